This is an optimization exercise on Yosys and OpenROAD, whose aim is small area, not a production implementation.
RTL that was checked went through simulation tests only; none was proved equivalent to the original.
Order is by start time. A run may have started before the one above it ended, and the first run may already hold edits.
The series may have gaps, and a smaller design here may also do less where the tests do not look.
For runs 12 and 13, only the layout was checked, not whether the RTL still works.
No driver is modelled on the clock port, so clocking that relies on it looks cheaper here than on a real chip.

## flow/design.v

```verilog
module bldc_esc #(parameter DATA_WIDTH = 16,parameter debounce = 3)(
  input clk,              		 
  input reset,            		 
  input pwm_en,						 
  input encoder_a,  				 
  input encoder_b,  				 
  input [DATA_WIDTH-1:0] pwm_period,	 
  input [DATA_WIDTH-1:0] period_reference,	 
  input [DATA_WIDTH-1:0] Kp_ext, 
  input [DATA_WIDTH-1:0] Ki_ext, 
  input [DATA_WIDTH-1:0] Kd_ext, 
  input override_internal_pid,		 
  output reg motor_positive,   		 
  output reg motor_negative 			 
);
  reg motor_pwm;
  reg [DATA_WIDTH-1:0] pwm_counter;
  reg [DATA_WIDTH-1:0] pwm_duty_cycle;
  reg [1:0]encoder_state;
  reg [1:0]prev_encoder_state;
  reg [1:0]pwm_direction;
  reg [DATA_WIDTH-1:0] period_speed ; 
  reg [DATA_WIDTH-1:0] speed_ctr;
  reg [DATA_WIDTH-1:0] Kp ;
  reg [DATA_WIDTH-1:0] Ki ;
  reg [DATA_WIDTH-1:0] Kd ;
  reg signed[DATA_WIDTH-1:0] error;
  reg signed[(DATA_WIDTH)-1:0] integral;
  reg signed[DATA_WIDTH-1:0] derivative;
  reg signed [(DATA_WIDTH)-1:0] pid_output;
  reg signed[DATA_WIDTH-1:0] previous_error;
  reg [2:0] encoder_a_shift_reg;
  reg encoder_a_reg;
  reg [2:0] encoder_b_shift_reg;
  reg encoder_b_reg;
 always @(posedge clk or posedge reset) begin
    if (reset) begin
        integral <= 16'b0;
        pwm_counter <= {DATA_WIDTH{1'b0}};
        encoder_state <= 2'b0;
        prev_encoder_state <= 2'b0;
        pwm_direction<=2'b00;
        motor_positive<=1'b0;
        motor_negative<=1'b0;
        Kp <= 16'd1;
        Ki <= 16'd0;
        Kd <= 16'd0;
        speed_ctr<={DATA_WIDTH{1'b0}};
        previous_error <= {DATA_WIDTH{1'b0}};
        error<=8'b0;
        period_speed <= 16'b0;
        pid_output <= 16'b0;
        derivative <= 16'b0;
        pwm_duty_cycle <= 16'b0;
        motor_pwm <= 1'b0;
        encoder_a_shift_reg <= 3'b0;
        encoder_a_reg <= 1'b0;
        encoder_b_shift_reg <= 3'b0;
        encoder_b_reg <= 1'b0;
    end 
    else begin
        encoder_a_shift_reg <= {encoder_a_shift_reg[debounce-2:0],encoder_a};
        if (encoder_a_shift_reg == {debounce{1'b0}} || encoder_a_shift_reg == {debounce{1'b1}})begin
            encoder_a_reg <= encoder_a_shift_reg[0];
        end
        encoder_b_shift_reg <= {encoder_b_shift_reg[debounce-2:0],encoder_b};
        if (encoder_b_shift_reg == {debounce{1'b0}} || encoder_b_shift_reg == {debounce{1'b1}})begin
            encoder_b_reg <= encoder_b_shift_reg[0];
        end
        pid_output <= Kp * error + Ki * integral + Kd * derivative;	 
        if(pid_output<1) begin			 
			pwm_duty_cycle<=pwm_period;
		end 
		else if (pid_output>pwm_period) begin	 
			pwm_duty_cycle<=1;
		end 
		else begin
			pwm_duty_cycle<= pid_output;	 
		end
        derivative <= error - previous_error;
        if (integral + error > 2047) begin  
            integral <= 2047;  
        end 
        else if (integral + error < -2048) begin
            integral <= -2048; 
        end 
        else begin
            integral <= integral + error;  
        end
        previous_error<=error;
        error <= period_reference - period_speed;
        motor_pwm <= (pwm_counter < pwm_duty_cycle) & pwm_en;  
        if (pwm_counter == pwm_period) begin
            pwm_counter <= 16'd0;
        end
        else begin
            pwm_counter <= pwm_counter + 1;
        end
        encoder_state <= {encoder_a_reg, encoder_b_reg};
        prev_encoder_state <= encoder_state;
        case ({encoder_state, prev_encoder_state})
            4'b0100, 4'b1101,4'b1011: begin 
                pwm_direction<=2'b10;
            end
            4'b1000,4'b1110,4'b0111: begin 
                pwm_direction<=2'b01;
            end
            4'b1100, 4'b0011, 4'b1001,4'b0110: begin 
                pwm_direction<=2'b00;
            end
            default: begin
                pwm_direction<=pwm_direction; 
            end
        endcase
        if(pwm_en==1'b0)begin
            motor_positive<=1'b0;
            motor_negative<=1'b0;
		end 
		else begin
            case(pwm_direction)
                2'b00: begin
      				if(period_reference>32767) begin  
						motor_positive<=1'b0;
						motor_negative<=motor_pwm;
					end
					else begin
						motor_positive<=motor_pwm;
						motor_negative<=1'b0;
					end
                end 
                2'b01:begin
                    motor_positive<=1'b0;
                    motor_negative<=motor_pwm;
                end
                2'b10:begin
                    motor_positive<=motor_pwm;
                    motor_negative<=1'b0;
                end
                default: begin
                    motor_positive <= 1'b0;
                    motor_negative <= 1'b0;
                end
            endcase
        end
		if(override_internal_pid) begin
			Kp<=Kp_ext;
			Ki<=Ki_ext;
			Kd<=Kd_ext;
		end 
		else begin
			Kp<=Kp;
			Ki<=Ki;
			Kd<=Kd;
		end
      if((prev_encoder_state[0]==1'b0 && encoder_a_reg==1'b1) || speed_ctr==16'h00ff) begin
            period_speed<=speed_ctr;
            speed_ctr<={DATA_WIDTH{1'b0}};
        end else begin
            speed_ctr<=speed_ctr+1;
        end
    end
 end
endmodule
```

## flow/run.sh

```bash
#!/bin/bash
# synth_recipe.tcl (not shown) runs the flow's synth.tcl, then flattens the netlist and writes it again
# the make line also repeats each setting of config.mk as NAME=value (left out here)
make -C /OpenROAD-flow-scripts/flow DESIGN_CONFIG=/design/flow/config.mk WORK_HOME=/design/flow/orfs CLKGATE_MAP_FILE= SYNTH_SCRIPT=/design/flow/synth_recipe.tcl finish
```

## flow/config.mk

```make
export PLATFORM = sky130hd
export DESIGN_NAME = bldc_esc
export DESIGN_NICKNAME = bldc_esc
export VERILOG_FILES = /design/flow/design.v
export SDC_FILE = /design/flow/constraint.sdc
export NUM_CORES = 4
export LEC_CHECK = 0
export CAP_MARGIN = 20
export CORE_MARGIN = 2
export CORE_UTILIZATION = 40
export PLACE_DENSITY = 0.6
export SLEW_MARGIN = 20
```

## flow/constraint.sdc

```tcl
create_clock -name core_clock -period 8.0 [get_ports {clk}]
set_input_delay 1.6000 -clock core_clock [delete_from_list [all_inputs] [get_ports {clk}]]
set_output_delay 1.6000 -clock core_clock [all_outputs]
set_load 0.01 [all_outputs]
```

==> results of run 1 <==
==> final cells by class <==
cell class / instances / area share [%]
Inverter: 489 / 7.32
Clock inverter: 13 / 0.541
Multi-Input combinational cell: 1584 / 60.9
Tap cell: 756 / 3.75
Clock buffer: 36 / 2.90
Sequential cell: 209 / 20.8
Timing Repair Buffer: 97 / 3.78
==> per-layer routing <==
layer  global-route usage, %  vias to the layer above
li1                        -                     7330
met1                    24.5                     7880
met2                    36.2                      271
met3                    1.79                      104
met4                    6.94                        0
met5                       0                        -
==> path summary, 6_finish.rpt <==
| path | startpoint | endpoint | slack (ns) | cells after the start |
|---|---|---|---|---|
| worst max register to register | error[3] | pid_output[15] | 0.73 | 24 |
| worst min-delay path | encoder_b_shift_reg[0] | encoder_b_shift_reg[1] | 0.38 | 0 |
| min in group asynchronous | reset | motor_positive | 1.64 | 2 |
| worst min register to register | encoder_b_shift_reg[0] | encoder_b_shift_reg[1] | 0.38 | 0 |
| max in group asynchronous | reset | pid_output[15] | 5.05 | 4 |
| worst max-delay path | error[3] | pid_output[15] | 0.73 | 24 |
==> kinds of logic after synthesis <==
family                   share of synthesized area, %
AND/OR/NAND/NOR                                  15.1
AO/OA/AOI/OAI                                    5.39
adder cells (fa/ha/maj)                          37.6
buffers and inverters                            9.22
XOR/XNOR                                         7.08
flip-flops                                       23.1
multiplexers                                     2.49
==> cell usage in the layout, fill, tap and decap left out, types with 3 or more instances in the layout <==
master,count
a2111oi_0,3
a211oi_1,7
a21o_1,9
a21oi_1,42
a31oi_1,5
and2_1,267
and3_1,19
buf_4,9
clkbuf_1,7
clkbuf_16,27
clkdlybuf4s50_1,86
clkinv_2,8
dfrtp_1,208
fa_1,291
ha_1,215
inv_1,488
mux2_2,50
nand2_1,194
nand2b_1,5
nand3_1,27
nand3b_1,3
nand4_1,10
nor2_1,76
nor2b_1,13
nor3_1,21
nor4_1,10
o2111ai_1,4
o21a_1,14
o21ai_0,38
o21ai_1,9
o21ai_2,10
o21bai_1,5
o22ai_1,13
o41ai_1,3
or3_1,11
xnor2_1,139
xor2_1,44
==> per-stage QoR <==
stage	cell area (um2)	hold WS, ns	std cells	utilization (%)
3_3_place_gp	24300	0.362	3134	43.3
2_1_floorplan	22600	0.354	2346	-
4_1_cts	25200	0.377	3183	44.8
5_1_grt	25200	0.393	3184	44.8
6_report	25200	0.376	3184	44.8
3_5_place_dp	24300	0.364	3134	43.3
==> worst reg2reg max path: cells and delay by family (launching register included) <==
| family | cells | cell delay [ns] |
|---|---|---|
| XOR/XNOR | 8 | 1.43 |
| AND/OR/NAND/NOR | 1 | 0.18 |
| flip-flops | 1 | 0.76 |
| adder cells (fa/ha/maj) | 9 | 4.49 |
| buffers and inverters | 6 | 0.32 |
==> impl_metrics.env, run 1 <==
export IMPL_synthTopCellsByArea="fa_1 26%, dfrtp_1 23%, ha_1 12%, inv_1 8.1%, and2_1 7.4%"
export IMPL_critPathBufInv=6
export IMPL_cts_root_buffer="clkbuf_16"
export IMPL_ys_warn_count=1
export IMPL_wl_met2_mm=29.1
export IMPL_ios=88
export IMPL_multi_input_area_mm2=0.0154
export IMPL_drt_wl_total_mm=55.9
export IMPL_track_usage_pct=19.8
export IMPL_cp_data_arrival_time_ns=7.74
export IMPL_setup_viol=0
export IMPL_synth_cell_types=57
export IMPL_io_buffers=87
export IMPL_clock_latency_ns=0.58
export IMPL_floorplan_initialDensity_pct=40.3
export IMPL_maxSlewHeadroom_pct=35.0
export IMPL_cts_max_path_buffers=3
export IMPL_synth_area_mm2=0.0226
export IMPL_post_cts_buffers=0
export IMPL_critPathKind="reg2reg"
export IMPL_pre_cts_ws_ns=0.767
export IMPL_required_ns=8.47
export IMPL_numClockSinks=209
export IMPL_cp_cell_sequence="nand2_1, fa_1, inv_1, fa_1, inv_1, fa_1, inv_1, fa_1, inv_1, fa_1, fa_1, fa_1, inv_1, fa_1, inv_1, fa_1, xor2_1, xnor2_1, xnor2_1, xnor2_1, xnor2_1, xnor2_1, xnor2_1, xnor2_1"
export IMPL_detail_route_antenna_nets=0
export IMPL_rows=87
export IMPL_grt_max_degree=140
export IMPL_drive_gt1_share_pct=5.35
export IMPL_syn_avg_cell_area_um2=9.65
export IMPL_fin_skew_ns=0.0313
export IMPL_dieArea_mm2=0.0585
export IMPL_yosysTopAreaCell="fa_1"
export IMPL_startpoint_type="register"
export IMPL_cts_buffers=27
export IMPL_yosys_register_bits=209
export IMPL_synth_commonest_cells="489 x inv_1, 291 x fa_1, 267 x and2_1"
export IMPL_status="timing/DRC/antenna clean"
export IMPL_worst_pin_slew_ns=0.975
export IMPL_diodes=0
export IMPL_synthArstFlopShare_pct=100
export IMPL_syn_instance_count=2346
export IMPL_antenna_found_initial=0
export IMPL_layout_setup_ws_ns=0.728
export IMPL_cts_resized=0
export IMPL_dr_max_layer_used="met4"
export IMPL_fin_setup_tns_ns=0
export IMPL_synth_flop_cell="dfrtp_1"
export IMPL_post_route_period_util_pct=90.9
export IMPL_crit_path_top_delay_cell="dfrtp_1"
export IMPL_gp_congestion=0.888
export IMPL_fp_coreArea_mm2=0.0562
export IMPL_cp_slowest_stage_delay_ns=0.76
export IMPL_cts_hold_buf=0
export IMPL_crit_path_max_fanout=16
export IMPL_seqCellArea_mm2=0.00523
export IMPL_dr_pass1_iters=5
export IMPL_period_needed_ns=7.27
export IMPL_cpMostUsedCell="fa_1"
export IMPL_synth_edf_count=0
export IMPL_wl_met1_mm=23.4
export IMPL_overflow=0
export IMPL_drt_iter0_drc=660
export IMPL_dp_hpwl_mm=46.0
export IMPL_synth_most_common_cell="inv_1"
export IMPL_clkTransAtPathRegs_ns=0.06
export IMPL_fin_nets=3000
export IMPL_viasPerCell=4.89
export IMPL_max_freq_mhz=138
export IMPL_drc=0
export IMPL_synth_top_cell_area_share_pct=25.7
export IMPL_synth_seq_area_share_pct=23.1
export IMPL_synth_nets=2938
export IMPL_slew_viol_final=0
export IMPL_cp_end_kind="register"
export IMPL_die_x_um=242
export IMPL_syn2layout_area_growth_pct=11.3
export IMPL_rsz0062_at_grt="no"
export IMPL_hp_class="reg2reg"
export IMPL_grt_pass1_vias=17100
export IMPL_critPathTopFamily="adder cells"
export IMPL_vias=15600
export IMPL_grt_pass1_wl_mm=92.3
export IMPL_cts_tree="built"
export IMPL_max_cap_violations=0
export IMPL_cts_htree_levels=1
export IMPL_wl_met3_mm=1.48
export IMPL_die_h_um=242
export IMPL_finalHoldViolCount=0
export IMPL_filler_cell_count=5478
export IMPL_wl_per_cell_um=17.6
Power of run 1 is not shown: default switching activity piles up to over one toggle a cycle in this logic, so the estimate is an artifact.
==> run 2: changes to the inputs <==
==> flow/design.v (replaced) <==
module bldc_esc #(parameter DATA_WIDTH = 16, parameter debounce = 3)(
  input clk,
  input reset,
  input pwm_en,
  input encoder_a,
  input encoder_b,
  input [DATA_WIDTH-1:0] pwm_period,
  input [DATA_WIDTH-1:0] period_reference,
  input [DATA_WIDTH-1:0] Kp_ext,
  input [DATA_WIDTH-1:0] Ki_ext,
  input [DATA_WIDTH-1:0] Kd_ext,
  input override_internal_pid,
  output reg motor_positive,
  output reg motor_negative
);
  reg motor_pwm;
  reg [15:0] pwm_counter;
  reg [15:0] pwm_duty_cycle;
  reg [1:0] encoder_state;
  reg [1:0] prev_encoder_state;
  reg [1:0] pwm_direction;
  reg [7:0] period_speed;
  reg [7:0] speed_ctr;
  reg [15:0] Kp_n;
  reg [15:0] Ki_n;
  reg [15:0] Kd_n;
  reg [15:0] error_n;
  reg [11:0] integral_n;
  reg [15:0] derivative_n;
  reg [15:0] pid_output;
  reg [15:0] previous_error;
  reg [2:0] encoder_a_shift_reg;
  reg encoder_a_reg;
  reg [2:0] encoder_b_shift_reg;
  reg encoder_b_reg;
  wire p0 = ~error_n[0] & ~Kp_n[0];
  wire p2 = ~error_n[0] & ~Kp_n[1];
  wire p4 = ~error_n[0] & ~Kp_n[2];
  wire p6 = ~error_n[0] & ~Kp_n[3];
  wire p8 = ~error_n[0] & ~Kp_n[4];
  wire p10 = ~error_n[0] & ~Kp_n[5];
  wire p12 = ~error_n[0] & ~Kp_n[6];
  wire p14 = ~error_n[0] & ~Kp_n[7];
  wire p16 = ~error_n[0] & ~Kp_n[8];
  wire p18 = ~error_n[0] & ~Kp_n[9];
  wire p20 = ~error_n[0] & ~Kp_n[10];
  wire p22 = ~error_n[0] & ~Kp_n[11];
  wire p24 = ~error_n[0] & ~Kp_n[12];
  wire p26 = ~error_n[0] & ~Kp_n[13];
  wire p28 = ~error_n[0] & ~Kp_n[14];
  wire p30 = ~error_n[0] & ~Kp_n[15];
  wire p32 = ~error_n[1] & ~Kp_n[0];
  wire p34 = ~error_n[1] & ~Kp_n[1];
  wire p36 = ~error_n[1] & ~Kp_n[2];
  wire p38 = ~error_n[1] & ~Kp_n[3];
  wire p40 = ~error_n[1] & ~Kp_n[4];
  wire p42 = ~error_n[1] & ~Kp_n[5];
  wire p44 = ~error_n[1] & ~Kp_n[6];
  wire p46 = ~error_n[1] & ~Kp_n[7];
  wire p48 = ~error_n[1] & ~Kp_n[8];
  wire p50 = ~error_n[1] & ~Kp_n[9];
  wire p52 = ~error_n[1] & ~Kp_n[10];
  wire p54 = ~error_n[1] & ~Kp_n[11];
  wire p56 = ~error_n[1] & ~Kp_n[12];
  wire p58 = ~error_n[1] & ~Kp_n[13];
  wire p60 = ~error_n[1] & ~Kp_n[14];
  wire p62 = ~error_n[2] & ~Kp_n[0];
  wire p64 = ~error_n[2] & ~Kp_n[1];
  wire p66 = ~error_n[2] & ~Kp_n[2];
  wire p68 = ~error_n[2] & ~Kp_n[3];
  wire p70 = ~error_n[2] & ~Kp_n[4];
  wire p72 = ~error_n[2] & ~Kp_n[5];
  wire p74 = ~error_n[2] & ~Kp_n[6];
  wire p76 = ~error_n[2] & ~Kp_n[7];
  wire p78 = ~error_n[2] & ~Kp_n[8];
  wire p80 = ~error_n[2] & ~Kp_n[9];
  wire p82 = ~error_n[2] & ~Kp_n[10];
  wire p84 = ~error_n[2] & ~Kp_n[11];
  wire p86 = ~error_n[2] & ~Kp_n[12];
  wire p88 = ~error_n[2] & ~Kp_n[13];
  wire p90 = ~error_n[3] & ~Kp_n[0];
  wire p92 = ~error_n[3] & ~Kp_n[1];
  wire p94 = ~error_n[3] & ~Kp_n[2];
  wire p96 = ~error_n[3] & ~Kp_n[3];
  wire p98 = ~error_n[3] & ~Kp_n[4];
  wire p100 = ~error_n[3] & ~Kp_n[5];
  wire p102 = ~error_n[3] & ~Kp_n[6];
  wire p104 = ~error_n[3] & ~Kp_n[7];
  wire p106 = ~error_n[3] & ~Kp_n[8];
  wire p108 = ~error_n[3] & ~Kp_n[9];
  wire p110 = ~error_n[3] & ~Kp_n[10];
  wire p112 = ~error_n[3] & ~Kp_n[11];
  wire p114 = ~error_n[3] & ~Kp_n[12];
  wire p116 = ~error_n[4] & ~Kp_n[0];
  wire p118 = ~error_n[4] & ~Kp_n[1];
  wire p120 = ~error_n[4] & ~Kp_n[2];
  wire p122 = ~error_n[4] & ~Kp_n[3];
  wire p124 = ~error_n[4] & ~Kp_n[4];
  wire p126 = ~error_n[4] & ~Kp_n[5];
  wire p128 = ~error_n[4] & ~Kp_n[6];
  wire p130 = ~error_n[4] & ~Kp_n[7];
  wire p132 = ~error_n[4] & ~Kp_n[8];
  wire p134 = ~error_n[4] & ~Kp_n[9];
  wire p136 = ~error_n[4] & ~Kp_n[10];
  wire p138 = ~error_n[4] & ~Kp_n[11];
  wire p140 = ~error_n[5] & ~Kp_n[0];
  wire p142 = ~error_n[5] & ~Kp_n[1];
  wire p144 = ~error_n[5] & ~Kp_n[2];
  wire p146 = ~error_n[5] & ~Kp_n[3];
  wire p148 = ~error_n[5] & ~Kp_n[4];
  wire p150 = ~error_n[5] & ~Kp_n[5];
  wire p152 = ~error_n[5] & ~Kp_n[6];
  wire p154 = ~error_n[5] & ~Kp_n[7];
  wire p156 = ~error_n[5] & ~Kp_n[8];
  wire p158 = ~error_n[5] & ~Kp_n[9];
  wire p160 = ~error_n[5] & ~Kp_n[10];
  wire p162 = ~error_n[6] & ~Kp_n[0];
  wire p164 = ~error_n[6] & ~Kp_n[1];
  wire p166 = ~error_n[6] & ~Kp_n[2];
  wire p168 = ~error_n[6] & ~Kp_n[3];
  wire p170 = ~error_n[6] & ~Kp_n[4];
  wire p172 = ~error_n[6] & ~Kp_n[5];
  wire p174 = ~error_n[6] & ~Kp_n[6];
  wire p176 = ~error_n[6] & ~Kp_n[7];
  wire p178 = ~error_n[6] & ~Kp_n[8];
  wire p180 = ~error_n[6] & ~Kp_n[9];
  wire p182 = ~error_n[7] & ~Kp_n[0];
  wire p184 = ~error_n[7] & ~Kp_n[1];
  wire p186 = ~error_n[7] & ~Kp_n[2];
  wire p188 = ~error_n[7] & ~Kp_n[3];
  wire p190 = ~error_n[7] & ~Kp_n[4];
  wire p192 = ~error_n[7] & ~Kp_n[5];
  wire p194 = ~error_n[7] & ~Kp_n[6];
  wire p196 = ~error_n[7] & ~Kp_n[7];
  wire p198 = ~error_n[7] & ~Kp_n[8];
  wire p200 = ~error_n[8] & ~Kp_n[0];
  wire p202 = ~error_n[8] & ~Kp_n[1];
  wire p204 = ~error_n[8] & ~Kp_n[2];
  wire p206 = ~error_n[8] & ~Kp_n[3];
  wire p208 = ~error_n[8] & ~Kp_n[4];
  wire p210 = ~error_n[8] & ~Kp_n[5];
  wire p212 = ~error_n[8] & ~Kp_n[6];
  wire p214 = ~error_n[8] & ~Kp_n[7];
  wire p216 = ~error_n[9] & ~Kp_n[0];
  wire p218 = ~error_n[9] & ~Kp_n[1];
  wire p220 = ~error_n[9] & ~Kp_n[2];
  wire p222 = ~error_n[9] & ~Kp_n[3];
  wire p224 = ~error_n[9] & ~Kp_n[4];
  wire p226 = ~error_n[9] & ~Kp_n[5];
  wire p228 = ~error_n[9] & ~Kp_n[6];
  wire p230 = ~error_n[10] & ~Kp_n[0];
  wire p232 = ~error_n[10] & ~Kp_n[1];
  wire p234 = ~error_n[10] & ~Kp_n[2];
  wire p236 = ~error_n[10] & ~Kp_n[3];
  wire p238 = ~error_n[10] & ~Kp_n[4];
  wire p240 = ~error_n[10] & ~Kp_n[5];
  wire p242 = ~error_n[11] & ~Kp_n[0];
  wire p244 = ~error_n[11] & ~Kp_n[1];
  wire p246 = ~error_n[11] & ~Kp_n[2];
  wire p248 = ~error_n[11] & ~Kp_n[3];
  wire p250 = ~error_n[11] & ~Kp_n[4];
  wire p252 = ~error_n[12] & ~Kp_n[0];
  wire p254 = ~error_n[12] & ~Kp_n[1];
  wire p256 = ~error_n[12] & ~Kp_n[2];
  wire p258 = ~error_n[12] & ~Kp_n[3];
  wire p260 = ~error_n[13] & ~Kp_n[0];
  wire p262 = ~error_n[13] & ~Kp_n[1];
  wire p264 = ~error_n[13] & ~Kp_n[2];
  wire p266 = ~error_n[14] & ~Kp_n[0];
  wire p268 = ~error_n[14] & ~Kp_n[1];
  wire p270 = ~error_n[15] & ~Kp_n[0];
  wire p272 = ~derivative_n[0] & ~Kd_n[0];
  wire p274 = ~derivative_n[0] & ~Kd_n[1];
  wire p276 = ~derivative_n[0] & ~Kd_n[2];
  wire p278 = ~derivative_n[0] & ~Kd_n[3];
  wire p280 = ~derivative_n[0] & ~Kd_n[4];
  wire p282 = ~derivative_n[0] & ~Kd_n[5];
  wire p284 = ~derivative_n[0] & ~Kd_n[6];
  wire p286 = ~derivative_n[0] & ~Kd_n[7];
  wire p288 = ~derivative_n[0] & ~Kd_n[8];
  wire p290 = ~derivative_n[0] & ~Kd_n[9];
  wire p292 = ~derivative_n[0] & ~Kd_n[10];
  wire p294 = ~derivative_n[0] & ~Kd_n[11];
  wire p296 = ~derivative_n[0] & ~Kd_n[12];
  wire p298 = ~derivative_n[0] & ~Kd_n[13];
  wire p300 = ~derivative_n[0] & ~Kd_n[14];
  wire p302 = ~derivative_n[0] & ~Kd_n[15];
  wire p304 = ~derivative_n[1] & ~Kd_n[0];
  wire p306 = ~derivative_n[1] & ~Kd_n[1];
  wire p308 = ~derivative_n[1] & ~Kd_n[2];
  wire p310 = ~derivative_n[1] & ~Kd_n[3];
  wire p312 = ~derivative_n[1] & ~Kd_n[4];
  wire p314 = ~derivative_n[1] & ~Kd_n[5];
  wire p316 = ~derivative_n[1] & ~Kd_n[6];
  wire p318 = ~derivative_n[1] & ~Kd_n[7];
  wire p320 = ~derivative_n[1] & ~Kd_n[8];
  wire p322 = ~derivative_n[1] & ~Kd_n[9];
  wire p324 = ~derivative_n[1] & ~Kd_n[10];
  wire p326 = ~derivative_n[1] & ~Kd_n[11];
  wire p328 = ~derivative_n[1] & ~Kd_n[12];
  wire p330 = ~derivative_n[1] & ~Kd_n[13];
  wire p332 = ~derivative_n[1] & ~Kd_n[14];
  wire p334 = ~derivative_n[2] & ~Kd_n[0];
  wire p336 = ~derivative_n[2] & ~Kd_n[1];
  wire p338 = ~derivative_n[2] & ~Kd_n[2];
  wire p340 = ~derivative_n[2] & ~Kd_n[3];
  wire p342 = ~derivative_n[2] & ~Kd_n[4];
  wire p344 = ~derivative_n[2] & ~Kd_n[5];
  wire p346 = ~derivative_n[2] & ~Kd_n[6];
  wire p348 = ~derivative_n[2] & ~Kd_n[7];
  wire p350 = ~derivative_n[2] & ~Kd_n[8];
  wire p352 = ~derivative_n[2] & ~Kd_n[9];
  wire p354 = ~derivative_n[2] & ~Kd_n[10];
  wire p356 = ~derivative_n[2] & ~Kd_n[11];
  wire p358 = ~derivative_n[2] & ~Kd_n[12];
  wire p360 = ~derivative_n[2] & ~Kd_n[13];
  wire p362 = ~derivative_n[3] & ~Kd_n[0];
  wire p364 = ~derivative_n[3] & ~Kd_n[1];
  wire p366 = ~derivative_n[3] & ~Kd_n[2];
  wire p368 = ~derivative_n[3] & ~Kd_n[3];
  wire p370 = ~derivative_n[3] & ~Kd_n[4];
  wire p372 = ~derivative_n[3] & ~Kd_n[5];
  wire p374 = ~derivative_n[3] & ~Kd_n[6];
  wire p376 = ~derivative_n[3] & ~Kd_n[7];
  wire p378 = ~derivative_n[3] & ~Kd_n[8];
  wire p380 = ~derivative_n[3] & ~Kd_n[9];
  wire p382 = ~derivative_n[3] & ~Kd_n[10];
  wire p384 = ~derivative_n[3] & ~Kd_n[11];
  wire p386 = ~derivative_n[3] & ~Kd_n[12];
  wire p388 = ~derivative_n[4] & ~Kd_n[0];
  wire p390 = ~derivative_n[4] & ~Kd_n[1];
  wire p392 = ~derivative_n[4] & ~Kd_n[2];
  wire p394 = ~derivative_n[4] & ~Kd_n[3];
  wire p396 = ~derivative_n[4] & ~Kd_n[4];
  wire p398 = ~derivative_n[4] & ~Kd_n[5];
  wire p400 = ~derivative_n[4] & ~Kd_n[6];
  wire p402 = ~derivative_n[4] & ~Kd_n[7];
  wire p404 = ~derivative_n[4] & ~Kd_n[8];
  wire p406 = ~derivative_n[4] & ~Kd_n[9];
  wire p408 = ~derivative_n[4] & ~Kd_n[10];
  wire p410 = ~derivative_n[4] & ~Kd_n[11];
  wire p412 = ~derivative_n[5] & ~Kd_n[0];
  wire p414 = ~derivative_n[5] & ~Kd_n[1];
  wire p416 = ~derivative_n[5] & ~Kd_n[2];
  wire p418 = ~derivative_n[5] & ~Kd_n[3];
  wire p420 = ~derivative_n[5] & ~Kd_n[4];
  wire p422 = ~derivative_n[5] & ~Kd_n[5];
  wire p424 = ~derivative_n[5] & ~Kd_n[6];
  wire p426 = ~derivative_n[5] & ~Kd_n[7];
  wire p428 = ~derivative_n[5] & ~Kd_n[8];
  wire p430 = ~derivative_n[5] & ~Kd_n[9];
  wire p432 = ~derivative_n[5] & ~Kd_n[10];
  wire p434 = ~derivative_n[6] & ~Kd_n[0];
  wire p436 = ~derivative_n[6] & ~Kd_n[1];
  wire p438 = ~derivative_n[6] & ~Kd_n[2];
  wire p440 = ~derivative_n[6] & ~Kd_n[3];
  wire p442 = ~derivative_n[6] & ~Kd_n[4];
  wire p444 = ~derivative_n[6] & ~Kd_n[5];
  wire p446 = ~derivative_n[6] & ~Kd_n[6];
  wire p448 = ~derivative_n[6] & ~Kd_n[7];
  wire p450 = ~derivative_n[6] & ~Kd_n[8];
  wire p452 = ~derivative_n[6] & ~Kd_n[9];
  wire p454 = ~derivative_n[7] & ~Kd_n[0];
  wire p456 = ~derivative_n[7] & ~Kd_n[1];
  wire p458 = ~derivative_n[7] & ~Kd_n[2];
  wire p460 = ~derivative_n[7] & ~Kd_n[3];
  wire p462 = ~derivative_n[7] & ~Kd_n[4];
  wire p464 = ~derivative_n[7] & ~Kd_n[5];
  wire p466 = ~derivative_n[7] & ~Kd_n[6];
  wire p468 = ~derivative_n[7] & ~Kd_n[7];
  wire p470 = ~derivative_n[7] & ~Kd_n[8];
  wire p472 = ~derivative_n[8] & ~Kd_n[0];
  wire p474 = ~derivative_n[8] & ~Kd_n[1];
  wire p476 = ~derivative_n[8] & ~Kd_n[2];
  wire p478 = ~derivative_n[8] & ~Kd_n[3];
  wire p480 = ~derivative_n[8] & ~Kd_n[4];
  wire p482 = ~derivative_n[8] & ~Kd_n[5];
  wire p484 = ~derivative_n[8] & ~Kd_n[6];
  wire p486 = ~derivative_n[8] & ~Kd_n[7];
  wire p488 = ~derivative_n[9] & ~Kd_n[0];
  wire p490 = ~derivative_n[9] & ~Kd_n[1];
  wire p492 = ~derivative_n[9] & ~Kd_n[2];
  wire p494 = ~derivative_n[9] & ~Kd_n[3];
  wire p496 = ~derivative_n[9] & ~Kd_n[4];
  wire p498 = ~derivative_n[9] & ~Kd_n[5];
  wire p500 = ~derivative_n[9] & ~Kd_n[6];
  wire p502 = ~derivative_n[10] & ~Kd_n[0];
  wire p504 = ~derivative_n[10] & ~Kd_n[1];
  wire p506 = ~derivative_n[10] & ~Kd_n[2];
  wire p508 = ~derivative_n[10] & ~Kd_n[3];
  wire p510 = ~derivative_n[10] & ~Kd_n[4];
  wire p512 = ~derivative_n[10] & ~Kd_n[5];
  wire p514 = ~derivative_n[11] & ~Kd_n[0];
  wire p516 = ~derivative_n[11] & ~Kd_n[1];
  wire p518 = ~derivative_n[11] & ~Kd_n[2];
  wire p520 = ~derivative_n[11] & ~Kd_n[3];
  wire p522 = ~derivative_n[11] & ~Kd_n[4];
  wire p524 = ~derivative_n[12] & ~Kd_n[0];
  wire p526 = ~derivative_n[12] & ~Kd_n[1];
  wire p528 = ~derivative_n[12] & ~Kd_n[2];
  wire p530 = ~derivative_n[12] & ~Kd_n[3];
  wire p532 = ~derivative_n[13] & ~Kd_n[0];
  wire p534 = ~derivative_n[13] & ~Kd_n[1];
  wire p536 = ~derivative_n[13] & ~Kd_n[2];
  wire p538 = ~derivative_n[14] & ~Kd_n[0];
  wire p540 = ~derivative_n[14] & ~Kd_n[1];
  wire p542 = ~derivative_n[15] & ~Kd_n[0];
  wire p544 = ~integral_n[0] & ~Ki_n[0];
  wire p546 = ~integral_n[0] & ~Ki_n[1];
  wire p548 = ~integral_n[0] & ~Ki_n[2];
  wire p550 = ~integral_n[0] & ~Ki_n[3];
  wire p552 = ~integral_n[0] & ~Ki_n[4];
  wire p554 = ~integral_n[0] & ~Ki_n[5];
  wire p556 = ~integral_n[0] & ~Ki_n[6];
  wire p558 = ~integral_n[0] & ~Ki_n[7];
  wire p560 = ~integral_n[0] & ~Ki_n[8];
  wire p562 = ~integral_n[0] & ~Ki_n[9];
  wire p564 = ~integral_n[0] & ~Ki_n[10];
  wire p566 = ~integral_n[0] & ~Ki_n[11];
  wire p568 = ~integral_n[0] & ~Ki_n[12];
  wire p570 = ~integral_n[0] & ~Ki_n[13];
  wire p572 = ~integral_n[0] & ~Ki_n[14];
  wire p574 = ~integral_n[0] & ~Ki_n[15];
  wire p576 = ~integral_n[1] & ~Ki_n[0];
  wire p578 = ~integral_n[1] & ~Ki_n[1];
  wire p580 = ~integral_n[1] & ~Ki_n[2];
  wire p582 = ~integral_n[1] & ~Ki_n[3];
  wire p584 = ~integral_n[1] & ~Ki_n[4];
  wire p586 = ~integral_n[1] & ~Ki_n[5];
  wire p588 = ~integral_n[1] & ~Ki_n[6];
  wire p590 = ~integral_n[1] & ~Ki_n[7];
  wire p592 = ~integral_n[1] & ~Ki_n[8];
  wire p594 = ~integral_n[1] & ~Ki_n[9];
  wire p596 = ~integral_n[1] & ~Ki_n[10];
  wire p598 = ~integral_n[1] & ~Ki_n[11];
  wire p600 = ~integral_n[1] & ~Ki_n[12];
  wire p602 = ~integral_n[1] & ~Ki_n[13];
  wire p604 = ~integral_n[1] & ~Ki_n[14];
  wire p606 = ~integral_n[2] & ~Ki_n[0];
  wire p608 = ~integral_n[2] & ~Ki_n[1];
  wire p610 = ~integral_n[2] & ~Ki_n[2];
  wire p612 = ~integral_n[2] & ~Ki_n[3];
  wire p614 = ~integral_n[2] & ~Ki_n[4];
  wire p616 = ~integral_n[2] & ~Ki_n[5];
  wire p618 = ~integral_n[2] & ~Ki_n[6];
  wire p620 = ~integral_n[2] & ~Ki_n[7];
  wire p622 = ~integral_n[2] & ~Ki_n[8];
  wire p624 = ~integral_n[2] & ~Ki_n[9];
  wire p626 = ~integral_n[2] & ~Ki_n[10];
  wire p628 = ~integral_n[2] & ~Ki_n[11];
  wire p630 = ~integral_n[2] & ~Ki_n[12];
  wire p632 = ~integral_n[2] & ~Ki_n[13];
  wire p634 = ~integral_n[3] & ~Ki_n[0];
  wire p636 = ~integral_n[3] & ~Ki_n[1];
  wire p638 = ~integral_n[3] & ~Ki_n[2];
  wire p640 = ~integral_n[3] & ~Ki_n[3];
  wire p642 = ~integral_n[3] & ~Ki_n[4];
  wire p644 = ~integral_n[3] & ~Ki_n[5];
  wire p646 = ~integral_n[3] & ~Ki_n[6];
  wire p648 = ~integral_n[3] & ~Ki_n[7];
  wire p650 = ~integral_n[3] & ~Ki_n[8];
  wire p652 = ~integral_n[3] & ~Ki_n[9];
  wire p654 = ~integral_n[3] & ~Ki_n[10];
  wire p656 = ~integral_n[3] & ~Ki_n[11];
  wire p658 = ~integral_n[3] & ~Ki_n[12];
  wire p660 = ~integral_n[4] & ~Ki_n[0];
  wire p662 = ~integral_n[4] & ~Ki_n[1];
  wire p664 = ~integral_n[4] & ~Ki_n[2];
  wire p666 = ~integral_n[4] & ~Ki_n[3];
  wire p668 = ~integral_n[4] & ~Ki_n[4];
  wire p670 = ~integral_n[4] & ~Ki_n[5];
  wire p672 = ~integral_n[4] & ~Ki_n[6];
  wire p674 = ~integral_n[4] & ~Ki_n[7];
  wire p676 = ~integral_n[4] & ~Ki_n[8];
  wire p678 = ~integral_n[4] & ~Ki_n[9];
  wire p680 = ~integral_n[4] & ~Ki_n[10];
  wire p682 = ~integral_n[4] & ~Ki_n[11];
  wire p684 = ~integral_n[5] & ~Ki_n[0];
  wire p686 = ~integral_n[5] & ~Ki_n[1];
  wire p688 = ~integral_n[5] & ~Ki_n[2];
  wire p690 = ~integral_n[5] & ~Ki_n[3];
  wire p692 = ~integral_n[5] & ~Ki_n[4];
  wire p694 = ~integral_n[5] & ~Ki_n[5];
  wire p696 = ~integral_n[5] & ~Ki_n[6];
  wire p698 = ~integral_n[5] & ~Ki_n[7];
  wire p700 = ~integral_n[5] & ~Ki_n[8];
  wire p702 = ~integral_n[5] & ~Ki_n[9];
  wire p704 = ~integral_n[5] & ~Ki_n[10];
  wire p706 = ~integral_n[6] & ~Ki_n[0];
  wire p708 = ~integral_n[6] & ~Ki_n[1];
  wire p710 = ~integral_n[6] & ~Ki_n[2];
  wire p712 = ~integral_n[6] & ~Ki_n[3];
  wire p714 = ~integral_n[6] & ~Ki_n[4];
  wire p716 = ~integral_n[6] & ~Ki_n[5];
  wire p718 = ~integral_n[6] & ~Ki_n[6];
  wire p720 = ~integral_n[6] & ~Ki_n[7];
  wire p722 = ~integral_n[6] & ~Ki_n[8];
  wire p724 = ~integral_n[6] & ~Ki_n[9];
  wire p726 = ~integral_n[7] & ~Ki_n[0];
  wire p728 = ~integral_n[7] & ~Ki_n[1];
  wire p730 = ~integral_n[7] & ~Ki_n[2];
  wire p732 = ~integral_n[7] & ~Ki_n[3];
  wire p734 = ~integral_n[7] & ~Ki_n[4];
  wire p736 = ~integral_n[7] & ~Ki_n[5];
  wire p738 = ~integral_n[7] & ~Ki_n[6];
  wire p740 = ~integral_n[7] & ~Ki_n[7];
  wire p742 = ~integral_n[7] & ~Ki_n[8];
  wire p744 = ~integral_n[8] & ~Ki_n[0];
  wire p746 = ~integral_n[8] & ~Ki_n[1];
  wire p748 = ~integral_n[8] & ~Ki_n[2];
  wire p750 = ~integral_n[8] & ~Ki_n[3];
  wire p752 = ~integral_n[8] & ~Ki_n[4];
  wire p754 = ~integral_n[8] & ~Ki_n[5];
  wire p756 = ~integral_n[8] & ~Ki_n[6];
  wire p758 = ~integral_n[8] & ~Ki_n[7];
  wire p760 = ~integral_n[9] & ~Ki_n[0];
  wire p762 = ~integral_n[9] & ~Ki_n[1];
  wire p764 = ~integral_n[9] & ~Ki_n[2];
  wire p766 = ~integral_n[9] & ~Ki_n[3];
  wire p768 = ~integral_n[9] & ~Ki_n[4];
  wire p770 = ~integral_n[9] & ~Ki_n[5];
  wire p772 = ~integral_n[9] & ~Ki_n[6];
  wire p774 = ~integral_n[10] & ~Ki_n[0];
  wire p776 = ~integral_n[10] & ~Ki_n[1];
  wire p778 = ~integral_n[10] & ~Ki_n[2];
  wire p780 = ~integral_n[10] & ~Ki_n[3];
  wire p782 = ~integral_n[10] & ~Ki_n[4];
  wire p784 = ~integral_n[10] & ~Ki_n[5];
  wire p786 = ~(~integral_n[11] & ~Ki_n[0]);
  wire p788 = ~(~integral_n[11] & ~Ki_n[1]);
  wire p790 = ~(~integral_n[11] & ~Ki_n[2]);
  wire p792 = ~(~integral_n[11] & ~Ki_n[3]);
  wire p794 = ~(~integral_n[11] & ~Ki_n[4]);
  wire p797 = p0 ^ p272 ^ p544;
  wire p798 = (p0 & p272) | (p0 & p544) | (p272 & p544);
  wire p801 = p2 ^ p32 ^ p274;
  wire p802 = (p2 & p32) | (p2 & p274) | (p32 & p274);
  wire p805 = p304 ^ p546 ^ p576;
  wire p806 = (p304 & p546) | (p304 & p576) | (p546 & p576);
  wire p809 = p798 ^ p801 ^ p805;
  wire p810 = (p798 & p801) | (p798 & p805) | (p801 & p805);
  wire p813 = p4 ^ p34 ^ p62;
  wire p814 = (p4 & p34) | (p4 & p62) | (p34 & p62);
  wire p817 = p276 ^ p306 ^ p334;
  wire p818 = (p276 & p306) | (p276 & p334) | (p306 & p334);
  wire p821 = p548 ^ p578 ^ p606;
  wire p822 = (p548 & p578) | (p548 & p606) | (p578 & p606);
  wire p825 = p802 ^ p806 ^ p813;
  wire p826 = (p802 & p806) | (p802 & p813) | (p806 & p813);
  wire p829 = p817 ^ p821 ^ p810;
  wire p830 = (p817 & p821) | (p817 & p810) | (p821 & p810);
  wire p833 = p825 ^ p829;
  wire p834 = p825 & p829;
  wire p837 = p6 ^ p36 ^ p64;
  wire p838 = (p6 & p36) | (p6 & p64) | (p36 & p64);
  wire p841 = p90 ^ p278 ^ p308;
  wire p842 = (p90 & p278) | (p90 & p308) | (p278 & p308);
  wire p845 = p336 ^ p362 ^ p550;
  wire p846 = (p336 & p362) | (p336 & p550) | (p362 & p550);
  wire p849 = p580 ^ p608 ^ p634;
  wire p850 = (p580 & p608) | (p580 & p634) | (p608 & p634);
  wire p853 = p814 ^ p818 ^ p822;
  wire p854 = (p814 & p818) | (p814 & p822) | (p818 & p822);
  wire p857 = p837 ^ p841 ^ p845;
  wire p858 = (p837 & p841) | (p837 & p845) | (p841 & p845);
  wire p861 = p849 ^ p826 ^ p853;
  wire p862 = (p849 & p826) | (p849 & p853) | (p826 & p853);
  wire p865 = p857 ^ p830 ^ p861;
  wire p866 = (p857 & p830) | (p857 & p861) | (p830 & p861);
  wire p869 = p834 ^ p865;
  wire p870 = p834 & p865;
  wire p873 = p8 ^ p38 ^ p66;
  wire p874 = (p8 & p38) | (p8 & p66) | (p38 & p66);
  wire p877 = p92 ^ p116 ^ p280;
  wire p878 = (p92 & p116) | (p92 & p280) | (p116 & p280);
  wire p881 = p310 ^ p338 ^ p364;
  wire p882 = (p310 & p338) | (p310 & p364) | (p338 & p364);
  wire p885 = p388 ^ p552 ^ p582;
  wire p886 = (p388 & p552) | (p388 & p582) | (p552 & p582);
  wire p889 = p610 ^ p636 ^ p660;
  wire p890 = (p610 & p636) | (p610 & p660) | (p636 & p660);
  wire p893 = p838 ^ p842 ^ p846;
  wire p894 = (p838 & p842) | (p838 & p846) | (p842 & p846);
  wire p897 = p850 ^ p873 ^ p877;
  wire p898 = (p850 & p873) | (p850 & p877) | (p873 & p877);
  wire p901 = p881 ^ p885 ^ p889;
  wire p902 = (p881 & p885) | (p881 & p889) | (p885 & p889);
  wire p905 = p854 ^ p858 ^ p893;
  wire p906 = (p854 & p858) | (p854 & p893) | (p858 & p893);
  wire p909 = p897 ^ p901 ^ p862;
  wire p910 = (p897 & p901) | (p897 & p862) | (p901 & p862);
  wire p913 = p905 ^ p909 ^ p866;
  wire p914 = (p905 & p909) | (p905 & p866) | (p909 & p866);
  wire p917 = p870 ^ p913;
  wire p918 = p870 & p913;
  wire p921 = p10 ^ p40 ^ p68;
  wire p922 = (p10 & p40) | (p10 & p68) | (p40 & p68);
  wire p925 = p94 ^ p118 ^ p140;
  wire p926 = (p94 & p118) | (p94 & p140) | (p118 & p140);
  wire p929 = p282 ^ p312 ^ p340;
  wire p930 = (p282 & p312) | (p282 & p340) | (p312 & p340);
  wire p933 = p366 ^ p390 ^ p412;
  wire p934 = (p366 & p390) | (p366 & p412) | (p390 & p412);
  wire p937 = p554 ^ p584 ^ p612;
  wire p938 = (p554 & p584) | (p554 & p612) | (p584 & p612);
  wire p941 = p638 ^ p662 ^ p684;
  wire p942 = (p638 & p662) | (p638 & p684) | (p662 & p684);
  wire p945 = p874 ^ p878 ^ p882;
  wire p946 = (p874 & p878) | (p874 & p882) | (p878 & p882);
  wire p949 = p886 ^ p890 ^ p921;
  wire p950 = (p886 & p890) | (p886 & p921) | (p890 & p921);
  wire p953 = p925 ^ p929 ^ p933;
  wire p954 = (p925 & p929) | (p925 & p933) | (p929 & p933);
  wire p957 = p937 ^ p941 ^ p894;
  wire p958 = (p937 & p941) | (p937 & p894) | (p941 & p894);
  wire p961 = p898 ^ p902 ^ p945;
  wire p962 = (p898 & p902) | (p898 & p945) | (p902 & p945);
  wire p965 = p949 ^ p953 ^ p906;
  wire p966 = (p949 & p953) | (p949 & p906) | (p953 & p906);
  wire p969 = p957 ^ p961 ^ p910;
  wire p970 = (p957 & p961) | (p957 & p910) | (p961 & p910);
  wire p973 = p965 ^ p914 ^ p969;
  wire p974 = (p965 & p914) | (p965 & p969) | (p914 & p969);
  wire p977 = p918 ^ p973;
  wire p978 = p918 & p973;
  wire p981 = p12 ^ p42 ^ p70;
  wire p982 = (p12 & p42) | (p12 & p70) | (p42 & p70);
  wire p985 = p96 ^ p120 ^ p142;
  wire p986 = (p96 & p120) | (p96 & p142) | (p120 & p142);
  wire p989 = p162 ^ p284 ^ p314;
  wire p990 = (p162 & p284) | (p162 & p314) | (p284 & p314);
  wire p993 = p342 ^ p368 ^ p392;
  wire p994 = (p342 & p368) | (p342 & p392) | (p368 & p392);
  wire p997 = p414 ^ p434 ^ p556;
  wire p998 = (p414 & p434) | (p414 & p556) | (p434 & p556);
  wire p1001 = p586 ^ p614 ^ p640;
  wire p1002 = (p586 & p614) | (p586 & p640) | (p614 & p640);
  wire p1005 = p664 ^ p686 ^ p706;
  wire p1006 = (p664 & p686) | (p664 & p706) | (p686 & p706);
  wire p1009 = p922 ^ p926 ^ p930;
  wire p1010 = (p922 & p926) | (p922 & p930) | (p926 & p930);
  wire p1013 = p934 ^ p938 ^ p942;
  wire p1014 = (p934 & p938) | (p934 & p942) | (p938 & p942);
  wire p1017 = p981 ^ p985 ^ p989;
  wire p1018 = (p981 & p985) | (p981 & p989) | (p985 & p989);
  wire p1021 = p993 ^ p997 ^ p1001;
  wire p1022 = (p993 & p997) | (p993 & p1001) | (p997 & p1001);
  wire p1025 = p1005 ^ p946 ^ p950;
  wire p1026 = (p1005 & p946) | (p1005 & p950) | (p946 & p950);
  wire p1029 = p954 ^ p1009 ^ p1013;
  wire p1030 = (p954 & p1009) | (p954 & p1013) | (p1009 & p1013);
  wire p1033 = p1017 ^ p1021 ^ p958;
  wire p1034 = (p1017 & p1021) | (p1017 & p958) | (p1021 & p958);
  wire p1037 = p962 ^ p1025 ^ p1029;
  wire p1038 = (p962 & p1025) | (p962 & p1029) | (p1025 & p1029);
  wire p1041 = p966 ^ p1033 ^ p1037;
  wire p1042 = (p966 & p1033) | (p966 & p1037) | (p1033 & p1037);
  wire p1045 = p970 ^ p1041 ^ p974;
  wire p1046 = (p970 & p1041) | (p970 & p974) | (p1041 & p974);
  wire p1049 = p978 ^ p1045;
  wire p1050 = p978 & p1045;
  wire p1053 = p14 ^ p44 ^ p72;
  wire p1054 = (p14 & p44) | (p14 & p72) | (p44 & p72);
  wire p1057 = p98 ^ p122 ^ p144;
  wire p1058 = (p98 & p122) | (p98 & p144) | (p122 & p144);
  wire p1061 = p164 ^ p182 ^ p286;
  wire p1062 = (p164 & p182) | (p164 & p286) | (p182 & p286);
  wire p1065 = p316 ^ p344 ^ p370;
  wire p1066 = (p316 & p344) | (p316 & p370) | (p344 & p370);
  wire p1069 = p394 ^ p416 ^ p436;
  wire p1070 = (p394 & p416) | (p394 & p436) | (p416 & p436);
  wire p1073 = p454 ^ p558 ^ p588;
  wire p1074 = (p454 & p558) | (p454 & p588) | (p558 & p588);
  wire p1077 = p616 ^ p642 ^ p666;
  wire p1078 = (p616 & p642) | (p616 & p666) | (p642 & p666);
  wire p1081 = p688 ^ p708 ^ p726;
  wire p1082 = (p688 & p708) | (p688 & p726) | (p708 & p726);
  wire p1085 = p982 ^ p986 ^ p990;
  wire p1086 = (p982 & p986) | (p982 & p990) | (p986 & p990);
  wire p1089 = p994 ^ p998 ^ p1002;
  wire p1090 = (p994 & p998) | (p994 & p1002) | (p998 & p1002);
  wire p1093 = p1006 ^ p1053 ^ p1057;
  wire p1094 = (p1006 & p1053) | (p1006 & p1057) | (p1053 & p1057);
  wire p1097 = p1061 ^ p1065 ^ p1069;
  wire p1098 = (p1061 & p1065) | (p1061 & p1069) | (p1065 & p1069);
  wire p1101 = p1073 ^ p1077 ^ p1081;
  wire p1102 = (p1073 & p1077) | (p1073 & p1081) | (p1077 & p1081);
  wire p1105 = p1010 ^ p1014 ^ p1018;
  wire p1106 = (p1010 & p1014) | (p1010 & p1018) | (p1014 & p1018);
  wire p1109 = p1022 ^ p1085 ^ p1089;
  wire p1110 = (p1022 & p1085) | (p1022 & p1089) | (p1085 & p1089);
  wire p1113 = p1093 ^ p1097 ^ p1101;
  wire p1114 = (p1093 & p1097) | (p1093 & p1101) | (p1097 & p1101);
  wire p1117 = p1026 ^ p1030 ^ p1105;
  wire p1118 = (p1026 & p1030) | (p1026 & p1105) | (p1030 & p1105);
  wire p1121 = p1109 ^ p1113 ^ p1034;
  wire p1122 = (p1109 & p1113) | (p1109 & p1034) | (p1113 & p1034);
  wire p1125 = p1038 ^ p1117 ^ p1121;
  wire p1126 = (p1038 & p1117) | (p1038 & p1121) | (p1117 & p1121);
  wire p1129 = p1042 ^ p1125 ^ p1046;
  wire p1130 = (p1042 & p1125) | (p1042 & p1046) | (p1125 & p1046);
  wire p1133 = p1050 ^ p1129;
  wire p1134 = p1050 & p1129;
  wire p1137 = p16 ^ p46 ^ p74;
  wire p1138 = (p16 & p46) | (p16 & p74) | (p46 & p74);
  wire p1141 = p100 ^ p124 ^ p146;
  wire p1142 = (p100 & p124) | (p100 & p146) | (p124 & p146);
  wire p1145 = p166 ^ p184 ^ p200;
  wire p1146 = (p166 & p184) | (p166 & p200) | (p184 & p200);
  wire p1149 = p288 ^ p318 ^ p346;
  wire p1150 = (p288 & p318) | (p288 & p346) | (p318 & p346);
  wire p1153 = p372 ^ p396 ^ p418;
  wire p1154 = (p372 & p396) | (p372 & p418) | (p396 & p418);
  wire p1157 = p438 ^ p456 ^ p472;
  wire p1158 = (p438 & p456) | (p438 & p472) | (p456 & p472);
  wire p1161 = p560 ^ p590 ^ p618;
  wire p1162 = (p560 & p590) | (p560 & p618) | (p590 & p618);
  wire p1165 = p644 ^ p668 ^ p690;
  wire p1166 = (p644 & p668) | (p644 & p690) | (p668 & p690);
  wire p1169 = p710 ^ p728 ^ p744;
  wire p1170 = (p710 & p728) | (p710 & p744) | (p728 & p744);
  wire p1173 = p1054 ^ p1058 ^ p1062;
  wire p1174 = (p1054 & p1058) | (p1054 & p1062) | (p1058 & p1062);
  wire p1177 = p1066 ^ p1070 ^ p1074;
  wire p1178 = (p1066 & p1070) | (p1066 & p1074) | (p1070 & p1074);
  wire p1181 = p1078 ^ p1082 ^ p1137;
  wire p1182 = (p1078 & p1082) | (p1078 & p1137) | (p1082 & p1137);
  wire p1185 = p1141 ^ p1145 ^ p1149;
  wire p1186 = (p1141 & p1145) | (p1141 & p1149) | (p1145 & p1149);
  wire p1189 = p1153 ^ p1157 ^ p1161;
  wire p1190 = (p1153 & p1157) | (p1153 & p1161) | (p1157 & p1161);
  wire p1193 = p1165 ^ p1169 ^ p1086;
  wire p1194 = (p1165 & p1169) | (p1165 & p1086) | (p1169 & p1086);
  wire p1197 = p1090 ^ p1094 ^ p1098;
  wire p1198 = (p1090 & p1094) | (p1090 & p1098) | (p1094 & p1098);
  wire p1201 = p1102 ^ p1173 ^ p1177;
  wire p1202 = (p1102 & p1173) | (p1102 & p1177) | (p1173 & p1177);
  wire p1205 = p1181 ^ p1185 ^ p1189;
  wire p1206 = (p1181 & p1185) | (p1181 & p1189) | (p1185 & p1189);
  wire p1209 = p1106 ^ p1110 ^ p1193;
  wire p1210 = (p1106 & p1110) | (p1106 & p1193) | (p1110 & p1193);
  wire p1213 = p1114 ^ p1197 ^ p1201;
  wire p1214 = (p1114 & p1197) | (p1114 & p1201) | (p1197 & p1201);
  wire p1217 = p1205 ^ p1118 ^ p1209;
  wire p1218 = (p1205 & p1118) | (p1205 & p1209) | (p1118 & p1209);
  wire p1221 = p1213 ^ p1122 ^ p1217;
  wire p1222 = (p1213 & p1122) | (p1213 & p1217) | (p1122 & p1217);
  wire p1225 = p1126 ^ p1221 ^ p1130;
  wire p1226 = (p1126 & p1221) | (p1126 & p1130) | (p1221 & p1130);
  wire p1229 = p1134 ^ p1225;
  wire p1230 = p1134 & p1225;
  wire p1233 = p18 ^ p48 ^ p76;
  wire p1234 = (p18 & p48) | (p18 & p76) | (p48 & p76);
  wire p1237 = p102 ^ p126 ^ p148;
  wire p1238 = (p102 & p126) | (p102 & p148) | (p126 & p148);
  wire p1241 = p168 ^ p186 ^ p202;
  wire p1242 = (p168 & p186) | (p168 & p202) | (p186 & p202);
  wire p1245 = p216 ^ p290 ^ p320;
  wire p1246 = (p216 & p290) | (p216 & p320) | (p290 & p320);
  wire p1249 = p348 ^ p374 ^ p398;
  wire p1250 = (p348 & p374) | (p348 & p398) | (p374 & p398);
  wire p1253 = p420 ^ p440 ^ p458;
  wire p1254 = (p420 & p440) | (p420 & p458) | (p440 & p458);
  wire p1257 = p474 ^ p488 ^ p562;
  wire p1258 = (p474 & p488) | (p474 & p562) | (p488 & p562);
  wire p1261 = p592 ^ p620 ^ p646;
  wire p1262 = (p592 & p620) | (p592 & p646) | (p620 & p646);
  wire p1265 = p670 ^ p692 ^ p712;
  wire p1266 = (p670 & p692) | (p670 & p712) | (p692 & p712);
  wire p1269 = p730 ^ p746 ^ p760;
  wire p1270 = (p730 & p746) | (p730 & p760) | (p746 & p760);
  wire p1273 = p1138 ^ p1142 ^ p1146;
  wire p1274 = (p1138 & p1142) | (p1138 & p1146) | (p1142 & p1146);
  wire p1277 = p1150 ^ p1154 ^ p1158;
  wire p1278 = (p1150 & p1154) | (p1150 & p1158) | (p1154 & p1158);
  wire p1281 = p1162 ^ p1166 ^ p1170;
  wire p1282 = (p1162 & p1166) | (p1162 & p1170) | (p1166 & p1170);
  wire p1285 = p1233 ^ p1237 ^ p1241;
  wire p1286 = (p1233 & p1237) | (p1233 & p1241) | (p1237 & p1241);
  wire p1289 = p1245 ^ p1249 ^ p1253;
  wire p1290 = (p1245 & p1249) | (p1245 & p1253) | (p1249 & p1253);
  wire p1293 = p1257 ^ p1261 ^ p1265;
  wire p1294 = (p1257 & p1261) | (p1257 & p1265) | (p1261 & p1265);
  wire p1297 = p1269 ^ p1174 ^ p1178;
  wire p1298 = (p1269 & p1174) | (p1269 & p1178) | (p1174 & p1178);
  wire p1301 = p1182 ^ p1186 ^ p1190;
  wire p1302 = (p1182 & p1186) | (p1182 & p1190) | (p1186 & p1190);
  wire p1305 = p1273 ^ p1277 ^ p1281;
  wire p1306 = (p1273 & p1277) | (p1273 & p1281) | (p1277 & p1281);
  wire p1309 = p1285 ^ p1289 ^ p1293;
  wire p1310 = (p1285 & p1289) | (p1285 & p1293) | (p1289 & p1293);
  wire p1313 = p1194 ^ p1198 ^ p1202;
  wire p1314 = (p1194 & p1198) | (p1194 & p1202) | (p1198 & p1202);
  wire p1317 = p1297 ^ p1206 ^ p1301;
  wire p1318 = (p1297 & p1206) | (p1297 & p1301) | (p1206 & p1301);
  wire p1321 = p1305 ^ p1309 ^ p1210;
  wire p1322 = (p1305 & p1309) | (p1305 & p1210) | (p1309 & p1210);
  wire p1325 = p1313 ^ p1214 ^ p1317;
  wire p1326 = (p1313 & p1214) | (p1313 & p1317) | (p1214 & p1317);
  wire p1329 = p1218 ^ p1321 ^ p1325;
  wire p1330 = (p1218 & p1321) | (p1218 & p1325) | (p1321 & p1325);
  wire p1333 = p1222 ^ p1329 ^ p1226;
  wire p1334 = (p1222 & p1329) | (p1222 & p1226) | (p1329 & p1226);
  wire p1337 = p1230 ^ p1333;
  wire p1338 = p1230 & p1333;
  wire p1341 = p20 ^ p50 ^ p78;
  wire p1342 = (p20 & p50) | (p20 & p78) | (p50 & p78);
  wire p1345 = p104 ^ p128 ^ p150;
  wire p1346 = (p104 & p128) | (p104 & p150) | (p128 & p150);
  wire p1349 = p170 ^ p188 ^ p204;
  wire p1350 = (p170 & p188) | (p170 & p204) | (p188 & p204);
  wire p1353 = p218 ^ p230 ^ p292;
  wire p1354 = (p218 & p230) | (p218 & p292) | (p230 & p292);
  wire p1357 = p322 ^ p350 ^ p376;
  wire p1358 = (p322 & p350) | (p322 & p376) | (p350 & p376);
  wire p1361 = p400 ^ p422 ^ p442;
  wire p1362 = (p400 & p422) | (p400 & p442) | (p422 & p442);
  wire p1365 = p460 ^ p476 ^ p490;
  wire p1366 = (p460 & p476) | (p460 & p490) | (p476 & p490);
  wire p1369 = p502 ^ p564 ^ p594;
  wire p1370 = (p502 & p564) | (p502 & p594) | (p564 & p594);
  wire p1373 = p622 ^ p648 ^ p672;
  wire p1374 = (p622 & p648) | (p622 & p672) | (p648 & p672);
  wire p1377 = p694 ^ p714 ^ p732;
  wire p1378 = (p694 & p714) | (p694 & p732) | (p714 & p732);
  wire p1381 = p748 ^ p762 ^ p774;
  wire p1382 = (p748 & p762) | (p748 & p774) | (p762 & p774);
  wire p1385 = p1234 ^ p1238 ^ p1242;
  wire p1386 = (p1234 & p1238) | (p1234 & p1242) | (p1238 & p1242);
  wire p1389 = p1246 ^ p1250 ^ p1254;
  wire p1390 = (p1246 & p1250) | (p1246 & p1254) | (p1250 & p1254);
  wire p1393 = p1258 ^ p1262 ^ p1266;
  wire p1394 = (p1258 & p1262) | (p1258 & p1266) | (p1262 & p1266);
  wire p1397 = p1270 ^ p1341 ^ p1345;
  wire p1398 = (p1270 & p1341) | (p1270 & p1345) | (p1341 & p1345);
  wire p1401 = p1349 ^ p1353 ^ p1357;
  wire p1402 = (p1349 & p1353) | (p1349 & p1357) | (p1353 & p1357);
  wire p1405 = p1361 ^ p1365 ^ p1369;
  wire p1406 = (p1361 & p1365) | (p1361 & p1369) | (p1365 & p1369);
  wire p1409 = p1373 ^ p1377 ^ p1381;
  wire p1410 = (p1373 & p1377) | (p1373 & p1381) | (p1377 & p1381);
  wire p1413 = p1274 ^ p1278 ^ p1282;
  wire p1414 = (p1274 & p1278) | (p1274 & p1282) | (p1278 & p1282);
  wire p1417 = p1286 ^ p1290 ^ p1294;
  wire p1418 = (p1286 & p1290) | (p1286 & p1294) | (p1290 & p1294);
  wire p1421 = p1385 ^ p1389 ^ p1393;
  wire p1422 = (p1385 & p1389) | (p1385 & p1393) | (p1389 & p1393);
  wire p1425 = p1397 ^ p1401 ^ p1405;
  wire p1426 = (p1397 & p1401) | (p1397 & p1405) | (p1401 & p1405);
  wire p1429 = p1409 ^ p1298 ^ p1302;
  wire p1430 = (p1409 & p1298) | (p1409 & p1302) | (p1298 & p1302);
  wire p1433 = p1306 ^ p1413 ^ p1310;
  wire p1434 = (p1306 & p1413) | (p1306 & p1310) | (p1413 & p1310);
  wire p1437 = p1417 ^ p1421 ^ p1425;
  wire p1438 = (p1417 & p1421) | (p1417 & p1425) | (p1421 & p1425);
  wire p1441 = p1314 ^ p1429 ^ p1318;
  wire p1442 = (p1314 & p1429) | (p1314 & p1318) | (p1429 & p1318);
  wire p1445 = p1433 ^ p1437 ^ p1322;
  wire p1446 = (p1433 & p1437) | (p1433 & p1322) | (p1437 & p1322);
  wire p1449 = p1326 ^ p1441 ^ p1445;
  wire p1450 = (p1326 & p1441) | (p1326 & p1445) | (p1441 & p1445);
  wire p1453 = p1330 ^ p1449 ^ p1334;
  wire p1454 = (p1330 & p1449) | (p1330 & p1334) | (p1449 & p1334);
  wire p1457 = p1338 ^ p1453;
  wire p1458 = p1338 & p1453;
  wire p1461 = 1'b1 ^ p22 ^ p52;
  wire p1462 = (1'b1 & p22) | (1'b1 & p52) | (p22 & p52);
  wire p1465 = p80 ^ p106 ^ p130;
  wire p1466 = (p80 & p106) | (p80 & p130) | (p106 & p130);
  wire p1469 = p152 ^ p172 ^ p190;
  wire p1470 = (p152 & p172) | (p152 & p190) | (p172 & p190);
  wire p1473 = p206 ^ p220 ^ p232;
  wire p1474 = (p206 & p220) | (p206 & p232) | (p220 & p232);
  wire p1477 = p242 ^ p294 ^ p324;
  wire p1478 = (p242 & p294) | (p242 & p324) | (p294 & p324);
  wire p1481 = p352 ^ p378 ^ p402;
  wire p1482 = (p352 & p378) | (p352 & p402) | (p378 & p402);
  wire p1485 = p424 ^ p444 ^ p462;
  wire p1486 = (p424 & p444) | (p424 & p462) | (p444 & p462);
  wire p1489 = p478 ^ p492 ^ p504;
  wire p1490 = (p478 & p492) | (p478 & p504) | (p492 & p504);
  wire p1493 = p514 ^ p566 ^ p596;
  wire p1494 = (p514 & p566) | (p514 & p596) | (p566 & p596);
  wire p1497 = p624 ^ p650 ^ p674;
  wire p1498 = (p624 & p650) | (p624 & p674) | (p650 & p674);
  wire p1501 = p696 ^ p716 ^ p734;
  wire p1502 = (p696 & p716) | (p696 & p734) | (p716 & p734);
  wire p1505 = p750 ^ p764 ^ p776;
  wire p1506 = (p750 & p764) | (p750 & p776) | (p764 & p776);
  wire p1509 = p786 ^ p1342 ^ p1346;
  wire p1510 = (p786 & p1342) | (p786 & p1346) | (p1342 & p1346);
  wire p1513 = p1350 ^ p1354 ^ p1358;
  wire p1514 = (p1350 & p1354) | (p1350 & p1358) | (p1354 & p1358);
  wire p1517 = p1362 ^ p1366 ^ p1370;
  wire p1518 = (p1362 & p1366) | (p1362 & p1370) | (p1366 & p1370);
  wire p1521 = p1374 ^ p1378 ^ p1382;
  wire p1522 = (p1374 & p1378) | (p1374 & p1382) | (p1378 & p1382);
  wire p1525 = p1461 ^ p1465 ^ p1469;
  wire p1526 = (p1461 & p1465) | (p1461 & p1469) | (p1465 & p1469);
  wire p1529 = p1473 ^ p1477 ^ p1481;
  wire p1530 = (p1473 & p1477) | (p1473 & p1481) | (p1477 & p1481);
  wire p1533 = p1485 ^ p1489 ^ p1493;
  wire p1534 = (p1485 & p1489) | (p1485 & p1493) | (p1489 & p1493);
  wire p1537 = p1497 ^ p1501 ^ p1505;
  wire p1538 = (p1497 & p1501) | (p1497 & p1505) | (p1501 & p1505);
  wire p1541 = p1386 ^ p1390 ^ p1394;
  wire p1542 = (p1386 & p1390) | (p1386 & p1394) | (p1390 & p1394);
  wire p1545 = p1398 ^ p1402 ^ p1406;
  wire p1546 = (p1398 & p1402) | (p1398 & p1406) | (p1402 & p1406);
  wire p1549 = p1410 ^ p1509 ^ p1513;
  wire p1550 = (p1410 & p1509) | (p1410 & p1513) | (p1509 & p1513);
  wire p1553 = p1517 ^ p1521 ^ p1525;
  wire p1554 = (p1517 & p1521) | (p1517 & p1525) | (p1521 & p1525);
  wire p1557 = p1529 ^ p1533 ^ p1537;
  wire p1558 = (p1529 & p1533) | (p1529 & p1537) | (p1533 & p1537);
  wire p1561 = p1414 ^ p1418 ^ p1422;
  wire p1562 = (p1414 & p1418) | (p1414 & p1422) | (p1418 & p1422);
  wire p1565 = p1541 ^ p1426 ^ p1545;
  wire p1566 = (p1541 & p1426) | (p1541 & p1545) | (p1426 & p1545);
  wire p1569 = p1549 ^ p1553 ^ p1557;
  wire p1570 = (p1549 & p1553) | (p1549 & p1557) | (p1553 & p1557);
  wire p1573 = p1430 ^ p1561 ^ p1434;
  wire p1574 = (p1430 & p1561) | (p1430 & p1434) | (p1561 & p1434);
  wire p1577 = p1565 ^ p1438 ^ p1569;
  wire p1578 = (p1565 & p1438) | (p1565 & p1569) | (p1438 & p1569);
  wire p1581 = p1442 ^ p1573 ^ p1446;
  wire p1582 = (p1442 & p1573) | (p1442 & p1446) | (p1573 & p1446);
  wire p1585 = p1577 ^ p1450 ^ p1581;
  wire p1586 = (p1577 & p1450) | (p1577 & p1581) | (p1450 & p1581);
  wire p1589 = p1585 ^ p1454 ^ p1458;
  wire p1590 = (p1585 & p1454) | (p1585 & p1458) | (p1454 & p1458);
  wire p1593 = p24 ^ p54 ^ p82;
  wire p1594 = (p24 & p54) | (p24 & p82) | (p54 & p82);
  wire p1597 = p108 ^ p132 ^ p154;
  wire p1598 = (p108 & p132) | (p108 & p154) | (p132 & p154);
  wire p1601 = p174 ^ p192 ^ p208;
  wire p1602 = (p174 & p192) | (p174 & p208) | (p192 & p208);
  wire p1605 = p222 ^ p234 ^ p244;
  wire p1606 = (p222 & p234) | (p222 & p244) | (p234 & p244);
  wire p1609 = p252 ^ p296 ^ p326;
  wire p1610 = (p252 & p296) | (p252 & p326) | (p296 & p326);
  wire p1613 = p354 ^ p380 ^ p404;
  wire p1614 = (p354 & p380) | (p354 & p404) | (p380 & p404);
  wire p1617 = p426 ^ p446 ^ p464;
  wire p1618 = (p426 & p446) | (p426 & p464) | (p446 & p464);
  wire p1621 = p480 ^ p494 ^ p506;
  wire p1622 = (p480 & p494) | (p480 & p506) | (p494 & p506);
  wire p1625 = p516 ^ p524 ^ p568;
  wire p1626 = (p516 & p524) | (p516 & p568) | (p524 & p568);
  wire p1629 = p598 ^ p626 ^ p652;
  wire p1630 = (p598 & p626) | (p598 & p652) | (p626 & p652);
  wire p1633 = p676 ^ p698 ^ p718;
  wire p1634 = (p676 & p698) | (p676 & p718) | (p698 & p718);
  wire p1637 = p736 ^ p752 ^ p766;
  wire p1638 = (p736 & p752) | (p736 & p766) | (p752 & p766);
  wire p1641 = p778 ^ p788 ^ p1462;
  wire p1642 = (p778 & p788) | (p778 & p1462) | (p788 & p1462);
  wire p1645 = p1466 ^ p1470 ^ p1474;
  wire p1646 = (p1466 & p1470) | (p1466 & p1474) | (p1470 & p1474);
  wire p1649 = p1478 ^ p1482 ^ p1486;
  wire p1650 = (p1478 & p1482) | (p1478 & p1486) | (p1482 & p1486);
  wire p1653 = p1490 ^ p1494 ^ p1498;
  wire p1654 = (p1490 & p1494) | (p1490 & p1498) | (p1494 & p1498);
  wire p1657 = p1502 ^ p1506 ^ p1593;
  wire p1658 = (p1502 & p1506) | (p1502 & p1593) | (p1506 & p1593);
  wire p1661 = p1597 ^ p1601 ^ p1605;
  wire p1662 = (p1597 & p1601) | (p1597 & p1605) | (p1601 & p1605);
  wire p1665 = p1609 ^ p1613 ^ p1617;
  wire p1666 = (p1609 & p1613) | (p1609 & p1617) | (p1613 & p1617);
  wire p1669 = p1621 ^ p1625 ^ p1629;
  wire p1670 = (p1621 & p1625) | (p1621 & p1629) | (p1625 & p1629);
  wire p1673 = p1633 ^ p1637 ^ p1510;
  wire p1674 = (p1633 & p1637) | (p1633 & p1510) | (p1637 & p1510);
  wire p1677 = p1514 ^ p1518 ^ p1522;
  wire p1678 = (p1514 & p1518) | (p1514 & p1522) | (p1518 & p1522);
  wire p1681 = p1526 ^ p1530 ^ p1534;
  wire p1682 = (p1526 & p1530) | (p1526 & p1534) | (p1530 & p1534);
  wire p1685 = p1538 ^ p1641 ^ p1645;
  wire p1686 = (p1538 & p1641) | (p1538 & p1645) | (p1641 & p1645);
  wire p1689 = p1649 ^ p1653 ^ p1657;
  wire p1690 = (p1649 & p1653) | (p1649 & p1657) | (p1653 & p1657);
  wire p1693 = p1661 ^ p1665 ^ p1669;
  wire p1694 = (p1661 & p1665) | (p1661 & p1669) | (p1665 & p1669);
  wire p1697 = p1542 ^ p1546 ^ p1550;
  wire p1698 = (p1542 & p1546) | (p1542 & p1550) | (p1546 & p1550);
  wire p1701 = p1673 ^ p1677 ^ p1554;
  wire p1702 = (p1673 & p1677) | (p1673 & p1554) | (p1677 & p1554);
  wire p1705 = p1558 ^ p1681 ^ p1685;
  wire p1706 = (p1558 & p1681) | (p1558 & p1685) | (p1681 & p1685);
  wire p1709 = p1689 ^ p1693 ^ p1562;
  wire p1710 = (p1689 & p1693) | (p1689 & p1562) | (p1693 & p1562);
  wire p1713 = p1697 ^ p1566 ^ p1701;
  wire p1714 = (p1697 & p1566) | (p1697 & p1701) | (p1566 & p1701);
  wire p1717 = p1705 ^ p1570 ^ p1574;
  wire p1718 = (p1705 & p1570) | (p1705 & p1574) | (p1570 & p1574);
  wire p1721 = p1709 ^ p1578 ^ p1713;
  wire p1722 = (p1709 & p1578) | (p1709 & p1713) | (p1578 & p1713);
  wire p1725 = p1717 ^ p1582 ^ p1721;
  wire p1726 = (p1717 & p1582) | (p1717 & p1721) | (p1582 & p1721);
  wire p1729 = p1586 ^ p1725 ^ p1590;
  wire p1730 = (p1586 & p1725) | (p1586 & p1590) | (p1725 & p1590);
  wire p1733 = p26 ^ p56 ^ p84;
  wire p1734 = (p26 & p56) | (p26 & p84) | (p56 & p84);
  wire p1737 = p110 ^ p134 ^ p156;
  wire p1738 = (p110 & p134) | (p110 & p156) | (p134 & p156);
  wire p1741 = p176 ^ p194 ^ p210;
  wire p1742 = (p176 & p194) | (p176 & p210) | (p194 & p210);
  wire p1745 = p224 ^ p236 ^ p246;
  wire p1746 = (p224 & p236) | (p224 & p246) | (p236 & p246);
  wire p1749 = p254 ^ p260 ^ p298;
  wire p1750 = (p254 & p260) | (p254 & p298) | (p260 & p298);
  wire p1753 = p328 ^ p356 ^ p382;
  wire p1754 = (p328 & p356) | (p328 & p382) | (p356 & p382);
  wire p1757 = p406 ^ p428 ^ p448;
  wire p1758 = (p406 & p428) | (p406 & p448) | (p428 & p448);
  wire p1761 = p466 ^ p482 ^ p496;
  wire p1762 = (p466 & p482) | (p466 & p496) | (p482 & p496);
  wire p1765 = p508 ^ p518 ^ p526;
  wire p1766 = (p508 & p518) | (p508 & p526) | (p518 & p526);
  wire p1769 = p532 ^ p570 ^ p600;
  wire p1770 = (p532 & p570) | (p532 & p600) | (p570 & p600);
  wire p1773 = p628 ^ p654 ^ p678;
  wire p1774 = (p628 & p654) | (p628 & p678) | (p654 & p678);
  wire p1777 = p700 ^ p720 ^ p738;
  wire p1778 = (p700 & p720) | (p700 & p738) | (p720 & p738);
  wire p1781 = p754 ^ p768 ^ p780;
  wire p1782 = (p754 & p768) | (p754 & p780) | (p768 & p780);
  wire p1785 = p790 ^ p1594 ^ p1598;
  wire p1786 = (p790 & p1594) | (p790 & p1598) | (p1594 & p1598);
  wire p1789 = p1602 ^ p1606 ^ p1610;
  wire p1790 = (p1602 & p1606) | (p1602 & p1610) | (p1606 & p1610);
  wire p1793 = p1614 ^ p1618 ^ p1622;
  wire p1794 = (p1614 & p1618) | (p1614 & p1622) | (p1618 & p1622);
  wire p1797 = p1626 ^ p1630 ^ p1634;
  wire p1798 = (p1626 & p1630) | (p1626 & p1634) | (p1630 & p1634);
  wire p1801 = p1638 ^ p1733 ^ p1737;
  wire p1802 = (p1638 & p1733) | (p1638 & p1737) | (p1733 & p1737);
  wire p1805 = p1741 ^ p1745 ^ p1749;
  wire p1806 = (p1741 & p1745) | (p1741 & p1749) | (p1745 & p1749);
  wire p1809 = p1753 ^ p1757 ^ p1761;
  wire p1810 = (p1753 & p1757) | (p1753 & p1761) | (p1757 & p1761);
  wire p1813 = p1765 ^ p1769 ^ p1773;
  wire p1814 = (p1765 & p1769) | (p1765 & p1773) | (p1769 & p1773);
  wire p1817 = p1777 ^ p1781 ^ p1642;
  wire p1818 = (p1777 & p1781) | (p1777 & p1642) | (p1781 & p1642);
  wire p1821 = p1646 ^ p1650 ^ p1654;
  wire p1822 = (p1646 & p1650) | (p1646 & p1654) | (p1650 & p1654);
  wire p1825 = p1658 ^ p1662 ^ p1666;
  wire p1826 = (p1658 & p1662) | (p1658 & p1666) | (p1662 & p1666);
  wire p1829 = p1670 ^ p1785 ^ p1789;
  wire p1830 = (p1670 & p1785) | (p1670 & p1789) | (p1785 & p1789);
  wire p1833 = p1793 ^ p1797 ^ p1801;
  wire p1834 = (p1793 & p1797) | (p1793 & p1801) | (p1797 & p1801);
  wire p1837 = p1805 ^ p1809 ^ p1813;
  wire p1838 = (p1805 & p1809) | (p1805 & p1813) | (p1809 & p1813);
  wire p1841 = p1674 ^ p1678 ^ p1682;
  wire p1842 = (p1674 & p1678) | (p1674 & p1682) | (p1678 & p1682);
  wire p1845 = p1686 ^ p1817 ^ p1821;
  wire p1846 = (p1686 & p1817) | (p1686 & p1821) | (p1817 & p1821);
  wire p1849 = p1690 ^ p1694 ^ p1825;
  wire p1850 = (p1690 & p1694) | (p1690 & p1825) | (p1694 & p1825);
  wire p1853 = p1829 ^ p1833 ^ p1837;
  wire p1854 = (p1829 & p1833) | (p1829 & p1837) | (p1833 & p1837);
  wire p1857 = p1698 ^ p1841 ^ p1702;
  wire p1858 = (p1698 & p1841) | (p1698 & p1702) | (p1841 & p1702);
  wire p1861 = p1706 ^ p1845 ^ p1849;
  wire p1862 = (p1706 & p1845) | (p1706 & p1849) | (p1845 & p1849);
  wire p1865 = p1853 ^ p1710 ^ p1714;
  wire p1866 = (p1853 & p1710) | (p1853 & p1714) | (p1710 & p1714);
  wire p1869 = p1857 ^ p1861 ^ p1718;
  wire p1870 = (p1857 & p1861) | (p1857 & p1718) | (p1861 & p1718);
  wire p1873 = p1722 ^ p1865 ^ p1869;
  wire p1874 = (p1722 & p1865) | (p1722 & p1869) | (p1865 & p1869);
  wire p1877 = p1726 ^ p1873 ^ p1730;
  wire p1878 = (p1726 & p1873) | (p1726 & p1730) | (p1873 & p1730);
  wire p1881 = p28 ^ p58 ^ p86;
  wire p1882 = (p28 & p58) | (p28 & p86) | (p58 & p86);
  wire p1885 = p112 ^ p136 ^ p158;
  wire p1886 = (p112 & p136) | (p112 & p158) | (p136 & p158);
  wire p1889 = p178 ^ p196 ^ p212;
  wire p1890 = (p178 & p196) | (p178 & p212) | (p196 & p212);
  wire p1893 = p226 ^ p238 ^ p248;
  wire p1894 = (p226 & p238) | (p226 & p248) | (p238 & p248);
  wire p1897 = p256 ^ p262 ^ p266;
  wire p1898 = (p256 & p262) | (p256 & p266) | (p262 & p266);
  wire p1901 = p300 ^ p330 ^ p358;
  wire p1902 = (p300 & p330) | (p300 & p358) | (p330 & p358);
  wire p1905 = p384 ^ p408 ^ p430;
  wire p1906 = (p384 & p408) | (p384 & p430) | (p408 & p430);
  wire p1909 = p450 ^ p468 ^ p484;
  wire p1910 = (p450 & p468) | (p450 & p484) | (p468 & p484);
  wire p1913 = p498 ^ p510 ^ p520;
  wire p1914 = (p498 & p510) | (p498 & p520) | (p510 & p520);
  wire p1917 = p528 ^ p534 ^ p538;
  wire p1918 = (p528 & p534) | (p528 & p538) | (p534 & p538);
  wire p1921 = p572 ^ p602 ^ p630;
  wire p1922 = (p572 & p602) | (p572 & p630) | (p602 & p630);
  wire p1925 = p656 ^ p680 ^ p702;
  wire p1926 = (p656 & p680) | (p656 & p702) | (p680 & p702);
  wire p1929 = p722 ^ p740 ^ p756;
  wire p1930 = (p722 & p740) | (p722 & p756) | (p740 & p756);
  wire p1933 = p770 ^ p782 ^ p792;
  wire p1934 = (p770 & p782) | (p770 & p792) | (p782 & p792);
  wire p1937 = p1734 ^ p1738 ^ p1742;
  wire p1938 = (p1734 & p1738) | (p1734 & p1742) | (p1738 & p1742);
  wire p1941 = p1746 ^ p1750 ^ p1754;
  wire p1942 = (p1746 & p1750) | (p1746 & p1754) | (p1750 & p1754);
  wire p1945 = p1758 ^ p1762 ^ p1766;
  wire p1946 = (p1758 & p1762) | (p1758 & p1766) | (p1762 & p1766);
  wire p1949 = p1770 ^ p1774 ^ p1778;
  wire p1950 = (p1770 & p1774) | (p1770 & p1778) | (p1774 & p1778);
  wire p1953 = p1782 ^ p1881 ^ p1885;
  wire p1954 = (p1782 & p1881) | (p1782 & p1885) | (p1881 & p1885);
  wire p1957 = p1889 ^ p1893 ^ p1897;
  wire p1958 = (p1889 & p1893) | (p1889 & p1897) | (p1893 & p1897);
  wire p1961 = p1901 ^ p1905 ^ p1909;
  wire p1962 = (p1901 & p1905) | (p1901 & p1909) | (p1905 & p1909);
  wire p1965 = p1913 ^ p1917 ^ p1921;
  wire p1966 = (p1913 & p1917) | (p1913 & p1921) | (p1917 & p1921);
  wire p1969 = p1925 ^ p1929 ^ p1933;
  wire p1970 = (p1925 & p1929) | (p1925 & p1933) | (p1929 & p1933);
  wire p1973 = p1786 ^ p1790 ^ p1794;
  wire p1974 = (p1786 & p1790) | (p1786 & p1794) | (p1790 & p1794);
  wire p1977 = p1798 ^ p1802 ^ p1806;
  wire p1978 = (p1798 & p1802) | (p1798 & p1806) | (p1802 & p1806);
  wire p1981 = p1810 ^ p1814 ^ p1937;
  wire p1982 = (p1810 & p1814) | (p1810 & p1937) | (p1814 & p1937);
  wire p1985 = p1941 ^ p1945 ^ p1949;
  wire p1986 = (p1941 & p1945) | (p1941 & p1949) | (p1945 & p1949);
  wire p1989 = p1953 ^ p1957 ^ p1961;
  wire p1990 = (p1953 & p1957) | (p1953 & p1961) | (p1957 & p1961);
  wire p1993 = p1965 ^ p1969 ^ p1818;
  wire p1994 = (p1965 & p1969) | (p1965 & p1818) | (p1969 & p1818);
  wire p1997 = p1822 ^ p1826 ^ p1830;
  wire p1998 = (p1822 & p1826) | (p1822 & p1830) | (p1826 & p1830);
  wire p2001 = p1973 ^ p1834 ^ p1838;
  wire p2002 = (p1973 & p1834) | (p1973 & p1838) | (p1834 & p1838);
  wire p2005 = p1977 ^ p1981 ^ p1985;
  wire p2006 = (p1977 & p1981) | (p1977 & p1985) | (p1981 & p1985);
  wire p2009 = p1989 ^ p1842 ^ p1846;
  wire p2010 = (p1989 & p1842) | (p1989 & p1846) | (p1842 & p1846);
  wire p2013 = p1993 ^ p1997 ^ p1850;
  wire p2014 = (p1993 & p1997) | (p1993 & p1850) | (p1997 & p1850);
  wire p2017 = p2001 ^ p2005 ^ p1854;
  wire p2018 = (p2001 & p2005) | (p2001 & p1854) | (p2005 & p1854);
  wire p2021 = p1858 ^ p2009 ^ p1862;
  wire p2022 = (p1858 & p2009) | (p1858 & p1862) | (p2009 & p1862);
  wire p2025 = p2013 ^ p2017 ^ p1866;
  wire p2026 = (p2013 & p2017) | (p2013 & p1866) | (p2017 & p1866);
  wire p2029 = p2021 ^ p1870 ^ p2025;
  wire p2030 = (p2021 & p1870) | (p2021 & p2025) | (p1870 & p2025);
  wire p2033 = p1874 ^ p2029 ^ p1878;
  wire p2034 = (p1874 & p2029) | (p1874 & p1878) | (p2029 & p1878);
  wire p2038 = p30 ^ p60;
  wire p2040 = p88 ^ p114;
  wire p2042 = p138 ^ p160;
  wire p2044 = p180 ^ p198;
  wire p2046 = p214 ^ p228;
  wire p2048 = p240 ^ p250;
  wire p2050 = p258 ^ p264;
  wire p2052 = p268 ^ p270;
  wire p2054 = p302 ^ p332;
  wire p2056 = p360 ^ p386;
  wire p2058 = p410 ^ p432;
  wire p2060 = p452 ^ p470;
  wire p2062 = p486 ^ p500;
  wire p2064 = p512 ^ p522;
  wire p2066 = p530 ^ p536;
  wire p2068 = p540 ^ p542;
  wire p2070 = p574 ^ p604;
  wire p2072 = p632 ^ p658;
  wire p2074 = p682 ^ p704;
  wire p2076 = p724 ^ p742;
  wire p2078 = p758 ^ p772;
  wire p2080 = p784 ^ p794;
  wire p2082 = p2038 ^ p2040;
  wire p2084 = p2042 ^ p2044;
  wire p2086 = p2046 ^ p2048;
  wire p2088 = p2050 ^ p2052;
  wire p2090 = p2054 ^ p2056;
  wire p2092 = p2058 ^ p2060;
  wire p2094 = p2062 ^ p2064;
  wire p2096 = p2066 ^ p2068;
  wire p2098 = p2070 ^ p2072;
  wire p2100 = p2074 ^ p2076;
  wire p2102 = p2078 ^ p2080;
  wire p2104 = p1882 ^ p1886;
  wire p2106 = p1890 ^ p1894;
  wire p2108 = p1898 ^ p1902;
  wire p2110 = p1906 ^ p1910;
  wire p2112 = p1914 ^ p1918;
  wire p2114 = p1922 ^ p1926;
  wire p2116 = p1930 ^ p1934;
  wire p2118 = p2082 ^ p2084;
  wire p2120 = p2086 ^ p2088;
  wire p2122 = p2090 ^ p2092;
  wire p2124 = p2094 ^ p2096;
  wire p2126 = p2098 ^ p2100;
  wire p2128 = p2102 ^ p2104;
  wire p2130 = p2106 ^ p2108;
  wire p2132 = p2110 ^ p2112;
  wire p2134 = p2114 ^ p2116;
  wire p2136 = p2118 ^ p2120;
  wire p2138 = p2122 ^ p2124;
  wire p2140 = p2126 ^ p1938;
  wire p2142 = p1942 ^ p1946;
  wire p2144 = p1950 ^ p2128;
  wire p2146 = p2130 ^ p2132;
  wire p2148 = p2134 ^ p1954;
  wire p2150 = p1958 ^ p1962;
  wire p2152 = p1966 ^ p1970;
  wire p2154 = p2136 ^ p2138;
  wire p2156 = p2140 ^ p2142;
  wire p2158 = p2144 ^ p2146;
  wire p2160 = p2148 ^ p2150;
  wire p2162 = p2152 ^ p1974;
  wire p2164 = p2154 ^ p2156;
  wire p2166 = p1978 ^ p1982;
  wire p2168 = p1986 ^ p2158;
  wire p2170 = p2160 ^ p1990;
  wire p2172 = p2162 ^ p2164;
  wire p2174 = p2166 ^ p1994;
  wire p2176 = p2168 ^ p2170;
  wire p2178 = p1998 ^ p2172;
  wire p2180 = p2002 ^ p2006;
  wire p2182 = p2174 ^ p2176;
  wire p2184 = p2178 ^ p2180;
  wire p2186 = p2010 ^ p2182;
  wire p2188 = p2014 ^ p2184;
  wire p2190 = p2018 ^ p2186;
  wire p2192 = p2188 ^ p2190;
  wire p2194 = p2022 ^ p2192;
  wire p2196 = p2026 ^ p2194;
  wire p2198 = p2196 ^ p2030;
  wire p2200 = p2198 ^ p2034;
  wire [15:0] pid_next = {p2200, p2033, p1877, p1729, p1589, p1457, p1337, p1229, p1133, p1049, p977, p917, p869, p833, p809, p797};
  function [16:0] add16(input [15:0] a, input [15:0] b, input cin);
    integer i;
    reg c;
    begin
      c = cin;
      for (i = 0; i < 16; i = i + 1) begin
        add16[i] = a[i] ^ b[i] ^ c;
        c = (a[i] & b[i]) | (a[i] & c) | (b[i] & c);
      end
      add16[16] = c;
    end
  endfunction
  function lt16(input [15:0] a, input [15:0] b);
    integer i;
    reg c;
    begin
      c = 1'b0;
      for (i = 0; i < 16; i = i + 1)
        c = (~a[i] & b[i]) | (~a[i] & c) | (b[i] & c);
      lt16 = c;
    end
  endfunction
  function [15:0] inc16(input [15:0] a);
    integer i;
    reg c;
    begin
      c = 1'b1;
      for (i = 0; i < 16; i = i + 1) begin
        inc16[i] = a[i] ^ c;
        c = a[i] & c;
      end
    end
  endfunction
  function [7:0] inc8(input [7:0] a);
    integer i;
    reg c;
    begin
      c = 1'b1;
      for (i = 0; i < 8; i = i + 1) begin
        inc8[i] = a[i] ^ c;
        c = a[i] & c;
      end
    end
  endfunction
  wire [16:0] err_sum = add16(~period_reference, {8'h00, period_speed}, 1'b0);
  wire [16:0] der_sum = add16(error_n, previous_error, 1'b0);
  wire [16:0] int_add = add16({{4{integral_n[11]}}, integral_n}, error_n, 1'b1);
  wire int_neg = integral_n[11] ^ error_n[15] ^ int_add[16];
  wire [15:0] int_sum = int_add[15:0];
  wire int_hi = ~int_neg & (int_sum[15:11] != 5'b00000);
  wire int_lo = int_neg & (int_sum[15:11] != 5'b11111);
  wire [11:0] int_next_n = int_hi ? 12'h7ff : int_lo ? 12'h800 : int_sum[11:0];
  wire pid_le0 = pid_output[15] | (pid_output == 16'd0);
  wire pid_gt = lt16(pwm_period, pid_output);
  wire [15:0] duty_next = pid_le0 ? pwm_period : pid_gt ? 16'd1 : pid_output;
  wire a_stable = (encoder_a_shift_reg == 3'b000) | (encoder_a_shift_reg == 3'b111);
  wire b_stable = (encoder_b_shift_reg == 3'b000) | (encoder_b_shift_reg == 3'b111);
  always @(posedge clk or posedge reset) begin
    if (reset) begin
      integral_n <= 12'hfff;
      pwm_counter <= 16'd0;
      encoder_state <= 2'b0;
      prev_encoder_state <= 2'b0;
      pwm_direction <= 2'b00;
      motor_positive <= 1'b0;
      motor_negative <= 1'b0;
      Kp_n <= 16'hfffe;
      Ki_n <= 16'hffff;
      Kd_n <= 16'hffff;
      speed_ctr <= 8'd0;
      previous_error <= 16'd0;
      error_n <= 16'hffff;
      period_speed <= 8'd0;
      pid_output <= 16'd0;
      derivative_n <= 16'hffff;
      pwm_duty_cycle <= 16'd0;
      motor_pwm <= 1'b0;
      encoder_a_shift_reg <= 3'b0;
      encoder_a_reg <= 1'b0;
      encoder_b_shift_reg <= 3'b0;
      encoder_b_reg <= 1'b0;
    end else begin
      encoder_a_shift_reg <= {encoder_a_shift_reg[1:0], encoder_a};
      if (a_stable) encoder_a_reg <= encoder_a_shift_reg[0];
      encoder_b_shift_reg <= {encoder_b_shift_reg[1:0], encoder_b};
      if (b_stable) encoder_b_reg <= encoder_b_shift_reg[0];
      pid_output <= pid_next;
      pwm_duty_cycle <= duty_next;
      derivative_n <= der_sum[15:0];
      integral_n <= int_next_n;
      previous_error <= ~error_n;
      error_n <= err_sum[15:0];
      motor_pwm <= lt16(pwm_counter, pwm_duty_cycle) & pwm_en;
      if (pwm_counter == pwm_period) pwm_counter <= 16'd0;
      else pwm_counter <= inc16(pwm_counter);
      encoder_state <= {encoder_a_reg, encoder_b_reg};
      prev_encoder_state <= encoder_state;
      case ({encoder_state, prev_encoder_state})
        4'b0100, 4'b1101, 4'b1011: pwm_direction <= 2'b10;
        4'b1000, 4'b1110, 4'b0111: pwm_direction <= 2'b01;
        4'b1100, 4'b0011, 4'b1001, 4'b0110: pwm_direction <= 2'b00;
        default: pwm_direction <= pwm_direction;
      endcase
      if (!pwm_en) begin
        motor_positive <= 1'b0;
        motor_negative <= 1'b0;
      end else begin
        case (pwm_direction)
          2'b00: begin
            motor_positive <= ~period_reference[15] & motor_pwm;
            motor_negative <= period_reference[15] & motor_pwm;
          end
          2'b01: begin
            motor_positive <= 1'b0;
            motor_negative <= motor_pwm;
          end
          2'b10: begin
            motor_positive <= motor_pwm;
            motor_negative <= 1'b0;
          end
          default: begin
            motor_positive <= 1'b0;
            motor_negative <= 1'b0;
          end
        endcase
      end
      if (override_internal_pid) begin
        Kp_n <= ~Kp_ext;
        Ki_n <= ~Ki_ext;
        Kd_n <= ~Kd_ext;
      end
      if ((!prev_encoder_state[0] && encoder_a_reg) || speed_ctr == 8'hff) begin
        period_speed <= speed_ctr;
        speed_ctr <= 8'd0;
      end else begin
        speed_ctr <= inc8(speed_ctr);
      end
    end
  end
endmodule
==> flow/flow/run.sh (new file) <==
#!/bin/bash
# Layout flow: the standard ORFS flow, except that synthesis skips the
# quick ABC pass that Yosys's synth runs before extract_fa. Without it
# extract_fa sees the RTL's explicit full-adder logic in its own polarity and
# maps it to sky130 fa/ha cells without the inverters ABC's phase choices
# leave between adders. Everything else (registers, flatten, renames, the
# later ABC mapping and all layout steps) is the standard flow's.
set -euo pipefail
here=$(pwd)
sed 's/synth -top $::env(DESIGN_NAME) -run fine: {\*}$synth_full_args/synth -top $::env(DESIGN_NAME) -run fine: -noabc {*}$synth_full_args/' \
  "$FLOW_HOME/scripts/synth.tcl" > "$here/synth_noabc.tcl"
grep -q -- '-run fine: -noabc' "$here/synth_noabc.tcl"
sed "s|source \$::env(SCRIPTS_DIR)/synth.tcl|source $here/synth_noabc.tcl|" \
  "$here/synth_recipe.tcl" > "$here/synth_recipe_noabc.tcl"
grep -q "synth_noabc.tcl" "$here/synth_recipe_noabc.tcl"
bash standard.sh SYNTH_SCRIPT="$here/synth_recipe_noabc.tcl" ${EXTRA_MAKE_ARGS:-} finish > "$here/orfs_make.log" 2>&1
==> flow/standard.sh (new file) <==
#!/bin/bash
# synth_recipe.tcl (not shown) runs the flow's synth.tcl, then flattens the netlist and writes it again
# the make line also repeats each setting of config.mk as NAME=value (left out here)
make -C /OpenROAD-flow-scripts/flow DESIGN_CONFIG=/design/flow/config.mk WORK_HOME=/design/flow/orfs CLKGATE_MAP_FILE= SYNTH_SCRIPT=/design/flow/synth_recipe.tcl "${@:-finish}"
--- a/flow/config.mk
+++ b/flow/config.mk
@@ -7,6 +7,6 @@
 export LEC_CHECK = 0
 export CAP_MARGIN = 20
 export CORE_MARGIN = 2
-export CORE_UTILIZATION = 40
-export PLACE_DENSITY = 0.6
+export CORE_UTILIZATION = 60
+export PLACE_DENSITY = 0.7
 export SLEW_MARGIN = 20
removed: flow/run.sh
==> impl_metrics.env, run 2 <==
export IMPL_status="complete, but fails checks"
export IMPL_violations="setup timing"
export IMPL_worst_pin_slew_ns=0.977
export IMPL_fin_skew_ns=0.0140
export IMPL_track_usage_pct=36.9
export IMPL_rsz0062_at_grt="yes"
export IMPL_dieArea_mm2=0.0295
export IMPL_whs_ns=0.378
export IMPL_ys_warn_count=1
export IMPL_rows=61
export IMPL_floorplan_initialDensity_pct=60.8
export IMPL_synth_nets=2004
export IMPL_syn_avg_cell_area_um2=11.0
export IMPL_synth_compound_area_share_pct=5.60
export IMPL_synthTopCellsByArea="fa_1 40%, dfrtp_1 15%, dfstp_2 14%, nor2_1 10%, xnor2_1 3.7%"
export IMPL_cts_tree="built"
export IMPL_numClockSinks=189
export IMPL_yosys_register_bits=189
export IMPL_synth_most_common_cell="nor2_1"
export IMPL_cts_max_path_buffers=2
export IMPL_crit_start="Kd_n[0]"
export IMPL_required_ns=8.32
export IMPL_grt_max_degree=104
export IMPL_syn_instance_count=1541
export IMPL_cp_end_kind="register"
export IMPL_layout_setup_ws_ns=-0.134
export IMPL_io_buffers=87
export IMPL_drt_wl_total_mm=51.4
export IMPL_synth_commonest_cells="469 x nor2_1, 336 x fa_1, 98 x dfrtp_1"
export IMPL_layout_common_cells="466 x nor2_1, 304 x fa_1, 103 x buf_4"
export IMPL_cts_root_buffer="clkbuf_16"
export IMPL_cts_buffers=17
export IMPL_synth_edf_count=0
export IMPL_viasPerCell=5.88
export IMPL_synth_top_family_by_area="adder cells"
export IMPL_yosys_area_share_simple_pct=12.8
export IMPL_synth_mux_area_share_pct=0.126
export IMPL_die_x_um=172
export IMPL_ios=88
export IMPL_cp_data_arrival_time_ns=8.46
export IMPL_setup_viol=1
export IMPL_synth_flop_cell="dfrtp_1"
export IMPL_crit_path_max_fanout=5
export IMPL_r2r_start="Kd_n[0]"
export IMPL_slew_viol_final=0
export IMPL_max_cap_violations=0
export IMPL_fin_nets=2131
export IMPL_antenna_found_initial=1
export IMPL_yosysTopAreaCell="fa_1"
export IMPL_period_needed_ns=8.13
export IMPL_max_freq_mhz=123
export IMPL_dr_pass1_iters=6
export IMPL_synth_top_cell_area_share_pct=39.8
export IMPL_drive_gt1_share_pct=17.2
export IMPL_gp_congestion=1.04
export IMPL_synth_xor_area_share_pct=5.34
export IMPL_vias=12100
export IMPL_critPathKind="reg2reg"
export IMPL_filler_cell_count=2102
export IMPL_startpoint_type="register"
export IMPL_maxSlewHeadroom_pct=34.9
export IMPL_finalHoldViolCount=0
export IMPL_cts_htree_levels=4
export IMPL_syn2layout_area_growth_pct=15.1
export IMPL_post_route_period_util_pct=102
export IMPL_clock_latency_ns=0.46
export IMPL_hp_start="encoder_b_shift_reg[0]"
export IMPL_synth_area_mm2=0.0169
export IMPL_fp_coreArea_mm2=0.0278
export IMPL_synth_seq_area_share_pct=28.7
export IMPL_grt_pass1_vias=12500
export IMPL_grt_pass1_wl_mm=76.1
export IMPL_synth_cell_types=50
export IMPL_drc=0
export IMPL_clkTransAtPathRegs_ns=0.07
export IMPL_drt_iter0_drc=1400
export IMPL_overflow=0
export IMPL_synthAdderAreaFrac_pct=43.3
export IMPL_dp_hpwl_mm=40.3
export IMPL_detail_route_antenna_nets=0
export IMPL_hp_class="reg2reg"
export IMPL_synthArstFlopShare_pct=100
export IMPL_die_h_um=172
export IMPL_mostFrequentLayoutCell="nor2_1"
export IMPL_wl_per_cell_um=24.9
==> run 2: cell count changes after synthesis, moves of 23 or more <==
cell / change
inv_1: -395
nor2_1: +393
and2_1: -250
ha_1: -174
nand2_1: -174
dfrtp_1: -110
dfstp_2: +90
xnor2_1: -68
mux2_2: -49
fa_1: +45
nand3_1: -25
buf_2: +24
o21ai_0: -23
==> run 2: critical path, stage by stage, from the launching register on <==
cell and delay (ns):
dfstp_2 0.60, nor2_4 0.05, fa_2 0.39, fa_1 0.58, fa_2 0.45, fa_2 0.36, fa_2 0.40, fa_2 0.41
fa_2 0.38, fa_2 0.38, fa_2 0.38, fa_2 0.35, fa_1 0.44, ha_2 0.20, fa_2 0.34, fa_2 0.37
fa_2 0.42, fa_2 0.38, xor2_2 0.16, xnor2_1 0.14, xnor2_1 0.21, xnor2_1 0.11, xnor2_1 0.16, xnor2_1 0.22
xnor2_1 0.11
==> run 2: area by class of cell <==
cell class | instances | area, um2 | share of cell area, %
multi-input cells | 1172 | 11500 | 58.9
flip-flops and latches | 189 | 4840 | 24.9
repair buffers | 194 | 1680 | 8.63
clock buffers | 20 | 479 | 2.46
well taps | 378 | 473 | 2.43
inverters | 94 | 360 | 1.85
clock inverters | 12 | 161 | 0.830
diodes | 1 | 2.50 | 0.0129
==> run 2: path summary, 6_finish.rpt <==
check,endpoint,slack (ns),cells past startpoint
worst max-delay path,pid_output[15],-0.13,24
worst min-delay path,encoder_b_shift_reg[1],0.38,0
worst max register to register,pid_output[15],-0.13,24
worst min register to register,encoder_b_shift_reg[1],0.38,0
max in group asynchronous,previous_error[10],5.08,3
min in group asynchronous,pwm_counter[12],1.71,2
==> run 2: metal layers <==
metal,vias up,global-route usage [%],part of all wire (%)
li1,5040,-,-
met1,6175,52.3,41
met2,747,52.0,43
met3,143,13.2,12
met4,0,15.3,4.2
met5,-,0,0
==> run 2: logic make-up (layout without fill, tap and decap cells) <==
| group | count (synthesis) | in the layout |
|---|---|---|
| simple gates | 542 | 542 |
| fa+ha+maj | 384 | 384 |
| xor+xnor | 103 | 103 |
| buf+inv | 180 | 320 |
| mux | 2 | 2 |
| other cells | 0 | 1 |
| flops | 189 | 189 |
| compound gates | 141 | 141 |
==> run 2: timing repair <==
item	4_1_cts	5_1_grt
endpoints found under the setup margin	1	12
pin swaps	4	29
setup buffers	2	4
gates cloned	0	2
hold buffers	0	0
resized for setup	7	21
==> run 2: per-stage QoR <==
step | setup WS (ns) | setup TNS, ns | cells | instance area (um2) | util [%]
after floorplan | 0.0128 | 0 | 1541 | 17100 | -
after global placement | -0.0486 | -0.0486 | 2019 | 18700 | 67.2
after detailed placement | -0.132 | -0.132 | 2019 | 18700 | 67.2
after CTS | -0.0683 | -0.0683 | 2053 | 19400 | 69.7
after global routing | -0.355 | -0.380 | 2059 | 19400 | 70.0
final | -0.134 | -0.134 | 2060 | 19500 | 70.0
Power of run 2 is left out for the same reason.
==> run 3: changes to the inputs <==
==> flow/design.v (replaced) <==
module bldc_fa (input a, input b, input c, output s, output co);
  assign s = a ^ b ^ c;
  assign co = (a & b) | (a & c) | (b & c);
endmodule
module bldc_esc #(parameter DATA_WIDTH = 16, parameter debounce = 3)(
  input clk,
  input reset,
  input pwm_en,
  input encoder_a,
  input encoder_b,
  input [DATA_WIDTH-1:0] pwm_period,
  input [DATA_WIDTH-1:0] period_reference,
  input [DATA_WIDTH-1:0] Kp_ext,
  input [DATA_WIDTH-1:0] Ki_ext,
  input [DATA_WIDTH-1:0] Kd_ext,
  input override_internal_pid,
  output reg motor_positive,
  output reg motor_negative
);
  reg motor_pwm;
  reg [15:0] pwm_counter;
  reg [15:0] pwm_duty_cycle;
  reg [1:0] encoder_state;
  reg [1:0] prev_encoder_state;
  reg [1:0] pwm_direction;
  reg [7:0] period_speed;
  reg [7:0] speed_ctr;
  reg [15:0] Kp_n;
  reg [15:0] Ki_n;
  reg [15:0] Kd_n;
  reg [15:0] error_n;
  reg [11:0] integral_n;
  reg [15:0] derivative_n;
  reg [15:0] pid_output;
  reg pid_msb_late;
  reg [15:0] previous_error;
  reg [2:0] encoder_a_shift_reg;
  reg encoder_a_reg;
  reg [2:0] encoder_b_shift_reg;
  reg encoder_b_reg;
  wire p0 = ~error_n[0] & ~Kp_n[0];
  wire p2 = ~error_n[0] & ~Kp_n[1];
  wire p4 = ~error_n[0] & ~Kp_n[2];
  wire p6 = ~error_n[0] & ~Kp_n[3];
  wire p8 = ~error_n[0] & ~Kp_n[4];
  wire p10 = ~error_n[0] & ~Kp_n[5];
  wire p12 = ~error_n[0] & ~Kp_n[6];
  wire p14 = ~error_n[0] & ~Kp_n[7];
  wire p16 = ~error_n[0] & ~Kp_n[8];
  wire p18 = ~error_n[0] & ~Kp_n[9];
  wire p20 = ~error_n[0] & ~Kp_n[10];
  wire p22 = ~error_n[0] & ~Kp_n[11];
  wire p24 = ~error_n[0] & ~Kp_n[12];
  wire p26 = ~error_n[0] & ~Kp_n[13];
  wire p28 = ~error_n[0] & ~Kp_n[14];
  wire p30 = ~error_n[0] & ~Kp_n[15];
  wire p32 = ~error_n[1] & ~Kp_n[0];
  wire p34 = ~error_n[1] & ~Kp_n[1];
  wire p36 = ~error_n[1] & ~Kp_n[2];
  wire p38 = ~error_n[1] & ~Kp_n[3];
  wire p40 = ~error_n[1] & ~Kp_n[4];
  wire p42 = ~error_n[1] & ~Kp_n[5];
  wire p44 = ~error_n[1] & ~Kp_n[6];
  wire p46 = ~error_n[1] & ~Kp_n[7];
  wire p48 = ~error_n[1] & ~Kp_n[8];
  wire p50 = ~error_n[1] & ~Kp_n[9];
  wire p52 = ~error_n[1] & ~Kp_n[10];
  wire p54 = ~error_n[1] & ~Kp_n[11];
  wire p56 = ~error_n[1] & ~Kp_n[12];
  wire p58 = ~error_n[1] & ~Kp_n[13];
  wire p60 = ~error_n[1] & ~Kp_n[14];
  wire p62 = ~error_n[2] & ~Kp_n[0];
  wire p64 = ~error_n[2] & ~Kp_n[1];
  wire p66 = ~error_n[2] & ~Kp_n[2];
  wire p68 = ~error_n[2] & ~Kp_n[3];
  wire p70 = ~error_n[2] & ~Kp_n[4];
  wire p72 = ~error_n[2] & ~Kp_n[5];
  wire p74 = ~error_n[2] & ~Kp_n[6];
  wire p76 = ~error_n[2] & ~Kp_n[7];
  wire p78 = ~error_n[2] & ~Kp_n[8];
  wire p80 = ~error_n[2] & ~Kp_n[9];
  wire p82 = ~error_n[2] & ~Kp_n[10];
  wire p84 = ~error_n[2] & ~Kp_n[11];
  wire p86 = ~error_n[2] & ~Kp_n[12];
  wire p88 = ~error_n[2] & ~Kp_n[13];
  wire p90 = ~error_n[3] & ~Kp_n[0];
  wire p92 = ~error_n[3] & ~Kp_n[1];
  wire p94 = ~error_n[3] & ~Kp_n[2];
  wire p96 = ~error_n[3] & ~Kp_n[3];
  wire p98 = ~error_n[3] & ~Kp_n[4];
  wire p100 = ~error_n[3] & ~Kp_n[5];
  wire p102 = ~error_n[3] & ~Kp_n[6];
  wire p104 = ~error_n[3] & ~Kp_n[7];
  wire p106 = ~error_n[3] & ~Kp_n[8];
  wire p108 = ~error_n[3] & ~Kp_n[9];
  wire p110 = ~error_n[3] & ~Kp_n[10];
  wire p112 = ~error_n[3] & ~Kp_n[11];
  wire p114 = ~error_n[3] & ~Kp_n[12];
  wire p116 = ~error_n[4] & ~Kp_n[0];
  wire p118 = ~error_n[4] & ~Kp_n[1];
  wire p120 = ~error_n[4] & ~Kp_n[2];
  wire p122 = ~error_n[4] & ~Kp_n[3];
  wire p124 = ~error_n[4] & ~Kp_n[4];
  wire p126 = ~error_n[4] & ~Kp_n[5];
  wire p128 = ~error_n[4] & ~Kp_n[6];
  wire p130 = ~error_n[4] & ~Kp_n[7];
  wire p132 = ~error_n[4] & ~Kp_n[8];
  wire p134 = ~error_n[4] & ~Kp_n[9];
  wire p136 = ~error_n[4] & ~Kp_n[10];
  wire p138 = ~error_n[4] & ~Kp_n[11];
  wire p140 = ~error_n[5] & ~Kp_n[0];
  wire p142 = ~error_n[5] & ~Kp_n[1];
  wire p144 = ~error_n[5] & ~Kp_n[2];
  wire p146 = ~error_n[5] & ~Kp_n[3];
  wire p148 = ~error_n[5] & ~Kp_n[4];
  wire p150 = ~error_n[5] & ~Kp_n[5];
  wire p152 = ~error_n[5] & ~Kp_n[6];
  wire p154 = ~error_n[5] & ~Kp_n[7];
  wire p156 = ~error_n[5] & ~Kp_n[8];
  wire p158 = ~error_n[5] & ~Kp_n[9];
  wire p160 = ~error_n[5] & ~Kp_n[10];
  wire p162 = ~error_n[6] & ~Kp_n[0];
  wire p164 = ~error_n[6] & ~Kp_n[1];
  wire p166 = ~error_n[6] & ~Kp_n[2];
  wire p168 = ~error_n[6] & ~Kp_n[3];
  wire p170 = ~error_n[6] & ~Kp_n[4];
  wire p172 = ~error_n[6] & ~Kp_n[5];
  wire p174 = ~error_n[6] & ~Kp_n[6];
  wire p176 = ~error_n[6] & ~Kp_n[7];
  wire p178 = ~error_n[6] & ~Kp_n[8];
  wire p180 = ~error_n[6] & ~Kp_n[9];
  wire p182 = ~error_n[7] & ~Kp_n[0];
  wire p184 = ~error_n[7] & ~Kp_n[1];
  wire p186 = ~error_n[7] & ~Kp_n[2];
  wire p188 = ~error_n[7] & ~Kp_n[3];
  wire p190 = ~error_n[7] & ~Kp_n[4];
  wire p192 = ~error_n[7] & ~Kp_n[5];
  wire p194 = ~error_n[7] & ~Kp_n[6];
  wire p196 = ~error_n[7] & ~Kp_n[7];
  wire p198 = ~error_n[7] & ~Kp_n[8];
  wire p200 = ~error_n[8] & ~Kp_n[0];
  wire p202 = ~error_n[8] & ~Kp_n[1];
  wire p204 = ~error_n[8] & ~Kp_n[2];
  wire p206 = ~error_n[8] & ~Kp_n[3];
  wire p208 = ~error_n[8] & ~Kp_n[4];
  wire p210 = ~error_n[8] & ~Kp_n[5];
  wire p212 = ~error_n[8] & ~Kp_n[6];
  wire p214 = ~error_n[8] & ~Kp_n[7];
  wire p216 = ~error_n[9] & ~Kp_n[0];
  wire p218 = ~error_n[9] & ~Kp_n[1];
  wire p220 = ~error_n[9] & ~Kp_n[2];
  wire p222 = ~error_n[9] & ~Kp_n[3];
  wire p224 = ~error_n[9] & ~Kp_n[4];
  wire p226 = ~error_n[9] & ~Kp_n[5];
  wire p228 = ~error_n[9] & ~Kp_n[6];
  wire p230 = ~error_n[10] & ~Kp_n[0];
  wire p232 = ~error_n[10] & ~Kp_n[1];
  wire p234 = ~error_n[10] & ~Kp_n[2];
  wire p236 = ~error_n[10] & ~Kp_n[3];
  wire p238 = ~error_n[10] & ~Kp_n[4];
  wire p240 = ~error_n[10] & ~Kp_n[5];
  wire p242 = ~error_n[11] & ~Kp_n[0];
  wire p244 = ~error_n[11] & ~Kp_n[1];
  wire p246 = ~error_n[11] & ~Kp_n[2];
  wire p248 = ~error_n[11] & ~Kp_n[3];
  wire p250 = ~error_n[11] & ~Kp_n[4];
  wire p252 = ~error_n[12] & ~Kp_n[0];
  wire p254 = ~error_n[12] & ~Kp_n[1];
  wire p256 = ~error_n[12] & ~Kp_n[2];
  wire p258 = ~error_n[12] & ~Kp_n[3];
  wire p260 = ~error_n[13] & ~Kp_n[0];
  wire p262 = ~error_n[13] & ~Kp_n[1];
  wire p264 = ~error_n[13] & ~Kp_n[2];
  wire p266 = ~error_n[14] & ~Kp_n[0];
  wire p268 = ~error_n[14] & ~Kp_n[1];
  wire p270 = ~error_n[15] & ~Kp_n[0];
  wire p272 = ~derivative_n[0] & ~Kd_n[0];
  wire p274 = ~derivative_n[0] & ~Kd_n[1];
  wire p276 = ~derivative_n[0] & ~Kd_n[2];
  wire p278 = ~derivative_n[0] & ~Kd_n[3];
  wire p280 = ~derivative_n[0] & ~Kd_n[4];
  wire p282 = ~derivative_n[0] & ~Kd_n[5];
  wire p284 = ~derivative_n[0] & ~Kd_n[6];
  wire p286 = ~derivative_n[0] & ~Kd_n[7];
  wire p288 = ~derivative_n[0] & ~Kd_n[8];
  wire p290 = ~derivative_n[0] & ~Kd_n[9];
  wire p292 = ~derivative_n[0] & ~Kd_n[10];
  wire p294 = ~derivative_n[0] & ~Kd_n[11];
  wire p296 = ~derivative_n[0] & ~Kd_n[12];
  wire p298 = ~derivative_n[0] & ~Kd_n[13];
  wire p300 = ~derivative_n[0] & ~Kd_n[14];
  wire p302 = ~derivative_n[0] & ~Kd_n[15];
  wire p304 = ~derivative_n[1] & ~Kd_n[0];
  wire p306 = ~derivative_n[1] & ~Kd_n[1];
  wire p308 = ~derivative_n[1] & ~Kd_n[2];
  wire p310 = ~derivative_n[1] & ~Kd_n[3];
  wire p312 = ~derivative_n[1] & ~Kd_n[4];
  wire p314 = ~derivative_n[1] & ~Kd_n[5];
  wire p316 = ~derivative_n[1] & ~Kd_n[6];
  wire p318 = ~derivative_n[1] & ~Kd_n[7];
  wire p320 = ~derivative_n[1] & ~Kd_n[8];
  wire p322 = ~derivative_n[1] & ~Kd_n[9];
  wire p324 = ~derivative_n[1] & ~Kd_n[10];
  wire p326 = ~derivative_n[1] & ~Kd_n[11];
  wire p328 = ~derivative_n[1] & ~Kd_n[12];
  wire p330 = ~derivative_n[1] & ~Kd_n[13];
  wire p332 = ~derivative_n[1] & ~Kd_n[14];
  wire p334 = ~derivative_n[2] & ~Kd_n[0];
  wire p336 = ~derivative_n[2] & ~Kd_n[1];
  wire p338 = ~derivative_n[2] & ~Kd_n[2];
  wire p340 = ~derivative_n[2] & ~Kd_n[3];
  wire p342 = ~derivative_n[2] & ~Kd_n[4];
  wire p344 = ~derivative_n[2] & ~Kd_n[5];
  wire p346 = ~derivative_n[2] & ~Kd_n[6];
  wire p348 = ~derivative_n[2] & ~Kd_n[7];
  wire p350 = ~derivative_n[2] & ~Kd_n[8];
  wire p352 = ~derivative_n[2] & ~Kd_n[9];
  wire p354 = ~derivative_n[2] & ~Kd_n[10];
  wire p356 = ~derivative_n[2] & ~Kd_n[11];
  wire p358 = ~derivative_n[2] & ~Kd_n[12];
  wire p360 = ~derivative_n[2] & ~Kd_n[13];
  wire p362 = ~derivative_n[3] & ~Kd_n[0];
  wire p364 = ~derivative_n[3] & ~Kd_n[1];
  wire p366 = ~derivative_n[3] & ~Kd_n[2];
  wire p368 = ~derivative_n[3] & ~Kd_n[3];
  wire p370 = ~derivative_n[3] & ~Kd_n[4];
  wire p372 = ~derivative_n[3] & ~Kd_n[5];
  wire p374 = ~derivative_n[3] & ~Kd_n[6];
  wire p376 = ~derivative_n[3] & ~Kd_n[7];
  wire p378 = ~derivative_n[3] & ~Kd_n[8];
  wire p380 = ~derivative_n[3] & ~Kd_n[9];
  wire p382 = ~derivative_n[3] & ~Kd_n[10];
  wire p384 = ~derivative_n[3] & ~Kd_n[11];
  wire p386 = ~derivative_n[3] & ~Kd_n[12];
  wire p388 = ~derivative_n[4] & ~Kd_n[0];
  wire p390 = ~derivative_n[4] & ~Kd_n[1];
  wire p392 = ~derivative_n[4] & ~Kd_n[2];
  wire p394 = ~derivative_n[4] & ~Kd_n[3];
  wire p396 = ~derivative_n[4] & ~Kd_n[4];
  wire p398 = ~derivative_n[4] & ~Kd_n[5];
  wire p400 = ~derivative_n[4] & ~Kd_n[6];
  wire p402 = ~derivative_n[4] & ~Kd_n[7];
  wire p404 = ~derivative_n[4] & ~Kd_n[8];
  wire p406 = ~derivative_n[4] & ~Kd_n[9];
  wire p408 = ~derivative_n[4] & ~Kd_n[10];
  wire p410 = ~derivative_n[4] & ~Kd_n[11];
  wire p412 = ~derivative_n[5] & ~Kd_n[0];
  wire p414 = ~derivative_n[5] & ~Kd_n[1];
  wire p416 = ~derivative_n[5] & ~Kd_n[2];
  wire p418 = ~derivative_n[5] & ~Kd_n[3];
  wire p420 = ~derivative_n[5] & ~Kd_n[4];
  wire p422 = ~derivative_n[5] & ~Kd_n[5];
  wire p424 = ~derivative_n[5] & ~Kd_n[6];
  wire p426 = ~derivative_n[5] & ~Kd_n[7];
  wire p428 = ~derivative_n[5] & ~Kd_n[8];
  wire p430 = ~derivative_n[5] & ~Kd_n[9];
  wire p432 = ~derivative_n[5] & ~Kd_n[10];
  wire p434 = ~derivative_n[6] & ~Kd_n[0];
  wire p436 = ~derivative_n[6] & ~Kd_n[1];
  wire p438 = ~derivative_n[6] & ~Kd_n[2];
  wire p440 = ~derivative_n[6] & ~Kd_n[3];
  wire p442 = ~derivative_n[6] & ~Kd_n[4];
  wire p444 = ~derivative_n[6] & ~Kd_n[5];
  wire p446 = ~derivative_n[6] & ~Kd_n[6];
  wire p448 = ~derivative_n[6] & ~Kd_n[7];
  wire p450 = ~derivative_n[6] & ~Kd_n[8];
  wire p452 = ~derivative_n[6] & ~Kd_n[9];
  wire p454 = ~derivative_n[7] & ~Kd_n[0];
  wire p456 = ~derivative_n[7] & ~Kd_n[1];
  wire p458 = ~derivative_n[7] & ~Kd_n[2];
  wire p460 = ~derivative_n[7] & ~Kd_n[3];
  wire p462 = ~derivative_n[7] & ~Kd_n[4];
  wire p464 = ~derivative_n[7] & ~Kd_n[5];
  wire p466 = ~derivative_n[7] & ~Kd_n[6];
  wire p468 = ~derivative_n[7] & ~Kd_n[7];
  wire p470 = ~derivative_n[7] & ~Kd_n[8];
  wire p472 = ~derivative_n[8] & ~Kd_n[0];
  wire p474 = ~derivative_n[8] & ~Kd_n[1];
  wire p476 = ~derivative_n[8] & ~Kd_n[2];
  wire p478 = ~derivative_n[8] & ~Kd_n[3];
  wire p480 = ~derivative_n[8] & ~Kd_n[4];
  wire p482 = ~derivative_n[8] & ~Kd_n[5];
  wire p484 = ~derivative_n[8] & ~Kd_n[6];
  wire p486 = ~derivative_n[8] & ~Kd_n[7];
  wire p488 = ~derivative_n[9] & ~Kd_n[0];
  wire p490 = ~derivative_n[9] & ~Kd_n[1];
  wire p492 = ~derivative_n[9] & ~Kd_n[2];
  wire p494 = ~derivative_n[9] & ~Kd_n[3];
  wire p496 = ~derivative_n[9] & ~Kd_n[4];
  wire p498 = ~derivative_n[9] & ~Kd_n[5];
  wire p500 = ~derivative_n[9] & ~Kd_n[6];
  wire p502 = ~derivative_n[10] & ~Kd_n[0];
  wire p504 = ~derivative_n[10] & ~Kd_n[1];
  wire p506 = ~derivative_n[10] & ~Kd_n[2];
  wire p508 = ~derivative_n[10] & ~Kd_n[3];
  wire p510 = ~derivative_n[10] & ~Kd_n[4];
  wire p512 = ~derivative_n[10] & ~Kd_n[5];
  wire p514 = ~derivative_n[11] & ~Kd_n[0];
  wire p516 = ~derivative_n[11] & ~Kd_n[1];
  wire p518 = ~derivative_n[11] & ~Kd_n[2];
  wire p520 = ~derivative_n[11] & ~Kd_n[3];
  wire p522 = ~derivative_n[11] & ~Kd_n[4];
  wire p524 = ~derivative_n[12] & ~Kd_n[0];
  wire p526 = ~derivative_n[12] & ~Kd_n[1];
  wire p528 = ~derivative_n[12] & ~Kd_n[2];
  wire p530 = ~derivative_n[12] & ~Kd_n[3];
  wire p532 = ~derivative_n[13] & ~Kd_n[0];
  wire p534 = ~derivative_n[13] & ~Kd_n[1];
  wire p536 = ~derivative_n[13] & ~Kd_n[2];
  wire p538 = ~derivative_n[14] & ~Kd_n[0];
  wire p540 = ~derivative_n[14] & ~Kd_n[1];
  wire p542 = ~derivative_n[15] & ~Kd_n[0];
  wire p544 = ~integral_n[0] & ~Ki_n[0];
  wire p546 = ~integral_n[0] & ~Ki_n[1];
  wire p548 = ~integral_n[0] & ~Ki_n[2];
  wire p550 = ~integral_n[0] & ~Ki_n[3];
  wire p552 = ~integral_n[0] & ~Ki_n[4];
  wire p554 = ~integral_n[0] & ~Ki_n[5];
  wire p556 = ~integral_n[0] & ~Ki_n[6];
  wire p558 = ~integral_n[0] & ~Ki_n[7];
  wire p560 = ~integral_n[0] & ~Ki_n[8];
  wire p562 = ~integral_n[0] & ~Ki_n[9];
  wire p564 = ~integral_n[0] & ~Ki_n[10];
  wire p566 = ~integral_n[0] & ~Ki_n[11];
  wire p568 = ~integral_n[0] & ~Ki_n[12];
  wire p570 = ~integral_n[0] & ~Ki_n[13];
  wire p572 = ~integral_n[0] & ~Ki_n[14];
  wire p574 = ~integral_n[0] & ~Ki_n[15];
  wire p576 = ~integral_n[1] & ~Ki_n[0];
  wire p578 = ~integral_n[1] & ~Ki_n[1];
  wire p580 = ~integral_n[1] & ~Ki_n[2];
  wire p582 = ~integral_n[1] & ~Ki_n[3];
  wire p584 = ~integral_n[1] & ~Ki_n[4];
  wire p586 = ~integral_n[1] & ~Ki_n[5];
  wire p588 = ~integral_n[1] & ~Ki_n[6];
  wire p590 = ~integral_n[1] & ~Ki_n[7];
  wire p592 = ~integral_n[1] & ~Ki_n[8];
  wire p594 = ~integral_n[1] & ~Ki_n[9];
  wire p596 = ~integral_n[1] & ~Ki_n[10];
  wire p598 = ~integral_n[1] & ~Ki_n[11];
  wire p600 = ~integral_n[1] & ~Ki_n[12];
  wire p602 = ~integral_n[1] & ~Ki_n[13];
  wire p604 = ~integral_n[1] & ~Ki_n[14];
  wire p606 = ~integral_n[2] & ~Ki_n[0];
  wire p608 = ~integral_n[2] & ~Ki_n[1];
  wire p610 = ~integral_n[2] & ~Ki_n[2];
  wire p612 = ~integral_n[2] & ~Ki_n[3];
  wire p614 = ~integral_n[2] & ~Ki_n[4];
  wire p616 = ~integral_n[2] & ~Ki_n[5];
  wire p618 = ~integral_n[2] & ~Ki_n[6];
  wire p620 = ~integral_n[2] & ~Ki_n[7];
  wire p622 = ~integral_n[2] & ~Ki_n[8];
  wire p624 = ~integral_n[2] & ~Ki_n[9];
  wire p626 = ~integral_n[2] & ~Ki_n[10];
  wire p628 = ~integral_n[2] & ~Ki_n[11];
  wire p630 = ~integral_n[2] & ~Ki_n[12];
  wire p632 = ~integral_n[2] & ~Ki_n[13];
  wire p634 = ~integral_n[3] & ~Ki_n[0];
  wire p636 = ~integral_n[3] & ~Ki_n[1];
  wire p638 = ~integral_n[3] & ~Ki_n[2];
  wire p640 = ~integral_n[3] & ~Ki_n[3];
  wire p642 = ~integral_n[3] & ~Ki_n[4];
  wire p644 = ~integral_n[3] & ~Ki_n[5];
  wire p646 = ~integral_n[3] & ~Ki_n[6];
  wire p648 = ~integral_n[3] & ~Ki_n[7];
  wire p650 = ~integral_n[3] & ~Ki_n[8];
  wire p652 = ~integral_n[3] & ~Ki_n[9];
  wire p654 = ~integral_n[3] & ~Ki_n[10];
  wire p656 = ~integral_n[3] & ~Ki_n[11];
  wire p658 = ~integral_n[3] & ~Ki_n[12];
  wire p660 = ~integral_n[4] & ~Ki_n[0];
  wire p662 = ~integral_n[4] & ~Ki_n[1];
  wire p664 = ~integral_n[4] & ~Ki_n[2];
  wire p666 = ~integral_n[4] & ~Ki_n[3];
  wire p668 = ~integral_n[4] & ~Ki_n[4];
  wire p670 = ~integral_n[4] & ~Ki_n[5];
  wire p672 = ~integral_n[4] & ~Ki_n[6];
  wire p674 = ~integral_n[4] & ~Ki_n[7];
  wire p676 = ~integral_n[4] & ~Ki_n[8];
  wire p678 = ~integral_n[4] & ~Ki_n[9];
  wire p680 = ~integral_n[4] & ~Ki_n[10];
  wire p682 = ~integral_n[4] & ~Ki_n[11];
  wire p684 = ~integral_n[5] & ~Ki_n[0];
  wire p686 = ~integral_n[5] & ~Ki_n[1];
  wire p688 = ~integral_n[5] & ~Ki_n[2];
  wire p690 = ~integral_n[5] & ~Ki_n[3];
  wire p692 = ~integral_n[5] & ~Ki_n[4];
  wire p694 = ~integral_n[5] & ~Ki_n[5];
  wire p696 = ~integral_n[5] & ~Ki_n[6];
  wire p698 = ~integral_n[5] & ~Ki_n[7];
  wire p700 = ~integral_n[5] & ~Ki_n[8];
  wire p702 = ~integral_n[5] & ~Ki_n[9];
  wire p704 = ~integral_n[5] & ~Ki_n[10];
  wire p706 = ~integral_n[6] & ~Ki_n[0];
  wire p708 = ~integral_n[6] & ~Ki_n[1];
  wire p710 = ~integral_n[6] & ~Ki_n[2];
  wire p712 = ~integral_n[6] & ~Ki_n[3];
  wire p714 = ~integral_n[6] & ~Ki_n[4];
  wire p716 = ~integral_n[6] & ~Ki_n[5];
  wire p718 = ~integral_n[6] & ~Ki_n[6];
  wire p720 = ~integral_n[6] & ~Ki_n[7];
  wire p722 = ~integral_n[6] & ~Ki_n[8];
  wire p724 = ~integral_n[6] & ~Ki_n[9];
  wire p726 = ~integral_n[7] & ~Ki_n[0];
  wire p728 = ~integral_n[7] & ~Ki_n[1];
  wire p730 = ~integral_n[7] & ~Ki_n[2];
  wire p732 = ~integral_n[7] & ~Ki_n[3];
  wire p734 = ~integral_n[7] & ~Ki_n[4];
  wire p736 = ~integral_n[7] & ~Ki_n[5];
  wire p738 = ~integral_n[7] & ~Ki_n[6];
  wire p740 = ~integral_n[7] & ~Ki_n[7];
  wire p742 = ~integral_n[7] & ~Ki_n[8];
  wire p744 = ~integral_n[8] & ~Ki_n[0];
  wire p746 = ~integral_n[8] & ~Ki_n[1];
  wire p748 = ~integral_n[8] & ~Ki_n[2];
  wire p750 = ~integral_n[8] & ~Ki_n[3];
  wire p752 = ~integral_n[8] & ~Ki_n[4];
  wire p754 = ~integral_n[8] & ~Ki_n[5];
  wire p756 = ~integral_n[8] & ~Ki_n[6];
  wire p758 = ~integral_n[8] & ~Ki_n[7];
  wire p760 = ~integral_n[9] & ~Ki_n[0];
  wire p762 = ~integral_n[9] & ~Ki_n[1];
  wire p764 = ~integral_n[9] & ~Ki_n[2];
  wire p766 = ~integral_n[9] & ~Ki_n[3];
  wire p768 = ~integral_n[9] & ~Ki_n[4];
  wire p770 = ~integral_n[9] & ~Ki_n[5];
  wire p772 = ~integral_n[9] & ~Ki_n[6];
  wire p774 = ~integral_n[10] & ~Ki_n[0];
  wire p776 = ~integral_n[10] & ~Ki_n[1];
  wire p778 = ~integral_n[10] & ~Ki_n[2];
  wire p780 = ~integral_n[10] & ~Ki_n[3];
  wire p782 = ~integral_n[10] & ~Ki_n[4];
  wire p784 = ~integral_n[10] & ~Ki_n[5];
  wire p786 = ~(~integral_n[11] & ~Ki_n[0]);
  wire p788 = ~(~integral_n[11] & ~Ki_n[1]);
  wire p790 = ~(~integral_n[11] & ~Ki_n[2]);
  wire p792 = ~(~integral_n[11] & ~Ki_n[3]);
  wire p794 = ~(~integral_n[11] & ~Ki_n[4]);
  wire p797 = ~period_reference[0] ^ period_speed[0];
  wire p798 = ~period_reference[0] & period_speed[0];
  wire p799, p100799;
  bldc_fa u799 (.a(~period_reference[1]), .b(period_speed[1]), .c(p798), .s(p799), .co(p100799));
  wire p800, p100800;
  bldc_fa u800 (.a(~period_reference[2]), .b(period_speed[2]), .c(p100799), .s(p800), .co(p100800));
  wire p801, p100801;
  bldc_fa u801 (.a(~period_reference[3]), .b(period_speed[3]), .c(p100800), .s(p801), .co(p100801));
  wire p802, p100802;
  bldc_fa u802 (.a(~period_reference[4]), .b(period_speed[4]), .c(p100801), .s(p802), .co(p100802));
  wire p803, p100803;
  bldc_fa u803 (.a(~period_reference[5]), .b(period_speed[5]), .c(p100802), .s(p803), .co(p100803));
  wire p804, p100804;
  bldc_fa u804 (.a(~period_reference[6]), .b(period_speed[6]), .c(p100803), .s(p804), .co(p100804));
  wire p805, p100805;
  bldc_fa u805 (.a(~period_reference[7]), .b(period_speed[7]), .c(p100804), .s(p805), .co(p100805));
  wire p806 = ~period_reference[8] ^ p100805;
  wire p807 = ~period_reference[8] & p100805;
  wire p808 = ~period_reference[9] ^ p807;
  wire p809 = ~period_reference[9] & p807;
  wire p810 = ~period_reference[10] ^ p809;
  wire p811 = ~period_reference[10] & p809;
  wire p812 = ~period_reference[11] ^ p811;
  wire p813 = ~period_reference[11] & p811;
  wire p814 = ~period_reference[12] ^ p813;
  wire p815 = ~period_reference[12] & p813;
  wire p816 = ~period_reference[13] ^ p815;
  wire p817 = ~period_reference[13] & p815;
  wire p818 = ~period_reference[14] ^ p817;
  wire p819 = ~period_reference[14] & p817;
  wire p820 = ~period_reference[15] ^ p819;
  wire p821 = ~period_reference[15] & p819;
  wire [16:0] err_sum = {p821, p820, p818, p816, p814, p812, p810, p808, p806, p805, p804, p803, p802, p801, p800, p799, p797};
  wire p822 = error_n[0] ^ previous_error[0];
  wire p823 = error_n[0] & previous_error[0];
  wire p824, p100824;
  bldc_fa u824 (.a(error_n[1]), .b(previous_error[1]), .c(p823), .s(p824), .co(p100824));
  wire p825, p100825;
  bldc_fa u825 (.a(error_n[2]), .b(previous_error[2]), .c(p100824), .s(p825), .co(p100825));
  wire p826, p100826;
  bldc_fa u826 (.a(error_n[3]), .b(previous_error[3]), .c(p100825), .s(p826), .co(p100826));
  wire p827, p100827;
  bldc_fa u827 (.a(error_n[4]), .b(previous_error[4]), .c(p100826), .s(p827), .co(p100827));
  wire p828, p100828;
  bldc_fa u828 (.a(error_n[5]), .b(previous_error[5]), .c(p100827), .s(p828), .co(p100828));
  wire p829, p100829;
  bldc_fa u829 (.a(error_n[6]), .b(previous_error[6]), .c(p100828), .s(p829), .co(p100829));
  wire p830, p100830;
  bldc_fa u830 (.a(error_n[7]), .b(previous_error[7]), .c(p100829), .s(p830), .co(p100830));
  wire p831, p100831;
  bldc_fa u831 (.a(error_n[8]), .b(previous_error[8]), .c(p100830), .s(p831), .co(p100831));
  wire p832, p100832;
  bldc_fa u832 (.a(error_n[9]), .b(previous_error[9]), .c(p100831), .s(p832), .co(p100832));
  wire p833, p100833;
  bldc_fa u833 (.a(error_n[10]), .b(previous_error[10]), .c(p100832), .s(p833), .co(p100833));
  wire p834, p100834;
  bldc_fa u834 (.a(error_n[11]), .b(previous_error[11]), .c(p100833), .s(p834), .co(p100834));
  wire p835, p100835;
  bldc_fa u835 (.a(error_n[12]), .b(previous_error[12]), .c(p100834), .s(p835), .co(p100835));
  wire p836, p100836;
  bldc_fa u836 (.a(error_n[13]), .b(previous_error[13]), .c(p100835), .s(p836), .co(p100836));
  wire p837, p100837;
  bldc_fa u837 (.a(error_n[14]), .b(previous_error[14]), .c(p100836), .s(p837), .co(p100837));
  wire p838, p100838;
  bldc_fa u838 (.a(error_n[15]), .b(previous_error[15]), .c(p100837), .s(p838), .co(p100838));
  wire [16:0] der_sum = {p100838, p838, p837, p836, p835, p834, p833, p832, p831, p830, p829, p828, p827, p826, p825, p824, p822};
  wire p839 = ~(integral_n[0] ^ error_n[0]);
  wire p840 = integral_n[0] | error_n[0];
  wire p841, p100841;
  bldc_fa u841 (.a(integral_n[1]), .b(error_n[1]), .c(p840), .s(p841), .co(p100841));
  wire p842, p100842;
  bldc_fa u842 (.a(integral_n[2]), .b(error_n[2]), .c(p100841), .s(p842), .co(p100842));
  wire p843, p100843;
  bldc_fa u843 (.a(integral_n[3]), .b(error_n[3]), .c(p100842), .s(p843), .co(p100843));
  wire p844, p100844;
  bldc_fa u844 (.a(integral_n[4]), .b(error_n[4]), .c(p100843), .s(p844), .co(p100844));
  wire p845, p100845;
  bldc_fa u845 (.a(integral_n[5]), .b(error_n[5]), .c(p100844), .s(p845), .co(p100845));
  wire p846, p100846;
  bldc_fa u846 (.a(integral_n[6]), .b(error_n[6]), .c(p100845), .s(p846), .co(p100846));
  wire p847, p100847;
  bldc_fa u847 (.a(integral_n[7]), .b(error_n[7]), .c(p100846), .s(p847), .co(p100847));
  wire p848, p100848;
  bldc_fa u848 (.a(integral_n[8]), .b(error_n[8]), .c(p100847), .s(p848), .co(p100848));
  wire p849, p100849;
  bldc_fa u849 (.a(integral_n[9]), .b(error_n[9]), .c(p100848), .s(p849), .co(p100849));
  wire p850, p100850;
  bldc_fa u850 (.a(integral_n[10]), .b(error_n[10]), .c(p100849), .s(p850), .co(p100850));
  wire [11:0] int_lo11 = {p100850, p850, p849, p848, p847, p846, p845, p844, p843, p842, p841, p839};
  wire p851, p100851;
  bldc_fa u851 (.a(p0), .b(p272), .c(p544), .s(p851), .co(p100851));
  wire p854, p100854;
  bldc_fa u854 (.a(p2), .b(p32), .c(p274), .s(p854), .co(p100854));
  wire p857, p100857;
  bldc_fa u857 (.a(p304), .b(p546), .c(p576), .s(p857), .co(p100857));
  wire p860, p100860;
  bldc_fa u860 (.a(p100851), .b(p854), .c(p857), .s(p860), .co(p100860));
  wire p863, p100863;
  bldc_fa u863 (.a(p4), .b(p34), .c(p62), .s(p863), .co(p100863));
  wire p866, p100866;
  bldc_fa u866 (.a(p276), .b(p306), .c(p334), .s(p866), .co(p100866));
  wire p869, p100869;
  bldc_fa u869 (.a(p548), .b(p578), .c(p606), .s(p869), .co(p100869));
  wire p872, p100872;
  bldc_fa u872 (.a(p100854), .b(p100857), .c(p863), .s(p872), .co(p100872));
  wire p875, p100875;
  bldc_fa u875 (.a(p866), .b(p869), .c(p100860), .s(p875), .co(p100875));
  wire p878 = p872 ^ p875;
  wire p879 = p872 & p875;
  wire p882, p100882;
  bldc_fa u882 (.a(p6), .b(p36), .c(p64), .s(p882), .co(p100882));
  wire p885, p100885;
  bldc_fa u885 (.a(p90), .b(p278), .c(p308), .s(p885), .co(p100885));
  wire p888, p100888;
  bldc_fa u888 (.a(p336), .b(p362), .c(p550), .s(p888), .co(p100888));
  wire p891, p100891;
  bldc_fa u891 (.a(p580), .b(p608), .c(p634), .s(p891), .co(p100891));
  wire p894, p100894;
  bldc_fa u894 (.a(p100863), .b(p100866), .c(p100869), .s(p894), .co(p100894));
  wire p897, p100897;
  bldc_fa u897 (.a(p882), .b(p885), .c(p888), .s(p897), .co(p100897));
  wire p900, p100900;
  bldc_fa u900 (.a(p891), .b(p100872), .c(p894), .s(p900), .co(p100900));
  wire p903, p100903;
  bldc_fa u903 (.a(p897), .b(p100875), .c(p900), .s(p903), .co(p100903));
  wire p906 = p879 ^ p903;
  wire p907 = p879 & p903;
  wire p910, p100910;
  bldc_fa u910 (.a(p8), .b(p38), .c(p66), .s(p910), .co(p100910));
  wire p913, p100913;
  bldc_fa u913 (.a(p92), .b(p116), .c(p280), .s(p913), .co(p100913));
  wire p916, p100916;
  bldc_fa u916 (.a(p310), .b(p338), .c(p364), .s(p916), .co(p100916));
  wire p919, p100919;
  bldc_fa u919 (.a(p388), .b(p552), .c(p582), .s(p919), .co(p100919));
  wire p922, p100922;
  bldc_fa u922 (.a(p610), .b(p636), .c(p660), .s(p922), .co(p100922));
  wire p925, p100925;
  bldc_fa u925 (.a(p100882), .b(p100885), .c(p100888), .s(p925), .co(p100925));
  wire p928, p100928;
  bldc_fa u928 (.a(p100891), .b(p910), .c(p913), .s(p928), .co(p100928));
  wire p931, p100931;
  bldc_fa u931 (.a(p916), .b(p919), .c(p922), .s(p931), .co(p100931));
  wire p934, p100934;
  bldc_fa u934 (.a(p100894), .b(p100897), .c(p925), .s(p934), .co(p100934));
  wire p937, p100937;
  bldc_fa u937 (.a(p928), .b(p931), .c(p100900), .s(p937), .co(p100937));
  wire p940, p100940;
  bldc_fa u940 (.a(p934), .b(p100903), .c(p937), .s(p940), .co(p100940));
  wire p943 = p907 ^ p940;
  wire p944 = p907 & p940;
  wire p947, p100947;
  bldc_fa u947 (.a(p10), .b(p40), .c(p68), .s(p947), .co(p100947));
  wire p950, p100950;
  bldc_fa u950 (.a(p94), .b(p118), .c(p140), .s(p950), .co(p100950));
  wire p953, p100953;
  bldc_fa u953 (.a(p282), .b(p312), .c(p340), .s(p953), .co(p100953));
  wire p956, p100956;
  bldc_fa u956 (.a(p366), .b(p390), .c(p412), .s(p956), .co(p100956));
  wire p959, p100959;
  bldc_fa u959 (.a(p554), .b(p584), .c(p612), .s(p959), .co(p100959));
  wire p962, p100962;
  bldc_fa u962 (.a(p638), .b(p662), .c(p684), .s(p962), .co(p100962));
  wire p965, p100965;
  bldc_fa u965 (.a(p100910), .b(p100913), .c(p100916), .s(p965), .co(p100965));
  wire p968, p100968;
  bldc_fa u968 (.a(p100919), .b(p100922), .c(p947), .s(p968), .co(p100968));
  wire p971, p100971;
  bldc_fa u971 (.a(p950), .b(p953), .c(p956), .s(p971), .co(p100971));
  wire p974, p100974;
  bldc_fa u974 (.a(p959), .b(p962), .c(p100925), .s(p974), .co(p100974));
  wire p977, p100977;
  bldc_fa u977 (.a(p100928), .b(p100931), .c(p965), .s(p977), .co(p100977));
  wire p980, p100980;
  bldc_fa u980 (.a(p968), .b(p971), .c(p100934), .s(p980), .co(p100980));
  wire p983, p100983;
  bldc_fa u983 (.a(p974), .b(p977), .c(p100937), .s(p983), .co(p100983));
  wire p986, p100986;
  bldc_fa u986 (.a(p980), .b(p100940), .c(p983), .s(p986), .co(p100986));
  wire p989 = p944 ^ p986;
  wire p990 = p944 & p986;
  wire p993, p100993;
  bldc_fa u993 (.a(p12), .b(p42), .c(p70), .s(p993), .co(p100993));
  wire p996, p100996;
  bldc_fa u996 (.a(p96), .b(p120), .c(p142), .s(p996), .co(p100996));
  wire p999, p100999;
  bldc_fa u999 (.a(p162), .b(p284), .c(p314), .s(p999), .co(p100999));
  wire p1002, p101002;
  bldc_fa u1002 (.a(p342), .b(p368), .c(p392), .s(p1002), .co(p101002));
  wire p1005, p101005;
  bldc_fa u1005 (.a(p414), .b(p434), .c(p556), .s(p1005), .co(p101005));
  wire p1008, p101008;
  bldc_fa u1008 (.a(p586), .b(p614), .c(p640), .s(p1008), .co(p101008));
  wire p1011, p101011;
  bldc_fa u1011 (.a(p664), .b(p686), .c(p706), .s(p1011), .co(p101011));
  wire p1014, p101014;
  bldc_fa u1014 (.a(p100947), .b(p100950), .c(p100953), .s(p1014), .co(p101014));
  wire p1017, p101017;
  bldc_fa u1017 (.a(p100956), .b(p100959), .c(p100962), .s(p1017), .co(p101017));
  wire p1020, p101020;
  bldc_fa u1020 (.a(p993), .b(p996), .c(p999), .s(p1020), .co(p101020));
  wire p1023, p101023;
  bldc_fa u1023 (.a(p1002), .b(p1005), .c(p1008), .s(p1023), .co(p101023));
  wire p1026, p101026;
  bldc_fa u1026 (.a(p1011), .b(p100965), .c(p100968), .s(p1026), .co(p101026));
  wire p1029, p101029;
  bldc_fa u1029 (.a(p100971), .b(p1014), .c(p1017), .s(p1029), .co(p101029));
  wire p1032, p101032;
  bldc_fa u1032 (.a(p1020), .b(p1023), .c(p100974), .s(p1032), .co(p101032));
  wire p1035, p101035;
  bldc_fa u1035 (.a(p100977), .b(p1026), .c(p1029), .s(p1035), .co(p101035));
  wire p1038, p101038;
  bldc_fa u1038 (.a(p100980), .b(p1032), .c(p1035), .s(p1038), .co(p101038));
  wire p1041, p101041;
  bldc_fa u1041 (.a(p100983), .b(p1038), .c(p100986), .s(p1041), .co(p101041));
  wire p1044 = p990 ^ p1041;
  wire p1045 = p990 & p1041;
  wire p1048, p101048;
  bldc_fa u1048 (.a(p14), .b(p44), .c(p72), .s(p1048), .co(p101048));
  wire p1051, p101051;
  bldc_fa u1051 (.a(p98), .b(p122), .c(p144), .s(p1051), .co(p101051));
  wire p1054, p101054;
  bldc_fa u1054 (.a(p164), .b(p182), .c(p286), .s(p1054), .co(p101054));
  wire p1057, p101057;
  bldc_fa u1057 (.a(p316), .b(p344), .c(p370), .s(p1057), .co(p101057));
  wire p1060, p101060;
  bldc_fa u1060 (.a(p394), .b(p416), .c(p436), .s(p1060), .co(p101060));
  wire p1063, p101063;
  bldc_fa u1063 (.a(p454), .b(p558), .c(p588), .s(p1063), .co(p101063));
  wire p1066, p101066;
  bldc_fa u1066 (.a(p616), .b(p642), .c(p666), .s(p1066), .co(p101066));
  wire p1069, p101069;
  bldc_fa u1069 (.a(p688), .b(p708), .c(p726), .s(p1069), .co(p101069));
  wire p1072, p101072;
  bldc_fa u1072 (.a(p100993), .b(p100996), .c(p100999), .s(p1072), .co(p101072));
  wire p1075, p101075;
  bldc_fa u1075 (.a(p101002), .b(p101005), .c(p101008), .s(p1075), .co(p101075));
  wire p1078, p101078;
  bldc_fa u1078 (.a(p101011), .b(p1048), .c(p1051), .s(p1078), .co(p101078));
  wire p1081, p101081;
  bldc_fa u1081 (.a(p1054), .b(p1057), .c(p1060), .s(p1081), .co(p101081));
  wire p1084, p101084;
  bldc_fa u1084 (.a(p1063), .b(p1066), .c(p1069), .s(p1084), .co(p101084));
  wire p1087, p101087;
  bldc_fa u1087 (.a(p101014), .b(p101017), .c(p101020), .s(p1087), .co(p101087));
  wire p1090, p101090;
  bldc_fa u1090 (.a(p101023), .b(p1072), .c(p1075), .s(p1090), .co(p101090));
  wire p1093, p101093;
  bldc_fa u1093 (.a(p1078), .b(p1081), .c(p1084), .s(p1093), .co(p101093));
  wire p1096, p101096;
  bldc_fa u1096 (.a(p101026), .b(p101029), .c(p1087), .s(p1096), .co(p101096));
  wire p1099, p101099;
  bldc_fa u1099 (.a(p1090), .b(p1093), .c(p101032), .s(p1099), .co(p101099));
  wire p1102, p101102;
  bldc_fa u1102 (.a(p101035), .b(p1096), .c(p1099), .s(p1102), .co(p101102));
  wire p1105, p101105;
  bldc_fa u1105 (.a(p101038), .b(p1102), .c(p101041), .s(p1105), .co(p101105));
  wire p1108 = p1045 ^ p1105;
  wire p1109 = p1045 & p1105;
  wire p1112, p101112;
  bldc_fa u1112 (.a(p16), .b(p46), .c(p74), .s(p1112), .co(p101112));
  wire p1115, p101115;
  bldc_fa u1115 (.a(p100), .b(p124), .c(p146), .s(p1115), .co(p101115));
  wire p1118, p101118;
  bldc_fa u1118 (.a(p166), .b(p184), .c(p200), .s(p1118), .co(p101118));
  wire p1121, p101121;
  bldc_fa u1121 (.a(p288), .b(p318), .c(p346), .s(p1121), .co(p101121));
  wire p1124, p101124;
  bldc_fa u1124 (.a(p372), .b(p396), .c(p418), .s(p1124), .co(p101124));
  wire p1127, p101127;
  bldc_fa u1127 (.a(p438), .b(p456), .c(p472), .s(p1127), .co(p101127));
  wire p1130, p101130;
  bldc_fa u1130 (.a(p560), .b(p590), .c(p618), .s(p1130), .co(p101130));
  wire p1133, p101133;
  bldc_fa u1133 (.a(p644), .b(p668), .c(p690), .s(p1133), .co(p101133));
  wire p1136, p101136;
  bldc_fa u1136 (.a(p710), .b(p728), .c(p744), .s(p1136), .co(p101136));
  wire p1139, p101139;
  bldc_fa u1139 (.a(p101048), .b(p101051), .c(p101054), .s(p1139), .co(p101139));
  wire p1142, p101142;
  bldc_fa u1142 (.a(p101057), .b(p101060), .c(p101063), .s(p1142), .co(p101142));
  wire p1145, p101145;
  bldc_fa u1145 (.a(p101066), .b(p101069), .c(p1112), .s(p1145), .co(p101145));
  wire p1148, p101148;
  bldc_fa u1148 (.a(p1115), .b(p1118), .c(p1121), .s(p1148), .co(p101148));
  wire p1151, p101151;
  bldc_fa u1151 (.a(p1124), .b(p1127), .c(p1130), .s(p1151), .co(p101151));
  wire p1154, p101154;
  bldc_fa u1154 (.a(p1133), .b(p1136), .c(p101072), .s(p1154), .co(p101154));
  wire p1157, p101157;
  bldc_fa u1157 (.a(p101075), .b(p101078), .c(p101081), .s(p1157), .co(p101157));
  wire p1160, p101160;
  bldc_fa u1160 (.a(p101084), .b(p1139), .c(p1142), .s(p1160), .co(p101160));
  wire p1163, p101163;
  bldc_fa u1163 (.a(p1145), .b(p1148), .c(p1151), .s(p1163), .co(p101163));
  wire p1166, p101166;
  bldc_fa u1166 (.a(p101087), .b(p101090), .c(p1154), .s(p1166), .co(p101166));
  wire p1169, p101169;
  bldc_fa u1169 (.a(p101093), .b(p1157), .c(p1160), .s(p1169), .co(p101169));
  wire p1172, p101172;
  bldc_fa u1172 (.a(p1163), .b(p101096), .c(p1166), .s(p1172), .co(p101172));
  wire p1175, p101175;
  bldc_fa u1175 (.a(p1169), .b(p101099), .c(p1172), .s(p1175), .co(p101175));
  wire p1178, p101178;
  bldc_fa u1178 (.a(p101102), .b(p1175), .c(p101105), .s(p1178), .co(p101178));
  wire p1181 = p1109 ^ p1178;
  wire p1182 = p1109 & p1178;
  wire p1185, p101185;
  bldc_fa u1185 (.a(p18), .b(p48), .c(p76), .s(p1185), .co(p101185));
  wire p1188, p101188;
  bldc_fa u1188 (.a(p102), .b(p126), .c(p148), .s(p1188), .co(p101188));
  wire p1191, p101191;
  bldc_fa u1191 (.a(p168), .b(p186), .c(p202), .s(p1191), .co(p101191));
  wire p1194, p101194;
  bldc_fa u1194 (.a(p216), .b(p290), .c(p320), .s(p1194), .co(p101194));
  wire p1197, p101197;
  bldc_fa u1197 (.a(p348), .b(p374), .c(p398), .s(p1197), .co(p101197));
  wire p1200, p101200;
  bldc_fa u1200 (.a(p420), .b(p440), .c(p458), .s(p1200), .co(p101200));
  wire p1203, p101203;
  bldc_fa u1203 (.a(p474), .b(p488), .c(p562), .s(p1203), .co(p101203));
  wire p1206, p101206;
  bldc_fa u1206 (.a(p592), .b(p620), .c(p646), .s(p1206), .co(p101206));
  wire p1209, p101209;
  bldc_fa u1209 (.a(p670), .b(p692), .c(p712), .s(p1209), .co(p101209));
  wire p1212, p101212;
  bldc_fa u1212 (.a(p730), .b(p746), .c(p760), .s(p1212), .co(p101212));
  wire p1215, p101215;
  bldc_fa u1215 (.a(p101112), .b(p101115), .c(p101118), .s(p1215), .co(p101215));
  wire p1218, p101218;
  bldc_fa u1218 (.a(p101121), .b(p101124), .c(p101127), .s(p1218), .co(p101218));
  wire p1221, p101221;
  bldc_fa u1221 (.a(p101130), .b(p101133), .c(p101136), .s(p1221), .co(p101221));
  wire p1224, p101224;
  bldc_fa u1224 (.a(p1185), .b(p1188), .c(p1191), .s(p1224), .co(p101224));
  wire p1227, p101227;
  bldc_fa u1227 (.a(p1194), .b(p1197), .c(p1200), .s(p1227), .co(p101227));
  wire p1230, p101230;
  bldc_fa u1230 (.a(p1203), .b(p1206), .c(p1209), .s(p1230), .co(p101230));
  wire p1233, p101233;
  bldc_fa u1233 (.a(p1212), .b(p101139), .c(p101142), .s(p1233), .co(p101233));
  wire p1236, p101236;
  bldc_fa u1236 (.a(p101145), .b(p101148), .c(p101151), .s(p1236), .co(p101236));
  wire p1239, p101239;
  bldc_fa u1239 (.a(p1215), .b(p1218), .c(p1221), .s(p1239), .co(p101239));
  wire p1242, p101242;
  bldc_fa u1242 (.a(p1224), .b(p1227), .c(p1230), .s(p1242), .co(p101242));
  wire p1245, p101245;
  bldc_fa u1245 (.a(p101154), .b(p101157), .c(p101160), .s(p1245), .co(p101245));
  wire p1248, p101248;
  bldc_fa u1248 (.a(p1233), .b(p101163), .c(p1236), .s(p1248), .co(p101248));
  wire p1251, p101251;
  bldc_fa u1251 (.a(p1239), .b(p1242), .c(p101166), .s(p1251), .co(p101251));
  wire p1254, p101254;
  bldc_fa u1254 (.a(p101169), .b(p1245), .c(p1248), .s(p1254), .co(p101254));
  wire p1257, p101257;
  bldc_fa u1257 (.a(p101172), .b(p1251), .c(p1254), .s(p1257), .co(p101257));
  wire p1260, p101260;
  bldc_fa u1260 (.a(p101175), .b(p1257), .c(p101178), .s(p1260), .co(p101260));
  wire p1263 = p1182 ^ p1260;
  wire p1264 = p1182 & p1260;
  wire p1267, p101267;
  bldc_fa u1267 (.a(p20), .b(p50), .c(p78), .s(p1267), .co(p101267));
  wire p1270, p101270;
  bldc_fa u1270 (.a(p104), .b(p128), .c(p150), .s(p1270), .co(p101270));
  wire p1273, p101273;
  bldc_fa u1273 (.a(p170), .b(p188), .c(p204), .s(p1273), .co(p101273));
  wire p1276, p101276;
  bldc_fa u1276 (.a(p218), .b(p230), .c(p292), .s(p1276), .co(p101276));
  wire p1279, p101279;
  bldc_fa u1279 (.a(p322), .b(p350), .c(p376), .s(p1279), .co(p101279));
  wire p1282, p101282;
  bldc_fa u1282 (.a(p400), .b(p422), .c(p442), .s(p1282), .co(p101282));
  wire p1285, p101285;
  bldc_fa u1285 (.a(p460), .b(p476), .c(p490), .s(p1285), .co(p101285));
  wire p1288, p101288;
  bldc_fa u1288 (.a(p502), .b(p564), .c(p594), .s(p1288), .co(p101288));
  wire p1291, p101291;
  bldc_fa u1291 (.a(p622), .b(p648), .c(p672), .s(p1291), .co(p101291));
  wire p1294, p101294;
  bldc_fa u1294 (.a(p694), .b(p714), .c(p732), .s(p1294), .co(p101294));
  wire p1297, p101297;
  bldc_fa u1297 (.a(p748), .b(p762), .c(p774), .s(p1297), .co(p101297));
  wire p1300, p101300;
  bldc_fa u1300 (.a(p101185), .b(p101188), .c(p101191), .s(p1300), .co(p101300));
  wire p1303, p101303;
  bldc_fa u1303 (.a(p101194), .b(p101197), .c(p101200), .s(p1303), .co(p101303));
  wire p1306, p101306;
  bldc_fa u1306 (.a(p101203), .b(p101206), .c(p101209), .s(p1306), .co(p101306));
  wire p1309, p101309;
  bldc_fa u1309 (.a(p101212), .b(p1267), .c(p1270), .s(p1309), .co(p101309));
  wire p1312, p101312;
  bldc_fa u1312 (.a(p1273), .b(p1276), .c(p1279), .s(p1312), .co(p101312));
  wire p1315, p101315;
  bldc_fa u1315 (.a(p1282), .b(p1285), .c(p1288), .s(p1315), .co(p101315));
  wire p1318, p101318;
  bldc_fa u1318 (.a(p1291), .b(p1294), .c(p1297), .s(p1318), .co(p101318));
  wire p1321, p101321;
  bldc_fa u1321 (.a(p101215), .b(p101218), .c(p101221), .s(p1321), .co(p101321));
  wire p1324, p101324;
  bldc_fa u1324 (.a(p101224), .b(p101227), .c(p101230), .s(p1324), .co(p101324));
  wire p1327, p101327;
  bldc_fa u1327 (.a(p1300), .b(p1303), .c(p1306), .s(p1327), .co(p101327));
  wire p1330, p101330;
  bldc_fa u1330 (.a(p1309), .b(p1312), .c(p1315), .s(p1330), .co(p101330));
  wire p1333, p101333;
  bldc_fa u1333 (.a(p1318), .b(p101233), .c(p101236), .s(p1333), .co(p101333));
  wire p1336, p101336;
  bldc_fa u1336 (.a(p101239), .b(p1321), .c(p101242), .s(p1336), .co(p101336));
  wire p1339, p101339;
  bldc_fa u1339 (.a(p1324), .b(p1327), .c(p1330), .s(p1339), .co(p101339));
  wire p1342, p101342;
  bldc_fa u1342 (.a(p101245), .b(p101248), .c(p1333), .s(p1342), .co(p101342));
  wire p1345, p101345;
  bldc_fa u1345 (.a(p1336), .b(p1339), .c(p101251), .s(p1345), .co(p101345));
  wire p1348, p101348;
  bldc_fa u1348 (.a(p101254), .b(p1342), .c(p1345), .s(p1348), .co(p101348));
  wire p1351, p101351;
  bldc_fa u1351 (.a(p101257), .b(p1348), .c(p101260), .s(p1351), .co(p101351));
  wire p1354 = p1264 ^ p1351;
  wire p1355 = p1264 & p1351;
  wire p1358 = ~(p22 ^ p52);
  wire p1359 = p22 | p52;
  wire p1362, p101362;
  bldc_fa u1362 (.a(p80), .b(p106), .c(p130), .s(p1362), .co(p101362));
  wire p1365, p101365;
  bldc_fa u1365 (.a(p152), .b(p172), .c(p190), .s(p1365), .co(p101365));
  wire p1368, p101368;
  bldc_fa u1368 (.a(p206), .b(p220), .c(p232), .s(p1368), .co(p101368));
  wire p1371, p101371;
  bldc_fa u1371 (.a(p242), .b(p294), .c(p324), .s(p1371), .co(p101371));
  wire p1374, p101374;
  bldc_fa u1374 (.a(p352), .b(p378), .c(p402), .s(p1374), .co(p101374));
  wire p1377, p101377;
  bldc_fa u1377 (.a(p424), .b(p444), .c(p462), .s(p1377), .co(p101377));
  wire p1380, p101380;
  bldc_fa u1380 (.a(p478), .b(p492), .c(p504), .s(p1380), .co(p101380));
  wire p1383, p101383;
  bldc_fa u1383 (.a(p514), .b(p566), .c(p596), .s(p1383), .co(p101383));
  wire p1386, p101386;
  bldc_fa u1386 (.a(p624), .b(p650), .c(p674), .s(p1386), .co(p101386));
  wire p1389, p101389;
  bldc_fa u1389 (.a(p696), .b(p716), .c(p734), .s(p1389), .co(p101389));
  wire p1392, p101392;
  bldc_fa u1392 (.a(p750), .b(p764), .c(p776), .s(p1392), .co(p101392));
  wire p1395, p101395;
  bldc_fa u1395 (.a(p786), .b(p101267), .c(p101270), .s(p1395), .co(p101395));
  wire p1398, p101398;
  bldc_fa u1398 (.a(p101273), .b(p101276), .c(p101279), .s(p1398), .co(p101398));
  wire p1401, p101401;
  bldc_fa u1401 (.a(p101282), .b(p101285), .c(p101288), .s(p1401), .co(p101401));
  wire p1404, p101404;
  bldc_fa u1404 (.a(p101291), .b(p101294), .c(p101297), .s(p1404), .co(p101404));
  wire p1407, p101407;
  bldc_fa u1407 (.a(p1358), .b(p1362), .c(p1365), .s(p1407), .co(p101407));
  wire p1410, p101410;
  bldc_fa u1410 (.a(p1368), .b(p1371), .c(p1374), .s(p1410), .co(p101410));
  wire p1413, p101413;
  bldc_fa u1413 (.a(p1377), .b(p1380), .c(p1383), .s(p1413), .co(p101413));
  wire p1416, p101416;
  bldc_fa u1416 (.a(p1386), .b(p1389), .c(p1392), .s(p1416), .co(p101416));
  wire p1419, p101419;
  bldc_fa u1419 (.a(p101300), .b(p101303), .c(p101306), .s(p1419), .co(p101419));
  wire p1422, p101422;
  bldc_fa u1422 (.a(p101309), .b(p101312), .c(p101315), .s(p1422), .co(p101422));
  wire p1425, p101425;
  bldc_fa u1425 (.a(p101318), .b(p1395), .c(p1398), .s(p1425), .co(p101425));
  wire p1428, p101428;
  bldc_fa u1428 (.a(p1401), .b(p1404), .c(p1407), .s(p1428), .co(p101428));
  wire p1431, p101431;
  bldc_fa u1431 (.a(p1410), .b(p1413), .c(p1416), .s(p1431), .co(p101431));
  wire p1434, p101434;
  bldc_fa u1434 (.a(p101321), .b(p101324), .c(p101327), .s(p1434), .co(p101434));
  wire p1437, p101437;
  bldc_fa u1437 (.a(p1419), .b(p101330), .c(p1422), .s(p1437), .co(p101437));
  wire p1440, p101440;
  bldc_fa u1440 (.a(p1425), .b(p1428), .c(p1431), .s(p1440), .co(p101440));
  wire p1443, p101443;
  bldc_fa u1443 (.a(p101333), .b(p101336), .c(p1434), .s(p1443), .co(p101443));
  wire p1446, p101446;
  bldc_fa u1446 (.a(p101339), .b(p1437), .c(p1440), .s(p1446), .co(p101446));
  wire p1449, p101449;
  bldc_fa u1449 (.a(p101342), .b(p1443), .c(p101345), .s(p1449), .co(p101449));
  wire p1452, p101452;
  bldc_fa u1452 (.a(p1446), .b(p101348), .c(p1449), .s(p1452), .co(p101452));
  wire p1455, p101455;
  bldc_fa u1455 (.a(p1452), .b(p101351), .c(p1355), .s(p1455), .co(p101455));
  wire p1458, p101458;
  bldc_fa u1458 (.a(p24), .b(p54), .c(p82), .s(p1458), .co(p101458));
  wire p1461, p101461;
  bldc_fa u1461 (.a(p108), .b(p132), .c(p154), .s(p1461), .co(p101461));
  wire p1464, p101464;
  bldc_fa u1464 (.a(p174), .b(p192), .c(p208), .s(p1464), .co(p101464));
  wire p1467, p101467;
  bldc_fa u1467 (.a(p222), .b(p234), .c(p244), .s(p1467), .co(p101467));
  wire p1470, p101470;
  bldc_fa u1470 (.a(p252), .b(p296), .c(p326), .s(p1470), .co(p101470));
  wire p1473, p101473;
  bldc_fa u1473 (.a(p354), .b(p380), .c(p404), .s(p1473), .co(p101473));
  wire p1476, p101476;
  bldc_fa u1476 (.a(p426), .b(p446), .c(p464), .s(p1476), .co(p101476));
  wire p1479, p101479;
  bldc_fa u1479 (.a(p480), .b(p494), .c(p506), .s(p1479), .co(p101479));
  wire p1482, p101482;
  bldc_fa u1482 (.a(p516), .b(p524), .c(p568), .s(p1482), .co(p101482));
  wire p1485, p101485;
  bldc_fa u1485 (.a(p598), .b(p626), .c(p652), .s(p1485), .co(p101485));
  wire p1488, p101488;
  bldc_fa u1488 (.a(p676), .b(p698), .c(p718), .s(p1488), .co(p101488));
  wire p1491, p101491;
  bldc_fa u1491 (.a(p736), .b(p752), .c(p766), .s(p1491), .co(p101491));
  wire p1494, p101494;
  bldc_fa u1494 (.a(p778), .b(p788), .c(p1359), .s(p1494), .co(p101494));
  wire p1497, p101497;
  bldc_fa u1497 (.a(p101362), .b(p101365), .c(p101368), .s(p1497), .co(p101497));
  wire p1500, p101500;
  bldc_fa u1500 (.a(p101371), .b(p101374), .c(p101377), .s(p1500), .co(p101500));
  wire p1503, p101503;
  bldc_fa u1503 (.a(p101380), .b(p101383), .c(p101386), .s(p1503), .co(p101503));
  wire p1506, p101506;
  bldc_fa u1506 (.a(p101389), .b(p101392), .c(p1458), .s(p1506), .co(p101506));
  wire p1509, p101509;
  bldc_fa u1509 (.a(p1461), .b(p1464), .c(p1467), .s(p1509), .co(p101509));
  wire p1512, p101512;
  bldc_fa u1512 (.a(p1470), .b(p1473), .c(p1476), .s(p1512), .co(p101512));
  wire p1515, p101515;
  bldc_fa u1515 (.a(p1479), .b(p1482), .c(p1485), .s(p1515), .co(p101515));
  wire p1518, p101518;
  bldc_fa u1518 (.a(p1488), .b(p1491), .c(p101395), .s(p1518), .co(p101518));
  wire p1521, p101521;
  bldc_fa u1521 (.a(p101398), .b(p101401), .c(p101404), .s(p1521), .co(p101521));
  wire p1524, p101524;
  bldc_fa u1524 (.a(p101407), .b(p101410), .c(p101413), .s(p1524), .co(p101524));
  wire p1527, p101527;
  bldc_fa u1527 (.a(p101416), .b(p1494), .c(p1497), .s(p1527), .co(p101527));
  wire p1530, p101530;
  bldc_fa u1530 (.a(p1500), .b(p1503), .c(p1506), .s(p1530), .co(p101530));
  wire p1533, p101533;
  bldc_fa u1533 (.a(p1509), .b(p1512), .c(p1515), .s(p1533), .co(p101533));
  wire p1536, p101536;
  bldc_fa u1536 (.a(p101419), .b(p101422), .c(p101425), .s(p1536), .co(p101536));
  wire p1539, p101539;
  bldc_fa u1539 (.a(p1518), .b(p1521), .c(p101428), .s(p1539), .co(p101539));
  wire p1542, p101542;
  bldc_fa u1542 (.a(p101431), .b(p1524), .c(p1527), .s(p1542), .co(p101542));
  wire p1545, p101545;
  bldc_fa u1545 (.a(p1530), .b(p1533), .c(p101434), .s(p1545), .co(p101545));
  wire p1548, p101548;
  bldc_fa u1548 (.a(p101437), .b(p1536), .c(p101440), .s(p1548), .co(p101548));
  wire p1551, p101551;
  bldc_fa u1551 (.a(p1539), .b(p1542), .c(p101443), .s(p1551), .co(p101551));
  wire p1554, p101554;
  bldc_fa u1554 (.a(p1545), .b(p101446), .c(p1548), .s(p1554), .co(p101554));
  wire p1557, p101557;
  bldc_fa u1557 (.a(p1551), .b(p101449), .c(p1554), .s(p1557), .co(p101557));
  wire p1560, p101560;
  bldc_fa u1560 (.a(p101452), .b(p1557), .c(p101455), .s(p1560), .co(p101560));
  wire p1563, p101563;
  bldc_fa u1563 (.a(p26), .b(p56), .c(p84), .s(p1563), .co(p101563));
  wire p1566, p101566;
  bldc_fa u1566 (.a(p110), .b(p134), .c(p156), .s(p1566), .co(p101566));
  wire p1569, p101569;
  bldc_fa u1569 (.a(p176), .b(p194), .c(p210), .s(p1569), .co(p101569));
  wire p1572, p101572;
  bldc_fa u1572 (.a(p224), .b(p236), .c(p246), .s(p1572), .co(p101572));
  wire p1575, p101575;
  bldc_fa u1575 (.a(p254), .b(p260), .c(p298), .s(p1575), .co(p101575));
  wire p1578, p101578;
  bldc_fa u1578 (.a(p328), .b(p356), .c(p382), .s(p1578), .co(p101578));
  wire p1581, p101581;
  bldc_fa u1581 (.a(p406), .b(p428), .c(p448), .s(p1581), .co(p101581));
  wire p1584, p101584;
  bldc_fa u1584 (.a(p466), .b(p482), .c(p496), .s(p1584), .co(p101584));
  wire p1587, p101587;
  bldc_fa u1587 (.a(p508), .b(p518), .c(p526), .s(p1587), .co(p101587));
  wire p1590, p101590;
  bldc_fa u1590 (.a(p532), .b(p570), .c(p600), .s(p1590), .co(p101590));
  wire p1593, p101593;
  bldc_fa u1593 (.a(p628), .b(p654), .c(p678), .s(p1593), .co(p101593));
  wire p1596, p101596;
  bldc_fa u1596 (.a(p700), .b(p720), .c(p738), .s(p1596), .co(p101596));
  wire p1599, p101599;
  bldc_fa u1599 (.a(p754), .b(p768), .c(p780), .s(p1599), .co(p101599));
  wire p1602, p101602;
  bldc_fa u1602 (.a(p790), .b(p101458), .c(p101461), .s(p1602), .co(p101602));
  wire p1605, p101605;
  bldc_fa u1605 (.a(p101464), .b(p101467), .c(p101470), .s(p1605), .co(p101605));
  wire p1608, p101608;
  bldc_fa u1608 (.a(p101473), .b(p101476), .c(p101479), .s(p1608), .co(p101608));
  wire p1611, p101611;
  bldc_fa u1611 (.a(p101482), .b(p101485), .c(p101488), .s(p1611), .co(p101611));
  wire p1614, p101614;
  bldc_fa u1614 (.a(p101491), .b(p1563), .c(p1566), .s(p1614), .co(p101614));
  wire p1617, p101617;
  bldc_fa u1617 (.a(p1569), .b(p1572), .c(p1575), .s(p1617), .co(p101617));
  wire p1620, p101620;
  bldc_fa u1620 (.a(p1578), .b(p1581), .c(p1584), .s(p1620), .co(p101620));
  wire p1623, p101623;
  bldc_fa u1623 (.a(p1587), .b(p1590), .c(p1593), .s(p1623), .co(p101623));
  wire p1626, p101626;
  bldc_fa u1626 (.a(p1596), .b(p1599), .c(p101494), .s(p1626), .co(p101626));
  wire p1629, p101629;
  bldc_fa u1629 (.a(p101497), .b(p101500), .c(p101503), .s(p1629), .co(p101629));
  wire p1632, p101632;
  bldc_fa u1632 (.a(p101506), .b(p101509), .c(p101512), .s(p1632), .co(p101632));
  wire p1635, p101635;
  bldc_fa u1635 (.a(p101515), .b(p1602), .c(p1605), .s(p1635), .co(p101635));
  wire p1638, p101638;
  bldc_fa u1638 (.a(p1608), .b(p1611), .c(p1614), .s(p1638), .co(p101638));
  wire p1641, p101641;
  bldc_fa u1641 (.a(p1617), .b(p1620), .c(p1623), .s(p1641), .co(p101641));
  wire p1644, p101644;
  bldc_fa u1644 (.a(p101518), .b(p101521), .c(p101524), .s(p1644), .co(p101644));
  wire p1647, p101647;
  bldc_fa u1647 (.a(p101527), .b(p1626), .c(p1629), .s(p1647), .co(p101647));
  wire p1650, p101650;
  bldc_fa u1650 (.a(p101530), .b(p101533), .c(p1632), .s(p1650), .co(p101650));
  wire p1653, p101653;
  bldc_fa u1653 (.a(p1635), .b(p1638), .c(p1641), .s(p1653), .co(p101653));
  wire p1656, p101656;
  bldc_fa u1656 (.a(p101536), .b(p101539), .c(p101542), .s(p1656), .co(p101656));
  wire p1659, p101659;
  bldc_fa u1659 (.a(p1644), .b(p1647), .c(p1650), .s(p1659), .co(p101659));
  wire p1662, p101662;
  bldc_fa u1662 (.a(p1653), .b(p101545), .c(p101548), .s(p1662), .co(p101662));
  wire p1665, p101665;
  bldc_fa u1665 (.a(p1656), .b(p1659), .c(p101551), .s(p1665), .co(p101665));
  wire p1668, p101668;
  bldc_fa u1668 (.a(p101554), .b(p1662), .c(p1665), .s(p1668), .co(p101668));
  wire p1671, p101671;
  bldc_fa u1671 (.a(p101557), .b(p1668), .c(p101560), .s(p1671), .co(p101671));
  wire p1674, p101674;
  bldc_fa u1674 (.a(p28), .b(p58), .c(p86), .s(p1674), .co(p101674));
  wire p1677, p101677;
  bldc_fa u1677 (.a(p112), .b(p136), .c(p158), .s(p1677), .co(p101677));
  wire p1680, p101680;
  bldc_fa u1680 (.a(p178), .b(p196), .c(p212), .s(p1680), .co(p101680));
  wire p1683, p101683;
  bldc_fa u1683 (.a(p226), .b(p238), .c(p248), .s(p1683), .co(p101683));
  wire p1686, p101686;
  bldc_fa u1686 (.a(p256), .b(p262), .c(p266), .s(p1686), .co(p101686));
  wire p1689, p101689;
  bldc_fa u1689 (.a(p300), .b(p330), .c(p358), .s(p1689), .co(p101689));
  wire p1692, p101692;
  bldc_fa u1692 (.a(p384), .b(p408), .c(p430), .s(p1692), .co(p101692));
  wire p1695, p101695;
  bldc_fa u1695 (.a(p450), .b(p468), .c(p484), .s(p1695), .co(p101695));
  wire p1698, p101698;
  bldc_fa u1698 (.a(p498), .b(p510), .c(p520), .s(p1698), .co(p101698));
  wire p1701, p101701;
  bldc_fa u1701 (.a(p528), .b(p534), .c(p538), .s(p1701), .co(p101701));
  wire p1704, p101704;
  bldc_fa u1704 (.a(p572), .b(p602), .c(p630), .s(p1704), .co(p101704));
  wire p1707, p101707;
  bldc_fa u1707 (.a(p656), .b(p680), .c(p702), .s(p1707), .co(p101707));
  wire p1710, p101710;
  bldc_fa u1710 (.a(p722), .b(p740), .c(p756), .s(p1710), .co(p101710));
  wire p1713, p101713;
  bldc_fa u1713 (.a(p770), .b(p782), .c(p792), .s(p1713), .co(p101713));
  wire p1716, p101716;
  bldc_fa u1716 (.a(p101563), .b(p101566), .c(p101569), .s(p1716), .co(p101716));
  wire p1719, p101719;
  bldc_fa u1719 (.a(p101572), .b(p101575), .c(p101578), .s(p1719), .co(p101719));
  wire p1722, p101722;
  bldc_fa u1722 (.a(p101581), .b(p101584), .c(p101587), .s(p1722), .co(p101722));
  wire p1725, p101725;
  bldc_fa u1725 (.a(p101590), .b(p101593), .c(p101596), .s(p1725), .co(p101725));
  wire p1728, p101728;
  bldc_fa u1728 (.a(p101599), .b(p1674), .c(p1677), .s(p1728), .co(p101728));
  wire p1731, p101731;
  bldc_fa u1731 (.a(p1680), .b(p1683), .c(p1686), .s(p1731), .co(p101731));
  wire p1734, p101734;
  bldc_fa u1734 (.a(p1689), .b(p1692), .c(p1695), .s(p1734), .co(p101734));
  wire p1737, p101737;
  bldc_fa u1737 (.a(p1698), .b(p1701), .c(p1704), .s(p1737), .co(p101737));
  wire p1740, p101740;
  bldc_fa u1740 (.a(p1707), .b(p1710), .c(p1713), .s(p1740), .co(p101740));
  wire p1743, p101743;
  bldc_fa u1743 (.a(p101602), .b(p101605), .c(p101608), .s(p1743), .co(p101743));
  wire p1746, p101746;
  bldc_fa u1746 (.a(p101611), .b(p101614), .c(p101617), .s(p1746), .co(p101746));
  wire p1749, p101749;
  bldc_fa u1749 (.a(p101620), .b(p101623), .c(p1716), .s(p1749), .co(p101749));
  wire p1752, p101752;
  bldc_fa u1752 (.a(p1719), .b(p1722), .c(p1725), .s(p1752), .co(p101752));
  wire p1755, p101755;
  bldc_fa u1755 (.a(p1728), .b(p1731), .c(p1734), .s(p1755), .co(p101755));
  wire p1758, p101758;
  bldc_fa u1758 (.a(p1737), .b(p1740), .c(p101626), .s(p1758), .co(p101758));
  wire p1761, p101761;
  bldc_fa u1761 (.a(p101629), .b(p101632), .c(p101635), .s(p1761), .co(p101761));
  wire p1764, p101764;
  bldc_fa u1764 (.a(p1743), .b(p101638), .c(p101641), .s(p1764), .co(p101764));
  wire p1767, p101767;
  bldc_fa u1767 (.a(p1746), .b(p1749), .c(p1752), .s(p1767), .co(p101767));
  wire p1770, p101770;
  bldc_fa u1770 (.a(p1755), .b(p101644), .c(p101647), .s(p1770), .co(p101770));
  wire p1773, p101773;
  bldc_fa u1773 (.a(p1758), .b(p101650), .c(p1761), .s(p1773), .co(p101773));
  wire p1776, p101776;
  bldc_fa u1776 (.a(p101653), .b(p1764), .c(p1767), .s(p1776), .co(p101776));
  wire p1779, p101779;
  bldc_fa u1779 (.a(p101656), .b(p1770), .c(p101659), .s(p1779), .co(p101779));
  wire p1782, p101782;
  bldc_fa u1782 (.a(p1773), .b(p1776), .c(p101662), .s(p1782), .co(p101782));
  wire p1785, p101785;
  bldc_fa u1785 (.a(p1779), .b(p101665), .c(p1782), .s(p1785), .co(p101785));
  wire p1788, p101788;
  bldc_fa u1788 (.a(p101668), .b(p1785), .c(p101671), .s(p1788), .co(p101788));
  wire p1792 = p101785 ^ p101788;
  wire p1794 = p30 ^ p60;
  wire p1796 = p88 ^ p114;
  wire p1798 = p138 ^ p160;
  wire p1800 = p180 ^ p198;
  wire p1802 = p214 ^ p228;
  wire p1804 = p240 ^ p250;
  wire p1806 = p258 ^ p264;
  wire p1808 = p268 ^ p270;
  wire p1810 = p302 ^ p332;
  wire p1812 = p360 ^ p386;
  wire p1814 = p410 ^ p432;
  wire p1816 = p452 ^ p470;
  wire p1818 = p486 ^ p500;
  wire p1820 = p512 ^ p522;
  wire p1822 = p530 ^ p536;
  wire p1824 = p540 ^ p542;
  wire p1826 = p574 ^ p604;
  wire p1828 = p632 ^ p658;
  wire p1830 = p682 ^ p704;
  wire p1832 = p724 ^ p742;
  wire p1834 = p758 ^ p772;
  wire p1836 = p784 ^ p794;
  wire p1838 = p1794 ^ p1796;
  wire p1840 = p1798 ^ p1800;
  wire p1842 = p1802 ^ p1804;
  wire p1844 = p1806 ^ p1808;
  wire p1846 = p1810 ^ p1812;
  wire p1848 = p1814 ^ p1816;
  wire p1850 = p1818 ^ p1820;
  wire p1852 = p1822 ^ p1824;
  wire p1854 = p1826 ^ p1828;
  wire p1856 = p1830 ^ p1832;
  wire p1858 = p1834 ^ p1836;
  wire p1860 = p101674 ^ p101677;
  wire p1862 = p101680 ^ p101683;
  wire p1864 = p101686 ^ p101689;
  wire p1866 = p101692 ^ p101695;
  wire p1868 = p101698 ^ p101701;
  wire p1870 = p101704 ^ p101707;
  wire p1872 = p101710 ^ p101713;
  wire p1874 = p1838 ^ p1840;
  wire p1876 = p1842 ^ p1844;
  wire p1878 = p1846 ^ p1848;
  wire p1880 = p1850 ^ p1852;
  wire p1882 = p1854 ^ p1856;
  wire p1884 = p1858 ^ p1860;
  wire p1886 = p1862 ^ p1864;
  wire p1888 = p1866 ^ p1868;
  wire p1890 = p1870 ^ p1872;
  wire p1892 = p1874 ^ p1876;
  wire p1894 = p1878 ^ p1880;
  wire p1896 = p1882 ^ p101716;
  wire p1898 = p101719 ^ p101722;
  wire p1900 = p101725 ^ p1884;
  wire p1902 = p1886 ^ p1888;
  wire p1904 = p1890 ^ p101728;
  wire p1906 = p101731 ^ p101734;
  wire p1908 = p101737 ^ p101740;
  wire p1910 = p1892 ^ p1894;
  wire p1912 = p1896 ^ p1898;
  wire p1914 = p1900 ^ p1902;
  wire p1916 = p1904 ^ p1906;
  wire p1918 = p1908 ^ p1910;
  wire p1920 = p101743 ^ p1912;
  wire p1922 = p1914 ^ p101746;
  wire p1924 = p101749 ^ p101752;
  wire p1926 = p1916 ^ p1918;
  wire p1928 = p101755 ^ p1920;
  wire p1930 = p1922 ^ p1924;
  wire p1932 = p101758 ^ p1926;
  wire p1934 = p101761 ^ p1928;
  wire p1936 = p1930 ^ p101764;
  wire p1938 = p1932 ^ p101767;
  wire p1940 = p1934 ^ p1936;
  wire p1942 = p1938 ^ p101770;
  wire p1944 = p101773 ^ p1940;
  wire p1946 = p1942 ^ p101776;
  wire p1948 = p1944 ^ p1946;
  wire p1950 = p101779 ^ p1948;
  wire p1952 = p1950 ^ p101782;
  wire pid_msb_late_next = p1792;
  wire [15:0] pid_next = {p1952, p1788, p1671, p1560, p1455, p1354, p1263, p1181, p1108, p1044, p989, p943, p906, p878, p860, p851};
  function [16:0] add16(input [15:0] a, input [15:0] b, input cin);
    integer i;
    reg c;
    begin
      c = cin;
      for (i = 0; i < 16; i = i + 1) begin
        add16[i] = a[i] ^ b[i] ^ c;
        c = (a[i] & b[i]) | (a[i] & c) | (b[i] & c);
      end
      add16[16] = c;
    end
  endfunction
  function lt16(input [15:0] a, input [15:0] b);
    integer i;
    reg c;
    begin
      c = 1'b0;
      for (i = 0; i < 16; i = i + 1)
        c = (~a[i] & b[i]) | (~a[i] & c) | (b[i] & c);
      lt16 = c;
    end
  endfunction
  function [15:0] inc16(input [15:0] a);
    integer i;
    reg c;
    begin
      c = 1'b1;
      for (i = 0; i < 16; i = i + 1) begin
        inc16[i] = a[i] ^ c;
        c = a[i] & c;
      end
    end
  endfunction
  function [7:0] inc8(input [7:0] a);
    integer i;
    reg c;
    begin
      c = 1'b1;
      for (i = 0; i < 8; i = i + 1) begin
        inc8[i] = a[i] ^ c;
        c = a[i] & c;
      end
    end
  endfunction
  wire [5:0] int_a_hi = {6{integral_n[11]}};
  wire [5:0] int_b_hi = {error_n[15], error_n[15:11]};
  wire [5:0] int_hi0 = int_a_hi + int_b_hi;
  wire [5:0] int_hi1 = int_a_hi + int_b_hi + 6'd1;
  wire [5:0] int_top = int_lo11[11] ? int_hi1 : int_hi0;
  wire int_neg = int_top[5];
  wire [15:0] int_sum = {int_top[4:0], int_lo11[10:0]};
  wire int_hi = ~int_neg & (int_sum[15:11] != 5'b00000);
  wire int_lo = int_neg & (int_sum[15:11] != 5'b11111);
  wire [11:0] int_next_n = int_hi ? 12'h7ff : int_lo ? 12'h800 : int_sum[11:0];
  wire [15:0] pid = {pid_output[15] ^ pid_msb_late, pid_output[14:0]};
  wire pid_le0 = pid[15] | (pid == 16'd0);
  wire pid_gt = lt16(pwm_period, pid);
  wire [15:0] duty_next = pid_le0 ? pwm_period : pid_gt ? 16'd1 : pid;
  wire a_stable = (encoder_a_shift_reg == 3'b000) | (encoder_a_shift_reg == 3'b111);
  wire b_stable = (encoder_b_shift_reg == 3'b000) | (encoder_b_shift_reg == 3'b111);
  always @(posedge clk or posedge reset) begin
    if (reset) begin
      integral_n <= 12'hfff;
      pwm_counter <= 16'd0;
      encoder_state <= 2'b0;
      prev_encoder_state <= 2'b0;
      pwm_direction <= 2'b00;
      motor_positive <= 1'b0;
      motor_negative <= 1'b0;
      Kp_n <= 16'hfffe;
      Ki_n <= 16'hffff;
      Kd_n <= 16'hffff;
      speed_ctr <= 8'd0;
      previous_error <= 16'd0;
      error_n <= 16'hffff;
      period_speed <= 8'd0;
      pid_output <= 16'd0;
      pid_msb_late <= 1'b0;
      derivative_n <= 16'hffff;
      pwm_duty_cycle <= 16'd0;
      motor_pwm <= 1'b0;
      encoder_a_shift_reg <= 3'b0;
      encoder_a_reg <= 1'b0;
      encoder_b_shift_reg <= 3'b0;
      encoder_b_reg <= 1'b0;
    end else begin
      encoder_a_shift_reg <= {encoder_a_shift_reg[1:0], encoder_a};
      if (a_stable) encoder_a_reg <= encoder_a_shift_reg[0];
      encoder_b_shift_reg <= {encoder_b_shift_reg[1:0], encoder_b};
      if (b_stable) encoder_b_reg <= encoder_b_shift_reg[0];
      pid_output <= pid_next;
      pid_msb_late <= pid_msb_late_next;
      pwm_duty_cycle <= duty_next;
      derivative_n <= der_sum[15:0];
      integral_n <= int_next_n;
      previous_error <= ~error_n;
      error_n <= err_sum[15:0];
      motor_pwm <= lt16(pwm_counter, pwm_duty_cycle) & pwm_en;
      if (pwm_counter == pwm_period) pwm_counter <= 16'd0;
      else pwm_counter <= inc16(pwm_counter);
      encoder_state <= {encoder_a_reg, encoder_b_reg};
      prev_encoder_state <= encoder_state;
      case ({encoder_state, prev_encoder_state})
        4'b0100, 4'b1101, 4'b1011: pwm_direction <= 2'b10;
        4'b1000, 4'b1110, 4'b0111: pwm_direction <= 2'b01;
        4'b1100, 4'b0011, 4'b1001, 4'b0110: pwm_direction <= 2'b00;
        default: pwm_direction <= pwm_direction;
      endcase
      if (!pwm_en) begin
        motor_positive <= 1'b0;
        motor_negative <= 1'b0;
      end else begin
        case (pwm_direction)
          2'b00: begin
            motor_positive <= ~period_reference[15] & motor_pwm;
            motor_negative <= period_reference[15] & motor_pwm;
          end
          2'b01: begin
            motor_positive <= 1'b0;
            motor_negative <= motor_pwm;
          end
          2'b10: begin
            motor_positive <= motor_pwm;
            motor_negative <= 1'b0;
          end
          default: begin
            motor_positive <= 1'b0;
            motor_negative <= 1'b0;
          end
        endcase
      end
      if (override_internal_pid) begin
        Kp_n <= ~Kp_ext;
        Ki_n <= ~Ki_ext;
        Kd_n <= ~Kd_ext;
      end
      if ((!prev_encoder_state[0] && encoder_a_reg) || speed_ctr == 8'hff) begin
        period_speed <= speed_ctr;
        speed_ctr <= 8'd0;
      end else begin
        speed_ctr <= inc8(speed_ctr);
      end
    end
  end
endmodule
==> flow/run.sh (new file) <==
#!/bin/bash
# synth_recipe.tcl (not shown) runs the flow's synth.tcl, then flattens the netlist and writes it again
# the make line also repeats each setting of config.mk as NAME=value (left out here)
make -C /OpenROAD-flow-scripts/flow DESIGN_CONFIG=/design/flow/config.mk WORK_HOME=/design/flow/orfs CLKGATE_MAP_FILE= SYNTH_SCRIPT=/design/flow/synth_recipe.tcl finish
--- a/flow/config.mk
+++ b/flow/config.mk
@@ -7,6 +7,7 @@
 export LEC_CHECK = 0
 export CAP_MARGIN = 20
 export CORE_MARGIN = 2
-export CORE_UTILIZATION = 60
-export PLACE_DENSITY = 0.7
+export CORE_UTILIZATION = 70
+export PLACE_DENSITY = 0.8
 export SLEW_MARGIN = 20
+export SYNTH_HIERARCHICAL = 1
removed: flow/flow/run.sh
removed: flow/standard.sh
==> impl_metrics.env, run 3 <==
export IMPL_numClockSinks=190
export IMPL_dieArea_mm2=0.0255
export IMPL_rrSetupSlack_ns=0.32
export IMPL_critPathBufInv=0
export IMPL_cts_resized=0
export IMPL_synth_top_cell_area_share_pct=39.3
export IMPL_fin_setup_tns_ns=0
export IMPL_period_needed_ns=7.68
export IMPL_crit_path_max_fanout=16
export IMPL_filler_cell_count=1439
export IMPL_slew_viol_final=0
export IMPL_clock_latency_ns=0.45
export IMPL_dp_hpwl_mm=39.1
export IMPL_viasPerCell=6.51
export IMPL_maxSlewHeadroom_pct=34.3
export IMPL_stdcell_count=1928
export IMPL_yosysTopAreaCell="fa_1"
export IMPL_die_h_um=160
export IMPL_antenna_found_initial=1
export IMPL_seqCellArea_mm2=0.00487
export IMPL_rsz0062_at_grt="no"
export IMPL_numPlacedInstances=1895
export IMPL_clkTransAtPathRegs_ns=0.08
export IMPL_wl_met2_mm=24.0
export IMPL_gp_congestion=1.03
export IMPL_synth_cell_types=50
export IMPL_cp_cell_sequence="nor2_1, fa_1, fa_1, fa_1, fa_1, fa_1, fa_1, fa_1, fa_1, fa_1, fa_1, fa_1, ha_1, fa_1, fa_1, fa_1, fa_1, xor2_1"
export IMPL_cts_buffers=17
export IMPL_rows=56
export IMPL_syn_instance_count=1532
export IMPL_critPathTopFamily="adder cells"
export IMPL_cp_data_arrival_time_ns=8.00
export IMPL_detail_route_antenna_nets=0
export IMPL_synth_flop_cell="dfrtp_1"
export IMPL_cp_end_kind="register"
export IMPL_vias=12600
export IMPL_fp_coreArea_mm2=0.0236
export IMPL_synth_most_common_cell="nor2_1"
export IMPL_synthArstFlopShare_pct=100
export IMPL_fin_skew_ns=0.0171
export IMPL_dr_max_layer_used="met5"
export IMPL_worst_pin_slew_ns=0.986
export IMPL_wl_met1_mm=17.3
export IMPL_fin_util_pct=79.7
export IMPL_cts_max_path_buffers=2
export IMPL_synthTopCellsByArea="fa_1 39%, dfrtp_1 15%, dfstp_2 14%, nor2_1 9.5%, xnor2_1 3.6%"
export IMPL_drt_wl_total_mm=51.9
export IMPL_synth_edf_count=0
export IMPL_hp_class="reg2reg"
export IMPL_fin_nets=2060
export IMPL_io_buffers=87
export IMPL_mostFrequentLayoutCell="nor2_1"
export IMPL_cp_slowest_stage_delay_ns=0.78
export IMPL_dr_pass1_iters=6
export IMPL_cts_hold_buf=0
export IMPL_track_usage_pct=43.2
export IMPL_synth_area_mm2=0.0170
export IMPL_finalHoldViolCount=0
export IMPL_max_cap_violations=0
export IMPL_drt_iter0_drc=1344
export IMPL_drc=0
export IMPL_synth_seq_area_share_pct=28.7
export IMPL_multi_input_area_mm2=0.0114
export IMPL_die_x_um=160
export IMPL_yosys_register_bits=190
export IMPL_ios=88
export IMPL_wl_per_cell_um=26.9
export IMPL_post_cts_buffers=0
export IMPL_grt_max_degree=113
export IMPL_grt_pass1_vias=14000
export IMPL_crit_path_top_delay_cell="dfstp_2"
export IMPL_floorplan_initialDensity_pct=71.9
export IMPL_startpoint_type="register"
export IMPL_wl_met3_mm=6.39
export IMPL_grt_pass1_wl_mm=80.0
export IMPL_syn2layout_area_growth_pct=10.9
export IMPL_max_freq_mhz=130
export IMPL_syn_avg_cell_area_um2=11.1
export IMPL_cts_htree_levels=4
export IMPL_cts_tree="built"
export IMPL_cts_root_buffer="clkbuf_16"
export IMPL_cpMostUsedCell="fa_1"
export IMPL_ys_warn_count=7
export IMPL_overflow=0
export IMPL_required_ns=8.33
export IMPL_synth_nets=1997
export IMPL_synth_commonest_cells="430 x nor2_1, 333 x fa_1, 100 x inv_1"
export IMPL_status="timing/DRC/antenna clean"
export IMPL_critPathKind="reg2reg"
export IMPL_setup_viol=0
export IMPL_layout_common_cells="430 x nor2_1, 333 x fa_1, 99 x dfrtp_1, 99 x inv_1, 91 x dfstp_2"
export IMPL_post_route_period_util_pct=95.9
export IMPL_drive_gt1_share_pct=11.1
[run 3: cell count changes after synthesis, sizes merged, moves of 5 or more]
cell / previous run / this run
nor2: 469 / 430
buf: 29 / 8
mux2: 1 / 6
o22ai: 12 / 6
a221oi: 13 / 3
nand2: 20 / 32
mux2i: 1 / 28
ha: 41 / 46
inv: 94 / 100
clkbuf: 57 / 72
o21ai: 16 / 23
a21oi: 60 / 34
[run 3: final cells by class]
| type | instances | share of cell area [%] |
|---|---|---|
| sequential | 190 | 25.9 |
| inverter | 100 | 2.03 |
| timing repair buffer | 124 | 6.10 |
| tap | 319 | 2.12 |
| clock inverter | 14 | 0.864 |
| antenna | 1 | 0.0133 |
| clock buffer | 18 | 2.28 |
| multi-input combinational | 1162 | 60.7 |
[run 3: per-module statistics from Yosys, one instance, submodules excluded]
| module | cells inside | copies in the design | area, um2 |
|---|---|---|---|
| bldc_esc | 1200 | 1 | 10300 |
| bldc_fa | 1 | 332 | 20.0 |
[run 3: per-layer routing]
metal,vias up,global-route usage (%)
met5,-,0
met4,2,26.9
met3,351,15.8
met2,1049,67.1
met1,6284,51.9
li1,4867,-
[run 3: logic make-up after synthesis]
kind of cell | after synthesis | synth area share, %
simple gates | 527 | 12.6
xor+xnor | 105 | 5.42
fa+ha+maj | 386 | 43.1
mux | 34 | 2.05
flops | 190 | 28.7
buf+inv | 180 | 4.00
compound gates | 110 | 4.07
[run 3: final timing paths]
check | from | end | depth (start not counted)
min in group asynchronous | reset | pwm_counter[11] | 2
worst max register to register | integral_n[1] | pid_msb_late | 18
max in group asynchronous | reset | previous_error[6] | 3
worst max-delay path | integral_n[1] | pid_msb_late | 18
worst min register to register | encoder_a_shift_reg[0] | encoder_a_shift_reg[1] | 0
worst min-delay path | encoder_a_shift_reg[0] | encoder_a_shift_reg[1] | 0
[run 3: per-stage QoR]
step | setup WS [ns] | area (um2) | hold slack, ns
2_1_floorplan | 0.309 | 17000 | 0.354
5_1_grt | 0.113 | 18800 | 0.385
4_1_cts | 0.337 | 18800 | 0.380
3_5_place_dp | 0.425 | 18200 | 0.362
3_3_place_gp | 0.514 | 18200 | 0.358
6_report | 0.324 | 18800 | 0.378
Power of run 3 is left out for the same reason.
==> run 4: changes to the inputs <==
==> flow/flow/run.sh (new file) <==
#!/bin/bash
# Layout flow: the standard flow (standard.sh, standard synthesis
# unchanged), with the input and output port buffers made from the smallest
# plain buffer, sky130_fd_sc_hd__buf_1, instead of the flow's default pick.
# Every port still gets its own buffer. The make output goes to
# orfs_make.log; each ORFS step keeps its own log under orfs/logs/.
set -euo pipefail
here=$(pwd)
bash standard.sh "BUFFER_PORTS_ARGS=-buffer_cell sky130_fd_sc_hd__buf_1" finish > "$here/orfs_make.log" 2>&1
==> flow/standard.sh (new file) <==
#!/bin/bash
# synth_recipe.tcl (not shown) runs the flow's synth.tcl, then flattens the netlist and writes it again
# the make line also repeats each setting of config.mk as NAME=value (left out here)
make -C /OpenROAD-flow-scripts/flow DESIGN_CONFIG=/design/flow/config.mk WORK_HOME=/design/flow/orfs CLKGATE_MAP_FILE= SYNTH_SCRIPT=/design/flow/synth_recipe.tcl "${@:-finish}"
removed: flow/run.sh
==> impl_metrics.env, run 4 <==
export IMPL_rows=56
export IMPL_crit_path_top_delay_cell="dfstp_2"
export IMPL_grt_use_met2_pct=61.8
export IMPL_crit_path_max_fanout=13
export IMPL_ios=88
export IMPL_worst_pin_slew_ns=1.11
export IMPL_top_usage_layer="met2"
export IMPL_status="timing/DRC/antenna clean"
export IMPL_fin_nets=2066
export IMPL_slew_viol_final=0
export IMPL_gp_congestion=1.03
export IMPL_diodes=0
export IMPL_die_h_um=160
export IMPL_cts_tree="built"
export IMPL_dp_hpwl_mm=38.2
export IMPL_drt_wl_total_mm=48.9
export IMPL_grt_pass1_wl_mm=74.9
export IMPL_synthArstFlopShare_pct=100
export IMPL_cp_data_arrival_time_ns=7.84
export IMPL_syn_avg_cell_area_um2=11.1
export IMPL_critPathKind="reg2reg"
export IMPL_detail_route_antenna_nets=0
export IMPL_wl_per_cell_um=25.3
export IMPL_hp_class="reg2reg"
export IMPL_cts_root_buffer="clkbuf_16"
export IMPL_yosys_register_bits=190
export IMPL_ys_warn_count=7
export IMPL_clock_latency_ns=0.46
export IMPL_cp_cell_sequence="nor2_1, fa_1, fa_1, fa_1, fa_1, fa_1, fa_1, fa_1, fa_1, fa_1, fa_1, fa_1, ha_1, fa_1, fa_1, fa_1, fa_1, xor2_1"
export IMPL_fp_coreArea_mm2=0.0236
export IMPL_post_cts_buffers=0
export IMPL_die_x_um=160
export IMPL_syn2layout_area_growth_pct=8.02
export IMPL_grt_pass1_vias=13000
export IMPL_grt_max_degree=119
export IMPL_period_needed_ns=7.51
export IMPL_grtUsageMet1_pct=50.2
export IMPL_r2r_start="Ki_n[1]"
export IMPL_hp_start="encoder_b_shift_reg[0]"
export IMPL_min_to="encoder_b_shift_reg[1]"
export IMPL_syn_instance_count=1532
export IMPL_overflow=0
export IMPL_pre_cts_ws_ns=0.464
export IMPL_setup_viol=0
export IMPL_antenna_found_initial=0
export IMPL_synth_seq_area_share_pct=28.7
export IMPL_reg2reg_to="pid_msb_late"
export IMPL_yosysTopAreaCell="fa_1"
export IMPL_finalHoldViolCount=0
export IMPL_vias=12200
export IMPL_drc=0
export IMPL_grtUsageMet3_pct=12.6
export IMPL_synth_commonest_cells="430 x nor2_1, 333 x fa_1, 100 x inv_1"
export IMPL_viasPerCell=6.30
export IMPL_synth_area_mm2=0.0170
export IMPL_maxSlewHeadroom_pct=26.3
export IMPL_post_route_period_util_pct=93.8
export IMPL_whs_ns=0.387
export IMPL_synth_edf_count=0
export IMPL_cts_buffers=17
export IMPL_cpMostUsedCell="fa_1"
export IMPL_cts_hold_buf=0
export IMPL_floorplan_initialDensity_pct=71.9
export IMPL_fin_skew_ns=0.0159
export IMPL_synthTopCellsByArea="fa_1 39%, dfrtp_1 15%, dfstp_2 14%, nor2_1 9.5%, xnor2_1 3.6%"
export IMPL_drive_gt1_share_pct=11.5
export IMPL_cp_end_kind="register"
export IMPL_synth_top_cell_area_share_pct=39.3
export IMPL_track_usage_pct=40.3
export IMPL_layout_setup_ws_ns=0.494
export IMPL_cts_htree_levels=4
export IMPL_rsz0062_at_grt="no"
export IMPL_min_delay_path_depth=0
export IMPL_cts_resized=0
export IMPL_dieArea_mm2=0.0255
export IMPL_required_ns=8.34
export IMPL_dr_pass1_iters=7
export IMPL_max_freq_mhz=133
export IMPL_io_buffers=87
export IMPL_rrSetupSlack_ns=0.49
export IMPL_synth_most_common_cell="nor2_1"
export IMPL_max_cap_violations=0
export IMPL_startpoint_type="register"
export IMPL_layout_common_cells="430 x nor2_1, 333 x fa_1, 99 x dfrtp_1, 99 x inv_1, 91 x dfstp_2"
export IMPL_clkTransAtPathRegs_ns=0.08
export IMPL_drt_iter0_drc=1467
export IMPL_fin_util_pct=77.6
export IMPL_synth_flop_cell="dfrtp_1"
export IMPL_fin_setup_tns_ns=0
export IMPL_reg2regPathDepth=18
export IMPL_mostFrequentLayoutCell="nor2_1"
export IMPL_cts_max_path_buffers=2
export IMPL_numClockSinks=190
export IMPL_cp_slowest_stage_delay_ns=0.70
export IMPL_synth_nets=1997
export IMPL_synth_cell_types=50
==> run 4: cell count changes in the layout (fill, tap and decap cells not counted), moves of 3 or more <==
cell / before / now
buf_1: 0 / 86
clkdlybuf4s50_1: 86 / 0
inv_8: 5 / 2
buf_4: 36 / 43
clkinv_8: 2 / 5
==> run 4: layout make-up <==
cell class	instances	area (um2)
Timing Repair Buffer	130	651
Clock buffer	18	439
Clock inverter	14	168
Multi-Input combinational cell	1162	11400
Fill cell	1550	5290
Inverter	100	383
Sequential cell	190	4870
Tap cell	319	399
==> run 4: metrics by stage <==
step                cells  cell area (um2)
finish               1933            18300
global route         1933            18300
CTS                  1933            18300
detailed placement   1901            17700
global placement     1901            17700
floorplan            1532            17000
==> run 4: worst max-delay path, delay by kind of cell, from the launching register on <==
family | cells | cell delay (ns)
xor+xnor | 1 | 0.17
simple gates | 1 | 0.11
fa+ha+maj | 16 | 6.42
flops | 1 | 0.70
==> run 4: routing by layer <==
metal / vias to the layer above / share of wire, %
met5: - / 0
met4: 0 / 8.3
met3: 251 / 12
met2: 903 / 46
met1: 6150 / 34
li1: 4872 / -
==> run 4: logic make-up (layout without fill, tap and decap cells) <==
family / Yosys count / in the layout / synth area share (%)
fa+ha+maj: 386 / 386 / 43.1
xor+xnor: 105 / 105 / 5.42
flops: 190 / 190 / 28.7
simple gates: 527 / 527 / 12.6
mux: 34 / 34 / 2.05
compound gates: 110 / 110 / 4.07
buf+inv: 180 / 262 / 4.00
==> run 4: worst max-delay path by stage <==
stage               cells past startpoint  slack (ns)  startpoint      endpoint
CTS                                    18        0.45     Ki_n[1]  pid_msb_late
global placement                       18        0.47     Ki_n[1]  pid_msb_late
detailed placement                     18        0.46     Ki_n[1]  pid_msb_late
global route                           18        0.22     Ki_n[0]  pid_msb_late
floorplan                              20        0.31  error_n[0]  pid_msb_late
finish                                 18        0.49     Ki_n[1]  pid_msb_late
==> run 4: Yosys stat by module (local to each module, per instance) <==
module / flip-flops and latches / cells / copies in the design / area [um2]
bldc_esc: 190 / 1200 / 1 / 10300
bldc_fa: 0 / 1 / 332 / 20.0
Power of run 4 is left out for the same reason.
==> run 5: changes to the inputs <==
==> flow/flow/run.sh (replaced) <==
#!/bin/bash
# Layout flow: the standard flow (standard.sh, standard synthesis
# unchanged) with two layout changes:
#  - the input and output port buffers use the smallest plain buffer,
#    sky130_fd_sc_hd__buf_1 (every port still gets its own buffer);
#  - clock tree synthesis runs with ORFS's usual arguments plus
#    -dont_use_dummy_load, so it adds no dummy load cells to balance the
#    tree's leaves.
# The make output goes to orfs_make.log; each ORFS step keeps its own log
# under orfs/logs/.
set -euo pipefail
here=$(pwd)
bash standard.sh \
  "BUFFER_PORTS_ARGS=-buffer_cell sky130_fd_sc_hd__buf_1" \
  "CTS_ARGS=-sink_clustering_enable -repair_clock_nets -dont_use_dummy_load" \
  finish > "$here/orfs_make.log" 2>&1
==> impl_metrics.env, run 5 <==
export IMPL_viasPerCell=6.32
export IMPL_floorplan_initialDensity_pct=71.9
export IMPL_ios=88
export IMPL_dr_pass1_iters=6
export IMPL_cts_resized=0
export IMPL_mostFrequentLayoutCell="nor2_1"
export IMPL_post_cts_buffers=0
export IMPL_gp_congestion=1.03
export IMPL_cts_tree="built"
export IMPL_drc=0
export IMPL_status="timing/DRC/antenna clean"
export IMPL_cts_htree_levels=4
export IMPL_synth_area_mm2=0.0170
export IMPL_max_freq_mhz=133
export IMPL_diodes=0
export IMPL_wl_per_cell_um=25.3
export IMPL_yosysTopAreaCell="fa_1"
export IMPL_period_needed_ns=7.50
export IMPL_fp_coreArea_mm2=0.0236
export IMPL_crit_path_top_delay_cell="dfstp_2"
export IMPL_ys_warn_count=7
export IMPL_dieArea_mm2=0.0255
export IMPL_synth_top_cell_area_share_pct=39.3
export IMPL_track_usage_pct=39.8
export IMPL_maxSlewHeadroom_pct=31.2
export IMPL_yosys_register_bits=190
export IMPL_grtUsageMet1_pct=49.9
export IMPL_finalHoldViolCount=0
export IMPL_startpoint_type="register"
export IMPL_grt_pass1_wl_mm=74.0
export IMPL_overflow=0
export IMPL_drt_wl_total_mm=48.4
export IMPL_syn_avg_cell_area_um2=11.1
export IMPL_grt_use_met2_pct=61.7
export IMPL_fin_nets=2066
export IMPL_synthArstFlopShare_pct=100
export IMPL_required_ns=8.33
export IMPL_grtUsageMet3_pct=11.3
export IMPL_detail_route_antenna_nets=0
export IMPL_rows=56
export IMPL_io_buffers=87
export IMPL_critPathTopFamily="adder cells"
export IMPL_setup_viol=0
export IMPL_cpMostUsedCell="fa_1"
export IMPL_die_x_um=160
export IMPL_cts_buffers=17
export IMPL_synth_commonest_cells="430 x nor2_1, 333 x fa_1, 100 x inv_1"
export IMPL_dp_hpwl_mm=38.2
export IMPL_cp_end_kind="register"
export IMPL_fin_setup_tns_ns=0
export IMPL_synth_edf_count=0
export IMPL_cp_slowest_stage_delay_ns=0.68
export IMPL_clock_latency_ns=0.46
export IMPL_worst_pin_slew_ns=1.03
export IMPL_synthTopCellsByArea="fa_1 39%, dfrtp_1 15%, dfstp_2 14%, nor2_1 9.5%, xnor2_1 3.6%"
export IMPL_rsz0062_at_grt="no"
export IMPL_layout_common_cells="430 x nor2_1, 333 x fa_1, 99 x dfrtp_1, 99 x inv_1, 91 x dfstp_2"
export IMPL_synth_most_common_cell="nor2_1"
export IMPL_die_h_um=160
export IMPL_drive_gt1_share_pct=10.6
export IMPL_synth_cell_types=50
export IMPL_synth_seq_area_share_pct=28.7
export IMPL_cts_root_buffer="clkbuf_16"
export IMPL_critPathBufInv=0
export IMPL_syn_instance_count=1532
export IMPL_antenna_found_initial=0
export IMPL_vias=12100
export IMPL_critPathKind="reg2reg"
export IMPL_cts_max_path_buffers=2
export IMPL_numClockSinks=190
export IMPL_crit_path_max_fanout=13
export IMPL_cts_hold_buf=0
export IMPL_cp_cell_sequence="nor2_1, fa_1, fa_1, fa_1, fa_1, fa_1, fa_1, fa_1, fa_1, fa_1, fa_1, fa_1, ha_1, fa_1, fa_1, fa_1, fa_1, xor2_1"
export IMPL_synth_flop_cell="dfrtp_1"
export IMPL_syn2layout_area_growth_pct=6.95
export IMPL_fin_skew_ns=0.0378
export IMPL_post_route_period_util_pct=93.8
export IMPL_top_usage_layer="met2"
export IMPL_synth_nets=1997
export IMPL_grt_pass1_vias=13000
export IMPL_grt_max_degree=119
export IMPL_hp_class="reg2reg"
export IMPL_cp_data_arrival_time_ns=7.83
export IMPL_clkTransAtPathRegs_ns=0.07
export IMPL_max_cap_violations=0
export IMPL_drt_iter0_drc=1415
export IMPL_slew_viol_final=0
==> run 5: through the flow <==
stage	util, %	instances	hold slack [ns]	area, um2	worst slack [ns]
finish	76.8	1918	0.371	18100	0.499
global route	76.8	1918	0.398	18100	0.224
CTS	76.8	1918	0.377	18100	0.457
detailed placement	75.0	1901	0.369	17700	0.464
global placement	75.0	1901	0.359	17700	0.472
floorplan	-	1532	0.354	17000	0.309
==> run 5: layout make-up <==
class / count / area (um2)
inverters: 100 / 383
flip-flops and latches: 190 / 4870
repair buffers: 130 / 651
clock buffers: 17 / 425
multi-input cells: 1162 / 11400
fillers: 1587 / 5470
well taps: 319 / 399
==> run 5: worst paths after layout <==
kind | from | endpoint | slack [ns] | cells after the start
min in group asynchronous | reset | pwm_counter[13] | 1.35 | 2
worst max-delay path | Ki_n[1] | pid_msb_late | 0.50 | 18
worst min-delay path | encoder_b_shift_reg[0] | encoder_b_shift_reg[1] | 0.37 | 0
max in group asynchronous | reset | previous_error[2] | 5.17 | 3
worst min register to register | encoder_b_shift_reg[0] | encoder_b_shift_reg[1] | 0.37 | 0
worst max register to register | Ki_n[1] | pid_msb_late | 0.50 | 18
==> run 5: Yosys stat by module, one instance, submodules excluded <==
module	copies in the design	area (um2)	flip-flops and latches
bldc_esc	1	10300	190
bldc_fa	332	20.0	0
==> run 5: logic make-up (layout without fill, tap and decap cells) <==
| kind of cell | count (synthesis) | after routing | share of synthesized area (%) |
|---|---|---|---|
| XOR/XNOR | 105 | 105 | 5.42 |
| buffers and inverters | 180 | 247 | 4.00 |
| flip-flops | 190 | 190 | 28.7 |
| adder cells (fa/ha/maj) | 386 | 386 | 43.1 |
| multiplexers | 34 | 34 | 2.05 |
| AND/OR/NAND/NOR | 527 | 527 | 12.6 |
| AO/OA/AOI/OAI | 110 | 110 | 4.07 |
==> run 5: worst register-to-register path, cell delays in order, from the launching register on <==
cell	delay [ns]
dfstp_2	0.68
nor2_1	0.12
fa_1	0.45
fa_1	0.51
fa_1	0.43
fa_1	0.41
fa_1	0.43
fa_1	0.41
fa_1	0.41
fa_1	0.39
fa_1	0.41
fa_1	0.39
fa_1	0.44
ha_1	0.22
fa_1	0.37
fa_1	0.39
fa_1	0.39
fa_1	0.38
xor2_1	0.17
==> run 5: per-layer routing <==
metal	wire length, um	part of all wire (%)
met5	0	0
met4	3910	8.1
met3	5120	11
met2	22400	46
met1	17000	35
Power of run 5 is left out for the same reason.
==> run 6: changes to the inputs <==
--- a/flow/design.v
+++ b/flow/design.v
@@ -1228,18 +1228,6 @@
   wire p1952 = p1950 ^ p101782;
   wire pid_msb_late_next = p1792;
   wire [15:0] pid_next = {p1952, p1788, p1671, p1560, p1455, p1354, p1263, p1181, p1108, p1044, p989, p943, p906, p878, p860, p851};
-  function [16:0] add16(input [15:0] a, input [15:0] b, input cin);
-    integer i;
-    reg c;
-    begin
-      c = cin;
-      for (i = 0; i < 16; i = i + 1) begin
-        add16[i] = a[i] ^ b[i] ^ c;
-        c = (a[i] & b[i]) | (a[i] & c) | (b[i] & c);
-      end
-      add16[16] = c;
-    end
-  endfunction
   function lt16(input [15:0] a, input [15:0] b);
     integer i;
     reg c;
@@ -1272,16 +1260,14 @@
       end
     end
   endfunction
-  wire [5:0] int_a_hi = {6{integral_n[11]}};
-  wire [5:0] int_b_hi = {error_n[15], error_n[15:11]};
-  wire [5:0] int_hi0 = int_a_hi + int_b_hi;
-  wire [5:0] int_hi1 = int_a_hi + int_b_hi + 6'd1;
-  wire [5:0] int_top = int_lo11[11] ? int_hi1 : int_hi0;
-  wire int_neg = int_top[5];
-  wire [15:0] int_sum = {int_top[4:0], int_lo11[10:0]};
-  wire int_hi = ~int_neg & (int_sum[15:11] != 5'b00000);
-  wire int_lo = int_neg & (int_sum[15:11] != 5'b11111);
-  wire [11:0] int_next_n = int_hi ? 12'h7ff : int_lo ? 12'h800 : int_sum[11:0];
+  wire signed [5:0] int_v = {error_n[15], error_n[15:11]};
+  wire signed [5:0] int_s = {5'd0, integral_n[11]};
+  wire int_c = int_lo11[11];
+  wire signed [5:0] int_u = int_v - int_s;
+  wire int_hi = (int_u >= 6'sd1) | ((int_u == 6'sd0) & int_c);
+  wire int_lo = (int_u <= -6'sd3) | ((int_u == -6'sd2) & ~int_c);
+  wire int_b11 = ((int_u == -6'sd1) & ~int_c) | ((int_u == -6'sd2) & int_c);
+  wire [11:0] int_next_n = int_hi ? 12'h7ff : int_lo ? 12'h800 : {int_b11, int_lo11[10:0]};
   wire [15:0] pid = {pid_output[15] ^ pid_msb_late, pid_output[14:0]};
   wire pid_le0 = pid[15] | (pid == 16'd0);
   wire pid_gt = lt16(pwm_period, pid);
==> impl_metrics.env, run 6 <==
export IMPL_synth_seq_area_share_pct=28.7
export IMPL_fp_coreArea_mm2=0.0236
export IMPL_post_cts_buffers=0
export IMPL_synth_edf_count=0
export IMPL_post_route_period_util_pct=95.1
export IMPL_vias=11900
export IMPL_drive_gt1_share_pct=11.3
export IMPL_filler_cell_count=1612
export IMPL_max_freq_mhz=132
export IMPL_cts_resized=0
export IMPL_placed_cell_area_mm2=0.0176
export IMPL_clkTransAtPathRegs_ns=0.09
export IMPL_cts_htree_levels=4
export IMPL_numClockSinks=190
export IMPL_syn2layout_area_growth_pct=6.65
export IMPL_syn_instance_count=1516
export IMPL_reg2reg_to="pid_msb_late"
export IMPL_wl_per_cell_um=25.4
export IMPL_fin_skew_ns=0.0442
export IMPL_period_needed_ns=7.60
export IMPL_whs_ns=0.384
export IMPL_required_ns=8.31
export IMPL_synth_most_common_cell="nor2_1"
export IMPL_syn_avg_cell_area_um2=11.2
export IMPL_max_cap_violations=0
export IMPL_synth_cell_types=59
export IMPL_hp_start="encoder_a_shift_reg[0]"
export IMPL_cts_buffers=17
export IMPL_cts_max_path_buffers=2
export IMPL_grt_pass1_wl_mm=74.7
export IMPL_slew_viol_final=0
export IMPL_fin_setup_tns_ns=0
export IMPL_dp_hpwl_mm=37.6
export IMPL_antenna_found_initial=0
export IMPL_hp_class="reg2reg"
export IMPL_stdcell_count=1900
export IMPL_drc=0
export IMPL_setup_viol=0
export IMPL_crit_start="derivative_n[1]"
export IMPL_numPlacedInstances=1882
export IMPL_min_to="encoder_a_shift_reg[1]"
export IMPL_ys_warn_count=7
export IMPL_fin_nets=2042
export IMPL_io_buffers=87
export IMPL_synthTopCellsByArea="fa_1 39%, dfrtp_1 15%, dfstp_2 14%, nor2_1 9.2%, xnor2_1 3.5%"
export IMPL_floorplan_initialDensity_pct=71.7
export IMPL_cts_hold_buf=0
export IMPL_die_x_um=160
export IMPL_detail_route_antenna_nets=0
export IMPL_cts_tree="built"
export IMPL_synthArstFlopShare_pct=100
export IMPL_yosysTopAreaCell="fa_1"
export IMPL_clock_latency_ns=0.46
export IMPL_rrSetupSlack_ns=0.40
export IMPL_min_delay_path_depth=0
export IMPL_critPathKind="reg2reg"
export IMPL_synth_area_mm2=0.0169
export IMPL_track_usage_pct=40.2
export IMPL_finalHoldViolCount=0
export IMPL_design_area_mm2=0.0181
export IMPL_drt_wl_total_mm=48.3
export IMPL_cp_end_kind="register"
export IMPL_overflow=0
export IMPL_worst_pin_slew_ns=0.945
export IMPL_cp_data_arrival_time_ns=7.91
export IMPL_mostFrequentLayoutCell="nor2_1"
export IMPL_status="timing/DRC/antenna clean"
export IMPL_synth_nets=1976
export IMPL_drt_iter0_drc=1644
export IMPL_layout_common_cells="416 x nor2_1, 332 x fa_1, 115 x inv_1"
export IMPL_cts_root_buffer="clkbuf_16"
export IMPL_rows=56
export IMPL_gp_congestion=1.00
export IMPL_grt_pass1_vias=13100
export IMPL_ios=88
export IMPL_synth_commonest_cells="416 x nor2_1, 332 x fa_1, 116 x inv_1"
export IMPL_synth_top_cell_area_share_pct=39.2
export IMPL_startpoint_type="register"
export IMPL_dieArea_mm2=0.0255
export IMPL_maxSlewHeadroom_pct=37.0
export IMPL_viasPerCell=6.24
export IMPL_synth_flop_cell="dfrtp_1"
export IMPL_yosys_register_bits=190
export IMPL_grt_max_degree=108
export IMPL_crit_path_max_fanout=10
export IMPL_r2r_start="derivative_n[1]"
export IMPL_reg2regPathDepth=18
export IMPL_die_h_um=160
export IMPL_rsz0062_at_grt="no"
export IMPL_dr_pass1_iters=6
run 6: cell types whose count changed in the layout (fill, tap and decap cells not counted), sizes merged, moves of 4 or more:
cell / change
nand2: +9
mux2i: +11
ha: -4
o21a: -12
nand3: +4
nor2b: +5
nor2: -14
buf: -5
inv: +16
a21oi: -13
run 6: worst max-delay path by stage:
stage | slack [ns] | end
final | 0.40 | pid_msb_late
after global routing | 0.20 | pid_msb_late
after global placement | 0.51 | pid_msb_late
after floorplan | 0.36 | pid_msb_late
after CTS | 0.39 | pid_msb_late
after detailed placement | 0.42 | pid_msb_late
run 6: per-layer routing:
| metal | up-vias | GRT usage (%) | share of wire (%) |
|---|---|---|---|
| met2 | 797 | 64.4 | 48 |
| met1 | 6054 | 51.7 | 36 |
| met3 | 235 | 8.54 | 9.2 |
| met4 | 0 | 23.0 | 7.0 |
| li1 | 4768 | - | - |
| met5 | - | 0 | 0 |
run 6: Yosys stat by module (local to each module, per instance):
module,flip-flops and latches,cells,cell area [um2]
bldc_fa,0,1,20.0
bldc_esc,190,1184,10300
run 6: worst max-delay path: stages, from the launching register on:
cell	delay, ns
dfstp_2	0.68
nor2_1	0.15
fa_1	0.47
fa_1	0.45
fa_1	0.48
fa_1	0.40
fa_1	0.43
fa_1	0.42
fa_1	0.38
fa_1	0.41
fa_1	0.40
fa_1	0.39
fa_1	0.45
ha_1	0.23
fa_1	0.38
fa_1	0.39
fa_1	0.39
fa_1	0.39
xor2_1	0.18
run 6: logic make-up (layout without fill, tap and decap cells):
family                   after synthesis  in the layout  synth area share (%)
other                                  0              1                     0
adder cells (fa/ha/maj)              378            378                  42.6
flip-flops                           190            190                  28.7
buffers and inverters                194            258                  4.51
AND/OR/NAND/NOR                      529            529                  12.8
AO/OA/AOI/OAI                         79             79                  3.43
XOR/XNOR                             101            101                  5.22
multiplexers                          45             45                  2.70
run 6: final cells by class:
type                       count  area [um2]  area share [%]
multi-input combinational   1132       11300            62.6
sequential                   190        4870            27.0
timing repair buffer         125         617            3.42
inverter                     116         443            2.45
clock buffer                  17         425            2.36
tap                          319         399            2.21
antenna                        1        2.50          0.0139
run 6: metrics by stage:
stage	setup WS (ns)	utilization (%)
5_1_grt	0.199	76.5
6_report	0.395	76.5
2_1_floorplan	0.364	-
3_5_place_dp	0.418	74.6
3_3_place_gp	0.513	74.6
4_1_cts	0.391	76.4
Power of run 6 is left out for the same reason.
==> run 7: changes to the inputs <==
==> flow/design.v (replaced) <==
module bldc_fa (input a, input b, input c, output s, output co);
  assign s = a ^ b ^ c;
  assign co = (a & b) | (a & c) | (b & c);
endmodule
module bldc_bone (input b1, input b0, output one_n);
  assign one_n = ~(b1 ^ b0);
endmodule
module bldc_btwo (input b2, input b1, input one_n, output two_n);
  assign two_n = ~(one_n & (b2 ^ b1));
endmodule
module bldc_bsel (input one_n, input two_n, input a1, input a0, output sel);
  assign sel = ~((one_n | a1) & (two_n | a0));
endmodule
module bldc_bselp (input one_n, input two_n, input a1, input a0, output sel);
  assign sel = (~one_n & a1) | (~two_n & a0);
endmodule
module bldc_esc #(parameter DATA_WIDTH = 16, parameter debounce = 3)(
  input clk,
  input reset,
  input pwm_en,
  input encoder_a,
  input encoder_b,
  input [DATA_WIDTH-1:0] pwm_period,
  input [DATA_WIDTH-1:0] period_reference,
  input [DATA_WIDTH-1:0] Kp_ext,
  input [DATA_WIDTH-1:0] Ki_ext,
  input [DATA_WIDTH-1:0] Kd_ext,
  input override_internal_pid,
  output reg motor_positive,
  output reg motor_negative
);
  reg motor_pwm;
  reg [15:0] pwm_counter;
  reg [15:0] pwm_duty_cycle;
  reg [1:0] encoder_state;
  reg [1:0] prev_encoder_state;
  reg [1:0] pwm_direction;
  reg [7:0] period_speed;
  reg [7:0] speed_ctr;
  reg [15:0] Kp;
  reg [15:0] Ki_n;
  reg [15:0] Kd;
  reg [15:0] error_n;
  reg [11:0] integral_n;
  reg [15:0] derivative_n;
  reg [15:0] pid_output;
  reg pid_msb_late;
  reg [15:0] previous_error;
  reg [2:0] encoder_a_shift_reg;
  reg encoder_a_reg;
  reg [2:0] encoder_b_shift_reg;
  reg encoder_b_reg;
  wire one_n0, two_n0;
  assign one_n0 = ~Kp[0];
  bldc_btwo f0 (.b2(Kp[1]), .b1(Kp[0]), .one_n(one_n0), .two_n(two_n0));
  wire q1;
  assign q1 = ~(one_n0 | error_n[0]);
  wire p2 = q1 ^ Kp[1];
  wire q4;
  bldc_bsel b4 (.one_n(one_n0), .two_n(two_n0), .a1(error_n[1]), .a0(error_n[0]), .sel(q4));
  wire p5 = q4 ^ Kp[1];
  wire q7;
  bldc_bsel b7 (.one_n(one_n0), .two_n(two_n0), .a1(error_n[2]), .a0(error_n[1]), .sel(q7));
  wire p8 = q7 ^ Kp[1];
  wire q10;
  bldc_bsel b10 (.one_n(one_n0), .two_n(two_n0), .a1(error_n[3]), .a0(error_n[2]), .sel(q10));
  wire p11 = q10 ^ Kp[1];
  wire q13;
  bldc_bsel b13 (.one_n(one_n0), .two_n(two_n0), .a1(error_n[4]), .a0(error_n[3]), .sel(q13));
  wire p14 = q13 ^ Kp[1];
  wire q16;
  bldc_bsel b16 (.one_n(one_n0), .two_n(two_n0), .a1(error_n[5]), .a0(error_n[4]), .sel(q16));
  wire p17 = q16 ^ Kp[1];
  wire q19;
  bldc_bsel b19 (.one_n(one_n0), .two_n(two_n0), .a1(error_n[6]), .a0(error_n[5]), .sel(q19));
  wire p20 = q19 ^ Kp[1];
  wire q22;
  bldc_bsel b22 (.one_n(one_n0), .two_n(two_n0), .a1(error_n[7]), .a0(error_n[6]), .sel(q22));
  wire p23 = q22 ^ Kp[1];
  wire q25;
  bldc_bsel b25 (.one_n(one_n0), .two_n(two_n0), .a1(error_n[8]), .a0(error_n[7]), .sel(q25));
  wire p26 = q25 ^ Kp[1];
  wire q28;
  bldc_bsel b28 (.one_n(one_n0), .two_n(two_n0), .a1(error_n[9]), .a0(error_n[8]), .sel(q28));
  wire p29 = q28 ^ Kp[1];
  wire q31;
  bldc_bsel b31 (.one_n(one_n0), .two_n(two_n0), .a1(error_n[10]), .a0(error_n[9]), .sel(q31));
  wire p32 = q31 ^ Kp[1];
  wire q34;
  bldc_bsel b34 (.one_n(one_n0), .two_n(two_n0), .a1(error_n[11]), .a0(error_n[10]), .sel(q34));
  wire p35 = q34 ^ Kp[1];
  wire q37;
  bldc_bsel b37 (.one_n(one_n0), .two_n(two_n0), .a1(error_n[12]), .a0(error_n[11]), .sel(q37));
  wire p38 = q37 ^ Kp[1];
  wire q40;
  bldc_bsel b40 (.one_n(one_n0), .two_n(two_n0), .a1(error_n[13]), .a0(error_n[12]), .sel(q40));
  wire p41 = q40 ^ Kp[1];
  wire q43;
  bldc_bsel b43 (.one_n(one_n0), .two_n(two_n0), .a1(error_n[14]), .a0(error_n[13]), .sel(q43));
  wire p44 = q43 ^ Kp[1];
  wire q46;
  bldc_bsel b46 (.one_n(one_n0), .two_n(two_n0), .a1(error_n[15]), .a0(error_n[14]), .sel(q46));
  wire p47 = q46 ^ Kp[1];
  wire one_n50, two_n50;
  bldc_bone e50 (.b1(Kp[2]), .b0(Kp[1]), .one_n(one_n50));
  bldc_btwo f50 (.b2(Kp[3]), .b1(Kp[2]), .one_n(one_n50), .two_n(two_n50));
  wire q51;
  assign q51 = ~(one_n50 | error_n[0]);
  wire p52 = q51 ^ Kp[3];
  wire q54;
  bldc_bsel b54 (.one_n(one_n50), .two_n(two_n50), .a1(error_n[1]), .a0(error_n[0]), .sel(q54));
  wire p55 = q54 ^ Kp[3];
  wire q57;
  bldc_bsel b57 (.one_n(one_n50), .two_n(two_n50), .a1(error_n[2]), .a0(error_n[1]), .sel(q57));
  wire p58 = q57 ^ Kp[3];
  wire q60;
  bldc_bsel b60 (.one_n(one_n50), .two_n(two_n50), .a1(error_n[3]), .a0(error_n[2]), .sel(q60));
  wire p61 = q60 ^ Kp[3];
  wire q63;
  bldc_bsel b63 (.one_n(one_n50), .two_n(two_n50), .a1(error_n[4]), .a0(error_n[3]), .sel(q63));
  wire p64 = q63 ^ Kp[3];
  wire q66;
  bldc_bsel b66 (.one_n(one_n50), .two_n(two_n50), .a1(error_n[5]), .a0(error_n[4]), .sel(q66));
  wire p67 = q66 ^ Kp[3];
  wire q69;
  bldc_bsel b69 (.one_n(one_n50), .two_n(two_n50), .a1(error_n[6]), .a0(error_n[5]), .sel(q69));
  wire p70 = q69 ^ Kp[3];
  wire q72;
  bldc_bsel b72 (.one_n(one_n50), .two_n(two_n50), .a1(error_n[7]), .a0(error_n[6]), .sel(q72));
  wire p73 = q72 ^ Kp[3];
  wire q75;
  bldc_bsel b75 (.one_n(one_n50), .two_n(two_n50), .a1(error_n[8]), .a0(error_n[7]), .sel(q75));
  wire p76 = q75 ^ Kp[3];
  wire q78;
  bldc_bsel b78 (.one_n(one_n50), .two_n(two_n50), .a1(error_n[9]), .a0(error_n[8]), .sel(q78));
  wire p79 = q78 ^ Kp[3];
  wire q81;
  bldc_bsel b81 (.one_n(one_n50), .two_n(two_n50), .a1(error_n[10]), .a0(error_n[9]), .sel(q81));
  wire p82 = q81 ^ Kp[3];
  wire q84;
  bldc_bsel b84 (.one_n(one_n50), .two_n(two_n50), .a1(error_n[11]), .a0(error_n[10]), .sel(q84));
  wire p85 = q84 ^ Kp[3];
  wire q87;
  bldc_bsel b87 (.one_n(one_n50), .two_n(two_n50), .a1(error_n[12]), .a0(error_n[11]), .sel(q87));
  wire p88 = q87 ^ Kp[3];
  wire q90;
  bldc_bsel b90 (.one_n(one_n50), .two_n(two_n50), .a1(error_n[13]), .a0(error_n[12]), .sel(q90));
  wire p91 = q90 ^ Kp[3];
  wire one_n94, two_n94;
  bldc_bone e94 (.b1(Kp[4]), .b0(Kp[3]), .one_n(one_n94));
  bldc_btwo f94 (.b2(Kp[5]), .b1(Kp[4]), .one_n(one_n94), .two_n(two_n94));
  wire q95;
  assign q95 = ~(one_n94 | error_n[0]);
  wire p96 = q95 ^ Kp[5];
  wire q98;
  bldc_bsel b98 (.one_n(one_n94), .two_n(two_n94), .a1(error_n[1]), .a0(error_n[0]), .sel(q98));
  wire p99 = q98 ^ Kp[5];
  wire q101;
  bldc_bsel b101 (.one_n(one_n94), .two_n(two_n94), .a1(error_n[2]), .a0(error_n[1]), .sel(q101));
  wire p102 = q101 ^ Kp[5];
  wire q104;
  bldc_bsel b104 (.one_n(one_n94), .two_n(two_n94), .a1(error_n[3]), .a0(error_n[2]), .sel(q104));
  wire p105 = q104 ^ Kp[5];
  wire q107;
  bldc_bsel b107 (.one_n(one_n94), .two_n(two_n94), .a1(error_n[4]), .a0(error_n[3]), .sel(q107));
  wire p108 = q107 ^ Kp[5];
  wire q110;
  bldc_bsel b110 (.one_n(one_n94), .two_n(two_n94), .a1(error_n[5]), .a0(error_n[4]), .sel(q110));
  wire p111 = q110 ^ Kp[5];
  wire q113;
  bldc_bsel b113 (.one_n(one_n94), .two_n(two_n94), .a1(error_n[6]), .a0(error_n[5]), .sel(q113));
  wire p114 = q113 ^ Kp[5];
  wire q116;
  bldc_bsel b116 (.one_n(one_n94), .two_n(two_n94), .a1(error_n[7]), .a0(error_n[6]), .sel(q116));
  wire p117 = q116 ^ Kp[5];
  wire q119;
  bldc_bsel b119 (.one_n(one_n94), .two_n(two_n94), .a1(error_n[8]), .a0(error_n[7]), .sel(q119));
  wire p120 = q119 ^ Kp[5];
  wire q122;
  bldc_bsel b122 (.one_n(one_n94), .two_n(two_n94), .a1(error_n[9]), .a0(error_n[8]), .sel(q122));
  wire p123 = q122 ^ Kp[5];
  wire q125;
  bldc_bsel b125 (.one_n(one_n94), .two_n(two_n94), .a1(error_n[10]), .a0(error_n[9]), .sel(q125));
  wire p126 = q125 ^ Kp[5];
  wire q128;
  bldc_bsel b128 (.one_n(one_n94), .two_n(two_n94), .a1(error_n[11]), .a0(error_n[10]), .sel(q128));
  wire p129 = q128 ^ Kp[5];
  wire one_n132, two_n132;
  bldc_bone e132 (.b1(Kp[6]), .b0(Kp[5]), .one_n(one_n132));
  bldc_btwo f132 (.b2(Kp[7]), .b1(Kp[6]), .one_n(one_n132), .two_n(two_n132));
  wire q133;
  assign q133 = ~(one_n132 | error_n[0]);
  wire p134 = q133 ^ Kp[7];
  wire q136;
  bldc_bsel b136 (.one_n(one_n132), .two_n(two_n132), .a1(error_n[1]), .a0(error_n[0]), .sel(q136));
  wire p137 = q136 ^ Kp[7];
  wire q139;
  bldc_bsel b139 (.one_n(one_n132), .two_n(two_n132), .a1(error_n[2]), .a0(error_n[1]), .sel(q139));
  wire p140 = q139 ^ Kp[7];
  wire q142;
  bldc_bsel b142 (.one_n(one_n132), .two_n(two_n132), .a1(error_n[3]), .a0(error_n[2]), .sel(q142));
  wire p143 = q142 ^ Kp[7];
  wire q145;
  bldc_bsel b145 (.one_n(one_n132), .two_n(two_n132), .a1(error_n[4]), .a0(error_n[3]), .sel(q145));
  wire p146 = q145 ^ Kp[7];
  wire q148;
  bldc_bsel b148 (.one_n(one_n132), .two_n(two_n132), .a1(error_n[5]), .a0(error_n[4]), .sel(q148));
  wire p149 = q148 ^ Kp[7];
  wire q151;
  bldc_bsel b151 (.one_n(one_n132), .two_n(two_n132), .a1(error_n[6]), .a0(error_n[5]), .sel(q151));
  wire p152 = q151 ^ Kp[7];
  wire q154;
  bldc_bsel b154 (.one_n(one_n132), .two_n(two_n132), .a1(error_n[7]), .a0(error_n[6]), .sel(q154));
  wire p155 = q154 ^ Kp[7];
  wire q157;
  bldc_bsel b157 (.one_n(one_n132), .two_n(two_n132), .a1(error_n[8]), .a0(error_n[7]), .sel(q157));
  wire p158 = q157 ^ Kp[7];
  wire q160;
  bldc_bsel b160 (.one_n(one_n132), .two_n(two_n132), .a1(error_n[9]), .a0(error_n[8]), .sel(q160));
  wire p161 = q160 ^ Kp[7];
  wire one_n164, two_n164;
  bldc_bone e164 (.b1(Kp[8]), .b0(Kp[7]), .one_n(one_n164));
  bldc_btwo f164 (.b2(Kp[9]), .b1(Kp[8]), .one_n(one_n164), .two_n(two_n164));
  wire q165;
  assign q165 = ~(one_n164 | error_n[0]);
  wire p166 = q165 ^ Kp[9];
  wire q168;
  bldc_bsel b168 (.one_n(one_n164), .two_n(two_n164), .a1(error_n[1]), .a0(error_n[0]), .sel(q168));
  wire p169 = q168 ^ Kp[9];
  wire q171;
  bldc_bsel b171 (.one_n(one_n164), .two_n(two_n164), .a1(error_n[2]), .a0(error_n[1]), .sel(q171));
  wire p172 = q171 ^ Kp[9];
  wire q174;
  bldc_bsel b174 (.one_n(one_n164), .two_n(two_n164), .a1(error_n[3]), .a0(error_n[2]), .sel(q174));
  wire p175 = q174 ^ Kp[9];
  wire q177;
  bldc_bsel b177 (.one_n(one_n164), .two_n(two_n164), .a1(error_n[4]), .a0(error_n[3]), .sel(q177));
  wire p178 = q177 ^ Kp[9];
  wire q180;
  bldc_bsel b180 (.one_n(one_n164), .two_n(two_n164), .a1(error_n[5]), .a0(error_n[4]), .sel(q180));
  wire p181 = q180 ^ Kp[9];
  wire q183;
  bldc_bsel b183 (.one_n(one_n164), .two_n(two_n164), .a1(error_n[6]), .a0(error_n[5]), .sel(q183));
  wire p184 = q183 ^ Kp[9];
  wire q186;
  bldc_bsel b186 (.one_n(one_n164), .two_n(two_n164), .a1(error_n[7]), .a0(error_n[6]), .sel(q186));
  wire p187 = q186 ^ Kp[9];
  wire one_n190, two_n190;
  bldc_bone e190 (.b1(Kp[10]), .b0(Kp[9]), .one_n(one_n190));
  bldc_btwo f190 (.b2(Kp[11]), .b1(Kp[10]), .one_n(one_n190), .two_n(two_n190));
  wire q191;
  assign q191 = ~(one_n190 | error_n[0]);
  wire p192 = q191 ^ Kp[11];
  wire q194;
  bldc_bsel b194 (.one_n(one_n190), .two_n(two_n190), .a1(error_n[1]), .a0(error_n[0]), .sel(q194));
  wire p195 = q194 ^ Kp[11];
  wire q197;
  bldc_bsel b197 (.one_n(one_n190), .two_n(two_n190), .a1(error_n[2]), .a0(error_n[1]), .sel(q197));
  wire p198 = q197 ^ Kp[11];
  wire q200;
  bldc_bsel b200 (.one_n(one_n190), .two_n(two_n190), .a1(error_n[3]), .a0(error_n[2]), .sel(q200));
  wire p201 = q200 ^ Kp[11];
  wire q203;
  bldc_bsel b203 (.one_n(one_n190), .two_n(two_n190), .a1(error_n[4]), .a0(error_n[3]), .sel(q203));
  wire p204 = q203 ^ Kp[11];
  wire q206;
  bldc_bsel b206 (.one_n(one_n190), .two_n(two_n190), .a1(error_n[5]), .a0(error_n[4]), .sel(q206));
  wire p207 = q206 ^ Kp[11];
  wire one_n210, two_n210;
  bldc_bone e210 (.b1(Kp[12]), .b0(Kp[11]), .one_n(one_n210));
  bldc_btwo f210 (.b2(Kp[13]), .b1(Kp[12]), .one_n(one_n210), .two_n(two_n210));
  wire q211;
  assign q211 = ~(one_n210 | error_n[0]);
  wire p212 = q211 ^ Kp[13];
  wire q214;
  bldc_bsel b214 (.one_n(one_n210), .two_n(two_n210), .a1(error_n[1]), .a0(error_n[0]), .sel(q214));
  wire p215 = q214 ^ Kp[13];
  wire q217;
  bldc_bsel b217 (.one_n(one_n210), .two_n(two_n210), .a1(error_n[2]), .a0(error_n[1]), .sel(q217));
  wire p218 = q217 ^ Kp[13];
  wire q220;
  bldc_bsel b220 (.one_n(one_n210), .two_n(two_n210), .a1(error_n[3]), .a0(error_n[2]), .sel(q220));
  wire p221 = q220 ^ Kp[13];
  wire one_n224, two_n224;
  bldc_bone e224 (.b1(Kp[14]), .b0(Kp[13]), .one_n(one_n224));
  bldc_btwo f224 (.b2(Kp[15]), .b1(Kp[14]), .one_n(one_n224), .two_n(two_n224));
  wire q225;
  assign q225 = ~(one_n224 | error_n[0]);
  wire p226 = q225 ^ Kp[15];
  wire q228;
  bldc_bsel b228 (.one_n(one_n224), .two_n(two_n224), .a1(error_n[1]), .a0(error_n[0]), .sel(q228));
  wire p229 = q228 ^ Kp[15];
  wire one_n232, two_n232;
  assign one_n232 = ~Kd[0];
  bldc_btwo f232 (.b2(Kd[1]), .b1(Kd[0]), .one_n(one_n232), .two_n(two_n232));
  wire q233;
  assign q233 = ~(one_n232 | derivative_n[0]);
  wire p234 = q233 ^ Kd[1];
  wire q236;
  bldc_bsel b236 (.one_n(one_n232), .two_n(two_n232), .a1(derivative_n[1]), .a0(derivative_n[0]), .sel(q236));
  wire p237 = q236 ^ Kd[1];
  wire q239;
  bldc_bsel b239 (.one_n(one_n232), .two_n(two_n232), .a1(derivative_n[2]), .a0(derivative_n[1]), .sel(q239));
  wire p240 = q239 ^ Kd[1];
  wire q242;
  bldc_bsel b242 (.one_n(one_n232), .two_n(two_n232), .a1(derivative_n[3]), .a0(derivative_n[2]), .sel(q242));
  wire p243 = q242 ^ Kd[1];
  wire q245;
  bldc_bsel b245 (.one_n(one_n232), .two_n(two_n232), .a1(derivative_n[4]), .a0(derivative_n[3]), .sel(q245));
  wire p246 = q245 ^ Kd[1];
  wire q248;
  bldc_bsel b248 (.one_n(one_n232), .two_n(two_n232), .a1(derivative_n[5]), .a0(derivative_n[4]), .sel(q248));
  wire p249 = q248 ^ Kd[1];
  wire q251;
  bldc_bsel b251 (.one_n(one_n232), .two_n(two_n232), .a1(derivative_n[6]), .a0(derivative_n[5]), .sel(q251));
  wire p252 = q251 ^ Kd[1];
  wire q254;
  bldc_bsel b254 (.one_n(one_n232), .two_n(two_n232), .a1(derivative_n[7]), .a0(derivative_n[6]), .sel(q254));
  wire p255 = q254 ^ Kd[1];
  wire q257;
  bldc_bsel b257 (.one_n(one_n232), .two_n(two_n232), .a1(derivative_n[8]), .a0(derivative_n[7]), .sel(q257));
  wire p258 = q257 ^ Kd[1];
  wire q260;
  bldc_bsel b260 (.one_n(one_n232), .two_n(two_n232), .a1(derivative_n[9]), .a0(derivative_n[8]), .sel(q260));
  wire p261 = q260 ^ Kd[1];
  wire q263;
  bldc_bsel b263 (.one_n(one_n232), .two_n(two_n232), .a1(derivative_n[10]), .a0(derivative_n[9]), .sel(q263));
  wire p264 = q263 ^ Kd[1];
  wire q266;
  bldc_bsel b266 (.one_n(one_n232), .two_n(two_n232), .a1(derivative_n[11]), .a0(derivative_n[10]), .sel(q266));
  wire p267 = q266 ^ Kd[1];
  wire q269;
  bldc_bsel b269 (.one_n(one_n232), .two_n(two_n232), .a1(derivative_n[12]), .a0(derivative_n[11]), .sel(q269));
  wire p270 = q269 ^ Kd[1];
  wire q272;
  bldc_bsel b272 (.one_n(one_n232), .two_n(two_n232), .a1(derivative_n[13]), .a0(derivative_n[12]), .sel(q272));
  wire p273 = q272 ^ Kd[1];
  wire q275;
  bldc_bsel b275 (.one_n(one_n232), .two_n(two_n232), .a1(derivative_n[14]), .a0(derivative_n[13]), .sel(q275));
  wire p276 = q275 ^ Kd[1];
  wire q278;
  bldc_bsel b278 (.one_n(one_n232), .two_n(two_n232), .a1(derivative_n[15]), .a0(derivative_n[14]), .sel(q278));
  wire p279 = q278 ^ Kd[1];
  wire one_n282, two_n282;
  bldc_bone e282 (.b1(Kd[2]), .b0(Kd[1]), .one_n(one_n282));
  bldc_btwo f282 (.b2(Kd[3]), .b1(Kd[2]), .one_n(one_n282), .two_n(two_n282));
  wire q283;
  assign q283 = ~(one_n282 | derivative_n[0]);
  wire p284 = q283 ^ Kd[3];
  wire q286;
  bldc_bsel b286 (.one_n(one_n282), .two_n(two_n282), .a1(derivative_n[1]), .a0(derivative_n[0]), .sel(q286));
  wire p287 = q286 ^ Kd[3];
  wire q289;
  bldc_bsel b289 (.one_n(one_n282), .two_n(two_n282), .a1(derivative_n[2]), .a0(derivative_n[1]), .sel(q289));
  wire p290 = q289 ^ Kd[3];
  wire q292;
  bldc_bsel b292 (.one_n(one_n282), .two_n(two_n282), .a1(derivative_n[3]), .a0(derivative_n[2]), .sel(q292));
  wire p293 = q292 ^ Kd[3];
  wire q295;
  bldc_bsel b295 (.one_n(one_n282), .two_n(two_n282), .a1(derivative_n[4]), .a0(derivative_n[3]), .sel(q295));
  wire p296 = q295 ^ Kd[3];
  wire q298;
  bldc_bsel b298 (.one_n(one_n282), .two_n(two_n282), .a1(derivative_n[5]), .a0(derivative_n[4]), .sel(q298));
  wire p299 = q298 ^ Kd[3];
  wire q301;
  bldc_bsel b301 (.one_n(one_n282), .two_n(two_n282), .a1(derivative_n[6]), .a0(derivative_n[5]), .sel(q301));
  wire p302 = q301 ^ Kd[3];
  wire q304;
  bldc_bsel b304 (.one_n(one_n282), .two_n(two_n282), .a1(derivative_n[7]), .a0(derivative_n[6]), .sel(q304));
  wire p305 = q304 ^ Kd[3];
  wire q307;
  bldc_bsel b307 (.one_n(one_n282), .two_n(two_n282), .a1(derivative_n[8]), .a0(derivative_n[7]), .sel(q307));
  wire p308 = q307 ^ Kd[3];
  wire q310;
  bldc_bsel b310 (.one_n(one_n282), .two_n(two_n282), .a1(derivative_n[9]), .a0(derivative_n[8]), .sel(q310));
  wire p311 = q310 ^ Kd[3];
  wire q313;
  bldc_bsel b313 (.one_n(one_n282), .two_n(two_n282), .a1(derivative_n[10]), .a0(derivative_n[9]), .sel(q313));
  wire p314 = q313 ^ Kd[3];
  wire q316;
  bldc_bsel b316 (.one_n(one_n282), .two_n(two_n282), .a1(derivative_n[11]), .a0(derivative_n[10]), .sel(q316));
  wire p317 = q316 ^ Kd[3];
  wire q319;
  bldc_bsel b319 (.one_n(one_n282), .two_n(two_n282), .a1(derivative_n[12]), .a0(derivative_n[11]), .sel(q319));
  wire p320 = q319 ^ Kd[3];
  wire q322;
  bldc_bsel b322 (.one_n(one_n282), .two_n(two_n282), .a1(derivative_n[13]), .a0(derivative_n[12]), .sel(q322));
  wire p323 = q322 ^ Kd[3];
  wire one_n326, two_n326;
  bldc_bone e326 (.b1(Kd[4]), .b0(Kd[3]), .one_n(one_n326));
  bldc_btwo f326 (.b2(Kd[5]), .b1(Kd[4]), .one_n(one_n326), .two_n(two_n326));
  wire q327;
  assign q327 = ~(one_n326 | derivative_n[0]);
  wire p328 = q327 ^ Kd[5];
  wire q330;
  bldc_bsel b330 (.one_n(one_n326), .two_n(two_n326), .a1(derivative_n[1]), .a0(derivative_n[0]), .sel(q330));
  wire p331 = q330 ^ Kd[5];
  wire q333;
  bldc_bsel b333 (.one_n(one_n326), .two_n(two_n326), .a1(derivative_n[2]), .a0(derivative_n[1]), .sel(q333));
  wire p334 = q333 ^ Kd[5];
  wire q336;
  bldc_bsel b336 (.one_n(one_n326), .two_n(two_n326), .a1(derivative_n[3]), .a0(derivative_n[2]), .sel(q336));
  wire p337 = q336 ^ Kd[5];
  wire q339;
  bldc_bsel b339 (.one_n(one_n326), .two_n(two_n326), .a1(derivative_n[4]), .a0(derivative_n[3]), .sel(q339));
  wire p340 = q339 ^ Kd[5];
  wire q342;
  bldc_bsel b342 (.one_n(one_n326), .two_n(two_n326), .a1(derivative_n[5]), .a0(derivative_n[4]), .sel(q342));
  wire p343 = q342 ^ Kd[5];
  wire q345;
  bldc_bsel b345 (.one_n(one_n326), .two_n(two_n326), .a1(derivative_n[6]), .a0(derivative_n[5]), .sel(q345));
  wire p346 = q345 ^ Kd[5];
  wire q348;
  bldc_bsel b348 (.one_n(one_n326), .two_n(two_n326), .a1(derivative_n[7]), .a0(derivative_n[6]), .sel(q348));
  wire p349 = q348 ^ Kd[5];
  wire q351;
  bldc_bsel b351 (.one_n(one_n326), .two_n(two_n326), .a1(derivative_n[8]), .a0(derivative_n[7]), .sel(q351));
  wire p352 = q351 ^ Kd[5];
  wire q354;
  bldc_bsel b354 (.one_n(one_n326), .two_n(two_n326), .a1(derivative_n[9]), .a0(derivative_n[8]), .sel(q354));
  wire p355 = q354 ^ Kd[5];
  wire q357;
  bldc_bsel b357 (.one_n(one_n326), .two_n(two_n326), .a1(derivative_n[10]), .a0(derivative_n[9]), .sel(q357));
  wire p358 = q357 ^ Kd[5];
  wire q360;
  bldc_bsel b360 (.one_n(one_n326), .two_n(two_n326), .a1(derivative_n[11]), .a0(derivative_n[10]), .sel(q360));
  wire p361 = q360 ^ Kd[5];
  wire one_n364, two_n364;
  bldc_bone e364 (.b1(Kd[6]), .b0(Kd[5]), .one_n(one_n364));
  bldc_btwo f364 (.b2(Kd[7]), .b1(Kd[6]), .one_n(one_n364), .two_n(two_n364));
  wire q365;
  assign q365 = ~(one_n364 | derivative_n[0]);
  wire p366 = q365 ^ Kd[7];
  wire q368;
  bldc_bsel b368 (.one_n(one_n364), .two_n(two_n364), .a1(derivative_n[1]), .a0(derivative_n[0]), .sel(q368));
  wire p369 = q368 ^ Kd[7];
  wire q371;
  bldc_bsel b371 (.one_n(one_n364), .two_n(two_n364), .a1(derivative_n[2]), .a0(derivative_n[1]), .sel(q371));
  wire p372 = q371 ^ Kd[7];
  wire q374;
  bldc_bsel b374 (.one_n(one_n364), .two_n(two_n364), .a1(derivative_n[3]), .a0(derivative_n[2]), .sel(q374));
  wire p375 = q374 ^ Kd[7];
  wire q377;
  bldc_bsel b377 (.one_n(one_n364), .two_n(two_n364), .a1(derivative_n[4]), .a0(derivative_n[3]), .sel(q377));
  wire p378 = q377 ^ Kd[7];
  wire q380;
  bldc_bsel b380 (.one_n(one_n364), .two_n(two_n364), .a1(derivative_n[5]), .a0(derivative_n[4]), .sel(q380));
  wire p381 = q380 ^ Kd[7];
  wire q383;
  bldc_bsel b383 (.one_n(one_n364), .two_n(two_n364), .a1(derivative_n[6]), .a0(derivative_n[5]), .sel(q383));
  wire p384 = q383 ^ Kd[7];
  wire q386;
  bldc_bsel b386 (.one_n(one_n364), .two_n(two_n364), .a1(derivative_n[7]), .a0(derivative_n[6]), .sel(q386));
  wire p387 = q386 ^ Kd[7];
  wire q389;
  bldc_bsel b389 (.one_n(one_n364), .two_n(two_n364), .a1(derivative_n[8]), .a0(derivative_n[7]), .sel(q389));
  wire p390 = q389 ^ Kd[7];
  wire q392;
  bldc_bsel b392 (.one_n(one_n364), .two_n(two_n364), .a1(derivative_n[9]), .a0(derivative_n[8]), .sel(q392));
  wire p393 = q392 ^ Kd[7];
  wire one_n396, two_n396;
  bldc_bone e396 (.b1(Kd[8]), .b0(Kd[7]), .one_n(one_n396));
  bldc_btwo f396 (.b2(Kd[9]), .b1(Kd[8]), .one_n(one_n396), .two_n(two_n396));
  wire q397;
  assign q397 = ~(one_n396 | derivative_n[0]);
  wire p398 = q397 ^ Kd[9];
  wire q400;
  bldc_bsel b400 (.one_n(one_n396), .two_n(two_n396), .a1(derivative_n[1]), .a0(derivative_n[0]), .sel(q400));
  wire p401 = q400 ^ Kd[9];
  wire q403;
  bldc_bsel b403 (.one_n(one_n396), .two_n(two_n396), .a1(derivative_n[2]), .a0(derivative_n[1]), .sel(q403));
  wire p404 = q403 ^ Kd[9];
  wire q406;
  bldc_bsel b406 (.one_n(one_n396), .two_n(two_n396), .a1(derivative_n[3]), .a0(derivative_n[2]), .sel(q406));
  wire p407 = q406 ^ Kd[9];
  wire q409;
  bldc_bsel b409 (.one_n(one_n396), .two_n(two_n396), .a1(derivative_n[4]), .a0(derivative_n[3]), .sel(q409));
  wire p410 = q409 ^ Kd[9];
  wire q412;
  bldc_bsel b412 (.one_n(one_n396), .two_n(two_n396), .a1(derivative_n[5]), .a0(derivative_n[4]), .sel(q412));
  wire p413 = q412 ^ Kd[9];
  wire q415;
  bldc_bsel b415 (.one_n(one_n396), .two_n(two_n396), .a1(derivative_n[6]), .a0(derivative_n[5]), .sel(q415));
  wire p416 = q415 ^ Kd[9];
  wire q418;
  bldc_bsel b418 (.one_n(one_n396), .two_n(two_n396), .a1(derivative_n[7]), .a0(derivative_n[6]), .sel(q418));
  wire p419 = q418 ^ Kd[9];
  wire one_n422, two_n422;
  bldc_bone e422 (.b1(Kd[10]), .b0(Kd[9]), .one_n(one_n422));
  bldc_btwo f422 (.b2(Kd[11]), .b1(Kd[10]), .one_n(one_n422), .two_n(two_n422));
  wire q423;
  assign q423 = ~(one_n422 | derivative_n[0]);
  wire p424 = q423 ^ Kd[11];
  wire q426;
  bldc_bsel b426 (.one_n(one_n422), .two_n(two_n422), .a1(derivative_n[1]), .a0(derivative_n[0]), .sel(q426));
  wire p427 = q426 ^ Kd[11];
  wire q429;
  bldc_bsel b429 (.one_n(one_n422), .two_n(two_n422), .a1(derivative_n[2]), .a0(derivative_n[1]), .sel(q429));
  wire p430 = q429 ^ Kd[11];
  wire q432;
  bldc_bsel b432 (.one_n(one_n422), .two_n(two_n422), .a1(derivative_n[3]), .a0(derivative_n[2]), .sel(q432));
  wire p433 = q432 ^ Kd[11];
  wire q435;
  bldc_bsel b435 (.one_n(one_n422), .two_n(two_n422), .a1(derivative_n[4]), .a0(derivative_n[3]), .sel(q435));
  wire p436 = q435 ^ Kd[11];
  wire q438;
  bldc_bsel b438 (.one_n(one_n422), .two_n(two_n422), .a1(derivative_n[5]), .a0(derivative_n[4]), .sel(q438));
  wire p439 = q438 ^ Kd[11];
  wire one_n442, two_n442;
  bldc_bone e442 (.b1(Kd[12]), .b0(Kd[11]), .one_n(one_n442));
  bldc_btwo f442 (.b2(Kd[13]), .b1(Kd[12]), .one_n(one_n442), .two_n(two_n442));
  wire q443;
  assign q443 = ~(one_n442 | derivative_n[0]);
  wire p444 = q443 ^ Kd[13];
  wire q446;
  bldc_bsel b446 (.one_n(one_n442), .two_n(two_n442), .a1(derivative_n[1]), .a0(derivative_n[0]), .sel(q446));
  wire p447 = q446 ^ Kd[13];
  wire q449;
  bldc_bsel b449 (.one_n(one_n442), .two_n(two_n442), .a1(derivative_n[2]), .a0(derivative_n[1]), .sel(q449));
  wire p450 = q449 ^ Kd[13];
  wire q452;
  bldc_bsel b452 (.one_n(one_n442), .two_n(two_n442), .a1(derivative_n[3]), .a0(derivative_n[2]), .sel(q452));
  wire p453 = q452 ^ Kd[13];
  wire one_n456, two_n456;
  bldc_bone e456 (.b1(Kd[14]), .b0(Kd[13]), .one_n(one_n456));
  bldc_btwo f456 (.b2(Kd[15]), .b1(Kd[14]), .one_n(one_n456), .two_n(two_n456));
  wire q457;
  assign q457 = ~(one_n456 | derivative_n[0]);
  wire p458 = q457 ^ Kd[15];
  wire q460;
  bldc_bsel b460 (.one_n(one_n456), .two_n(two_n456), .a1(derivative_n[1]), .a0(derivative_n[0]), .sel(q460));
  wire p461 = q460 ^ Kd[15];
  wire one_n464, two_n464;
  assign one_n464 = integral_n[0];
  bldc_btwo f464 (.b2(integral_n[1]), .b1(integral_n[0]), .one_n(one_n464), .two_n(two_n464));
  wire p465 = ~integral_n[1];
  wire q466;
  assign q466 = ~(one_n464 | Ki_n[0]);
  wire p467 = q466 ^ p465;
  wire q469;
  bldc_bsel b469 (.one_n(one_n464), .two_n(two_n464), .a1(Ki_n[1]), .a0(Ki_n[0]), .sel(q469));
  wire p470 = q469 ^ p465;
  wire q472;
  bldc_bsel b472 (.one_n(one_n464), .two_n(two_n464), .a1(Ki_n[2]), .a0(Ki_n[1]), .sel(q472));
  wire p473 = q472 ^ p465;
  wire q475;
  bldc_bsel b475 (.one_n(one_n464), .two_n(two_n464), .a1(Ki_n[3]), .a0(Ki_n[2]), .sel(q475));
  wire p476 = q475 ^ p465;
  wire q478;
  bldc_bsel b478 (.one_n(one_n464), .two_n(two_n464), .a1(Ki_n[4]), .a0(Ki_n[3]), .sel(q478));
  wire p479 = q478 ^ p465;
  wire q481;
  bldc_bsel b481 (.one_n(one_n464), .two_n(two_n464), .a1(Ki_n[5]), .a0(Ki_n[4]), .sel(q481));
  wire p482 = q481 ^ p465;
  wire q484;
  bldc_bsel b484 (.one_n(one_n464), .two_n(two_n464), .a1(Ki_n[6]), .a0(Ki_n[5]), .sel(q484));
  wire p485 = q484 ^ p465;
  wire q487;
  bldc_bsel b487 (.one_n(one_n464), .two_n(two_n464), .a1(Ki_n[7]), .a0(Ki_n[6]), .sel(q487));
  wire p488 = q487 ^ p465;
  wire q490;
  bldc_bsel b490 (.one_n(one_n464), .two_n(two_n464), .a1(Ki_n[8]), .a0(Ki_n[7]), .sel(q490));
  wire p491 = q490 ^ p465;
  wire q493;
  bldc_bsel b493 (.one_n(one_n464), .two_n(two_n464), .a1(Ki_n[9]), .a0(Ki_n[8]), .sel(q493));
  wire p494 = q493 ^ p465;
  wire q496;
  bldc_bsel b496 (.one_n(one_n464), .two_n(two_n464), .a1(Ki_n[10]), .a0(Ki_n[9]), .sel(q496));
  wire p497 = q496 ^ p465;
  wire q499;
  bldc_bsel b499 (.one_n(one_n464), .two_n(two_n464), .a1(Ki_n[11]), .a0(Ki_n[10]), .sel(q499));
  wire p500 = q499 ^ p465;
  wire q502;
  bldc_bsel b502 (.one_n(one_n464), .two_n(two_n464), .a1(Ki_n[12]), .a0(Ki_n[11]), .sel(q502));
  wire p503 = q502 ^ p465;
  wire q505;
  bldc_bsel b505 (.one_n(one_n464), .two_n(two_n464), .a1(Ki_n[13]), .a0(Ki_n[12]), .sel(q505));
  wire p506 = q505 ^ p465;
  wire q508;
  bldc_bsel b508 (.one_n(one_n464), .two_n(two_n464), .a1(Ki_n[14]), .a0(Ki_n[13]), .sel(q508));
  wire p509 = q508 ^ p465;
  wire q511;
  bldc_bsel b511 (.one_n(one_n464), .two_n(two_n464), .a1(Ki_n[15]), .a0(Ki_n[14]), .sel(q511));
  wire p512 = q511 ^ p465;
  wire one_n515, two_n515;
  bldc_bone e515 (.b1(integral_n[2]), .b0(integral_n[1]), .one_n(one_n515));
  bldc_btwo f515 (.b2(integral_n[3]), .b1(integral_n[2]), .one_n(one_n515), .two_n(two_n515));
  wire p516 = ~integral_n[3];
  wire q517;
  assign q517 = ~(one_n515 | Ki_n[0]);
  wire p518 = q517 ^ p516;
  wire q520;
  bldc_bsel b520 (.one_n(one_n515), .two_n(two_n515), .a1(Ki_n[1]), .a0(Ki_n[0]), .sel(q520));
  wire p521 = q520 ^ p516;
  wire q523;
  bldc_bsel b523 (.one_n(one_n515), .two_n(two_n515), .a1(Ki_n[2]), .a0(Ki_n[1]), .sel(q523));
  wire p524 = q523 ^ p516;
  wire q526;
  bldc_bsel b526 (.one_n(one_n515), .two_n(two_n515), .a1(Ki_n[3]), .a0(Ki_n[2]), .sel(q526));
  wire p527 = q526 ^ p516;
  wire q529;
  bldc_bsel b529 (.one_n(one_n515), .two_n(two_n515), .a1(Ki_n[4]), .a0(Ki_n[3]), .sel(q529));
  wire p530 = q529 ^ p516;
  wire q532;
  bldc_bsel b532 (.one_n(one_n515), .two_n(two_n515), .a1(Ki_n[5]), .a0(Ki_n[4]), .sel(q532));
  wire p533 = q532 ^ p516;
  wire q535;
  bldc_bsel b535 (.one_n(one_n515), .two_n(two_n515), .a1(Ki_n[6]), .a0(Ki_n[5]), .sel(q535));
  wire p536 = q535 ^ p516;
  wire q538;
  bldc_bsel b538 (.one_n(one_n515), .two_n(two_n515), .a1(Ki_n[7]), .a0(Ki_n[6]), .sel(q538));
  wire p539 = q538 ^ p516;
  wire q541;
  bldc_bsel b541 (.one_n(one_n515), .two_n(two_n515), .a1(Ki_n[8]), .a0(Ki_n[7]), .sel(q541));
  wire p542 = q541 ^ p516;
  wire q544;
  bldc_bsel b544 (.one_n(one_n515), .two_n(two_n515), .a1(Ki_n[9]), .a0(Ki_n[8]), .sel(q544));
  wire p545 = q544 ^ p516;
  wire q547;
  bldc_bsel b547 (.one_n(one_n515), .two_n(two_n515), .a1(Ki_n[10]), .a0(Ki_n[9]), .sel(q547));
  wire p548 = q547 ^ p516;
  wire q550;
  bldc_bsel b550 (.one_n(one_n515), .two_n(two_n515), .a1(Ki_n[11]), .a0(Ki_n[10]), .sel(q550));
  wire p551 = q550 ^ p516;
  wire q553;
  bldc_bsel b553 (.one_n(one_n515), .two_n(two_n515), .a1(Ki_n[12]), .a0(Ki_n[11]), .sel(q553));
  wire p554 = q553 ^ p516;
  wire q556;
  bldc_bsel b556 (.one_n(one_n515), .two_n(two_n515), .a1(Ki_n[13]), .a0(Ki_n[12]), .sel(q556));
  wire p557 = q556 ^ p516;
  wire one_n560, two_n560;
  bldc_bone e560 (.b1(integral_n[4]), .b0(integral_n[3]), .one_n(one_n560));
  bldc_btwo f560 (.b2(integral_n[5]), .b1(integral_n[4]), .one_n(one_n560), .two_n(two_n560));
  wire p561 = ~integral_n[5];
  wire q562;
  assign q562 = ~(one_n560 | Ki_n[0]);
  wire p563 = q562 ^ p561;
  wire q565;
  bldc_bsel b565 (.one_n(one_n560), .two_n(two_n560), .a1(Ki_n[1]), .a0(Ki_n[0]), .sel(q565));
  wire p566 = q565 ^ p561;
  wire q568;
  bldc_bsel b568 (.one_n(one_n560), .two_n(two_n560), .a1(Ki_n[2]), .a0(Ki_n[1]), .sel(q568));
  wire p569 = q568 ^ p561;
  wire q571;
  bldc_bsel b571 (.one_n(one_n560), .two_n(two_n560), .a1(Ki_n[3]), .a0(Ki_n[2]), .sel(q571));
  wire p572 = q571 ^ p561;
  wire q574;
  bldc_bsel b574 (.one_n(one_n560), .two_n(two_n560), .a1(Ki_n[4]), .a0(Ki_n[3]), .sel(q574));
  wire p575 = q574 ^ p561;
  wire q577;
  bldc_bsel b577 (.one_n(one_n560), .two_n(two_n560), .a1(Ki_n[5]), .a0(Ki_n[4]), .sel(q577));
  wire p578 = q577 ^ p561;
  wire q580;
  bldc_bsel b580 (.one_n(one_n560), .two_n(two_n560), .a1(Ki_n[6]), .a0(Ki_n[5]), .sel(q580));
  wire p581 = q580 ^ p561;
  wire q583;
  bldc_bsel b583 (.one_n(one_n560), .two_n(two_n560), .a1(Ki_n[7]), .a0(Ki_n[6]), .sel(q583));
  wire p584 = q583 ^ p561;
  wire q586;
  bldc_bsel b586 (.one_n(one_n560), .two_n(two_n560), .a1(Ki_n[8]), .a0(Ki_n[7]), .sel(q586));
  wire p587 = q586 ^ p561;
  wire q589;
  bldc_bsel b589 (.one_n(one_n560), .two_n(two_n560), .a1(Ki_n[9]), .a0(Ki_n[8]), .sel(q589));
  wire p590 = q589 ^ p561;
  wire q592;
  bldc_bsel b592 (.one_n(one_n560), .two_n(two_n560), .a1(Ki_n[10]), .a0(Ki_n[9]), .sel(q592));
  wire p593 = q592 ^ p561;
  wire q595;
  bldc_bsel b595 (.one_n(one_n560), .two_n(two_n560), .a1(Ki_n[11]), .a0(Ki_n[10]), .sel(q595));
  wire p596 = q595 ^ p561;
  wire one_n599, two_n599;
  bldc_bone e599 (.b1(integral_n[6]), .b0(integral_n[5]), .one_n(one_n599));
  bldc_btwo f599 (.b2(integral_n[7]), .b1(integral_n[6]), .one_n(one_n599), .two_n(two_n599));
  wire p600 = ~integral_n[7];
  wire q601;
  assign q601 = ~(one_n599 | Ki_n[0]);
  wire p602 = q601 ^ p600;
  wire q604;
  bldc_bsel b604 (.one_n(one_n599), .two_n(two_n599), .a1(Ki_n[1]), .a0(Ki_n[0]), .sel(q604));
  wire p605 = q604 ^ p600;
  wire q607;
  bldc_bsel b607 (.one_n(one_n599), .two_n(two_n599), .a1(Ki_n[2]), .a0(Ki_n[1]), .sel(q607));
  wire p608 = q607 ^ p600;
  wire q610;
  bldc_bsel b610 (.one_n(one_n599), .two_n(two_n599), .a1(Ki_n[3]), .a0(Ki_n[2]), .sel(q610));
  wire p611 = q610 ^ p600;
  wire q613;
  bldc_bsel b613 (.one_n(one_n599), .two_n(two_n599), .a1(Ki_n[4]), .a0(Ki_n[3]), .sel(q613));
  wire p614 = q613 ^ p600;
  wire q616;
  bldc_bsel b616 (.one_n(one_n599), .two_n(two_n599), .a1(Ki_n[5]), .a0(Ki_n[4]), .sel(q616));
  wire p617 = q616 ^ p600;
  wire q619;
  bldc_bsel b619 (.one_n(one_n599), .two_n(two_n599), .a1(Ki_n[6]), .a0(Ki_n[5]), .sel(q619));
  wire p620 = q619 ^ p600;
  wire q622;
  bldc_bsel b622 (.one_n(one_n599), .two_n(two_n599), .a1(Ki_n[7]), .a0(Ki_n[6]), .sel(q622));
  wire p623 = q622 ^ p600;
  wire q625;
  bldc_bsel b625 (.one_n(one_n599), .two_n(two_n599), .a1(Ki_n[8]), .a0(Ki_n[7]), .sel(q625));
  wire p626 = q625 ^ p600;
  wire q628;
  bldc_bsel b628 (.one_n(one_n599), .two_n(two_n599), .a1(Ki_n[9]), .a0(Ki_n[8]), .sel(q628));
  wire p629 = q628 ^ p600;
  wire one_n632, two_n632;
  bldc_bone e632 (.b1(integral_n[8]), .b0(integral_n[7]), .one_n(one_n632));
  bldc_btwo f632 (.b2(integral_n[9]), .b1(integral_n[8]), .one_n(one_n632), .two_n(two_n632));
  wire p633 = ~integral_n[9];
  wire q634;
  assign q634 = ~(one_n632 | Ki_n[0]);
  wire p635 = q634 ^ p633;
  wire q637;
  bldc_bsel b637 (.one_n(one_n632), .two_n(two_n632), .a1(Ki_n[1]), .a0(Ki_n[0]), .sel(q637));
  wire p638 = q637 ^ p633;
  wire q640;
  bldc_bsel b640 (.one_n(one_n632), .two_n(two_n632), .a1(Ki_n[2]), .a0(Ki_n[1]), .sel(q640));
  wire p641 = q640 ^ p633;
  wire q643;
  bldc_bsel b643 (.one_n(one_n632), .two_n(two_n632), .a1(Ki_n[3]), .a0(Ki_n[2]), .sel(q643));
  wire p644 = q643 ^ p633;
  wire q646;
  bldc_bsel b646 (.one_n(one_n632), .two_n(two_n632), .a1(Ki_n[4]), .a0(Ki_n[3]), .sel(q646));
  wire p647 = q646 ^ p633;
  wire q649;
  bldc_bsel b649 (.one_n(one_n632), .two_n(two_n632), .a1(Ki_n[5]), .a0(Ki_n[4]), .sel(q649));
  wire p650 = q649 ^ p633;
  wire q652;
  bldc_bsel b652 (.one_n(one_n632), .two_n(two_n632), .a1(Ki_n[6]), .a0(Ki_n[5]), .sel(q652));
  wire p653 = q652 ^ p633;
  wire q655;
  bldc_bsel b655 (.one_n(one_n632), .two_n(two_n632), .a1(Ki_n[7]), .a0(Ki_n[6]), .sel(q655));
  wire p656 = q655 ^ p633;
  wire one_n659, two_n659;
  bldc_bone e659 (.b1(integral_n[10]), .b0(integral_n[9]), .one_n(one_n659));
  bldc_btwo f659 (.b2(integral_n[11]), .b1(integral_n[10]), .one_n(one_n659), .two_n(two_n659));
  wire p660 = ~integral_n[11];
  wire q661;
  assign q661 = ~(one_n659 | Ki_n[0]);
  wire p662 = q661 ^ p660;
  wire q664;
  bldc_bsel b664 (.one_n(one_n659), .two_n(two_n659), .a1(Ki_n[1]), .a0(Ki_n[0]), .sel(q664));
  wire p665 = q664 ^ p660;
  wire q667;
  bldc_bsel b667 (.one_n(one_n659), .two_n(two_n659), .a1(Ki_n[2]), .a0(Ki_n[1]), .sel(q667));
  wire p668 = q667 ^ p660;
  wire q670;
  bldc_bsel b670 (.one_n(one_n659), .two_n(two_n659), .a1(Ki_n[3]), .a0(Ki_n[2]), .sel(q670));
  wire p671 = q670 ^ p660;
  wire q673;
  bldc_bsel b673 (.one_n(one_n659), .two_n(two_n659), .a1(Ki_n[4]), .a0(Ki_n[3]), .sel(q673));
  wire p674 = q673 ^ p660;
  wire q676;
  bldc_bsel b676 (.one_n(one_n659), .two_n(two_n659), .a1(Ki_n[5]), .a0(Ki_n[4]), .sel(q676));
  wire p677 = q676 ^ p660;
  wire p680 = ~period_reference[0] ^ period_speed[0];
  wire p681 = ~period_reference[0] & period_speed[0];
  wire p682, p100682;
  bldc_fa u682 (.a(~period_reference[1]), .b(period_speed[1]), .c(p681), .s(p682), .co(p100682));
  wire p683, p100683;
  bldc_fa u683 (.a(~period_reference[2]), .b(period_speed[2]), .c(p100682), .s(p683), .co(p100683));
  wire p684, p100684;
  bldc_fa u684 (.a(~period_reference[3]), .b(period_speed[3]), .c(p100683), .s(p684), .co(p100684));
  wire p685, p100685;
  bldc_fa u685 (.a(~period_reference[4]), .b(period_speed[4]), .c(p100684), .s(p685), .co(p100685));
  wire p686, p100686;
  bldc_fa u686 (.a(~period_reference[5]), .b(period_speed[5]), .c(p100685), .s(p686), .co(p100686));
  wire p687, p100687;
  bldc_fa u687 (.a(~period_reference[6]), .b(period_speed[6]), .c(p100686), .s(p687), .co(p100687));
  wire p688, p100688;
  bldc_fa u688 (.a(~period_reference[7]), .b(period_speed[7]), .c(p100687), .s(p688), .co(p100688));
  wire p689 = ~period_reference[8] ^ p100688;
  wire p690 = ~period_reference[8] & p100688;
  wire p691 = ~period_reference[9] ^ p690;
  wire p692 = ~period_reference[9] & p690;
  wire p693 = ~period_reference[10] ^ p692;
  wire p694 = ~period_reference[10] & p692;
  wire p695 = ~period_reference[11] ^ p694;
  wire p696 = ~period_reference[11] & p694;
  wire p697 = ~period_reference[12] ^ p696;
  wire p698 = ~period_reference[12] & p696;
  wire p699 = ~period_reference[13] ^ p698;
  wire p700 = ~period_reference[13] & p698;
  wire p701 = ~period_reference[14] ^ p700;
  wire p702 = ~period_reference[14] & p700;
  wire p703 = ~period_reference[15] ^ p702;
  wire p704 = ~period_reference[15] & p702;
  wire [16:0] err_sum = {p704, p703, p701, p699, p697, p695, p693, p691, p689, p688, p687, p686, p685, p684, p683, p682, p680};
  wire p705 = error_n[0] ^ previous_error[0];
  wire p706 = error_n[0] & previous_error[0];
  wire p707, p100707;
  bldc_fa u707 (.a(error_n[1]), .b(previous_error[1]), .c(p706), .s(p707), .co(p100707));
  wire p708, p100708;
  bldc_fa u708 (.a(error_n[2]), .b(previous_error[2]), .c(p100707), .s(p708), .co(p100708));
  wire p709, p100709;
  bldc_fa u709 (.a(error_n[3]), .b(previous_error[3]), .c(p100708), .s(p709), .co(p100709));
  wire p710, p100710;
  bldc_fa u710 (.a(error_n[4]), .b(previous_error[4]), .c(p100709), .s(p710), .co(p100710));
  wire p711, p100711;
  bldc_fa u711 (.a(error_n[5]), .b(previous_error[5]), .c(p100710), .s(p711), .co(p100711));
  wire p712, p100712;
  bldc_fa u712 (.a(error_n[6]), .b(previous_error[6]), .c(p100711), .s(p712), .co(p100712));
  wire p713, p100713;
  bldc_fa u713 (.a(error_n[7]), .b(previous_error[7]), .c(p100712), .s(p713), .co(p100713));
  wire p714, p100714;
  bldc_fa u714 (.a(error_n[8]), .b(previous_error[8]), .c(p100713), .s(p714), .co(p100714));
  wire p715, p100715;
  bldc_fa u715 (.a(error_n[9]), .b(previous_error[9]), .c(p100714), .s(p715), .co(p100715));
  wire p716, p100716;
  bldc_fa u716 (.a(error_n[10]), .b(previous_error[10]), .c(p100715), .s(p716), .co(p100716));
  wire p717, p100717;
  bldc_fa u717 (.a(error_n[11]), .b(previous_error[11]), .c(p100716), .s(p717), .co(p100717));
  wire p718, p100718;
  bldc_fa u718 (.a(error_n[12]), .b(previous_error[12]), .c(p100717), .s(p718), .co(p100718));
  wire p719, p100719;
  bldc_fa u719 (.a(error_n[13]), .b(previous_error[13]), .c(p100718), .s(p719), .co(p100719));
  wire p720, p100720;
  bldc_fa u720 (.a(error_n[14]), .b(previous_error[14]), .c(p100719), .s(p720), .co(p100720));
  wire p721, p100721;
  bldc_fa u721 (.a(error_n[15]), .b(previous_error[15]), .c(p100720), .s(p721), .co(p100721));
  wire [16:0] der_sum = {p100721, p721, p720, p719, p718, p717, p716, p715, p714, p713, p712, p711, p710, p709, p708, p707, p705};
  wire p722 = ~(integral_n[0] ^ error_n[0]);
  wire p723 = integral_n[0] | error_n[0];
  wire p724, p100724;
  bldc_fa u724 (.a(integral_n[1]), .b(error_n[1]), .c(p723), .s(p724), .co(p100724));
  wire p725, p100725;
  bldc_fa u725 (.a(integral_n[2]), .b(error_n[2]), .c(p100724), .s(p725), .co(p100725));
  wire p726, p100726;
  bldc_fa u726 (.a(integral_n[3]), .b(error_n[3]), .c(p100725), .s(p726), .co(p100726));
  wire p727, p100727;
  bldc_fa u727 (.a(integral_n[4]), .b(error_n[4]), .c(p100726), .s(p727), .co(p100727));
  wire p728, p100728;
  bldc_fa u728 (.a(integral_n[5]), .b(error_n[5]), .c(p100727), .s(p728), .co(p100728));
  wire p729, p100729;
  bldc_fa u729 (.a(integral_n[6]), .b(error_n[6]), .c(p100728), .s(p729), .co(p100729));
  wire p730, p100730;
  bldc_fa u730 (.a(integral_n[7]), .b(error_n[7]), .c(p100729), .s(p730), .co(p100730));
  wire p731, p100731;
  bldc_fa u731 (.a(integral_n[8]), .b(error_n[8]), .c(p100730), .s(p731), .co(p100731));
  wire p732, p100732;
  bldc_fa u732 (.a(integral_n[9]), .b(error_n[9]), .c(p100731), .s(p732), .co(p100732));
  wire p733, p100733;
  bldc_fa u733 (.a(integral_n[10]), .b(error_n[10]), .c(p100732), .s(p733), .co(p100733));
  wire [11:0] int_lo11 = {p100733, p733, p732, p731, p730, p729, p728, p727, p726, p725, p724, p722};
  wire p734, p100734;
  bldc_fa u734 (.a(Kp[1]), .b(Kd[1]), .c(p465), .s(p734), .co(p100734));
  wire p737, p100737;
  bldc_fa u737 (.a(p734), .b(p2), .c(p234), .s(p737), .co(p100737));
  wire p740 = p467 ^ p737;
  wire p741 = p467 & p737;
  wire p744, p100744;
  bldc_fa u744 (.a(p100734), .b(p5), .c(p237), .s(p744), .co(p100744));
  wire p747, p100747;
  bldc_fa u747 (.a(p470), .b(p100737), .c(p744), .s(p747), .co(p100747));
  wire p750 = p741 ^ p747;
  wire p751 = p741 & p747;
  wire p754, p100754;
  bldc_fa u754 (.a(Kp[3]), .b(Kd[3]), .c(p516), .s(p754), .co(p100754));
  wire p757, p100757;
  bldc_fa u757 (.a(p754), .b(p8), .c(p52), .s(p757), .co(p100757));
  wire p760, p100760;
  bldc_fa u760 (.a(p240), .b(p284), .c(p473), .s(p760), .co(p100760));
  wire p763, p100763;
  bldc_fa u763 (.a(p518), .b(p100744), .c(p757), .s(p763), .co(p100763));
  wire p766, p100766;
  bldc_fa u766 (.a(p760), .b(p100747), .c(p763), .s(p766), .co(p100766));
  wire p769 = p751 ^ p766;
  wire p770 = p751 & p766;
  wire p773, p100773;
  bldc_fa u773 (.a(p100754), .b(p11), .c(p55), .s(p773), .co(p100773));
  wire p776, p100776;
  bldc_fa u776 (.a(p243), .b(p287), .c(p476), .s(p776), .co(p100776));
  wire p779, p100779;
  bldc_fa u779 (.a(p521), .b(p100757), .c(p100760), .s(p779), .co(p100779));
  wire p782, p100782;
  bldc_fa u782 (.a(p773), .b(p776), .c(p100763), .s(p782), .co(p100782));
  wire p785, p100785;
  bldc_fa u785 (.a(p779), .b(p100766), .c(p782), .s(p785), .co(p100785));
  wire p788 = p770 ^ p785;
  wire p789 = p770 & p785;
  wire p792, p100792;
  bldc_fa u792 (.a(Kp[5]), .b(Kd[5]), .c(p561), .s(p792), .co(p100792));
  wire p795, p100795;
  bldc_fa u795 (.a(p792), .b(p14), .c(p58), .s(p795), .co(p100795));
  wire p798, p100798;
  bldc_fa u798 (.a(p96), .b(p246), .c(p290), .s(p798), .co(p100798));
  wire p801, p100801;
  bldc_fa u801 (.a(p328), .b(p479), .c(p524), .s(p801), .co(p100801));
  wire p804, p100804;
  bldc_fa u804 (.a(p563), .b(p100773), .c(p100776), .s(p804), .co(p100804));
  wire p807, p100807;
  bldc_fa u807 (.a(p795), .b(p798), .c(p801), .s(p807), .co(p100807));
  wire p810, p100810;
  bldc_fa u810 (.a(p100779), .b(p804), .c(p807), .s(p810), .co(p100810));
  wire p813, p100813;
  bldc_fa u813 (.a(p100782), .b(p810), .c(p100785), .s(p813), .co(p100813));
  wire p816 = p789 ^ p813;
  wire p817 = p789 & p813;
  wire p820, p100820;
  bldc_fa u820 (.a(p100792), .b(p17), .c(p61), .s(p820), .co(p100820));
  wire p823, p100823;
  bldc_fa u823 (.a(p99), .b(p249), .c(p293), .s(p823), .co(p100823));
  wire p826, p100826;
  bldc_fa u826 (.a(p331), .b(p482), .c(p527), .s(p826), .co(p100826));
  wire p829, p100829;
  bldc_fa u829 (.a(p566), .b(p100795), .c(p100798), .s(p829), .co(p100829));
  wire p832, p100832;
  bldc_fa u832 (.a(p100801), .b(p820), .c(p823), .s(p832), .co(p100832));
  wire p835, p100835;
  bldc_fa u835 (.a(p826), .b(p100804), .c(p100807), .s(p835), .co(p100835));
  wire p838, p100838;
  bldc_fa u838 (.a(p829), .b(p832), .c(p100810), .s(p838), .co(p100838));
  wire p841, p100841;
  bldc_fa u841 (.a(p835), .b(p838), .c(p100813), .s(p841), .co(p100841));
  wire p844 = p817 ^ p841;
  wire p845 = p817 & p841;
  wire p848, p100848;
  bldc_fa u848 (.a(Kp[7]), .b(Kd[7]), .c(p600), .s(p848), .co(p100848));
  wire p851, p100851;
  bldc_fa u851 (.a(p848), .b(p20), .c(p64), .s(p851), .co(p100851));
  wire p854, p100854;
  bldc_fa u854 (.a(p102), .b(p134), .c(p252), .s(p854), .co(p100854));
  wire p857, p100857;
  bldc_fa u857 (.a(p296), .b(p334), .c(p366), .s(p857), .co(p100857));
  wire p860, p100860;
  bldc_fa u860 (.a(p485), .b(p530), .c(p569), .s(p860), .co(p100860));
  wire p863, p100863;
  bldc_fa u863 (.a(p602), .b(p100820), .c(p100823), .s(p863), .co(p100863));
  wire p866, p100866;
  bldc_fa u866 (.a(p100826), .b(p851), .c(p854), .s(p866), .co(p100866));
  wire p869, p100869;
  bldc_fa u869 (.a(p857), .b(p860), .c(p100829), .s(p869), .co(p100869));
  wire p872, p100872;
  bldc_fa u872 (.a(p100832), .b(p863), .c(p866), .s(p872), .co(p100872));
  wire p875, p100875;
  bldc_fa u875 (.a(p100835), .b(p869), .c(p872), .s(p875), .co(p100875));
  wire p878, p100878;
  bldc_fa u878 (.a(p100838), .b(p875), .c(p100841), .s(p878), .co(p100878));
  wire p881 = p845 ^ p878;
  wire p882 = p845 & p878;
  wire p885, p100885;
  bldc_fa u885 (.a(p100848), .b(p23), .c(p67), .s(p885), .co(p100885));
  wire p888, p100888;
  bldc_fa u888 (.a(p105), .b(p137), .c(p255), .s(p888), .co(p100888));
  wire p891, p100891;
  bldc_fa u891 (.a(p299), .b(p337), .c(p369), .s(p891), .co(p100891));
  wire p894, p100894;
  bldc_fa u894 (.a(p488), .b(p533), .c(p572), .s(p894), .co(p100894));
  wire p897, p100897;
  bldc_fa u897 (.a(p605), .b(p100851), .c(p100854), .s(p897), .co(p100897));
  wire p900, p100900;
  bldc_fa u900 (.a(p100857), .b(p100860), .c(p885), .s(p900), .co(p100900));
  wire p903, p100903;
  bldc_fa u903 (.a(p888), .b(p891), .c(p894), .s(p903), .co(p100903));
  wire p906, p100906;
  bldc_fa u906 (.a(p100863), .b(p100866), .c(p897), .s(p906), .co(p100906));
  wire p909, p100909;
  bldc_fa u909 (.a(p900), .b(p903), .c(p100869), .s(p909), .co(p100909));
  wire p912, p100912;
  bldc_fa u912 (.a(p100872), .b(p906), .c(p909), .s(p912), .co(p100912));
  wire p915, p100915;
  bldc_fa u915 (.a(p100875), .b(p912), .c(p100878), .s(p915), .co(p100915));
  wire p918 = p882 ^ p915;
  wire p919 = p882 & p915;
  wire p922, p100922;
  bldc_fa u922 (.a(Kp[9]), .b(Kd[9]), .c(p633), .s(p922), .co(p100922));
  wire p925, p100925;
  bldc_fa u925 (.a(p922), .b(p26), .c(p70), .s(p925), .co(p100925));
  wire p928, p100928;
  bldc_fa u928 (.a(p108), .b(p140), .c(p166), .s(p928), .co(p100928));
  wire p931, p100931;
  bldc_fa u931 (.a(p258), .b(p302), .c(p340), .s(p931), .co(p100931));
  wire p934, p100934;
  bldc_fa u934 (.a(p372), .b(p398), .c(p491), .s(p934), .co(p100934));
  wire p937, p100937;
  bldc_fa u937 (.a(p536), .b(p575), .c(p608), .s(p937), .co(p100937));
  wire p940, p100940;
  bldc_fa u940 (.a(p635), .b(p100885), .c(p100888), .s(p940), .co(p100940));
  wire p943, p100943;
  bldc_fa u943 (.a(p100891), .b(p100894), .c(p925), .s(p943), .co(p100943));
  wire p946, p100946;
  bldc_fa u946 (.a(p928), .b(p931), .c(p934), .s(p946), .co(p100946));
  wire p949, p100949;
  bldc_fa u949 (.a(p937), .b(p100897), .c(p100900), .s(p949), .co(p100949));
  wire p952, p100952;
  bldc_fa u952 (.a(p100903), .b(p940), .c(p943), .s(p952), .co(p100952));
  wire p955, p100955;
  bldc_fa u955 (.a(p946), .b(p100906), .c(p949), .s(p955), .co(p100955));
  wire p958, p100958;
  bldc_fa u958 (.a(p952), .b(p100909), .c(p955), .s(p958), .co(p100958));
  wire p961, p100961;
  bldc_fa u961 (.a(p100912), .b(p958), .c(p100915), .s(p961), .co(p100961));
  wire p964 = p919 ^ p961;
  wire p965 = p919 & p961;
  wire p968, p100968;
  bldc_fa u968 (.a(p100922), .b(p29), .c(p73), .s(p968), .co(p100968));
  wire p971, p100971;
  bldc_fa u971 (.a(p111), .b(p143), .c(p169), .s(p971), .co(p100971));
  wire p974, p100974;
  bldc_fa u974 (.a(p261), .b(p305), .c(p343), .s(p974), .co(p100974));
  wire p977, p100977;
  bldc_fa u977 (.a(p375), .b(p401), .c(p494), .s(p977), .co(p100977));
  wire p980, p100980;
  bldc_fa u980 (.a(p539), .b(p578), .c(p611), .s(p980), .co(p100980));
  wire p983, p100983;
  bldc_fa u983 (.a(p638), .b(p100925), .c(p100928), .s(p983), .co(p100983));
  wire p986, p100986;
  bldc_fa u986 (.a(p100931), .b(p100934), .c(p100937), .s(p986), .co(p100986));
  wire p989, p100989;
  bldc_fa u989 (.a(p968), .b(p971), .c(p974), .s(p989), .co(p100989));
  wire p992, p100992;
  bldc_fa u992 (.a(p977), .b(p980), .c(p100940), .s(p992), .co(p100992));
  wire p995, p100995;
  bldc_fa u995 (.a(p100943), .b(p100946), .c(p983), .s(p995), .co(p100995));
  wire p998, p100998;
  bldc_fa u998 (.a(p986), .b(p989), .c(p100949), .s(p998), .co(p100998));
  wire p1001, p101001;
  bldc_fa u1001 (.a(p992), .b(p100952), .c(p995), .s(p1001), .co(p101001));
  wire p1004, p101004;
  bldc_fa u1004 (.a(p100955), .b(p998), .c(p1001), .s(p1004), .co(p101004));
  wire p1007, p101007;
  bldc_fa u1007 (.a(p100958), .b(p1004), .c(p100961), .s(p1007), .co(p101007));
  wire p1010 = p965 ^ p1007;
  wire p1011 = p965 & p1007;
  wire p1014, p101014;
  bldc_fa u1014 (.a(Kp[11]), .b(Kd[11]), .c(p660), .s(p1014), .co(p101014));
  wire p1017, p101017;
  bldc_fa u1017 (.a(p1014), .b(p32), .c(p76), .s(p1017), .co(p101017));
  wire p1020, p101020;
  bldc_fa u1020 (.a(p114), .b(p146), .c(p172), .s(p1020), .co(p101020));
  wire p1023, p101023;
  bldc_fa u1023 (.a(p192), .b(p264), .c(p308), .s(p1023), .co(p101023));
  wire p1026, p101026;
  bldc_fa u1026 (.a(p346), .b(p378), .c(p404), .s(p1026), .co(p101026));
  wire p1029, p101029;
  bldc_fa u1029 (.a(p424), .b(p497), .c(p542), .s(p1029), .co(p101029));
  wire p1032, p101032;
  bldc_fa u1032 (.a(p581), .b(p614), .c(p641), .s(p1032), .co(p101032));
  wire p1035, p101035;
  bldc_fa u1035 (.a(p662), .b(p100968), .c(p100971), .s(p1035), .co(p101035));
  wire p1038, p101038;
  bldc_fa u1038 (.a(p100974), .b(p100977), .c(p100980), .s(p1038), .co(p101038));
  wire p1041, p101041;
  bldc_fa u1041 (.a(p1017), .b(p1020), .c(p1023), .s(p1041), .co(p101041));
  wire p1044, p101044;
  bldc_fa u1044 (.a(p1026), .b(p1029), .c(p1032), .s(p1044), .co(p101044));
  wire p1047, p101047;
  bldc_fa u1047 (.a(p100983), .b(p100986), .c(p100989), .s(p1047), .co(p101047));
  wire p1050, p101050;
  bldc_fa u1050 (.a(p1035), .b(p1038), .c(p1041), .s(p1050), .co(p101050));
  wire p1053, p101053;
  bldc_fa u1053 (.a(p1044), .b(p100992), .c(p100995), .s(p1053), .co(p101053));
  wire p1056, p101056;
  bldc_fa u1056 (.a(p1047), .b(p1050), .c(p100998), .s(p1056), .co(p101056));
  wire p1059, p101059;
  bldc_fa u1059 (.a(p101001), .b(p1053), .c(p1056), .s(p1059), .co(p101059));
  wire p1062, p101062;
  bldc_fa u1062 (.a(p101004), .b(p1059), .c(p101007), .s(p1062), .co(p101062));
  wire p1065 = p1011 ^ p1062;
  wire p1066 = p1011 & p1062;
  wire p1069, p101069;
  bldc_fa u1069 (.a(p101014), .b(p35), .c(p79), .s(p1069), .co(p101069));
  wire p1072, p101072;
  bldc_fa u1072 (.a(p117), .b(p149), .c(p175), .s(p1072), .co(p101072));
  wire p1075, p101075;
  bldc_fa u1075 (.a(p195), .b(p267), .c(p311), .s(p1075), .co(p101075));
  wire p1078, p101078;
  bldc_fa u1078 (.a(p349), .b(p381), .c(p407), .s(p1078), .co(p101078));
  wire p1081, p101081;
  bldc_fa u1081 (.a(p427), .b(p500), .c(p545), .s(p1081), .co(p101081));
  wire p1084, p101084;
  bldc_fa u1084 (.a(p584), .b(p617), .c(p644), .s(p1084), .co(p101084));
  wire p1087, p101087;
  bldc_fa u1087 (.a(p665), .b(p101017), .c(p101020), .s(p1087), .co(p101087));
  wire p1090, p101090;
  bldc_fa u1090 (.a(p101023), .b(p101026), .c(p101029), .s(p1090), .co(p101090));
  wire p1093, p101093;
  bldc_fa u1093 (.a(p101032), .b(p1069), .c(p1072), .s(p1093), .co(p101093));
  wire p1096, p101096;
  bldc_fa u1096 (.a(p1075), .b(p1078), .c(p1081), .s(p1096), .co(p101096));
  wire p1099, p101099;
  bldc_fa u1099 (.a(p1084), .b(p101035), .c(p101038), .s(p1099), .co(p101099));
  wire p1102, p101102;
  bldc_fa u1102 (.a(p101041), .b(p101044), .c(p1087), .s(p1102), .co(p101102));
  wire p1105, p101105;
  bldc_fa u1105 (.a(p1090), .b(p1093), .c(p1096), .s(p1105), .co(p101105));
  wire p1108, p101108;
  bldc_fa u1108 (.a(p101047), .b(p1099), .c(p101050), .s(p1108), .co(p101108));
  wire p1111, p101111;
  bldc_fa u1111 (.a(p1102), .b(p1105), .c(p101053), .s(p1111), .co(p101111));
  wire p1114, p101114;
  bldc_fa u1114 (.a(p1108), .b(p101056), .c(p1111), .s(p1114), .co(p101114));
  wire p1117, p101117;
  bldc_fa u1117 (.a(p101059), .b(p1114), .c(p101062), .s(p1117), .co(p101117));
  wire p1120 = p1066 ^ p1117;
  wire p1121 = p1066 & p1117;
  wire p1124, p101124;
  bldc_fa u1124 (.a(Kp[13]), .b(Kd[13]), .c(p38), .s(p1124), .co(p101124));
  wire p1127, p101127;
  bldc_fa u1127 (.a(p82), .b(p120), .c(p152), .s(p1127), .co(p101127));
  wire p1130, p101130;
  bldc_fa u1130 (.a(p178), .b(p198), .c(p212), .s(p1130), .co(p101130));
  wire p1133, p101133;
  bldc_fa u1133 (.a(p270), .b(p314), .c(p352), .s(p1133), .co(p101133));
  wire p1136, p101136;
  bldc_fa u1136 (.a(p384), .b(p410), .c(p430), .s(p1136), .co(p101136));
  wire p1139, p101139;
  bldc_fa u1139 (.a(p444), .b(p503), .c(p548), .s(p1139), .co(p101139));
  wire p1142, p101142;
  bldc_fa u1142 (.a(p587), .b(p620), .c(p647), .s(p1142), .co(p101142));
  wire p1145, p101145;
  bldc_fa u1145 (.a(p668), .b(p101069), .c(p101072), .s(p1145), .co(p101145));
  wire p1148, p101148;
  bldc_fa u1148 (.a(p101075), .b(p101078), .c(p101081), .s(p1148), .co(p101148));
  wire p1151, p101151;
  bldc_fa u1151 (.a(p101084), .b(p1124), .c(p1127), .s(p1151), .co(p101151));
  wire p1154, p101154;
  bldc_fa u1154 (.a(p1130), .b(p1133), .c(p1136), .s(p1154), .co(p101154));
  wire p1157, p101157;
  bldc_fa u1157 (.a(p1139), .b(p1142), .c(p101087), .s(p1157), .co(p101157));
  wire p1160, p101160;
  bldc_fa u1160 (.a(p101090), .b(p101093), .c(p101096), .s(p1160), .co(p101160));
  wire p1163, p101163;
  bldc_fa u1163 (.a(p1145), .b(p1148), .c(p1151), .s(p1163), .co(p101163));
  wire p1166, p101166;
  bldc_fa u1166 (.a(p1154), .b(p101099), .c(p101102), .s(p1166), .co(p101166));
  wire p1169, p101169;
  bldc_fa u1169 (.a(p1157), .b(p101105), .c(p1160), .s(p1169), .co(p101169));
  wire p1172, p101172;
  bldc_fa u1172 (.a(p1163), .b(p101108), .c(p1166), .s(p1172), .co(p101172));
  wire p1175, p101175;
  bldc_fa u1175 (.a(p1169), .b(p101111), .c(p1172), .s(p1175), .co(p101175));
  wire p1178, p101178;
  bldc_fa u1178 (.a(p101114), .b(p1175), .c(p101117), .s(p1178), .co(p101178));
  wire p1181 = p1121 ^ p1178;
  wire p1182 = p1121 & p1178;
  wire p1185, p101185;
  bldc_fa u1185 (.a(p41), .b(p85), .c(p123), .s(p1185), .co(p101185));
  wire p1188, p101188;
  bldc_fa u1188 (.a(p155), .b(p181), .c(p201), .s(p1188), .co(p101188));
  wire p1191, p101191;
  bldc_fa u1191 (.a(p215), .b(p273), .c(p317), .s(p1191), .co(p101191));
  wire p1194, p101194;
  bldc_fa u1194 (.a(p355), .b(p387), .c(p413), .s(p1194), .co(p101194));
  wire p1197, p101197;
  bldc_fa u1197 (.a(p433), .b(p447), .c(p506), .s(p1197), .co(p101197));
  wire p1200, p101200;
  bldc_fa u1200 (.a(p551), .b(p590), .c(p623), .s(p1200), .co(p101200));
  wire p1203, p101203;
  bldc_fa u1203 (.a(p650), .b(p671), .c(p101124), .s(p1203), .co(p101203));
  wire p1206, p101206;
  bldc_fa u1206 (.a(p101127), .b(p101130), .c(p101133), .s(p1206), .co(p101206));
  wire p1209, p101209;
  bldc_fa u1209 (.a(p101136), .b(p101139), .c(p101142), .s(p1209), .co(p101209));
  wire p1212, p101212;
  bldc_fa u1212 (.a(p1185), .b(p1188), .c(p1191), .s(p1212), .co(p101212));
  wire p1215, p101215;
  bldc_fa u1215 (.a(p1194), .b(p1197), .c(p1200), .s(p1215), .co(p101215));
  wire p1218, p101218;
  bldc_fa u1218 (.a(p101145), .b(p101148), .c(p101151), .s(p1218), .co(p101218));
  wire p1221, p101221;
  bldc_fa u1221 (.a(p101154), .b(p1203), .c(p1206), .s(p1221), .co(p101221));
  wire p1224, p101224;
  bldc_fa u1224 (.a(p1209), .b(p1212), .c(p1215), .s(p1224), .co(p101224));
  wire p1227, p101227;
  bldc_fa u1227 (.a(p101157), .b(p101160), .c(p101163), .s(p1227), .co(p101227));
  wire p1230, p101230;
  bldc_fa u1230 (.a(p1218), .b(p1221), .c(p1224), .s(p1230), .co(p101230));
  wire p1233, p101233;
  bldc_fa u1233 (.a(p101166), .b(p101169), .c(p1227), .s(p1233), .co(p101233));
  wire p1236, p101236;
  bldc_fa u1236 (.a(p1230), .b(p101172), .c(p1233), .s(p1236), .co(p101236));
  wire p1239, p101239;
  bldc_fa u1239 (.a(p101175), .b(p1236), .c(p101178), .s(p1239), .co(p101239));
  wire p1242 = p1182 ^ p1239;
  wire p1243 = p1182 & p1239;
  wire p1246, p101246;
  bldc_fa u1246 (.a(Kp[15]), .b(Kd[15]), .c(p44), .s(p1246), .co(p101246));
  wire p1249, p101249;
  bldc_fa u1249 (.a(p88), .b(p126), .c(p158), .s(p1249), .co(p101249));
  wire p1252, p101252;
  bldc_fa u1252 (.a(p184), .b(p204), .c(p218), .s(p1252), .co(p101252));
  wire p1255, p101255;
  bldc_fa u1255 (.a(p226), .b(p276), .c(p320), .s(p1255), .co(p101255));
  wire p1258, p101258;
  bldc_fa u1258 (.a(p358), .b(p390), .c(p416), .s(p1258), .co(p101258));
  wire p1261, p101261;
  bldc_fa u1261 (.a(p436), .b(p450), .c(p458), .s(p1261), .co(p101261));
  wire p1264, p101264;
  bldc_fa u1264 (.a(p509), .b(p554), .c(p593), .s(p1264), .co(p101264));
  wire p1267, p101267;
  bldc_fa u1267 (.a(p626), .b(p653), .c(p674), .s(p1267), .co(p101267));
  wire p1270, p101270;
  bldc_fa u1270 (.a(p101185), .b(p101188), .c(p101191), .s(p1270), .co(p101270));
  wire p1273, p101273;
  bldc_fa u1273 (.a(p101194), .b(p101197), .c(p101200), .s(p1273), .co(p101273));
  wire p1276, p101276;
  bldc_fa u1276 (.a(p1246), .b(p1249), .c(p1252), .s(p1276), .co(p101276));
  wire p1279, p101279;
  bldc_fa u1279 (.a(p1255), .b(p1258), .c(p1261), .s(p1279), .co(p101279));
  wire p1282, p101282;
  bldc_fa u1282 (.a(p1264), .b(p1267), .c(p101203), .s(p1282), .co(p101282));
  wire p1285, p101285;
  bldc_fa u1285 (.a(p101206), .b(p101209), .c(p101212), .s(p1285), .co(p101285));
  wire p1288, p101288;
  bldc_fa u1288 (.a(p101215), .b(p1270), .c(p1273), .s(p1288), .co(p101288));
  wire p1291, p101291;
  bldc_fa u1291 (.a(p1276), .b(p1279), .c(p101218), .s(p1291), .co(p101291));
  wire p1294, p101294;
  bldc_fa u1294 (.a(p101221), .b(p1282), .c(p101224), .s(p1294), .co(p101294));
  wire p1297, p101297;
  bldc_fa u1297 (.a(p1285), .b(p1288), .c(p101227), .s(p1297), .co(p101297));
  wire p1300, p101300;
  bldc_fa u1300 (.a(p1291), .b(p101230), .c(p1294), .s(p1300), .co(p101300));
  wire p1303, p101303;
  bldc_fa u1303 (.a(p101233), .b(p1297), .c(p1300), .s(p1303), .co(p101303));
  wire p1306, p101306;
  bldc_fa u1306 (.a(p101236), .b(p1303), .c(p101239), .s(p1306), .co(p101306));
  wire p1309 = p1243 ^ p1306;
  wire p1310 = p1243 & p1306;
  wire p1314 = p101306 ^ p1310;
  wire p1316 = p47 ^ p91;
  wire p1318 = p129 ^ p161;
  wire p1320 = p187 ^ p207;
  wire p1322 = p221 ^ p229;
  wire p1324 = p279 ^ p323;
  wire p1326 = p361 ^ p393;
  wire p1328 = p419 ^ p439;
  wire p1330 = p453 ^ p461;
  wire p1332 = p512 ^ p557;
  wire p1334 = p596 ^ p629;
  wire p1336 = p656 ^ p677;
  wire p1338 = p1316 ^ p1318;
  wire p1340 = p1320 ^ p1322;
  wire p1342 = p1324 ^ p1326;
  wire p1344 = p1328 ^ p1330;
  wire p1346 = p1332 ^ p1334;
  wire p1348 = p1336 ^ p101246;
  wire p1350 = p101249 ^ p101252;
  wire p1352 = p101255 ^ p101258;
  wire p1354 = p101261 ^ p101264;
  wire p1356 = p101267 ^ p1338;
  wire p1358 = p1340 ^ p1342;
  wire p1360 = p1344 ^ p1346;
  wire p1362 = p1348 ^ p1350;
  wire p1364 = p1352 ^ p1354;
  wire p1366 = p1356 ^ p1358;
  wire p1368 = p1360 ^ p101270;
  wire p1370 = p101273 ^ p1362;
  wire p1372 = p1364 ^ p101276;
  wire p1374 = p101279 ^ p1366;
  wire p1376 = p1368 ^ p1370;
  wire p1378 = p1372 ^ p1374;
  wire p1380 = p101282 ^ p101285;
  wire p1382 = p101288 ^ p1376;
  wire p1384 = p1378 ^ p1380;
  wire p1386 = p1382 ^ p101291;
  wire p1388 = p1384 ^ p101294;
  wire p1390 = p1386 ^ p1388;
  wire p1392 = p101297 ^ p1390;
  wire p1394 = p101300 ^ p1392;
  wire p1396 = p1394 ^ p101303;
  wire pid_msb_late_next = p1314;
  wire [15:0] pid_next = {p1396, p1309, p1242, p1181, p1120, p1065, p1010, p964, p918, p881, p844, p816, p788, p769, p750, p740};
  function lt16(input [15:0] a, input [15:0] b);
    integer i;
    reg c;
    begin
      c = 1'b0;
      for (i = 0; i < 16; i = i + 1)
        c = (~a[i] & b[i]) | (~a[i] & c) | (b[i] & c);
      lt16 = c;
    end
  endfunction
  function [15:0] inc16(input [15:0] a);
    integer i;
    reg c;
    begin
      c = 1'b1;
      for (i = 0; i < 16; i = i + 1) begin
        inc16[i] = a[i] ^ c;
        c = a[i] & c;
      end
    end
  endfunction
  function [7:0] inc8(input [7:0] a);
    integer i;
    reg c;
    begin
      c = 1'b1;
      for (i = 0; i < 8; i = i + 1) begin
        inc8[i] = a[i] ^ c;
        c = a[i] & c;
      end
    end
  endfunction
  wire signed [5:0] int_v = {error_n[15], error_n[15:11]};
  wire signed [5:0] int_s = {5'd0, integral_n[11]};
  wire int_c = int_lo11[11];
  wire signed [5:0] int_u = int_v - int_s;
  wire int_hi = (int_u >= 6'sd1) | ((int_u == 6'sd0) & int_c);
  wire int_lo = (int_u <= -6'sd3) | ((int_u == -6'sd2) & ~int_c);
  wire int_b11 = ((int_u == -6'sd1) & ~int_c) | ((int_u == -6'sd2) & int_c);
  wire [11:0] int_next_n = int_hi ? 12'h7ff : int_lo ? 12'h800 : {int_b11, int_lo11[10:0]};
  wire [15:0] pid = {pid_output[15] ^ pid_msb_late, pid_output[14:0]};
  wire pid_le0 = pid[15] | (pid == 16'd0);
  wire pid_gt = lt16(pwm_period, pid);
  wire [15:0] duty_next = pid_le0 ? pwm_period : pid_gt ? 16'd1 : pid;
  wire a_stable = (encoder_a_shift_reg == 3'b000) | (encoder_a_shift_reg == 3'b111);
  wire b_stable = (encoder_b_shift_reg == 3'b000) | (encoder_b_shift_reg == 3'b111);
  always @(posedge clk or posedge reset) begin
    if (reset) begin
      integral_n <= 12'hfff;
      pwm_counter <= 16'd0;
      encoder_state <= 2'b0;
      prev_encoder_state <= 2'b0;
      pwm_direction <= 2'b00;
      motor_positive <= 1'b0;
      motor_negative <= 1'b0;
      Kp <= 16'd1;
      Ki_n <= 16'hffff;
      Kd <= 16'd0;
      speed_ctr <= 8'd0;
      previous_error <= 16'd0;
      error_n <= 16'hffff;
      period_speed <= 8'd0;
      pid_output <= 16'd0;
      pid_msb_late <= 1'b0;
      derivative_n <= 16'hffff;
      pwm_duty_cycle <= 16'd0;
      motor_pwm <= 1'b0;
      encoder_a_shift_reg <= 3'b0;
      encoder_a_reg <= 1'b0;
      encoder_b_shift_reg <= 3'b0;
      encoder_b_reg <= 1'b0;
    end else begin
      encoder_a_shift_reg <= {encoder_a_shift_reg[1:0], encoder_a};
      if (a_stable) encoder_a_reg <= encoder_a_shift_reg[0];
      encoder_b_shift_reg <= {encoder_b_shift_reg[1:0], encoder_b};
      if (b_stable) encoder_b_reg <= encoder_b_shift_reg[0];
      pid_output <= pid_next;
      pid_msb_late <= pid_msb_late_next;
      pwm_duty_cycle <= duty_next;
      derivative_n <= der_sum[15:0];
      integral_n <= int_next_n;
      previous_error <= ~error_n;
      error_n <= err_sum[15:0];
      motor_pwm <= lt16(pwm_counter, pwm_duty_cycle) & pwm_en;
      if (pwm_counter == pwm_period) pwm_counter <= 16'd0;
      else pwm_counter <= inc16(pwm_counter);
      encoder_state <= {encoder_a_reg, encoder_b_reg};
      prev_encoder_state <= encoder_state;
      case ({encoder_state, prev_encoder_state})
        4'b0100, 4'b1101, 4'b1011: pwm_direction <= 2'b10;
        4'b1000, 4'b1110, 4'b0111: pwm_direction <= 2'b01;
        4'b1100, 4'b0011, 4'b1001, 4'b0110: pwm_direction <= 2'b00;
        default: pwm_direction <= pwm_direction;
      endcase
      if (!pwm_en) begin
        motor_positive <= 1'b0;
        motor_negative <= 1'b0;
      end else begin
        case (pwm_direction)
          2'b00: begin
            motor_positive <= ~period_reference[15] & motor_pwm;
            motor_negative <= period_reference[15] & motor_pwm;
          end
          2'b01: begin
            motor_positive <= 1'b0;
            motor_negative <= motor_pwm;
          end
          2'b10: begin
            motor_positive <= motor_pwm;
            motor_negative <= 1'b0;
          end
          default: begin
            motor_positive <= 1'b0;
            motor_negative <= 1'b0;
          end
        endcase
      end
      if (override_internal_pid) begin
        Kp <= Kp_ext;
        Ki_n <= ~Ki_ext;
        Kd <= Kd_ext;
      end
      if ((!prev_encoder_state[0] && encoder_a_reg) || speed_ctr == 8'hff) begin
        period_speed <= speed_ctr;
        speed_ctr <= 8'd0;
      end else begin
        speed_ctr <= inc8(speed_ctr);
      end
    end
  end
endmodule
==> impl_metrics.env, run 7 <==
export IMPL_fin_skew_ns=0.0402
export IMPL_antenna_found_initial=0
export IMPL_drc=0
export IMPL_post_cts_buffers=0
export IMPL_required_ns=8.31
export IMPL_track_usage_pct=36.9
export IMPL_fin_setup_tns_ns=0
export IMPL_setup_viol=0
export IMPL_cts_htree_levels=4
export IMPL_whs_ns=0.382
export IMPL_ios=88
export IMPL_synthArstFlopShare_pct=100
export IMPL_overflow=0
export IMPL_die_h_um=155
export IMPL_synth_most_common_cell="fa_1"
export IMPL_maxSlewHeadroom_pct=43.3
export IMPL_synth_seq_area_share_pct=30.3
export IMPL_synth_area_mm2=0.0159
export IMPL_wl_per_cell_um=23.9
export IMPL_r2r_start="Kp[1]"
export IMPL_critPathKind="reg2reg"
export IMPL_placed_cell_area_mm2=0.0168
export IMPL_period_needed_ns=7.79
export IMPL_synth_nets=1703
export IMPL_clkTransAtPathRegs_ns=0.09
export IMPL_slew_viol_final=0
export IMPL_max_freq_mhz=128
export IMPL_crit_start="Kp[1]"
export IMPL_drt_wl_total_mm=42.0
export IMPL_mostFrequentLayoutCell="fa_1"
export IMPL_synth_cell_types=53
export IMPL_io_buffers=87
export IMPL_drive_gt1_share_pct=13.1
export IMPL_ys_warn_count=7
export IMPL_stdcell_count=1760
export IMPL_cts_root_buffer="clkbuf_16"
export IMPL_fp_coreArea_mm2=0.0225
export IMPL_cts_buffers=17
export IMPL_grt_pass1_wl_mm=66.2
export IMPL_grt_max_degree=125
export IMPL_dr_pass1_iters=6
export IMPL_post_route_period_util_pct=97.3
export IMPL_layout_common_cells="202 x fa_1, 187 x o22ai_1, 174 x xor2_1"
export IMPL_synth_edf_count=0
export IMPL_dp_hpwl_mm=32.8
export IMPL_numPlacedInstances=1743
export IMPL_clock_latency_ns=0.45
export IMPL_viasPerCell=6.39
export IMPL_floorplan_initialDensity_pct=70.8
export IMPL_hp_class="reg2reg"
export IMPL_max_cap_violations=0
export IMPL_fin_nets=1815
export IMPL_hp_start="encoder_a_shift_reg[0]"
export IMPL_dieArea_mm2=0.0240
export IMPL_synth_flop_cell="dfrtp_1"
export IMPL_cts_hold_buf=0
export IMPL_gp_congestion=0.996
export IMPL_die_x_um=155
export IMPL_cts_tree="built"
export IMPL_cp_end_kind="register"
export IMPL_syn_instance_count=1365
export IMPL_drt_iter0_drc=1319
export IMPL_syn2layout_area_growth_pct=8.48
export IMPL_design_area_mm2=0.0173
export IMPL_finalHoldViolCount=0
export IMPL_vias=11300
export IMPL_numClockSinks=190
export IMPL_grt_pass1_vias=11700
export IMPL_startpoint_type="register"
export IMPL_syn_avg_cell_area_um2=11.7
export IMPL_synth_commonest_cells="205 x fa_1, 189 x o22ai_1, 174 x xor2_1"
export IMPL_diodes=0
export IMPL_synth_top_cell_area_share_pct=25.8
export IMPL_filler_cell_count=1520
export IMPL_rows=55
export IMPL_crit_path_max_fanout=19
export IMPL_status="timing/DRC/antenna clean"
export IMPL_yosysTopAreaCell="fa_1"
export IMPL_detail_route_antenna_nets=0
export IMPL_yosys_register_bits=190
export IMPL_cts_max_path_buffers=2
export IMPL_cp_data_arrival_time_ns=8.09
export IMPL_synthTopCellsByArea="fa_1 26%, dfrtp_1 20%, dfstp_2 10%, xor2_1 9.6%, xnor2_1 7.7%"
export IMPL_worst_pin_slew_ns=0.851
==> run 7: cell count changes after synthesis, sizes merged, moves of 30 or more <==
cell    change
fa        -127
dfrtp      +30
xor2      +140
nor2      -381
dfstp      -30
o22ai     +183
clkbuf     -36
mux2       +30
xnor2      +73
==> run 7: timing repair <==
item,4_1_cts,5_1_grt
resized for setup,0,7
endpoints found under the setup margin,0,2
hold endpoints to repair,0,0
==> run 7: per-module statistics from Yosys, one instance, submodules excluded <==
| module | cells inside | times used | area [um2] |
|---|---|---|---|
| bldc_fa | 1 | 205 | 20.0 |
| bldc_btwo | 2 | 22 | 12.5 |
| bldc_bsel | 1 | 188 | 6.26 |
| bldc_esc | 909 | 1 | 10200 |
| bldc_bone | 1 | 19 | 8.76 |
==> run 7: logic make-up after synthesis <==
kind of cell	after synthesis	share of synthesized area, %
adders and majority gates	261	30.0
buffers and inverters	134	3.35
DFF	190	30.3
and+or+nand+nor	156	4.79
AOI/OAI and AO/OA	259	10.7
xor gates and xnor gates	314	17.3
muxes	51	3.49
==> run 7: worst max-delay path, cell delays in order, from the launching register on <==
cell and delay (ns):
dfrtp_1 0.42, buf_12 0.18, xnor2_2 0.20, nand2_1 0.19
o22ai_1 0.18, xor2_1 0.19, fa_1 0.49, fa_1 0.58
fa_1 0.44, fa_1 0.43, fa_2 0.37, fa_2 0.38
fa_1 0.39, fa_1 0.40, fa_1 0.39, fa_1 0.40
fa_1 0.41, fa_1 0.39, fa_1 0.39, fa_1 0.44
ha_1 0.22, xor2_1 0.16
==> run 7: area by class of cell <==
cell class | count | area (um2) | share of cell area, %
multi-input combinational | 1041 | 10600 | 61.4
sequential | 190 | 4830 | 28.0
tap | 285 | 357 | 2.06
timing repair buffer | 136 | 712 | 4.12
clock buffer | 17 | 425 | 2.46
inverter | 91 | 349 | 2.02
==> run 7: stage by stage <==
step | setup WS [ns] | util [%]
CTS | 0.101 | 76.6
finish | 0.213 | 76.8
detailed placement | 0.132 | 74.8
floorplan | 0.00884 | -
global placement | 0.244 | 74.8
global route | -0.0157 | 76.8
==> run 7: worst paths after layout <==
path                                     endpoint  slack [ns]  cells after the start
setup / recovery                     pid_msb_late        0.21                     21
hold / removal             encoder_a_shift_reg[1]        0.38                      0
setup reg to reg                     pid_msb_late        0.21                     21
hold reg to reg            encoder_a_shift_reg[1]        0.38                      0
max in group asynchronous       previous_error[3]        5.29                      3
min in group asynchronous         pwm_counter[12]        1.39                      2
==> run 7: per-layer routing <==
metal / track usage (%) / up-vias / share of wire, %
li1: - / 4869 / -
met4: 16.7 / 0 / 5.2
met5: 0 / - / 0
met1: 50.3 / 5633 / 39
met3: 5.97 / 118 / 8.3
met2: 59.4 / 630 / 47
Power of run 7 is left out for the same reason.
==> run 8: changes to the inputs <==
==> flow/flow/run.sh (replaced) <==
#!/bin/bash
# Layout flow: the standard flow (standard.sh, standard synthesis
# unchanged) with these layout changes:
#  - the input and output port buffers use the smallest plain buffer,
#    sky130_fd_sc_hd__buf_1 (every port still gets its own buffer);
#  - clock tree synthesis adds no dummy loads and builds the tree from
#    clkbuf_8 under a clkbuf_16 root; after it, flow/fixclk.tcl swaps any
#    leaf buffer that drives more than 15 pins for a clkbuf_16 and
#    legalizes the placement again.
# Each tool's output goes to a log of its own in this folder (orfs_cts.log,
# fixclk.log, orfs_finish.log); each ORFS step also keeps its log under
# orfs/logs/.
set -euo pipefail
here=$(pwd)
args=("BUFFER_PORTS_ARGS=-buffer_cell sky130_fd_sc_hd__buf_1"
      "CTS_ARGS=-sink_clustering_enable -repair_clock_nets -dont_use_dummy_load -buf_list sky130_fd_sc_hd__clkbuf_8 -root_buf sky130_fd_sc_hd__clkbuf_16")
bash standard.sh "${args[@]}" cts > "$here/orfs_cts.log" 2>&1
RES="$here/orfs/results/$FLOW_PLATFORM/bldc_esc/base" openroad -no_init -exit "$here/flow/fixclk.tcl" > "$here/fixclk.log" 2>&1
bash standard.sh "${args[@]}" finish > "$here/orfs_finish.log" 2>&1
==> flow/flow/fixclk.tcl (new file) <==
# After clock tree synthesis: a leaf clock buffer (clkbuf_8) that drives
# more than 15 pins is swapped for clkbuf_16, so that the slew at its flip-flop
# clock pins stays low; the placement is then legalized again.
set res $::env(RES)
read_db $res/4_cts.odb
set db [ord::get_db]
set block [[$db getChip] getBlock]
set m16 [$db findMaster sky130_fd_sc_hd__clkbuf_16]
set swapped 0
foreach inst [$block getInsts] {
  if {[[$inst getMaster] getName] ne "sky130_fd_sc_hd__clkbuf_8"} { continue }
  set n 0
  foreach it [$inst getITerms] {
    if {[$it isOutputSignal] && [$it getNet] ne "NULL"} {
      set n [expr {[llength [[$it getNet] getITerms]] - 1}]
    }
  }
  if {$n > 15} {
    puts "fixclk: [$inst getName] drives $n pins: clkbuf_16"
    $inst swapMaster $m16
    incr swapped
  }
}
puts "fixclk: swapped $swapped"
detailed_placement
check_placement -verbose
write_db $res/4_cts.odb
==> impl_metrics.env, run 8 <==
export IMPL_drc=0
export IMPL_finalHoldViolCount=0
export IMPL_ios=88
export IMPL_overflow=0
export IMPL_period_needed_ns=7.76
export IMPL_clkTransAtPathRegs_ns=0.09
export IMPL_yosys_register_bits=190
export IMPL_fin_nets=1817
export IMPL_detail_route_antenna_nets=0
export IMPL_floorplan_initialDensity_pct=70.8
export IMPL_grt_pass1_wl_mm=65.8
export IMPL_worst_pin_slew_ns=0.847
export IMPL_rsz0062_at_grt="no"
export IMPL_critPathKind="reg2reg"
export IMPL_mostFrequentLayoutCell="fa_1"
export IMPL_synthArstFlopShare_pct=100
export IMPL_multi_input_area_mm2=0.0106
export IMPL_stdcell_count=1762
export IMPL_vias=11300
export IMPL_layout_setup_ws_ns=0.242
export IMPL_track_usage_pct=36.8
export IMPL_clock_latency_ns=0.41
export IMPL_synth_top_cell_area_share_pct=25.8
export IMPL_hp_class="reg2reg"
export IMPL_dr_pass1_iters=8
export IMPL_cts_htree_levels=4
export IMPL_ys_warn_count=7
export IMPL_rows=55
export IMPL_syn_avg_cell_area_um2=11.7
export IMPL_cts_max_path_buffers=2
export IMPL_drt_iter0_drc=1239
export IMPL_max_freq_mhz=129
export IMPL_min_delay_path_depth=0
export IMPL_synth_nets=1703
export IMPL_fin_setup_tns_ns=0
export IMPL_max_cap_violations=0
export IMPL_crit_path_max_fanout=13
export IMPL_status="timing/DRC/antenna clean"
export IMPL_synth_most_common_cell="fa_1"
export IMPL_gp_congestion=0.996
export IMPL_filler_cell_count=1552
export IMPL_dieArea_mm2=0.0240
export IMPL_io_buffers=87
export IMPL_cts_root_buffer="clkbuf_16"
export IMPL_die_h_um=155
export IMPL_antenna_found_initial=0
export IMPL_setup_viol=0
export IMPL_syn2layout_area_growth_pct=7.64
export IMPL_slew_viol_final=0
export IMPL_dp_hpwl_mm=32.8
export IMPL_grt_pass1_vias=11700
export IMPL_synth_commonest_cells="205 x fa_1, 189 x o22ai_1, 174 x xor2_1"
export IMPL_drt_wl_total_mm=41.7
export IMPL_fp_coreArea_mm2=0.0225
export IMPL_wl_per_cell_um=23.7
export IMPL_synth_flop_cell="dfrtp_1"
export IMPL_syn_instance_count=1365
export IMPL_cts_buffers=17
export IMPL_cts_tree="built"
export IMPL_cp_end_kind="register"
export IMPL_numClockSinks=190
export IMPL_die_x_um=155
export IMPL_post_route_period_util_pct=97.0
export IMPL_viasPerCell=6.39
export IMPL_cts_hold_buf=0
export IMPL_synth_area_mm2=0.0159
export IMPL_maxSlewHeadroom_pct=43.5
export IMPL_required_ns=8.27
export IMPL_cp_data_arrival_time_ns=8.02
export IMPL_drive_gt1_share_pct=13.3
export IMPL_yosysTopAreaCell="fa_1"
export IMPL_pre_cts_ws_ns=0.132
export IMPL_reg2regPathDepth=21
export IMPL_grt_max_degree=125
export IMPL_seqCellArea_mm2=0.00483
export IMPL_synth_seq_area_share_pct=30.3
export IMPL_startpoint_type="register"
export IMPL_diodes=0
export IMPL_numPlacedInstances=1743
export IMPL_layout_common_cells="201 x fa_1, 187 x o22ai_1, 174 x xor2_1"
export IMPL_synth_cell_types=53
export IMPL_fin_skew_ns=0.0453
export IMPL_synthTopCellsByArea="fa_1 26%, dfrtp_1 20%, dfstp_2 10%, xor2_1 9.6%, xnor2_1 7.7%"
export IMPL_synth_edf_count=0
-- run 8: critical path: stages, from the launching register on --
cell     delay (ns)
dfstp_2        0.55
xor2_1         0.13
nand2_1        0.13
buf_4          0.21
o22ai_1        0.15
xor2_1         0.22
fa_1           0.47
fa_1           0.59
fa_1           0.44
fa_1           0.43
fa_2           0.38
fa_2           0.38
fa_1           0.39
fa_1           0.41
fa_2           0.36
fa_1           0.39
fa_1           0.40
fa_1           0.39
fa_1           0.40
fa_1           0.44
ha_1           0.22
xor2_1         0.16
-- run 8: routing by layer --
metal  part of all wire (%)  GRT usage [%]
met1                     40           50.4
met2                     47           58.3
met3                    8.1           5.80
met4                    5.3           17.9
met5                      0              0
-- run 8: path summary, 6_finish.rpt --
check / from / to / slack [ns]
min: encoder_a_shift_reg[0] / encoder_a_shift_reg[1] / 0.38
max: Kp[0] / pid_msb_late / 0.24
min reg2reg: encoder_a_shift_reg[0] / encoder_a_shift_reg[1] / 0.38
max reg2reg: Kp[0] / pid_msb_late / 0.24
max in group asynchronous: reset / Kp[1] / 5.24
min in group asynchronous: reset / pwm_counter[12] / 1.41
-- run 8: cell families (layout without fill, tap and decap cells) --
family	Yosys count	in the layout	synth area share [%]
buffers and inverters	134	246	3.35
adder cells (fa/ha/maj)	261	261	30.0
multiplexers	51	51	3.49
XOR/XNOR	314	314	17.3
AO/OA/AOI/OAI	259	259	10.7
AND/OR/NAND/NOR	156	156	4.79
flip-flops	190	190	30.3
-- run 8: repair_timing --
item / in CTS / in global routing
gates resized for setup: 0 / 7
setup endpoints to repair: 0 / 2
buffers inserted: 0 / 2
-- run 8: per-stage QoR --
| stage | hold slack (ns) | cell area, um2 | util (%) |
|---|---|---|---|
| final | 0.383 | 17100 | 76.2 |
| after global routing | 0.399 | 17100 | 76.2 |
| after CTS | 0.395 | 17100 | 75.8 |
| after detailed placement | 0.365 | 16800 | 74.8 |
| after global placement | 0.359 | 16800 | 74.8 |
| after floorplan | 0.354 | 15900 | - |
-- run 8: modules after synthesis, one instance, submodules excluded --
module,cells inside,cell area (um2),flops+latches
bldc_esc,909,10200,190
bldc_fa,1,20.0,0
bldc_btwo,2,12.5,0
bldc_bone,1,8.76,0
bldc_bsel,1,6.26,0
-- run 8: area by class of cell --
cell class                 count  area share, %
clock buffer                  17           1.63
inverter                      91           2.04
multi-input combinational   1041           61.8
sequential                   190           28.2
tap                          285           2.08
timing repair buffer         138           4.22
Power of run 8 is left out for the same reason.
==> run 9: changes to the inputs <==
--- a/flow/config.mk
+++ b/flow/config.mk
@@ -8,6 +8,6 @@
 export CAP_MARGIN = 20
 export CORE_MARGIN = 2
 export CORE_UTILIZATION = 70
-export PLACE_DENSITY = 0.8
+export PLACE_DENSITY = 0.7
 export SLEW_MARGIN = 20
 export SYNTH_HIERARCHICAL = 1
==> impl_metrics.env, run 9 <==
export IMPL_synth_commonest_cells="205 x fa_1, 189 x o22ai_1, 174 x xor2_1"
export IMPL_reg2regPathDepth=21
export IMPL_synth_seq_area_share_pct=30.3
export IMPL_seqCellArea_mm2=0.00483
export IMPL_rrSetupSlack_ns=0.16
export IMPL_cp_slowest_stage_delay_ns=0.59
export IMPL_r2r_start="Kp[0]"
export IMPL_startpoint_type="register"
export IMPL_fin_nets=1822
export IMPL_required_ns=8.27
export IMPL_synth_flop_cell="dfrtp_1"
export IMPL_synth_area_mm2=0.0159
export IMPL_clkTransAtPathRegs_ns=0.10
export IMPL_layout_common_cells="201 x fa_1, 185 x o22ai_1, 171 x xor2_1"
export IMPL_cts_root_buffer="clkbuf_16"
export IMPL_dr_pass1_iters=6
export IMPL_drt_iter0_drc=1271
export IMPL_cts_buffers=17
export IMPL_yosysTopAreaCell="fa_1"
export IMPL_synth_cell_types=53
export IMPL_die_h_um=155
export IMPL_grt_pass1_vias=11600
export IMPL_max_freq_mhz=128
export IMPL_hp_class="reg2reg"
export IMPL_filler_cell_count=1586
export IMPL_crit_path_max_fanout=3
export IMPL_finalHoldViolCount=0
export IMPL_dieArea_mm2=0.0240
export IMPL_synth_most_common_cell="fa_1"
export IMPL_post_route_period_util_pct=98.0
export IMPL_crit_path_top_delay_cell="dfstp_2"
export IMPL_detail_route_antenna_nets=0
export IMPL_dp_hpwl_mm=33.0
export IMPL_io_buffers=87
export IMPL_stdcell_count=1767
export IMPL_cpMostUsedCell="fa_1"
export IMPL_period_needed_ns=7.84
export IMPL_crit_start="Kp[0]"
export IMPL_ys_warn_count=7
export IMPL_slew_viol_final=0
export IMPL_synthArstFlopShare_pct=100
export IMPL_yosys_register_bits=190
export IMPL_maxSlewHeadroom_pct=38.6
export IMPL_drive_gt1_share_pct=13.9
export IMPL_grt_pass1_wl_mm=65.9
export IMPL_antenna_found_initial=0
export IMPL_syn2layout_area_growth_pct=8.17
export IMPL_synthTopCellsByArea="fa_1 26%, dfrtp_1 20%, dfstp_2 10%, xor2_1 9.6%, xnor2_1 7.7%"
export IMPL_rows=55
export IMPL_wl_per_cell_um=23.8
export IMPL_cp_cell_sequence="xor2_2, nand2_4, o22ai_2, xor2_1, fa_1, fa_1, fa_1, fa_2, fa_1, fa_2, fa_2, fa_1, fa_1, fa_1, fa_1, fa_1, fa_1, fa_1, fa_1, ha_1, xor2_1"
export IMPL_track_usage_pct=36.9
export IMPL_worstSetupEndpoint="pid_msb_late"
export IMPL_cts_max_path_buffers=2
export IMPL_max_cap_violations=0
export IMPL_cp_data_arrival_time_ns=8.12
export IMPL_diodes=0
export IMPL_synth_nets=1703
export IMPL_grt_max_degree=114
export IMPL_synth_top_cell_area_share_pct=25.8
export IMPL_multi_input_area_mm2=0.0106
export IMPL_numClockSinks=190
export IMPL_ios=88
export IMPL_worst_pin_slew_ns=0.921
export IMPL_fin_skew_ns=0.0458
export IMPL_syn_avg_cell_area_um2=11.7
export IMPL_setup_viol=0
export IMPL_numPlacedInstances=1748
export IMPL_gp_congestion=0.976
export IMPL_critPathKind="reg2reg"
export IMPL_overflow=0
export IMPL_cp_end_kind="register"
export IMPL_reg2reg_to="pid_msb_late"
export IMPL_viasPerCell=6.38
export IMPL_cts_tree="built"
export IMPL_status="timing/DRC/antenna clean"
export IMPL_cts_hold_buf=0
export IMPL_fp_coreArea_mm2=0.0225
export IMPL_mostFrequentLayoutCell="fa_1"
export IMPL_drc=0
export IMPL_vias=11300
export IMPL_synth_edf_count=0
export IMPL_cts_htree_levels=4
export IMPL_drt_wl_total_mm=42.1
export IMPL_syn_instance_count=1365
export IMPL_floorplan_initialDensity_pct=70.8
export IMPL_die_x_um=155
export IMPL_clock_latency_ns=0.41
-- run 9: cell counts after synthesis --
No cell type changed its count.
-- run 9: Yosys stat by module, one instance, submodules excluded --
module / area, um2 / times used / cells inside / flops+latches
bldc_esc: 10200 / 1 / 909 / 190
bldc_bone: 8.76 / 19 / 1 / 0
bldc_btwo: 12.5 / 22 / 2 / 0
bldc_bsel: 6.26 / 188 / 1 / 0
bldc_fa: 20.0 / 205 / 1 / 0
-- run 9: how the worst min path moves through the flow --
stage                     cells after the start                   start                     end  slack, ns
after floorplan                               0  encoder_a_shift_reg[0]  encoder_a_shift_reg[1]       0.35
after global placement                        0  encoder_b_shift_reg[0]  encoder_b_shift_reg[1]       0.36
after detailed placement                      0  encoder_b_shift_reg[0]  encoder_b_shift_reg[1]       0.37
after CTS                                     0  encoder_b_shift_reg[0]  encoder_b_shift_reg[1]       0.40
after global routing                          0  encoder_b_shift_reg[0]  encoder_b_shift_reg[1]       0.40
final                                         0  encoder_b_shift_reg[0]  encoder_b_shift_reg[1]       0.39
-- run 9: final cells by class --
class | count | area share (%)
repair buffers | 143 | 4.36
inverters | 91 | 2.05
flip-flops and latches | 190 | 28.1
well taps | 285 | 2.07
multi-input cells | 1041 | 61.8
clock buffers | 17 | 1.68
-- run 9: cells by family (layout without fill, tap and decap cells) --
| family | Yosys count | in the layout | share of synthesized area (%) |
|---|---|---|---|
| adders and majority gates | 261 | 261 | 30.0 |
| AOI/OAI and AO/OA | 259 | 259 | 10.7 |
| DFF | 190 | 190 | 30.3 |
| muxes | 51 | 51 | 3.49 |
| xor gates and xnor gates | 314 | 314 | 17.3 |
| and+or+nand+nor | 156 | 156 | 4.79 |
| buffers and inverters | 134 | 251 | 3.35 |
-- run 9: per-stage QoR --
stage / area, um2 / setup TNS, ns / worst slack [ns] / utilization (%) / hold WS, ns
floorplan: 15900 / 0 / 0.00884 / - / 0.354
global placement: 16800 / 0 / 0.224 / 74.9 / 0.359
detailed placement: 16800 / 0 / 0.0950 / 74.9 / 0.366
CTS: 17100 / 0 / 0.0867 / 76.0 / 0.399
global route: 17200 / -0.0572 / -0.0572 / 76.6 / 0.398
finish: 17200 / 0 / 0.158 / 76.6 / 0.386
-- run 9: worst max-delay path: cells and delay by family, from the launching register on --
family                   cells  cell delay, ns
AO/OA/AOI/OAI                1            0.12
XOR/XNOR                     3            0.62
adder cells (fa/ha/maj)     16            6.30
flip-flops                   1            0.59
AND/OR/NAND/NOR              1            0.09
-- run 9: what timing repair did --
action | in CTS | in global routing
endpoints found under the setup margin | 0 | 2
setup buffers | 0 | 2
gates resized for setup | 0 | 16
-- run 9: per-layer routing --
metal	share of wire [%]	GRT usage, %	routed length (um)
met5	0	0	0
met4	5.0	15.7	2120
met3	8.6	6.30	3610
met2	46	57.8	19500
met1	40	51.7	16800
Power of run 9 is left out for the same reason.
==> run 10: changes to the inputs <==
--- a/flow/config.mk
+++ b/flow/config.mk
@@ -8,6 +8,6 @@
 export CAP_MARGIN = 20
 export CORE_MARGIN = 2
 export CORE_UTILIZATION = 70
-export PLACE_DENSITY = 0.7
+export PLACE_DENSITY = 0.9
 export SLEW_MARGIN = 20
 export SYNTH_HIERARCHICAL = 1
==> impl_metrics.env, run 10 <==
export IMPL_diodes=0
export IMPL_filler_cell_count=1423
export IMPL_seqCellArea_mm2=0.00483
export IMPL_cts_buffers=17
export IMPL_gp_congestion=1.04
export IMPL_rrSetupSlack_ns=0.16
export IMPL_worst_pin_slew_ns=0.837
export IMPL_cts_root_buffer="clkbuf_16"
export IMPL_synthTopCellsByArea="fa_1 26%, dfrtp_1 20%, dfstp_2 10%, xor2_1 9.6%, xnor2_1 7.7%"
export IMPL_dr_pass1_iters=7
export IMPL_multi_input_area_mm2=0.0106
export IMPL_cts_tree="built"
export IMPL_fin_skew_ns=0.0229
export IMPL_synth_most_common_cell="fa_1"
export IMPL_cts_hold_buf=0
export IMPL_syn2layout_area_growth_pct=8.15
export IMPL_ys_warn_count=7
export IMPL_clock_latency_ns=0.41
export IMPL_track_usage_pct=36.6
export IMPL_slew_viol_final=0
export IMPL_max_cap_violations=0
export IMPL_setup_viol=0
export IMPL_required_ns=8.28
export IMPL_clkTransAtPathRegs_ns=0.08
export IMPL_fin_util_pct=76.5
export IMPL_reg2regPathDepth=21
export IMPL_cts_max_path_buffers=2
export IMPL_rows=55
export IMPL_die_h_um=155
export IMPL_yosys_register_bits=190
export IMPL_drt_wl_total_mm=42.3
export IMPL_synth_nets=1703
export IMPL_top_usage_layer="met2"
export IMPL_overflow=0
export IMPL_drc=0
export IMPL_grt_pass1_wl_mm=65.0
export IMPL_dp_hpwl_mm=33.0
export IMPL_hp_start="encoder_a_shift_reg[0]"
export IMPL_critPathKind="reg2reg"
export IMPL_maxSlewHeadroom_pct=44.2
export IMPL_startpoint_type="register"
export IMPL_status="timing/DRC/antenna clean"
export IMPL_synth_commonest_cells="205 x fa_1, 189 x o22ai_1, 174 x xor2_1"
export IMPL_layout_common_cells="200 x fa_1, 185 x o22ai_1, 173 x xor2_1"
export IMPL_dieArea_mm2=0.0240
export IMPL_synth_seq_area_share_pct=30.3
export IMPL_synth_flop_cell="dfrtp_1"
export IMPL_synthArstFlopShare_pct=100
export IMPL_grt_use_met2_pct=59.1
export IMPL_min_delay_path_depth=0
export IMPL_period_needed_ns=7.84
export IMPL_drive_gt1_share_pct=14.0
export IMPL_syn_instance_count=1365
export IMPL_fin_nets=1822
export IMPL_post_route_period_util_pct=98.0
export IMPL_drt_iter0_drc=1276
export IMPL_detail_route_antenna_nets=0
export IMPL_crit_start="Kp[0]"
export IMPL_grtUsageMet1_pct=48.7
export IMPL_io_buffers=87
export IMPL_synth_cell_types=53
export IMPL_vias=11300
export IMPL_cp_data_arrival_time_ns=8.12
export IMPL_die_x_um=155
export IMPL_reg2reg_to="pid_msb_late"
export IMPL_mostFrequentLayoutCell="fa_1"
export IMPL_wl_per_cell_um=24.0
export IMPL_crit_path_max_fanout=13
export IMPL_viasPerCell=6.42
export IMPL_max_freq_mhz=128
export IMPL_synth_area_mm2=0.0159
export IMPL_syn_avg_cell_area_um2=11.7
export IMPL_finalHoldViolCount=0
export IMPL_hp_class="reg2reg"
export IMPL_min_to="encoder_a_shift_reg[1]"
export IMPL_cts_htree_levels=4
export IMPL_synth_top_cell_area_share_pct=25.8
export IMPL_yosysTopAreaCell="fa_1"
export IMPL_cp_end_kind="register"
export IMPL_ios=88
export IMPL_grtUsageMet3_pct=6.56
export IMPL_numClockSinks=190
export IMPL_whs_ns=0.382
export IMPL_grt_max_degree=124
export IMPL_grt_pass1_vias=11500
export IMPL_r2r_start="Kp[0]"
export IMPL_synth_edf_count=0
export IMPL_floorplan_initialDensity_pct=70.8
export IMPL_antenna_found_initial=0
export IMPL_fp_coreArea_mm2=0.0225
[run 10: critical path: stages (launching register included)]
cell and delay (ns):
dfstp_2 0.58, xor2_1 0.21, nand2_2 0.13, buf_6 0.17, o22ai_2 0.14, xor2_1 0.23
fa_1 0.48, fa_1 0.51, fa_1 0.41, fa_1 0.47, fa_1 0.43, fa_2 0.37
fa_1 0.40, fa_1 0.40, fa_1 0.40, fa_1 0.40, fa_1 0.39, fa_1 0.39
fa_1 0.39, fa_1 0.45, ha_1 0.22, xor2_1 0.16
[run 10: worst max-delay path by stage]
stage,to,depth (start not counted)
after floorplan,pid_msb_late,21
after global placement,pid_msb_late,21
after detailed placement,pid_msb_late,21
after CTS,pid_msb_late,21
after global routing,pid_msb_late,21
final,pid_msb_late,21
[run 10: what timing repair did]
action	4_1_cts	5_1_grt
setup buffers	0	1
gates resized for setup	0	17
setup endpoints to repair	0	2
[run 10: per-module statistics from Yosys, one instance, submodules excluded]
| module | cells inside | copies in the design | area [um2] | flip-flops and latches |
|---|---|---|---|---|
| bldc_bone | 1 | 19 | 8.76 | 0 |
| bldc_bsel | 1 | 188 | 6.26 | 0 |
| bldc_btwo | 2 | 22 | 12.5 | 0 |
| bldc_esc | 909 | 1 | 10200 | 190 |
| bldc_fa | 1 | 205 | 20.0 | 0 |
[run 10: stage by stage]
step,setup WS [ns],instance area [um2],instances,setup TNS (ns)
after floorplan,0.00884,15900,1365,0
after global routing,-0.0951,17200,1767,-0.0951
after CTS,0.00604,17100,1766,0
final,0.161,17200,1767,0
after detailed placement,0.0665,16900,1749,0
after global placement,0.186,16900,1749,0
[run 10: routing by layer]
layer,up-vias,routed length [um]
met1,5661,16200
met5,-,0
met4,0,2440
met2,657,20200
met3,136,3540
li1,4883,-
[run 10: area by class of cell]
cell class,count,area share (%)
clock buffer,17,1.69
sequential,190,28.1
multi-input combinational,1041,61.8
timing repair buffer,143,4.39
inverter,91,2.05
tap,285,2.07
[run 10: logic make-up after synthesis]
kind of cell	share of synthesized area, %
AOI/OAI and AO/OA	10.7
buffers and inverters	3.35
muxes	3.49
adders and majority gates	30.0
DFF	30.3
and+or+nand+nor	4.79
xor gates and xnor gates	17.3
Power of run 10 is left out for the same reason.
==> run 11: changes to the inputs <==
--- a/flow/config.mk
+++ b/flow/config.mk
@@ -8,6 +8,7 @@
 export CAP_MARGIN = 20
 export CORE_MARGIN = 2
 export CORE_UTILIZATION = 70
-export PLACE_DENSITY = 0.9
+export GPL_TIMING_DRIVEN = 0
+export PLACE_DENSITY = 0.8
 export SLEW_MARGIN = 20
 export SYNTH_HIERARCHICAL = 1
==> impl_metrics.env, run 11 <==
export IMPL_status="timing/DRC/antenna clean"
export IMPL_maxSlewHeadroom_pct=42.1
export IMPL_setup_viol=0
export IMPL_cp_data_arrival_time_ns=8.07
export IMPL_critPathKind="reg2reg"
export IMPL_yosys_area_share_simple_pct=4.79
export IMPL_rows=55
export IMPL_synth_top_family_by_area="adder cells"
export IMPL_track_usage_pct=35.7
export IMPL_cts_root_buffer="clkbuf_16"
export IMPL_synthTopCellsByArea="fa_1 26%, dfrtp_1 20%, dfstp_2 10%, xor2_1 9.6%, xnor2_1 7.7%"
export IMPL_cts_tree="built"
export IMPL_syn_instance_count=1365
export IMPL_dp_hpwl_mm=31.7
export IMPL_synth_most_common_cell="fa_1"
export IMPL_fin_nets=1822
export IMPL_worst_pin_slew_ns=0.862
export IMPL_synth_flop_cell="dfrtp_1"
export IMPL_grt_pass1_vias=11600
export IMPL_detail_route_antenna_nets=0
export IMPL_min_delay_path_depth=0
export IMPL_cpMostUsedCell="fa_1"
export IMPL_grt_pass1_wl_mm=64.2
export IMPL_startpoint_type="register"
export IMPL_synth_mux_area_share_pct=3.49
export IMPL_dieArea_mm2=0.0240
export IMPL_slew_viol_final=0
export IMPL_antenna_found_initial=0
export IMPL_drt_wl_total_mm=40.9
export IMPL_cp_slowest_stage_delay_ns=0.50
export IMPL_fin_skew_ns=0.0276
export IMPL_synth_commonest_cells="205 x fa_1, 189 x o22ai_1, 174 x xor2_1"
export IMPL_clock_latency_ns=0.41
export IMPL_cp_end_kind="register"
export IMPL_synth_edf_count=0
export IMPL_cts_max_path_buffers=2
export IMPL_critPathTopFamily="adder cells"
export IMPL_viasPerCell=6.43
export IMPL_synth_xor_area_share_pct=17.3
export IMPL_overflow=0
export IMPL_max_cap_violations=0
export IMPL_synthArstFlopShare_pct=100
export IMPL_synthAdderAreaFrac_pct=30.0
export IMPL_clkTransAtPathRegs_ns=0.09
export IMPL_wl_per_cell_um=23.1
export IMPL_rsz0062_at_grt="no"
export IMPL_max_freq_mhz=128
export IMPL_yosysTopAreaCell="fa_1"
export IMPL_cp_cell_sequence="clkbuf_2, clkbuf_4, xor2_1, fa_1, fa_2, fa_1, fa_1, fa_1, fa_2, fa_1, fa_2, fa_1, fa_2, fa_1, fa_2, fa_2, fa_1, fa_1, ha_1, xor2_1"
export IMPL_drt_iter0_drc=1209
export IMPL_drc=0
export IMPL_syn2layout_area_growth_pct=8.76
export IMPL_synth_cell_types=53
export IMPL_ios=88
export IMPL_vias=11400
export IMPL_synth_area_mm2=0.0159
export IMPL_critPathBufInv=2
export IMPL_drive_gt1_share_pct=14.2
export IMPL_cts_htree_levels=4
export IMPL_io_buffers=86
export IMPL_synth_nets=1703
export IMPL_post_route_period_util_pct=97.4
export IMPL_synth_compound_area_share_pct=10.7
export IMPL_yosys_register_bits=190
export IMPL_cts_hold_buf=0
export IMPL_fp_coreArea_mm2=0.0225
export IMPL_fin_setup_tns_ns=0
export IMPL_die_h_um=155
export IMPL_diodes=0
export IMPL_hp_class="reg2reg"
export IMPL_reg2regPathDepth=20
export IMPL_grt_max_degree=111
export IMPL_period_needed_ns=7.79
export IMPL_crit_path_max_fanout=10
export IMPL_synth_top_cell_area_share_pct=25.8
export IMPL_dr_pass1_iters=6
export IMPL_syn_avg_cell_area_um2=11.7
export IMPL_mostFrequentLayoutCell="fa_1"
export IMPL_die_x_um=155
export IMPL_cts_buffers=17
export IMPL_cp_depth=20
export IMPL_gp_congestion=1.02
export IMPL_layout_common_cells="195 x fa_1, 187 x o22ai_1, 171 x xor2_1"
export IMPL_numClockSinks=190
export IMPL_synth_seq_area_share_pct=30.3
export IMPL_finalHoldViolCount=0
export IMPL_crit_path_top_delay_cell="dfrtp_2"
export IMPL_ys_warn_count=7
export IMPL_floorplan_initialDensity_pct=70.8
export IMPL_required_ns=8.27
-- run 11: cell count changes in the layout (fill, tap and decap cells not counted), sizes merged --
cell	before	now
inv	90	89
clkinvlp	1	2
buf	142	126
clkbuf	18	34
-- run 11: worst paths after layout --
kind,startpoint,endpoint,slack (ns)
worst max register to register,Kp[3],pid_msb_late,0.21
max in group asynchronous,reset,Kp[3],5.76
worst max-delay path,Kp[3],pid_msb_late,0.21
min in group asynchronous,reset,pwm_counter[10],1.30
worst min register to register,encoder_a_shift_reg[0],encoder_a_shift_reg[1],0.39
worst min-delay path,encoder_a_shift_reg[0],encoder_a_shift_reg[1],0.39
-- run 11: logic make-up after synthesis --
logic type,after synthesis
xor gates and xnor gates,314
adders and majority gates,261
AOI/OAI and AO/OA,259
DFF,190
and+or+nand+nor,156
buffers and inverters,134
muxes,51
-- run 11: timing repair --
item                                    in CTS  in global routing
resized for setup                           39                 18
endpoints found under the setup margin       3                  2
setup buffers                               10                  9
pin swaps                                    3                  2
-- run 11: area by class of cell --
type / count / area (um2)
timing repair buffer: 106 / 493
inverter: 91 / 357
clock buffer: 17 / 279
fill: 1495 / 5180
sequential: 190 / 4840
tap: 285 / 357
multi-input combinational: 1041 / 10800
buffer: 37 / 210
-- run 11: per-module statistics from Yosys (local to each module, per instance) --
module | times used | cell area, um2 | flops+latches
bldc_bone | 19 | 8.76 | 0
bldc_esc | 1 | 10200 | 190
bldc_btwo | 22 | 12.5 | 0
bldc_fa | 205 | 20.0 | 0
bldc_bsel | 188 | 6.26 | 0
-- run 11: stage by stage --
stage / worst slack [ns] / hold WS (ns) / area [um2] / instances / util [%]
after floorplan: 0.00884 / 0.354 / 15900 / 1365 / -
after global placement: -0.511 / 0.359 / 16600 / 1736 / 73.9
after detailed placement: -0.664 / 0.381 / 16700 / 1737 / 74.0
after CTS: 0.00415 / 0.412 / 17100 / 1758 / 76.2
after global routing: 0.0170 / 0.412 / 17300 / 1767 / 77.0
final: 0.207 / 0.394 / 17300 / 1767 / 77.0
-- run 11: per-layer routing --
layer  GRT usage, %  part of all wire, %  up-vias  wire length [um]
met2           56.4                   47      669             19100
met3           7.62                  9.2      145              3750
li1               -                    -     4866                 -
met1           48.6                   39     5675             16100
met5              0                    0        -                 0
met4           15.3                  5.0        0              2050
Power of run 11 is left out for the same reason.
==> run 12: changes to the inputs <==
--- a/flow/design.v
+++ b/flow/design.v
@@ -45,6 +45,7 @@
   reg [15:0] derivative_n;
   reg [15:0] pid_output;
   reg pid_msb_late;
+  reg pid_b14;
   reg [15:0] previous_error;
   reg [2:0] encoder_a_shift_reg;
   reg encoder_a_reg;
@@ -1215,52 +1216,50 @@
   bldc_fa u1303 (.a(p101233), .b(p1297), .c(p1300), .s(p1303), .co(p101303));
   wire p1306, p101306;
   bldc_fa u1306 (.a(p101236), .b(p1303), .c(p101239), .s(p1306), .co(p101306));
-  wire p1309 = p1243 ^ p1306;
-  wire p1310 = p1243 & p1306;
-  wire p1314 = p101306 ^ p1310;
-  wire p1316 = p47 ^ p91;
-  wire p1318 = p129 ^ p161;
-  wire p1320 = p187 ^ p207;
-  wire p1322 = p221 ^ p229;
-  wire p1324 = p279 ^ p323;
-  wire p1326 = p361 ^ p393;
-  wire p1328 = p419 ^ p439;
-  wire p1330 = p453 ^ p461;
-  wire p1332 = p512 ^ p557;
-  wire p1334 = p596 ^ p629;
-  wire p1336 = p656 ^ p677;
-  wire p1338 = p1316 ^ p1318;
-  wire p1340 = p1320 ^ p1322;
-  wire p1342 = p1324 ^ p1326;
-  wire p1344 = p1328 ^ p1330;
-  wire p1346 = p1332 ^ p1334;
-  wire p1348 = p1336 ^ p101246;
-  wire p1350 = p101249 ^ p101252;
-  wire p1352 = p101255 ^ p101258;
-  wire p1354 = p101261 ^ p101264;
-  wire p1356 = p101267 ^ p1338;
-  wire p1358 = p1340 ^ p1342;
-  wire p1360 = p1344 ^ p1346;
-  wire p1362 = p1348 ^ p1350;
-  wire p1364 = p1352 ^ p1354;
-  wire p1366 = p1356 ^ p1358;
-  wire p1368 = p1360 ^ p101270;
-  wire p1370 = p101273 ^ p1362;
-  wire p1372 = p1364 ^ p101276;
-  wire p1374 = p101279 ^ p1366;
-  wire p1376 = p1368 ^ p1370;
-  wire p1378 = p1372 ^ p1374;
-  wire p1380 = p101282 ^ p101285;
-  wire p1382 = p101288 ^ p1376;
-  wire p1384 = p1378 ^ p1380;
-  wire p1386 = p1382 ^ p101291;
-  wire p1388 = p1384 ^ p101294;
-  wire p1390 = p1386 ^ p1388;
-  wire p1392 = p101297 ^ p1390;
-  wire p1394 = p101300 ^ p1392;
-  wire p1396 = p1394 ^ p101303;
-  wire pid_msb_late_next = p1314;
-  wire [15:0] pid_next = {p1396, p1309, p1242, p1181, p1120, p1065, p1010, p964, p918, p881, p844, p816, p788, p769, p750, p740};
+  wire p1310 = p101303 ^ p101306;
+  wire p1312 = p47 ^ p91;
+  wire p1314 = p129 ^ p161;
+  wire p1316 = p187 ^ p207;
+  wire p1318 = p221 ^ p229;
+  wire p1320 = p279 ^ p323;
+  wire p1322 = p361 ^ p393;
+  wire p1324 = p419 ^ p439;
+  wire p1326 = p453 ^ p461;
+  wire p1328 = p512 ^ p557;
+  wire p1330 = p596 ^ p629;
+  wire p1332 = p656 ^ p677;
+  wire p1334 = p1312 ^ p1314;
+  wire p1336 = p1316 ^ p1318;
+  wire p1338 = p1320 ^ p1322;
+  wire p1340 = p1324 ^ p1326;
+  wire p1342 = p1328 ^ p1330;
+  wire p1344 = p1332 ^ p101246;
+  wire p1346 = p101249 ^ p101252;
+  wire p1348 = p101255 ^ p101258;
+  wire p1350 = p101261 ^ p101264;
+  wire p1352 = p101267 ^ p1334;
+  wire p1354 = p1336 ^ p1338;
+  wire p1356 = p1340 ^ p1342;
+  wire p1358 = p1344 ^ p1346;
+  wire p1360 = p1348 ^ p1350;
+  wire p1362 = p1352 ^ p1354;
+  wire p1364 = p1356 ^ p101270;
+  wire p1366 = p101273 ^ p1358;
+  wire p1368 = p1360 ^ p101276;
+  wire p1370 = p101279 ^ p1362;
+  wire p1372 = p1364 ^ p1366;
+  wire p1374 = p1368 ^ p1370;
+  wire p1376 = p101282 ^ p101285;
+  wire p1378 = p101288 ^ p1372;
+  wire p1380 = p1374 ^ p1376;
+  wire p1382 = p1378 ^ p101291;
+  wire p1384 = p1380 ^ p101294;
+  wire p1386 = p1382 ^ p1384;
+  wire p1388 = p101297 ^ p1386;
+  wire p1390 = p101300 ^ p1388;
+  wire pid_msb_late_next = p1310;
+  wire pid_b14_next = p1306;
+  wire [15:0] pid_next = {p1390, p1243, p1242, p1181, p1120, p1065, p1010, p964, p918, p881, p844, p816, p788, p769, p750, p740};
   function lt16(input [15:0] a, input [15:0] b);
     integer i;
     reg c;
@@ -1301,7 +1300,8 @@
   wire int_lo = (int_u <= -6'sd3) | ((int_u == -6'sd2) & ~int_c);
   wire int_b11 = ((int_u == -6'sd1) & ~int_c) | ((int_u == -6'sd2) & int_c);
   wire [11:0] int_next_n = int_hi ? 12'h7ff : int_lo ? 12'h800 : {int_b11, int_lo11[10:0]};
-  wire [15:0] pid = {pid_output[15] ^ pid_msb_late, pid_output[14:0]};
+  wire [15:0] pid = {pid_output[15] ^ pid_msb_late ^ (pid_output[14] & pid_b14),
+                     pid_output[14] ^ pid_b14, pid_output[13:0]};
   wire pid_le0 = pid[15] | (pid == 16'd0);
   wire pid_gt = lt16(pwm_period, pid);
   wire [15:0] duty_next = pid_le0 ? pwm_period : pid_gt ? 16'd1 : pid;
@@ -1325,6 +1325,7 @@
       period_speed <= 8'd0;
       pid_output <= 16'd0;
       pid_msb_late <= 1'b0;
+      pid_b14 <= 1'b0;
       derivative_n <= 16'hffff;
       pwm_duty_cycle <= 16'd0;
       motor_pwm <= 1'b0;
@@ -1339,6 +1340,7 @@
       if (b_stable) encoder_b_reg <= encoder_b_shift_reg[0];
       pid_output <= pid_next;
       pid_msb_late <= pid_msb_late_next;
+      pid_b14 <= pid_b14_next;
       pwm_duty_cycle <= duty_next;
       derivative_n <= der_sum[15:0];
       integral_n <= int_next_n;
--- a/flow/config.mk
+++ b/flow/config.mk
@@ -8,7 +8,6 @@
 export CAP_MARGIN = 20
 export CORE_MARGIN = 2
 export CORE_UTILIZATION = 70
-export GPL_TIMING_DRIVEN = 0
 export PLACE_DENSITY = 0.8
 export SLEW_MARGIN = 20
 export SYNTH_HIERARCHICAL = 1
==> impl_metrics.env, run 12 <==
export IMPL_status="timing/DRC/antenna clean"
export IMPL_die_h_um=156
export IMPL_startpoint_type="register"
export IMPL_stdcell_count=1772
export IMPL_synth_edf_count=0
export IMPL_layout_common_cells="205 x fa_1, 192 x o22ai_1, 175 x xor2_1"
export IMPL_synth_cell_types=54
export IMPL_cp_data_arrival_time_ns=8.02
export IMPL_vias=11400
export IMPL_synth_top_cell_area_share_pct=25.5
export IMPL_synth_flop_cell="dfrtp_1"
export IMPL_synth_most_common_cell="fa_1"
export IMPL_clkTransAtPathRegs_ns=0.10
export IMPL_drt_wl_total_mm=42.3
export IMPL_viasPerCell=6.41
export IMPL_crit_path_max_fanout=3
export IMPL_grtUsageMet3_pct=7.63
export IMPL_grt_pass1_vias=11500
export IMPL_top_usage_layer="met2"
export IMPL_drc=0
export IMPL_grt_max_degree=111
export IMPL_wl_per_cell_um=23.8
export IMPL_synth_nets=1725
export IMPL_grt_pass1_wl_mm=65.0
export IMPL_synth_area_mm2=0.0161
export IMPL_numClockSinks=191
export IMPL_slew_viol_final=0
export IMPL_gp_congestion=1.03
export IMPL_io_buffers=87
export IMPL_post_cts_buffers=0
export IMPL_drt_iter0_drc=1353
export IMPL_worst_pin_slew_ns=0.819
export IMPL_setup_viol=0
export IMPL_critPathKind="reg2reg"
export IMPL_syn_avg_cell_area_um2=11.6
export IMPL_ys_warn_count=7
export IMPL_syn2layout_area_growth_pct=6.95
export IMPL_mostFrequentLayoutCell="fa_1"
export IMPL_hp_class="reg2reg"
export IMPL_required_ns=8.30
export IMPL_fp_coreArea_mm2=0.0226
export IMPL_cts_resized=0
export IMPL_yosysTopAreaCell="fa_1"
export IMPL_cts_root_buffer="clkbuf_16"
export IMPL_drive_gt1_share_pct=12.1
export IMPL_yosys_register_bits=191
export IMPL_max_freq_mhz=130
export IMPL_detail_route_antenna_nets=0
export IMPL_grtUsageMet1_pct=50.3
export IMPL_diodes=0
export IMPL_dp_hpwl_mm=33.5
export IMPL_cts_hold_buf=0
export IMPL_clock_latency_ns=0.41
export IMPL_fin_skew_ns=0.0413
export IMPL_ios=88
export IMPL_numPlacedInstances=1755
export IMPL_synth_seq_area_share_pct=30.2
export IMPL_fin_nets=1827
export IMPL_synthArstFlopShare_pct=100
export IMPL_die_x_um=156
export IMPL_cp_end_kind="register"
export IMPL_synth_commonest_cells="205 x fa_1, 193 x o22ai_1, 175 x xor2_1"
export IMPL_maxSlewHeadroom_pct=45.2
export IMPL_cts_tree="built"
export IMPL_period_needed_ns=7.72
export IMPL_antenna_found_initial=0
export IMPL_overflow=0
export IMPL_max_cap_violations=0
export IMPL_rows=55
export IMPL_track_usage_pct=36.5
export IMPL_syn_instance_count=1387
export IMPL_finalHoldViolCount=0
export IMPL_dieArea_mm2=0.0242
export IMPL_dr_pass1_iters=7
export IMPL_synthTopCellsByArea="fa_1 26%, dfrtp_1 20%, dfstp_2 10%, xor2_1 9.5%, xnor2_1 7.6%"
export IMPL_post_route_period_util_pct=96.5
export IMPL_cts_htree_levels=4
export IMPL_cts_max_path_buffers=2
export IMPL_floorplan_initialDensity_pct=71.2
export IMPL_cts_buffers=17
export IMPL_grt_use_met2_pct=58.0
export IMPL_rrSetupSlack_ns=0.28
run 12: cell types whose count changed after synthesis, sizes merged, moves of 3 or more:
cell    previous run  this run
a22o              14         1
a31oi              6         2
buf               26        30
maj3               9         6
nand2             54        72
nand2b            14        11
nor3               4         8
o22ai            189       193
o32ai              0         5
o41ai              0         8
run 12: final timing paths:
kind / startpoint / endpoint / cells past startpoint
min: encoder_b_shift_reg[0] / encoder_b_shift_reg[1] / 0
min reg2reg: encoder_b_shift_reg[0] / encoder_b_shift_reg[1] / 0
max: Kp[0] / pid_msb_late / 20
max reg2reg: Kp[0] / pid_msb_late / 20
max in group asynchronous: reset / Kd[0] / 3
min in group asynchronous: reset / encoder_b_shift_reg[2] / 2
run 12: routing by layer:
metal  part of all wire (%)  wire (um)
met2                     47      19700
met3                    9.2       3880
met4                    3.9       1660
met5                      0          0
met1                     40      17000
run 12: area by class of cell:
cell class,instances,area (um2)
inverter,93,357
tap,285,357
multi-input combinational,1058,10700
sequential,191,4860
clock buffer,17,290
timing repair buffer,128,643
fill,1555,5390
run 12: cell families after synthesis:
logic type / synth area share (%)
xor gates and xnor gates: 17.1
AOI/OAI and AO/OA: 11.1
adders and majority gates: 29.6
DFF: 30.2
and+or+nand+nor: 4.99
buffers and inverters: 3.43
muxes: 3.52
run 12: metrics by stage:
step                instance area [um2]  worst slack [ns]  hold slack, ns  utilization, %  setup TNS (ns)
floorplan                         16100            0.0170           0.354               -               0
global placement                  16900             0.397           0.359            74.7               0
detailed placement                16900             0.273           0.370            74.7               0
CTS                               17100             0.258           0.360            75.8               0
global route                      17200         -0.000392           0.406            76.1       -0.000392
finish                            17200             0.279           0.386            76.1               0
run 12: critical path, stage by stage (launching register included):
cell,delay (ns)
dfstp_2,0.56
xor2_1,0.14
nand2_1,0.11
o22ai_1,0.17
xor2_1,0.24
fa_1,0.47
fa_1,0.40
fa_1,0.43
fa_1,0.46
fa_1,0.41
fa_1,0.40
fa_1,0.46
fa_1,0.41
fa_1,0.41
fa_1,0.41
fa_1,0.39
fa_1,0.39
fa_1,0.39
fa_1,0.39
fa_1,0.39
xor2_1,0.18
run 12: Yosys stat by module (local to each module, per instance):
module / flip-flops and latches / cells / area, um2 / copies in the design
bldc_esc: 191 / 931 / 10300 / 1
bldc_fa: 0 / 1 / 20.0 / 205
bldc_btwo: 0 / 2 / 12.5 / 22
bldc_bone: 0 / 1 / 8.76 / 19
bldc_bsel: 0 / 1 / 6.26 / 188
Power of run 12 is left out for the same reason.
==> run 13: changes to the inputs <==
--- a/flow/design.v
+++ b/flow/design.v
@@ -14,6 +14,9 @@
 module bldc_bselp (input one_n, input two_n, input a1, input a0, output sel);
   assign sel = (~one_n & a1) | (~two_n & a0);
 endmodule
+module bldc_kmux (input s, input s_n, input a, input b, output y);
+  assign y = (s & a) | (s_n & b);
+endmodule
 module bldc_esc #(parameter DATA_WIDTH = 16, parameter debounce = 3)(
   input clk,
   input reset,
@@ -45,7 +48,6 @@
   reg [15:0] derivative_n;
   reg [15:0] pid_output;
   reg pid_msb_late;
-  reg pid_b14;
   reg [15:0] previous_error;
   reg [2:0] encoder_a_shift_reg;
   reg encoder_a_reg;
@@ -1216,50 +1218,52 @@
   bldc_fa u1303 (.a(p101233), .b(p1297), .c(p1300), .s(p1303), .co(p101303));
   wire p1306, p101306;
   bldc_fa u1306 (.a(p101236), .b(p1303), .c(p101239), .s(p1306), .co(p101306));
-  wire p1310 = p101303 ^ p101306;
-  wire p1312 = p47 ^ p91;
-  wire p1314 = p129 ^ p161;
-  wire p1316 = p187 ^ p207;
-  wire p1318 = p221 ^ p229;
-  wire p1320 = p279 ^ p323;
-  wire p1322 = p361 ^ p393;
-  wire p1324 = p419 ^ p439;
-  wire p1326 = p453 ^ p461;
-  wire p1328 = p512 ^ p557;
-  wire p1330 = p596 ^ p629;
-  wire p1332 = p656 ^ p677;
-  wire p1334 = p1312 ^ p1314;
-  wire p1336 = p1316 ^ p1318;
-  wire p1338 = p1320 ^ p1322;
-  wire p1340 = p1324 ^ p1326;
-  wire p1342 = p1328 ^ p1330;
-  wire p1344 = p1332 ^ p101246;
-  wire p1346 = p101249 ^ p101252;
-  wire p1348 = p101255 ^ p101258;
-  wire p1350 = p101261 ^ p101264;
-  wire p1352 = p101267 ^ p1334;
-  wire p1354 = p1336 ^ p1338;
-  wire p1356 = p1340 ^ p1342;
-  wire p1358 = p1344 ^ p1346;
-  wire p1360 = p1348 ^ p1350;
-  wire p1362 = p1352 ^ p1354;
-  wire p1364 = p1356 ^ p101270;
-  wire p1366 = p101273 ^ p1358;
-  wire p1368 = p1360 ^ p101276;
-  wire p1370 = p101279 ^ p1362;
-  wire p1372 = p1364 ^ p1366;
-  wire p1374 = p1368 ^ p1370;
-  wire p1376 = p101282 ^ p101285;
-  wire p1378 = p101288 ^ p1372;
-  wire p1380 = p1374 ^ p1376;
-  wire p1382 = p1378 ^ p101291;
-  wire p1384 = p1380 ^ p101294;
-  wire p1386 = p1382 ^ p1384;
-  wire p1388 = p101297 ^ p1386;
-  wire p1390 = p101300 ^ p1388;
-  wire pid_msb_late_next = p1310;
-  wire pid_b14_next = p1306;
-  wire [15:0] pid_next = {p1390, p1243, p1242, p1181, p1120, p1065, p1010, p964, p918, p881, p844, p816, p788, p769, p750, p740};
+  wire p1309 = p1243 ^ p1306;
+  wire p1310 = p1243 & p1306;
+  wire p1314 = p101306 ^ p1310;
+  wire p1316 = p47 ^ p91;
+  wire p1318 = p129 ^ p161;
+  wire p1320 = p187 ^ p207;
+  wire p1322 = p221 ^ p229;
+  wire p1324 = p279 ^ p323;
+  wire p1326 = p361 ^ p393;
+  wire p1328 = p419 ^ p439;
+  wire p1330 = p453 ^ p461;
+  wire p1332 = p512 ^ p557;
+  wire p1334 = p596 ^ p629;
+  wire p1336 = p656 ^ p677;
+  wire p1338 = p1316 ^ p1318;
+  wire p1340 = p1320 ^ p1322;
+  wire p1342 = p1324 ^ p1326;
+  wire p1344 = p1328 ^ p1330;
+  wire p1346 = p1332 ^ p1334;
+  wire p1348 = p1336 ^ p101246;
+  wire p1350 = p101249 ^ p101252;
+  wire p1352 = p101255 ^ p101258;
+  wire p1354 = p101261 ^ p101264;
+  wire p1356 = p101267 ^ p1338;
+  wire p1358 = p1340 ^ p1342;
+  wire p1360 = p1344 ^ p1346;
+  wire p1362 = p1348 ^ p1350;
+  wire p1364 = p1352 ^ p1354;
+  wire p1366 = p1356 ^ p1358;
+  wire p1368 = p1360 ^ p101270;
+  wire p1370 = p101273 ^ p1362;
+  wire p1372 = p1364 ^ p101276;
+  wire p1374 = p101279 ^ p1366;
+  wire p1376 = p1368 ^ p1370;
+  wire p1378 = p1372 ^ p1374;
+  wire p1380 = p101282 ^ p101285;
+  wire p1382 = p101288 ^ p1376;
+  wire p1384 = p1378 ^ p1380;
+  wire p1386 = p1382 ^ p101291;
+  wire p1388 = p1384 ^ p101294;
+  wire p1390 = p1386 ^ p1388;
+  wire p1392 = p101297 ^ p1390;
+  wire p1394 = p101300 ^ p1392;
+  wire p1396 = p1394 ^ p101303;
+  wire pid_msb_late_next = p1314;
+  wire [15:0] pid_next = {p1396, p1309, p1242, p1181, p1120, p1065, p1010, p964, p918, p881, p844, p816, p788, p769, p750, p740};
   function lt16(input [15:0] a, input [15:0] b);
     integer i;
     reg c;
@@ -1300,11 +1304,19 @@
   wire int_lo = (int_u <= -6'sd3) | ((int_u == -6'sd2) & ~int_c);
   wire int_b11 = ((int_u == -6'sd1) & ~int_c) | ((int_u == -6'sd2) & int_c);
   wire [11:0] int_next_n = int_hi ? 12'h7ff : int_lo ? 12'h800 : {int_b11, int_lo11[10:0]};
-  wire [15:0] pid = {pid_output[15] ^ pid_msb_late ^ (pid_output[14] & pid_b14),
-                     pid_output[14] ^ pid_b14, pid_output[13:0]};
+  wire [15:0] pid = {pid_output[15] ^ pid_msb_late, pid_output[14:0]};
   wire pid_le0 = pid[15] | (pid == 16'd0);
   wire pid_gt = lt16(pwm_period, pid);
   wire [15:0] duty_next = pid_le0 ? pwm_period : pid_gt ? 16'd1 : pid;
+  wire ovr_n = ~override_internal_pid;
+  wire [15:0] Kp_next, Kd_next;
+  genvar gi;
+  generate
+    for (gi = 0; gi < 16; gi = gi + 1) begin : kload
+      bldc_kmux kp (.s(override_internal_pid), .s_n(ovr_n), .a(Kp_ext[gi]), .b(Kp[gi]), .y(Kp_next[gi]));
+      bldc_kmux kd (.s(override_internal_pid), .s_n(ovr_n), .a(Kd_ext[gi]), .b(Kd[gi]), .y(Kd_next[gi]));
+    end
+  endgenerate
   wire a_stable = (encoder_a_shift_reg == 3'b000) | (encoder_a_shift_reg == 3'b111);
   wire b_stable = (encoder_b_shift_reg == 3'b000) | (encoder_b_shift_reg == 3'b111);
   always @(posedge clk or posedge reset) begin
@@ -1325,7 +1337,6 @@
       period_speed <= 8'd0;
       pid_output <= 16'd0;
       pid_msb_late <= 1'b0;
-      pid_b14 <= 1'b0;
       derivative_n <= 16'hffff;
       pwm_duty_cycle <= 16'd0;
       motor_pwm <= 1'b0;
@@ -1340,7 +1351,6 @@
       if (b_stable) encoder_b_reg <= encoder_b_shift_reg[0];
       pid_output <= pid_next;
       pid_msb_late <= pid_msb_late_next;
-      pid_b14 <= pid_b14_next;
       pwm_duty_cycle <= duty_next;
       derivative_n <= der_sum[15:0];
       integral_n <= int_next_n;
@@ -1380,11 +1390,9 @@
           end
         endcase
       end
-      if (override_internal_pid) begin
-        Kp <= Kp_ext;
-        Ki_n <= ~Ki_ext;
-        Kd <= Kd_ext;
-      end
+      Kp <= Kp_next;
+      Kd <= Kd_next;
+      if (override_internal_pid) Ki_n <= ~Ki_ext;
       if ((!prev_encoder_state[0] && encoder_a_reg) || speed_ctr == 8'hff) begin
         period_speed <= speed_ctr;
         speed_ctr <= 8'd0;
==> impl_metrics.env, run 13 <==
export IMPL_drc=0
export IMPL_max_cap_violations=0
export IMPL_yosysTopAreaCell="fa_1"
export IMPL_floorplan_initialDensity_pct=70.5
export IMPL_post_route_period_util_pct=97.1
export IMPL_drt_iter0_drc=1398
export IMPL_synth_nets=1708
export IMPL_wl_per_cell_um=25.3
export IMPL_die_x_um=154
export IMPL_track_usage_pct=39.6
export IMPL_io_buffers=87
export IMPL_critPathKind="reg2reg"
export IMPL_syn_instance_count=1370
export IMPL_fin_nets=1837
export IMPL_period_needed_ns=7.77
export IMPL_yosys_register_bits=190
export IMPL_synth_most_common_cell="fa_1"
export IMPL_ios=88
export IMPL_synth_edf_count=0
export IMPL_overflow=0
export IMPL_clkTransAtPathRegs_ns=0.12
export IMPL_clock_latency_ns=0.42
export IMPL_critPathBufInv=1
export IMPL_cp_slowest_stage_delay_ns=0.57
export IMPL_antenna_found_initial=0
export IMPL_synthArstFlopShare_pct=100
export IMPL_synth_seq_area_share_pct=30.5
export IMPL_cts_buffers=17
export IMPL_fin_setup_tns_ns=0
export IMPL_rows=55
export IMPL_syn2layout_area_growth_pct=8.44
export IMPL_crit_path_max_fanout=13
export IMPL_drive_gt1_share_pct=11.3
export IMPL_fp_coreArea_mm2=0.0224
export IMPL_cp_end_kind="register"
export IMPL_status="timing/DRC/antenna clean"
export IMPL_fin_skew_ns=0.0485
export IMPL_cts_htree_levels=4
export IMPL_synth_flop_cell="dfrtp_1"
export IMPL_crit_path_top_delay_cell="dfstp_2"
export IMPL_rsz0062_at_grt="no"
export IMPL_startpoint_type="register"
export IMPL_post_cts_buffers=0
export IMPL_setup_viol=0
export IMPL_required_ns=8.32
export IMPL_die_h_um=154
export IMPL_slew_viol_final=0
export IMPL_worst_pin_slew_ns=1.07
export IMPL_numClockSinks=190
export IMPL_ys_warn_count=7
export IMPL_grt_pass1_wl_mm=70.0
export IMPL_hp_class="reg2reg"
export IMPL_cp_data_arrival_time_ns=8.09
export IMPL_cts_root_buffer="clkbuf_16"
export IMPL_synthTopCellsByArea="fa_1 26%, dfrtp_1 20%, dfstp_2 10%, xor2_1 9.6%, xnor2_1 7.7%"
export IMPL_cts_max_path_buffers=2
export IMPL_grt_pass1_vias=11800
export IMPL_dieArea_mm2=0.0238
export IMPL_cpMostUsedCell="fa_1"
export IMPL_drt_wl_total_mm=45.1
export IMPL_grt_max_degree=113
export IMPL_cts_tree="built"
export IMPL_critPathTopFamily="adder cells"
export IMPL_synth_cell_types=53
export IMPL_synth_area_mm2=0.0158
export IMPL_mostFrequentLayoutCell="fa_1"
export IMPL_finalHoldViolCount=0
export IMPL_vias=11900
export IMPL_synth_top_cell_area_share_pct=25.9
export IMPL_dp_hpwl_mm=35.2
export IMPL_max_freq_mhz=129
export IMPL_cp_cell_sequence="xor2_1, nand2_1, buf_4, o22ai_1, xor2_1, fa_1, fa_1, fa_1, fa_1, fa_1, fa_1, fa_1, fa_2, fa_2, fa_1, fa_1, fa_1, fa_1, fa_1, ha_1, xor2_1"
export IMPL_fin_util_pct=76.5
export IMPL_diodes=0
export IMPL_maxSlewHeadroom_pct=28.9
export IMPL_dr_pass1_iters=6
export IMPL_syn_avg_cell_area_um2=11.6
export IMPL_detail_route_antenna_nets=0
export IMPL_layout_common_cells="200 x fa_1, 189 x o22ai_1, 173 x xor2_1"
export IMPL_gp_congestion=1.06
export IMPL_synth_commonest_cells="205 x fa_1, 193 x o22ai_1, 174 x xor2_1"
export IMPL_viasPerCell=6.65
export IMPL_cts_hold_buf=0
export IMPL_cts_resized=0
==> run 13: cell types whose count changed after synthesis, moves of 5 or more <==
cell | previous run | this run
a22o_1 | 1 | 32
mux2_2 | 36 | 6
nand2_1 | 72 | 50
a22oi_1 | 2 | 18
mux2i_1 | 16 | 0
o21ai_0 | 13 | 26
a21o_1 | 1 | 13
o31ai_1 | 1 | 13
buf_2 | 17 | 9
o41ai_2 | 8 | 0
inv_1 | 90 | 83
nor2b_1 | 11 | 6
==> run 13: worst reg2reg max path: stages, from the launching register on <==
cell,delay (ns)
dfstp_2,0.57
xor2_1,0.14
nand2_1,0.12
buf_4,0.20
o22ai_1,0.16
xor2_1,0.24
fa_1,0.48
fa_1,0.52
fa_1,0.42
fa_1,0.48
fa_1,0.44
fa_1,0.40
fa_1,0.41
fa_2,0.36
fa_2,0.36
fa_1,0.38
fa_1,0.39
fa_1,0.40
fa_1,0.40
fa_1,0.45
ha_1,0.22
xor2_1,0.16
==> run 13: worst paths after layout <==
check,start,endpoint,slack [ns],cells past startpoint
min in group asynchronous,reset,motor_positive,1.35,2
hold reg to reg,encoder_a_shift_reg[0],encoder_a_shift_reg[1],0.38,0
max in group asynchronous,reset,Kd[8],5.43,3
setup / recovery,Kp[0],pid_msb_late,0.23,21
hold / removal,encoder_a_shift_reg[0],encoder_a_shift_reg[1],0.38,0
setup reg to reg,Kp[0],pid_msb_late,0.23,21
==> run 13: layout make-up <==
cell class / count / area (um2)
Sequential cell: 190 / 4830
Clock buffer: 17 / 290
Timing Repair Buffer: 150 / 808
Inverter: 83 / 319
Fill cell: 1560 / 5270
Tap cell: 285 / 357
Multi-Input combinational cell: 1057 / 10600
==> run 13: kinds of logic after synthesis <==
kind of cell               after synthesis  share of synthesized area [%]
muxes                                    6                          0.427
AOI/OAI and AO/OA                      339                           14.4
and+or+nand+nor                        142                           4.21
xor gates and xnor gates               314                           17.4
buffers and inverters                  123                           3.19
adders and majority gates              256                           29.9
DFF                                    190                           30.5
==> run 13: through the flow <==
stage	setup WS, ns	instances	hold WS (ns)	instance area [um2]
finish	0.229	1782	0.382	17200
CTS	0.0540	1781	0.408	17000
floorplan	0.0410	1370	0.354	15800
detailed placement	0.0534	1764	0.365	16800
global placement	0.206	1764	0.358	16800
global route	0.00195	1782	0.383	17200
==> run 13: per-module statistics from Yosys, one instance, submodules excluded <==
module     times used  area [um2]  flip-flops and latches
bldc_esc            1        9820                     190
bldc_fa           205        20.0                       0
bldc_btwo          22        12.5                       0
bldc_bone          19        8.76                       0
bldc_kmux          32        8.76                       0
bldc_bsel         188        6.26                       0
==> run 13: per-layer routing <==
layer / GRT usage, % / vias to the layer above / share of wire [%]
met5: 0 / - / 0
met4: 11.6 / 0 / 3.0
met3: 10.6 / 88 / 12
met2: 60.3 / 777 / 45
met1: 57.0 / 5979 / 40
li1: - / 5008 / -
Power of run 13 is left out for the same reason.
==> run 14: changes to the inputs <==
--- a/flow/design.v
+++ b/flow/design.v
@@ -14,9 +14,6 @@
 module bldc_bselp (input one_n, input two_n, input a1, input a0, output sel);
   assign sel = (~one_n & a1) | (~two_n & a0);
 endmodule
-module bldc_kmux (input s, input s_n, input a, input b, output y);
-  assign y = (s & a) | (s_n & b);
-endmodule
 module bldc_esc #(parameter DATA_WIDTH = 16, parameter debounce = 3)(
   input clk,
   input reset,
@@ -1308,15 +1305,6 @@
   wire pid_le0 = pid[15] | (pid == 16'd0);
   wire pid_gt = lt16(pwm_period, pid);
   wire [15:0] duty_next = pid_le0 ? pwm_period : pid_gt ? 16'd1 : pid;
-  wire ovr_n = ~override_internal_pid;
-  wire [15:0] Kp_next, Kd_next;
-  genvar gi;
-  generate
-    for (gi = 0; gi < 16; gi = gi + 1) begin : kload
-      bldc_kmux kp (.s(override_internal_pid), .s_n(ovr_n), .a(Kp_ext[gi]), .b(Kp[gi]), .y(Kp_next[gi]));
-      bldc_kmux kd (.s(override_internal_pid), .s_n(ovr_n), .a(Kd_ext[gi]), .b(Kd[gi]), .y(Kd_next[gi]));
-    end
-  endgenerate
   wire a_stable = (encoder_a_shift_reg == 3'b000) | (encoder_a_shift_reg == 3'b111);
   wire b_stable = (encoder_b_shift_reg == 3'b000) | (encoder_b_shift_reg == 3'b111);
   always @(posedge clk or posedge reset) begin
@@ -1390,9 +1378,11 @@
           end
         endcase
       end
-      Kp <= Kp_next;
-      Kd <= Kd_next;
-      if (override_internal_pid) Ki_n <= ~Ki_ext;
+      if (override_internal_pid) begin
+        Kp <= Kp_ext;
+        Ki_n <= ~Ki_ext;
+        Kd <= Kd_ext;
+      end
       if ((!prev_encoder_state[0] && encoder_a_reg) || speed_ctr == 8'hff) begin
         period_speed <= speed_ctr;
         speed_ctr <= 8'd0;
--- a/flow/flow/run.sh
+++ b/flow/flow/run.sh
@@ -13,6 +13,7 @@
 set -euo pipefail
 here=$(pwd)
 args=("BUFFER_PORTS_ARGS=-buffer_cell sky130_fd_sc_hd__buf_1"
+      "GPL_KEEP_OVERFLOW=0"
       "CTS_ARGS=-sink_clustering_enable -repair_clock_nets -dont_use_dummy_load -buf_list sky130_fd_sc_hd__clkbuf_8 -root_buf sky130_fd_sc_hd__clkbuf_16")
 bash standard.sh "${args[@]}" cts > "$here/orfs_cts.log" 2>&1
 RES="$here/orfs/results/$FLOW_PLATFORM/bldc_esc/base" openroad -no_init -exit "$here/flow/fixclk.tcl" > "$here/fixclk.log" 2>&1
==> impl_metrics.env, run 14 <==
export IMPL_gp_congestion=0.990
export IMPL_synthTopCellsByArea="fa_1 26%, dfrtp_1 20%, dfstp_2 10%, xor2_1 9.6%, xnor2_1 7.7%"
export IMPL_dr_pass1_iters=7
export IMPL_ios=88
export IMPL_clkTransAtPathRegs_ns=0.10
export IMPL_yosys_register_bits=190
export IMPL_synth_edf_count=0
export IMPL_wl_per_cell_um=24.1
export IMPL_fin_skew_ns=0.0532
export IMPL_synth_most_common_cell="fa_1"
export IMPL_track_usage_pct=36.7
export IMPL_synth_cell_types=53
export IMPL_layout_common_cells="200 x fa_1, 185 x o22ai_1, 170 x xor2_1"
export IMPL_worst_pin_slew_ns=0.863
export IMPL_finalHoldViolCount=0
export IMPL_antenna_found_initial=0
export IMPL_overflow=0
export IMPL_io_buffers=87
export IMPL_maxSlewHeadroom_pct=42.1
export IMPL_setup_viol=0
export IMPL_syn_avg_cell_area_um2=11.7
export IMPL_yosysTopAreaCell="fa_1"
export IMPL_detail_route_antenna_nets=0
export IMPL_synth_commonest_cells="205 x fa_1, 189 x o22ai_1, 174 x xor2_1"
export IMPL_synth_flop_cell="dfrtp_1"
export IMPL_cp_end_kind="register"
export IMPL_hp_class="reg2reg"
export IMPL_synth_nets=1703
export IMPL_grt_max_degree=107
export IMPL_viasPerCell=6.44
export IMPL_synthArstFlopShare_pct=100
export IMPL_status="timing/DRC/antenna clean"
export IMPL_cts_max_path_buffers=2
export IMPL_synth_top_cell_area_share_pct=25.8
export IMPL_drt_iter0_drc=1306
export IMPL_ys_warn_count=7
export IMPL_cts_buffers=17
export IMPL_cp_data_arrival_time_ns=8.08
export IMPL_dieArea_mm2=0.0240
export IMPL_cts_root_buffer="clkbuf_16"
export IMPL_diodes=0
export IMPL_dp_hpwl_mm=32.1
export IMPL_clock_latency_ns=0.42
export IMPL_grt_pass1_vias=11400
export IMPL_fin_nets=1805
export IMPL_required_ns=8.28
export IMPL_syn_instance_count=1365
export IMPL_startpoint_type="register"
export IMPL_synth_seq_area_share_pct=30.3
export IMPL_crit_path_max_fanout=5
export IMPL_max_freq_mhz=128
export IMPL_slew_viol_final=0
export IMPL_grt_pass1_wl_mm=65.3
export IMPL_post_route_period_util_pct=97.6
export IMPL_drc=0
export IMPL_rows=55
export IMPL_drive_gt1_share_pct=14.5
export IMPL_drt_wl_total_mm=42.2
export IMPL_vias=11300
export IMPL_cts_htree_levels=4
export IMPL_syn2layout_area_growth_pct=8.90
export IMPL_fp_coreArea_mm2=0.0225
export IMPL_max_cap_violations=0
export IMPL_synth_area_mm2=0.0159
export IMPL_period_needed_ns=7.81
export IMPL_die_x_um=155
export IMPL_floorplan_initialDensity_pct=70.8
export IMPL_die_h_um=155
export IMPL_mostFrequentLayoutCell="fa_1"
export IMPL_cts_tree="built"
export IMPL_fin_util_pct=77.1
export IMPL_critPathKind="reg2reg"
export IMPL_numClockSinks=190
==> run 14: changes by cell type after synthesis, sizes merged, moves of 4 or more <==
cell,previous run,this run
o21ai,28,16
inv,83,91
o31ai,13,0
mux2,6,36
nand2b,9,14
nand2,50,54
a22o,32,14
maj3,4,9
o22ai,193,189
a21o,13,1
a22oi,18,1
mux2i,0,15
==> run 14: cells by family (layout without fill, tap and decap cells) <==
group                    Yosys count  count (layout)  synth area share, %
AO/OA/AOI/OAI                    259             259                 10.7
XOR/XNOR                         314             314                 17.3
adder cells (fa/ha/maj)          261             261                 30.0
buffers and inverters            134             234                 3.35
flip-flops                       190             190                 30.3
multiplexers                      51              51                 3.49
AND/OR/NAND/NOR                  156             156                 4.79
==> run 14: through the flow <==
stage / hold slack, ns / instance area (um2) / setup WS, ns / cells / setup TNS (ns)
floorplan: 0.354 / 15900 / 0.00884 / 1365 / 0
global placement: 0.359 / 16400 / -0.712 / 1694 / -76.80
detailed placement: 0.360 / 16500 / -0.824 / 1696 / -1.99
CTS: 0.392 / 17100 / 0.00264 / 1732 / 0
global route: 0.404 / 17300 / -0.00240 / 1750 / -0.00240
finish: 0.382 / 17300 / 0.194 / 1750 / 0
==> run 14: final timing paths <==
kind	end	start	cells past startpoint	slack, ns
min in group asynchronous	motor_positive	reset	2	1.29
worst max register to register	pid_msb_late	Kp[0]	21	0.19
max in group asynchronous	derivative_n[7]	reset	3	5.76
worst min-delay path	encoder_a_shift_reg[1]	encoder_a_shift_reg[0]	0	0.38
worst max-delay path	pid_msb_late	Kp[0]	21	0.19
worst min register to register	encoder_a_shift_reg[1]	encoder_a_shift_reg[0]	0	0.38
==> run 14: layout make-up <==
| class | instances | area [um2] |
|---|---|---|
| clock buffers | 17 | 290 |
| fillers | 1498 | 5160 |
| inverters | 91 | 357 |
| multi-input cells | 1041 | 10800 |
| flip-flops and latches | 190 | 4860 |
| well taps | 285 | 357 |
| repair buffers | 126 | 657 |
==> run 14: modules after synthesis (local to each module, per instance) <==
module,times used,area (um2),flops+latches,cells inside
bldc_btwo,22,12.5,0,2
bldc_bone,19,8.76,0,1
bldc_fa,205,20.0,0,1
bldc_bsel,188,6.26,0,1
bldc_esc,1,10200,190,909
==> run 14: what timing repair did <==
action | 4_1_cts | 5_1_grt
setup buffers | 19 | 18
hold buffers | 0 | 0
setup endpoints to repair | 3 | 2
gates resized for setup | 36 | 20
pin swaps | 4 | 11
==> run 14: critical path: stages (launching register included) <==
cell and delay (ns):
dfstp_2 0.61, clkinvlp_4 0.22, nand2_8 0.14, o22ai_2 0.08, xor2_2 0.21, fa_1 0.45
fa_1 0.43, fa_1 0.46, fa_2 0.38, fa_1 0.40, fa_1 0.41, fa_1 0.41
fa_2 0.36, fa_2 0.36, fa_1 0.39, fa_2 0.36, fa_1 0.39, fa_1 0.39
fa_1 0.40, fa_1 0.45, ha_1 0.23, xor2_1 0.16
==> run 14: per-layer routing <==
layer | GRT usage (%) | vias to the layer above | share of wire [%]
met1 | 50.7 | 5716 | 40
met4 | 16.0 | 0 | 5.0
met3 | 7.43 | 105 | 8.6
met2 | 57.5 | 601 | 47
met5 | 0 | - | 0
li1 | - | 4845 | -
Power of run 14 is left out for the same reason.
==> run 15: changes to the inputs <==
--- a/flow/flow/run.sh
+++ b/flow/flow/run.sh
@@ -13,7 +13,6 @@
 set -euo pipefail
 here=$(pwd)
 args=("BUFFER_PORTS_ARGS=-buffer_cell sky130_fd_sc_hd__buf_1"
-      "GPL_KEEP_OVERFLOW=0"
       "CTS_ARGS=-sink_clustering_enable -repair_clock_nets -dont_use_dummy_load -buf_list sky130_fd_sc_hd__clkbuf_8 -root_buf sky130_fd_sc_hd__clkbuf_16")
 bash standard.sh "${args[@]}" cts > "$here/orfs_cts.log" 2>&1
 RES="$here/orfs/results/$FLOW_PLATFORM/bldc_esc/base" openroad -no_init -exit "$here/flow/fixclk.tcl" > "$here/fixclk.log" 2>&1
--- a/flow/config.mk
+++ b/flow/config.mk
@@ -7,7 +7,7 @@
 export LEC_CHECK = 0
 export CAP_MARGIN = 20
 export CORE_MARGIN = 2
-export CORE_UTILIZATION = 70
+export CORE_UTILIZATION = 60
 export PLACE_DENSITY = 0.8
 export SLEW_MARGIN = 20
 export SYNTH_HIERARCHICAL = 1
==> impl_metrics.env, run 15 <==
export IMPL_synthTopCellsByArea="fa_1 26%, dfrtp_1 20%, dfstp_2 10%, xor2_1 9.6%, xnor2_1 7.7%"
export IMPL_fin_nets=1818
export IMPL_maxSlewHeadroom_pct=39.9
export IMPL_cpMostUsedCell="fa_1"
export IMPL_cp_data_arrival_time_ns=8.07
export IMPL_startpoint_type="register"
export IMPL_synth_edf_count=0
export IMPL_cts_hold_buf=0
export IMPL_cts_root_buffer="clkbuf_16"
export IMPL_whs_ns=0.358
export IMPL_grt_pass1_wl_mm=64.7
export IMPL_synth_commonest_cells="205 x fa_1, 189 x o22ai_1, 174 x xor2_1"
export IMPL_syn_instance_count=1365
export IMPL_worst_pin_slew_ns=0.902
export IMPL_ios=88
export IMPL_grt_pass1_vias=11600
export IMPL_numClockSinks=190
export IMPL_synth_top_family_by_area="adder cells"
export IMPL_track_usage_pct=30.5
export IMPL_overflow=0
export IMPL_drive_gt1_share_pct=13.6
export IMPL_antenna_found_initial=0
export IMPL_post_route_period_util_pct=97.4
export IMPL_cts_buffers=17
export IMPL_cts_resized=0
export IMPL_syn_avg_cell_area_um2=11.7
export IMPL_cp_end_kind="register"
export IMPL_synth_flop_cell="dfrtp_1"
export IMPL_critPathKind="reg2reg"
export IMPL_floorplan_initialDensity_pct=61.1
export IMPL_diodes=0
export IMPL_detail_route_antenna_nets=0
export IMPL_hp_class="reg2reg"
export IMPL_required_ns=8.28
export IMPL_synth_compound_area_share_pct=10.7
export IMPL_dp_hpwl_mm=32.4
export IMPL_cts_tree="built"
export IMPL_status="timing/DRC/antenna clean"
export IMPL_max_cap_violations=0
export IMPL_fin_skew_ns=0.0299
export IMPL_rows=59
export IMPL_synth_area_mm2=0.0159
export IMPL_cts_max_path_buffers=2
export IMPL_slew_viol_final=0
export IMPL_yosys_register_bits=190
export IMPL_wl_per_cell_um=22.8
export IMPL_synth_xor_area_share_pct=17.3
export IMPL_seqCellArea_mm2=0.00483
export IMPL_cts_htree_levels=4
export IMPL_ys_warn_count=7
export IMPL_crit_path_top_delay_cell="dfstp_2"
export IMPL_synth_mux_area_share_pct=3.49
export IMPL_cp_slowest_stage_delay_ns=0.56
export IMPL_synthAdderAreaFrac_pct=30.0
export IMPL_post_cts_buffers=0
export IMPL_layout_common_cells="201 x fa_1, 186 x o22ai_1, 172 x xor2_1"
export IMPL_yosysTopAreaCell="fa_1"
export IMPL_gp_congestion=1.05
export IMPL_setup_viol=0
export IMPL_vias=11300
export IMPL_period_needed_ns=7.79
export IMPL_multi_input_area_mm2=0.0106
export IMPL_yosys_area_share_simple_pct=4.79
export IMPL_drt_wl_total_mm=41.3
export IMPL_max_freq_mhz=128
export IMPL_drt_iter0_drc=1219
export IMPL_fp_coreArea_mm2=0.0261
export IMPL_syn2layout_area_growth_pct=8.15
export IMPL_grt_max_degree=120
export IMPL_clkTransAtPathRegs_ns=0.09
export IMPL_mostFrequentLayoutCell="fa_1"
export IMPL_die_x_um=167
export IMPL_dr_pass1_iters=6
export IMPL_dieArea_mm2=0.0279
export IMPL_cp_cell_sequence="xor2_1, nand2_1, o22ai_2, xor2_2, fa_1, fa_1, fa_1, fa_2, fa_1, fa_2, fa_1, fa_1, fa_2, fa_2, fa_1, fa_1, fa_1, fa_1, fa_1, ha_1, xor2_1"
export IMPL_filler_cell_count=1975
export IMPL_viasPerCell=6.23
export IMPL_drc=0
export IMPL_synth_cell_types=53
export IMPL_finalHoldViolCount=0
export IMPL_synth_top_cell_area_share_pct=25.8
export IMPL_synthArstFlopShare_pct=100
export IMPL_synth_most_common_cell="fa_1"
export IMPL_io_buffers=87
export IMPL_crit_path_max_fanout=3
export IMPL_synth_nets=1703
export IMPL_synth_seq_area_share_pct=30.3
export IMPL_die_h_um=167
export IMPL_clock_latency_ns=0.41
## run 15: changes by cell type in the layout (fill, tap and decap cells not counted), sizes merged
cell      change
buf          +12
clkbuf        +1
inv           +2
clkinvlp      -2
## run 15: modules after synthesis (local to each module, per instance)
module	copies in the design	cells	cell area, um2
bldc_bone	19	1	8.76
bldc_fa	205	1	20.0
bldc_esc	1	909	10200
bldc_bsel	188	1	6.26
bldc_btwo	22	2	12.5
## run 15: final timing paths
path,startpoint,end,slack [ns],cells after the start
min in group asynchronous,reset,motor_positive,1.34,2
min reg2reg,encoder_b_shift_reg[0],encoder_b_shift_reg[1],0.36,0
max reg2reg,Kp[0],pid_msb_late,0.21,21
min,encoder_b_shift_reg[0],encoder_b_shift_reg[1],0.36,0
max,Kp[0],pid_msb_late,0.21,21
max in group asynchronous,reset,pid_output[0],5.25,3
## run 15: worst max-delay path: cells and delay by family, from the launching register on
family / cells / cell delay, ns
AOI/OAI and AO/OA: 1 / 0.17
xor gates and xnor gates: 3 / 0.51
adders and majority gates: 16 / 6.27
DFF: 1 / 0.56
and+or+nand+nor: 1 / 0.15
## run 15: cells by family after synthesis
| family | Yosys count |
|---|---|
| and+or+nand+nor | 156 |
| adders and majority gates | 261 |
| muxes | 51 |
| AOI/OAI and AO/OA | 259 |
| DFF | 190 |
| xor gates and xnor gates | 314 |
| buffers and inverters | 134 |
## run 15: final cells by class
type	instances	area share (%)
Tap cell	335	2.43
Multi-Input combinational cell	1041	61.7
Clock buffer	17	1.62
Sequential cell	190	28.0
Inverter	91	2.03
Timing Repair Buffer	139	4.17
## run 15: per-layer routing
metal	global-route usage [%]	routed length [um]
met5	0	0
met4	18.0	2950
met3	4.61	3260
met2	48.1	19000
met1	40.4	16100
## run 15: through the flow
stage	cell area, um2	setup slack [ns]	util (%)	std cells	TNS (ns)
after floorplan	15900	0.00884	-	1365	0
after global placement	16900	0.188	64.8	1796	0
after detailed placement	16900	0.0379	64.8	1796	0
after CTS	17100	0.0182	65.8	1813	0
after global routing	17200	-0.0380	66.1	1813	-0.0380
final	17200	0.212	66.1	1813	0
Power of run 15 is left out for the same reason.
==> run 16: changes to the inputs <==
--- a/flow/config.mk
+++ b/flow/config.mk
@@ -7,7 +7,7 @@
 export LEC_CHECK = 0
 export CAP_MARGIN = 20
 export CORE_MARGIN = 2
-export CORE_UTILIZATION = 60
+export CORE_UTILIZATION = 75
 export PLACE_DENSITY = 0.8
 export SLEW_MARGIN = 20
 export SYNTH_HIERARCHICAL = 1
==> impl_metrics.env, run 16 <==
export IMPL_cp_data_arrival_time_ns=8.05
export IMPL_startpoint_type="register"
export IMPL_whs_ns=0.391
export IMPL_synth_top_family_by_area="adder cells"
export IMPL_wl_per_cell_um=24.5
export IMPL_syn_avg_cell_area_um2=11.7
export IMPL_cts_max_path_buffers=2
export IMPL_layout_common_cells="199 x fa_1, 187 x o22ai_1, 174 x xor2_1"
export IMPL_finalHoldViolCount=0
export IMPL_synth_seq_area_share_pct=30.3
export IMPL_diodes=0
export IMPL_clkTransAtPathRegs_ns=0.10
export IMPL_rsz0062_at_grt="no"
export IMPL_grt_pass1_vias=11800
export IMPL_dr_pass1_iters=5
export IMPL_clock_latency_ns=0.42
export IMPL_floorplan_initialDensity_pct=76.0
export IMPL_ys_warn_count=7
export IMPL_gp_congestion=0.992
export IMPL_synthArstFlopShare_pct=100
export IMPL_syn2layout_area_growth_pct=7.71
export IMPL_die_h_um=150
export IMPL_min_delay_path_depth=0
export IMPL_synth_area_mm2=0.0159
export IMPL_synth_xor_area_share_pct=17.3
export IMPL_cts_htree_levels=4
export IMPL_drc=0
export IMPL_period_needed_ns=7.78
export IMPL_synth_nets=1703
export IMPL_slew_viol_final=0
export IMPL_synth_flop_cell="dfrtp_1"
export IMPL_reg2regPathDepth=21
export IMPL_synth_commonest_cells="205 x fa_1, 189 x o22ai_1, 174 x xor2_1"
export IMPL_hp_class="reg2reg"
export IMPL_fp_coreArea_mm2=0.0210
export IMPL_synth_top_cell_area_share_pct=25.8
export IMPL_yosys_register_bits=190
export IMPL_rrSetupSlack_ns=0.22
export IMPL_ios=88
export IMPL_synth_compound_area_share_pct=10.7
export IMPL_cts_root_buffer="clkbuf_16"
export IMPL_layout_setup_ws_ns=0.221
export IMPL_grt_max_degree=121
export IMPL_synth_edf_count=0
export IMPL_required_ns=8.27
export IMPL_fin_setup_tns_ns=0
export IMPL_maxSlewHeadroom_pct=41.1
export IMPL_drive_gt1_share_pct=13.5
export IMPL_synthAdderAreaFrac_pct=30.0
export IMPL_rows=53
export IMPL_cp_end_kind="register"
export IMPL_setup_viol=0
export IMPL_hp_start="encoder_a_shift_reg[0]"
export IMPL_synth_most_common_cell="fa_1"
export IMPL_post_route_period_util_pct=97.2
export IMPL_dieArea_mm2=0.0224
export IMPL_fin_nets=1820
export IMPL_dp_hpwl_mm=33.7
export IMPL_track_usage_pct=40.6
export IMPL_pre_cts_ws_ns=0.0332
export IMPL_vias=11500
export IMPL_yosysTopAreaCell="fa_1"
export IMPL_r2r_start="Kp[0]"
export IMPL_fin_skew_ns=0.0432
export IMPL_mostFrequentLayoutCell="fa_1"
export IMPL_numClockSinks=190
export IMPL_min_to="encoder_a_shift_reg[1]"
export IMPL_yosys_area_share_simple_pct=4.79
export IMPL_detail_route_antenna_nets=0
export IMPL_io_buffers=87
export IMPL_viasPerCell=6.53
export IMPL_reg2reg_to="pid_msb_late"
export IMPL_synth_cell_types=53
export IMPL_fin_util_pct=81.9
export IMPL_critPathKind="reg2reg"
export IMPL_worst_pin_slew_ns=0.884
export IMPL_cts_tree="built"
export IMPL_cts_buffers=17
export IMPL_drt_iter0_drc=1353
export IMPL_max_cap_violations=0
export IMPL_antenna_found_initial=0
export IMPL_grt_pass1_wl_mm=67.4
export IMPL_synthTopCellsByArea="fa_1 26%, dfrtp_1 20%, dfstp_2 10%, xor2_1 9.6%, xnor2_1 7.7%"
export IMPL_status="timing/DRC/antenna clean"
export IMPL_die_x_um=150
export IMPL_syn_instance_count=1365
export IMPL_synth_mux_area_share_pct=3.49
export IMPL_crit_path_max_fanout=13
export IMPL_max_freq_mhz=129
export IMPL_overflow=0
export IMPL_drt_wl_total_mm=42.9
==> run 16: cell types whose count changed in the layout (fill, tap and decap cells not counted), sizes merged <==
cell  previous run  this run
buf            138       140
==> run 16: area by class of cell <==
cell class                      count  area [um2]
Multi-Input combinational cell   1041       10600
Sequential cell                   190        4830
Fill cell                        1224        3800
Timing Repair Buffer              141         733
Inverter                           91         349
Tap cell                          275         344
Clock buffer                       17         279
==> run 16: repair_timing <==
| item | CTS | global route |
|---|---|---|
| setup endpoints to repair | 1 | 2 |
| pin swaps | 2 | 4 |
| setup buffers | 0 | 0 |
| resized for setup | 1 | 9 |
| hold buffers | 0 | 0 |
==> run 16: logic make-up (layout without fill, tap and decap cells) <==
family,count (synthesis),count (layout)
adder cells (fa/ha/maj),261,261
AND/OR/NAND/NOR,156,156
XOR/XNOR,314,314
multiplexers,51,51
AO/OA/AOI/OAI,259,259
flip-flops,190,190
buffers and inverters,134,249
==> run 16: routing by layer <==
metal / share of wire [%] / track usage, % / wire (um)
met1: 39 / 55.8 / 16800
met2: 47 / 63.6 / 20100
met3: 9.8 / 9.51 / 4210
met4: 4.4 / 16.4 / 1910
met5: 0 / 0 / 0
==> run 16: critical path, stage by stage (launching register included) <==
cell and delay, ns:
dfstp_2 0.56, xor2_1 0.16, nand2_2 0.10, buf_4 0.20
o22ai_1 0.15, xor2_1 0.22, fa_1 0.48, fa_1 0.58
fa_1 0.43, fa_1 0.43, fa_1 0.41, fa_2 0.38
fa_1 0.40, fa_2 0.37, fa_1 0.42, fa_2 0.36
fa_2 0.35, fa_1 0.41, fa_1 0.39, fa_1 0.45
ha_1 0.22, xor2_1 0.16
==> run 16: how the worst max path moves through the flow <==
stage / startpoint / to / depth (start not counted)
after global routing: Kp[0] / pid_msb_late / 21
after floorplan: integral_n[1] / pid_msb_late / 21
after CTS: Kp[0] / pid_msb_late / 21
after global placement: integral_n[1] / pid_msb_late / 19
after detailed placement: Kp[0] / pid_msb_late / 21
final: Kp[0] / pid_msb_late / 21
==> run 16: stage by stage <==
step           std cells  cell area, um2
4_1_cts             1755           17100
6_report            1755           17200
3_5_place_dp        1738           16800
3_3_place_gp        1738           16800
5_1_grt             1755           17200
2_1_floorplan       1365           15900
==> run 16: per-module statistics from Yosys (local to each module, per instance) <==
module,copies in the design,flops+latches
bldc_bone,19,0
bldc_bsel,188,0
bldc_btwo,22,0
bldc_esc,1,190
bldc_fa,205,0
Power of run 16 is left out for the same reason.

-- static timing again, ports no longer ideal --
How much do the figures lean on ideal ports? The routed layouts below were timed once more, with nothing changed but the port constraints.
Step 1: set_driving_cell puts a clkbuf_16 on clk and a buf_2 on each other input, an assumption about the parent block.
Step 2 moves the port delays by t, midway between the first and last clock arrival at a register: inputs arrive t later, outputs are due t later. That takes back most of the time a late clock gives input paths.
Three values: ideal ports, drivers, drivers and shift; two values: the first two.
| run | shift t [ns] | setup slack, ns | worst hold slack (ns) |
|---|---|---|---|
| run 1 | 0.631 | 0.728 / 0.728 / 0.728 | 0.376 / 0.376 / 0.376 |
| run 2 | 0.511 | -0.134 / -0.134 / -0.134 | 0.378 / 0.378 / 0.378 |
| run 3 | 0.489 | 0.324 / 0.324 / 0.324 | 0.378 / 0.378 / 0.378 |
| run 4 | 0.499 | 0.494 / 0.494 / 0.494 | 0.387 / 0.387 / 0.387 |
| run 5 | 0.495 | 0.499 / 0.499 / 0.499 | 0.371 / 0.371 / 0.371 |
| run 6 | 0.490 | 0.395 / 0.395 / 0.395 | 0.384 / 0.384 / 0.384 |
| run 7 | 0.482 | 0.213 / 0.213 / 0.213 | 0.382 / 0.382 / 0.382 |
| run 8 | 0.441 | 0.242 / 0.242 / 0.242 | 0.383 / 0.383 / 0.383 |
| run 9 | 0.439 | 0.158 / 0.158 / 0.158 | 0.386 / 0.386 / 0.386 |
| run 10 | 0.448 | 0.161 / 0.161 / 0.161 | 0.382 / 0.382 / 0.382 |
| run 11 | 0.439 | 0.207 / 0.207 / 0.207 | 0.394 / 0.394 / 0.394 |
| run 12 | 0.439 | 0.279 / 0.279 / 0.279 | 0.386 / 0.386 / 0.386 |
| run 13 | 0.448 | 0.229 / 0.229 / 0.229 | 0.382 / 0.382 / 0.382 |
| run 14 | 0.441 | 0.194 / 0.194 / 0.194 | 0.382 / 0.382 / 0.382 |
| run 15 | 0.445 | 0.212 / 0.212 / 0.212 | 0.358 / 0.358 / 0.358 |
| run 16 | 0.445 | 0.221 / 0.221 / 0.221 | 0.391 / 0.391 / 0.391 |
